This is an optimization exercise on Yosys and OpenROAD, whose aim is small area, a short achievable clock period and few clock cycles per item, not a production implementation.
At most, simulation tests tie the RTL to the original design; equivalence was not proved.
Order is by start time. A run may have started before the one above it ended, and the first run may already hold edits.
Some runs may be left out. An edit can pass the tests and still lose a function that they never use.
No functional check of the RTL was part of runs 3 to 11, 14, 15, 19 to 25, 32 to 36 and 42.

==> design/flow/design.v <==
module svmstorage(clk,dataIn,address,read,write,dataOut);
input signed [8:0] dataIn;
output signed[8:0] dataOut;
input clk;
input [7:0]address;
input read;
input write;
reg signed[8:0] memory[0:120];
wire signed[8:0] dataOut;
assign dataOut=read?memory[address]:9'b0;
always@(posedge clk)
	begin
	if(write)
		memory[address]<=dataIn;
	end
endmodule
module testDataModule(clk,dataIn,address,read,write,dataOut);
input signed [1:0]  dataIn;
output signed [1:0] dataOut;
input clk;
input [8:0]address;
input read;
input write;
reg signed [1:0] memory[0:10];
wire signed [1:0] dataOut;
assign dataOut=read?memory[address]:2'b0;
always@(posedge clk)
	begin
	if(write)
		memory[address]<=dataIn;
	end
endmodule
module fsm_Hand(clk,rst,start,ready,result,write1,write2,SVMin,datain);
input clk,rst,start;
input write1;
input write2;
input signed [8:0] SVMin;
input signed [1:0]datain;
output result;
output ready;
reg ready;
reg read1,read2;
reg result;
reg signed[15:0] reg_step1;
reg signed[15:0] step2_last;
reg signed[15:0] last;
reg[6:0]state;
parameter IDLE=7'b0000000,setdata=7'b0000001,setdata2=7'b0000010,step1=7'b0000100,step2=7'b0001000,step3=7'b0010000,finish=7'b0100000;
parameter bias=8'b11111111;
wire signed [8:0] svmOut;
wire signed [1:0] dataOut;
reg[7:0]i;
reg[8:0]j,k,l; 
always@(posedge clk or negedge rst)
	if(!rst)
		begin
			ready<=0;
			result<=0;
			i<=0;
			j<=0;
			k<=0;
			reg_step1<=0;		
			step2_last<=0;
			last<=0;
			state<=IDLE;
			read1<=0;
			read2<=0;
		end
	else
		case(state)
			IDLE:begin
				if(start)
					begin
						state<=setdata;
						ready<=0;
						result<=0;
						i<=0;
						j<=0;
						k<=0;
						reg_step1<=0;		
						step2_last<=0;
						last<=0;
						read1<=0;
						read2<=0;	
					end
				else
					state<=IDLE;
			     end
			setdata:begin
					if(write1)
						begin
							if(i==120)
								begin
									i<=i-120;
									state<=setdata2;
									read1<=1;
								end
							else
							begin
								i<=i+1;
								state<=setdata;
							end
						end 
				end
			setdata2:begin
					if(write2)
						begin
							if(j==10)
								begin
									state<=step1;
									read2<=1;
									j<=j-10;
								end
							else
								begin
									j<=j+1;		
									state<=setdata2;
								end
						end
				 end
			step1:begin
				if(j==11)
					begin
						state<=step2;	
						j<=j+k-11;
					end
				else
				   begin
					i<=i+1; 
					j<=j+1; 
					reg_step1<=reg_step1+svmOut*dataOut;
					state<=step1;
				   end
			      end
			step2:begin
				if(k==11)
				  begin
					state<=step3;
				  end
				else
				   begin
					k<=k+1; 
					step2_last<=step2_last+reg_step1*dataOut;
					reg_step1<=0;
					state<=step1;
					j<=j-k;						
				   end
			      end
			step3:begin
				last<=step2_last+bias;
				state<=finish;
			      end
			finish:begin
				ready<=1;
				if(last>0)
					result<=1;
				else
					result<=0;
				state<=IDLE;
			       end
		endcase
svmstorage  svmdata(.clk(clk),.address(i),.read(read1),.write(write1),.dataIn(SVMin),.dataOut(svmOut));
testDataModule testdata(.clk(clk),.address(j),.read(read2),.write(write2),.dataIn(datain),.dataOut(dataOut));
endmodule
==> design/flow/run.sh <==
#!/bin/bash
# synth_recipe.tcl (not shown) runs the flow's synth.tcl, then flattens the netlist and writes it again
# the make line also repeats each setting of config.mk as NAME=value (left out here)
make -C /OpenROAD-flow-scripts/flow DESIGN_CONFIG=/design/flow/config.mk WORK_HOME=/design/flow/orfs CLKGATE_MAP_FILE= SYNTH_SCRIPT=/design/flow/synth_recipe.tcl finish
==> design/flow/config.mk <==
export PLATFORM = sky130hd
export DESIGN_NAME = fsm_Hand
export DESIGN_NICKNAME = fsm_Hand
export VERILOG_FILES = /design/flow/design.v
export SDC_FILE = /design/flow/constraint.sdc
export NUM_CORES = 4
export LEC_CHECK = 0
export CAP_MARGIN = 20
export CORE_MARGIN = 2
export CORE_UTILIZATION = 40
export SLEW_MARGIN = 20
==> design/flow/constraint.sdc <==
create_clock -name core_clock -period 7.0 [get_ports {clk}]
set_input_delay 1.4000 -clock core_clock [delete_from_list [all_inputs] [get_ports {clk}]]
set_output_delay 1.4000 -clock core_clock [all_outputs]
set_load 0.01 [all_outputs]
==> results.json, run 1 <==
{
  "status": "complete, no violations",
  "skew_pair_late_insertion_delay_ps": 740,
  "synthDistinctLibCells": 83,
  "critical_path_class": "flip-flop to flip-flop",
  "critical_path.endpoint": "reg_step1[14]",
  "grt_setup_unrepaired": "no",
  "hold_removal_path_class": "flip-flop to flip-flop",
  "critical_path.max_fanout": 39,
  "design.final.nets": 3658,
  "layout_min_cycle_time_ps": 6570,
  "root_buffer": "clkbuf_16",
  "io-pin-count": 18,
  "maxCapViolCount": 0,
  "instances_no_fill": 5280,
  "drt-vias-per-instance": 5.98,
  "worst-slew-pin-transition_ps": 1260,
  "cts_buffer_depth": 3,
  "synth_edf_count": 1111,
  "post_detailed_route_wirelength_per_cell_um": 28.0,
  "place_inst": 5058,
  "htreeDepth": 3,
  "hold_viol": 0,
  "synth.net_count": 3579,
  "number_of_antenna_cells_inserted": 0,
  "synth_cells": 3464,
  "dr_vias": 31600,
  "worst-r2r-cell-count": 25,
  "crit_top_cell": "a21oi_1",
  "timing.setup.tns_ps": 0,
  "syn-mean-instance-area_um2": 14.5,
  "grtUsageTotal_pct": 22.9,
  "synth.yosys.seq_area_share_pct": 70.8,
  "achievable-frequency_mhz": 152,
  "layout-drive-gt1-share_pct": 12.8,
  "die_h_um": 358,
  "synth.ff_latch_count": 1195,
  "largest_net_degree_at_the_start_of_global_routing": 91,
  "critical_path.top_delay_family": "compound AO/OA/AOI/OAI gates",
  "postLayoutCoreUtil_pct": 45.7,
  "synth.cell_area_um2": 50100,
  "cts_resized": 0,
  "hold_ws_ps": 481,
  "ys.flop_type": "edfxtp_1",
  "cpMaxStageDelayCell": "dfrtp_4",
  "required_time_at_the_endpoint_of_the_critical_path_ps": 7580,
  "antenna_found_initial": 1,
  "slew_violations": 0,
  "report.final.setup_viol": 0,
  "timing.critical_path.from": "i[1]",
  "timing.final.crit_share_pct": 93.9,
  "cts_tree": "yes",
  "globalRoute.totalOverflow": 0,
  "grt_pass1_vias": 30300,
  "critical_path.n_buffers_inverters": 4,
  "yosys_warnings": 3,
  "timing.reg2reg.setup_slack_ps": 430,
  "setup.worst_path.end_class": "flip-flop",
  "layout-area-overhead-vs-synth_pct": 13.1,
  "totalWireLength_um": 148000,
  "cp_data_arrival_time_ps": 7150,
  "postSynth.asyncResetShare_pct": 7.03,
  "clk_pin_slew_ps": 60,
  "drt_iter0_drc": 4358,
  "port_buffers": 17,
  "drt-pass1-iter-count": 7,
  "dpl.hpwl_um": 91300,
  "std_cell_rows": 129,
  "regToRegEndpoint": "reg_step1[14]",
  "numCtsBuffers": 116,
  "post-route-drc-count": 0,
  "initial_core_util_pct": 40.4,
  "design.core.area_um2": 124000,
  "die_w_um": 358,
  "tritoncts_num_sinks": 1195,
  "finalClockSkew_ps": 60.3,
  "gp_routability_congestion": 0.889,
  "grt_first_pass_wirelength_um": 214000,
  "timing.max_slew.rel_slack_pct": 15.6,
  "worst_setup_path_start_kind": "flip-flop",
  "critical_path_cell_count": 25,
  "regToRegStartpoint": "i[1]",
  "ant_nets": 0,
  "die_area_um2": 128000,
  "cpPeakStageDelay_ps": 590,
  "fill_cell_instance_count_of_the_final_layout": 10900
}
[worst reg2reg max path: cells and delay by family (launching register included)]
family	cells	cell delay, ps
AOI/OAI and AO/OA	14	3220
buffers and inverters	4	960
DFF	1	590
adders and majority gates	2	800
and+or+nand+nor	5	820
[per-layer routing]
metal	up-vias	wire length, µm	global-route usage [%]
met1	15900	60800	32.3
li1	13500	-	-
met2	1790	67800	35.7
met4	0	5450	7.76
met3	313	13700	4.20
met5	-	0	0
[worst min-delay path by stage]
stage	from	end	slack (ps)	cells after the start
final	last[13]	last[13]	480	2
after global routing	last[8]	last[8]	510	2
after CTS	last[13]	last[13]	490	2
after detailed placement	last[13]	last[13]	470	2
after global placement	ready	ready	460	1
after floorplan	last[0]	last[0]	450	2
[flip-flops by register name (all words and copies together) (netlist names), 6 cells and up]
register         flops
k                    9
state                6
testdata.memory     22
reg_step1           16
step2_last          16
i                    8
last                16
svmdata.memory    1089
j                    9
[through the flow]
| step | cell area (µm²) | worst slack (ps) |
|---|---|---|
| final | 56700 | 428 |
| after global routing | 56700 | 179 |
| after CTS | 56600 | 237 |
| after detailed placement | 52800 | 306 |
| after global placement | 52700 | 240 |
| after floorplan | 50100 | 1700 |
[timing repair]
action	4_1_cts	5_1_grt
buffers inserted	0	4
setup endpoints to repair	0	1
hold buffers	0	0
[kinds of logic after synthesis]
family | synth area share, %
fa+ha+maj | 2.86
mux | 4.57
compound gates | 11.3
xor+xnor | 1.22
simple gates | 6.49
flops | 70.8
buf+inv | 2.77
[cells in the final DEF (no fill, tap or decap), types with 43 or more instances in the layout]
cell       netlist  routed
edfxtp_1      1111    1111
nor2_1         259     246
a21oi_1        240     240
nand2_1        227     226
o21ai_0        182     181
a22oi_1        167     167
buf_4           12     141
clkbuf_16        0     118
inv_1          117     116
nand3_1         97      97
mux2i_1         95      95
a221oi_1        82      82
dfrtp_1         84      78
ha_1            73      73
xnor2_1         52      52
mux2_2          43      43
[synth_stat cells, drive strengths merged (13+ instances only)]
library cell / count / share of area (%)
mux4: 38 / 1.7
edfxtp: 1111 / 67
nor3: 42 / 0.43
ha: 73 / 1.8
mux2: 43 / 0.97
nand2: 227 / 1.7
a211oi: 23 / 0.34
nor4: 17 / 0.22
a22o: 30 / 0.52
buf: 104 / 1.1
nand2b: 21 / 0.26
a22oi: 167 / 2.5
inv: 119 / 0.89
nor2: 260 / 2.0
a221oi: 83 / 1.5
nand3: 97 / 0.97
xnor2: 52 / 0.91
clkbuf: 100 / 0.75
o21bai: 13 / 0.20
o211ai: 14 / 0.21
dfrtp: 84 / 4.2
a31oi: 16 / 0.20
mux2i: 95 / 1.9
o21ai: 183 / 1.8
fa: 26 / 1.0
xor2: 18 / 0.31
a21oi: 240 / 2.4
[cell type report]
type / instances / area, µm² / area share, %
clock buffers: 143 / 3080 / 5.43
clock inverters: 75 / 786 / 1.39
inverters: 121 / 454 / 0.801
multi-input cells: 1944 / 13400 / 23.6
flip-flops and latches: 1195 / 35500 / 62.6
well taps: 1637 / 2050 / 3.61
repair buffers: 165 / 1450 / 2.56
Testbench counts, summed over its fixed seeds: cycles 55,872, items 192.
Power of run 1 is not shown: the default activity estimate is doubtful for this run.
==> inputs of run 2 (changes only) <==
==> design/flow/design.v (replaced) <==
module svmstorage #(parameter W = 10, parameter DEPTH = 1) (
    input                  clk,
    input                  en,
    input      [W-1:0]     din,
    output     [W-1:0]     tail
);
reg [W-1:0] q [0:DEPTH-1];
integer n;
always @(posedge clk)
    if (en) begin
        q[0] <= din;
        for (n = 1; n < DEPTH; n = n + 1)
            q[n] <= q[n-1];
    end
assign tail = q[DEPTH-1];
endmodule
module testDataModule #(parameter W = 10) (
    input      [1:0]   x,
    input      [W-1:0] v,
    output     [W:0]   opnd,    
    output             neg
);
wire [W:0] vs  = {v[W-1], v};
wire [W:0] mag = x[0] ? vs : (x[1] ? {v, 1'b0} : {(W+1){1'b0}});
assign neg  = x[1];
assign opnd = mag ^ {(W+1){neg}};
endmodule
module fsm_Hand(clk,rst,start,ready,result,write1,write2,SVMin,datain);
input clk,rst,start;
input write1;
input write2;
input signed [8:0] SVMin;
input signed [1:0] datain;
output result;
output ready;
reg ready;
reg result;
localparam IDLE = 2'd0, LW = 2'd1, LX = 2'd2, CP = 2'd3;
reg [1:0] st;
reg [3:0] row, col, k;
reg [8:0]  Wq;
reg [1:0]  xq;
reg [10:1] en;
reg        den;
reg        rot;
reg [10:1] rsel;
reg        fq;
reg [3:0]  kq;
reg        lastq;
wire wbeat = (st == LW) & write1;
wire xbeat = (st == LX) & write2;
always @(posedge clk or negedge rst)
    if (!rst) begin
        st <= IDLE; ready <= 1'b0; result <= 1'b0;
        row <= 4'd0; col <= 4'd0; k <= 4'd0;
        fq <= 1'b0; lastq <= 1'b0; en <= 10'd0; den <= 1'b0;
    end else begin
        lastq <= fq & (kq == 4'd10);
        case (st)
        IDLE: if (start) begin
                st <= LW; ready <= 1'b0; row <= 4'd0; col <= 4'd0; k <= 4'd0;
              end
        LW:   if (write1) begin
                if (col == 4'd10) begin
                    col <= 4'd0; row <= row + 4'd1;
                    if (row == 4'd10) st <= LX;
                end else
                    col <= col + 4'd1;
              end
        LX:   if (write2) begin
                k <= k + 4'd1;
                if (k == 4'd10) st <= CP;
              end
        CP:   if (lastq) begin
                ready  <= 1'b1;
                result <= ~S[15] & (|S);
                st     <= IDLE;
              end
        endcase
        den <= (wbeat & (col == row)) | xbeat;
        begin : enc
            integer c;
            for (c = 1; c <= 10; c = c + 1)
                en[c] <= (wbeat & (((row < c) & (col == c)) | ((row == c) & (col < c)))) | xbeat;
        end
        fq <= xbeat;
    end
always @(posedge clk) begin
    Wq  <= SVMin;
    xq  <= datain;
    kq  <= k;
    rot <= col < row;
    begin : rs
        integer c;
        for (c = 1; c <= 10; c = c + 1)
            rsel[c] <= (row == c);
    end
end
wire [9:0] tail [1:10];
wire [8:0] dtail;
reg [9:0] rtail;
always @* begin : rsel_mux
    integer c;
    rtail = 10'd0;
    for (c = 1; c <= 10; c = c + 1)
        rtail = rtail | ({10{rsel[c]}} & tail[c]);
end
wire [9:0] Wx = {Wq[8], Wq};
wire [9:0] head = rot ? (rtail + Wx) : Wx;
genvar g;
generate
    for (g = 1; g <= 10; g = g + 1) begin : col_q
        svmstorage #(.W(10), .DEPTH(g)) q (.clk(clk), .en(en[g]), .din(head), .tail(tail[g]));
    end
endgenerate
svmstorage #(.W(9), .DEPTH(11)) dq (.clk(clk), .en(den), .din(Wq), .tail(dtail));
wire first = (kq == 4'd0);
wire [14:0] cout [1:10];
reg  [14:0] acc  [2:10];
generate
    for (g = 1; g <= 10; g = g + 1) begin : col_a
        wire [10:0] op;
        wire        ng;
        testDataModule #(.W(10)) m (.x(xq), .v(tail[g]), .opnd(op), .neg(ng));
        if (g == 1) begin : r
            assign cout[g] = {{4{op[10]}}, op} + {14'd0, ng};
        end else begin : r
            wire [14:0] a = first ? 15'd0 : acc[g];
            assign cout[g] = a + {{4{op[10]}}, op} + {14'd0, ng};
            always @(posedge clk)
                if (fq && kq < g - 1) acc[g] <= cout[g];
        end
    end
endgenerate
reg [14:0] fin;
reg [14:0] fsel;
always @* begin : fmux
    integer c;
    fsel = 15'd0;
    for (c = 1; c <= 10; c = c + 1)
        if (kq == c - 1) fsel = cout[c];
end
always @(posedge clk)
    if (fq) fin <= fsel;
reg [15:0] S;
wire [14:0] fop; wire fng; wire fop_hi;
testDataModule #(.W(15)) mf (.x(xq), .v(fin), .opnd({fop_hi, fop}), .neg(fng));
wire [15:0] fterm = first ? 16'd0 : {fop_hi, fop};
wire        fcin  = first ? 1'b0 : fng;
wire [10:0] dterm = xq[0] ? {{2{dtail[8]}}, dtail} : (xq[1] ? {dtail, 2'b00} : 11'd0);
wire [15:0] sbase = first ? 16'd255 : S;
always @(posedge clk)
    if (fq) S <= sbase + fterm + {{5{dterm[10]}}, dterm} + {15'd0, fcin};
endmodule
==> run 2 against run 1 <==
  * Die area fell by 20%
  * Global-route usage down 4.6 points
  * Synthesized cell count fell by 13%
  * Register-to-register slack better by 1400 ps
  * Critical path type unchanged
  * Via count fell by 26%
  * Area after synthesis is 21% lower
  * Critical endpoint is now fin[14]
  * Core utilization down 0.65 points
  * Critical path depth down 13
  * Still clean on timing, DRC and antenna
  * Cell area fell by 22%
  * Setup slack improved by 1400 ps
  * Highest routed layer is now met5
  * Maximum frequency increased by 28%
==> results.json, run 2 <==
{
  "status": "complete, no violations",
  "timing.final.crit_share_pct": 73.6,
  "ant_nets": 0,
  "dr_vias": 23300,
  "synth.area.mux_share_pct": 1.64,
  "synth_cells": 2999,
  "cts_hold_repair.buffers": 0,
  "tritoncts_num_sinks": 870,
  "fill_cell_instance_count_of_the_final_layout": 8843,
  "port_buffers": 17,
  "std_cell_rows": 115,
  "cts_tree": "yes",
  "hold_removal_path_class": "flip-flop to flip-flop",
  "area.sequential_um2": 25700,
  "regToRegEndpoint": "fin[14]",
  "postSynth.asyncResetShare_pct": 3.33,
  "grt_setup_unrepaired": "no",
  "synth_top_family_by_area": "simple AND/OR/NAND/NOR gates",
  "post-route-drc-count": 0,
  "die_h_um": 319,
  "synth_xor_area_share_pct": 3.50,
  "required_time_at_the_endpoint_of_the_critical_path_ps": 7390,
  "drt-pass1-iter-count": 5,
  "slew_violations": 0,
  "antenna_found_initial": 5,
  "synth.cell_area_um2": 39800,
  "worst-slew-pin-transition_ps": 1030,
  "skew_pair_late_insertion_delay_ps": 690,
  "netlist.top_cell.by_area": "edfxtp_1",
  "drt-vias-per-instance": 5.32,
  "achievable-frequency_mhz": 194,
  "synth-compound-area-share_pct": 10.5,
  "largest_register": "col_q.q.q",
  "synth_edf_count": 815,
  "cts_post_setup_buffers_inserted": 0,
  "grt_first_pass_wirelength_um": 139000,
  "hold_viol": 0,
  "design.core.area_um2": 98400,
  "io-pin-count": 18,
  "largest_net_degree_at_the_start_of_global_routing": 159,
  "hold_depth": 0,
  "post_detailed_route_wirelength_per_cell_um": 21.5,
  "numCtsBuffers": 90,
  "globalRoute.totalOverflow": 0,
  "die_area_um2": 102000,
  "timing.setup.tns_ps": 0,
  "clk_pin_slew_ps": 60,
  "critical_path.max_fanout": 56,
  "layout-area-overhead-vs-synth_pct": 11.6,
  "totalWireLength_um": 94200,
  "regToRegStartpoint": "kq[2]",
  "grtUsageTotal_pct": 18.3,
  "ys.flop_type": "edfxtp_1",
  "count_leader_synth": "edfxtp_1",
  "top_regs": "col_q.q.q (550), acc (135), dq.q (99)",
  "maxCapViolCount": 0,
  "cts_resized": 0,
  "cts_buffer_depth": 3,
  "finalClockSkew_ps": 55.0,
  "min-delay-start": "col_q[5].q.q[3][3]",
  "max_reg_flops": 550,
  "cp_data_arrival_time_ps": 5540,
  "gp_routability_congestion": 0.944,
  "timing.max_slew.rel_slack_pct": 30.9,
  "top_cells_by_area_synth": "edfxtp_1 62%, ha_1 5.1%, xnor2_1 2.3%",
  "root_buffer": "clkbuf_16",
  "initial_core_util_pct": 40.4,
  "layout.cells.most_common_list": "815 x edfxtp_1, 235 x nand2_1, 165 x o21ai_0",
  "dpl.hpwl_um": 65700,
  "synth_simple_gate_area_share_pct": 11.2,
  "layout.cells.most_common": "edfxtp_1",
  "htreeDepth": 3,
  "multiInputGateArea_um2": 13300,
  "critical_path_class": "flip-flop to flip-flop",
  "worst_setup_path_start_kind": "flip-flop",
  "synth.yosys.seq_area_share_pct": 64.7,
  "synth.top_cells.by_count": "815 x edfxtp_1, 235 x nand2_1, 165 x o21ai_0",
  "drt_iter0_drc": 2065,
  "whs_endpoint": "col_q[5].q.q[4][3]",
  "grt_pass1_vias": 21800,
  "yosys_warnings": 25,
  "timing.reg2reg.setup_slack_ps": 1850,
  "synth.ff_latch_count": 870,
  "synth_largest_type_area_fraction_pct": 61.6,
  "layout_min_cycle_time_ps": 5150,
  "die_w_um": 319,
  "adder_cell_fraction_of_synth_area_pct": 6.44,
  "report.final.setup_viol": 0,
  "syn-mean-instance-area_um2": 13.3,
  "design.final.nets": 3234,
  "layout-drive-gt1-share_pct": 6.78,
  "setup.worst_path.end_class": "flip-flop",
  "synthDistinctLibCells": 82,
  "synth.net_count": 3204,
  "worst-r2r-cell-count": 12
}
run 2: cell families after synthesis:
logic type / Yosys count
xor gates and xnor gates: 159
DFF: 870
buffers and inverters: 214
AOI/OAI and AO/OA: 618
and+or+nand+nor: 886
adders and majority gates: 189
muxes: 63
run 2: layout make-up:
cell class                      count  share of cell area, %
Inverter                          104                  0.880
Antenna cell                        1                0.00564
Tap cell                         1287                   3.63
Sequential cell                   870                   58.0
Clock inverter                     42                   1.07
Multi-Input combinational cell   1915                   29.9
Timing Repair Buffer               48                   1.04
Clock buffer                      120                   5.46
run 2: through the flow:
step | cell area, µm² | instances | hold slack (ps) | utilization, % | setup slack [ps]
6_report | 44400 | 4387 | 399 | 45.1 | 1850
5_1_grt | 44400 | 4386 | 412 | 45.1 | 1380
4_1_cts | 44300 | 4384 | 408 | 45.0 | 1850
3_5_place_dp | 41400 | 4222 | 405 | 42.1 | 1880
3_3_place_gp | 41400 | 4221 | 400 | 42.1 | 1920
2_1_floorplan | 39800 | 2999 | 400 | - | 1760
run 2: worst max path at each step:
stage	from	end	slack, ps	cells after the start
CTS	kq[2]	fin[14]	1850	12
finish	kq[2]	fin[14]	1850	12
global route	kq[2]	fin[14]	1380	12
floorplan	xq[1]	fin[14]	1760	19
global placement	kq[2]	fin[14]	1920	12
detailed placement	kq[2]	fin[14]	1880	12
run 2: critical path, stage by stage (launching register included):
cell and delay (ps):
dfxtp_1 560, or4_4 910, and2_1 300, ha_1 370
a2111oi_1 740, o211ai_1 300, a2111oi_2 490, o31ai_1 150
xnor2_1 160, a221oi_1 310, o21ai_1 200, a211oi_1 250
o32ai_1 120
run 2: layer usage:
layer / track usage, % / wire length, µm / vias up
met5: 0 / 13 / -
met4: 8.06 / 4320 / 2
met3: 2.86 / 5040 / 174
met2: 28.9 / 43300 / 676
met1: 25.0 / 41500 / 11200
li1: - / - / 11300
Testbench counts for the RTL of run 2, summed over its fixed seeds: cycles 25,920, items 192.
Power of run 2 is not shown: the default activity estimate is doubtful for this run.
==> inputs of run 3 (changes only) <==
--- a/design/flow/design.v
+++ b/design/flow/design.v
@@ -45,7 +45,9 @@
 reg        rot;
 reg [10:1] rsel;
 reg        fq;
-reg [3:0]  kq;
+reg [10:0] kh;       
+reg        first;    
+reg [10:2] accen;
 reg        lastq;
 wire wbeat = (st == LW) & write1;
 wire xbeat = (st == LX) & write2;
@@ -53,9 +55,9 @@
     if (!rst) begin
         st <= IDLE; ready <= 1'b0; result <= 1'b0;
         row <= 4'd0; col <= 4'd0; k <= 4'd0;
-        fq <= 1'b0; lastq <= 1'b0; en <= 10'd0; den <= 1'b0;
+        fq <= 1'b0; first <= 1'b0; kh <= 11'd0; accen <= 9'd0; lastq <= 1'b0; en <= 10'd0; den <= 1'b0;
     end else begin
-        lastq <= fq & (kq == 4'd10);
+        lastq <= kh[10];
         case (st)
         IDLE: if (start) begin
                 st <= LW; ready <= 1'b0; row <= 4'd0; col <= 4'd0; k <= 4'd0;
@@ -84,11 +86,18 @@
                 en[c] <= (wbeat & (((row < c) & (col == c)) | ((row == c) & (col < c)))) | xbeat;
         end
         fq <= xbeat;
+        first <= xbeat & (k == 4'd0);
+        begin : kh_l
+            integer c;
+            for (c = 0; c <= 10; c = c + 1)
+                kh[c] <= xbeat & (k == c);
+            for (c = 2; c <= 10; c = c + 1)
+                accen[c] <= xbeat & (k < c - 1);
+        end
     end
 always @(posedge clk) begin
     Wq  <= SVMin;
     xq  <= datain;
-    kq  <= k;
     rot <= col < row;
     begin : rs
         integer c;
@@ -114,7 +123,6 @@
     end
 endgenerate
 svmstorage #(.W(9), .DEPTH(11)) dq (.clk(clk), .en(den), .din(Wq), .tail(dtail));
-wire first = (kq == 4'd0);
 wire [14:0] cout [1:10];
 reg  [14:0] acc  [2:10];
 generate
@@ -128,7 +136,7 @@
             wire [14:0] a = first ? 15'd0 : acc[g];
             assign cout[g] = a + {{4{op[10]}}, op} + {14'd0, ng};
             always @(posedge clk)
-                if (fq && kq < g - 1) acc[g] <= cout[g];
+                if (accen[g]) acc[g] <= cout[g];
         end
     end
 endgenerate
@@ -138,7 +146,7 @@
     integer c;
     fsel = 15'd0;
     for (c = 1; c <= 10; c = c + 1)
-        if (kq == c - 1) fsel = cout[c];
+        fsel = fsel | ({15{kh[c-1]}} & cout[c]);
 end
 always @(posedge clk)
     if (fq) fin <= fsel;
--- a/design/flow/config.mk
+++ b/design/flow/config.mk
@@ -5,6 +5,7 @@
 export SDC_FILE = /design/flow/constraint.sdc
 export NUM_CORES = 4
 export LEC_CHECK = 0
+export ABC_CLOCK_PERIOD_IN_PS = 2500
 export CAP_MARGIN = 20
 export CORE_MARGIN = 2
 export CORE_UTILIZATION = 40
==> run 3 against run 2 <==
  * First-iteration DRC count rose by 3.5%
  * Synthesized cell count is 2.4% lower
  * Cell count is 1.8% lower
  * Still clean
  * Critical path type unchanged
  * Non-clock buffer count shrank 2
  * Count of clock-buffer cells in the layout shrank 10
  * Flip-flop and latch count up 16
  * Cell area up 0.13%
  * Worst hold slack lost 42 ps
  * Largest cell class unchanged
  * Maximum frequency decreased by 3.1%
==> results.json, run 3 <==
{
  "timing.max_slew.rel_slack_pct": 28.4,
  "synth.net_count": 3134,
  "design.final.nets": 3159,
  "initial_core_util_pct": 40.5,
  "drt_iter0_drc": 2137,
  "cts_post_setup_buffers_inserted": 0,
  "cts_hold_repair.buffers": 0,
  "hold_removal_path_class": "flip-flop to flip-flop",
  "max_reg_flops": 550,
  "gp_routability_congestion": 0.923,
  "synth.top_cells.by_count": "815 x edfxtp_1, 179 x nand2_1, 166 x ha_1",
  "synth_cells": 2926,
  "timing.setup.tns_ps": 0,
  "top_cells_by_area_synth": "edfxtp_1 61%, ha_1 5.2%, dfrtp_1 3.1%",
  "clk_pin_slew_ps": 60,
  "hold_ws_ps": 356,
  "post_detailed_route_wirelength_per_cell_um": 22.1,
  "die_area_um2": 102000,
  "port_buffers": 17,
  "root_buffer": "clkbuf_16",
  "setup.worst_path.end_class": "flip-flop",
  "maxCapViolCount": 0,
  "dr_vias": 23100,
  "antenna_found_initial": 3,
  "yosys_warnings": 25,
  "synth.cell_area_um2": 39900,
  "drt-vias-per-instance": 5.37,
  "ant_nets": 0,
  "layout_min_cycle_time_ps": 5320,
  "cts_resized": 0,
  "grt_pass1_vias": 22400,
  "ys.flop_type": "edfxtp_1",
  "design.core.area_um2": 98600,
  "grt_first_pass_wirelength_um": 143000,
  "achievable-frequency_mhz": 188,
  "layout.cells.most_common": "edfxtp_1",
  "area.sequential_um2": 26200,
  "largest_net_degree_at_the_start_of_global_routing": 82,
  "largest_register": "col_q.q.q",
  "io-pin-count": 18,
  "synth.yosys.seq_area_share_pct": 65.6,
  "count_leader_synth": "edfxtp_1",
  "slew_violations": 0,
  "layout-area-overhead-vs-synth_pct": 11.4,
  "std_cell_rows": 115,
  "htreeDepth": 3,
  "cts_tree": "yes",
  "postSynth.asyncResetShare_pct": 5.53,
  "top_regs": "col_q.q.q (550), acc (135), dq.q (99)",
  "number_of_antenna_cells_inserted": 0,
  "grtUsageTotal_pct": 18.7,
  "cp_data_arrival_time_ps": 5680,
  "globalRoute.totalOverflow": 0,
  "report.final.setup_viol": 0,
  "required_time_at_the_endpoint_of_the_critical_path_ps": 7370,
  "drt-pass1-iter-count": 6,
  "status": "complete, no violations",
  "finalClockSkew_ps": 41.4,
  "worst-slew-pin-transition_ps": 1070,
  "skew_pair_late_insertion_delay_ps": 680,
  "grt_setup_unrepaired": "no",
  "layout-drive-gt1-share_pct": 7.58,
  "synth.ff_latch_count": 886,
  "timing.final.crit_share_pct": 76.0,
  "die_w_um": 320,
  "synth_largest_type_area_fraction_pct": 61.4,
  "netlist.top_cell.by_area": "edfxtp_1",
  "post-route-drc-count": 0,
  "syn-mean-instance-area_um2": 13.6,
  "dpl.hpwl_um": 67100,
  "synth_edf_count": 815,
  "critical_path_class": "flip-flop to flip-flop",
  "numCtsBuffers": 92,
  "critical_path.max_fanout": 81,
  "multiInputGateArea_um2": 12900,
  "worst_setup_path_start_kind": "flip-flop",
  "fill_cell_instance_count_of_the_final_layout": 8628,
  "die_h_um": 320,
  "synthDistinctLibCells": 86,
  "tritoncts_num_sinks": 886,
  "totalWireLength_um": 95200,
  "layout.cells.most_common_list": "815 x edfxtp_1, 179 x nand2_1, 166 x ha_1",
  "cts_buffer_depth": 3,
  "hold_viol": 0
}
-- run 3: cell types whose count changed in the layout (fill, tap and decap cells not counted), sizes merged, moves of 12 or more --
cell	previous run	this run
o211ai	17	4
o21a	14	26
nor2b	31	156
xor2	56	36
nor2	141	112
a222oi	2	14
nand2	235	180
a22oi	60	74
and2	139	24
xnor2	103	121
nand2b	102	125
dfrtp	29	49
a211oi	23	6
a21oi	112	91
-- run 3: per-stage QoR --
step / setup slack, ps / std cells / util, % / cell area, µm²
finish: 1680 / 4310 / 45.1 / 44400
global route: 1240 / 4310 / 45.1 / 44400
CTS: 1660 / 4309 / 45.0 / 44400
detailed placement: 1670 / 4143 / 42.1 / 41500
global placement: 1760 / 4143 / 42.1 / 41500
floorplan: 1980 / 2926 / - / 39900
-- run 3: per-layer routing --
metal | up-vias | GRT usage [%] | wire, µm
met5 | - | 0 | 0
met2 | 637 | 29.7 | 43900
met4 | 0 | 7.20 | 3550
met1 | 11300 | 25.9 | 43000
met3 | 175 | 2.76 | 4700
li1 | 11000 | - | -
-- run 3: worst paths after layout --
kind | startpoint | endpoint | slack (ps) | depth (start not counted)
worst max-delay path | xq[1] | fin[11] | 1680 | 13
worst min-delay path | kh[10] | lastq | 360 | 0
worst max register to register | xq[1] | fin[11] | 1680 | 13
worst min register to register | kh[10] | lastq | 360 | 0
max in group asynchronous | rst | en[8] | 5760 | 1
min in group asynchronous | rst | k[3] | 740 | 1
-- run 3: cell type report --
type / instances / share of cell area [%]
Inverter: 110 / 0.929
Multi-Input combinational cell: 1815 / 29.0
Clock buffer: 110 / 5.36
Clock inverter: 56 / 1.26
Tap cell: 1287 / 3.62
Timing Repair Buffer: 46 / 0.912
Sequential cell: 886 / 58.9
-- run 3: cells by family after synthesis --
kind of cell    synth area share, %
fa+ha+maj                      6.51
mux                            1.60
compound gates                 9.57
simple gates                   11.2
xor+xnor                       3.45
buf+inv                        2.15
flops                          65.6
-- run 3: worst max-delay path, stage by stage (launching register included) --
cell       delay (ps)
dfxtp_4           840
buf_4             580
o21ai_0           190
ha_1              370
a21oi_1           220
a2bb2oi_1         190
o31ai_1           120
o41ai_1           640
o21ai_1           310
nand3_1           160
nand2_1            70
xor2_1            170
a2111oi_0         940
nand3_1           180
Power of run 3 is not shown: the default activity estimate is doubtful for this run.
==> inputs of run 4 (changes only) <==
--- a/design/flow/config.mk
+++ b/design/flow/config.mk
@@ -9,4 +9,5 @@
 export CAP_MARGIN = 20
 export CORE_MARGIN = 2
 export CORE_UTILIZATION = 40
+export SETUP_SLACK_MARGIN = 4.3
 export SLEW_MARGIN = 20
==> run 4 against run 3 <==
  * Still clean on timing, DRC and antenna
  * Critical path depth grew 6
  * Die area unchanged
  * Register-to-register slack better by 1400 ps
  * Via count increased by 9.5%
  * Cell count increased by 5.5%
  * Maximum frequency up 35%
  * Worst hold slack got worse by 6.1 ps
==> results.json, run 4 <==
{
  "numCtsBuffers": 93,
  "layout_min_cycle_time_ps": 3940,
  "cp_data_arrival_time_ps": 4480,
  "synth-compound-area-share_pct": 9.57,
  "timing.setup.tns_ps": 0,
  "initial_core_util_pct": 40.5,
  "timing.final.crit_share_pct": 56.3,
  "layout-area-overhead-vs-synth_pct": 25.7,
  "critical_path_class": "flip-flop to flip-flop",
  "die_w_um": 320,
  "layout.cells.most_common_list": "815 x edfxtp_1, 169 x buf_4, 151 x nand2_1",
  "syn-mean-instance-area_um2": 13.6,
  "report.final.setup_viol": 0,
  "io-pin-count": 18,
  "antenna_found_initial": 5,
  "worst-r2r-cell-count": 19,
  "number_of_antenna_cells_inserted": 0,
  "worst-slew-pin-transition_ps": 1140,
  "gp_routability_congestion": 1.01,
  "hold_removal_path_class": "flip-flop to flip-flop",
  "layout-drive-gt1-share_pct": 26.8,
  "postSynth.asyncResetShare_pct": 5.53,
  "adder_cell_fraction_of_synth_area_pct": 6.51,
  "root_buffer": "clkbuf_16",
  "ant_nets": 0,
  "totalWireLength_um": 111000,
  "die_area_um2": 102000,
  "die_h_um": 320,
  "tritoncts_num_sinks": 886,
  "synth.net_count": 3134,
  "timing.max_slew.rel_slack_pct": 24.0,
  "design.final.nets": 3392,
  "critical_path.max_fanout": 7,
  "dpl.hpwl_um": 65900,
  "synth.area.mux_share_pct": 1.60,
  "hold_viol": 0,
  "status": "complete, no violations",
  "achievable-frequency_mhz": 254,
  "clk_pin_slew_ps": 60,
  "std_cell_rows": 115,
  "top_regs": "col_q.q.q (550), acc (135), dq.q (99)",
  "synth.yosys.seq_area_share_pct": 65.6,
  "max_reg_flops": 550,
  "synth.top_cells.by_count": "815 x edfxtp_1, 179 x nand2_1, 166 x ha_1",
  "top_cells_by_area_synth": "edfxtp_1 61%, ha_1 5.2%, dfrtp_1 3.1%",
  "drt_iter0_drc": 2434,
  "globalRoute.totalOverflow": 0,
  "maxCapViolCount": 0,
  "synth_cells": 2926,
  "cts_buffer_depth": 3,
  "drt-vias-per-instance": 5.57,
  "port_buffers": 17,
  "drt-pass1-iter-count": 7,
  "layout.cells.most_common": "edfxtp_1",
  "synth_top_family_by_area": "simple AND/OR/NAND/NOR gates",
  "synth_simple_gate_area_share_pct": 11.2,
  "worst_setup_path_start_kind": "flip-flop",
  "ys.flop_type": "edfxtp_1",
  "skew_pair_late_insertion_delay_ps": 690,
  "design.core.area_um2": 98600,
  "finalClockSkew_ps": 42.9,
  "synth_xor_area_share_pct": 3.45,
  "hold_depth": 0,
  "fill_cell_instance_count_of_the_final_layout": 8134,
  "cts_hold_repair.buffers": 0,
  "largest_register": "col_q.q.q",
  "count_leader_synth": "edfxtp_1",
  "grt_first_pass_wirelength_um": 160000,
  "synth_edf_count": 815,
  "setup.worst_path.end_class": "flip-flop",
  "synth.ff_latch_count": 886,
  "grt_setup_unrepaired": "yes",
  "synth.cell_area_um2": 39900,
  "dr_vias": 25300,
  "yosys_warnings": 25,
  "grtUsageTotal_pct": 21.0,
  "netlist.top_cell.by_area": "edfxtp_1",
  "required_time_at_the_endpoint_of_the_critical_path_ps": 7530,
  "post-route-drc-count": 0,
  "grt_pass1_vias": 24800,
  "htreeDepth": 3,
  "synthDistinctLibCells": 86,
  "synth_largest_type_area_fraction_pct": 61.4,
  "largest_net_degree_at_the_start_of_global_routing": 91,
  "cts_tree": "yes",
  "slew_violations": 0,
  "post_detailed_route_wirelength_per_cell_um": 24.5
}
## run 4: cell count changes in the layout (fill, tap and decap cells not counted), sizes merged
cell           change
bufbuf             +6
inv                -2
buf              +217
clkinv             -9
mux2               +6
dlymetal6s2s       +1
clkbuf            +13
clkdlybuf4s50      -3
clkinvlp           +7
## run 4: path summary, 6_finish.rpt
path                                to  slack [ps]  startpoint
worst max-delay path             S[14]        3060       xq[0]
worst min-delay path             lastq         350      kh[10]
worst max register to register   S[14]        3060       xq[0]
worst min register to register   lastq         350      kh[10]
max in group asynchronous        kh[0]        5640         rst
min in group asynchronous       col[1]         830         rst
## run 4: layout make-up
cell class	instances	area, µm²	share of cell area (%)
clock inverter	52	543	1.08
tap	1287	1610	3.21
clock buffer	118	2440	4.87
multi-input combinational	1821	15900	31.6
timing repair buffer	272	3070	6.13
inverter	110	415	0.829
sequential	886	26200	52.2
## run 4: timing repair
action / 4_1_cts / 5_1_grt
buffers inserted: 123 / 87
pin swaps: 153 / 145
cloned: 24 / 8
setup endpoints to repair: 245 / 203
endpoints found under the hold margin: 0 / 0
resized for setup: 334 / 301
## run 4: kinds of logic after synthesis
logic type / count (synthesis)
and+or+nand+nor: 847
AOI/OAI and AO/OA: 559
adders and majority gates: 192
DFF: 886
buffers and inverters: 225
muxes: 60
xor gates and xnor gates: 157
## run 4: layer usage
layer,vias up,part of all wire [%],GRT usage (%)
li1,11500,-,-
met1,12600,41,27.8
met2,990,47,33.5
met3,291,5.9,3.01
met4,0,5.9,11.2
met5,-,0,0
## run 4: critical path: stages, from the launching register on
cell and delay [ps]:
dfxtp_4 510, buf_12 160, buf_8 100, nand2_2 40, xor2_1 160, nor2_1 140
fa_1 470, ha_2 220, inv_2 60, fa_2 210, nor2b_2 50, o21ai_2 160
a21boi_2 80, o21ai_2 170, a21boi_2 90, o2111ai_2 220, nand3_2 120, or4_4 450
a211o_1 320, nand3_2 60
## run 4: per-stage QoR
step                      cells  hold WS [ps]  cell area [µm²]  util [%]  worst slack (ps)
after floorplan            2926           331            40400         -              2860
after global placement     4133           345            41700      42.3              2230
after detailed placement   4133           348            41700      42.3              2160
after CTS                  4450           355            47700      48.4              3080
after global routing       4546           357            50100      50.8              2910
final                      4546           350            50100      50.8              3060
Power of run 4 is not shown: the default activity estimate is doubtful for this run.
==> inputs of run 5 (changes only) <==
==> design/flow/design.v (replaced) <==
module svmstorage #(parameter W = 10, parameter DEPTH = 1) (
    input                  clk,
    input                  en,
    input      [W-1:0]     din,
    output     [W-1:0]     tail
);
reg [W-1:0] q [0:DEPTH-1];
integer n;
always @(posedge clk)
    if (en) begin
        q[0] <= din;
        for (n = 1; n < DEPTH; n = n + 1)
            q[n] <= q[n-1];
    end
assign tail = q[DEPTH-1];
endmodule
module testDataModule #(parameter W = 15) (
    input              clk,
    input              clr,
    input              pass,
    input              dbl,
    input              neg,
    input      [9:0]   v,
    output reg [W-1:0] acc
);
wire [W-1:0] vs  = {{(W-10){v[9]}}, v};
wire [W-1:0] mag = ({W{pass}} & vs) | ({W{dbl}} & {vs[W-2:0], 1'b0});
wire [W-1:0] op  = mag ^ {W{neg}};
wire [W-1:0] a   = clr ? {W{1'b0}} : acc;
wire [W:0]   sum = {a, 1'b1} + {op, neg};
always @(posedge clk)
    acc <= sum[W:1];
endmodule
module fsm_Hand(clk,rst,start,ready,result,write1,write2,SVMin,datain);
input clk,rst,start;
input write1;
input write2;
input signed [8:0] SVMin;
input signed [1:0] datain;
output result;
output ready;
reg ready;
reg result;
localparam IDLE = 2'd0, LW = 2'd1, LX = 2'd2, CP = 2'd3;
reg [1:0] st;
reg [3:0] row, col, k;
wire wbeat = (st == LW) & write1;
wire xbeat = (st == LX) & write2;
wire x_pass = datain[0];
wire x_dbl  = datain[1] & ~datain[0];
wire x_neg  = datain[1];
reg lastq;
always @(posedge clk or negedge rst)
    if (!rst) begin
        st <= IDLE; ready <= 1'b0; result <= 1'b0;
    end else
        case (st)
        IDLE: if (start) begin
                st <= LW; ready <= 1'b0;
              end
        LW:   if (write1 && row == 4'd10 && col == 4'd10) st <= LX;
        LX:   if (write2 && k == 4'd10) st <= CP;
        CP:   if (lastq) begin
                ready  <= 1'b1;
                result <= ~ssum[15] & (|ssum);
                st     <= IDLE;
              end
        endcase
always @(posedge clk) begin
    if (st == IDLE) begin
        row <= 4'd0; col <= 4'd0; k <= 4'd0;
    end else begin
        if (wbeat) begin
            if (col == 4'd10) begin
                col <= 4'd0; row <= row + 4'd1;
            end else
                col <= col + 4'd1;
        end
        if (xbeat) k <= k + 4'd1;
    end
end
reg [8:0]  Wq;
reg [10:1] en;
reg        den;
reg        rot;
reg [10:1] rsel;
reg [10:0] kh;                  
reg [10:1] cp, cd, cn;          
reg        clr;                 
reg        sp, sd, sn, dq1, dq4;
always @(posedge clk) begin : ctl
    integer c;
    Wq    <= SVMin;
    den   <= (wbeat & (col == row)) | xbeat;
    rot   <= col < row;
    lastq <= kh[10];
    clr   <= xbeat & (k == 4'd0);
    for (c = 1; c <= 10; c = c + 1) begin
        en[c]   <= (wbeat & (((row < c) & (col == c)) | ((row == c) & (col < c)))) | xbeat;
        rsel[c] <= (row == c);
        cp[c]   <= xbeat & (k < c) & x_pass;
        cd[c]   <= xbeat & (k < c) & x_dbl;
        cn[c]   <= xbeat & (k < c) & x_neg;
    end
    for (c = 0; c <= 10; c = c + 1)
        kh[c] <= xbeat & (k == c);
    sp  <= xbeat & (k != 4'd0) & x_pass;
    sd  <= xbeat & (k != 4'd0) & x_dbl;
    sn  <= xbeat & (k != 4'd0) & x_neg;
    dq1 <= xbeat & datain[0];
    dq4 <= xbeat & x_dbl;
end
wire [9:0] tail [1:10];
wire [8:0] dtail;
reg [9:0] rtail;
always @* begin : rsel_mux
    integer c;
    rtail = 10'd0;
    for (c = 1; c <= 10; c = c + 1)
        rtail = rtail | ({10{rsel[c]}} & tail[c]);
end
wire [9:0] Wx = {Wq[8], Wq};
wire [9:0] head = rot ? (rtail + Wx) : Wx;
genvar g;
generate
    for (g = 1; g <= 10; g = g + 1) begin : col_q
        svmstorage #(.W(10), .DEPTH(g)) q (.clk(clk), .en(en[g]), .din(head), .tail(tail[g]));
    end
endgenerate
svmstorage #(.W(9), .DEPTH(11)) dq (.clk(clk), .en(den), .din(Wq), .tail(dtail));
wire [15:0] accx [1:10];        
generate
    for (g = 1; g <= 10; g = g + 1) begin : col_a
        localparam W = (g == 1) ? 12 : (g <= 3) ? 13 : (g <= 7) ? 14 : 15;
        wire [W-1:0] acc;
        testDataModule #(.W(W)) a (.clk(clk), .clr(clr), .pass(cp[g]), .dbl(cd[g]), .neg(cn[g]),
                                   .v(tail[g]), .acc(acc));
        assign accx[g] = {{(16-W){acc[W-1]}}, acc};
    end
endgenerate
reg [15:0] gsel;
always @* begin : gmux
    integer c;
    gsel = 16'd0;
    for (c = 1; c <= 10; c = c + 1)
        gsel = gsel | ({16{kh[c]}} & accx[c]);
end
wire [15:0] gmag  = ({16{sp}} & gsel) | ({16{sd}} & {gsel[14:0], 1'b0});
wire [15:0] gterm = gmag ^ {16{sn}};
wire [15:0] dx    = {{7{dtail[8]}}, dtail};
wire [15:0] dterm = ({16{dq1}} & dx) | ({16{dq4}} & {dx[13:0], 2'b00});
reg  [15:0] Ss, Sc;
wire [15:0] s0 = clr ? 16'd255 : Ss;
wire [15:0] c0 = clr ? 16'd0   : Sc;
wire [15:0] t1s = s0 ^ c0 ^ gterm;
wire [15:0] t1c = {((s0 & c0) | (s0 & gterm) | (c0 & gterm)), sn} ;
wire [15:0] t2s = t1s ^ t1c[15:0] ^ dterm;
wire [15:0] t2c = {((t1s & t1c[15:0]) | (t1s & dterm) | (t1c[15:0] & dterm)), 1'b0};
always @(posedge clk) begin
    Ss <= t2s;
    Sc <= t2c[15:0];
end
wire [15:0] ssum = Ss + Sc;
endmodule
==> design/flow/config.mk (replaced) <==
export PLATFORM = sky130hd
export DESIGN_NAME = fsm_Hand
export DESIGN_NICKNAME = fsm_Hand
export VERILOG_FILES = /design/flow/design.v
export SDC_FILE = /design/flow/constraint.sdc
export NUM_CORES = 4
export LEC_CHECK = 0
export CAP_MARGIN = 20
export CORE_MARGIN = 2
export CORE_UTILIZATION = 40
export SETUP_SLACK_MARGIN = 4.5
export SLEW_MARGIN = 20
==> run 5 against run 4 <==
  * Cell count fell by 4.6%
  * Non-clock buffer count decreased by 61
  * Setup slack better by 710 ps
  * Sequential share of layout area up 0.86 points
  * Cell area fell by 6.4%
  * Still clean
  * Area after synthesis down 4.0%
  * Flip-flop and latch count grew 27
  * Global-route usage fell by 2.0 points
  * Via count down 9.5%
  * Count of clock-buffer cells in the layout up 2
==> results.json, run 5 <==
{
  "finalClockSkew_ps": 53.9,
  "htreeDepth": 3,
  "grt_setup_unrepaired": "yes",
  "top_cells_by_area_synth": "edfxtp_1 51%, dfxtp_1 14%, ha_1 5.8%",
  "dpl.hpwl_um": 63600,
  "post_dp_cell_area_um2": 39900,
  "place_inst": 3976,
  "maxCapViolCount": 0,
  "synth.yosys.seq_area_share_pct": 64.8,
  "crit_top_cell": "buf_4",
  "synthDistinctLibCells": 72,
  "design.final.nets": 3213,
  "root_buffer": "clkbuf_16",
  "gp_routability_congestion": 0.886,
  "cts_buffer_depth": 3,
  "grt_first_pass_wirelength_um": 140000,
  "layout-drive-gt1-share_pct": 24.4,
  "cpPeakStageDelay_ps": 410,
  "die_h_um": 313,
  "synth_edf_count": 649,
  "drt-vias-per-instance": 5.29,
  "layout.cells.most_common": "edfxtp_1",
  "status": "complete, no violations",
  "globalRoute.totalOverflow": 0,
  "setup.worst_path.end_class": "flip-flop",
  "synth.top_cells.by_count": "649 x edfxtp_1, 260 x dfxtp_1, 238 x xnor2_1",
  "number_of_antenna_cells_inserted": 0,
  "cpMaxStageDelayCell": "edfxtp_1",
  "die_area_um2": 98200,
  "layout.cells.most_common_list": "649 x edfxtp_1, 206 x xnor2_1, 201 x dfxtp_1",
  "synth-compound-area-share_pct": 11.1,
  "synth.ff_latch_count": 913,
  "synth.cell_area_um2": 38300,
  "post_detailed_route_wirelength_per_cell_um": 22.0,
  "die_w_um": 313,
  "timing.final.crit_share_pct": 46.2,
  "timing.reg2reg.setup_slack_ps": 3770,
  "dr_vias": 22900,
  "post-route-drc-count": 0,
  "hold_removal_path_class": "flip-flop to flip-flop",
  "instances_no_fill": 4335,
  "count_leader_synth": "edfxtp_1",
  "ant_nets": 0,
  "layout_min_cycle_time_ps": 3230,
  "clk_pin_slew_ps": 60,
  "fill_cell_instance_count_of_the_final_layout": 8062,
  "initial_core_util_pct": 40.3,
  "syn-mean-instance-area_um2": 13.7,
  "numCtsBuffers": 94,
  "postSynth.asyncResetShare_pct": 0.438,
  "worst-r2r-cell-count": 15,
  "crit_chain": "a22o_1, a221oi_4, nand4_1, ha_1, nor2b_2, o21ai_2, a21boi_2, o21ai_2, buf_4, buf_4, buf_4, nand2_1, nor2_1, nor2_1, mux2_4",
  "synth_xor_area_share_pct": 6.55,
  "critical_path_class": "flip-flop to flip-flop",
  "ys.flop_type": "edfxtp_1",
  "worst-slew-pin-transition_ps": 1050,
  "io-pin-count": 18,
  "synth_simple_gate_area_share_pct": 8.15,
  "hold_depth": 0,
  "largest_net_degree_at_the_start_of_global_routing": 90,
  "totalWireLength_um": 95400,
  "hold_viol": 0,
  "synth_largest_type_area_fraction_pct": 50.9,
  "drt_iter0_drc": 1753,
  "achievable-frequency_mhz": 309,
  "synth_cells": 2783,
  "grt_pass1_vias": 22500,
  "top_regs": "col_q.q.q (550), col_a.a.acc (139), dq.q (99)",
  "grtUsageTotal_pct": 18.9,
  "port_buffers": 17,
  "synth.net_count": 3006,
  "slew_violations": 0,
  "std_cell_rows": 113,
  "cts_hold_repair.buffers": 0,
  "yosys_warnings": 27,
  "skew_pair_late_insertion_delay_ps": 690,
  "layout-area-overhead-vs-synth_pct": 22.6,
  "cts_tree": "yes",
  "cp_data_arrival_time_ps": 3620,
  "report.final.setup_viol": 0,
  "timing.setup.tns_ps": 0,
  "timing.max_slew.rel_slack_pct": 29.9,
  "design.core.area_um2": 94900,
  "post-route-cell-area_um2": 46900,
  "synth_top_family_by_area": "compound AO/OA/AOI/OAI gates",
  "netlist.top_cell.by_area": "edfxtp_1",
  "antenna_found_initial": 1,
  "critical_path.max_fanout": 10,
  "worst_setup_path_start_kind": "flip-flop",
  "largest_register": "col_q.q.q",
  "tritoncts_num_sinks": 913,
  "adder_cell_fraction_of_synth_area_pct": 7.38,
  "drt-pass1-iter-count": 5,
  "required_time_at_the_endpoint_of_the_critical_path_ps": 7380,
  "max_reg_flops": 550,
  "synth.area.mux_share_pct": 0.441
}
## run 5: changes by cell type in the layout (fill, tap and decap cells not counted), moves of 29 or more
cell	delta
buf_4	-29
a22oi_2	+60
nand2b_1	-75
dfrtp_1	-36
inv_1	-44
a21oi_1	+34
dfxtp_1	+186
a22oi_1	+41
nand3_1	-74
ha_1	+35
dfxtp_2	+41
xnor2_1	+120
nand2_1	-83
edfxtp_1	-166
## run 5: cells by family after synthesis
family	count (synthesis)
compound gates	611
xor+xnor	286
fa+ha+maj	207
buf+inv	164
flops	913
mux	16
simple gates	586
## run 5: cell type report
cell class	count	area [µm²]	area share [%]
multi-input cells	1707	14900	31.7
flip-flops and latches	913	24900	53.1
repair buffers	211	2050	4.37
inverters	63	236	0.504
well taps	1265	1580	3.37
clock buffers	120	2510	5.35
clock inverters	56	744	1.59
## run 5: worst max-delay path, delay by kind of cell (launching register included)
family	cells	cell delay, ps
buffers and inverters	3	320
AO/OA/AOI/OAI	5	1000
flip-flops	1	410
adder cells (fa/ha/maj)	1	350
multiplexers	1	350
AND/OR/NAND/NOR	5	500
## run 5: per-stage QoR
stage | worst slack, ps | hold slack (ps) | util, %
after CTS | 3690 | 391 | 47.8
final | 3770 | 398 | 49.4
after detailed placement | 3430 | 405 | 42.0
after global routing | 3640 | 407 | 49.4
after global placement | 3410 | 400 | 42.0
after floorplan | 4160 | 397 | -
## run 5: routing by layer
metal	vias up	GRT usage (%)	wire length, µm
met4	0	6.89	3530
met2	527	30.6	45100
met1	11400	26.2	42600
met3	183	2.49	4220
li1	10800	-	-
met5	-	0	0
## run 5: what timing repair did
action	4_1_cts	5_1_grt
setup buffers	110	64
resized for setup	278	212
endpoints found under the setup margin	235	185
pin swaps	188	170
cloned	7	2
## run 5: path summary, 6_finish.rpt
check / startpoint / endpoint
max: col_q[7].q.q[6][2] / col_q[4].q.q[0][6]
min: col_q[8].q.q[4][7] / col_q[8].q.q[5][7]
max reg2reg: col_q[7].q.q[6][2] / col_q[4].q.q[0][6]
min reg2reg: col_q[8].q.q[4][7] / col_q[8].q.q[5][7]
max in group asynchronous: rst / ready
min in group asynchronous: rst / st[0]
Power of run 5 is not shown: the default activity estimate is doubtful for this run.
==> inputs of run 6 (changes only) <==
--- a/design/flow/config.mk
+++ b/design/flow/config.mk
@@ -8,5 +8,4 @@
 export CAP_MARGIN = 20
 export CORE_MARGIN = 2
 export CORE_UTILIZATION = 40
-export SETUP_SLACK_MARGIN = 4.5
 export SLEW_MARGIN = 20
==> run 6 against run 5 <==
  * Still clean on timing, DRC and antenna
  * Flip-flop and latch count unchanged
  * Die area is the same
  * First-iteration DRC count is 3.1% higher
  * Critical path depth down 3
  * Count of clock-buffer cells in the layout increased by 16
  * Synthesized cell count did not move
  * Global-route usage shrank 0.72 points
  * Core utilization decreased by 4.1 points
  * Critical path type unchanged
==> results.json, run 6 <==
{
  "cts_resized": 0,
  "cts_tree": "yes",
  "post-route-drc-count": 0,
  "skew_pair_late_insertion_delay_ps": 680,
  "initial_core_util_pct": 40.3,
  "layout.cells.most_common": "edfxtp_1",
  "grt_first_pass_wirelength_um": 134000,
  "required_time_at_the_endpoint_of_the_critical_path_ps": 7340,
  "cp_data_arrival_time_ps": 4290,
  "yosys_warnings": 27,
  "cts_buffer_depth": 3,
  "std_cell_rows": 113,
  "regToRegEndpoint": "col_q[3].q.q[0][9]",
  "critical_path_class": "flip-flop to flip-flop",
  "drt-vias-per-instance": 5.26,
  "port_buffers": 17,
  "synth.yosys.seq_area_share_pct": 64.8,
  "top_regs": "col_q.q.q (550), col_a.a.acc (139), dq.q (99)",
  "synthDistinctLibCells": 72,
  "io-pin-count": 18,
  "dr_vias": 21900,
  "numCtsBuffers": 96,
  "ys.flop_type": "edfxtp_1",
  "maxCapViolCount": 0,
  "timing.reg2reg.setup_slack_ps": 3050,
  "slew_violations": 0,
  "antenna_found_initial": 3,
  "layout.cells.most_common_list": "649 x edfxtp_1, 250 x dfxtp_1, 238 x xnor2_1",
  "clk_pin_slew_ps": 60,
  "hold_depth": 0,
  "layout-area-overhead-vs-synth_pct": 12.3,
  "cpMaxStageDelayCell": "xnor2_1",
  "drt-pass1-iter-count": 6,
  "whs_endpoint": "col_q[3].q.q[2][6]",
  "setup.worst_path.end_class": "flip-flop",
  "synth.net_count": 3006,
  "cpPeakStageDelay_ps": 690,
  "synth_cells": 2783,
  "synth.ff_latch_count": 913,
  "post_detailed_route_wirelength_per_cell_um": 21.6,
  "netlist.top_cell.by_area": "edfxtp_1",
  "hold_removal_path_class": "flip-flop to flip-flop",
  "dpl.hpwl_um": 64600,
  "timing.max_slew.rel_slack_pct": 27.5,
  "worst-r2r-cell-count": 12,
  "critical_path.max_fanout": 10,
  "cts_post_setup_buffers_inserted": 0,
  "die_h_um": 313,
  "synth_largest_type_area_fraction_pct": 50.9,
  "timing.final.crit_share_pct": 56.5,
  "worst-slew-pin-transition_ps": 1090,
  "crit_chain": "a22o_1, a221oi_1, nand4_1, ha_1, a21o_1, a21o_1, a21oi_1, o21ai_0, a41o_1, nor3_1, o21ai_0, xnor2_1",
  "die_w_um": 313,
  "largest_register": "col_q.q.q",
  "max_reg_flops": 550,
  "synth_edf_count": 649,
  "drt_iter0_drc": 1807,
  "status": "complete, no violations",
  "postSynth.asyncResetShare_pct": 0.438,
  "largest_net_degree_at_the_start_of_global_routing": 100,
  "synth.cell_area_um2": 38300,
  "regToRegStartpoint": "rsel[7]",
  "timing.critical_path.from": "rsel[7]",
  "grtUsageTotal_pct": 18.2,
  "top_cells_by_area_synth": "edfxtp_1 51%, dfxtp_1 14%, ha_1 5.8%",
  "worst_setup_path_start_kind": "flip-flop",
  "htreeDepth": 3,
  "globalRoute.totalOverflow": 0,
  "count_leader_synth": "edfxtp_1",
  "cts_hold_repair.buffers": 0,
  "ant_nets": 0,
  "layout-drive-gt1-share_pct": 6.84,
  "design.final.nets": 3036,
  "achievable-frequency_mhz": 253,
  "layout_min_cycle_time_ps": 3950,
  "tritoncts_num_sinks": 913,
  "min-delay-start": "col_q[3].q.q[1][6]",
  "die_area_um2": 98200,
  "gp_routability_congestion": 0.898,
  "syn-mean-instance-area_um2": 13.7,
  "grt_pass1_vias": 21400,
  "report.final.setup_viol": 0,
  "grt_setup_unrepaired": "no",
  "totalWireLength_um": 89700,
  "finalClockSkew_ps": 48.2,
  "timing.setup.tns_ps": 0,
  "synth.top_cells.by_count": "649 x edfxtp_1, 260 x dfxtp_1, 238 x xnor2_1",
  "design.core.area_um2": 94900,
  "hold_viol": 0,
  "fill_cell_instance_count_of_the_final_layout": 8426,
  "root_buffer": "clkbuf_16"
}
run 6: cell counts after synthesis:
No cell type changed its count.
run 6: cells by family (layout without fill, tap and decap cells):
family / count (synthesis) / after routing / synth area share (%)
fa+ha+maj: 207 / 207 / 7.38
other cells: 0 / 1 / 0
xor+xnor: 286 / 286 / 6.55
flops: 913 / 913 / 64.8
compound gates: 611 / 611 / 11.1
mux: 16 / 16 / 0.441
buf+inv: 164 / 277 / 1.62
simple gates: 586 / 586 / 8.15
run 6: layout make-up:
type | count | area (µm²) | share of cell area, %
flip-flops and latches | 913 | 24800 | 57.8
clock inverters | 45 | 425 | 0.990
diodes | 1 | 2.50 | 0.00582
inverters | 63 | 236 | 0.550
repair buffers | 33 | 294 | 0.684
multi-input cells | 1706 | 12900 | 29.9
well taps | 1265 | 1580 | 3.68
clock buffers | 136 | 2760 | 6.43
run 6: worst max path at each step:
stage / end / slack (ps) / depth (start not counted)
after floorplan: col_a[9].a.acc[13] / 3750 / 13
after global placement: col_q[10].q.q[0][9] / 3060 / 12
after detailed placement: col_q[8].q.q[0][9] / 3000 / 12
after CTS: col_q[6].q.q[0][9] / 2980 / 12
after global routing: col_q[3].q.q[0][9] / 2660 / 12
final: col_q[3].q.q[0][9] / 3050 / 12
run 6: routing by layer:
layer | wire (µm) | share of wire, % | global-route usage (%) | vias to the layer above
li1 | - | - | - | 10400
met5 | 0 | 0 | 0 | -
met2 | 40900 | 46 | 28.7 | 565
met4 | 3330 | 3.7 | 6.93 | 0
met3 | 3930 | 4.4 | 2.69 | 159
met1 | 41600 | 46 | 25.6 | 10700
run 6: per-stage QoR:
| step | hold WS, ps | instance area (µm²) | util (%) | std cells | setup WS [ps] |
|---|---|---|---|---|---|
| global placement | 401 | 39800 | 41.9 | 3980 | 3060 |
| CTS | 394 | 43000 | 45.3 | 4161 | 2980 |
| global route | 410 | 43000 | 45.3 | 4161 | 2660 |
| floorplan | 397 | 38300 | - | 2783 | 3750 |
| finish | 394 | 43000 | 45.3 | 4162 | 3050 |
| detailed placement | 405 | 39800 | 41.9 | 3980 | 3000 |
run 6: critical path, delay by kind of cell (launching register included):
family                     cells  cell delay, ps
and+or+nand+nor                2             320
xor gates and xnor gates       1             690
AOI/OAI and AO/OA              8            1870
adders and majority gates      1             310
DFF                            1             430
Power of run 6 is not shown: the default activity estimate is doubtful for this run.
==> inputs of run 7 (changes only) <==
--- a/design/flow/config.mk
+++ b/design/flow/config.mk
@@ -7,5 +7,6 @@
 export LEC_CHECK = 0
 export CAP_MARGIN = 20
 export CORE_MARGIN = 2
-export CORE_UTILIZATION = 40
+export CORE_UTILIZATION = 60
+export SETUP_SLACK_MARGIN = 4.5
 export SLEW_MARGIN = 20
==> run 7 against run 6 <==
  * Largest cell class unchanged
  * Via count is 4.9% higher
  * Sequential share of layout area is 3.3 points lower
  * Critical path depth is 1 lower
==> results.json, run 7 <==
{
  "totalWireLength_um": 94100,
  "design.final.nets": 3188,
  "synth_xor_area_share_pct": 6.55,
  "worst_setup_path_start_kind": "flip-flop",
  "timing.setup.tns_ps": 0,
  "grt_setup_unrepaired": "yes",
  "cts_hold_repair.buffers": 0,
  "hold_viol": 0,
  "setup.worst_path.end_class": "flip-flop",
  "grt_pass1_vias": 22300,
  "antenna_found_initial": 0,
  "synthDistinctLibCells": 72,
  "synth_cells": 2783,
  "numCtsBuffers": 91,
  "drt-pass1-iter-count": 6,
  "layout.cells.most_common_list": "649 x edfxtp_1, 214 x xnor2_1, 202 x dfxtp_1",
  "crit_chain": "a22oi_1, nand4_1, ha_1, nor2b_2, o21ai_2, a21boi_2, o21ai_2, a21boi_2, o21ai_2, mux2i_4, nand2_4",
  "timing.max_slew.rel_slack_pct": 14.5,
  "grtUsageTotal_pct": 27.9,
  "required_time_at_the_endpoint_of_the_critical_path_ps": 7330,
  "tritoncts_num_sinks": 913,
  "postSynth.asyncResetShare_pct": 0.438,
  "post-route-drc-count": 0,
  "achievable-frequency_mhz": 305,
  "htreeDepth": 3,
  "synth.area.mux_share_pct": 0.441,
  "die_area_um2": 65800,
  "top_regs": "col_q.q.q (550), col_a.a.acc (139), dq.q (99)",
  "drt_iter0_drc": 2159,
  "layout.cells.most_common": "edfxtp_1",
  "skew_pair_late_insertion_delay_ps": 680,
  "dr_vias": 23000,
  "largest_register": "col_q.q.q",
  "count_leader_synth": "edfxtp_1",
  "top_cells_by_area_synth": "edfxtp_1 51%, dfxtp_1 14%, ha_1 5.8%",
  "cpPeakStageDelay_ps": 510,
  "std_cell_rows": 92,
  "critical_path_class": "flip-flop to flip-flop",
  "cts_tree": "yes",
  "drt-vias-per-instance": 5.91,
  "cp_data_arrival_time_ps": 3610,
  "synth.ff_latch_count": 913,
  "layout-area-overhead-vs-synth_pct": 19.5,
  "synth-compound-area-share_pct": 11.1,
  "synth.yosys.seq_area_share_pct": 64.8,
  "ys.flop_type": "edfxtp_1",
  "synth_largest_type_area_fraction_pct": 50.9,
  "grt_first_pass_wirelength_um": 137000,
  "crit_top_cell": "o21ai_2",
  "synth_simple_gate_area_share_pct": 8.15,
  "synth.top_cells.by_count": "649 x edfxtp_1, 260 x dfxtp_1, 238 x xnor2_1",
  "report.final.setup_viol": 0,
  "design.core.area_um2": 63100,
  "cts_buffer_depth": 3,
  "io-pin-count": 18,
  "hold_removal_path_class": "flip-flop to flip-flop",
  "cpMaxStageDelayCell": "edfxtp_1",
  "timing.final.crit_share_pct": 46.8,
  "clk_pin_slew_ps": 60,
  "max_reg_flops": 550,
  "die_h_um": 257,
  "die_w_um": 257,
  "globalRoute.totalOverflow": 0,
  "maxCapViolCount": 0,
  "layout_min_cycle_time_ps": 3280,
  "dpl.hpwl_um": 60800,
  "post_detailed_route_wirelength_per_cell_um": 24.2,
  "number_of_antenna_cells_inserted": 0,
  "initial_core_util_pct": 60.7,
  "adder_cell_fraction_of_synth_area_pct": 7.38,
  "syn-mean-instance-area_um2": 13.7,
  "synth_edf_count": 649,
  "slew_violations": 0,
  "layout-drive-gt1-share_pct": 21.9,
  "ant_nets": 0,
  "critical_path.max_fanout": 5,
  "gp_routability_congestion": 0.991,
  "synth_top_family_by_area": "compound AO/OA/AOI/OAI gates",
  "fill_cell_instance_count_of_the_final_layout": 4131,
  "worst-slew-pin-transition_ps": 1280,
  "port_buffers": 17,
  "netlist.top_cell.by_area": "edfxtp_1",
  "status": "complete, no violations",
  "finalClockSkew_ps": 62.8,
  "largest_net_degree_at_the_start_of_global_routing": 89,
  "yosys_warnings": 27,
  "root_buffer": "clkbuf_16",
  "hold_ws_ps": 399,
  "synth.cell_area_um2": 38300,
  "synth.net_count": 3006
}
## run 7: final timing paths
path	from	to	slack, ps	cells past startpoint
setup / recovery	col_q[10].q.q[9][2]	col_q[4].q.q[0][8]	3720	11
hold / removal	dq.q[7][8]	dq.q[8][8]	400	0
setup reg to reg	col_q[10].q.q[9][2]	col_q[4].q.q[0][8]	3720	11
hold reg to reg	dq.q[7][8]	dq.q[8][8]	400	0
max in group asynchronous	rst	st[1]	5610	1
min in group asynchronous	rst	ready	1070	1
## run 7: critical path, delay by kind of cell (launching register included)
kind / cells / cell delay [ps]
flip-flops: 1 / 510
AO/OA/AOI/OAI: 6 / 1160
multiplexers: 1 / 390
adder cells (fa/ha/maj): 1 / 370
AND/OR/NAND/NOR: 3 / 520
## run 7: stage by stage
stage | area, µm² | utilization (%) | setup WS [ps] | instances
6_report | 45700 | 72.5 | 3720 | 3888
4_1_cts | 44200 | 70.1 | 3760 | 3809
5_1_grt | 45700 | 72.5 | 3620 | 3888
3_5_place_dp | 39300 | 62.3 | 3370 | 3555
2_1_floorplan | 38500 | - | 4160 | 2783
3_3_place_gp | 39300 | 62.3 | 3420 | 3555
## run 7: cell type report
cell class / instances / area (µm²) / share of cell area (%)
multi-input combinational: 1712 / 14700 / 32.1
tap: 846 / 1060 / 2.31
timing repair buffer: 184 / 1820 / 3.98
clock buffer: 125 / 2450 / 5.37
sequential: 913 / 24900 / 54.5
clock inverter: 45 / 573 / 1.25
inverter: 63 / 236 / 0.517
## run 7: cells by family (layout without fill, tap and decap cells)
logic type	count (synthesis)	after routing
AO/OA/AOI/OAI	611	611
XOR/XNOR	286	286
adder cells (fa/ha/maj)	207	207
buffers and inverters	164	417
flip-flops	913	913
multiplexers	16	21
AND/OR/NAND/NOR	586	587
## run 7: metal layers
layer | GRT usage, % | wire, µm | vias to the layer above
met5 | 0 | 0 | -
met4 | 10.9 | 4400 | 0
met3 | 3.80 | 5210 | 203
met2 | 44.7 | 44200 | 723
met1 | 39.2 | 40300 | 11300
li1 | - | - | 10700
## run 7: repair_timing
action,CTS,global route
hold endpoints to repair,0,0
setup buffers,75,75
pin swaps,136,170
gates cloned,9,3
endpoints found under the setup margin,232,178
gates resized for setup,241,194
Power of run 7 is not shown: the default activity estimate is doubtful for this run.
==> inputs of run 8 (changes only) <==
==> design/flow/design.v (replaced) <==
module svmstorage #(parameter W = 10, parameter DEPTH = 1) (
    input                  clk,
    input                  en,
    input      [W-1:0]     din,
    output     [W-1:0]     tail,
    output     [W-1:0]     pre
);
reg [W-1:0] q [0:DEPTH-1];
integer n;
always @(posedge clk)
    if (en) begin
        q[0] <= din;
        for (n = 1; n < DEPTH; n = n + 1)
            q[n] <= q[n-1];
    end
assign tail = q[DEPTH-1];
assign pre  = q[(DEPTH > 1) ? DEPTH-2 : 0];
endmodule
module testDataModule #(parameter W = 15) (
    input              clk,
    input              clr,
    input              pass,
    input              dbl,
    input              neg,
    input      [9:0]   v,
    output     [W-1:0] acc
);
reg [7:0]   lo;
reg [W-9:0] hi;
reg         pc;
wire [W-1:0] vs  = {{(W-10){v[9]}}, v};
wire [W-1:0] mag = ({W{pass}} & vs) | ({W{dbl}} & {vs[W-2:0], 1'b0});
wire [W-1:0] op  = mag ^ {W{neg}};
wire [7:0]   al  = clr ? 8'd0 : lo;
wire [W-9:0] ah  = clr ? {(W-8){1'b0}} : hi;
wire         ac  = clr ? 1'b0 : pc;
wire [9:0]   sl  = {1'b0, al, 1'b1} + {1'b0, op[7:0], neg};
wire [W-8:0] sh  = {ah, 1'b1} + {op[W-1:8], ac};
always @(posedge clk) begin
    lo <= sl[8:1];
    pc <= sl[9];
    hi <= sh[W-8:1];
end
assign acc = {hi, lo};
endmodule
module fsm_Hand(clk,rst,start,ready,result,write1,write2,SVMin,datain);
input clk,rst,start;
input write1;
input write2;
input signed [8:0] SVMin;
input signed [1:0] datain;
output result;
output ready;
reg ready;
reg result;
localparam IDLE = 2'd0, LW = 2'd1, LX = 2'd2, CP = 2'd3;
reg [1:0] st;
reg [3:0] row, col, k;
wire wbeat = (st == LW) & write1;
wire xbeat = (st == LX) & write2;
wire x_pass = datain[0];
wire x_dbl  = datain[1] & ~datain[0];
wire x_neg  = datain[1];
reg fin;
always @(posedge clk or negedge rst)
    if (!rst) begin
        st <= IDLE; ready <= 1'b0;
    end else
        case (st)
        IDLE: if (start) begin
                st <= LW; ready <= 1'b0;
              end
        LW:   if (write1 && row == 4'd10 && col == 4'd10) st <= LX;
        LX:   if (write2 && k == 4'd10) st <= CP;
        CP:   if (fin) begin
                ready <= 1'b1;
                st    <= IDLE;
              end
        endcase
always @(posedge clk) begin
    if (st == IDLE) begin
        row <= 4'd0; col <= 4'd0; k <= 4'd0;
    end else begin
        if (wbeat) begin
            if (col == 4'd10) begin
                col <= 4'd0; row <= row + 4'd1;
            end else
                col <= col + 4'd1;
        end
        if (xbeat) k <= k + 4'd1;
    end
end
reg [8:0]  Wq;
reg [10:1] en;
reg        den;
reg        rot;
reg [9:0]  rtail;
reg [10:1] cp, cd, cn;          
reg        clr;                 
reg        dq1, dq4;            
reg [10:1] kh;                  
reg        sp, sd, sn, last;
reg [10:1] kh2;
reg        sp2, sd2, sn2, last2;
always @(posedge clk) begin : ctl
    integer c;
    Wq    <= SVMin;
    den   <= (wbeat & (col == row)) | xbeat;
    rot   <= col < row;
    clr   <= xbeat & (k == 4'd0);
    for (c = 1; c <= 10; c = c + 1) begin
        en[c] <= (wbeat & (((row < c) & (col == c)) | ((row == c) & (col < c)))) | xbeat;
        cp[c] <= xbeat & (k < c) & x_pass;
        cd[c] <= xbeat & (k < c) & x_dbl;
        cn[c] <= xbeat & (k < c) & x_neg;
        kh[c] <= xbeat & (k == c);
    end
    dq1  <= xbeat & datain[0];
    dq4  <= xbeat & x_dbl;
    sp   <= xbeat & (k != 4'd0) & x_pass;
    sd   <= xbeat & (k != 4'd0) & x_dbl;
    sn   <= xbeat & (k != 4'd0) & x_neg;
    last <= xbeat & (k == 4'd10);
    kh2  <= kh;
    sp2  <= sp; sd2 <= sd; sn2 <= sn;
    last2 <= last;
    fin  <= last2;
end
wire [9:0] tail [1:10];
wire [9:0] pre  [1:10];
wire [8:0] dtail;
reg [9:0] rnext;
always @* begin : rsel_mux
    integer c;
    rnext = 10'd0;
    for (c = 1; c <= 10; c = c + 1)
        rnext = rnext | ({10{row == c}} & (en[c] ? pre[c] : tail[c]));
end
always @(posedge clk)
    rtail <= rnext;
wire [9:0] Wx = {Wq[8], Wq};
wire [9:0] head = rot ? (rtail + Wx) : Wx;
genvar g;
generate
    for (g = 1; g <= 10; g = g + 1) begin : col_q
        svmstorage #(.W(10), .DEPTH(g)) q (.clk(clk), .en(en[g]), .din(head), .tail(tail[g]), .pre(pre[g]));
    end
endgenerate
svmstorage #(.W(9), .DEPTH(11)) dq (.clk(clk), .en(den), .din(Wq), .tail(dtail), .pre());
wire [15:0] accx [1:10];        
generate
    for (g = 1; g <= 10; g = g + 1) begin : col_a
        localparam W = (g == 1) ? 12 : (g <= 3) ? 13 : (g <= 7) ? 14 : 15;
        wire [W-1:0] acc;
        testDataModule #(.W(W)) a (.clk(clk), .clr(clr), .pass(cp[g]), .dbl(cd[g]), .neg(cn[g]),
                                   .v(tail[g]), .acc(acc));
        assign accx[g] = {{(16-W){acc[W-1]}}, acc};
    end
endgenerate
reg [15:0] gsel;
always @* begin : gmux
    integer c;
    gsel = 16'd0;
    for (c = 1; c <= 10; c = c + 1)
        gsel = gsel | ({16{kh2[c]}} & accx[c]);
end
wire [15:0] gmag  = ({16{sp2}} & gsel) | ({16{sd2}} & {gsel[14:0], 1'b0});
wire [15:0] gterm = gmag ^ {16{sn2}};
wire [15:0] dx    = {{7{dtail[8]}}, dtail};
wire [15:0] dterm = ({16{dq1}} & dx) | ({16{dq4}} & {dx[13:0], 2'b00});
reg  [15:0] Ss, Sc;
wire [15:0] s0 = clr ? 16'd255 : Ss;
wire [15:0] c0 = clr ? 16'd0   : Sc;
wire [15:0] t1s = s0 ^ c0 ^ gterm;
wire [15:0] t1c = {((s0 & c0) | (s0 & gterm) | (c0 & gterm)), sn2};
wire [15:0] t2s = t1s ^ t1c ^ dterm;
wire [15:0] t2c = {((t1s & t1c) | (t1s & dterm) | (t1c & dterm)), 1'b0};
always @(posedge clk) begin
    Ss <= t2s;
    Sc <= t2c;
end
wire [8:0] rlo  = Ss[7:0] + Sc[7:0];
wire [7:0] rhi0 = Ss[15:8] + Sc[15:8];
wire [7:0] rhi1 = Ss[15:8] + Sc[15:8] + 8'd1;
wire       pos0 = ~rhi0[7] & ((|rhi0) | (|rlo[7:0]));
wire       pos1 = ~rhi1[7] & ((|rhi1) | (|rlo[7:0]));
always @(posedge clk)
    if (fin) result <= rlo[8] ? pos1 : pos0;
endmodule
--- a/design/flow/config.mk
+++ b/design/flow/config.mk
@@ -7,6 +7,7 @@
 export LEC_CHECK = 0
 export CAP_MARGIN = 20
 export CORE_MARGIN = 2
-export CORE_UTILIZATION = 60
+export CORE_UTILIZATION = 55
+export CTS_CLUSTER_SIZE = 25
 export SETUP_SLACK_MARGIN = 4.5
 export SLEW_MARGIN = 20
==> run 8 against run 7 <==
  * Critical endpoint is now Ss[6]
  * Largest cell class unchanged
  * Non-clock buffer count fell by 105
  * Cell area fell by 3.9%
  * Highest routed layer unchanged
  * Critical path type unchanged
  * Count of clock-buffer cells in the layout up 2
  * Still clean
==> results.json, run 8 <==
{
  "maxCapViolCount": 0,
  "required_time_at_the_endpoint_of_the_critical_path_ps": 7590,
  "design.final.nets": 3101,
  "cts_hold_repair.buffers": 0,
  "ys.flop_type": "edfxtp_1",
  "cp_data_arrival_time_ps": 3280,
  "drt-pass1-iter-count": 7,
  "layout.cells.most_common": "edfxtp_1",
  "preCtsSetupSlack_ps": 3610,
  "tritoncts_num_sinks": 936,
  "synth.top_cells.by_count": "560 x edfxtp_1, 373 x dfxtp_1, 215 x xnor2_1",
  "dr_vias": 21900,
  "largest_net_degree_at_the_start_of_global_routing": 71,
  "globalRoute.totalOverflow": 0,
  "grt_pass1_vias": 21200,
  "timing.max_slew.rel_slack_pct": 49.7,
  "synth.yosys.seq_area_share_pct": 63.4,
  "timing.final.crit_share_pct": 38.3,
  "slew_violations": 0,
  "yosys_warnings": 27,
  "io-pin-count": 18,
  "area.sequential_um2": 24500,
  "drt_iter0_drc": 1657,
  "synth_largest_type_area_fraction_pct": 43.8,
  "post_detailed_route_wirelength_per_cell_um": 23.1,
  "postSynth.asyncResetShare_pct": 0.321,
  "worst-r2r-cell-count": 9,
  "antenna_found_initial": 1,
  "numCtsBuffers": 94,
  "critical_path.max_fanout": 6,
  "worst_setup_path_start_kind": "flip-flop",
  "initial_core_util_pct": 55.8,
  "status": "complete, no violations",
  "grt_first_pass_wirelength_um": 132000,
  "syn-mean-instance-area_um2": 13.7,
  "dpl.hpwl_um": 62100,
  "regToRegStartpoint": "kh2[3]",
  "netlist.top_cell.by_area": "edfxtp_1",
  "synthDistinctLibCells": 77,
  "ant_nets": 0,
  "grtUsageTotal_pct": 25.1,
  "die_h_um": 268,
  "design.core.area_um2": 68800,
  "layout.cells.most_common_list": "560 x edfxtp_1, 318 x dfxtp_1, 198 x xnor2_1",
  "cts_buffer_depth": 3,
  "max_reg_flops": 550,
  "layout_min_cycle_time_ps": 2680,
  "hold_depth": 0,
  "drt-vias-per-instance": 5.64,
  "timing.reg2reg.setup_slack_ps": 4320,
  "totalWireLength_um": 89500,
  "synth_cells": 2802,
  "die_w_um": 268,
  "synth_edf_count": 560,
  "port_buffers": 17,
  "fill_cell_instance_count_of_the_final_layout": 5121,
  "count_leader_synth": "edfxtp_1",
  "skew_pair_late_insertion_delay_ps": 660,
  "critical_path_class": "flip-flop to flip-flop",
  "root_buffer": "clkbuf_16",
  "finalClockSkew_ps": 23.6,
  "top_regs": "col_q.q.q (550), dq.q (99), col_a.a.lo (80)",
  "layout-area-overhead-vs-synth_pct": 14.4,
  "whs_endpoint": "kh2[3]",
  "layout-drive-gt1-share_pct": 16.9,
  "setup.worst_path.end_class": "flip-flop",
  "synth.cell_area_um2": 38400,
  "die_area_um2": 72000,
  "synth.ff_latch_count": 936,
  "std_cell_rows": 96,
  "synth.net_count": 3035,
  "report.final.setup_viol": 0,
  "regToRegEndpoint": "Ss[6]",
  "multiInputGateArea_um2": 14100,
  "layout_setup_ws_ps": 4320,
  "grt_setup_unrepaired": "yes",
  "achievable-frequency_mhz": 373,
  "number_of_antenna_cells_inserted": 0,
  "worst-slew-pin-transition_ps": 754,
  "hold_removal_path_class": "flip-flop to flip-flop",
  "gp_routability_congestion": 0.909,
  "cts_tree": "yes",
  "largest_register": "col_q.q.q",
  "timing.setup.tns_ps": 0,
  "hold_viol": 0,
  "min-delay-start": "kh[3]",
  "clk_pin_slew_ps": 60,
  "top_cells_by_area_synth": "edfxtp_1 44%, dfxtp_1 19%, ha_1 5.7%",
  "htreeDepth": 3,
  "post-route-drc-count": 0
}
[run 8: final cells by class]
class                           count  area share, %
Clock buffer                      127           5.85
Clock inverter                     48           1.35
Inverter                           66          0.564
Multi-Input combinational cell   1691           32.0
Sequential cell                   936           55.7
Tap cell                          931           2.65
Timing Repair Buffer               79           1.93
[run 8: critical path, stage by stage, from the launching register on]
cell	delay (ps)
dfxtp_4	380
buf_4	170
buf_4	140
a221oi_2	220
nand4_1	230
a22oi_1	270
xor2_1	120
fa_1	520
inv_2	40
fa_2	550
[run 8: logic make-up (layout without fill, tap and decap cells)]
| logic type | count (synthesis) | in the layout | synth area share (%) |
|---|---|---|---|
| fa+ha+maj | 217 | 217 | 7.89 |
| simple gates | 559 | 559 | 7.87 |
| flops | 936 | 936 | 63.4 |
| xor+xnor | 266 | 266 | 6.06 |
| mux | 99 | 99 | 2.89 |
| compound gates | 550 | 550 | 10.2 |
| buf+inv | 175 | 320 | 1.75 |
[run 8: worst max-delay path by stage]
stage               startpoint               end  cells after the start
floorplan               en[10]          rtail[6]                      5
global placement        write2             cp[1]                      7
detailed placement      write2             cp[1]                      7
CTS                      cp[8]  col_a[8].a.hi[6]                      9
global route            kh2[1]             Ss[1]                      9
finish                  kh2[3]             Ss[6]                      9
[run 8: per-layer routing]
metal	track usage [%]	wire length, µm
met2	40.3	41800
met1	35.0	40800
met4	10.3	3810
met5	0	0
met3	2.93	3190
[run 8: what timing repair did]
action / CTS / global route
gates cloned: 1 / 2
pin swaps: 38 / 39
setup buffers: 28 / 17
gates resized for setup: 134 / 90
endpoints found under the setup margin: 195 / 126
[run 8: stage by stage]
stage	cell area [µm²]	util, %	hold slack [ps]	std cells
6_report	44000	63.9	322	3878
5_1_grt	44000	63.9	326	3878
4_1_cts	43500	63.2	322	3859
3_5_place_dp	39500	57.4	313	3655
3_3_place_gp	39500	57.4	314	3655
2_1_floorplan	38500	-	310	2802
Power of run 8 is not shown: the default activity estimate is doubtful for this run.
==> inputs of run 9 (changes only) <==
--- a/design/flow/config.mk
+++ b/design/flow/config.mk
@@ -7,7 +7,6 @@
 export LEC_CHECK = 0
 export CAP_MARGIN = 20
 export CORE_MARGIN = 2
-export CORE_UTILIZATION = 55
-export CTS_CLUSTER_SIZE = 25
+export CORE_UTILIZATION = 40
 export SETUP_SLACK_MARGIN = 4.5
 export SLEW_MARGIN = 20
==> run 9 against run 8 <==
  * Core utilization decreased by 17 points
  * Flip-flop and latch count is the same
  * Critical endpoint is now Ss[3]
  * Setup slack got worse by 48 ps
  * First-iteration DRC count up 1.5%
  * Critical path type unchanged
  * Maximum frequency fell by 1.8%
  * Cell count rose by 9.0%
==> results.json, run 9 <==
{
  "layout.cells.most_common_list": "560 x edfxtp_1, 317 x dfxtp_1, 195 x xnor2_1",
  "numCtsBuffers": 97,
  "timing.max_slew.rel_slack_pct": 23.4,
  "syn-mean-instance-area_um2": 13.7,
  "hold_removal_path_class": "flip-flop to flip-flop",
  "largest_net_degree_at_the_start_of_global_routing": 84,
  "clk_pin_slew_ps": 60,
  "synth_cells": 2802,
  "port_buffers": 17,
  "synth_edf_count": 560,
  "critical_path_class": "flip-flop to flip-flop",
  "fill_cell_instance_count_of_the_final_layout": 8225,
  "report.final.setup_viol": 0,
  "status": "complete, no violations",
  "post-route-drc-count": 0,
  "worst_setup_path_start_kind": "flip-flop",
  "cts_tree": "yes",
  "design.final.nets": 3110,
  "synthDistinctLibCells": 77,
  "finalClockSkew_ps": 63.1,
  "multiInputGateArea_um2": 14000,
  "grt_first_pass_wirelength_um": 135000,
  "top_cells_by_area_synth": "edfxtp_1 44%, dfxtp_1 19%, ha_1 5.7%",
  "die_h_um": 314,
  "max_reg_flops": 550,
  "cp_data_arrival_time_ps": 3270,
  "timing.setup.tns_ps": 0,
  "layout.cells.most_common": "edfxtp_1",
  "number_of_antenna_cells_inserted": 0,
  "io-pin-count": 18,
  "synth.net_count": 3035,
  "synth.ff_latch_count": 936,
  "largest_register": "col_q.q.q",
  "post_detailed_route_wirelength_per_cell_um": 21.4,
  "htreeDepth": 3,
  "drt-pass1-iter-count": 6,
  "critical_path.max_fanout": 13,
  "cts_buffer_depth": 3,
  "std_cell_rows": 113,
  "hold_viol": 0,
  "dpl.hpwl_um": 64200,
  "ys.flop_type": "edfxtp_1",
  "netlist.top_cell.by_area": "edfxtp_1",
  "yosys_warnings": 27,
  "grtUsageTotal_pct": 18.1,
  "place_inst": 3994,
  "maxCapViolCount": 0,
  "die_w_um": 314,
  "postSynth.asyncResetShare_pct": 0.321,
  "grt_setup_unrepaired": "yes",
  "synth_largest_type_area_fraction_pct": 43.8,
  "required_time_at_the_endpoint_of_the_critical_path_ps": 7540,
  "timing.final.crit_share_pct": 39.0,
  "area.sequential_um2": 24500,
  "design.core.area_um2": 95200,
  "gp_routability_congestion": 0.892,
  "achievable-frequency_mhz": 366,
  "skew_pair_late_insertion_delay_ps": 670,
  "dr_vias": 22100,
  "drt-vias-per-instance": 5.23,
  "die_area_um2": 98600,
  "globalRoute.totalOverflow": 0,
  "slew_violations": 0,
  "setup.worst_path.end_class": "flip-flop",
  "tritoncts_num_sinks": 936,
  "totalWireLength_um": 90400,
  "layout_min_cycle_time_ps": 2730,
  "synth.yosys.seq_area_share_pct": 63.4,
  "instances_no_fill": 4226,
  "top_regs": "col_q.q.q (550), dq.q (99), col_a.a.lo (80)",
  "worst-slew-pin-transition_ps": 1150,
  "antenna_found_initial": 1,
  "grt_pass1_vias": 22000,
  "synth.top_cells.by_count": "560 x edfxtp_1, 373 x dfxtp_1, 215 x xnor2_1",
  "root_buffer": "clkbuf_16",
  "count_leader_synth": "edfxtp_1",
  "layout-area-overhead-vs-synth_pct": 15.7,
  "initial_core_util_pct": 40.4,
  "layout-drive-gt1-share_pct": 16.9,
  "synth.cell_area_um2": 38400,
  "ant_nets": 0,
  "drt_iter0_drc": 1682,
  "cts_hold_repair.buffers": 0
}
## run 9: final cells by class
class                      instances  area share, %
timing repair buffer              85           1.95
inverter                          66          0.560
clock inverter                    46           1.20
tap                             1265           3.56
multi-input combinational       1691           31.5
sequential                       936           55.1
clock buffer                     137           6.09
## run 9: worst paths after layout
kind,from,endpoint,slack (ps),cells past startpoint
worst max-delay path,kh2[1],Ss[3],4270,8
worst min-delay path,kh[7],kh2[7],310,0
worst max register to register,kh2[1],Ss[3],4270,8
worst min register to register,kh[7],kh2[7],310,0
max in group asynchronous,rst,st[1],5960,1
min in group asynchronous,rst,ready,900,1
## run 9: timing repair
| action | CTS | global route |
|---|---|---|
| resized for setup | 104 | 110 |
| gates cloned | 1 | 1 |
| endpoints found under the setup margin | 157 | 125 |
| pin swaps | 27 | 53 |
| setup buffers | 24 | 23 |
## run 9: routing by layer
| metal | GRT usage [%] | vias up | wire [µm] |
|---|---|---|---|
| li1 | - | 10500 | - |
| met3 | 2.12 | 152 | 3260 |
| met5 | 0 | - | 0 |
| met1 | 25.1 | 11000 | 41300 |
| met4 | 6.85 | 0 | 3220 |
| met2 | 29.3 | 486 | 42700 |
## run 9: logic make-up after synthesis
kind of cell	Yosys count	share of synthesized area [%]
buf+inv	175	1.75
fa+ha+maj	217	7.89
xor+xnor	266	6.06
simple gates	559	7.87
flops	936	63.4
compound gates	550	10.2
mux	99	2.89
## run 9: per-stage QoR
stage	worst slack (ps)	cell area, µm²	hold slack, ps	utilization, %
after global routing	4150	44400	299	46.7
after CTS	4280	43800	298	46.1
after floorplan	4470	38500	310	-
after detailed placement	3620	40000	313	42.0
after global placement	3680	40000	318	42.0
final	4270	44400	311	46.7
## run 9: critical path: stages, from the launching register on
cell      delay (ps)
dfxtp_4          390
a22o_1           290
a221oi_2         180
nand4_1          290
a22oi_2          290
xor2_1           120
fa_1             550
inv_1             60
fa_1             450
Power of run 9 is not shown: the default activity estimate is doubtful for this run.
==> inputs of run 10 (changes only) <==
==> design/flow/design.v (replaced) <==
module svmstorage #(parameter W = 10, parameter DEPTH = 1) (
    input                  clk,
    input                  en,
    input      [W-1:0]     din,
    output     [W-1:0]     tail,
    output     [W-1:0]     pre
);
reg [W-1:0] q [0:DEPTH-1];
integer n;
always @(posedge clk)
    if (en) begin
        q[0] <= din;
        for (n = 1; n < DEPTH; n = n + 1)
            q[n] <= q[n-1];
    end
assign tail = q[DEPTH-1];
assign pre  = q[(DEPTH > 1) ? DEPTH-2 : 0];
endmodule
module testDataModule (
    input              a1,
    input              a2,
    input              a4,
    input              ng,
    input      [9:0]   v,
    output     [11:0]  u
);
wire [11:0] vs  = {{2{v[9]}}, v};
wire [11:0] mag = ({12{a1}} & vs) | ({12{a2}} & {vs[10:0], 1'b0}) | ({12{a4}} & {vs[9:0], 2'b00});
wire [11:0] t   = mag ^ {12{ng}};
assign u = {~t[11], t[10:0]};
endmodule
module fsm_Hand(clk,rst,start,ready,result,write1,write2,SVMin,datain);
input clk,rst,start;
input write1;
input write2;
input signed [8:0] SVMin;
input signed [1:0] datain;
output result;
output ready;
reg ready;
reg result;
localparam IDLE = 2'd0, LW = 2'd1, LX = 2'd2, CP = 2'd3;
reg [1:0] st;
reg [3:0] row, col, k;
wire wbeat = (st == LW) & write1;
wire xbeat = (st == LX) & write2;
reg fin;
always @(posedge clk or negedge rst)
    if (!rst) begin
        st <= IDLE; ready <= 1'b0;
    end else
        case (st)
        IDLE: if (start) begin
                st <= LW; ready <= 1'b0;
              end
        LW:   if (write1 && row == 4'd10 && col == 4'd10) st <= LX;
        LX:   if (write2 && k == 4'd10) st <= CP;
        CP:   if (fin) begin
                ready <= 1'b1;
                st    <= IDLE;
              end
        endcase
always @(posedge clk) begin
    if (st == IDLE) begin
        row <= 4'd0; col <= 4'd0; k <= 4'd0;
    end else begin
        if (wbeat) begin
            if (col == 4'd10) begin
                col <= 4'd0; row <= row + 4'd1;
            end else
                col <= col + 4'd1;
        end
        if (xbeat) k <= k + 4'd1;
    end
end
reg [9:0] xm1, xm2, xs;
wire dm1 = datain[0];
wire dm2 = datain[1] & ~datain[0];
wire ds  = datain[1];
always @(posedge clk) begin : xh
    integer i;
    for (i = 0; i <= 9; i = i + 1)
        if (xbeat && k == i) begin
            xm1[i] <= dm1; xm2[i] <= dm2; xs[i] <= ds;
        end
end
reg [8:0]  Wq;
reg [9:0]  en;
reg        den;
reg        rot;
reg [9:0]  rtail;
reg [9:0]  a1, a2, a4, ng;      
reg        d1, d4;              
reg        vA, vB, first, last, last2;
always @(posedge clk) begin : ctl
    integer i;
    Wq  <= SVMin;
    den <= (wbeat & (col == row)) | xbeat;
    rot <= col < row;
    for (i = 0; i <= 9; i = i + 1) begin
        en[i] <= (wbeat & (((row == i) & (col > i)) | ((row > i) & (col == i)))) | (xbeat & (k > i));
        a1[i] <= xbeat & (k > i) & dm1 & xm1[i];
        a2[i] <= xbeat & (k > i) & ((dm1 & xm2[i]) | (dm2 & xm1[i]));
        a4[i] <= xbeat & (k > i) & dm2 & xm2[i];
        ng[i] <= xbeat & (k > i) & (ds ^ xs[i]) & (dm1 | dm2) & (xm1[i] | xm2[i]);
    end
    d1    <= xbeat & dm1;
    d4    <= xbeat & dm2;
    vA    <= xbeat;
    vB    <= vA;
    first <= xbeat & (k == 4'd0);
    last  <= xbeat & (k == 4'd10);
    last2 <= last;
    fin   <= last2;
end
wire [9:0] tail [0:9];
wire [9:0] pre  [0:9];
wire [8:0] dtail;
reg [9:0] rnext;
always @* begin : rsel_mux
    integer i;
    rnext = 10'd0;
    for (i = 0; i <= 9; i = i + 1)
        rnext = rnext | ({10{col == i}} & (en[i] ? pre[i] : tail[i]));
end
always @(posedge clk)
    rtail <= rnext;
wire [9:0] Wx = {Wq[8], Wq};
wire [9:0] head = rot ? (rtail + Wx) : Wx;
genvar g;
generate
    for (g = 0; g <= 9; g = g + 1) begin : row_q
        svmstorage #(.W(10), .DEPTH(10 - g)) q (.clk(clk), .en(en[g]), .din(head), .tail(tail[g]), .pre(pre[g]));
    end
endgenerate
svmstorage #(.W(9), .DEPTH(11)) dq (.clk(clk), .en(den), .din(Wq), .tail(dtail), .pre());
wire [11:0] u [0:10];
generate
    for (g = 0; g <= 9; g = g + 1) begin : term
        testDataModule t (.a1(a1[g]), .a2(a2[g]), .a4(a4[g]), .ng(ng[g]), .v(tail[g]), .u(u[g]));
    end
endgenerate
testDataModule td (.a1(d1), .a2(1'b0), .a4(d4), .ng(1'b0), .v({dtail[8], dtail}), .u(u[10]));
function [31:0] csa;            
    input [15:0] a, b, c;
    input        ci;
    begin
        csa[15:0]  = a ^ b ^ c;
        csa[31:16] = {((a & b) | (a & c) | (b & c)), ci};
    end
endfunction
wire [15:0] z [0:10];
generate
    for (g = 0; g <= 10; g = g + 1) begin : zx
        assign z[g] = {4'd0, u[g]};
    end
endgenerate
wire [31:0] l1a = csa(z[0], z[1], z[2], ng[0]);
wire [31:0] l1b = csa(z[3], z[4], z[5], ng[1]);
wire [31:0] l1c = csa(z[6], z[7], z[8], ng[2]);
wire [31:0] l2a = csa(l1a[15:0], l1a[31:16], l1b[15:0], ng[3]);
wire [31:0] l2b = csa(l1b[31:16], l1c[15:0], l1c[31:16], ng[4]);
wire [31:0] l3a = csa(l2a[15:0], l2a[31:16], l2b[15:0], ng[5]);
wire [31:0] l3b = csa(l2b[31:16], z[9], z[10], ng[6]);
reg [15:0] P0, P1, P2, P3;
reg [2:0]  ngB;
always @(posedge clk) begin
    P0 <= l3a[15:0]; P1 <= l3a[31:16]; P2 <= l3b[15:0]; P3 <= l3b[31:16];
    ngB <= ng[9:7];
end
reg firstB;
always @(posedge clk) firstB <= first;
reg  [15:0] Ss, Sc;
wire [15:0] s0 = firstB ? 16'h38FF : Ss;
wire [15:0] c0 = firstB ? 16'h0000 : Sc;
wire [31:0] m1a = csa(P0, P1, P2, ngB[0]);
wire [31:0] m1b = csa(P3, s0, c0, ngB[1]);
wire [31:0] m2  = csa(m1a[15:0], m1a[31:16], m1b[15:0], ngB[2]);
wire [31:0] m3  = csa(m2[15:0], m2[31:16], m1b[31:16], 1'b0);
always @(posedge clk)
    if (vB) begin
        Ss <= m3[15:0];
        Sc <= m3[31:16];
    end
wire [8:0] rlo  = Ss[7:0] + Sc[7:0];
wire [7:0] rhi0 = Ss[15:8] + Sc[15:8];
wire [7:0] rhi1 = Ss[15:8] + Sc[15:8] + 8'd1;
wire       pos0 = ~rhi0[7] & ((|rhi0) | (|rlo[7:0]));
wire       pos1 = ~rhi1[7] & ((|rhi1) | (|rlo[7:0]));
always @(posedge clk)
    if (fin) result <= rlo[8] ? pos1 : pos0;
endmodule
--- a/design/flow/config.mk
+++ b/design/flow/config.mk
@@ -7,6 +7,7 @@
 export LEC_CHECK = 0
 export CAP_MARGIN = 20
 export CORE_MARGIN = 2
-export CORE_UTILIZATION = 40
+export CORE_UTILIZATION = 55
+export CTS_CLUSTER_SIZE = 25
 export SETUP_SLACK_MARGIN = 4.5
 export SLEW_MARGIN = 20
==> run 10 against run 9 <==
  * Area after synthesis decreased by 12%
  * Still clean on timing, DRC and antenna
  * Synthesized cell count decreased by 27%
  * Count of clock-buffer cells in the layout decreased by 24
  * Flip-flop and latch count decreased by 73
  * Maximum frequency decreased by 5.3%
  * Via count decreased by 22%
  * Setup slack got worse by 150 ps
==> results.json, run 10 <==
{
  "io-pin-count": 18,
  "slew_violations": 0,
  "synth_largest_type_area_fraction_pct": 55.4,
  "top_regs": "row_q.q.q (550), dq.q (99), Ss (16)",
  "dpl.hpwl_um": 52300,
  "regToRegEndpoint": "P0[7]",
  "grt_setup_unrepaired": "yes",
  "tritoncts_num_sinks": 863,
  "post-route-drc-count": 0,
  "grt_pass1_vias": 17300,
  "layout-drive-gt1-share_pct": 20.8,
  "netlist.top_cell.by_area": "edfxtp_1",
  "timing.reg2reg.setup_slack_ps": 4110,
  "grt_first_pass_wirelength_um": 111000,
  "globalRoute.totalOverflow": 0,
  "skew_pair_late_insertion_delay_ps": 660,
  "yosys_warnings": 23,
  "synth.cell_area_um2": 33600,
  "std_cell_rows": 90,
  "die_w_um": 251,
  "top_cells_by_area_synth": "edfxtp_1 55%, dfxtp_1 14%, fa_1 8.4%",
  "synth.top_cells.by_count": "621 x edfxtp_1, 239 x dfxtp_1, 142 x fa_1",
  "hold_viol": 0,
  "drt-pass1-iter-count": 10,
  "worst-r2r-cell-count": 7,
  "achievable-frequency_mhz": 347,
  "worst_setup_path_start_kind": "flip-flop",
  "timing.max_slew.rel_slack_pct": 28.0,
  "synth_cells": 2057,
  "ys.flop_type": "edfxtp_1",
  "root_buffer": "clkbuf_16",
  "design.core.area_um2": 60500,
  "required_time_at_the_endpoint_of_the_critical_path_ps": 7500,
  "htreeDepth": 3,
  "die_area_um2": 63200,
  "antenna_found_initial": 7,
  "report.final.setup_viol": 0,
  "finalClockSkew_ps": 45.9,
  "crit_top_cell": "fa_1",
  "layout.cells.most_common_list": "621 x edfxtp_1, 179 x dfxtp_1, 117 x fa_1",
  "regToRegStartpoint": "a1[8]",
  "timing.critical_path.from": "a1[8]",
  "critical_path.n_buffers_inverters": 2,
  "critical_path.max_fanout": 7,
  "count_leader_synth": "edfxtp_1",
  "layout.cells.most_common": "edfxtp_1",
  "cp_data_arrival_time_ps": 3390,
  "design.final.nets": 2333,
  "post_detailed_route_wirelength_per_cell_um": 25.3,
  "dr_vias": 17300,
  "clk_pin_slew_ps": 60,
  "largest_register": "row_q.q.q",
  "grtUsageTotal_pct": 24.2,
  "timing.final.crit_share_pct": 41.2,
  "gp_routability_congestion": 0.890,
  "cpPeakStageDelay_ps": 610,
  "crit_chain": "a222oi_1, xnor2_1, fa_1, inv_1, fa_1, inv_1, fa_1",
  "synthDistinctLibCells": 65,
  "ant_nets": 0,
  "layout-area-overhead-vs-synth_pct": 14.5,
  "cts_tree": "yes",
  "critical_path.top_delay_family": "adder cells",
  "timing.setup.tns_ps": 0,
  "critical_path_cell_count": 7,
  "postSynth.asyncResetShare_pct": 0.348,
  "drt-vias-per-instance": 5.80,
  "worst-slew-pin-transition_ps": 1080,
  "hold_ws_ps": 332,
  "critical_path.endpoint": "P0[7]",
  "number_of_antenna_cells_inserted": 0,
  "status": "complete, no violations",
  "die_h_um": 251,
  "cpMaxStageDelayCell": "a222oi_1",
  "hold_removal_path_class": "flip-flop to flip-flop",
  "maxCapViolCount": 0,
  "synth.net_count": 2262,
  "setup.worst_path.end_class": "flip-flop",
  "fill_cell_instance_count_of_the_final_layout": 4330,
  "largest_net_degree_at_the_start_of_global_routing": 98,
  "synth.yosys.seq_area_share_pct": 69.9,
  "syn-mean-instance-area_um2": 16.4,
  "port_buffers": 17,
  "drt_iter0_drc": 2123,
  "layout_min_cycle_time_ps": 2890,
  "initial_core_util_pct": 55.6,
  "synth.ff_latch_count": 863,
  "numCtsBuffers": 86,
  "max_reg_flops": 550,
  "totalWireLength_um": 75600,
  "cts_buffer_depth": 3,
  "critical_path_class": "flip-flop to flip-flop",
  "synth_edf_count": 621
}
## run 10: changes by cell type in the layout (fill, tap and decap cells not counted), sizes merged, moves of 68 or more
cell	previous run	this run
a21oi	97	26
dfxtp	373	239
a222oi	4	80
a22oi	162	58
xnor2	215	93
inv	67	135
fa	42	142
ha	175	47
nor2b	180	17
## run 10: worst min-delay path by stage
stage	startpoint	to	slack, ps	depth (start not counted)
finish	first	firstB	330	0
global placement	last2	fin	320	0
detailed placement	last	last2	310	0
global route	first	firstB	340	0
floorplan	last2	fin	310	0
CTS	vA	vB	330	0
## run 10: logic make-up after synthesis
logic type	count (synthesis)	synth area share, %
compound gates	295	6.82
xor+xnor	145	3.77
fa+ha+maj	189	10.2
buf+inv	216	2.43
flops	863	69.9
mux	100	3.34
simple gates	249	3.57
## run 10: layout make-up
type / count / area [µm²] / area share (%)
flip-flops and latches: 863 / 23600 / 61.4
multi-input cells: 980 / 9860 / 25.6
clock buffers: 113 / 2350 / 6.09
well taps: 782 / 978 / 2.54
repair buffers: 60 / 613 / 1.59
clock inverters: 49 / 561 / 1.45
inverters: 137 / 531 / 1.38
## run 10: metrics by stage
step,setup slack (ps),cells,util (%),instance area (µm²)
6_report,4110,2984,63.7,38500
5_1_grt,4080,2984,63.7,38500
4_1_cts,4190,2978,63.1,38100
3_5_place_dp,3260,2791,57.3,34600
3_3_place_gp,3310,2791,57.3,34600
2_1_floorplan,4370,2057,-,33800
## run 10: repair_timing
action | in CTS | in global routing
endpoints found under the setup margin | 152 | 128
hold buffers | 0 | 0
pin swaps | 72 | 53
gates resized for setup | 142 | 93
setup buffers | 23 | 5
gates cloned | 2 | 1
endpoints found under the hold margin | 0 | 0
## run 10: per-layer routing
layer	up-vias	wire, µm	GRT usage, %
met4	2	1840	6.58
met2	578	36000	39.1
met5	-	13	0
met3	122	4110	3.55
met1	8833	33500	34.8
li1	7760	-	-
Power of run 10 is not shown: the default activity estimate is doubtful for this run.
==> inputs of run 11 (changes only) <==
--- a/design/flow/config.mk
+++ b/design/flow/config.mk
@@ -7,7 +7,6 @@
 export LEC_CHECK = 0
 export CAP_MARGIN = 20
 export CORE_MARGIN = 2
-export CORE_UTILIZATION = 55
-export CTS_CLUSTER_SIZE = 25
-export SETUP_SLACK_MARGIN = 4.5
+export CORE_UTILIZATION = 60
+export SETUP_SLACK_MARGIN = 4.7
 export SLEW_MARGIN = 20
==> run 11 against run 10 <==
  * Critical path type unchanged
  * Core utilization increased by 7.5 points
  * Via count increased by 1.0%
  * Critical endpoint is now P0[6]
  * First-iteration DRC count increased by 6.6%
  * Maximum frequency decreased by 2.3%
==> results.json, run 11 <==
{
  "initial_core_util_pct": 60.8,
  "die_w_um": 241,
  "top_cells_by_area_synth": "edfxtp_1 55%, dfxtp_1 14%, fa_1 8.4%",
  "max_reg_flops": 550,
  "preCtsSetupSlack_ps": 3300,
  "dr_vias": 17500,
  "top_regs": "row_q.q.q (550), dq.q (99), Ss (16)",
  "synth_cells": 2057,
  "report.final.setup_viol": 0,
  "worst-slew-pin-transition_ps": 939,
  "htreeDepth": 3,
  "critical_path.max_fanout": 10,
  "critical_path.n_buffers_inverters": 2,
  "cpMaxStageDelayCell": "fa_1",
  "synth.area.mux_share_pct": 3.34,
  "crit_top_cell": "fa_1",
  "netlist.top_cell.by_area": "edfxtp_1",
  "post-route-drc-count": 0,
  "numCtsBuffers": 83,
  "layout.cells.most_common_list": "621 x edfxtp_1, 181 x dfxtp_1, 105 x inv_1",
  "layout.cells.most_common": "edfxtp_1",
  "grt_setup_unrepaired": "yes",
  "yosys_warnings": 23,
  "status": "complete, no violations",
  "cts_buffer_depth": 3,
  "synth_simple_gate_area_share_pct": 3.57,
  "worst_setup_path_start_kind": "flip-flop",
  "timing.setup.tns_ps": 0,
  "synthDistinctLibCells": 65,
  "grt_first_pass_wirelength_um": 110000,
  "adder_cell_fraction_of_synth_area_pct": 10.2,
  "fill_cell_instance_count_of_the_final_layout": 3617,
  "maxCapViolCount": 0,
  "globalRoute.totalOverflow": 0,
  "timing.final.crit_share_pct": 42.2,
  "slew_violations": 0,
  "dpl.hpwl_um": 51000,
  "largest_net_degree_at_the_start_of_global_routing": 76,
  "root_buffer": "clkbuf_16",
  "postLayoutCoreUtil_pct": 71.2,
  "cts_tree": "yes",
  "count_leader_synth": "edfxtp_1",
  "place_inst": 2757,
  "crit_chain": "buf_4, a222oi_1, xor2_1, fa_1, fa_1, inv_1, fa_2",
  "cp_data_arrival_time_ps": 3510,
  "layout-drive-gt1-share_pct": 25.2,
  "cpPeakStageDelay_ps": 560,
  "postSynth.asyncResetShare_pct": 0.348,
  "layout_setup_ws_ps": 4050,
  "totalWireLength_um": 76100,
  "ant_nets": 0,
  "layout-area-overhead-vs-synth_pct": 17.0,
  "syn-mean-instance-area_um2": 16.4,
  "multiInputGateArea_um2": 10200,
  "tritoncts_num_sinks": 863,
  "hold_removal_path_class": "flip-flop to flip-flop",
  "area.sequential_um2": 23700,
  "whs_endpoint": "last2",
  "skew_pair_late_insertion_delay_ps": 650,
  "synth.cell_area_um2": 33600,
  "die_area_um2": 58000,
  "synth.top_cells.by_count": "621 x edfxtp_1, 239 x dfxtp_1, 142 x fa_1",
  "ys.flop_type": "edfxtp_1",
  "clk_pin_slew_ps": 60,
  "largest_register": "row_q.q.q",
  "synth_xor_area_share_pct": 3.77,
  "gp_routability_congestion": 0.967,
  "antenna_found_initial": 3,
  "regToRegStartpoint": "a1[5]",
  "synth-compound-area-share_pct": 6.82,
  "grt_pass1_vias": 17400,
  "synth.net_count": 2262,
  "critical_path.top_delay_family": "adder cells",
  "timing.max_slew.rel_slack_pct": 37.3,
  "finalClockSkew_ps": 41.3,
  "synth_largest_type_area_fraction_pct": 55.4,
  "regToRegEndpoint": "P0[6]",
  "worst-r2r-cell-count": 7,
  "synth_edf_count": 621,
  "design.final.nets": 2361,
  "drt-vias-per-instance": 5.87,
  "post_detailed_route_wirelength_per_cell_um": 25.6,
  "drt_iter0_drc": 2264,
  "timing.reg2reg.setup_slack_ps": 4050,
  "port_buffers": 17,
  "hold_depth": 0,
  "instances_no_fill": 2978,
  "required_time_at_the_endpoint_of_the_critical_path_ps": 7550,
  "design.core.area_um2": 55300,
  "critical_path_class": "flip-flop to flip-flop",
  "drt-pass1-iter-count": 10,
  "min-delay-start": "last",
  "hold_viol": 0,
  "layout_min_cycle_time_ps": 2950,
  "synth_top_family_by_area": "adder cells",
  "grtUsageTotal_pct": 26.6,
  "achievable-frequency_mhz": 338,
  "synth.yosys.seq_area_share_pct": 69.9,
  "cts_hold_repair.buffers": 0,
  "setup.worst_path.end_class": "flip-flop",
  "std_cell_rows": 86,
  "io-pin-count": 18,
  "synth.ff_latch_count": 863,
  "die_h_um": 241
}
==> run 11: cell counts after synthesis <==
Identical to the previous run, type by type.
==> run 11: layout make-up <==
type,instances,share of cell area (%)
Sequential cell,863,60.1
Tap cell,748,2.38
Timing Repair Buffer,90,2.56
Multi-Input combinational cell,981,25.9
Inverter,137,1.34
Clock buffer,101,5.81
Clock inverter,55,1.93
Antenna cell,3,0.0191
==> run 11: layer usage <==
metal  routed length [µm]  global-route usage (%)  vias to the layer above
met5                   13                       0                        -
met1                32200                    37.5                     8844
met4                 2430                    8.64                        2
li1                     -                       -                     7837
met3                 4930                    4.03                      130
met2                36500                    43.3                      655
==> run 11: worst max path at each step <==
stage                       start  endpoint  slack (ps)  depth (start not counted)
2_1_floorplan               a1[6]     P0[6]        4370                          8
3_3_place_gp            datain[1]     a2[9]        3350                          5
3_5_place_dp            datain[1]     a2[3]        3300                          5
4_1_cts                     a1[8]     P0[8]        4140                          7
5_1_grt        row_q[4].q.q[5][8]     P0[8]        4020                          6
6_report                    a1[5]     P0[6]        4050                          7
==> run 11: timing repair <==
action,CTS,global route
buffers inserted,38,17
endpoints found under the setup margin,218,161
pin swaps,87,43
cloned,6,1
gates resized for setup,227,68
==> run 11: stage by stage <==
| stage | hold slack (ps) | instance area, µm² |
|---|---|---|
| CTS | 332 | 39000 |
| floorplan | 310 | 34100 |
| detailed placement | 318 | 34800 |
| global placement | 312 | 34800 |
| global route | 335 | 39400 |
| finish | 332 | 39400 |
==> run 11: kinds of logic (layout without fill, tap and decap cells) <==
group,count (synthesis),in the layout
buffers and inverters,216,383
adder cells (fa/ha/maj),189,189
multiplexers,100,102
other,0,3
flip-flops,863,863
XOR/XNOR,145,145
AO/OA/AOI/OAI,295,296
AND/OR/NAND/NOR,249,249
Power of run 11 is not shown: the default activity estimate is doubtful for this run.
==> inputs of run 12 (changes only) <==
--- a/design/flow/design.v
+++ b/design/flow/design.v
@@ -73,17 +73,24 @@
         if (xbeat) k <= k + 4'd1;
     end
 end
-reg [9:0] xm1, xm2, xs;
+reg [1:0] xv [0:9];
 wire dm1 = datain[0];
 wire dm2 = datain[1] & ~datain[0];
 wire ds  = datain[1];
+wire [9:0] xm1, xm2, xs;         
 always @(posedge clk) begin : xh
     integer i;
     for (i = 0; i <= 9; i = i + 1)
-        if (xbeat && k == i) begin
-            xm1[i] <= dm1; xm2[i] <= dm2; xs[i] <= ds;
-        end
-end
+        if (xbeat && k == i) xv[i] <= datain;
+end
+genvar g;
+generate
+    for (g = 0; g <= 9; g = g + 1) begin : xd
+        assign xm1[g] = xv[g][0];
+        assign xm2[g] = xv[g][1] & ~xv[g][0];
+        assign xs[g]  = xv[g][1];
+    end
+endgenerate
 reg [8:0]  Wq;
 reg [9:0]  en;
 reg        den;
@@ -102,7 +109,7 @@
         a1[i] <= xbeat & (k > i) & dm1 & xm1[i];
         a2[i] <= xbeat & (k > i) & ((dm1 & xm2[i]) | (dm2 & xm1[i]));
         a4[i] <= xbeat & (k > i) & dm2 & xm2[i];
-        ng[i] <= xbeat & (k > i) & (ds ^ xs[i]) & (dm1 | dm2) & (xm1[i] | xm2[i]);
+        ng[i] <= xbeat & (k > i) & (ds ^ xs[i]) & (dm1 | dm2) & (xv[i] != 2'b00);
     end
     d1    <= xbeat & dm1;
     d4    <= xbeat & dm2;
@@ -121,13 +128,12 @@
     integer i;
     rnext = 10'd0;
     for (i = 0; i <= 9; i = i + 1)
-        rnext = rnext | ({10{col == i}} & (en[i] ? pre[i] : tail[i]));
+        rnext = rnext | ({10{col == i}} & ((i == 0 && en[0]) ? pre[0] : tail[i]));
 end
 always @(posedge clk)
     rtail <= rnext;
 wire [9:0] Wx = {Wq[8], Wq};
 wire [9:0] head = rot ? (rtail + Wx) : Wx;
-genvar g;
 generate
     for (g = 0; g <= 9; g = g + 1) begin : row_q
         svmstorage #(.W(10), .DEPTH(10 - g)) q (.clk(clk), .en(en[g]), .din(head), .tail(tail[g]), .pre(pre[g]));
@@ -160,33 +166,51 @@
 wire [31:0] l1c = csa(z[6], z[7], z[8], ng[2]);
 wire [31:0] l2a = csa(l1a[15:0], l1a[31:16], l1b[15:0], ng[3]);
 wire [31:0] l2b = csa(l1b[31:16], l1c[15:0], l1c[31:16], ng[4]);
-wire [31:0] l3a = csa(l2a[15:0], l2a[31:16], l2b[15:0], ng[5]);
-wire [31:0] l3b = csa(l2b[31:16], z[9], z[10], ng[6]);
-reg [15:0] P0, P1, P2, P3;
-reg [2:0]  ngB;
+reg [15:0] P [0:5];
+reg [4:0]  ngB;
+reg        firstB;
 always @(posedge clk) begin
-    P0 <= l3a[15:0]; P1 <= l3a[31:16]; P2 <= l3b[15:0]; P3 <= l3b[31:16];
-    ngB <= ng[9:7];
-end
-reg firstB;
-always @(posedge clk) firstB <= first;
+    P[0] <= l2a[15:0]; P[1] <= l2a[31:16];
+    P[2] <= l2b[15:0]; P[3] <= l2b[31:16];
+    P[4] <= z[9];      P[5] <= z[10];
+    ngB    <= ng[9:5];
+    firstB <= first;
+end
 reg  [15:0] Ss, Sc;
 wire [15:0] s0 = firstB ? 16'h38FF : Ss;
 wire [15:0] c0 = firstB ? 16'h0000 : Sc;
-wire [31:0] m1a = csa(P0, P1, P2, ngB[0]);
-wire [31:0] m1b = csa(P3, s0, c0, ngB[1]);
-wire [31:0] m2  = csa(m1a[15:0], m1a[31:16], m1b[15:0], ngB[2]);
-wire [31:0] m3  = csa(m2[15:0], m2[31:16], m1b[31:16], 1'b0);
+wire [31:0] m1a = csa(P[0], P[1], P[2], ngB[0]);
+wire [31:0] m1b = csa(P[3], P[4], P[5], ngB[1]);
+wire [31:0] m2a = csa(m1a[15:0], m1a[31:16], m1b[15:0], ngB[2]);
+wire [31:0] m2b = csa(m1b[31:16], s0, c0, ngB[3]);
+wire [31:0] m3  = csa(m2a[15:0], m2a[31:16], m2b[15:0], ngB[4]);
+wire [31:0] m4  = csa(m3[15:0], m3[31:16], m2b[31:16], 1'b0);
 always @(posedge clk)
     if (vB) begin
-        Ss <= m3[15:0];
-        Sc <= m3[31:16];
-    end
-wire [8:0] rlo  = Ss[7:0] + Sc[7:0];
-wire [7:0] rhi0 = Ss[15:8] + Sc[15:8];
-wire [7:0] rhi1 = Ss[15:8] + Sc[15:8] + 8'd1;
-wire       pos0 = ~rhi0[7] & ((|rhi0) | (|rlo[7:0]));
-wire       pos1 = ~rhi1[7] & ((|rhi1) | (|rlo[7:0]));
-always @(posedge clk)
-    if (fin) result <= rlo[8] ? pos1 : pos0;
+        Ss <= m4[15:0];
+        Sc <= m4[31:16];
+    end
+wire [15:0] rp = Ss ^ Sc;
+wire [15:0] rg = Ss & Sc;
+wire        rzero = (rp == {(Ss[14:0] | Sc[14:0]), 1'b0});
+reg  [14:0] G [0:4];
+reg  [14:0] Pp [0:4];
+always @* begin : ks
+    integer lv, b, d;
+    G[0] = rg[14:0]; Pp[0] = rp[14:0];
+    for (lv = 1; lv <= 4; lv = lv + 1) begin
+        d = 1 << (lv - 1);
+        for (b = 0; b < 15; b = b + 1)
+            if (b >= d) begin
+                G[lv][b]  = G[lv-1][b] | (Pp[lv-1][b] & G[lv-1][b-d]);
+                Pp[lv][b] = Pp[lv-1][b] & Pp[lv-1][b-d];
+            end else begin
+                G[lv][b]  = G[lv-1][b];
+                Pp[lv][b] = Pp[lv-1][b];
+            end
+    end
+end
+wire rsign = rp[15] ^ G[4][14];
+always @(posedge clk)
+    if (fin) result <= ~rsign & ~rzero;
 endmodule
--- a/design/flow/config.mk
+++ b/design/flow/config.mk
@@ -7,6 +7,7 @@
 export LEC_CHECK = 0
 export CAP_MARGIN = 20
 export CORE_MARGIN = 2
-export CORE_UTILIZATION = 60
-export SETUP_SLACK_MARGIN = 4.7
+export CORE_UTILIZATION = 55
+export CTS_CLUSTER_SIZE = 25
+export SETUP_SLACK_MARGIN = 4.5
 export SLEW_MARGIN = 20
==> run 12 against run 11 <==
  * Global-route usage is 1.9 points lower
  * Maximum frequency is 7.7% higher
  * Via count is 1.0% lower
  * Worst hold slack worse by 2.9 ps
  * Non-clock buffer count is 42 lower
  * Register-to-register slack better by 210 ps
  * Setup slack better by 210 ps
  * Flip-flop and latch count is 15 higher
  * Cell count is 3.9% higher
  * Routed wire length is 2.4% higher
==> results.json, run 12 <==
{
  "status": "complete, no violations",
  "die_area_um2": 64700,
  "drt-vias-per-instance": 5.59,
  "cpPeakStageDelay_ps": 560,
  "timing.reg2reg.setup_slack_ps": 4260,
  "tritoncts_num_sinks": 878,
  "fill_cell_instance_count_of_the_final_layout": 4551,
  "grt_setup_unrepaired": "yes",
  "cts_tree": "yes",
  "crit_chain": "inv_2, fa_1, inv_2, fa_2, inv_2, fa_2, inv_2, fa_2",
  "crit_top_cell": "inv_2",
  "timing.max_slew.rel_slack_pct": 27.8,
  "port_buffers": 17,
  "clk_pin_slew_ps": 60,
  "synth_edf_count": 691,
  "cp_data_arrival_time_ps": 3110,
  "synth.ff_latch_count": 878,
  "synth_cells": 2130,
  "gp_routability_congestion": 0.928,
  "worst_setup_path_start_kind": "flip-flop",
  "grt_first_pass_wirelength_um": 114000,
  "synth.net_count": 2347,
  "root_buffer": "clkbuf_16",
  "max_reg_flops": 550,
  "largest_register": "row_q.q.q",
  "initial_core_util_pct": 55.8,
  "design.core.area_um2": 61800,
  "layout.cells.most_common": "edfxtp_1",
  "netlist.top_cell.by_area": "edfxtp_1",
  "die_w_um": 254,
  "die_h_um": 254,
  "layout.cells.most_common_list": "691 x edfxtp_1, 189 x inv_1, 145 x dfxtp_1",
  "worst-slew-pin-transition_ps": 1080,
  "yosys_warnings": 31,
  "timing.setup.tns_ps": 0,
  "largest_net_degree_at_the_start_of_global_routing": 100,
  "syn-mean-instance-area_um2": 16.2,
  "hold_viol": 0,
  "critical_path.max_fanout": 1,
  "timing.critical_path.from": "P[0][11]",
  "totalWireLength_um": 77900,
  "post-route-drc-count": 0,
  "min-delay-start": "first",
  "postSynth.asyncResetShare_pct": 0.342,
  "grt_pass1_vias": 17300,
  "ant_nets": 0,
  "dr_vias": 17300,
  "synth.yosys.seq_area_share_pct": 71.0,
  "count_leader_synth": "edfxtp_1",
  "layout-drive-gt1-share_pct": 13.8,
  "synth.top_cells.by_count": "691 x edfxtp_1, 221 x inv_1, 184 x dfxtp_1",
  "achievable-frequency_mhz": 365,
  "finalClockSkew_ps": 36.2,
  "setup.worst_path.end_class": "flip-flop",
  "io-pin-count": 18,
  "drt_iter0_drc": 2197,
  "grtUsageTotal_pct": 24.8,
  "globalRoute.totalOverflow": 0,
  "drt-pass1-iter-count": 11,
  "layout_setup_ws_ps": 4260,
  "cts_hold_repair.buffers": 0,
  "post_dp_cell_area_um2": 35600,
  "timing.final.crit_share_pct": 39.2,
  "worst-r2r-cell-count": 8,
  "globalRoute.busiestLayer": "met2",
  "ys.flop_type": "edfxtp_1",
  "htreeDepth": 3,
  "hold_removal_path_class": "flip-flop to flip-flop",
  "top_cells_by_area_synth": "edfxtp_1 60%, dfxtp_1 11%, fa_1 8.1%",
  "required_time_at_the_endpoint_of_the_critical_path_ps": 7370,
  "skew_pair_late_insertion_delay_ps": 650,
  "design.final.nets": 2404,
  "cpMaxStageDelayCell": "fa_2",
  "synthDistinctLibCells": 71,
  "slew_violations": 0,
  "whs_endpoint": "firstB",
  "dpl.hpwl_um": 54500,
  "preCtsSetupSlack_ps": 3070,
  "grt.met2_usage_pct": 39.9,
  "globalRouteMet1Util_pct": 34.5,
  "synth.cell_area_um2": 34500,
  "post-route-cell-area_um2": 38700,
  "regToRegEndpoint": "Ss[11]",
  "synth_largest_type_area_fraction_pct": 60.1,
  "numCtsBuffers": 85,
  "critical_path_class": "flip-flop to flip-flop",
  "top_regs": "row_q.q.q (550), dq.q (99), P (77)",
  "post_detailed_route_wirelength_per_cell_um": 25.2,
  "grt_use_met3_pct": 3.26,
  "cts_buffer_depth": 3,
  "antenna_found_initial": 2,
  "std_cell_rows": 91,
  "layout_min_cycle_time_ps": 2740,
  "report.final.setup_viol": 0,
  "maxCapViolCount": 0,
  "layout-area-overhead-vs-synth_pct": 12.3,
  "hold_depth": 0,
  "regToRegStartpoint": "P[0][11]"
}
-- run 12: cell count changes in the layout (fill, tap and decap cells not counted), moves of 17 or more --
cell | previous run | this run
inv_1 | 105 | 189
mux2_2 | 91 | 19
edfxtp_1 | 621 | 691
o21ai_0 | 24 | 62
dfxtp_1 | 181 | 145
fa_2 | 57 | 22
fa_1 | 85 | 118
a22oi_1 | 50 | 26
dfxtp_4 | 30 | 8
ha_1 | 40 | 60
xor2_1 | 50 | 70
buf_4 | 43 | 26
-- run 12: metal layers --
| layer | part of all wire (%) | up-vias |
|---|---|---|
| li1 | - | 7829 |
| met1 | 43 | 8769 |
| met2 | 48 | 551 |
| met3 | 5.6 | 141 |
| met4 | 3.7 | 0 |
| met5 | 0 | - |
-- run 12: logic make-up (layout without fill, tap and decap cells) --
group | count (synthesis) | count (layout) | synth area share, %
buf+inv | 303 | 429 | 3.36
flops | 878 | 878 | 71.0
compound gates | 298 | 298 | 6.55
simple gates | 266 | 266 | 3.82
xor+xnor | 151 | 151 | 3.83
fa+ha+maj | 201 | 201 | 10.3
other cells | 0 | 1 | 0
mux | 33 | 34 | 1.07
-- run 12: layout make-up --
type | instances | area (µm²) | share of cell area, %
Tap cell | 837 | 1050 | 2.70
Clock inverter | 47 | 523 | 1.35
Timing Repair Buffer | 48 | 433 | 1.12
Sequential cell | 878 | 24600 | 63.4
Timing Repair inverter | 1 | 7.51 | 0.0194
Antenna cell | 1 | 2.50 | 0.00646
Multi-Input combinational cell | 950 | 9000 | 23.2
Inverter | 223 | 841 | 2.17
Clock buffer | 110 | 2310 | 5.97
-- run 12: worst max-delay path: cells and delay by family (launching register included) --
family | cells | cell delay, ps
adders and majority gates | 4 | 2020
DFF | 1 | 320
buffers and inverters | 4 | 150
-- run 12: repair_timing --
action,4_1_cts,5_1_grt
gates resized for setup,77,40
gates cloned,2,0
endpoints found under the setup margin,135,119
buffers inserted,9,6
pin swaps,28,32
-- run 12: worst max-delay path by stage --
stage	to	slack, ps
2_1_floorplan	Ss[11]	4370
4_1_cts	Ss[11]	4270
5_1_grt	Ss[11]	4170
6_report	Ss[11]	4260
3_3_place_gp	a2[9]	3230
3_5_place_dp	a4[3]	3070
-- run 12: through the flow --
step                      cells  hold slack [ps]  utilization, %
after floorplan            2130              310               -
after detailed placement   2920              318            57.5
after CTS                  3088              329            62.5
final                      3095              329            62.7
after global routing       3094              334            62.7
after global placement     2920              311            57.5
Testbench counts for the RTL of run 12, summed over its fixed seeds: cycles 26,112, items 192.
Power of run 12 is not shown: the default activity estimate is doubtful for this run.
==> inputs of run 13 (changes only) <==
--- a/design/flow/config.mk
+++ b/design/flow/config.mk
@@ -7,7 +7,8 @@
 export LEC_CHECK = 0
 export CAP_MARGIN = 20
 export CORE_MARGIN = 2
-export CORE_UTILIZATION = 55
-export CTS_CLUSTER_SIZE = 25
-export SETUP_SLACK_MARGIN = 4.5
+export CORE_UTILIZATION = 65
+export CTS_CLUSTER_DIAMETER = 60
+export CTS_CLUSTER_SIZE = 30
+export SETUP_SLACK_MARGIN = 4.4
 export SLEW_MARGIN = 20
==> run 13 against run 12 <==
  * Still clean
  * Via count rose by 0.71%
  * Core utilization grew 8.4 points
  * Sequential share of layout area grew 2.3 points
  * Cell area down 3.6%
  * Critical path depth down 3
  * Non-clock buffer count decreased by 6
  * Cell count shrank 7.4%
  * Count of clock-buffer cells in the layout shrank 56
  * Routed wire length down 0.78%
  * Setup slack improved by 8.3 ps
  * Area after synthesis unchanged
  * Critical path type unchanged
==> results.json, run 13 <==
{
  "synth.ff_latch_count": 878,
  "die_w_um": 234,
  "postSynth.asyncResetShare_pct": 0.342,
  "critical_path_class": "flip-flop to flip-flop",
  "post-route-drc-count": 0,
  "dpl.hpwl_um": 53600,
  "fill_cell_instance_count_of_the_final_layout": 3287,
  "top_cells_by_area_synth": "edfxtp_1 60%, dfxtp_1 11%, fa_1 8.1%",
  "antenna_found_initial": 1,
  "layout.cells.most_common_list": "691 x edfxtp_1, 197 x inv_1, 150 x dfxtp_1",
  "timing.reg2reg.setup_slack_ps": 4270,
  "totalWireLength_um": 77300,
  "drt-vias-per-instance": 6.08,
  "ant_nets": 0,
  "required_time_at_the_endpoint_of_the_critical_path_ps": 7540,
  "status": "complete, no violations",
  "hold_viol": 0,
  "timing.max_slew.rel_slack_pct": 24.9,
  "port_buffers": 17,
  "io-pin-count": 18,
  "setup.worst_path.end_class": "flip-flop",
  "crit_top_cell": "fa_2",
  "largest_net_degree_at_the_start_of_global_routing": 100,
  "die_h_um": 234,
  "top_regs": "row_q.q.q (550), dq.q (99), P (77)",
  "layout-area-overhead-vs-synth_pct": 8.28,
  "layout.cells.most_common": "edfxtp_1",
  "design.core.area_um2": 52600,
  "cts_hold_repair.buffers": 0,
  "tritoncts_num_sinks": 878,
  "maxCapViolCount": 0,
  "cts_tree": "yes",
  "skew_pair_late_insertion_delay_ps": 620,
  "htreeDepth": 2,
  "synth_edf_count": 691,
  "numCtsBuffers": 46,
  "grtUsageTotal_pct": 29.1,
  "critical_path.max_fanout": 3,
  "initial_core_util_pct": 65.7,
  "timing.setup.tns_ps": 0,
  "critical_path.top_delay_family": "adder cells",
  "synthDistinctLibCells": 71,
  "drt-pass1-iter-count": 13,
  "worst-slew-pin-transition_ps": 1130,
  "worst-r2r-cell-count": 5,
  "drt_iter0_drc": 2379,
  "synth.cell_area_um2": 34500,
  "cpMaxStageDelayCell": "a222oi_1",
  "root_buffer": "clkbuf_16",
  "max_reg_flops": 550,
  "std_cell_rows": 84,
  "whs_endpoint": "last2",
  "hold_depth": 0,
  "count_leader_synth": "edfxtp_1",
  "synth.net_count": 2347,
  "largest_register": "row_q.q.q",
  "finalClockSkew_ps": 36.7,
  "critical_path.n_buffers_inverters": 1,
  "crit_chain": "a222oi_1, xor2_1, fa_2, inv_2, fa_2",
  "layout_min_cycle_time_ps": 2730,
  "min-delay-start": "last",
  "grt_setup_unrepaired": "yes",
  "yosys_warnings": 31,
  "layout-drive-gt1-share_pct": 10.4,
  "clk_pin_slew_ps": 100,
  "ys.flop_type": "edfxtp_1",
  "worst_setup_path_start_kind": "flip-flop",
  "post_detailed_route_wirelength_per_cell_um": 27.0,
  "syn-mean-instance-area_um2": 16.2,
  "achievable-frequency_mhz": 366,
  "grt_pass1_vias": 17300,
  "cp_data_arrival_time_ps": 3280,
  "netlist.top_cell.by_area": "edfxtp_1",
  "cts_buffer_depth": 3,
  "synth.top_cells.by_count": "691 x edfxtp_1, 221 x inv_1, 184 x dfxtp_1",
  "timing.final.crit_share_pct": 39.1,
  "gp_routability_congestion": 0.963,
  "multiInputGateArea_um2": 8930,
  "dr_vias": 17400,
  "hold_removal_path_class": "flip-flop to flip-flop",
  "area.sequential_um2": 24600,
  "synth.yosys.seq_area_share_pct": 71.0,
  "cpPeakStageDelay_ps": 810,
  "synth_cells": 2130,
  "slew_violations": 0,
  "grt_first_pass_wirelength_um": 113000,
  "die_area_um2": 54900,
  "globalRoute.totalOverflow": 0,
  "design.final.nets": 2358,
  "regToRegEndpoint": "P[0][6]",
  "synth_largest_type_area_fraction_pct": 60.1,
  "regToRegStartpoint": "row_q[3].q.q[6][6]",
  "report.final.setup_viol": 0
}
==> run 13: cell counts after synthesis <==
Identical to the previous run, type by type.
==> run 13: routing by layer <==
metal	vias to the layer above	share of wire [%]	track usage, %	wire (µm)
li1	7708	-	-	-
met1	8809	40	39.9	31300
met2	747	48	47.3	37200
met3	149	6.6	3.50	5070
met4	0	4.9	13.4	3780
met5	-	0	0	0
==> run 13: layout make-up <==
type,count,area share [%]
clock buffers,54,3.27
inverters,223,2.25
well taps,688,2.30
repair inverters,1,0.0201
clock inverters,30,1.34
flip-flops and latches,878,65.8
repair buffers,42,1.12
multi-input cells,949,23.9
diodes,1,0.00670
==> run 13: worst max-delay path by stage <==
| stage | start | to | slack [ps] | cells after the start |
|---|---|---|---|---|
| floorplan | P[3][11] | Ss[11] | 4350 | 8 |
| global placement | datain[0] | a2[9] | 3280 | 5 |
| detailed placement | datain[0] | a4[3] | 3170 | 4 |
| CTS | P[5][11] | Ss[11] | 4310 | 8 |
| global route | P[5][11] | Ss[11] | 4220 | 8 |
| finish | row_q[3].q.q[6][6] | P[0][6] | 4270 | 5 |
==> run 13: stage by stage <==
stage               util [%]  instance area [µm²]  setup slack, ps  hold slack (ps)  instances
floorplan                  -                34500             4350              310       2130
global placement        67.2                35300             3280              310       2767
detailed placement      67.2                35300             3170              323       2767
CTS                     70.8                37200             4310              348       2860
global route            71.1                37400             4220              351       2865
finish                  71.1                37400             4270              344       2866
==> run 13: logic make-up after synthesis <==
group / count (synthesis) / share of synthesized area, %
simple gates: 266 / 3.82
flops: 878 / 71.0
fa+ha+maj: 201 / 10.3
xor+xnor: 151 / 3.83
buf+inv: 303 / 3.36
compound gates: 298 / 6.55
mux: 33 / 1.07
==> run 13: what timing repair did <==
item                       CTS  global route
pin swaps                   30            20
cloned                       1             0
setup endpoints to repair  115            70
buffers inserted             8             3
resized for setup           57            42
Power of run 13 is not shown: the default activity estimate is doubtful for this run.
==> inputs of run 14 (changes only) <==
--- a/design/flow/design.v
+++ b/design/flow/design.v
@@ -17,15 +17,14 @@
 assign pre  = q[(DEPTH > 1) ? DEPTH-2 : 0];
 endmodule
 module testDataModule (
-    input              a1,
-    input              a2,
-    input              a4,
+    input              pass,
+    input              dbl,
     input              ng,
-    input      [9:0]   v,
+    input      [10:0]  v,
     output     [11:0]  u
 );
-wire [11:0] vs  = {{2{v[9]}}, v};
-wire [11:0] mag = ({12{a1}} & vs) | ({12{a2}} & {vs[10:0], 1'b0}) | ({12{a4}} & {vs[9:0], 2'b00});
+wire [11:0] vs  = {v[10], v};
+wire [11:0] mag = ({12{pass}} & vs) | ({12{dbl}} & {vs[10:0], 1'b0});
 wire [11:0] t   = mag ^ {12{ng}};
 assign u = {~t[11], t[10:0]};
 endmodule
@@ -74,51 +73,47 @@
     end
 end
 reg [1:0] xv [0:9];
+reg [3:0] negs;
 wire dm1 = datain[0];
 wire dm2 = datain[1] & ~datain[0];
 wire ds  = datain[1];
-wire [9:0] xm1, xm2, xs;         
 always @(posedge clk) begin : xh
     integer i;
     for (i = 0; i <= 9; i = i + 1)
         if (xbeat && k == i) xv[i] <= datain;
+    if (st == IDLE) negs <= 4'd0;
+    else if (xbeat) negs <= negs + {3'd0, ds};
 end
 genvar g;
-generate
-    for (g = 0; g <= 9; g = g + 1) begin : xd
-        assign xm1[g] = xv[g][0];
-        assign xm2[g] = xv[g][1] & ~xv[g][0];
-        assign xs[g]  = xv[g][1];
-    end
-endgenerate
 reg [8:0]  Wq;
 reg [9:0]  en;
 reg        den;
 reg        rot;
+reg        pend0;               
 reg [9:0]  rtail;
-reg [9:0]  a1, a2, a4, ng;      
-reg        d1, d4;              
-reg        vA, vB, first, last, last2;
+reg [9:0]  tp, td, tn;          
+reg        kp, kd, kn;          
+reg [3:0]  nneg;                
+reg        vA, first, last;
 always @(posedge clk) begin : ctl
     integer i;
-    Wq  <= SVMin;
-    den <= (wbeat & (col == row)) | xbeat;
-    rot <= col < row;
+    Wq    <= SVMin;
+    den   <= (wbeat & (col == row)) | xbeat;
+    rot   <= col < row;
+    pend0 <= wbeat & (row == 4'd0) & (col == 4'd10);
     for (i = 0; i <= 9; i = i + 1) begin
         en[i] <= (wbeat & (((row == i) & (col > i)) | ((row > i) & (col == i)))) | (xbeat & (k > i));
-        a1[i] <= xbeat & (k > i) & dm1 & xm1[i];
-        a2[i] <= xbeat & (k > i) & ((dm1 & xm2[i]) | (dm2 & xm1[i]));
-        a4[i] <= xbeat & (k > i) & dm2 & xm2[i];
-        ng[i] <= xbeat & (k > i) & (ds ^ xs[i]) & (dm1 | dm2) & (xv[i] != 2'b00);
-    end
-    d1    <= xbeat & dm1;
-    d4    <= xbeat & dm2;
+        tp[i] <= xbeat & (k > i) & xv[i][0];
+        td[i] <= xbeat & (k > i) & xv[i][1] & ~xv[i][0];
+        tn[i] <= xbeat & (k > i) & xv[i][1];
+    end
+    kp    <= xbeat & dm1;
+    kd    <= xbeat & dm2;
+    kn    <= xbeat & ds;
+    nneg  <= xbeat ? negs + {3'd0, ds} : 4'd0;
     vA    <= xbeat;
-    vB    <= vA;
     first <= xbeat & (k == 4'd0);
     last  <= xbeat & (k == 4'd10);
-    last2 <= last;
-    fin   <= last2;
 end
 wire [9:0] tail [0:9];
 wire [9:0] pre  [0:9];
@@ -128,7 +123,7 @@
     integer i;
     rnext = 10'd0;
     for (i = 0; i <= 9; i = i + 1)
-        rnext = rnext | ({10{col == i}} & ((i == 0 && en[0]) ? pre[0] : tail[i]));
+        rnext = rnext | ({10{col == i}} & ((i == 0 && pend0) ? pre[0] : tail[i]));
 end
 always @(posedge clk)
     rtail <= rnext;
@@ -143,53 +138,65 @@
 wire [11:0] u [0:10];
 generate
     for (g = 0; g <= 9; g = g + 1) begin : term
-        testDataModule t (.a1(a1[g]), .a2(a2[g]), .a4(a4[g]), .ng(ng[g]), .v(tail[g]), .u(u[g]));
+        testDataModule t (.pass(tp[g]), .dbl(td[g]), .ng(tn[g]), .v({tail[g][9], tail[g]}), .u(u[g]));
     end
 endgenerate
-testDataModule td (.a1(d1), .a2(1'b0), .a4(d4), .ng(1'b0), .v({dtail[8], dtail}), .u(u[10]));
+testDataModule td0 (.pass(kp), .dbl(kd), .ng(kn), .v({{2{dtail[8]}}, dtail}), .u(u[10]));
 function [31:0] csa;            
     input [15:0] a, b, c;
-    input        ci;
     begin
         csa[15:0]  = a ^ b ^ c;
-        csa[31:16] = {((a & b) | (a & c) | (b & c)), ci};
+        csa[31:16] = {((a & b) | (a & c) | (b & c)), 1'b0};
     end
 endfunction
-wire [15:0] z [0:10];
+wire [15:0] z [0:11];
 generate
     for (g = 0; g <= 10; g = g + 1) begin : zx
         assign z[g] = {4'd0, u[g]};
     end
 endgenerate
-wire [31:0] l1a = csa(z[0], z[1], z[2], ng[0]);
-wire [31:0] l1b = csa(z[3], z[4], z[5], ng[1]);
-wire [31:0] l1c = csa(z[6], z[7], z[8], ng[2]);
-wire [31:0] l2a = csa(l1a[15:0], l1a[31:16], l1b[15:0], ng[3]);
-wire [31:0] l2b = csa(l1b[31:16], l1c[15:0], l1c[31:16], ng[4]);
+assign z[11] = {12'hA80, nneg};
+wire [31:0] l1a = csa(z[0], z[1], z[2]);
+wire [31:0] l1b = csa(z[3], z[4], z[5]);
+wire [31:0] l1c = csa(z[6], z[7], z[8]);
+wire [31:0] l1d = csa(z[9], z[10], z[11]);
+wire [31:0] l2a = csa(l1a[15:0], l1a[31:16], l1b[15:0]);
+wire [31:0] l2b = csa(l1b[31:16], l1c[15:0], l1c[31:16]);
 reg [15:0] P [0:5];
-reg [4:0]  ngB;
-reg        firstB;
+reg        kpB, kdB, knB, vB, firstB, lastB;
 always @(posedge clk) begin
     P[0] <= l2a[15:0]; P[1] <= l2a[31:16];
     P[2] <= l2b[15:0]; P[3] <= l2b[31:16];
-    P[4] <= z[9];      P[5] <= z[10];
-    ngB    <= ng[9:5];
-    firstB <= first;
-end
+    P[4] <= l1d[15:0]; P[5] <= l1d[31:16];
+    kpB <= kp; kdB <= kd; knB <= kn;
+    vB <= vA; firstB <= first; lastB <= last;
+end
+wire [31:0] m1a = csa(P[0], P[1], P[2]);
+wire [31:0] m1b = csa(P[3], P[4], P[5]);
+wire [31:0] m2  = csa(m1a[15:0], m1a[31:16], m1b[15:0]);
+wire [31:0] m3  = csa(m2[15:0], m2[31:16], m1b[31:16]);
+reg [15:0] Q0, Q1;
+reg        kpC, kdC, knC, vC, firstC, lastC;
+always @(posedge clk) begin
+    Q0 <= m3[15:0]; Q1 <= m3[31:16];
+    kpC <= kpB; kdC <= kdB; knC <= knB;
+    vC <= vB; firstC <= firstB; lastC <= lastB;
+end
+wire [15:0] g0 = ({16{kpC}} & Q0) | ({16{kdC}} & {Q0[14:0], 1'b0});
+wire [15:0] g1 = ({16{kpC}} & Q1) | ({16{kdC}} & {Q1[14:0], 1'b0});
+wire [15:0] o0 = g0 ^ {16{knC}};
+wire [15:0] o1 = g1 ^ {16{knC}};
 reg  [15:0] Ss, Sc;
-wire [15:0] s0 = firstB ? 16'h38FF : Ss;
-wire [15:0] c0 = firstB ? 16'h0000 : Sc;
-wire [31:0] m1a = csa(P[0], P[1], P[2], ngB[0]);
-wire [31:0] m1b = csa(P[3], P[4], P[5], ngB[1]);
-wire [31:0] m2a = csa(m1a[15:0], m1a[31:16], m1b[15:0], ngB[2]);
-wire [31:0] m2b = csa(m1b[31:16], s0, c0, ngB[3]);
-wire [31:0] m3  = csa(m2a[15:0], m2a[31:16], m2b[15:0], ngB[4]);
-wire [31:0] m4  = csa(m3[15:0], m3[31:16], m2b[31:16], 1'b0);
-always @(posedge clk)
-    if (vB) begin
-        Ss <= m4[15:0];
-        Sc <= m4[31:16];
-    end
+wire [15:0] s0 = firstC ? 16'd255 : Ss;
+wire [15:0] c0 = firstC ? 16'd0   : Sc;
+wire [31:0] n1 = csa(s0, c0, o0);
+wire [31:0] n2 = csa(n1[15:0], {n1[31:17], knC}, o1);
+always @(posedge clk)
+    if (vC) begin
+        Ss <= n2[15:0];
+        Sc <= {n2[31:17], knC};
+    end
+always @(posedge clk) fin <= lastC;
 wire [15:0] rp = Ss ^ Sc;
 wire [15:0] rg = Ss & Sc;
 wire        rzero = (rp == {(Ss[14:0] | Sc[14:0]), 1'b0});
==> run 14 against run 13 <==
  * Still clean on timing, DRC and antenna
  * Synthesized cell count is 3.6% lower
  * Routed wire length is 12% lower
  * Register-to-register slack better by 240 ps
  * Core utilization is 0.32 points lower
  * Non-clock buffer count is 9 lower
  * Critical path depth is 4 lower
==> results.json, run 14 <==
{
  "top_cells_by_area_synth": "edfxtp_1 60%, dfxtp_1 12%, fa_1 7.7%",
  "critical_path.max_fanout": 1,
  "status": "complete, no violations",
  "post-route-drc-count": 0,
  "instances_no_fill": 2775,
  "layout_setup_ws_ps": 4360,
  "skew_pair_late_insertion_delay_ps": 620,
  "globalRoute.totalOverflow": 0,
  "synth_edf_count": 702,
  "slew_violations": 0,
  "port_buffers": 17,
  "cpPeakStageDelay_ps": 440,
  "synthDistinctLibCells": 71,
  "yosys_warnings": 31,
  "layout-area-overhead-vs-synth_pct": 7.13,
  "initial_core_util_pct": 66.1,
  "cpMaxStageDelayCell": "edfxtp_1",
  "htreeDepth": 2,
  "synth.ff_latch_count": 909,
  "synth_cells": 2053,
  "std_cell_rows": 84,
  "largest_net_degree_at_the_start_of_global_routing": 100,
  "hold_viol": 0,
  "critical_path.top_delay_family": "flip-flops",
  "fill_cell_instance_count_of_the_final_layout": 3307,
  "cts_tree": "yes",
  "place_inst": 2693,
  "hold_removal_path_class": "flip-flop to flip-flop",
  "layout_min_cycle_time_ps": 2640,
  "cp_data_arrival_time_ps": 1240,
  "die_area_um2": 55600,
  "achievable-frequency_mhz": 379,
  "totalWireLength_um": 67700,
  "synth.top_cells.by_count": "702 x edfxtp_1, 204 x dfxtp_1, 136 x xnor2_1",
  "drt-pass1-iter-count": 5,
  "post_dp_cell_area_um2": 35700,
  "ant_nets": 0,
  "preCtsSetupSlack_ps": 3120,
  "root_buffer": "clkbuf_16",
  "grt_first_pass_wirelength_um": 102000,
  "io-pin-count": 18,
  "crit_chain": "buf_2",
  "post_detailed_route_wirelength_per_cell_um": 24.4,
  "ys.flop_type": "edfxtp_1",
  "synth.yosys.seq_area_share_pct": 72.3,
  "grtUsageTotal_pct": 24.9,
  "worst_setup_path_start_kind": "flip-flop",
  "timing.max_slew.rel_slack_pct": 28.0,
  "drt_iter0_drc": 1563,
  "max_reg_flops": 550,
  "synth.cell_area_um2": 34900,
  "cts_buffer_depth": 3,
  "count_leader_synth": "edfxtp_1",
  "design.core.area_um2": 52900,
  "grt_setup_unrepaired": "yes",
  "worst-slew-pin-transition_ps": 1080,
  "gp_routability_congestion": 1.03,
  "drt-vias-per-instance": 5.87,
  "postSynth.asyncResetShare_pct": 0.330,
  "cts_hold_repair.buffers": 0,
  "required_time_at_the_endpoint_of_the_critical_path_ps": 5600,
  "clk_pin_slew_ps": 110,
  "layout-drive-gt1-share_pct": 6.90,
  "syn-mean-instance-area_um2": 17.0,
  "die_h_um": 236,
  "synth_largest_type_area_fraction_pct": 60.4,
  "layout.cells.most_common_list": "702 x edfxtp_1, 192 x dfxtp_1, 136 x xnor2_1",
  "setup.worst_path.end_class": "primary output",
  "die_w_um": 236,
  "top_regs": "row_q.q.q (550), dq.q (99), P (74)",
  "largest_register": "row_q.q.q",
  "design.final.nets": 2281,
  "tritoncts_num_sinks": 909,
  "dpl.hpwl_um": 47000,
  "grt_pass1_vias": 16400,
  "netlist.top_cell.by_area": "edfxtp_1",
  "numCtsBuffers": 46,
  "critical_path.n_buffers_inverters": 1,
  "timing.setup.tns_ps": 0,
  "synth.net_count": 2279,
  "post-route-cell-area_um2": 37400,
  "maxCapViolCount": 0,
  "antenna_found_initial": 3,
  "layout.cells.most_common": "edfxtp_1",
  "critical_path_class": "flip-flop to primary output",
  "dr_vias": 16300,
  "finalClockSkew_ps": 24.0,
  "timing.final.crit_share_pct": 37.7,
  "report.final.setup_viol": 0
}
## run 14: area by class of cell
class / instances / area (µm²) / area share, %
antenna: 1 / 2.50 / 0.00669
clock buffer: 48 / 1160 / 3.10
tap: 688 / 861 / 2.30
multi-input combinational: 942 / 8930 / 23.9
timing repair buffer: 33 / 300 / 0.803
clock inverter: 31 / 423 / 1.13
sequential: 909 / 25300 / 67.5
inverter: 123 / 467 / 1.25
## run 14: cell families (layout without fill, tap and decap cells)
family / after synthesis / count (layout) / share of synthesized area, %
adders and majority gates: 210 / 210 / 10.4
xor gates and xnor gates: 184 / 184 / 4.61
and+or+nand+nor: 232 / 232 / 3.51
muxes: 41 / 41 / 1.40
other: 0 / 1 / 0
buffers and inverters: 202 / 235 / 2.28
AOI/OAI and AO/OA: 275 / 275 / 5.49
DFF: 909 / 909 / 72.3
## run 14: repair_timing
item | CTS | global route
pin swaps | 0 | 1
resized for setup | 17 | 7
buffers inserted | 1 | 0
setup endpoints to repair | 76 | 31
## run 14: per-stage QoR
stage	hold slack [ps]	utilization, %
final	333	70.8
after global routing	339	70.8
after CTS	338	70.7
after detailed placement	313	67.6
after global placement	310	67.6
after floorplan	310	-
## run 14: final timing paths
| kind | start | endpoint | slack [ps] | cells past startpoint |
|---|---|---|---|---|
| min in group asynchronous | rst | st[1] | 980 | 1 |
| max in group asynchronous | rst | ready | 5820 | 1 |
| max reg2reg | tp[5] | P[0][11] | 4510 | 5 |
| min reg2reg | firstB | firstC | 330 | 0 |
| min | firstB | firstC | 330 | 0 |
| max | result | result | 4360 | 1 |
## run 14: metal layers
metal  vias to the layer above  wire length (µm)  global-route usage, %
met5                         -                 0                      0
met4                         0              2110                   8.11
met3                       123              3890                   3.19
met2                       567             33200                   41.2
met1                      8170             28600                   35.1
li1                       7424                 -                      -
Power of run 14 is not shown: the default activity estimate is doubtful for this run.
==> inputs of run 15 (changes only) <==
--- a/design/flow/design.v
+++ b/design/flow/design.v
@@ -52,24 +52,55 @@
         IDLE: if (start) begin
                 st <= LW; ready <= 1'b0;
               end
-        LW:   if (write1 && row == 4'd10 && col == 4'd10) st <= LX;
-        LX:   if (write2 && k == 4'd10) st <= CP;
+        LW:   if (write1 && wl) st <= LX;
+        LX:   if (write2 && kh[10]) st <= CP;
         CP:   if (fin) begin
                 ready <= 1'b1;
                 st    <= IDLE;
               end
         endcase
+function [13:0] wdec;           
+    input [3:0] r, c;
+    integer i;
+    begin
+        for (i = 0; i <= 10; i = i + 1) wdec[i] = (c == i);
+        wdec[11] = (c == r);
+        wdec[12] = (c < r);
+        wdec[13] = (r == 4'd10) && (c == 4'd10);
+    end
+endfunction
+function [9:0] cdec;
+    input [3:0] r, c;
+    integer i;
+    begin
+        for (i = 0; i <= 9; i = i + 1)
+            cdec[i] = ((r == i) && (c > i)) || ((r > i) && (c == i));
+    end
+endfunction
+wire [3:0] col_n = (col == 4'd10) ? 4'd0 : col + 4'd1;
+wire [3:0] row_n = (col == 4'd10) ? row + 4'd1 : row;
+reg  [9:0]  cnd;
+reg  [10:0] colh;
+reg         dg, lt, wl;
+reg  [10:0] kh;
+reg  [9:0]  kgt;
 always @(posedge clk) begin
     if (st == IDLE) begin
         row <= 4'd0; col <= 4'd0; k <= 4'd0;
+        cnd <= cdec(4'd0, 4'd0);
+        {wl, lt, dg, colh} <= wdec(4'd0, 4'd0);
+        kh <= 11'd1; kgt <= 10'd0;
     end else begin
         if (wbeat) begin
-            if (col == 4'd10) begin
-                col <= 4'd0; row <= row + 4'd1;
-            end else
-                col <= col + 4'd1;
+            col <= col_n; row <= row_n;
+            cnd <= cdec(row_n, col_n);
+            {wl, lt, dg, colh} <= wdec(row_n, col_n);
         end
-        if (xbeat) k <= k + 4'd1;
+        if (xbeat) begin
+            k <= k + 4'd1;
+            kh <= {kh[9:0], 1'b0};
+            kgt <= {kgt[8:0], 1'b1};
+        end
     end
 end
 reg [1:0] xv [0:9];
@@ -80,7 +111,7 @@
 always @(posedge clk) begin : xh
     integer i;
     for (i = 0; i <= 9; i = i + 1)
-        if (xbeat && k == i) xv[i] <= datain;
+        if (xbeat && kh[i]) xv[i] <= datain;
     if (st == IDLE) negs <= 4'd0;
     else if (xbeat) negs <= negs + {3'd0, ds};
 end
@@ -98,22 +129,22 @@
 always @(posedge clk) begin : ctl
     integer i;
     Wq    <= SVMin;
-    den   <= (wbeat & (col == row)) | xbeat;
-    rot   <= col < row;
-    pend0 <= wbeat & (row == 4'd0) & (col == 4'd10);
+    den   <= (wbeat & dg) | xbeat;
+    rot   <= lt;
+    pend0 <= wbeat & cnd[0] & colh[10];
     for (i = 0; i <= 9; i = i + 1) begin
-        en[i] <= (wbeat & (((row == i) & (col > i)) | ((row > i) & (col == i)))) | (xbeat & (k > i));
-        tp[i] <= xbeat & (k > i) & xv[i][0];
-        td[i] <= xbeat & (k > i) & xv[i][1] & ~xv[i][0];
-        tn[i] <= xbeat & (k > i) & xv[i][1];
+        en[i] <= (wbeat & cnd[i]) | (xbeat & kgt[i]);
+        tp[i] <= xbeat & kgt[i] & xv[i][0];
+        td[i] <= xbeat & kgt[i] & xv[i][1] & ~xv[i][0];
+        tn[i] <= xbeat & kgt[i] & xv[i][1];
     end
     kp    <= xbeat & dm1;
     kd    <= xbeat & dm2;
     kn    <= xbeat & ds;
     nneg  <= xbeat ? negs + {3'd0, ds} : 4'd0;
     vA    <= xbeat;
-    first <= xbeat & (k == 4'd0);
-    last  <= xbeat & (k == 4'd10);
+    first <= xbeat & kh[0];
+    last  <= xbeat & kh[10];
 end
 wire [9:0] tail [0:9];
 wire [9:0] pre  [0:9];
@@ -123,7 +154,7 @@
     integer i;
     rnext = 10'd0;
     for (i = 0; i <= 9; i = i + 1)
-        rnext = rnext | ({10{col == i}} & ((i == 0 && pend0) ? pre[0] : tail[i]));
+        rnext = rnext | ({10{colh[i]}} & ((i == 0 && pend0) ? pre[0] : tail[i]));
 end
 always @(posedge clk)
     rtail <= rnext;
@@ -219,5 +250,5 @@
 end
 wire rsign = rp[15] ^ G[4][14];
 always @(posedge clk)
-    if (fin) result <= ~rsign & ~rzero;
+    result <= ~rsign & ~rzero;
 endmodule
==> run 15 against run 14 <==
  * Still clean
  * Via count up 8.7%
  * Cell area up 4.4%
  * Setup slack better by 75 ps
  * Die area up 3.4%
  * Non-clock buffer count up 12
  * Area after synthesis up 3.4%
  * Critical path type is now input pin to flip-flop
==> results.json, run 15 <==
{
  "synth_edf_count": 701,
  "port_buffers": 17,
  "preCtsSetupSlack_ps": 2870,
  "grt_setup_unrepaired": "yes",
  "htreeDepth": 2,
  "whs_endpoint": "vC",
  "layout-drive-gt1-share_pct": 7.98,
  "maxCapViolCount": 0,
  "dr_vias": 17700,
  "drt-pass1-iter-count": 9,
  "die_w_um": 240,
  "top_regs": "row_q.q.q (550), dq.q (99), P (74)",
  "worst-r2r-cell-count": 6,
  "postSynth.asyncResetShare_pct": 0.316,
  "antenna_found_initial": 2,
  "top_cells_by_area_synth": "edfxtp_1 58%, dfxtp_1 14%, fa_1 7.5%",
  "totalWireLength_um": 75400,
  "synth.cell_area_um2": 36100,
  "die_area_um2": 57500,
  "regToRegStartpoint": "col[0]",
  "number_of_antenna_cells_inserted": 0,
  "hold_depth": 0,
  "report.final.setup_viol": 0,
  "layout_min_cycle_time_ps": 2560,
  "synth.top_cells.by_count": "701 x edfxtp_1, 246 x dfxtp_1, 142 x xnor2_1",
  "min-delay-start": "vB",
  "finalClockSkew_ps": 37.6,
  "status": "complete, no violations",
  "ys.flop_type": "edfxtp_1",
  "postLayoutCoreUtil_pct": 71.0,
  "timing.setup.tns_ps": 0,
  "worst-slew-pin-transition_ps": 1070,
  "netlist.top_cell.by_area": "edfxtp_1",
  "timing.reg2reg.setup_slack_ps": 4470,
  "yosys_warnings": 31,
  "regToRegEndpoint": "cnd[6]",
  "root_buffer": "clkbuf_16",
  "synthDistinctLibCells": 74,
  "cts_buffer_depth": 3,
  "timing.final.crit_share_pct": 36.6,
  "synth.ff_latch_count": 950,
  "drt-vias-per-instance": 5.92,
  "synth_cells": 2200,
  "post_detailed_route_wirelength_per_cell_um": 25.2,
  "dpl.hpwl_um": 51900,
  "die_h_um": 240,
  "layout.cells.most_common": "edfxtp_1",
  "syn-mean-instance-area_um2": 16.4,
  "gp_routability_congestion": 0.910,
  "grtUsageTotal_pct": 26.7,
  "numCtsBuffers": 49,
  "critical_path_class": "input pin to flip-flop",
  "globalRoute.totalOverflow": 0,
  "tritoncts_num_sinks": 950,
  "critical_path.max_fanout": 41,
  "std_cell_rows": 86,
  "io-pin-count": 18,
  "achievable-frequency_mhz": 391,
  "cp_data_arrival_time_ps": 3120,
  "clk_pin_slew_ps": 90,
  "timing.max_slew.rel_slack_pct": 28.6,
  "drt_iter0_drc": 1690,
  "hold_viol": 0,
  "required_time_at_the_endpoint_of_the_critical_path_ps": 7560,
  "setup.worst_path.end_class": "flip-flop",
  "largest_net_degree_at_the_start_of_global_routing": 82,
  "layout-area-overhead-vs-synth_pct": 8.12,
  "cts_tree": "yes",
  "hold_removal_path_class": "flip-flop to flip-flop",
  "layout_setup_ws_ps": 4440,
  "layout.cells.most_common_list": "701 x edfxtp_1, 232 x dfxtp_1, 142 x xnor2_1",
  "skew_pair_late_insertion_delay_ps": 640,
  "slew_violations": 0,
  "grt_first_pass_wirelength_um": 111000,
  "worst_setup_path_start_kind": "input pin",
  "synth.yosys.seq_area_share_pct": 72.1,
  "ant_nets": 0,
  "largest_register": "row_q.q.q",
  "count_leader_synth": "edfxtp_1",
  "synth_largest_type_area_fraction_pct": 58.3,
  "post-route-drc-count": 0,
  "synth.net_count": 2422,
  "design.core.area_um2": 55000,
  "design.final.nets": 2431,
  "max_reg_flops": 550,
  "initial_core_util_pct": 65.7,
  "grt_pass1_vias": 17800
}
run 15: changes by cell type after synthesis, moves of 13 or more:
cell,delta
and3_1,+15
nand2_1,+81
dfxtp_1,+42
nor2_1,-13
mux2i_1,-20
and2_1,-18
a21oi_1,+18
run 15: cells by family (layout without fill, tap and decap cells):
family / count (synthesis) / count (layout) / synth area share [%]
flip-flops: 950 / 950 / 72.1
buffers and inverters: 204 / 246 / 2.16
multiplexers: 20 / 20 / 0.610
adder cells (fa/ha/maj): 206 / 206 / 9.94
AND/OR/NAND/NOR: 309 / 310 / 4.25
AO/OA/AOI/OAI: 327 / 327 / 6.41
XOR/XNOR: 184 / 184 / 4.50
run 15: worst max-delay path, cell delays in order:
cell and delay [ps]:
clkdlybuf4s50_1 500, and2_1 130, buf_4 350, nand2_1 140
or4b_1 490, nand3_1 90
run 15: worst max-delay path by stage:
stage / start / cells after the start / slack (ps) / endpoint
2_1_floorplan: write2 / 6 / 4460 / xv[0][0]
6_report: write1 / 6 / 4440 / cnd[0]
4_1_cts: Wq[0] / 7 / 4420 / row_q[9].q.q[0][8]
3_3_place_gp: write2 / 5 / 2720 / xv[3][0]
5_1_grt: col[0] / 6 / 4310 / cnd[6]
3_5_place_dp: write2 / 6 / 2870 / xv[4][0]
run 15: per-layer routing:
layer / global-route usage (%) / part of all wire [%]
met3: 3.18 / 5.1
met2: 44.2 / 49
met5: 0 / 0
met4: 9.47 / 3.6
met1: 37.1 / 42
run 15: timing repair:
action / 4_1_cts / 5_1_grt
setup buffers: 8 / 1
endpoints found under the setup margin: 156 / 35
pin swaps: 1 / 2
cloned: 1 / 1
hold buffers: 0 / 0
gates resized for setup: 32 / 13
run 15: final cells by class:
type / instances / area (µm²)
Clock inverter: 34 / 514
Multi-Input combinational cell: 1047 / 9430
Timing Repair Buffer: 45 / 417
Fill cell: 3460 / 15900
Tap cell: 748 / 936
Clock buffer: 51 / 1230
Inverter: 115 / 437
Timing Repair inverter: 1 / 7.51
Sequential cell: 950 / 26100
run 15: through the flow:
stage                     std cells  area [µm²]  hold WS (ps)
final                          2991       39100           333
after global routing           2991       39100           336
after detailed placement       2894       37100           312
after global placement         2892       37000           311
after floorplan                2200       36100           310
after CTS                      2988       38900           335
Power of run 15 is not shown: the default activity estimate is doubtful for this run.
==> inputs of run 16 (changes only) <==
--- a/design/flow/design.v
+++ b/design/flow/design.v
@@ -52,55 +52,24 @@
         IDLE: if (start) begin
                 st <= LW; ready <= 1'b0;
               end
-        LW:   if (write1 && wl) st <= LX;
-        LX:   if (write2 && kh[10]) st <= CP;
+        LW:   if (write1 && row == 4'd10 && col == 4'd10) st <= LX;
+        LX:   if (write2 && k == 4'd10) st <= CP;
         CP:   if (fin) begin
                 ready <= 1'b1;
                 st    <= IDLE;
               end
         endcase
-function [13:0] wdec;           
-    input [3:0] r, c;
-    integer i;
-    begin
-        for (i = 0; i <= 10; i = i + 1) wdec[i] = (c == i);
-        wdec[11] = (c == r);
-        wdec[12] = (c < r);
-        wdec[13] = (r == 4'd10) && (c == 4'd10);
-    end
-endfunction
-function [9:0] cdec;
-    input [3:0] r, c;
-    integer i;
-    begin
-        for (i = 0; i <= 9; i = i + 1)
-            cdec[i] = ((r == i) && (c > i)) || ((r > i) && (c == i));
-    end
-endfunction
-wire [3:0] col_n = (col == 4'd10) ? 4'd0 : col + 4'd1;
-wire [3:0] row_n = (col == 4'd10) ? row + 4'd1 : row;
-reg  [9:0]  cnd;
-reg  [10:0] colh;
-reg         dg, lt, wl;
-reg  [10:0] kh;
-reg  [9:0]  kgt;
 always @(posedge clk) begin
     if (st == IDLE) begin
         row <= 4'd0; col <= 4'd0; k <= 4'd0;
-        cnd <= cdec(4'd0, 4'd0);
-        {wl, lt, dg, colh} <= wdec(4'd0, 4'd0);
-        kh <= 11'd1; kgt <= 10'd0;
     end else begin
         if (wbeat) begin
-            col <= col_n; row <= row_n;
-            cnd <= cdec(row_n, col_n);
-            {wl, lt, dg, colh} <= wdec(row_n, col_n);
+            if (col == 4'd10) begin
+                col <= 4'd0; row <= row + 4'd1;
+            end else
+                col <= col + 4'd1;
         end
-        if (xbeat) begin
-            k <= k + 4'd1;
-            kh <= {kh[9:0], 1'b0};
-            kgt <= {kgt[8:0], 1'b1};
-        end
+        if (xbeat) k <= k + 4'd1;
     end
 end
 reg [1:0] xv [0:9];
@@ -111,7 +80,7 @@
 always @(posedge clk) begin : xh
     integer i;
     for (i = 0; i <= 9; i = i + 1)
-        if (xbeat && kh[i]) xv[i] <= datain;
+        if (xbeat && k == i) xv[i] <= datain;
     if (st == IDLE) negs <= 4'd0;
     else if (xbeat) negs <= negs + {3'd0, ds};
 end
@@ -129,22 +98,22 @@
 always @(posedge clk) begin : ctl
     integer i;
     Wq    <= SVMin;
-    den   <= (wbeat & dg) | xbeat;
-    rot   <= lt;
-    pend0 <= wbeat & cnd[0] & colh[10];
+    den   <= (wbeat & (col == row)) | xbeat;
+    rot   <= col < row;
+    pend0 <= wbeat & (row == 4'd0) & (col == 4'd10);
     for (i = 0; i <= 9; i = i + 1) begin
-        en[i] <= (wbeat & cnd[i]) | (xbeat & kgt[i]);
-        tp[i] <= xbeat & kgt[i] & xv[i][0];
-        td[i] <= xbeat & kgt[i] & xv[i][1] & ~xv[i][0];
-        tn[i] <= xbeat & kgt[i] & xv[i][1];
+        en[i] <= (wbeat & (((row == i) & (col > i)) | ((row > i) & (col == i)))) | (xbeat & (k > i));
+        tp[i] <= xbeat & (k > i) & xv[i][0];
+        td[i] <= xbeat & (k > i) & xv[i][1] & ~xv[i][0];
+        tn[i] <= xbeat & (k > i) & xv[i][1];
     end
     kp    <= xbeat & dm1;
     kd    <= xbeat & dm2;
     kn    <= xbeat & ds;
     nneg  <= xbeat ? negs + {3'd0, ds} : 4'd0;
     vA    <= xbeat;
-    first <= xbeat & kh[0];
-    last  <= xbeat & kh[10];
+    first <= xbeat & (k == 4'd0);
+    last  <= xbeat & (k == 4'd10);
 end
 wire [9:0] tail [0:9];
 wire [9:0] pre  [0:9];
@@ -154,7 +123,7 @@
     integer i;
     rnext = 10'd0;
     for (i = 0; i <= 9; i = i + 1)
-        rnext = rnext | ({10{colh[i]}} & ((i == 0 && pend0) ? pre[0] : tail[i]));
+        rnext = rnext | ({10{col == i}} & ((i == 0 && pend0) ? pre[0] : tail[i]));
 end
 always @(posedge clk)
     rtail <= rnext;
==> run 16 against run 15 <==
  * Cell area is 3.9% lower
  * Worst hold slack better by 1.9 ps
  * Non-clock buffer count is 8 lower
  * Count of clock-buffer cells in the layout is 1 lower
  * First-iteration DRC count is 9.9% lower
  * Area after synthesis is 3.8% lower
  * Global-route usage hardly changed
  * Die area is 3.7% lower
  * Largest cell class unchanged
==> results.json, run 16 <==
{
  "worst-slew-pin-transition_ps": 1090,
  "achievable-frequency_mhz": 384,
  "gp_routability_congestion": 0.936,
  "dpl.hpwl_um": 49400,
  "netlist.top_cell.by_area": "edfxtp_1",
  "globalRoute.totalOverflow": 0,
  "synthDistinctLibCells": 58,
  "design.final.nets": 2286,
  "root_buffer": "clkbuf_16",
  "cp_data_arrival_time_ps": 2910,
  "finalClockSkew_ps": 33.9,
  "area.sequential_um2": 25300,
  "syn-mean-instance-area_um2": 17.0,
  "required_time_at_the_endpoint_of_the_critical_path_ps": 7300,
  "hold_ws_ps": 335,
  "die_h_um": 235,
  "layout.cells.most_common": "edfxtp_1",
  "initial_core_util_pct": 65.9,
  "synth.ff_latch_count": 909,
  "top_regs": "row_q.q.q (550), dq.q (99), P (74)",
  "grtUsageTotal_pct": 26.7,
  "report.final.setup_viol": 0,
  "skew_pair_late_insertion_delay_ps": 630,
  "layout-drive-gt1-share_pct": 7.69,
  "status": "complete, no violations",
  "totalWireLength_um": 71800,
  "clk_pin_slew_ps": 100,
  "setup.worst_path.end_class": "flip-flop",
  "layout.cells.most_common_list": "701 x edfxtp_1, 193 x dfxtp_1, 138 x a22oi_1",
  "numCtsBuffers": 49,
  "htreeDepth": 2,
  "dr_vias": 16500,
  "worst_setup_path_start_kind": "input pin",
  "synth.yosys.seq_area_share_pct": 72.6,
  "fill_cell_instance_count_of_the_final_layout": 3248,
  "maxCapViolCount": 0,
  "timing.setup.tns_ps": 0,
  "ant_nets": 0,
  "hold_removal_path_class": "flip-flop to flip-flop",
  "die_area_um2": 55300,
  "layout_min_cycle_time_ps": 2600,
  "cts_hold_repair.buffers": 0,
  "yosys_warnings": 31,
  "postSynth.asyncResetShare_pct": 0.330,
  "tritoncts_num_sinks": 909,
  "std_cell_rows": 84,
  "largest_register": "row_q.q.q",
  "count_leader_synth": "edfxtp_1",
  "synth_edf_count": 701,
  "post-route-drc-count": 0,
  "synth.net_count": 2274,
  "number_of_antenna_cells_inserted": 0,
  "top_cells_by_area_synth": "edfxtp_1 61%, dfxtp_1 12%, fa_1 7.8%",
  "synth.cell_area_um2": 34800,
  "drt_iter0_drc": 1522,
  "timing.max_slew.rel_slack_pct": 27.4,
  "synth.top_cells.by_count": "701 x edfxtp_1, 205 x dfxtp_1, 138 x a22oi_1",
  "port_buffers": 17,
  "die_w_um": 235,
  "cts_tree": "yes",
  "io-pin-count": 18,
  "hold_viol": 0,
  "drt-pass1-iter-count": 5,
  "drt-vias-per-instance": 5.94,
  "slew_violations": 0,
  "antenna_found_initial": 2,
  "largest_net_degree_at_the_start_of_global_routing": 79,
  "synth_cells": 2048,
  "synth_largest_type_area_fraction_pct": 60.6,
  "layout-area-overhead-vs-synth_pct": 8.01,
  "timing.final.crit_share_pct": 37.2,
  "max_reg_flops": 550,
  "grt_first_pass_wirelength_um": 107000,
  "ys.flop_type": "edfxtp_1",
  "critical_path.max_fanout": 22,
  "post_detailed_route_wirelength_per_cell_um": 25.8,
  "grt_setup_unrepaired": "yes",
  "design.core.area_um2": 52800,
  "grt_pass1_vias": 16900,
  "cts_buffer_depth": 3,
  "multiInputGateArea_um2": 8870,
  "critical_path_class": "input pin to flip-flop"
}
## run 16: cell count changes after synthesis, moves of 15 or more
cell	change
and2_1	+16
xor2_1	+17
nand2_1	-76
xnor2_1	-15
a21oi_1	-19
dfxtp_1	-41
## run 16: final timing paths
path,start,end,slack [ps],cells past startpoint
hold / removal,lastB,lastC,330,0
hold reg to reg,lastB,lastC,330,0
setup reg to reg,Wq[4],row_q[8].q.q[0][9],4480,8
setup / recovery,write2,xv[8][1],4400,5
min in group asynchronous,rst,ready,960,1
max in group asynchronous,rst,st[1],5880,1
## run 16: critical path, cell delays in order
cell and delay [ps]:
clkdlybuf4s50_1 550, nand2_4 210, clkinvlp_4 180, nand2_1 180
nor3b_1 380
## run 16: metrics by stage
| step | area, µm² | utilization, % | setup slack [ps] | instances |
|---|---|---|---|---|
| global route | 37500 | 71.2 | 4370 | 2782 |
| detailed placement | 35600 | 67.6 | 3010 | 2692 |
| global placement | 35600 | 67.6 | 3140 | 2692 |
| finish | 37500 | 71.2 | 4400 | 2782 |
| CTS | 37500 | 71.1 | 4390 | 2782 |
| floorplan | 34800 | - | 4530 | 2048 |
## run 16: layout make-up
type,instances,share of cell area (%)
inverter,120,1.21
tap,688,2.29
sequential,909,67.3
clock inverter,35,1.44
multi-input combinational,943,23.6
clock buffer,50,3.28
timing repair buffer,37,0.880
## run 16: timing repair
item	in CTS	in global routing
resized for setup	15	11
buffers inserted	5	0
endpoints found under the setup margin	103	43
pin swaps	2	2
## run 16: cells by family (layout without fill, tap and decap cells)
family | count (synthesis) | after routing | share of synthesized area [%]
compound gates | 285 | 285 | 5.67
xor+xnor | 184 | 184 | 4.64
fa+ha+maj | 210 | 210 | 10.5
buf+inv | 196 | 242 | 2.16
flops | 909 | 909 | 72.6
mux | 33 | 33 | 1.18
simple gates | 231 | 231 | 3.31
## run 16: per-layer routing
| metal | vias to the layer above | global-route usage, % | routed length (µm) |
|---|---|---|---|
| met5 | - | 0 | 0 |
| li1 | 7444 | - | - |
| met4 | 0 | 8.84 | 2380 |
| met3 | 112 | 3.08 | 3240 |
| met1 | 8506 | 36.4 | 29900 |
| met2 | 457 | 45.6 | 36300 |
Testbench counts for the RTL of run 16, summed over its fixed seeds: cycles 26,304, items 192.
Power of run 16 is not shown: the default activity estimate is doubtful for this run.
==> inputs of run 17 (changes only) <==
--- a/design/flow/config.mk
+++ b/design/flow/config.mk
@@ -10,5 +10,5 @@
 export CORE_UTILIZATION = 65
 export CTS_CLUSTER_DIAMETER = 60
 export CTS_CLUSTER_SIZE = 30
-export SETUP_SLACK_MARGIN = 4.4
+export SETUP_SLACK_MARGIN = 4.65
 export SLEW_MARGIN = 20
==> run 17 against run 16 <==
  * Still clean
  * Count of clock-buffer cells in the layout increased by 2
  * Sequential share of layout area decreased by 0.49 points
  * Clock skew increased by 7.8 ps
  * Maximum frequency increased by 2.0%
  * Critical path type is now flip-flop to primary output
  * Largest cell class unchanged
==> results.json, run 17 <==
{
  "largest_register": "row_q.q.q",
  "instances_no_fill": 2796,
  "critical_path.n_buffers_inverters": 1,
  "layout.cells.most_common": "edfxtp_1",
  "die_area_um2": 55300,
  "htreeDepth": 2,
  "regToRegEndpoint": "row_q[5].q.q[0][9]",
  "numCtsBuffers": 48,
  "cts_hold_repair.buffers": 0,
  "setup.worst_path.end_class": "primary output",
  "critical_path_class": "flip-flop to primary output",
  "cts_tree": "yes",
  "root_buffer": "clkbuf_16",
  "top_cells_by_area_synth": "edfxtp_1 61%, dfxtp_1 12%, fa_1 7.8%",
  "count_leader_synth": "edfxtp_1",
  "synth.yosys.seq_area_share_pct": 72.6,
  "die_h_um": 235,
  "skew_pair_late_insertion_delay_ps": 640,
  "largest_net_degree_at_the_start_of_global_routing": 81,
  "synth.cell_area_um2": 34800,
  "clk_pin_slew_ps": 100,
  "totalWireLength_um": 73800,
  "drt_iter0_drc": 1675,
  "die_w_um": 235,
  "maxCapViolCount": 0,
  "number_of_antenna_cells_inserted": 0,
  "worst-slew-pin-transition_ps": 1120,
  "drt-pass1-iter-count": 7,
  "grtUsageTotal_pct": 27.3,
  "dpl.hpwl_um": 50100,
  "postSynth.asyncResetShare_pct": 0.330,
  "achievable-frequency_mhz": 392,
  "cts_buffer_depth": 3,
  "tritoncts_num_sinks": 909,
  "report.final.setup_viol": 0,
  "dr_vias": 16700,
  "top_regs": "row_q.q.q (550), dq.q (99), P (74)",
  "crit_chain": "buf_2",
  "synth_cells": 2048,
  "netlist.top_cell.by_area": "edfxtp_1",
  "timing.final.crit_share_pct": 36.5,
  "drt-vias-per-instance": 5.98,
  "synth.net_count": 2274,
  "initial_core_util_pct": 65.9,
  "required_time_at_the_endpoint_of_the_critical_path_ps": 5600,
  "critical_path_cell_count": 1,
  "timing.reg2reg.setup_slack_ps": 4500,
  "port_buffers": 17,
  "max_reg_flops": 550,
  "cp_data_arrival_time_ps": 1150,
  "synth_edf_count": 701,
  "synth.top_cells.by_count": "701 x edfxtp_1, 205 x dfxtp_1, 138 x a22oi_1",
  "grt_first_pass_wirelength_um": 110000,
  "design.final.nets": 2300,
  "cpMaxStageDelayCell": "dfrtp_1",
  "synth.ff_latch_count": 909,
  "hold_viol": 0,
  "grt_setup_unrepaired": "yes",
  "design.core.area_um2": 52800,
  "regToRegStartpoint": "Wq[6]",
  "post_detailed_route_wirelength_per_cell_um": 26.4,
  "critical_path.endpoint": "ready",
  "syn-mean-instance-area_um2": 17.0,
  "synthDistinctLibCells": 58,
  "post-route-drc-count": 0,
  "place_inst": 2691,
  "grt_pass1_vias": 17100,
  "cpPeakStageDelay_ps": 390,
  "critical_path.max_fanout": 2,
  "gp_routability_congestion": 0.927,
  "io-pin-count": 18,
  "synth_largest_type_area_fraction_pct": 60.6,
  "finalClockSkew_ps": 41.7,
  "layout-area-overhead-vs-synth_pct": 9.01,
  "worst-r2r-cell-count": 9,
  "timing.critical_path.from": "ready",
  "timing.max_slew.rel_slack_pct": 25.1,
  "globalRoute.totalOverflow": 0,
  "timing.setup.tns_ps": 0,
  "layout_min_cycle_time_ps": 2550,
  "layout-drive-gt1-share_pct": 10.5,
  "worst_setup_path_start_kind": "flip-flop",
  "slew_violations": 0,
  "ant_nets": 0,
  "hold_removal_path_class": "flip-flop to flip-flop",
  "layout.cells.most_common_list": "701 x edfxtp_1, 168 x dfxtp_1, 137 x a22oi_1",
  "antenna_found_initial": 0,
  "status": "complete, no violations",
  "critical_path.top_delay_family": "flip-flops",
  "yosys_warnings": 31,
  "std_cell_rows": 84,
  "fill_cell_instance_count_of_the_final_layout": 3185,
  "ys.flop_type": "edfxtp_1"
}
-- run 17: cell counts after synthesis --
No cell type changed its count.
-- run 17: cells by family after synthesis --
| family | Yosys count | share of synthesized area (%) |
|---|---|---|
| compound gates | 285 | 5.67 |
| mux | 33 | 1.18 |
| xor+xnor | 184 | 4.64 |
| buf+inv | 196 | 2.16 |
| fa+ha+maj | 210 | 10.5 |
| simple gates | 231 | 3.31 |
| flops | 909 | 72.6 |
-- run 17: area by class of cell --
type	count	area [µm²]	area share (%)
Timing Repair Buffer	50	479	1.26
Clock buffer	52	1240	3.27
Multi-Input combinational cell	945	9060	23.9
Sequential cell	909	25300	66.8
Inverter	120	455	1.20
Tap cell	688	861	2.27
Clock inverter	32	498	1.31
-- run 17: routing by layer --
layer | up-vias | share of wire (%) | wire, µm | track usage (%)
met1 | 8516 | 40 | 29800 | 37.5
met3 | 158 | 5.8 | 4300 | 3.55
met4 | 0 | 4.3 | 3150 | 10.2
li1 | 7456 | - | - | -
met5 | - | 0 | 0 | 0
met2 | 599 | 50 | 36600 | 45.5
-- run 17: worst min-delay path by stage --
stage / from / endpoint / slack, ps / depth (start not counted)
6_report: knB / knC / 330 / 0
3_3_place_gp: last / lastB / 310 / 0
5_1_grt: kdB / kdC / 340 / 0
3_5_place_dp: vA / vB / 310 / 0
4_1_cts: kdB / kdC / 340 / 0
2_1_floorplan: lastC / fin / 310 / 0
-- run 17: through the flow --
stage	util, %	hold WS, ps	instance area [µm²]	setup slack, ps
floorplan	-	310	34800	4630
finish	71.8	334	37900	4450
CTS	71.3	336	37600	4400
global placement	67.6	312	35600	3210
global route	71.8	342	37900	4380
detailed placement	67.6	314	35600	2990
-- run 17: repair_timing --
action	CTS	global route
setup endpoints to repair	153	59
resized for setup	55	42
gates cloned	2	2
pin swaps	9	13
setup buffers	8	9
Power of run 17 is not shown: the default activity estimate is doubtful for this run.
==> inputs of run 18 (changes only) <==
--- a/design/flow/config.mk
+++ b/design/flow/config.mk
@@ -10,5 +10,5 @@
 export CORE_UTILIZATION = 65
 export CTS_CLUSTER_DIAMETER = 60
 export CTS_CLUSTER_SIZE = 30
-export SETUP_SLACK_MARGIN = 4.65
+export SETUP_SLACK_MARGIN = 4.55
 export SLEW_MARGIN = 20
==> run 18 against run 17 <==
  * Synthesized cell count stayed put
  * Worst hold slack better by 3.5 ps
  * Non-clock buffer count is 11 lower
  * Area after synthesis stayed put
  * Setup slack worse by 7.4 ps
  * Routed wire length is 0.89% lower
  * Core utilization is 0.62 points lower
  * Largest cell class unchanged
==> results.json, run 18 <==
{
  "setup.worst_path.end_class": "primary output",
  "critical_path.top_delay_family": "flip-flops",
  "grt_pass1_vias": 17000,
  "synth.net_count": 2274,
  "cts_buffer_depth": 3,
  "synth.top_cells.by_count": "701 x edfxtp_1, 205 x dfxtp_1, 138 x a22oi_1",
  "grt_setup_unrepaired": "yes",
  "drt-vias-per-instance": 5.94,
  "layout.cells.most_common": "edfxtp_1",
  "count_leader_synth": "edfxtp_1",
  "ys.flop_type": "edfxtp_1",
  "synth_cells": 2048,
  "layout-drive-gt1-share_pct": 8.54,
  "slew_violations": 0,
  "area.sequential_um2": 25300,
  "report.final.setup_viol": 0,
  "cpMaxStageDelayCell": "dfrtp_1",
  "initial_core_util_pct": 65.9,
  "worst_setup_path_start_kind": "flip-flop",
  "number_of_antenna_cells_inserted": 0,
  "die_area_um2": 55300,
  "std_cell_rows": 84,
  "critical_path.max_fanout": 2,
  "synth_edf_count": 701,
  "synth.yosys.seq_area_share_pct": 72.6,
  "max_reg_flops": 550,
  "antenna_found_initial": 2,
  "die_h_um": 235,
  "dpl.hpwl_um": 49900,
  "io-pin-count": 18,
  "grt_first_pass_wirelength_um": 108000,
  "achievable-frequency_mhz": 390,
  "synth.ff_latch_count": 909,
  "crit_chain": "buf_2",
  "drt-pass1-iter-count": 6,
  "timing.max_slew.rel_slack_pct": 31.5,
  "postLayoutCoreUtil_pct": 71.2,
  "netlist.top_cell.by_area": "edfxtp_1",
  "root_buffer": "clkbuf_16",
  "critical_path_class": "flip-flop to primary output",
  "die_w_um": 235,
  "clk_pin_slew_ps": 100,
  "totalWireLength_um": 73200,
  "finalClockSkew_ps": 43.7,
  "critical_path.n_buffers_inverters": 1,
  "numCtsBuffers": 47,
  "multiInputGateArea_um2": 8960,
  "top_regs": "row_q.q.q (550), dq.q (99), P (74)",
  "hold_removal_path_class": "flip-flop to flip-flop",
  "post_detailed_route_wirelength_per_cell_um": 26.3,
  "synthDistinctLibCells": 58,
  "grtUsageTotal_pct": 26.9,
  "synth.cell_area_um2": 34800,
  "cp_data_arrival_time_ps": 1160,
  "tritoncts_num_sinks": 909,
  "gp_routability_congestion": 0.944,
  "required_time_at_the_endpoint_of_the_critical_path_ps": 5600,
  "dr_vias": 16600,
  "layout.cells.most_common_list": "701 x edfxtp_1, 185 x dfxtp_1, 138 x a22oi_1",
  "htreeDepth": 2,
  "timing.final.crit_share_pct": 36.6,
  "cpPeakStageDelay_ps": 390,
  "port_buffers": 17,
  "drt_iter0_drc": 1642,
  "design.final.nets": 2288,
  "layout_min_cycle_time_ps": 2560,
  "skew_pair_late_insertion_delay_ps": 640,
  "maxCapViolCount": 0,
  "timing.setup.tns_ps": 0,
  "design.core.area_um2": 52800,
  "hold_viol": 0,
  "synth_largest_type_area_fraction_pct": 60.6,
  "layout-area-overhead-vs-synth_pct": 8.07,
  "worst-slew-pin-transition_ps": 1030,
  "syn-mean-instance-area_um2": 17.0,
  "cts_tree": "yes",
  "top_cells_by_area_synth": "edfxtp_1 61%, dfxtp_1 12%, fa_1 7.8%",
  "ant_nets": 0,
  "postSynth.asyncResetShare_pct": 0.330,
  "largest_net_degree_at_the_start_of_global_routing": 81,
  "fill_cell_instance_count_of_the_final_layout": 3213,
  "post-route-drc-count": 0,
  "largest_register": "row_q.q.q",
  "globalRoute.totalOverflow": 0,
  "yosys_warnings": 31,
  "status": "complete, no violations",
  "cts_hold_repair.buffers": 0
}
## run 18: changes by cell type in the layout (fill, tap and decap cells not counted), sizes merged
cell	previous run	this run
inv	132	133
clkdlybuf4s15	1	0
buf	34	23
clkinv	16	15
clkbuf	54	52
dlygate4sd2	1	3
## run 18: worst paths after layout
path / from / to / slack, ps / depth (start not counted)
setup / recovery: ready / ready / 4440 / 1
hold / removal: knB / knC / 340 / 0
setup reg to reg: Wq[1] / row_q[2].q.q[0][6] / 4570 / 8
hold reg to reg: knB / knC / 340 / 0
max in group asynchronous: rst / st[0] / 5890 / 1
min in group asynchronous: rst / ready / 950 / 1
## run 18: cell families after synthesis
family | count (synthesis) | synth area share (%)
fa+ha+maj | 210 | 10.5
buf+inv | 196 | 2.16
compound gates | 285 | 5.67
mux | 33 | 1.18
simple gates | 231 | 3.31
xor+xnor | 184 | 4.64
flops | 909 | 72.6
## run 18: stage by stage
stage / area (µm²) / setup slack, ps / hold WS [ps] / std cells
after floorplan: 34800 / 4580 / 310 / 2048
after global routing: 37600 / 4410 / 341 / 2784
after detailed placement: 35600 / 2980 / 314 / 2692
after CTS: 37400 / 4400 / 337 / 2779
final: 37600 / 4440 / 337 / 2784
after global placement: 35600 / 3160 / 313 / 2692
## run 18: layer usage
metal | routed length, µm | GRT usage [%] | up-vias
li1 | - | - | 7439
met1 | 29800 | 36.5 | 8417
met2 | 36500 | 45.5 | 546
met3 | 4090 | 3.60 | 148
met4 | 2720 | 9.36 | 0
met5 | 0 | 0 | -
## run 18: layout make-up
cell class              count  area share [%]
clock inverters            32            1.22
flip-flops and latches    909            67.3
inverters                 120            1.21
clock buffers              51            3.20
well taps                 688            2.29
multi-input cells         945            23.9
repair buffers             39           0.946
## run 18: repair_timing
item | in CTS | in global routing
pin swaps | 4 | 8
gates resized for setup | 29 | 23
buffers inserted | 3 | 3
endpoints found under the setup margin | 123 | 73
gates cloned | 1 | 2
Power of run 18 is not shown: the default activity estimate is doubtful for this run.
==> inputs of run 19 (changes only) <==
--- a/design/flow/design.v
+++ b/design/flow/design.v
@@ -94,7 +94,7 @@
 reg [9:0]  tp, td, tn;          
 reg        kp, kd, kn;          
 reg [3:0]  nneg;                
-reg        vA, first, last;
+reg        first, last;
 always @(posedge clk) begin : ctl
     integer i;
     Wq    <= SVMin;
@@ -111,7 +111,6 @@
     kd    <= xbeat & dm2;
     kn    <= xbeat & ds;
     nneg  <= xbeat ? negs + {3'd0, ds} : 4'd0;
-    vA    <= xbeat;
     first <= xbeat & (k == 4'd0);
     last  <= xbeat & (k == 4'd10);
 end
@@ -163,24 +162,24 @@
 wire [31:0] l2a = csa(l1a[15:0], l1a[31:16], l1b[15:0]);
 wire [31:0] l2b = csa(l1b[31:16], l1c[15:0], l1c[31:16]);
 reg [15:0] P [0:5];
-reg        kpB, kdB, knB, vB, firstB, lastB;
+reg        kpB, kdB, knB, firstB, lastB;
 always @(posedge clk) begin
     P[0] <= l2a[15:0]; P[1] <= l2a[31:16];
     P[2] <= l2b[15:0]; P[3] <= l2b[31:16];
     P[4] <= l1d[15:0]; P[5] <= l1d[31:16];
     kpB <= kp; kdB <= kd; knB <= kn;
-    vB <= vA; firstB <= first; lastB <= last;
+    firstB <= first; lastB <= last;
 end
 wire [31:0] m1a = csa(P[0], P[1], P[2]);
 wire [31:0] m1b = csa(P[3], P[4], P[5]);
 wire [31:0] m2  = csa(m1a[15:0], m1a[31:16], m1b[15:0]);
 wire [31:0] m3  = csa(m2[15:0], m2[31:16], m1b[31:16]);
 reg [15:0] Q0, Q1;
-reg        kpC, kdC, knC, vC, firstC, lastC;
+reg        kpC, kdC, knC, firstC, lastC;
 always @(posedge clk) begin
     Q0 <= m3[15:0]; Q1 <= m3[31:16];
     kpC <= kpB; kdC <= kdB; knC <= knB;
-    vC <= vB; firstC <= firstB; lastC <= lastB;
+    firstC <= firstB; lastC <= lastB;
 end
 wire [15:0] g0 = ({16{kpC}} & Q0) | ({16{kdC}} & {Q0[14:0], 1'b0});
 wire [15:0] g1 = ({16{kpC}} & Q1) | ({16{kdC}} & {Q1[14:0], 1'b0});
@@ -191,11 +190,10 @@
 wire [15:0] c0 = firstC ? 16'd0   : Sc;
 wire [31:0] n1 = csa(s0, c0, o0);
 wire [31:0] n2 = csa(n1[15:0], {n1[31:17], knC}, o1);
-always @(posedge clk)
-    if (vC) begin
-        Ss <= n2[15:0];
-        Sc <= {n2[31:17], knC};
-    end
+always @(posedge clk) begin
+    Ss <= n2[15:0];
+    Sc <= {n2[31:17], knC};
+end
 always @(posedge clk) fin <= lastC;
 wire [15:0] rp = Ss ^ Sc;
 wire [15:0] rg = Ss & Sc;
==> run 19 against run 18 <==
  * Worst hold slack worse by 3.7 ps
  * Core utilization is 0.35 points lower
  * Largest cell class unchanged
  * First-iteration DRC count is 0.24% lower
  * Flip-flop and latch count shrank 3
  * Area after synthesis is 0.59% lower
  * Via count fell by 0.31%
  * Sequential share of layout area down 0.43 points
  * Register-to-register slack is essentially flat
  * Still clean
  * Synthesized cell count increased by 0.78%
  * Critical path type unchanged
  * Cell count is 0.25% higher
==> results.json, run 19 <==
{
  "status": "complete, no violations",
  "cts_buffer_depth": 3,
  "die_h_um": 235,
  "slew_violations": 0,
  "ys.flop_type": "edfxtp_1",
  "timing.max_slew.rel_slack_pct": 25.1,
  "dr_vias": 16500,
  "report.final.setup_viol": 0,
  "setup.worst_path.end_class": "primary output",
  "cpMaxStageDelayCell": "dfrtp_1",
  "layout_setup_ws_ps": 4440,
  "htreeDepth": 2,
  "grt_setup_unrepaired": "yes",
  "post-route-drc-count": 0,
  "design.core.area_um2": 52600,
  "top_cells_by_area_synth": "edfxtp_1 58%, dfxtp_1 14%, fa_1 7.8%",
  "drt-vias-per-instance": 5.91,
  "largest_register": "row_q.q.q",
  "synth.ff_latch_count": 906,
  "initial_core_util_pct": 65.8,
  "antenna_found_initial": 1,
  "synth.yosys.seq_area_share_pct": 71.9,
  "layout.cells.most_common_list": "669 x edfxtp_1, 215 x dfxtp_1, 139 x a22oi_1",
  "clk_pin_slew_ps": 110,
  "synth_largest_type_area_fraction_pct": 58.1,
  "grt_pass1_vias": 16700,
  "timing.setup.tns_ps": 0,
  "fill_cell_instance_count_of_the_final_layout": 3294,
  "totalWireLength_um": 73100,
  "layout-drive-gt1-share_pct": 7.51,
  "top_regs": "row_q.q.q (550), dq.q (99), P (74)",
  "hold_removal_path_class": "flip-flop to flip-flop",
  "finalClockSkew_ps": 37.8,
  "die_area_um2": 55000,
  "tritoncts_num_sinks": 906,
  "yosys_warnings": 31,
  "syn-mean-instance-area_um2": 16.7,
  "synth_cells": 2064,
  "layout-area-overhead-vs-synth_pct": 7.74,
  "post_detailed_route_wirelength_per_cell_um": 26.2,
  "layout.cells.most_common": "edfxtp_1",
  "ant_nets": 0,
  "drt_iter0_drc": 1638,
  "layout_min_cycle_time_ps": 2560,
  "hold_viol": 0,
  "number_of_antenna_cells_inserted": 0,
  "critical_path_class": "flip-flop to primary output",
  "die_w_um": 235,
  "preCtsSetupSlack_ps": 3590,
  "critical_path.top_delay_family": "flip-flops",
  "synth.top_cells.by_count": "669 x edfxtp_1, 234 x dfxtp_1, 139 x a22oi_1",
  "io-pin-count": 18,
  "port_buffers": 17,
  "cts_tree": "yes",
  "critical_path.max_fanout": 2,
  "maxCapViolCount": 0,
  "timing.final.crit_share_pct": 36.6,
  "max_reg_flops": 550,
  "dpl.hpwl_um": 50800,
  "achievable-frequency_mhz": 390,
  "postSynth.asyncResetShare_pct": 0.331,
  "numCtsBuffers": 49,
  "count_leader_synth": "edfxtp_1",
  "cp_data_arrival_time_ps": 1160,
  "root_buffer": "clkbuf_16",
  "critical_path.n_buffers_inverters": 1,
  "synth.net_count": 2290,
  "synth.cell_area_um2": 34600,
  "worst-slew-pin-transition_ps": 1120,
  "synth_edf_count": 669,
  "grt_first_pass_wirelength_um": 107000,
  "drt-pass1-iter-count": 7,
  "synthDistinctLibCells": 70,
  "gp_routability_congestion": 0.951,
  "globalRoute.totalOverflow": 0,
  "std_cell_rows": 84,
  "design.final.nets": 2295,
  "cts_hold_repair.buffers": 0,
  "required_time_at_the_endpoint_of_the_critical_path_ps": 5600,
  "largest_net_degree_at_the_start_of_global_routing": 100,
  "worst_setup_path_start_kind": "flip-flop",
  "grtUsageTotal_pct": 27.4,
  "cpPeakStageDelay_ps": 400,
  "skew_pair_late_insertion_delay_ps": 630,
  "netlist.top_cell.by_area": "edfxtp_1",
  "crit_chain": "buf_2"
}
run 19: cell families after synthesis:
group | synth area share (%)
AO/OA/AOI/OAI | 6.09
buffers and inverters | 2.31
adder cells (fa/ha/maj) | 10.5
multiplexers | 0.978
XOR/XNOR | 4.69
flip-flops | 71.9
AND/OR/NAND/NOR | 3.50
run 19: through the flow:
step	instance area [µm²]	utilization (%)	hold slack, ps	std cells
detailed placement	35400	67.3	316	2702
global route	37200	70.9	339	2791
global placement	35400	67.3	314	2702
floorplan	34600	-	310	2064
CTS	37200	70.8	337	2790
finish	37200	70.9	333	2791
run 19: worst paths after layout:
path | from | to | slack [ps] | cells past startpoint
hold / removal | knB | knC | 330 | 0
hold reg to reg | knB | knC | 330 | 0
setup / recovery | ready | ready | 4440 | 1
setup reg to reg | tp[4] | P[0][11] | 4570 | 5
min in group asynchronous | rst | ready | 970 | 1
max in group asynchronous | rst | st[1] | 5860 | 1
run 19: layer usage:
metal | global-route usage, % | wire, µm | vias up
met5 | 0 | 0 | -
met3 | 3.59 | 3710 | 139
met4 | 11.5 | 3240 | 0
met1 | 37.0 | 30600 | 8406
met2 | 45.6 | 35600 | 506
li1 | - | - | 7448
run 19: repair_timing:
item,in CTS,in global routing
endpoints found under the setup margin,77,50
setup buffers,3,1
pin swaps,1,2
resized for setup,23,15
run 19: final cells by class:
cell class                 count  area, µm²  share of cell area [%]
multi-input combinational    960       8990                    24.1
clock buffer                  57       1300                    3.49
inverter                     118        443                    1.19
clock inverter                28        458                    1.23
sequential                   906      24900                    66.8
tap                          688        861                    2.31
timing repair buffer          34        293                   0.786
Power of run 19 is not shown: the default activity estimate is doubtful for this run.
==> inputs of run 20 (changes only) <==
==> design/flow/design.v (replaced) <==
module svmstorage #(parameter W = 10, parameter DEPTH = 1) (
    input                  clk,
    input                  en,
    input                  ld,
    input      [W-1:0]     din,
    output     [W-1:0]     head,
    output     [W-1:0]     tail
);
reg [W-1:0] q [0:DEPTH-1];
integer n;
always @(posedge clk) begin
    if (en | ld)
        q[0] <= din;
    if (en)
        for (n = 1; n < DEPTH; n = n + 1)
            q[n] <= q[n-1];
end
assign head = q[0];
assign tail = q[DEPTH-1];
endmodule
module testDataModule (
    input              pass,
    input              dbl,
    input              ng,
    input      [10:0]  v,
    output     [11:0]  u
);
wire [11:0] vs  = {v[10], v};
wire [11:0] mag = ({12{pass}} & vs) | ({12{dbl}} & {vs[10:0], 1'b0});
wire [11:0] t   = mag ^ {12{ng}};
assign u = {~t[11], t[10:0]};
endmodule
module fsm_Hand(clk,rst,start,ready,result,write1,write2,SVMin,datain);
input clk,rst,start;
input write1;
input write2;
input signed [8:0] SVMin;
input signed [1:0] datain;
output result;
output ready;
reg ready;
reg result;
localparam IDLE = 2'd0, LW = 2'd1, LX = 2'd2, CP = 2'd3;
reg [1:0] st;
reg [3:0] row, col, k;
wire wbeat = (st == LW) & write1;
wire xbeat = (st == LX) & write2;
reg fin;
always @(posedge clk or negedge rst)
    if (!rst) begin
        st <= IDLE; ready <= 1'b0;
    end else
        case (st)
        IDLE: if (start) begin
                st <= LW; ready <= 1'b0;
              end
        LW:   if (write1 && row == 4'd10 && col == 4'd10) st <= LX;
        LX:   if (write2 && k == 4'd10) st <= CP;
        CP:   if (fin) begin
                ready <= 1'b1;
                st    <= IDLE;
              end
        endcase
always @(posedge clk) begin
    if (st == IDLE) begin
        row <= 4'd0; col <= 4'd0; k <= 4'd0;
    end else begin
        if (wbeat) begin
            if (col == 4'd10) begin
                col <= 4'd0; row <= row + 4'd1;
            end else
                col <= col + 4'd1;
        end
        if (xbeat) k <= k + 4'd1;
    end
end
reg [1:0] xv [0:8];
reg [1:0] xl;
reg [3:0] negs;
wire dm1 = datain[0];
wire dm2 = datain[1] & ~datain[0];
wire ds  = datain[1];
always @(posedge clk) begin : xh
    integer i;
    for (i = 0; i <= 8; i = i + 1)
        if (xbeat && k == i) xv[i] <= datain;
    if (xbeat) xl <= datain;
    if (st == IDLE) negs <= 4'd0;
    else if (xbeat) negs <= negs + {3'd0, ds};
end
reg [8:0]  Wq;
reg [8:0]  enR;
reg        enN, ldN, den, rot;
reg [9:0]  rtail;
reg        sp, sd, sn;          
reg        dq1, dq4;            
reg        first, lastL;
always @(posedge clk) begin : ctl
    integer i;
    Wq  <= SVMin;
    for (i = 0; i <= 8; i = i + 1)
        enR[i] <= wbeat & (((row == i) & (col >= i + 2)) | ((row >= i + 2) & (col == i)));
    enN <= wbeat & (col == row + 4'd1);
    ldN <= wbeat & (col + 4'd1 == row);
    den <= (wbeat & (col == row)) | xbeat;
    rot <= col < row;
    sp  <= xbeat & (k != 4'd0) & dm1;
    sd  <= xbeat & (k != 4'd0) & dm2;
    sn  <= xbeat & (k != 4'd0) & ds;
    dq1 <= xbeat & dm1;
    dq4 <= xbeat & dm2;
    first <= xbeat & (k == 4'd0);
    lastL <= xbeat & (k == 4'd10);
    fin   <= lastL;
end
wire [9:0] tail [0:8];
wire [9:0] ntail, nhead;
wire [8:0] dtail;
reg [9:0] rnext;
always @* begin : rsel_mux
    integer i;
    rnext = (col + 4'd1 == row) ? nhead : 10'd0;
    for (i = 0; i <= 8; i = i + 1)
        rnext = rnext | ({10{col == i && col + 4'd1 != row}} & tail[i]);
end
always @(posedge clk)
    rtail <= rnext;
wire [9:0] Wx = {Wq[8], Wq};
wire [9:0] hin = rot ? (rtail + Wx) : Wx;
genvar g;
generate
    for (g = 0; g <= 8; g = g + 1) begin : row_q
        svmstorage #(.W(10), .DEPTH(9 - g)) q (.clk(clk), .en(enR[g] | (xbeat & (k > g))), .ld(1'b0),
                                               .din(hin), .head(), .tail(tail[g]));
    end
endgenerate
svmstorage #(.W(10), .DEPTH(10)) nq (.clk(clk), .en(enN | (xbeat & (k != 4'd0))), .ld(ldN),
                                     .din(hin), .head(nhead), .tail(ntail));
svmstorage #(.W(9), .DEPTH(11)) dq (.clk(clk), .en(den), .ld(1'b0),
                                    .din(Wq), .head(), .tail(dtail));
function [31:0] csa;            
    input [15:0] a, b, c;
    begin
        csa[15:0]  = a ^ b ^ c;
        csa[31:16] = {((a & b) | (a & c) | (b & c)), 1'b0};
    end
endfunction
wire [11:0] u [0:9];
wire [15:0] z [0:9];
generate
    for (g = 0; g <= 8; g = g + 1) begin : term
        wire act = (k > g);
        testDataModule t (.pass(act & xv[g][0]), .dbl(act & xv[g][1] & ~xv[g][0]), .ng(act & xv[g][1]),
                          .v({tail[g][9], tail[g]}), .u(u[g]));
        assign z[g] = {4'd0, u[g]};
    end
endgenerate
wire [31:0] l1a = csa(z[0], z[1], z[2]);
wire [31:0] l1b = csa(z[3], z[4], z[5]);
wire [31:0] l1c = csa(z[6], z[7], z[8]);
wire [31:0] l2a = csa(l1a[15:0], l1a[31:16], l1b[15:0]);
wire [31:0] l2b = csa(l1b[31:16], l1c[15:0], l1c[31:16]);
reg  [15:0] F [0:3];
always @(posedge clk)
    if (xbeat) begin
        F[0] <= l2a[15:0]; F[1] <= l2a[31:16];
        F[2] <= l2b[15:0]; F[3] <= l2b[31:16];
    end
testDataModule tl (.pass(xl[0]), .dbl(xl[1] & ~xl[0]), .ng(xl[1]),
                   .v({ntail[9], ntail}), .u(u[9]));
assign z[9] = {4'd0, u[9]};
wire [15:0] zc = {12'hB00, negs};
wire [31:0] m1a = csa(F[0], F[1], F[2]);
wire [31:0] m1b = csa(F[3], z[9], zc);
wire [31:0] m2  = csa(m1a[15:0], m1a[31:16], m1b[15:0]);
wire [31:0] m3  = csa(m2[15:0], m2[31:16], m1b[31:16]);
reg  [15:0] E0, E1;
always @(posedge clk) begin
    E0 <= m3[15:0]; E1 <= m3[31:16];
end
wire [15:0] g0 = ({16{sp}} & E0) | ({16{sd}} & {E0[14:0], 1'b0});
wire [15:0] g1 = ({16{sp}} & E1) | ({16{sd}} & {E1[14:0], 1'b0});
wire [15:0] o0 = g0 ^ {16{sn}};
wire [15:0] o1 = g1 ^ {16{sn}};
wire [15:0] dx = {{7{dtail[8]}}, dtail};
wire [15:0] dterm = ({16{dq1}} & dx) | ({16{dq4}} & {dx[13:0], 2'b00});
reg  [15:0] Ss, Sc;
wire [15:0] s0 = first ? 16'd255 : Ss;
wire [15:0] c0 = first ? 16'd0   : Sc;
wire [31:0] n1 = csa(s0, c0, dterm);
wire [31:0] n2 = csa(n1[15:0], {n1[31:17], sn}, o0);
wire [31:0] n3 = csa(n2[15:0], {n2[31:17], sn}, o1);
always @(posedge clk) begin
    Ss <= n3[15:0];
    Sc <= n3[31:16];
end
wire [15:0] rp = Ss ^ Sc;
wire [15:0] rg = Ss & Sc;
wire        rzero = (rp == {(Ss[14:0] | Sc[14:0]), 1'b0});
reg  [14:0] G [0:4];
reg  [14:0] Pp [0:4];
always @* begin : ks
    integer lv, b, d;
    G[0] = rg[14:0]; Pp[0] = rp[14:0];
    for (lv = 1; lv <= 4; lv = lv + 1) begin
        d = 1 << (lv - 1);
        for (b = 0; b < 15; b = b + 1)
            if (b >= d) begin
                G[lv][b]  = G[lv-1][b] | (Pp[lv-1][b] & G[lv-1][b-d]);
                Pp[lv][b] = Pp[lv-1][b] & Pp[lv-1][b-d];
            end else begin
                G[lv][b]  = G[lv-1][b];
                Pp[lv][b] = Pp[lv-1][b];
            end
    end
end
wire rsign = rp[15] ^ G[4][14];
always @(posedge clk)
    result <= ~rsign & ~rzero;
endmodule
==> run 20 against run 19 <==
  * Still clean
  * Cell area increased by 4.0%
  * Die area decreased by 1.2%
  * Setup slack improved by 2.7 ps
  * Core utilization increased by 4.2 points
  * Synthesized cell count increased by 7.4%
  * Cell count increased by 9.2%
  * First-iteration DRC count decreased by 8.9%
  * Sequential share of layout area decreased by 4.7 points
  * Count of clock-buffer cells in the layout unchanged
  * Register-to-register slack got worse by 130 ps
  * Critical endpoint is now E0[3]
  * Highest routed layer unchanged
==> results.json, run 20 <==
{
  "post_detailed_route_wirelength_per_cell_um": 22.1,
  "crit_top_cell": "fa_2",
  "synth_top_family_by_area": "adder cells",
  "critical_path.max_fanout": 6,
  "max_reg_flops": 450,
  "ant_nets": 0,
  "std_cell_rows": 83,
  "timing.setup.tns_ps": 0,
  "cp_data_arrival_time_ps": 3060,
  "drt_iter0_drc": 1492,
  "layout_min_cycle_time_ps": 2560,
  "slew_violations": 0,
  "netlist.top_cell.by_area": "edfxtp_1",
  "ys.flop_type": "edfxtp_1",
  "yosys_warnings": 31,
  "io-pin-count": 18,
  "post-route-drc-count": 0,
  "report.final.setup_viol": 0,
  "gp_routability_congestion": 0.916,
  "synth.net_count": 2448,
  "drt-vias-per-instance": 5.71,
  "clk_pin_slew_ps": 90,
  "die_h_um": 233,
  "initial_core_util_pct": 66.1,
  "totalWireLength_um": 67300,
  "synth-compound-area-share_pct": 5.51,
  "globalRoute.totalOverflow": 0,
  "preCtsSetupSlack_ps": 2710,
  "layout-area-overhead-vs-synth_pct": 13.4,
  "design.final.nets": 2561,
  "cts_tree": "yes",
  "achievable-frequency_mhz": 391,
  "synth_xor_area_share_pct": 4.10,
  "layout.cells.most_common_list": "719 x edfxtp_1, 165 x inv_1, 165 x nor2_1",
  "grt_setup_unrepaired": "yes",
  "port_buffers": 17,
  "root_buffer": "clkbuf_16",
  "setup.worst_path.end_class": "flip-flop",
  "count_leader_synth": "edfxtp_1",
  "antenna_found_initial": 5,
  "synth_cells": 2216,
  "top_regs": "row_q.q.q (450), nq.q (100), dq.q (99)",
  "syn-mean-instance-area_um2": 15.4,
  "maxCapViolCount": 0,
  "postSynth.asyncResetShare_pct": 0.358,
  "dr_vias": 17400,
  "post-route-cell-area_um2": 38700,
  "synth.yosys.seq_area_share_pct": 70.3,
  "synth.cell_area_um2": 34100,
  "synth.area.mux_share_pct": 0.590,
  "grt_first_pass_wirelength_um": 100000,
  "worst_setup_path_start_kind": "flip-flop",
  "hold_viol": 0,
  "finalClockSkew_ps": 21.9,
  "crit_chain": "nor3b_2, a21oi_2, fa_1, inv_2, fa_2, fa_2",
  "grt_pass1_vias": 17000,
  "skew_pair_late_insertion_delay_ps": 620,
  "tritoncts_num_sinks": 839,
  "timing.final.crit_share_pct": 36.5,
  "layout_setup_ws_ps": 4440,
  "synth.ff_latch_count": 839,
  "layout-drive-gt1-share_pct": 16.3,
  "synth_simple_gate_area_share_pct": 5.65,
  "dpl.hpwl_um": 44400,
  "drt-pass1-iter-count": 8,
  "cts_buffer_depth": 3,
  "adder_cell_fraction_of_synth_area_pct": 10.9,
  "postLayoutCoreUtil_pct": 75.0,
  "worst-slew-pin-transition_ps": 1170,
  "hold_removal_path_class": "flip-flop to flip-flop",
  "top_cells_by_area_synth": "edfxtp_1 63%, fa_1 8.0%, dfxtp_1 6.9%",
  "synth_edf_count": 719,
  "synth.top_cells.by_count": "719 x edfxtp_1, 184 x nor2_1, 176 x inv_1",
  "synth_largest_type_area_fraction_pct": 63.2,
  "post_dp_cell_area_um2": 35100,
  "largest_net_degree_at_the_start_of_global_routing": 74,
  "numCtsBuffers": 47,
  "design.core.area_um2": 51600,
  "largest_register": "row_q.q.q",
  "layout.cells.most_common": "edfxtp_1",
  "required_time_at_the_endpoint_of_the_critical_path_ps": 7500,
  "cpPeakStageDelay_ps": 560,
  "critical_path_class": "flip-flop to flip-flop",
  "grtUsageTotal_pct": 25.2,
  "die_area_um2": 54400,
  "synthDistinctLibCells": 62,
  "htreeDepth": 2,
  "cpMaxStageDelayCell": "fa_2",
  "die_w_um": 233,
  "status": "complete, no violations",
  "timing.max_slew.rel_slack_pct": 22.3
}
-- run 20: changes by cell type in the layout (fill, tap and decap cells not counted), moves of 50 or more --
cell,delta
dfxtp_1,-115
nor2_1,+103
xnor2_1,-84
a22oi_1,-80
nand2_1,+66
a21oi_1,+65
buf_4,+58
edfxtp_1,+50
inv_1,+50
-- run 20: critical path, delay by kind of cell, from the launching register on --
kind                       cells  cell delay, ps
and+or+nand+nor                1             280
adders and majority gates      3            1480
buffers and inverters          1              40
AOI/OAI and AO/OA              1              80
DFF                            1             550
-- run 20: layer usage --
| metal | global-route usage (%) | vias up | part of all wire, % | routed length, µm |
|---|---|---|---|---|
| met3 | 3.28 | 113 | 7.2 | 4880 |
| met4 | 7.78 | 0 | 3.0 | 2040 |
| met5 | 0 | - | 0 | 0 |
| met1 | 37.2 | 8589 | 42 | 28500 |
| li1 | - | 8046 | - | - |
| met2 | 40.0 | 645 | 47 | 32000 |
-- run 20: final timing paths --
check | cells after the start | to | startpoint | slack, ps
worst min-delay path | 0 | fin | lastL | 350
max in group asynchronous | 1 | st[0] | rst | 5850
worst max-delay path | 6 | E0[3] | xl[0] | 4440
worst max register to register | 6 | E0[3] | xl[0] | 4440
worst min register to register | 0 | fin | lastL | 350
min in group asynchronous | 1 | st[1] | rst | 980
-- run 20: area by class of cell --
type | instances | area (µm²)
tap | 680 | 851
fill | 3040 | 12900
timing repair buffer | 132 | 1340
clock inverter | 30 | 499
multi-input combinational | 1132 | 10000
antenna | 1 | 2.50
sequential | 839 | 24000
clock buffer | 57 | 1270
inverter | 177 | 689
-- run 20: metrics by stage --
step	hold WS, ps	cells
after CTS	348	3019
after global routing	350	3047
after floorplan	310	2216
after global placement	311	2844
after detailed placement	336	2844
final	348	3048
-- run 20: logic make-up (layout without fill, tap and decap cells) --
kind of cell,after synthesis,after routing
flops,839,839
simple gates,428,436
compound gates,296,302
buf+inv,259,396
fa+ha+maj,216,216
xor+xnor,159,159
mux,19,19
other cells,0,1
-- run 20: timing repair --
item,4_1_cts,5_1_grt
hold buffers,0,0
buffers inserted,73,25
gates cloned,15,3
pin swaps,54,63
setup endpoints to repair,793,132
resized for setup,131,122
Power of run 20 is not shown: the default activity estimate is doubtful for this run.
==> inputs of run 21 (changes only) <==
--- a/design/flow/design.v
+++ b/design/flow/design.v
@@ -75,7 +75,8 @@
     end
 end
 reg [1:0] xv [0:8];
-reg [1:0] xl;
+reg       lp, ld, ln;           
+reg [8:0] kgt;                  
 reg [3:0] negs;
 wire dm1 = datain[0];
 wire dm2 = datain[1] & ~datain[0];
@@ -84,9 +85,14 @@
     integer i;
     for (i = 0; i <= 8; i = i + 1)
         if (xbeat && k == i) xv[i] <= datain;
-    if (xbeat) xl <= datain;
-    if (st == IDLE) negs <= 4'd0;
-    else if (xbeat) negs <= negs + {3'd0, ds};
+    if (xbeat) begin
+        lp <= dm1; ld <= dm2; ln <= ds;
+    end
+    if (st == IDLE) begin
+        negs <= 4'd0; kgt <= 9'd0;
+    end else if (xbeat) begin
+        negs <= negs + {3'd0, ds}; kgt <= {kgt[7:0], 1'b1};
+    end
 end
 reg [8:0]  Wq;
 reg [8:0]  enR;
@@ -130,7 +136,7 @@
 genvar g;
 generate
     for (g = 0; g <= 8; g = g + 1) begin : row_q
-        svmstorage #(.W(10), .DEPTH(9 - g)) q (.clk(clk), .en(enR[g] | (xbeat & (k > g))), .ld(1'b0),
+        svmstorage #(.W(10), .DEPTH(9 - g)) q (.clk(clk), .en(enR[g] | (xbeat & kgt[g])), .ld(1'b0),
                                                .din(hin), .head(), .tail(tail[g]));
     end
 endgenerate
@@ -149,7 +155,7 @@
 wire [15:0] z [0:9];
 generate
     for (g = 0; g <= 8; g = g + 1) begin : term
-        wire act = (k > g);
+        wire act = kgt[g];
         testDataModule t (.pass(act & xv[g][0]), .dbl(act & xv[g][1] & ~xv[g][0]), .ng(act & xv[g][1]),
                           .v({tail[g][9], tail[g]}), .u(u[g]));
         assign z[g] = {4'd0, u[g]};
@@ -166,7 +172,7 @@
         F[0] <= l2a[15:0]; F[1] <= l2a[31:16];
         F[2] <= l2b[15:0]; F[3] <= l2b[31:16];
     end
-testDataModule tl (.pass(xl[0]), .dbl(xl[1] & ~xl[0]), .ng(xl[1]),
+testDataModule tl (.pass(lp), .dbl(ld), .ng(ln),
                    .v({ntail[9], ntail}), .u(u[9]));
 assign z[9] = {4'd0, u[9]};
 wire [15:0] zc = {12'hB00, negs};
==> run 21 against run 20 <==
  * Cell count rose by 1.8%
  * Via count is 4.1% higher
  * Routed wire length grew 14%
  * Still clean
  * Global-route usage rose by 2.9 points
  * Worst hold slack lost 5.4 ps
  * First-iteration DRC count up 22%
  * Non-clock buffer count shrank 3
  * Sequential share of layout area down 0.56 points
==> results.json, run 21 <==
{
  "status": "complete, no violations",
  "hold_viol": 0,
  "regToRegStartpoint": "lp",
  "syn-mean-instance-area_um2": 15.4,
  "synth_largest_type_area_fraction_pct": 62.7,
  "std_cell_rows": 84,
  "worst-slew-pin-transition_ps": 731,
  "grt_setup_unrepaired": "yes",
  "hold_removal_path_class": "flip-flop to flip-flop",
  "grt_pass1_vias": 17900,
  "synth_cells": 2248,
  "regToRegEndpoint": "E0[3]",
  "post-route-drc-count": 0,
  "largest_register": "row_q.q.q",
  "layout-area-overhead-vs-synth_pct": 14.3,
  "post_dp_cell_area_um2": 35400,
  "critical_path_class": "flip-flop to flip-flop",
  "drt_iter0_drc": 1823,
  "hold_ws_ps": 343,
  "layout.cells.most_common": "edfxtp_1",
  "postSynth.asyncResetShare_pct": 0.353,
  "drt-pass1-iter-count": 5,
  "totalWireLength_um": 76800,
  "grt.met2_usage_pct": 46.9,
  "netlist.top_cell.by_area": "edfxtp_1",
  "initial_core_util_pct": 65.7,
  "synth_edf_count": 720,
  "htreeDepth": 2,
  "slew_violations": 0,
  "timing.max_slew.rel_slack_pct": 51.1,
  "hold_depth": 0,
  "cp_data_arrival_time_ps": 3140,
  "top_regs": "row_q.q.q (450), nq.q (100), dq.q (99)",
  "setup.worst_path.end_class": "flip-flop",
  "worst-r2r-cell-count": 7,
  "clk_pin_slew_ps": 100,
  "largest_net_degree_at_the_start_of_global_routing": 92,
  "ys.flop_type": "edfxtp_1",
  "report.final.setup_viol": 0,
  "min-delay-start": "lastL",
  "count_leader_synth": "edfxtp_1",
  "cts_tree": "yes",
  "cts_hold_repair.buffers": 0,
  "die_w_um": 234,
  "antenna_found_initial": 4,
  "grt_first_pass_wirelength_um": 110000,
  "timing.final.crit_share_pct": 38.1,
  "dr_vias": 18100,
  "skew_pair_late_insertion_delay_ps": 630,
  "cts_buffer_depth": 3,
  "grtUsageTotal_pct": 28.2,
  "die_h_um": 234,
  "ant_nets": 0,
  "io-pin-count": 18,
  "globalRoute.busiestLayer": "met2",
  "finalClockSkew_ps": 42.7,
  "port_buffers": 17,
  "die_area_um2": 54900,
  "grt_use_met3_pct": 3.53,
  "post-route-cell-area_um2": 39400,
  "synth.net_count": 2480,
  "timing.reg2reg.setup_slack_ps": 4340,
  "timing.setup.tns_ps": 0,
  "design.core.area_um2": 52600,
  "number_of_antenna_cells_inserted": 0,
  "layout.cells.most_common_list": "720 x edfxtp_1, 159 x inv_1, 148 x nand2_1",
  "tritoncts_num_sinks": 849,
  "layout_min_cycle_time_ps": 2660,
  "post_detailed_route_wirelength_per_cell_um": 24.7,
  "critical_path.max_fanout": 4,
  "synthDistinctLibCells": 54,
  "achievable-frequency_mhz": 375,
  "dpl.hpwl_um": 48400,
  "worst_setup_path_start_kind": "flip-flop",
  "gp_routability_congestion": 0.928,
  "synth.ff_latch_count": 849,
  "synth.top_cells.by_count": "720 x edfxtp_1, 178 x inv_1, 162 x nand2_1",
  "top_cells_by_area_synth": "edfxtp_1 63%, fa_1 7.9%, dfxtp_1 7.3%",
  "numCtsBuffers": 45,
  "globalRoute.totalOverflow": 0,
  "drt-vias-per-instance": 5.84,
  "design.final.nets": 2613,
  "synth.yosys.seq_area_share_pct": 70.2,
  "synth.cell_area_um2": 34500,
  "required_time_at_the_endpoint_of_the_critical_path_ps": 7480,
  "max_reg_flops": 450,
  "layout-drive-gt1-share_pct": 17.7,
  "root_buffer": "clkbuf_16",
  "yosys_warnings": 31,
  "whs_endpoint": "fin",
  "maxCapViolCount": 0,
  "globalRouteMet1Util_pct": 37.1
}
[run 21: final cells by class]
cell class	instances	area [µm²]
Clock buffer	52	1190
Clock inverter	29	462
Fill cell	3004	13100
Inverter	179	701
Multi-Input combinational cell	1175	10600
Sequential cell	849	24300
Tap cell	688	861
Timing Repair Buffer	129	1320
Timing Repair inverter	2	32.5
[run 21: kinds of logic (layout without fill, tap and decap cells)]
logic type | count (synthesis) | count (layout) | share of synthesized area [%]
AND/OR/NAND/NOR | 474 | 517 | 6.87
multiplexers | 16 | 16 | 0.493
buffers and inverters | 267 | 391 | 2.93
flip-flops | 849 | 849 | 70.2
AO/OA/AOI/OAI | 300 | 300 | 5.46
adder cells (fa/ha/maj) | 216 | 216 | 10.8
XOR/XNOR | 126 | 126 | 3.24
[run 21: critical path, stage by stage, from the launching register on]
cell and delay, ps:
edfxtp_1 510, buf_4 190, a22oi_2 200, xor2_2 230
fa_1 450, inv_1 90, fa_2 450, fa_1 430
[run 21: what timing repair did]
item | in CTS | in global routing
pin swaps | 45 | 76
setup endpoints to repair | 775 | 105
cloned | 44 | 6
resized for setup | 150 | 132
buffers inserted | 70 | 30
endpoints found under the hold margin | 0 | 0
[run 21: through the flow]
stage / setup WS [ps] / utilization (%) / std cells
floorplan: 4230 / - / 2248
global placement: 2850 / 67.4 / 2871
detailed placement: 2780 / 67.4 / 2871
CTS: 4420 / 73.6 / 3066
global route: 4310 / 75.1 / 3103
finish: 4340 / 75.1 / 3103
[run 21: how the worst max path moves through the flow]
stage,from,to,slack (ps),depth (start not counted)
3_3_place_gp,write2,row_q[0].q.q[0][4],2850,5
5_1_grt,lp,E0[3],4310,7
2_1_floorplan,write2,row_q[0].q.q[0][0],4230,5
6_report,lp,E0[3],4340,7
3_5_place_dp,write2,row_q[1].q.q[0][1],2780,5
4_1_cts,lp,E0[2],4420,6
[run 21: routing by layer]
layer	vias up	wire, µm
met5	-	10
met4	2	3980
met3	170	4760
met2	648	38000
met1	9053	30000
li1	8234	-
Power of run 21 is not shown: the default activity estimate is doubtful for this run.
==> inputs of run 22 (changes only) <==
==> design/flow/design.v: back to that of run 19 <==
--- a/design/flow/config.mk
+++ b/design/flow/config.mk
@@ -7,8 +7,8 @@
 export LEC_CHECK = 0
 export CAP_MARGIN = 20
 export CORE_MARGIN = 2
-export CORE_UTILIZATION = 65
+export CORE_UTILIZATION = 60
 export CTS_CLUSTER_DIAMETER = 60
 export CTS_CLUSTER_SIZE = 30
-export SETUP_SLACK_MARGIN = 4.55
+export SETUP_SLACK_MARGIN = 4.5
 export SLEW_MARGIN = 20
==> run 22 against run 21 <==
  * Still clean
  * Worst hold slack improved by 3.6 ps
  * Area after synthesis rose by 0.15%
  * First-iteration DRC count down 27%
  * Die area rose by 8.3%
  * Largest cell class unchanged
==> results.json, run 22 <==
{
  "dr_vias": 16400,
  "achievable-frequency_mhz": 393,
  "status": "complete, no violations",
  "gp_routability_congestion": 0.976,
  "largest_net_degree_at_the_start_of_global_routing": 83,
  "skew_pair_late_insertion_delay_ps": 610,
  "drt-vias-per-instance": 5.73,
  "cpPeakStageDelay_ps": 390,
  "synthDistinctLibCells": 70,
  "netlist.top_cell.by_area": "edfxtp_1",
  "yosys_warnings": 31,
  "dpl.hpwl_um": 51300,
  "largest_register": "row_q.q.q",
  "tritoncts_num_sinks": 906,
  "drt-pass1-iter-count": 6,
  "timing.final.crit_share_pct": 36.4,
  "timing.setup.tns_ps": 0,
  "grt_setup_unrepaired": "yes",
  "number_of_antenna_cells_inserted": 0,
  "preCtsSetupSlack_ps": 3600,
  "worst-slew-pin-transition_ps": 1110,
  "slew_violations": 0,
  "clk_pin_slew_ps": 100,
  "std_cell_rows": 87,
  "hold_viol": 0,
  "cts_hold_repair.buffers": 0,
  "post-route-drc-count": 0,
  "synth_edf_count": 669,
  "design.final.nets": 2297,
  "antenna_found_initial": 6,
  "synth.yosys.seq_area_share_pct": 71.9,
  "top_cells_by_area_synth": "edfxtp_1 58%, dfxtp_1 14%, fa_1 7.8%",
  "io-pin-count": 18,
  "port_buffers": 17,
  "finalClockSkew_ps": 34.0,
  "postSynth.asyncResetShare_pct": 0.331,
  "layout_min_cycle_time_ps": 2550,
  "grt_first_pass_wirelength_um": 109000,
  "design.core.area_um2": 56700,
  "grt_pass1_vias": 16700,
  "ys.flop_type": "edfxtp_1",
  "critical_path.top_delay_family": "flip-flops",
  "globalRouteMet1Util_pct": 35.0,
  "timing.max_slew.rel_slack_pct": 26.0,
  "synth_cells": 2064,
  "die_h_um": 244,
  "grt.met2_usage_pct": 42.3,
  "syn-mean-instance-area_um2": 16.7,
  "layout.cells.most_common_list": "669 x edfxtp_1, 216 x dfxtp_1, 139 x a22oi_1",
  "max_reg_flops": 550,
  "critical_path.n_buffers_inverters": 1,
  "root_buffer": "clkbuf_16",
  "synth_largest_type_area_fraction_pct": 58.1,
  "cts_buffer_depth": 3,
  "ant_nets": 0,
  "post_detailed_route_wirelength_per_cell_um": 25.6,
  "drt_iter0_drc": 1337,
  "layout-drive-gt1-share_pct": 7.74,
  "report.final.setup_viol": 0,
  "count_leader_synth": "edfxtp_1",
  "postLayoutCoreUtil_pct": 65.9,
  "layout.cells.most_common": "edfxtp_1",
  "totalWireLength_um": 73300,
  "post-route-cell-area_um2": 37400,
  "crit_chain": "buf_2",
  "die_w_um": 244,
  "maxCapViolCount": 0,
  "worst_setup_path_start_kind": "flip-flop",
  "required_time_at_the_endpoint_of_the_critical_path_ps": 5600,
  "initial_core_util_pct": 60.9,
  "cp_data_arrival_time_ps": 1150,
  "hold_removal_path_class": "flip-flop to flip-flop",
  "synth.ff_latch_count": 906,
  "grtUsageTotal_pct": 25.2,
  "htreeDepth": 2,
  "critical_path.max_fanout": 2,
  "top_regs": "row_q.q.q (550), dq.q (99), P (74)",
  "globalRoute.totalOverflow": 0,
  "grt_use_met3_pct": 3.00,
  "cts_tree": "yes",
  "synth.cell_area_um2": 34600,
  "globalRoute.busiestLayer": "met2",
  "synth.top_cells.by_count": "669 x edfxtp_1, 234 x dfxtp_1, 139 x a22oi_1",
  "numCtsBuffers": 50,
  "critical_path_class": "flip-flop to primary output",
  "synth.net_count": 2290,
  "cpMaxStageDelayCell": "dfrtp_1",
  "die_area_um2": 59500,
  "layout_setup_ws_ps": 4450,
  "setup.worst_path.end_class": "primary output",
  "post_dp_cell_area_um2": 35500,
  "layout-area-overhead-vs-synth_pct": 8.14
}
==> run 22: routing by layer <==
metal  part of all wire (%)  up-vias
li1                       -     7467
met1                     43     8376
met2                     49      437
met3                    4.4      123
met4                    3.5        2
met5                  0.018        -
==> run 22: kinds of logic (layout without fill, tap and decap cells) <==
family          count (synthesis)  in the layout  share of synthesized area, %
xor+xnor                      185            185                          4.69
mux                            31             31                         0.978
compound gates                299            299                          6.09
fa+ha+maj                     210            210                          10.5
simple gates                  235            235                          3.50
flops                         906            906                          71.9
buf+inv                       198            239                          2.31
==> run 22: final cells by class <==
| class | instances | area (µm²) |
|---|---|---|
| repair buffers | 35 | 309 |
| fillers | 3797 | 19300 |
| well taps | 756 | 946 |
| clock buffers | 52 | 1280 |
| flip-flops and latches | 906 | 24900 |
| inverters | 118 | 443 |
| clock inverters | 34 | 512 |
| multi-input cells | 960 | 9000 |
==> run 22: worst register-to-register path: cells and delay by family, from the launching register on <==
kind / cells / cell delay, ps
AND/OR/NAND/NOR: 1 / 890
flip-flops: 1 / 320
buffers and inverters: 1 / 340
AO/OA/AOI/OAI: 3 / 840
==> run 22: worst paths after layout <==
kind,from,endpoint,slack [ps],cells past startpoint
min in group asynchronous,rst,ready,960,1
min,lastB,lastC,350,0
min reg2reg,lastB,lastC,350,0
max in group asynchronous,rst,st[0],5880,1
max,ready,ready,4450,1
max reg2reg,col[1],rtail[2],4480,5
==> run 22: what timing repair did <==
item,in CTS,in global routing
pin swaps,1,4
hold endpoints to repair,0,0
buffers inserted,1,3
gates resized for setup,22,14
setup endpoints to repair,53,56
==> run 22: metrics by stage <==
stage          std cells  hold slack [ps]
2_1_floorplan       2064              310
3_3_place_gp        2771              310
3_5_place_dp        2771              326
4_1_cts             2858              351
5_1_grt             2861              356
6_report            2861              347
Power of run 22 is not shown: the default activity estimate is doubtful for this run.
==> inputs of run 23 (changes only) <==
==> design/flow/design.v (replaced) <==
module svmstorage #(parameter W = 10, parameter DEPTH = 1) (
    input                  clk,
    input                  en,
    input                  ld,
    input      [W-1:0]     din,
    output     [W-1:0]     head,
    output     [W-1:0]     tail,
    output     [W-1:0]     pre
);
reg [W-1:0] q [0:DEPTH-1];
integer n;
always @(posedge clk) begin
    if (en | ld)
        q[0] <= din;
    if (en)
        for (n = 1; n < DEPTH; n = n + 1)
            q[n] <= q[n-1];
end
assign head = q[0];
assign tail = q[DEPTH-1];
assign pre  = q[(DEPTH > 1) ? DEPTH-2 : 0];
endmodule
module testDataModule (
    input              pass,
    input              dbl,
    input              ng,
    input      [10:0]  v,
    output     [11:0]  u
);
wire [11:0] vs  = {v[10], v};
wire [11:0] mag = ({12{pass}} & vs) | ({12{dbl}} & {vs[10:0], 1'b0});
wire [11:0] t   = mag ^ {12{ng}};
assign u = {~t[11], t[10:0]};
endmodule
module fsm_Hand(clk,rst,start,ready,result,write1,write2,SVMin,datain);
input clk,rst,start;
input write1;
input write2;
input signed [8:0] SVMin;
input signed [1:0] datain;
output result;
output ready;
reg ready;
reg result;
localparam IDLE = 2'd0, LW = 2'd1, LX = 2'd2, CP = 2'd3;
reg [1:0] st;
reg [3:0] row, col, k;
wire wbeat = (st == LW) & write1;
wire xbeat = (st == LX) & write2;
reg fin;
always @(posedge clk or negedge rst)
    if (!rst) begin
        st <= IDLE; ready <= 1'b0;
    end else
        case (st)
        IDLE: if (start) begin
                st <= LW; ready <= 1'b0;
              end
        LW:   if (write1 && row == 4'd10 && col == 4'd10) st <= LX;
        LX:   if (write2 && k == 4'd10) st <= CP;
        CP:   if (fin) begin
                ready <= 1'b1;
                st    <= IDLE;
              end
        endcase
always @(posedge clk) begin
    if (st == IDLE) begin
        row <= 4'd0; col <= 4'd0; k <= 4'd0;
    end else begin
        if (wbeat) begin
            if (col == 4'd10) begin
                col <= 4'd0; row <= row + 4'd1;
            end else
                col <= col + 4'd1;
        end
        if (xbeat) k <= k + 4'd1;
    end
end
reg [1:0] xv [0:8];
reg [8:0] kgt;                  
reg [3:0] negs;
wire dm1 = datain[0];
wire dm2 = datain[1] & ~datain[0];
wire ds  = datain[1];
always @(posedge clk) begin : xh
    integer i;
    for (i = 0; i <= 8; i = i + 1)
        if (xbeat && k == i) xv[i] <= datain;
    if (st == IDLE) begin
        negs <= 4'd0; kgt <= 9'd0;
    end else if (xbeat) begin
        negs <= negs + {3'd0, ds}; kgt <= {kgt[7:0], 1'b1};
    end
end
reg [8:0]  Wq;
reg [8:0]  enR;
reg        enN, ldN, den, rot;
reg [9:0]  rtail;
reg        sp, sd, sn;          
reg        dq1, dq4;            
reg        first, lastL;
always @(posedge clk) begin : ctl
    integer i;
    Wq  <= SVMin;
    for (i = 0; i <= 8; i = i + 1)
        enR[i] <= wbeat & (((row == i) & (col >= i + 2)) | ((row >= i + 2) & (col == i)));
    enN <= wbeat & (col == row + 4'd1);
    ldN <= wbeat & (col + 4'd1 == row);
    den <= (wbeat & (col == row)) | xbeat;
    rot <= col < row;
    sp  <= xbeat & (k != 4'd0) & dm1;
    sd  <= xbeat & (k != 4'd0) & dm2;
    sn  <= xbeat & (k != 4'd0) & ds;
    dq1 <= xbeat & dm1;
    dq4 <= xbeat & dm2;
    first <= xbeat & (k == 4'd0);
    lastL <= xbeat & (k == 4'd10);
    fin   <= lastL;
end
wire [9:0] tail [0:8];
wire [9:0] ntail, npre, nhead;
wire [8:0] dtail;
reg [9:0] rnext;
always @* begin : rsel_mux
    integer i;
    rnext = (col + 4'd1 == row) ? nhead : 10'd0;
    for (i = 0; i <= 8; i = i + 1)
        rnext = rnext | ({10{col == i && col + 4'd1 != row}} & tail[i]);
end
always @(posedge clk)
    rtail <= rnext;
wire [9:0] Wx = {Wq[8], Wq};
wire [9:0] hin = rot ? (rtail + Wx) : Wx;
genvar g;
generate
    for (g = 0; g <= 8; g = g + 1) begin : row_q
        svmstorage #(.W(10), .DEPTH(9 - g)) q (.clk(clk), .en(enR[g] | (xbeat & kgt[g])), .ld(1'b0),
                                               .din(hin), .head(), .tail(tail[g]), .pre());
    end
endgenerate
svmstorage #(.W(10), .DEPTH(10)) nq (.clk(clk), .en(enN | (xbeat & (k != 4'd0))), .ld(ldN),
                                     .din(hin), .head(nhead), .tail(ntail), .pre(npre));
svmstorage #(.W(9), .DEPTH(11)) dq (.clk(clk), .en(den), .ld(1'b0),
                                    .din(Wq), .head(), .tail(dtail), .pre());
function [31:0] csa;            
    input [15:0] a, b, c;
    begin
        csa[15:0]  = a ^ b ^ c;
        csa[31:16] = {((a & b) | (a & c) | (b & c)), 1'b0};
    end
endfunction
wire [11:0] u [0:9];
wire [15:0] z [0:9];
generate
    for (g = 0; g <= 8; g = g + 1) begin : term
        wire act = kgt[g];
        testDataModule t (.pass(act & xv[g][0]), .dbl(act & xv[g][1] & ~xv[g][0]), .ng(act & xv[g][1]),
                          .v({tail[g][9], tail[g]}), .u(u[g]));
        assign z[g] = {4'd0, u[g]};
    end
endgenerate
wire [31:0] l1a = csa(z[0], z[1], z[2]);
wire [31:0] l1b = csa(z[3], z[4], z[5]);
wire [31:0] l1c = csa(z[6], z[7], z[8]);
wire [31:0] l2a = csa(l1a[15:0], l1a[31:16], l1b[15:0]);
wire [31:0] l2b = csa(l1b[31:16], l1c[15:0], l1c[31:16]);
reg  [15:0] F [0:3];
always @(posedge clk)
    if (xbeat) begin
        F[0] <= l2a[15:0]; F[1] <= l2a[31:16];
        F[2] <= l2b[15:0]; F[3] <= l2b[31:16];
    end
wire [9:0] nnext = (k == 4'd0) ? ntail : npre;
reg  [11:0] ul;
testDataModule tl (.pass(dm1), .dbl(dm2), .ng(ds), .v({nnext[9], nnext}), .u(u[9]));
always @(posedge clk)
    if (xbeat) ul <= u[9];
assign z[9] = {4'd0, ul};
wire [15:0] zc = {12'hB00, negs};
wire [31:0] m1a = csa(F[0], F[1], F[2]);
wire [31:0] m1b = csa(F[3], z[9], zc);
wire [31:0] m2  = csa(m1a[15:0], m1a[31:16], m1b[15:0]);
wire [31:0] m3  = csa(m2[15:0], m2[31:16], m1b[31:16]);
reg  [15:0] E0, E1;
always @(posedge clk) begin
    E0 <= m3[15:0]; E1 <= m3[31:16];
end
wire [15:0] g0 = ({16{sp}} & E0) | ({16{sd}} & {E0[14:0], 1'b0});
wire [15:0] g1 = ({16{sp}} & E1) | ({16{sd}} & {E1[14:0], 1'b0});
wire [15:0] o0 = g0 ^ {16{sn}};
wire [15:0] o1 = g1 ^ {16{sn}};
wire [15:0] dx = {{7{dtail[8]}}, dtail};
wire [15:0] dterm = ({16{dq1}} & dx) | ({16{dq4}} & {dx[13:0], 2'b00});
reg  [15:0] Ss, Sc;
wire [15:0] s0 = first ? 16'd255 : Ss;
wire [15:0] c0 = first ? 16'd0   : Sc;
wire [31:0] n1 = csa(s0, c0, dterm);
wire [31:0] n2 = csa(n1[15:0], {n1[31:17], sn}, o0);
wire [31:0] n3 = csa(n2[15:0], {n2[31:17], sn}, o1);
always @(posedge clk) begin
    Ss <= n3[15:0];
    Sc <= n3[31:16];
end
wire [15:0] rp = Ss ^ Sc;
wire [15:0] rg = Ss & Sc;
wire        rzero = (rp == {(Ss[14:0] | Sc[14:0]), 1'b0});
reg  [14:0] G [0:4];
reg  [14:0] Pp [0:4];
always @* begin : ks
    integer lv, b, d;
    G[0] = rg[14:0]; Pp[0] = rp[14:0];
    for (lv = 1; lv <= 4; lv = lv + 1) begin
        d = 1 << (lv - 1);
        for (b = 0; b < 15; b = b + 1)
            if (b >= d) begin
                G[lv][b]  = G[lv-1][b] | (Pp[lv-1][b] & G[lv-1][b-d]);
                Pp[lv][b] = Pp[lv-1][b] & Pp[lv-1][b-d];
            end else begin
                G[lv][b]  = G[lv-1][b];
                Pp[lv][b] = Pp[lv-1][b];
            end
    end
end
wire rsign = rp[15] ^ G[4][14];
always @(posedge clk)
    result <= ~rsign & ~rzero;
endmodule
--- a/design/flow/config.mk
+++ b/design/flow/config.mk
@@ -7,8 +7,8 @@
 export LEC_CHECK = 0
 export CAP_MARGIN = 20
 export CORE_MARGIN = 2
-export CORE_UTILIZATION = 60
+export CORE_UTILIZATION = 65
 export CTS_CLUSTER_DIAMETER = 60
 export CTS_CLUSTER_SIZE = 30
-export SETUP_SLACK_MARGIN = 4.5
+export SETUP_SLACK_MARGIN = 4.55
 export SLEW_MARGIN = 20
==> run 23 against run 22 <==
  * Highest routed layer unchanged
  * Sequential share of layout area down 3.5 points
  * Via count up 9.2%
  * Critical endpoint unchanged
  * Core utilization up 7.7 points
  * First-iteration DRC count up 27%
  * Critical path depth unchanged
  * Count of clock-buffer cells in the layout up 2
  * Routed wire length up 2.4%
  * Worst hold slack worse by 11 ps
  * Clock skew down 8.4 ps
  * Cell count up 7.0%
  * Area after synthesis up 0.77%
==> results.json, run 23 <==
{
  "worst-r2r-cell-count": 8,
  "timing.setup.tns_ps": 0,
  "hold_viol": 0,
  "slew_violations": 0,
  "cpPeakStageDelay_ps": 390,
  "top_regs": "row_q.q.q (450), nq.q (100), dq.q (99)",
  "top_cells_by_area_synth": "edfxtp_1 63%, fa_1 7.9%, dfxtp_1 7.2%",
  "synth_cells": 2250,
  "dr_vias": 17900,
  "post_detailed_route_wirelength_per_cell_um": 24.5,
  "largest_net_degree_at_the_start_of_global_routing": 77,
  "hold_depth": 0,
  "design.core.area_um2": 52800,
  "hold_removal_path_class": "flip-flop to flip-flop",
  "cts_buffer_depth": 3,
  "drt_iter0_drc": 1698,
  "synthDistinctLibCells": 56,
  "totalWireLength_um": 75000,
  "die_area_um2": 55400,
  "number_of_antenna_cells_inserted": 0,
  "largest_register": "row_q.q.q",
  "status": "complete, no violations",
  "htreeDepth": 2,
  "netlist.top_cell.by_area": "edfxtp_1",
  "synth.net_count": 2482,
  "drt-vias-per-instance": 5.85,
  "grt_first_pass_wirelength_um": 111000,
  "critical_path.max_fanout": 2,
  "layout-drive-gt1-share_pct": 12.4,
  "synth.yosys.seq_area_share_pct": 70.3,
  "critical_path.endpoint": "ready",
  "synth.cell_area_um2": 34800,
  "critical_path_cell_count": 1,
  "design.final.nets": 2569,
  "required_time_at_the_endpoint_of_the_critical_path_ps": 5600,
  "initial_core_util_pct": 66.0,
  "antenna_found_initial": 2,
  "maxCapViolCount": 0,
  "grt_setup_unrepaired": "yes",
  "syn-mean-instance-area_um2": 15.5,
  "synth_edf_count": 729,
  "crit_chain": "buf_2",
  "report.final.setup_viol": 0,
  "layout_min_cycle_time_ps": 2540,
  "globalRoute.totalOverflow": 0,
  "layout-area-overhead-vs-synth_pct": 11.5,
  "critical_path.n_buffers_inverters": 1,
  "tritoncts_num_sinks": 858,
  "regToRegStartpoint": "rtail[1]",
  "cts_tree": "yes",
  "skew_pair_late_insertion_delay_ps": 620,
  "synth.ff_latch_count": 858,
  "port_buffers": 17,
  "drt-pass1-iter-count": 6,
  "die_h_um": 235,
  "yosys_warnings": 31,
  "synth_largest_type_area_fraction_pct": 62.9,
  "timing.reg2reg.setup_slack_ps": 4570,
  "worst-slew-pin-transition_ps": 917,
  "root_buffer": "clkbuf_16",
  "layout.cells.most_common": "edfxtp_1",
  "grt_pass1_vias": 17800,
  "ys.flop_type": "edfxtp_1",
  "finalClockSkew_ps": 25.6,
  "numCtsBuffers": 45,
  "timing.final.crit_share_pct": 36.3,
  "ant_nets": 0,
  "std_cell_rows": 84,
  "postSynth.asyncResetShare_pct": 0.350,
  "synth.top_cells.by_count": "729 x edfxtp_1, 164 x inv_1, 143 x nand2_1",
  "post-route-drc-count": 0,
  "timing.max_slew.rel_slack_pct": 38.9,
  "gp_routability_congestion": 0.955,
  "worst_setup_path_start_kind": "flip-flop",
  "layout.cells.most_common_list": "729 x edfxtp_1, 163 x inv_1, 135 x nand2_1",
  "dpl.hpwl_um": 48700,
  "cpMaxStageDelayCell": "dfrtp_1",
  "cp_data_arrival_time_ps": 1140,
  "min-delay-start": "lastL",
  "fill_cell_instance_count_of_the_final_layout": 3191,
  "grtUsageTotal_pct": 27.6,
  "max_reg_flops": 450,
  "setup.worst_path.end_class": "primary output",
  "regToRegEndpoint": "row_q[0].q.q[0][9]",
  "clk_pin_slew_ps": 90,
  "cts_hold_repair.buffers": 0,
  "achievable-frequency_mhz": 394,
  "io-pin-count": 18,
  "count_leader_synth": "edfxtp_1",
  "critical_path_class": "flip-flop to primary output",
  "die_w_um": 235,
  "critical_path.top_delay_family": "flip-flops",
  "timing.critical_path.from": "ready"
}
## run 23: cell count changes in the layout (fill, tap and decap cells not counted), moves of 21 or more
cell | previous run | this run
and2_1 | 20 | 47
a21oi_1 | 30 | 53
nand3_1 | 16 | 64
buf_4 | 17 | 52
inv_1 | 115 | 163
a22oi_1 | 139 | 46
dfxtp_1 | 216 | 113
xnor2_1 | 135 | 65
nand2b_4 | 0 | 38
nor2b_1 | 18 | 39
edfxtp_1 | 669 | 729
nand2_1 | 47 | 135
nand2b_1 | 11 | 67
o21ai_1 | 8 | 67
## run 23: how the worst min path moves through the flow
stage	endpoint	slack [ps]
after floorplan	fin	310
after global placement	fin	320
after detailed placement	fin	310
after CTS	fin	340
after global routing	fin	340
final	fin	340
## run 23: cells by family after synthesis
logic type / Yosys count / share of synthesized area, %
AOI/OAI and AO/OA: 291 / 5.42
muxes: 24 / 0.722
buffers and inverters: 259 / 2.85
xor gates and xnor gates: 113 / 2.86
adders and majority gates: 216 / 10.7
and+or+nand+nor: 489 / 7.12
DFF: 858 / 70.3
## run 23: area by class of cell
| type | count | area, µm² | area share (%) |
|---|---|---|---|
| inverters | 168 | 647 | 1.67 |
| clock inverters | 28 | 447 | 1.15 |
| well taps | 688 | 861 | 2.22 |
| clock buffers | 54 | 1210 | 3.12 |
| multi-input cells | 1171 | 10200 | 26.4 |
| repair buffers | 90 | 882 | 2.27 |
| repair inverters | 3 | 26.3 | 0.0677 |
| flip-flops and latches | 858 | 24500 | 63.1 |
## run 23: per-layer routing
metal	global-route usage, %	part of all wire (%)	up-vias
met1	37.3	40	9001
met4	9.71	3.7	2
met5	0	0.015	-
met2	47.0	50	589
met3	3.25	6.3	119
li1	-	-	8199
## run 23: repair_timing
action	in CTS	in global routing
setup endpoints to repair	747	95
resized for setup	76	65
buffers inserted	52	9
pin swaps	5	22
cloned	41	1
## run 23: per-stage QoR
step	utilization, %	area [µm²]	worst slack (ps)	hold slack, ps	cells
2_1_floorplan	-	35000	4170	310	2250
3_3_place_gp	67.7	35700	2710	321	2875
3_5_place_dp	67.7	35700	2640	314	2875
4_1_cts	73.0	38500	4420	338	3050
5_1_grt	73.6	38800	4410	342	3060
6_report	73.6	38800	4460	336	3060
Power of run 23 is not shown: the default activity estimate is doubtful for this run.
==> inputs of run 24 (changes only) <==
==> design/flow/design.v: back to that of run 19 <==
--- a/design/flow/config.mk
+++ b/design/flow/config.mk
@@ -10,5 +10,5 @@
 export CORE_UTILIZATION = 65
 export CTS_CLUSTER_DIAMETER = 60
 export CTS_CLUSTER_SIZE = 30
-export SETUP_SLACK_MARGIN = 4.55
+export SETUP_SLACK_MARGIN = 4.45
 export SLEW_MARGIN = 20
==> run 24 against run 23 <==
  * Sequential share of layout area up 3.6 points
  * Count of clock-buffer cells in the layout unchanged
  * Routed wire length down 2.0%
  * Register-to-register slack worse by 70 ps
  * Setup slack worse by 14 ps
  * Cell count down 8.8%
  * Synthesized cell count down 8.3%
  * Maximum frequency down 0.53%
  * Clock skew up 9.9 ps
  * Worst hold slack worse by 1.4 ps
  * Via count down 7.3%
==> results.json, run 24 <==
{
  "dpl.hpwl_um": 50600,
  "count_leader_synth": "edfxtp_1",
  "post_detailed_route_wirelength_per_cell_um": 26.3,
  "synthDistinctLibCells": 70,
  "post_dp_cell_area_um2": 35400,
  "initial_core_util_pct": 65.8,
  "htreeDepth": 2,
  "hold_viol": 0,
  "grt_pass1_vias": 16600,
  "post-route-cell-area_um2": 37300,
  "netlist.top_cell.by_area": "edfxtp_1",
  "status": "complete, no violations",
  "cts_tree": "yes",
  "crit_chain": "clkbuf_2",
  "required_time_at_the_endpoint_of_the_critical_path_ps": 5600,
  "layout.cells.most_common_list": "669 x edfxtp_1, 223 x dfxtp_1, 139 x a22oi_1",
  "worst-slew-pin-transition_ps": 1090,
  "tritoncts_num_sinks": 906,
  "layout_min_cycle_time_ps": 2550,
  "cp_data_arrival_time_ps": 1150,
  "regToRegStartpoint": "tp[6]",
  "slew_violations": 0,
  "skew_pair_late_insertion_delay_ps": 630,
  "cts_buffer_depth": 3,
  "top_regs": "row_q.q.q (550), dq.q (99), P (74)",
  "synth-compound-area-share_pct": 6.09,
  "synth.yosys.seq_area_share_pct": 71.9,
  "timing.reg2reg.setup_slack_ps": 4500,
  "port_buffers": 17,
  "die_w_um": 235,
  "critical_path.top_delay_family": "flip-flops",
  "timing.max_slew.rel_slack_pct": 27.3,
  "synth_simple_gate_area_share_pct": 3.50,
  "totalWireLength_um": 73500,
  "postSynth.asyncResetShare_pct": 0.331,
  "yosys_warnings": 31,
  "grt_setup_unrepaired": "yes",
  "gp_routability_congestion": 0.945,
  "synth_top_family_by_area": "adder cells",
  "io-pin-count": 18,
  "number_of_antenna_cells_inserted": 0,
  "grt_first_pass_wirelength_um": 108000,
  "drt-vias-per-instance": 5.95,
  "die_area_um2": 55000,
  "adder_cell_fraction_of_synth_area_pct": 10.5,
  "clk_pin_slew_ps": 110,
  "report.final.setup_viol": 0,
  "largest_net_degree_at_the_start_of_global_routing": 85,
  "cpMaxStageDelayCell": "dfrtp_1",
  "synth.cell_area_um2": 34600,
  "finalClockSkew_ps": 35.5,
  "syn-mean-instance-area_um2": 16.7,
  "critical_path.n_buffers_inverters": 1,
  "die_h_um": 235,
  "layout-drive-gt1-share_pct": 6.89,
  "synth.area.mux_share_pct": 0.978,
  "critical_path.max_fanout": 2,
  "setup.worst_path.end_class": "primary output",
  "worst_setup_path_start_kind": "flip-flop",
  "regToRegEndpoint": "P[2][8]",
  "drt_iter0_drc": 1635,
  "hold_depth": 0,
  "critical_path_class": "flip-flop to primary output",
  "drt-pass1-iter-count": 5,
  "numCtsBuffers": 48,
  "max_reg_flops": 550,
  "timing.setup.tns_ps": 0,
  "post-route-drc-count": 0,
  "ys.flop_type": "edfxtp_1",
  "root_buffer": "clkbuf_16",
  "worst-r2r-cell-count": 5,
  "whs_endpoint": "knC",
  "synth_edf_count": 669,
  "synth.top_cells.by_count": "669 x edfxtp_1, 234 x dfxtp_1, 139 x a22oi_1",
  "ant_nets": 0,
  "dr_vias": 16600,
  "min-delay-start": "knB",
  "antenna_found_initial": 1,
  "maxCapViolCount": 0,
  "timing.final.crit_share_pct": 36.5,
  "synth_largest_type_area_fraction_pct": 58.1,
  "grtUsageTotal_pct": 27.7,
  "synth_xor_area_share_pct": 4.69,
  "top_cells_by_area_synth": "edfxtp_1 58%, dfxtp_1 14%, fa_1 7.8%",
  "cts_hold_repair.buffers": 0,
  "hold_removal_path_class": "flip-flop to flip-flop",
  "largest_register": "row_q.q.q",
  "achievable-frequency_mhz": 392,
  "synth_cells": 2064,
  "synth.net_count": 2290,
  "design.core.area_um2": 52600,
  "globalRoute.totalOverflow": 0,
  "std_cell_rows": 84,
  "cpPeakStageDelay_ps": 410,
  "layout.cells.most_common": "edfxtp_1",
  "layout-area-overhead-vs-synth_pct": 7.82,
  "design.final.nets": 2296,
  "synth.ff_latch_count": 906
}
## run 24: cell count changes in the layout (fill, tap and decap cells not counted), sizes merged, moves of 15 or more
cell and delta:
nand2 -95, a22oi +92, nor2b -21, nand3 -48
o21ai -53, xnor2 +69, and2 -24, dfxtp +108
inv -54, edfxtp -60, nand2b -100, buf -55
a21oi -23, a22o -15
## run 24: cell families after synthesis
family / Yosys count
DFF: 906
AOI/OAI and AO/OA: 299
and+or+nand+nor: 235
adders and majority gates: 210
buffers and inverters: 198
xor gates and xnor gates: 185
muxes: 31
## run 24: timing repair
item / 4_1_cts / 5_1_grt
setup buffers: 1 / 1
pin swaps: 0 / 1
resized for setup: 14 / 7
cloned: 0 / 0
setup endpoints to repair: 44 / 34
## run 24: worst max-delay path by stage
| stage | startpoint | to | slack [ps] | cells past startpoint |
|---|---|---|---|---|
| final | ready | ready | 4450 | 1 |
| after global routing | write2 | td[8] | 4380 | 6 |
| after CTS | ready | ready | 4270 | 1 |
| after detailed placement | write2 | xv[8][1] | 3570 | 4 |
| after global placement | write2 | xv[8][0] | 3710 | 4 |
| after floorplan | write2 | xv[4][0] | 4460 | 5 |
## run 24: layout make-up
| type | count | area, µm² |
|---|---|---|
| Timing Repair Buffer | 36 | 340 |
| Clock inverter | 30 | 497 |
| Clock buffer | 54 | 1280 |
| Fill cell | 3279 | 15300 |
| Multi-Input combinational cell | 960 | 8970 |
| Sequential cell | 906 | 24900 |
| Tap cell | 688 | 861 |
| Inverter | 118 | 443 |
## run 24: metrics by stage
stage / setup WS (ps) / std cells / hold WS [ps] / util, %
finish: 4450 / 2792 / 335 / 70.9
global route: 4380 / 2792 / 349 / 70.9
CTS: 4270 / 2790 / 339 / 70.8
detailed placement: 3570 / 2705 / 314 / 67.4
global placement: 3710 / 2704 / 312 / 67.3
floorplan: 4460 / 2064 / 310 / -
## run 24: per-layer routing
metal  routed length (µm)  GRT usage, %
met5                    0             0
met4                 2790          9.79
met3                 3880          3.52
met2                36200          45.7
met1                30600          38.6
Power of run 24 is not shown: the default activity estimate is doubtful for this run.
==> inputs of run 25 (changes only) <==
==> design/flow/design.v (replaced) <==
module svmstorage #(parameter W = 10, parameter DEPTH = 1) (
    input                  clk,
    input                  en,
    input                  ld,
    input      [W-1:0]     din,
    output     [W-1:0]     head,
    output     [W-1:0]     tail,
    output     [W-1:0]     pre
);
reg [W-1:0] q [0:DEPTH-1];
integer n;
always @(posedge clk) begin
    if (en | ld)
        q[0] <= din;
    if (en)
        for (n = 1; n < DEPTH; n = n + 1)
            q[n] <= q[n-1];
end
assign head = q[0];
assign tail = q[DEPTH-1];
assign pre  = q[(DEPTH > 1) ? DEPTH-2 : 0];
endmodule
module testDataModule (
    input              pass,
    input              dbl,
    input              ng,
    input      [10:0]  v,
    output     [11:0]  u
);
wire [11:0] vs  = {v[10], v};
wire [11:0] mag = ({12{pass}} & vs) | ({12{dbl}} & {vs[10:0], 1'b0});
wire [11:0] t   = mag ^ {12{ng}};
assign u = {~t[11], t[10:0]};
endmodule
module fsm_Hand(clk,rst,start,ready,result,write1,write2,SVMin,datain);
input clk,rst,start;
input write1;
input write2;
input signed [8:0] SVMin;
input signed [1:0] datain;
output result;
output ready;
reg ready;
reg result;
localparam IDLE = 2'd0, LW = 2'd1, LX = 2'd2, CP = 2'd3;
reg [1:0] st;
reg [3:0] row, col, k;
wire wbeat = (st == LW) & write1;
wire xbeat = (st == LX) & write2;
reg fin;
always @(posedge clk or negedge rst)
    if (!rst) begin
        st <= IDLE; ready <= 1'b0;
    end else
        case (st)
        IDLE: if (start) begin
                st <= LW; ready <= 1'b0;
              end
        LW:   if (write1 && row == 4'd10 && col == 4'd10) st <= LX;
        LX:   if (write2 && k == 4'd10) st <= CP;
        CP:   if (fin) begin
                ready <= 1'b1;
                st    <= IDLE;
              end
        endcase
always @(posedge clk) begin
    if (st == IDLE) begin
        row <= 4'd0; col <= 4'd0; k <= 4'd0;
    end else begin
        if (wbeat) begin
            if (col == 4'd10) begin
                col <= 4'd0; row <= row + 4'd1;
            end else
                col <= col + 4'd1;
        end
        if (xbeat) k <= k + 4'd1;
    end
end
reg [1:0] xv [0:8];
reg [8:0] kgt;                  
reg [3:0] negs;
wire dm1 = datain[0];
wire dm2 = datain[1] & ~datain[0];
wire ds  = datain[1];
always @(posedge clk) begin : xh
    integer i;
    for (i = 0; i <= 8; i = i + 1)
        if (xbeat && k == i) xv[i] <= datain;
    if (st == IDLE) begin
        negs <= 4'd0; kgt <= 9'd0;
    end else if (xbeat) begin
        negs <= negs + {3'd0, ds}; kgt <= {kgt[7:0], 1'b1};
    end
end
reg [8:0]  Wq;
reg [8:0]  enR;
reg        enN, ldN, den, rot;
reg [9:0]  rtail;
reg        sp, sd, sn;          
reg        dq1, dq4;            
reg        first, lastL;
always @(posedge clk) begin : ctl
    integer i;
    Wq  <= SVMin;
    for (i = 0; i <= 8; i = i + 1)
        enR[i] <= wbeat & (((row == i) & (col >= i + 2)) | ((row >= i + 2) & (col == i)));
    enN <= wbeat & (col == row + 4'd1);
    ldN <= wbeat & (col + 4'd1 == row);
    den <= (wbeat & (col == row)) | xbeat;
    rot <= col < row;
    sp  <= xbeat & (k != 4'd0) & dm1;
    sd  <= xbeat & (k != 4'd0) & dm2;
    sn  <= xbeat & (k != 4'd0) & ds;
    dq1 <= xbeat & dm1;
    dq4 <= xbeat & dm2;
    first <= xbeat & (k == 4'd0);
    lastL <= xbeat & (k == 4'd10);
    fin   <= lastL;
end
wire [9:0] tail [0:8];
wire [9:0] ntail, npre, nhead;
wire [8:0] dtail;
reg [9:0] rnext;
always @* begin : rsel_mux
    integer i;
    rnext = (col + 4'd1 == row) ? nhead : 10'd0;
    for (i = 0; i <= 8; i = i + 1)
        rnext = rnext | ({10{col == i && col + 4'd1 != row}} & tail[i]);
end
always @(posedge clk)
    rtail <= rnext;
wire [9:0] Wx = {Wq[8], Wq};
wire [9:0] hin = rot ? (rtail + Wx) : Wx;
genvar g;
generate
    for (g = 0; g <= 8; g = g + 1) begin : row_q
        svmstorage #(.W(10), .DEPTH(9 - g)) q (.clk(clk), .en(enR[g] | (xbeat & kgt[g])), .ld(1'b0),
                                               .din(hin), .head(), .tail(tail[g]), .pre());
    end
endgenerate
svmstorage #(.W(10), .DEPTH(10)) nq (.clk(clk), .en(enN | (xbeat & (k != 4'd0))), .ld(ldN),
                                     .din(hin), .head(nhead), .tail(ntail), .pre(npre));
svmstorage #(.W(9), .DEPTH(11)) dq (.clk(clk), .en(den), .ld(1'b0),
                                    .din(Wq), .head(), .tail(dtail), .pre());
function [31:0] csa;            
    input [15:0] a, b, c;
    begin
        csa[15:0]  = a ^ b ^ c;
        csa[31:16] = {((a & b) | (a & c) | (b & c)), 1'b0};
    end
endfunction
wire [11:0] u [0:9];
wire [15:0] z [0:9];
generate
    for (g = 0; g <= 8; g = g + 1) begin : term
        wire act = kgt[g];
        testDataModule t (.pass(act & xv[g][0]), .dbl(act & xv[g][1] & ~xv[g][0]), .ng(act & xv[g][1]),
                          .v({tail[g][9], tail[g]}), .u(u[g]));
        assign z[g] = {4'd0, u[g]};
    end
endgenerate
wire [31:0] l1a = csa(z[0], z[1], z[2]);
wire [31:0] l1b = csa(z[3], z[4], z[5]);
wire [31:0] l1c = csa(z[6], z[7], z[8]);
wire [31:0] l2a = csa(l1a[15:0], l1a[31:16], l1b[15:0]);
wire [31:0] l2b = csa(l1b[31:16], l1c[15:0], l1c[31:16]);
reg  [15:0] F [0:3];
reg         vB;                 
always @(posedge clk) begin
    F[0] <= l2a[15:0]; F[1] <= l2a[31:16];
    F[2] <= l2b[15:0]; F[3] <= l2b[31:16];
    vB   <= xbeat;
end
wire [9:0] nnext = (k == 4'd0) ? ntail : npre;
reg  [11:0] ul;
testDataModule tl (.pass(dm1), .dbl(dm2), .ng(ds), .v({nnext[9], nnext}), .u(u[9]));
always @(posedge clk)
    ul <= u[9];
assign z[9] = {4'd0, ul};
wire [15:0] zc = {12'hB00, negs};
wire [31:0] m1a = csa(F[0], F[1], F[2]);
wire [31:0] m1b = csa(F[3], z[9], zc);
wire [31:0] m2  = csa(m1a[15:0], m1a[31:16], m1b[15:0]);
wire [31:0] m3  = csa(m2[15:0], m2[31:16], m1b[31:16]);
reg  [15:0] E0, E1;
always @(posedge clk)
    if (vB) begin
        E0 <= m3[15:0]; E1 <= m3[31:16];
    end
wire [15:0] g0 = ({16{sp}} & E0) | ({16{sd}} & {E0[14:0], 1'b0});
wire [15:0] g1 = ({16{sp}} & E1) | ({16{sd}} & {E1[14:0], 1'b0});
wire [15:0] o0 = g0 ^ {16{sn}};
wire [15:0] o1 = g1 ^ {16{sn}};
wire [15:0] dx = {{7{dtail[8]}}, dtail};
wire [15:0] dterm = ({16{dq1}} & dx) | ({16{dq4}} & {dx[13:0], 2'b00});
reg  [15:0] Ss, Sc;
wire [15:0] s0 = first ? 16'd255 : Ss;
wire [15:0] c0 = first ? 16'd0   : Sc;
wire [31:0] n1 = csa(s0, c0, dterm);
wire [31:0] n2 = csa(n1[15:0], {n1[31:17], sn}, o0);
wire [31:0] n3 = csa(n2[15:0], {n2[31:17], sn}, o1);
always @(posedge clk) begin
    Ss <= n3[15:0];
    Sc <= n3[31:16];
end
wire [15:0] rp = Ss ^ Sc;
wire [15:0] rg = Ss & Sc;
wire        rzero = (rp == {(Ss[14:0] | Sc[14:0]), 1'b0});
reg  [14:0] G [0:4];
reg  [14:0] Pp [0:4];
always @* begin : ks
    integer lv, b, d;
    G[0] = rg[14:0]; Pp[0] = rp[14:0];
    for (lv = 1; lv <= 4; lv = lv + 1) begin
        d = 1 << (lv - 1);
        for (b = 0; b < 15; b = b + 1)
            if (b >= d) begin
                G[lv][b]  = G[lv-1][b] | (Pp[lv-1][b] & G[lv-1][b-d]);
                Pp[lv][b] = Pp[lv-1][b] & Pp[lv-1][b-d];
            end else begin
                G[lv][b]  = G[lv-1][b];
                Pp[lv][b] = Pp[lv-1][b];
            end
    end
end
wire rsign = rp[15] ^ G[4][14];
always @(posedge clk)
    result <= ~rsign & ~rzero;
endmodule
--- a/design/flow/config.mk
+++ b/design/flow/config.mk
@@ -10,5 +10,5 @@
 export CORE_UTILIZATION = 65
 export CTS_CLUSTER_DIAMETER = 60
 export CTS_CLUSTER_SIZE = 30
-export SETUP_SLACK_MARGIN = 4.45
+export SETUP_SLACK_MARGIN = 4.55
 export SLEW_MARGIN = 20
==> run 25 against run 24 <==
  * Area after synthesis about the same
  * Largest cell class unchanged
  * Die area about the same
  * Setup slack worse by 11 ps
  * First-iteration DRC count down 0.98%
  * Highest routed layer unchanged
  * Critical path type unchanged
  * Critical endpoint unchanged
  * Cell count up 9.6%
  * Flip-flop and latch count down 47
  * Via count up 7.2%
  * Cell area up 2.9%
  * Critical path depth unchanged
==> results.json, run 25 <==
{
  "achievable-frequency_mhz": 390,
  "drt-vias-per-instance": 5.82,
  "htreeDepth": 2,
  "cp_data_arrival_time_ps": 1160,
  "hold_removal_path_class": "flip-flop to flip-flop",
  "tritoncts_num_sinks": 859,
  "critical_path.top_delay_family": "flip-flops",
  "hold_depth": 0,
  "port_buffers": 17,
  "timing.critical_path.from": "ready",
  "timing.max_slew.rel_slack_pct": 41.1,
  "synth_edf_count": 696,
  "synth.top_cells.by_count": "696 x edfxtp_1, 167 x nand2_1, 166 x inv_1",
  "status": "complete, no violations",
  "cts_buffer_depth": 3,
  "gp_routability_congestion": 1.02,
  "regToRegStartpoint": "dq1",
  "crit_chain": "buf_2",
  "number_of_antenna_cells_inserted": 0,
  "design.core.area_um2": 52600,
  "post_detailed_route_wirelength_per_cell_um": 24.5,
  "postSynth.asyncResetShare_pct": 0.349,
  "globalRoute.totalOverflow": 0,
  "largest_register": "row_q.q.q",
  "layout_min_cycle_time_ps": 2560,
  "die_h_um": 235,
  "drt-pass1-iter-count": 6,
  "synth_cells": 2274,
  "worst-r2r-cell-count": 6,
  "critical_path.max_fanout": 2,
  "antenna_found_initial": 1,
  "dpl.hpwl_um": 49300,
  "postLayoutCoreUtil_pct": 73.0,
  "syn-mean-instance-area_um2": 15.2,
  "yosys_warnings": 31,
  "die_w_um": 235,
  "synth.yosys.seq_area_share_pct": 69.9,
  "cpMaxStageDelayCell": "dfrtp_1",
  "die_area_um2": 55100,
  "critical_path_class": "flip-flop to primary output",
  "skew_pair_late_insertion_delay_ps": 650,
  "totalWireLength_um": 74900,
  "fill_cell_instance_count_of_the_final_layout": 3231,
  "grt_pass1_vias": 17400,
  "top_regs": "row_q.q.q (450), nq.q (100), dq.q (99)",
  "largest_net_degree_at_the_start_of_global_routing": 100,
  "max_reg_flops": 450,
  "io-pin-count": 18,
  "worst_setup_path_start_kind": "flip-flop",
  "timing.setup.tns_ps": 0,
  "drt_iter0_drc": 1619,
  "layout-area-overhead-vs-synth_pct": 10.9,
  "dr_vias": 17800,
  "layout.cells.most_common": "edfxtp_1",
  "worst-slew-pin-transition_ps": 881,
  "layout.cells.most_common_list": "696 x edfxtp_1, 165 x inv_1, 161 x nand2_1",
  "synthDistinctLibCells": 56,
  "report.final.setup_viol": 0,
  "netlist.top_cell.by_area": "edfxtp_1",
  "critical_path.n_buffers_inverters": 1,
  "synth.net_count": 2506,
  "root_buffer": "clkbuf_16",
  "design.final.nets": 2564,
  "ant_nets": 0,
  "timing.final.crit_share_pct": 36.6,
  "hold_viol": 0,
  "layout-drive-gt1-share_pct": 10.5,
  "min-delay-start": "lastL",
  "finalClockSkew_ps": 35.1,
  "synth.ff_latch_count": 859,
  "cts_tree": "yes",
  "ys.flop_type": "edfxtp_1",
  "count_leader_synth": "edfxtp_1",
  "critical_path_cell_count": 1,
  "std_cell_rows": 84,
  "cpPeakStageDelay_ps": 390,
  "clk_pin_slew_ps": 100,
  "slew_violations": 0,
  "setup.worst_path.end_class": "primary output",
  "synth.cell_area_um2": 34600,
  "maxCapViolCount": 0,
  "required_time_at_the_endpoint_of_the_critical_path_ps": 5600,
  "top_cells_by_area_synth": "edfxtp_1 60%, dfxtp_1 9.3%, fa_1 7.9%",
  "grtUsageTotal_pct": 27.1,
  "initial_core_util_pct": 65.8,
  "post-route-drc-count": 0,
  "grt_setup_unrepaired": "yes",
  "synth_largest_type_area_fraction_pct": 60.4,
  "grt_first_pass_wirelength_um": 109000,
  "numCtsBuffers": 48
}
[run 25: cell types whose count changed in the layout (fill, tap and decap cells not counted), moves of 43 or more]
cell and change:
a22oi_1 -75, nand2_1 +114, nand2b_1 +59, inv_1 +50, dfxtp_1 -78, nand3_1 +43, xnor2_1 -74
[run 25: final cells by class]
cell class / instances / area, µm² / share of cell area (%)
inverter: 167 / 642 / 1.67
clock buffer: 55 / 1230 / 3.20
clock inverter: 35 / 596 / 1.55
sequential: 859 / 24200 / 63.2
timing repair buffer: 83 / 852 / 2.22
multi-input combinational: 1173 / 9940 / 25.9
tap: 688 / 861 / 2.25
[run 25: routing by layer]
layer	part of all wire [%]	track usage (%)
met5	0	0
met4	5.4	12.3
met3	5.7	2.96
met2	48	43.7
met1	41	38.0
[run 25: logic make-up (layout without fill, tap and decap cells)]
| group | after synthesis | count (layout) | share of synthesized area, % |
|---|---|---|---|
| and+or+nand+nor | 522 | 534 | 7.64 |
| DFF | 859 | 859 | 69.9 |
| xor gates and xnor gates | 114 | 114 | 2.89 |
| adders and majority gates | 216 | 216 | 10.8 |
| muxes | 24 | 24 | 0.727 |
| buffers and inverters | 257 | 340 | 2.80 |
| AOI/OAI and AO/OA | 282 | 285 | 5.24 |
[run 25: final timing paths]
| check | end | slack [ps] |
|---|---|---|
| worst max-delay path | ready | 4440 |
| worst max register to register | Ss[7] | 4590 |
| worst min register to register | fin | 360 |
| worst min-delay path | fin | 360 |
| max in group asynchronous | ready | 5900 |
| min in group asynchronous | st[1] | 940 |
[run 25: stage by stage]
step / std cells / hold slack (ps) / cell area, µm² / worst slack (ps)
after floorplan: 2274 / 310 / 34700 / 4190
after global placement: 2895 / 316 / 35500 / 3080
after detailed placement: 2895 / 334 / 35500 / 3030
after CTS: 3035 / 359 / 38000 / 4410
after global routing: 3060 / 365 / 38300 / 4390
final: 3060 / 357 / 38300 / 4440
[run 25: what timing repair did]
action                     4_1_cts  5_1_grt
setup buffers                   35       24
hold buffers                     0        0
pin swaps                        8        9
cloned                          15        1
setup endpoints to repair      686       91
resized for setup               60       36
Power of run 25 is not shown: the default activity estimate is doubtful for this run.
==> inputs of run 26 (changes only) <==
--- a/design/flow/design.v
+++ b/design/flow/design.v
@@ -151,10 +151,22 @@
 endfunction
 wire [11:0] u [0:9];
 wire [15:0] z [0:9];
+reg [8:0] tp, td, tn;
+always @(posedge clk) begin : tc
+    integer i;
+    reg [1:0] xn;
+    reg       an;
+    for (i = 0; i <= 8; i = i + 1) begin
+        xn = (xbeat && k == i) ? datain : xv[i];
+        an = (st != IDLE) & (kgt[i] | (xbeat & (k == i)));
+        tp[i] <= an & xn[0];
+        td[i] <= an & xn[1] & ~xn[0];
+        tn[i] <= an & xn[1];
+    end
+end
 generate
     for (g = 0; g <= 8; g = g + 1) begin : term
-        wire act = kgt[g];
-        testDataModule t (.pass(act & xv[g][0]), .dbl(act & xv[g][1] & ~xv[g][0]), .ng(act & xv[g][1]),
+        testDataModule t (.pass(tp[g]), .dbl(td[g]), .ng(tn[g]),
                           .v({tail[g][9], tail[g]}), .u(u[g]));
         assign z[g] = {4'd0, u[g]};
     end
--- a/design/flow/config.mk
+++ b/design/flow/config.mk
@@ -12,3 +12,4 @@
 export CTS_CLUSTER_SIZE = 30
 export SETUP_SLACK_MARGIN = 4.55
 export SLEW_MARGIN = 20
+export TNS_END_PERCENT = 30
==> run 26 against run 25 <==
  * Synthesized cell count is 4.2% lower
  * Count of clock-buffer cells in the layout is 1 higher
  * Core utilization is 0.84 points lower
  * Register-to-register slack worse by 70 ps
  * Routed wire length is 8.7% lower
  * Non-clock buffer count is 37 lower
  * Cell area is 0.75% lower
  * Setup slack better by 46 ps
  * Cell count is 4.3% lower
==> results.json, run 26 <==
{
  "status": "complete, no violations",
  "ant_nets": 0,
  "count_leader_synth": "edfxtp_1",
  "critical_path.top_delay_family": "flip-flops",
  "finalClockSkew_ps": 27.4,
  "cts_tree": "yes",
  "synth.ff_latch_count": 886,
  "synth.yosys.seq_area_share_pct": 70.5,
  "post_detailed_route_wirelength_per_cell_um": 23.3,
  "layout.cells.most_common_list": "678 x edfxtp_1, 195 x dfxtp_1, 170 x inv_1",
  "hold_depth": 0,
  "dpl.hpwl_um": 47200,
  "slew_violations": 0,
  "max_reg_flops": 450,
  "io-pin-count": 18,
  "grtUsageTotal_pct": 25.0,
  "critical_path.endpoint": "ready",
  "skew_pair_late_insertion_delay_ps": 620,
  "die_w_um": 235,
  "critical_path.max_fanout": 2,
  "globalRoute.totalOverflow": 0,
  "root_buffer": "clkbuf_16",
  "drt_iter0_drc": 1598,
  "synth_edf_count": 678,
  "std_cell_rows": 84,
  "layout-area-overhead-vs-synth_pct": 9.37,
  "layout-drive-gt1-share_pct": 8.97,
  "regToRegStartpoint": "rot",
  "syn-mean-instance-area_um2": 16.0,
  "cts_buffer_depth": 3,
  "die_area_um2": 55400,
  "netlist.top_cell.by_area": "edfxtp_1",
  "drt-vias-per-instance": 5.86,
  "totalWireLength_um": 68300,
  "layout_min_cycle_time_ps": 2520,
  "dr_vias": 17200,
  "synth.top_cells.by_count": "678 x edfxtp_1, 205 x dfxtp_1, 173 x inv_1",
  "grt_first_pass_wirelength_um": 102000,
  "synthDistinctLibCells": 66,
  "synth_cells": 2179,
  "report.final.setup_viol": 0,
  "top_regs": "row_q.q.q (450), nq.q (100), dq.q (99)",
  "timing.setup.tns_ps": 0,
  "postSynth.asyncResetShare_pct": 0.339,
  "layout.cells.most_common": "edfxtp_1",
  "top_cells_by_area_synth": "edfxtp_1 59%, dfxtp_1 12%, fa_1 7.9%",
  "timing.reg2reg.setup_slack_ps": 4520,
  "synth_largest_type_area_fraction_pct": 58.5,
  "crit_chain": "clkbuf_2",
  "hold_viol": 0,
  "cpMaxStageDelayCell": "dfrtp_1",
  "worst_setup_path_start_kind": "flip-flop",
  "die_h_um": 235,
  "critical_path_class": "flip-flop to primary output",
  "regToRegEndpoint": "nq.q[0][6]",
  "worst-r2r-cell-count": 6,
  "initial_core_util_pct": 65.9,
  "hold_removal_path_class": "flip-flop to flip-flop",
  "cts_hold_repair.buffers": 0,
  "achievable-frequency_mhz": 397,
  "gp_routability_congestion": 0.979,
  "post-route-drc-count": 0,
  "yosys_warnings": 31,
  "design.core.area_um2": 52800,
  "critical_path_cell_count": 1,
  "port_buffers": 17,
  "timing.max_slew.rel_slack_pct": 43.2,
  "setup.worst_path.end_class": "primary output",
  "numCtsBuffers": 46,
  "tritoncts_num_sinks": 886,
  "maxCapViolCount": 0,
  "largest_register": "row_q.q.q",
  "grt_pass1_vias": 16900,
  "critical_path.n_buffers_inverters": 1,
  "timing.critical_path.from": "ready",
  "timing.final.crit_share_pct": 36.0,
  "drt-pass1-iter-count": 5,
  "grt_setup_unrepaired": "yes",
  "ys.flop_type": "edfxtp_1",
  "antenna_found_initial": 5,
  "htreeDepth": 2,
  "required_time_at_the_endpoint_of_the_critical_path_ps": 5600,
  "synth.net_count": 2411,
  "largest_net_degree_at_the_start_of_global_routing": 100,
  "worst-slew-pin-transition_ps": 851,
  "synth.cell_area_um2": 34800,
  "cpPeakStageDelay_ps": 390,
  "clk_pin_slew_ps": 90,
  "design.final.nets": 2438,
  "cp_data_arrival_time_ps": 1120
}
## run 26: cell count changes after synthesis, sizes merged, moves of 17 or more
cell / before / now
xnor2: 64 / 118
nand2b: 78 / 19
nand2: 167 / 96
nand3: 61 / 35
nor2b: 37 / 10
and2: 54 / 15
dfxtp: 160 / 205
o21ai: 87 / 23
clkbuf: 85 / 53
edfxtp: 696 / 678
a22oi: 67 / 133
buf: 5 / 33
nor3: 9 / 26
## run 26: worst min-delay path by stage
stage	start	slack, ps	to
CTS	lastL	340	fin
floorplan	lastL	310	fin
finish	lastL	330	fin
detailed placement	lastL	310	fin
global placement	lastL	320	fin
global route	lastL	360	fin
## run 26: cell families (layout without fill, tap and decap cells)
kind of cell / count (synthesis) / count (layout) / share of synthesized area [%]
buffers and inverters: 260 / 302 / 2.88
adders and majority gates: 216 / 216 / 10.7
muxes: 40 / 40 / 1.18
other: 0 / 1 / 0
DFF: 886 / 886 / 70.5
AOI/OAI and AO/OA: 275 / 275 / 5.56
and+or+nand+nor: 326 / 345 / 4.66
xor gates and xnor gates: 176 / 176 / 4.47
## run 26: through the flow
stage	utilization [%]	instance area, µm²	cells	setup WS [ps]	hold WS (ps)
CTS	71.4	37700	2916	4130	336
floorplan	-	34800	2179	3430	310
detailed placement	67.6	35700	2816	2900	314
global placement	67.6	35700	2816	2950	318
finish	72.1	38100	2929	4480	335
global route	72.1	38100	2928	4440	361
## run 26: layer usage
layer | wire length [µm] | vias up | part of all wire, % | global-route usage [%]
met1 | 28300 | 8588 | 41 | 34.0
li1 | - | 7847 | - | -
met2 | 33200 | 597 | 49 | 40.9
met4 | 2760 | 0 | 4.0 | 9.96
met3 | 4010 | 134 | 5.9 | 4.09
met5 | 0 | - | 0 | 0
## run 26: cell type report
class                   instances  area [µm²]
diodes                          1        2.50
fillers                      3267       14700
clock buffers                  56        1310
inverters                     174         653
well taps                     688         861
flip-flops and latches        886       24600
repair buffers                 46         544
multi-input cells            1052        9770
clock inverters                26         359
## run 26: timing repair
action                                  CTS  global route
pin swaps                                 1            11
endpoints found under the hold margin     0             0
gates resized for setup                  35            59
endpoints found under the setup margin  685           423
gates cloned                             17             4
setup buffers                             1             7
Testbench counts for the RTL of run 26, summed over its fixed seeds: cycles 25,920, items 192.
Power of run 26 is not shown: the default activity estimate is doubtful for this run.
==> inputs of run 27 (changes only) <==
--- a/design/flow/config.mk
+++ b/design/flow/config.mk
@@ -7,9 +7,8 @@
 export LEC_CHECK = 0
 export CAP_MARGIN = 20
 export CORE_MARGIN = 2
-export CORE_UTILIZATION = 65
+export CORE_UTILIZATION = 68
 export CTS_CLUSTER_DIAMETER = 60
 export CTS_CLUSTER_SIZE = 30
 export SETUP_SLACK_MARGIN = 4.55
 export SLEW_MARGIN = 20
-export TNS_END_PERCENT = 30
==> run 27 against run 26 <==
  * Sequential share of layout area is 0.20 points lower
  * First-iteration DRC count is 14% higher
  * Synthesized cell count stayed put
  * Worst hold slack hardly changed
  * Critical path type unchanged
==> results.json, run 27 <==
{
  "std_cell_rows": 82,
  "layout.cells.most_common_list": "678 x edfxtp_1, 195 x dfxtp_1, 173 x inv_1",
  "worst-r2r-cell-count": 6,
  "globalRoute.totalOverflow": 0,
  "synth.top_cells.by_count": "678 x edfxtp_1, 205 x dfxtp_1, 173 x inv_1",
  "ys.flop_type": "edfxtp_1",
  "post-route-cell-area_um2": 38200,
  "setup.worst_path.end_class": "primary output",
  "crit_chain": "buf_2",
  "top_cells_by_area_synth": "edfxtp_1 59%, dfxtp_1 12%, fa_1 7.9%",
  "largest_register": "row_q.q.q",
  "critical_path_class": "flip-flop to primary output",
  "numCtsBuffers": 45,
  "yosys_warnings": 31,
  "synth.cell_area_um2": 34800,
  "critical_path.endpoint": "ready",
  "die_area_um2": 53000,
  "hold_removal_path_class": "flip-flop to flip-flop",
  "drt_iter0_drc": 1825,
  "synth.yosys.seq_area_share_pct": 70.5,
  "achievable-frequency_mhz": 397,
  "dpl.hpwl_um": 47100,
  "syn-mean-instance-area_um2": 16.0,
  "critical_path.n_buffers_inverters": 1,
  "design.core.area_um2": 50400,
  "critical_path.top_delay_family": "flip-flops",
  "synth_largest_type_area_fraction_pct": 58.5,
  "synthDistinctLibCells": 66,
  "count_leader_synth": "edfxtp_1",
  "layout-drive-gt1-share_pct": 9.61,
  "grt_pass1_vias": 17400,
  "timing.critical_path.from": "ready",
  "worst-slew-pin-transition_ps": 887,
  "netlist.top_cell.by_area": "edfxtp_1",
  "die_w_um": 230,
  "tritoncts_num_sinks": 886,
  "synth_cells": 2179,
  "finalClockSkew_ps": 32.3,
  "drt-pass1-iter-count": 8,
  "regToRegStartpoint": "dq4",
  "post_detailed_route_wirelength_per_cell_um": 24.7,
  "slew_violations": 0,
  "post-route-drc-count": 0,
  "cpMaxStageDelayCell": "dfrtp_1",
  "cp_data_arrival_time_ps": 1120,
  "met2RoutedLength_um": 36300,
  "layout-area-overhead-vs-synth_pct": 9.71,
  "drt-vias-per-instance": 6.00,
  "totalWireLength_um": 72400,
  "postSynth.asyncResetShare_pct": 0.339,
  "area.sequential_um2": 24600,
  "top_regs": "row_q.q.q (450), nq.q (100), dq.q (99)",
  "io-pin-count": 18,
  "critical_path_cell_count": 1,
  "report.final.setup_viol": 0,
  "port_buffers": 17,
  "synth.ff_latch_count": 886,
  "htreeDepth": 2,
  "layout.cells.most_common": "edfxtp_1",
  "maxCapViolCount": 0,
  "ant_nets": 0,
  "max_reg_flops": 450,
  "synth_edf_count": 678,
  "largest_net_degree_at_the_start_of_global_routing": 100,
  "post_dp_cell_area_um2": 35700,
  "initial_core_util_pct": 69.1,
  "gp_routability_congestion": 0.958,
  "skew_pair_late_insertion_delay_ps": 610,
  "cpPeakStageDelay_ps": 390,
  "number_of_antenna_cells_inserted": 0,
  "grt_first_pass_wirelength_um": 106000,
  "hold_viol": 0,
  "synth.net_count": 2411,
  "root_buffer": "clkbuf_16",
  "die_h_um": 230,
  "grt_setup_unrepaired": "yes",
  "layout_min_cycle_time_ps": 2520,
  "cts_buffer_depth": 3,
  "required_time_at_the_endpoint_of_the_critical_path_ps": 5600,
  "multiInputGateArea_um2": 10000,
  "regToRegEndpoint": "Ss[6]",
  "dr_vias": 17600,
  "design.final.nets": 2454,
  "clk_pin_slew_ps": 100,
  "cts_tree": "yes",
  "top_signal_layer_used": "met5",
  "status": "complete, no violations",
  "timing.setup.tns_ps": 0,
  "grtUsageTotal_pct": 27.6,
  "route.layer.met1.wl_um": 28700,
  "timing.reg2reg.setup_slack_ps": 4530,
  "critical_path.max_fanout": 2,
  "timing.max_slew.rel_slack_pct": 40.9,
  "fill_cell_instance_count_of_the_final_layout": 2900,
  "timing.final.crit_share_pct": 35.9,
  "worst_setup_path_start_kind": "flip-flop",
  "antenna_found_initial": 6,
  "met3RoutedLength_um": 4650
}
## run 27: cell count changes in the layout (fill, tap and decap cells not counted), sizes merged
cell / delta
buf: -4
bufbuf: +1
bufinv: +1
clkinv: -5
diode: -1
inv: +4
nand2b: +19
o21bai: +1
## run 27: timing repair
action                     in CTS  in global routing
setup endpoints to repair     688                150
pin swaps                       3                  7
buffers inserted                5                  5
gates cloned                   38                  3
hold buffers                    0                  0
resized for setup              73                 24
## run 27: how the worst min path moves through the flow
stage	slack, ps	to	from	cells after the start
final	330	fin	lastL	0
after global routing	340	fin	lastL	0
after CTS	340	fin	lastL	0
after detailed placement	310	fin	lastL	0
after global placement	320	fin	lastL	0
after floorplan	310	fin	lastL	0
## run 27: stage by stage
| stage | std cells | worst slack [ps] | hold WS, ps | utilization [%] |
|---|---|---|---|---|
| 4_1_cts | 2920 | 4450 | 337 | 75.3 |
| 6_report | 2929 | 4480 | 335 | 75.8 |
| 5_1_grt | 2929 | 4460 | 344 | 75.8 |
| 3_3_place_gp | 2795 | 2850 | 317 | 70.8 |
| 2_1_floorplan | 2179 | 3430 | 310 | - |
| 3_5_place_dp | 2795 | 2750 | 314 | 70.8 |
## run 27: cell type report
cell class | instances | share of cell area, %
sequential | 886 | 64.4
multi-input combinational | 1072 | 26.2
clock buffer | 56 | 3.28
tap | 672 | 2.20
inverter | 174 | 1.72
timing repair buffer | 43 | 1.31
clock inverter | 26 | 0.905
## run 27: cell families (layout without fill, tap and decap cells)
family,count (synthesis),in the layout,synth area share [%]
AND/OR/NAND/NOR,326,364,4.66
AO/OA/AOI/OAI,275,276,5.56
adder cells (fa/ha/maj),216,216,10.7
multiplexers,40,40,1.18
XOR/XNOR,176,176,4.47
buffers and inverters,260,299,2.88
flip-flops,886,886,70.5
## run 27: layer usage
metal / up-vias / GRT usage (%)
li1: 7915 / -
met1: 8876 / 36.2
met2: 647 / 47.1
met3: 120 / 4.64
met4: 4 / 9.96
met5: - / 0
Power of run 27 is not shown: the default activity estimate is doubtful for this run.
==> inputs of run 28 (changes only) <==
--- a/design/flow/config.mk
+++ b/design/flow/config.mk
@@ -7,7 +7,7 @@
 export LEC_CHECK = 0
 export CAP_MARGIN = 20
 export CORE_MARGIN = 2
-export CORE_UTILIZATION = 68
+export CORE_UTILIZATION = 65
 export CTS_CLUSTER_DIAMETER = 60
 export CTS_CLUSTER_SIZE = 30
 export SETUP_SLACK_MARGIN = 4.55
==> run 28 against run 27 <==
  * First-iteration DRC count is 12% lower
  * Synthesized cell count stayed put
  * Die area up 4.5%
  * Core utilization down 3.1 points
  * Global-route usage fell by 1.7 points
  * Clock skew grew 12 ps
  * Routed wire length decreased by 2.2%
  * Count of clock-buffer cells in the layout down 6
  * Sequential share of layout area decreased by 0.25 points
  * Register-to-register slack better by 30 ps
==> results.json, run 28 <==
{
  "post-route-drc-count": 0,
  "cp_data_arrival_time_ps": 1110,
  "post_detailed_route_wirelength_per_cell_um": 24.0,
  "synth.cell_area_um2": 34800,
  "timing.final.crit_share_pct": 35.9,
  "synth_xor_area_share_pct": 4.47,
  "synth_edf_count": 678,
  "yosys_warnings": 31,
  "preCtsSetupSlack_ps": 2770,
  "regToRegStartpoint": "dq.q[10][8]",
  "synth.top_cells.by_count": "678 x edfxtp_1, 205 x dfxtp_1, 173 x inv_1",
  "achievable-frequency_mhz": 398,
  "layout_min_cycle_time_ps": 2510,
  "synthDistinctLibCells": 66,
  "drt_iter0_drc": 1608,
  "min-delay-start": "lastL",
  "instances_no_fill": 2948,
  "critical_path.n_buffers_inverters": 1,
  "netlist.top_cell.by_area": "edfxtp_1",
  "timing.critical_path.from": "ready",
  "report.final.setup_viol": 0,
  "dr_vias": 17500,
  "count_leader_synth": "edfxtp_1",
  "largest_register": "row_q.q.q",
  "place_inst": 2811,
  "max_reg_flops": 450,
  "layout_setup_ws_ps": 4490,
  "top_cells_by_area_synth": "edfxtp_1 59%, dfxtp_1 12%, fa_1 7.9%",
  "drt-pass1-iter-count": 6,
  "std_cell_rows": 84,
  "initial_core_util_pct": 65.9,
  "htreeDepth": 2,
  "cts_tree": "yes",
  "post_dp_cell_area_um2": 35700,
  "ant_nets": 0,
  "port_buffers": 17,
  "design.core.area_um2": 52800,
  "adder_cell_fraction_of_synth_area_pct": 10.7,
  "antenna_found_initial": 3,
  "worst_setup_path_start_kind": "flip-flop",
  "number_of_antenna_cells_inserted": 0,
  "grt_pass1_vias": 17300,
  "ys.flop_type": "edfxtp_1",
  "syn-mean-instance-area_um2": 16.0,
  "drt-vias-per-instance": 5.93,
  "layout-drive-gt1-share_pct": 9.91,
  "synth_largest_type_area_fraction_pct": 58.5,
  "slew_violations": 0,
  "layout-area-overhead-vs-synth_pct": 10.1,
  "globalRoute.totalOverflow": 0,
  "setup.worst_path.end_class": "primary output",
  "die_area_um2": 55400,
  "largest_net_degree_at_the_start_of_global_routing": 100,
  "cpPeakStageDelay_ps": 390,
  "critical_path.top_delay_family": "flip-flops",
  "post-route-cell-area_um2": 38300,
  "timing.max_slew.rel_slack_pct": 44.5,
  "totalWireLength_um": 70800,
  "die_w_um": 235,
  "maxCapViolCount": 0,
  "synth.ff_latch_count": 886,
  "clk_pin_slew_ps": 90,
  "layout.cells.most_common": "edfxtp_1",
  "status": "complete, no violations",
  "timing.reg2reg.setup_slack_ps": 4560,
  "synth.area.mux_share_pct": 1.18,
  "timing.setup.tns_ps": 0,
  "crit_chain": "buf_2",
  "critical_path_class": "flip-flop to primary output",
  "io-pin-count": 18,
  "required_time_at_the_endpoint_of_the_critical_path_ps": 5600,
  "hold_viol": 0,
  "synth-compound-area-share_pct": 5.56,
  "root_buffer": "clkbuf_16",
  "synth.net_count": 2411,
  "skew_pair_late_insertion_delay_ps": 630,
  "die_h_um": 235,
  "finalClockSkew_ps": 43.9,
  "numCtsBuffers": 45,
  "postSynth.asyncResetShare_pct": 0.339,
  "synth_simple_gate_area_share_pct": 4.66,
  "cts_buffer_depth": 3,
  "synth.yosys.seq_area_share_pct": 70.5,
  "layout.cells.most_common_list": "678 x edfxtp_1, 193 x dfxtp_1, 173 x inv_1",
  "dpl.hpwl_um": 47100,
  "cpMaxStageDelayCell": "dfrtp_1",
  "worst-slew-pin-transition_ps": 832,
  "top_regs": "row_q.q.q (450), nq.q (100), dq.q (99)",
  "grt_setup_unrepaired": "yes",
  "grtUsageTotal_pct": 25.9,
  "grt_first_pass_wirelength_um": 105000,
  "hold_removal_path_class": "flip-flop to flip-flop",
  "critical_path.max_fanout": 2,
  "gp_routability_congestion": 0.936,
  "tritoncts_num_sinks": 886,
  "synth_cells": 2179,
  "fill_cell_instance_count_of_the_final_layout": 3267,
  "design.final.nets": 2459,
  "synth_top_family_by_area": "adder cells"
}
-- run 28: layout make-up --
class	count	area (µm²)	area share, %
Sequential cell	886	24600	64.1
Tap cell	688	861	2.25
Clock inverter	30	479	1.25
Inverter	174	653	1.70
Multi-Input combinational cell	1071	10000	26.2
Timing Repair Buffer	49	507	1.32
Clock buffer	50	1210	3.15
-- run 28: cells by family (layout without fill, tap and decap cells) --
logic type | Yosys count | in the layout
simple gates | 326 | 364
flops | 886 | 886
mux | 40 | 40
compound gates | 275 | 275
fa+ha+maj | 216 | 216
xor+xnor | 176 | 176
buf+inv | 260 | 303
-- run 28: final timing paths --
kind / endpoint / depth (start not counted)
worst max register to register: Ss[10] / 7
max in group asynchronous: st[0] / 1
min in group asynchronous: st[1] / 1
worst max-delay path: ready / 1
worst min-delay path: fin / 0
worst min register to register: fin / 0
-- run 28: metal layers --
layer | up-vias | track usage (%) | part of all wire (%) | wire (µm)
li1 | 7939 | - | - | -
met1 | 8786 | 35.1 | 41 | 28700
met2 | 594 | 42.4 | 48 | 34300
met3 | 165 | 3.40 | 5.7 | 4030
met4 | 0 | 12.1 | 5.4 | 3820
met5 | - | 0 | 0 | 0
-- run 28: timing repair --
action	4_1_cts	5_1_grt
resized for setup	82	26
pin swaps	5	7
hold buffers	0	0
gates cloned	33	6
buffers inserted	5	12
setup endpoints to repair	674	165
-- run 28: per-stage QoR --
step,hold WS (ps),utilization (%)
2_1_floorplan,310,-
3_3_place_gp,321,67.6
3_5_place_dp,319,67.6
4_1_cts,341,72.1
5_1_grt,343,72.6
6_report,340,72.6
Power of run 28 is not shown: the default activity estimate is doubtful for this run.
==> inputs of run 29 (changes only) <==
--- a/design/flow/config.mk
+++ b/design/flow/config.mk
@@ -8,7 +8,7 @@
 export CAP_MARGIN = 20
 export CORE_MARGIN = 2
 export CORE_UTILIZATION = 65
-export CTS_CLUSTER_DIAMETER = 60
-export CTS_CLUSTER_SIZE = 30
+export CTS_CLUSTER_DIAMETER = 70
+export CTS_CLUSTER_SIZE = 36
 export SETUP_SLACK_MARGIN = 4.55
 export SLEW_MARGIN = 20
==> run 29 against run 28 <==
  * Still clean
  * Die area stayed put
  * Synthesized cell count stayed put
  * Count of clock-buffer cells in the layout is 7 lower
  * Core utilization is 0.25 points lower
  * Flip-flop and latch count stayed put
  * Largest cell class unchanged
==> results.json, run 29 <==
{
  "root_buffer": "clkbuf_16",
  "report.final.setup_viol": 0,
  "synth.yosys.seq_area_share_pct": 70.5,
  "top_regs": "row_q.q.q (450), nq.q (100), dq.q (99)",
  "layout.cells.most_common": "edfxtp_1",
  "maxCapViolCount": 0,
  "timing.setup.tns_ps": 0,
  "antenna_found_initial": 3,
  "crit_chain": "buf_2",
  "cts_tree": "yes",
  "ys.flop_type": "edfxtp_1",
  "critical_path.top_delay_family": "flip-flops",
  "dpl.hpwl_um": 47100,
  "grt_setup_unrepaired": "yes",
  "required_time_at_the_endpoint_of_the_critical_path_ps": 5600,
  "count_leader_synth": "edfxtp_1",
  "timing.critical_path.from": "ready",
  "syn-mean-instance-area_um2": 16.0,
  "skew_pair_late_insertion_delay_ps": 640,
  "globalRoute.totalOverflow": 0,
  "tritoncts_num_sinks": 886,
  "ant_nets": 0,
  "worst_setup_path_start_kind": "flip-flop",
  "synth_edf_count": 678,
  "cpPeakStageDelay_ps": 400,
  "layout-drive-gt1-share_pct": 10.2,
  "die_w_um": 235,
  "yosys_warnings": 31,
  "hold_viol": 0,
  "achievable-frequency_mhz": 391,
  "timing.max_slew.rel_slack_pct": 44.4,
  "layout.cells.most_common_list": "678 x edfxtp_1, 187 x dfxtp_1, 173 x inv_1",
  "critical_path.max_fanout": 2,
  "dr_vias": 17400,
  "synthDistinctLibCells": 66,
  "synth_xor_area_share_pct": 4.47,
  "synth_largest_type_area_fraction_pct": 58.5,
  "grtUsageTotal_pct": 25.9,
  "drt-vias-per-instance": 5.92,
  "design.final.nets": 2457,
  "layout_min_cycle_time_ps": 2560,
  "timing.final.crit_share_pct": 36.5,
  "slew_violations": 0,
  "die_h_um": 235,
  "grt_first_pass_wirelength_um": 105000,
  "post-route-drc-count": 0,
  "grt_pass1_vias": 17200,
  "synth_cells": 2179,
  "top_cells_by_area_synth": "edfxtp_1 59%, dfxtp_1 12%, fa_1 7.9%",
  "synth.ff_latch_count": 886,
  "regToRegStartpoint": "col[1]",
  "synth.cell_area_um2": 34800,
  "max_reg_flops": 450,
  "initial_core_util_pct": 65.9,
  "htreeDepth": 2,
  "cts_hold_repair.buffers": 0,
  "min-delay-start": "lastL",
  "largest_net_degree_at_the_start_of_global_routing": 100,
  "synth_top_family_by_area": "adder cells",
  "gp_routability_congestion": 0.936,
  "drt_iter0_drc": 1613,
  "die_area_um2": 55400,
  "hold_removal_path_class": "flip-flop to flip-flop",
  "netlist.top_cell.by_area": "edfxtp_1",
  "design.core.area_um2": 52800,
  "drt-pass1-iter-count": 6,
  "synth-compound-area-share_pct": 5.56,
  "totalWireLength_um": 71200,
  "layout-area-overhead-vs-synth_pct": 9.75,
  "adder_cell_fraction_of_synth_area_pct": 10.7,
  "synth_simple_gate_area_share_pct": 4.66,
  "worst-slew-pin-transition_ps": 834,
  "postSynth.asyncResetShare_pct": 0.339,
  "io-pin-count": 18,
  "port_buffers": 17,
  "number_of_antenna_cells_inserted": 0,
  "cp_data_arrival_time_ps": 1160,
  "cpMaxStageDelayCell": "dfrtp_1",
  "numCtsBuffers": 41,
  "finalClockSkew_ps": 41.3,
  "synth.area.mux_share_pct": 1.18,
  "critical_path_class": "flip-flop to primary output",
  "clk_pin_slew_ps": 110,
  "setup.worst_path.end_class": "primary output",
  "synth.top_cells.by_count": "678 x edfxtp_1, 205 x dfxtp_1, 173 x inv_1",
  "post_detailed_route_wirelength_per_cell_um": 24.2,
  "synth.net_count": 2411,
  "cts_buffer_depth": 3,
  "std_cell_rows": 84,
  "critical_path.n_buffers_inverters": 1,
  "largest_register": "row_q.q.q",
  "status": "complete, no violations"
}
==> run 29: cell counts after synthesis <==
No cell type changed its count.
==> run 29: area by class of cell <==
| cell class | count | area, µm² |
|---|---|---|
| Clock buffer | 43 | 1030 |
| Sequential cell | 886 | 24600 |
| Multi-Input combinational cell | 1073 | 10100 |
| Timing Repair Buffer | 49 | 523 |
| Clock inverter | 29 | 472 |
| Tap cell | 688 | 861 |
| Fill cell | 3291 | 14600 |
| Inverter | 174 | 657 |
==> run 29: layer usage <==
metal | wire length, µm | global-route usage (%) | part of all wire, % | up-vias
met5 | 0 | 0 | 0 | -
met4 | 2950 | 10.4 | 4.1 | 0
met3 | 4090 | 3.25 | 5.7 | 131
met2 | 35200 | 43.3 | 49 | 563
met1 | 29000 | 35.0 | 41 | 8796
li1 | - | - | - | 7922
==> run 29: cell families (layout without fill, tap and decap cells) <==
group	count (synthesis)	in the layout
compound gates	275	275
xor+xnor	176	176
fa+ha+maj	216	216
buf+inv	260	295
flops	886	886
mux	40	41
simple gates	326	365
==> run 29: path summary, 6_finish.rpt <==
kind | end | cells after the start | slack, ps
hold reg to reg | fin | 0 | 350
hold / removal | fin | 0 | 350
min in group asynchronous | st[0] | 1 | 960
max in group asynchronous | st[1] | 1 | 5870
setup reg to reg | rtail[3] | 7 | 4540
setup / recovery | ready | 1 | 4440
==> run 29: stage by stage <==
stage	util (%)	hold WS, ps	setup WS, ps	cells	cell area, µm²
5_1_grt	72.4	348	4420	2942	38200
3_3_place_gp	67.6	321	2830	2811	35700
6_report	72.4	345	4440	2942	38200
2_1_floorplan	-	310	3430	2179	34900
3_5_place_dp	67.6	319	2770	2811	35700
4_1_cts	71.9	345	4430	2927	37900
==> run 29: timing repair <==
item	4_1_cts	5_1_grt
setup buffers	5	10
pin swaps	5	10
setup endpoints to repair	672	100
gates resized for setup	89	28
cloned	39	4
Power of run 29 is not shown: the default activity estimate is doubtful for this run.
==> inputs of run 30 (changes only) <==
--- a/design/flow/config.mk
+++ b/design/flow/config.mk
@@ -8,7 +8,8 @@
 export CAP_MARGIN = 20
 export CORE_MARGIN = 2
 export CORE_UTILIZATION = 65
-export CTS_CLUSTER_DIAMETER = 70
-export CTS_CLUSTER_SIZE = 36
+export CTS_CLUSTER_DIAMETER = 60
+export CTS_CLUSTER_SIZE = 30
+export PLACE_DENSITY = 0.68
 export SETUP_SLACK_MARGIN = 4.55
 export SLEW_MARGIN = 20
==> run 30 against run 29 <==
  * Synthesized cell count unchanged
  * Worst hold slack lost 4.9 ps
  * Via count grew 0.41%
  * Flip-flop and latch count unchanged
  * Clock skew rose by 2.6 ps
  * Register-to-register slack gained 20 ps
  * Setup slack better by 42 ps
  * Count of clock-buffer cells in the layout increased by 7
  * Global-route usage barely moved
  * Critical path depth unchanged
  * Highest routed layer unchanged
  * Critical path type unchanged
  * Routed wire length down 0.60%
==> results.json, run 30 <==
{
  "port_buffers": 17,
  "antenna_found_initial": 3,
  "timing.final.crit_share_pct": 35.9,
  "htreeDepth": 2,
  "synth.net_count": 2411,
  "largest_net_degree_at_the_start_of_global_routing": 100,
  "achievable-frequency_mhz": 398,
  "place_inst": 2811,
  "critical_path.n_buffers_inverters": 1,
  "cts_buffer_depth": 3,
  "synth_edf_count": 678,
  "timing.setup.tns_ps": 0,
  "postSynth.asyncResetShare_pct": 0.339,
  "required_time_at_the_endpoint_of_the_critical_path_ps": 5600,
  "drt_iter0_drc": 1608,
  "cpMaxStageDelayCell": "dfrtp_1",
  "critical_path.max_fanout": 2,
  "instances_no_fill": 2948,
  "die_w_um": 235,
  "skew_pair_late_insertion_delay_ps": 630,
  "adder_cell_fraction_of_synth_area_pct": 10.7,
  "grt_first_pass_wirelength_um": 105000,
  "number_of_antenna_cells_inserted": 0,
  "top_cells_by_area_synth": "edfxtp_1 59%, dfxtp_1 12%, fa_1 7.9%",
  "dr_vias": 17500,
  "synth_simple_gate_area_share_pct": 4.66,
  "post-route-drc-count": 0,
  "count_leader_synth": "edfxtp_1",
  "dpl.hpwl_um": 47100,
  "synth_largest_type_area_fraction_pct": 58.5,
  "max_reg_flops": 450,
  "grt_setup_unrepaired": "yes",
  "maxCapViolCount": 0,
  "ys.flop_type": "edfxtp_1",
  "synth_cells": 2179,
  "crit_chain": "buf_2",
  "fill_cell_instance_count_of_the_final_layout": 3267,
  "grt_pass1_vias": 17300,
  "synth.area.mux_share_pct": 1.18,
  "netlist.top_cell.by_area": "edfxtp_1",
  "synth_xor_area_share_pct": 4.47,
  "cpPeakStageDelay_ps": 390,
  "post-route-cell-area_um2": 38300,
  "numCtsBuffers": 45,
  "initial_core_util_pct": 65.9,
  "layout.cells.most_common_list": "678 x edfxtp_1, 193 x dfxtp_1, 173 x inv_1",
  "cp_data_arrival_time_ps": 1110,
  "root_buffer": "clkbuf_16",
  "die_h_um": 235,
  "synth.ff_latch_count": 886,
  "die_area_um2": 55400,
  "postLayoutCoreUtil_pct": 72.6,
  "status": "complete, no violations",
  "cts_tree": "yes",
  "critical_path_class": "flip-flop to primary output",
  "top_regs": "row_q.q.q (450), nq.q (100), dq.q (99)",
  "setup.worst_path.end_class": "primary output",
  "syn-mean-instance-area_um2": 16.0,
  "synthDistinctLibCells": 66,
  "cts_hold_repair.buffers": 0,
  "totalWireLength_um": 70800,
  "io-pin-count": 18,
  "finalClockSkew_ps": 43.9,
  "drt-pass1-iter-count": 6,
  "clk_pin_slew_ps": 90,
  "layout-drive-gt1-share_pct": 9.91,
  "yosys_warnings": 31,
  "design.core.area_um2": 52800,
  "layout-area-overhead-vs-synth_pct": 10.1,
  "report.final.setup_viol": 0,
  "tritoncts_num_sinks": 886,
  "worst-slew-pin-transition_ps": 832,
  "slew_violations": 0,
  "post_dp_cell_area_um2": 35700,
  "worst_setup_path_start_kind": "flip-flop",
  "synth-compound-area-share_pct": 5.56,
  "drt-vias-per-instance": 5.93,
  "post_detailed_route_wirelength_per_cell_um": 24.0,
  "timing.max_slew.rel_slack_pct": 44.5,
  "ant_nets": 0,
  "hold_viol": 0,
  "synth_top_family_by_area": "adder cells",
  "layout_min_cycle_time_ps": 2510,
  "synth.yosys.seq_area_share_pct": 70.5,
  "layout.cells.most_common": "edfxtp_1",
  "globalRoute.totalOverflow": 0,
  "grtUsageTotal_pct": 25.9,
  "std_cell_rows": 84,
  "hold_removal_path_class": "flip-flop to flip-flop",
  "synth.top_cells.by_count": "678 x edfxtp_1, 205 x dfxtp_1, 173 x inv_1",
  "gp_routability_congestion": 0.936,
  "synth.cell_area_um2": 34800,
  "critical_path.top_delay_family": "flip-flops",
  "largest_register": "row_q.q.q",
  "design.final.nets": 2459
}
run 30: cell counts after synthesis:
No cell type changed its count.
run 30: through the flow:
step	worst slack, ps	hold WS, ps
after global placement	2830	321
after global routing	4450	343
after CTS	4450	341
after detailed placement	2770	319
after floorplan	3430	310
final	4490	340
run 30: repair_timing:
item | in CTS | in global routing
setup buffers | 5 | 12
pin swaps | 5 | 7
cloned | 33 | 6
gates resized for setup | 82 | 26
endpoints found under the setup margin | 674 | 165
run 30: cell families after synthesis:
family                   after synthesis
XOR/XNOR                             176
buffers and inverters                260
AND/OR/NAND/NOR                      326
AO/OA/AOI/OAI                        275
flip-flops                           886
adder cells (fa/ha/maj)              216
multiplexers                          40
run 30: layout make-up:
| class | instances | area [µm²] | share of cell area [%] |
|---|---|---|---|
| multi-input combinational | 1071 | 10000 | 26.2 |
| clock buffer | 50 | 1210 | 3.15 |
| timing repair buffer | 49 | 507 | 1.32 |
| tap | 688 | 861 | 2.25 |
| sequential | 886 | 24600 | 64.1 |
| clock inverter | 30 | 479 | 1.25 |
| inverter | 174 | 653 | 1.70 |
run 30: worst paths after layout:
| check | endpoint | slack [ps] | start | cells past startpoint |
|---|---|---|---|---|
| setup / recovery | ready | 4490 | ready | 1 |
| hold / removal | fin | 340 | lastL | 0 |
| setup reg to reg | Ss[10] | 4560 | dq.q[10][8] | 7 |
| hold reg to reg | fin | 340 | lastL | 0 |
| max in group asynchronous | st[0] | 5840 | rst | 1 |
| min in group asynchronous | st[1] | 1000 | rst | 1 |
run 30: metal layers:
metal | vias to the layer above | wire length, µm | track usage [%]
li1 | 7939 | - | -
met1 | 8786 | 28700 | 35.1
met2 | 594 | 34300 | 42.4
met4 | 0 | 3820 | 12.1
met3 | 165 | 4030 | 3.40
met5 | - | 0 | 0
Power of run 30 is not shown: the default activity estimate is doubtful for this run.
==> inputs of run 31 (changes only) <==
--- a/design/flow/config.mk
+++ b/design/flow/config.mk
@@ -10,6 +10,6 @@
 export CORE_UTILIZATION = 65
 export CTS_CLUSTER_DIAMETER = 60
 export CTS_CLUSTER_SIZE = 30
-export PLACE_DENSITY = 0.68
+export PLACE_DENSITY = 0.75
 export SETUP_SLACK_MARGIN = 4.55
 export SLEW_MARGIN = 20
==> run 31 against run 30 <==
  * Routed wire length down 0.27%
  * Sequential share of layout area up 0.082 points
  * Critical path type unchanged
  * Still clean
  * Critical endpoint unchanged
  * Worst hold slack better by 20 ps
  * Non-clock buffer count down 2
==> results.json, run 31 <==
{
  "status": "complete, no violations",
  "design.final.nets": 2451,
  "required_time_at_the_endpoint_of_the_critical_path_ps": 5600,
  "grtUsageTotal_pct": 25.6,
  "totalWireLength_um": 70600,
  "report.final.setup_viol": 0,
  "layout_setup_ws_ps": 4460,
  "area.sequential_um2": 24600,
  "syn-mean-instance-area_um2": 16.0,
  "gp_routability_congestion": 0.932,
  "netlist.top_cell.by_area": "edfxtp_1",
  "synth.ff_latch_count": 886,
  "grt_pass1_vias": 17200,
  "cp_data_arrival_time_ps": 1140,
  "timing.max_slew.rel_slack_pct": 40.6,
  "grt_first_pass_wirelength_um": 104000,
  "dr_vias": 17400,
  "htreeDepth": 2,
  "synth.net_count": 2411,
  "layout.cells.most_common_list": "678 x edfxtp_1, 191 x dfxtp_1, 173 x inv_1",
  "top_cells_by_area_synth": "edfxtp_1 59%, dfxtp_1 12%, fa_1 7.9%",
  "fill_cell_instance_count_of_the_final_layout": 3237,
  "finalClockSkew_ps": 28.1,
  "synth_largest_type_area_fraction_pct": 58.5,
  "largest_net_degree_at_the_start_of_global_routing": 100,
  "design.core.area_um2": 52800,
  "grt_setup_unrepaired": "yes",
  "count_leader_synth": "edfxtp_1",
  "port_buffers": 17,
  "ys.flop_type": "edfxtp_1",
  "drt-vias-per-instance": 5.90,
  "synth.yosys.seq_area_share_pct": 70.5,
  "critical_path_class": "flip-flop to primary output",
  "synthDistinctLibCells": 66,
  "synth.cell_area_um2": 34800,
  "timing.final.crit_share_pct": 36.2,
  "synth_edf_count": 678,
  "maxCapViolCount": 0,
  "die_h_um": 235,
  "achievable-frequency_mhz": 394,
  "worst-slew-pin-transition_ps": 891,
  "preCtsSetupSlack_ps": 2650,
  "synth_cells": 2179,
  "io-pin-count": 18,
  "max_reg_flops": 450,
  "synth.top_cells.by_count": "678 x edfxtp_1, 205 x dfxtp_1, 173 x inv_1",
  "postSynth.asyncResetShare_pct": 0.339,
  "drt-pass1-iter-count": 6,
  "die_area_um2": 55400,
  "initial_core_util_pct": 65.9,
  "layout-area-overhead-vs-synth_pct": 10.0,
  "hold_removal_path_class": "flip-flop to flip-flop",
  "drt_iter0_drc": 1703,
  "yosys_warnings": 31,
  "layout.cells.most_common": "edfxtp_1",
  "ant_nets": 0,
  "tritoncts_num_sinks": 886,
  "critical_path.max_fanout": 2,
  "layout-drive-gt1-share_pct": 9.95,
  "die_w_um": 235,
  "std_cell_rows": 84,
  "post-route-drc-count": 0,
  "skew_pair_late_insertion_delay_ps": 620,
  "cts_buffer_depth": 3,
  "cpMaxStageDelayCell": "dfrtp_1",
  "antenna_found_initial": 3,
  "cts_tree": "yes",
  "post_detailed_route_wirelength_per_cell_um": 24.0,
  "hold_ws_ps": 360,
  "multiInputGateArea_um2": 9910,
  "worst_setup_path_start_kind": "flip-flop",
  "largest_register": "row_q.q.q",
  "setup.worst_path.end_class": "primary output",
  "slew_violations": 0,
  "clk_pin_slew_ps": 100,
  "critical_path.top_delay_family": "flip-flops",
  "numCtsBuffers": 46,
  "timing.setup.tns_ps": 0,
  "dpl.hpwl_um": 47600,
  "globalRoute.totalOverflow": 0,
  "cpPeakStageDelay_ps": 390,
  "instances_no_fill": 2942,
  "top_regs": "row_q.q.q (450), nq.q (100), dq.q (99)",
  "critical_path.n_buffers_inverters": 1,
  "crit_chain": "buf_2",
  "place_inst": 2812,
  "hold_viol": 0,
  "root_buffer": "clkbuf_16",
  "layout_min_cycle_time_ps": 2540,
  "cts_hold_repair.buffers": 0
}
## run 31: final cells by class
cell class	count	area share [%]
sequential	886	64.2
multi-input combinational	1064	25.9
clock buffer	48	3.11
tap	688	2.25
inverter	174	1.74
clock inverter	32	1.49
timing repair buffer	47	1.30
antenna	3	0.0196
## run 31: per-layer routing
layer / global-route usage [%] / routed length, µm
met1: 34.5 / 28500
met2: 43.1 / 35000
met3: 3.33 / 4210
met4: 9.86 / 2920
met5: 0 / 0
## run 31: final timing paths
kind,from,endpoint,slack [ps],depth (start not counted)
max,ready,ready,4460,1
min,lastL,fin,360,0
max reg2reg,dq.q[10][8],Ss[8],4520,7
min reg2reg,lastL,fin,360,0
max in group asynchronous,rst,st[1],5850,1
min in group asynchronous,rst,ready,970,1
## run 31: cells by family (layout without fill, tap and decap cells)
group                    Yosys count  after routing  synth area share [%]
AND/OR/NAND/NOR                  326            357                  4.66
multiplexers                      40             40                  1.18
buffers and inverters            260            301                  2.88
adder cells (fa/ha/maj)          216            216                  10.7
flip-flops                       886            886                  70.5
AO/OA/AOI/OAI                    275            275                  5.56
XOR/XNOR                         176            176                  4.47
other                              0              3                     0
## run 31: stage by stage
| stage | util [%] | area, µm² |
|---|---|---|
| after global routing | 72.5 | 38300 |
| after CTS | 71.8 | 37900 |
| after floorplan | - | 34900 |
| after global placement | 67.7 | 35700 |
| final | 72.5 | 38300 |
| after detailed placement | 67.7 | 35700 |
## run 31: timing repair
item                       4_1_cts  5_1_grt
gates cloned                    19       13
pin swaps                        6        7
setup endpoints to repair      705      364
gates resized for setup         66       41
setup buffers                    5        9
## run 31: worst reg2reg max path: stages (launching register included)
cell,delay (ps)
edfxtp_1,470
buf_6,160
a22o_4,230
fa_1,490
inv_1,50
fa_1,480
inv_1,60
fa_1,420
Power of run 31 is not shown: the default activity estimate is doubtful for this run.
==> inputs of run 32 (changes only) <==
--- a/design/flow/design.v
+++ b/design/flow/design.v
@@ -99,22 +99,32 @@
 reg        sp, sd, sn;          
 reg        dq1, dq4;            
 reg        first, lastL;
+reg        dfx;                 
+reg        lp, ld, ln;          
+reg        sp1, sd1, sn1, dq11, dq41, first1, last1, dfx1;
 always @(posedge clk) begin : ctl
     integer i;
     Wq  <= SVMin;
     for (i = 0; i <= 8; i = i + 1)
-        enR[i] <= wbeat & (((row == i) & (col >= i + 2)) | ((row >= i + 2) & (col == i)));
-    enN <= wbeat & (col == row + 4'd1);
+        enR[i] <= (wbeat & (((row == i) & (col >= i + 2)) | ((row >= i + 2) & (col == i)))) |
+                  (xbeat & kgt[i]);
+    enN <= (wbeat & (col == row + 4'd1)) | xbeat;
     ldN <= wbeat & (col + 4'd1 == row);
-    den <= (wbeat & (col == row)) | xbeat;
+    den <= wbeat & (col == row);
     rot <= col < row;
-    sp  <= xbeat & (k != 4'd0) & dm1;
-    sd  <= xbeat & (k != 4'd0) & dm2;
-    sn  <= xbeat & (k != 4'd0) & ds;
-    dq1 <= xbeat & dm1;
-    dq4 <= xbeat & dm2;
-    first <= xbeat & (k == 4'd0);
-    lastL <= xbeat & (k == 4'd10);
+    lp  <= xbeat & dm1;
+    ld  <= xbeat & dm2;
+    ln  <= xbeat & ds;
+    sp1 <= xbeat & (k != 4'd0) & dm1;
+    sd1 <= xbeat & (k != 4'd0) & dm2;
+    sn1 <= xbeat & (k != 4'd0) & ds;
+    dq11 <= xbeat & dm1;
+    dq41 <= xbeat & dm2;
+    first1 <= xbeat & (k == 4'd0);
+    last1  <= xbeat & (k == 4'd10);
+    dfx1   <= xbeat;
+    sp <= sp1; sd <= sd1; sn <= sn1; dq1 <= dq11; dq4 <= dq41;
+    first <= first1; lastL <= last1; dfx <= dfx1;
     fin   <= lastL;
 end
 wire [9:0] tail [0:8];
@@ -134,13 +144,13 @@
 genvar g;
 generate
     for (g = 0; g <= 8; g = g + 1) begin : row_q
-        svmstorage #(.W(10), .DEPTH(9 - g)) q (.clk(clk), .en(enR[g] | (xbeat & kgt[g])), .ld(1'b0),
+        svmstorage #(.W(10), .DEPTH(9 - g)) q (.clk(clk), .en(enR[g]), .ld(1'b0),
                                                .din(hin), .head(), .tail(tail[g]), .pre());
     end
 endgenerate
-svmstorage #(.W(10), .DEPTH(10)) nq (.clk(clk), .en(enN | (xbeat & (k != 4'd0))), .ld(ldN),
+svmstorage #(.W(10), .DEPTH(10)) nq (.clk(clk), .en(enN), .ld(ldN),
                                      .din(hin), .head(nhead), .tail(ntail), .pre(npre));
-svmstorage #(.W(9), .DEPTH(11)) dq (.clk(clk), .en(den), .ld(1'b0),
+svmstorage #(.W(9), .DEPTH(11)) dq (.clk(clk), .en(den | dfx), .ld(1'b0),
                                     .din(Wq), .head(), .tail(dtail), .pre());
 function [31:0] csa;            
     input [15:0] a, b, c;
@@ -154,14 +164,10 @@
 reg [8:0] tp, td, tn;
 always @(posedge clk) begin : tc
     integer i;
-    reg [1:0] xn;
-    reg       an;
     for (i = 0; i <= 8; i = i + 1) begin
-        xn = (xbeat && k == i) ? datain : xv[i];
-        an = (st != IDLE) & (kgt[i] | (xbeat & (k == i)));
-        tp[i] <= an & xn[0];
-        td[i] <= an & xn[1] & ~xn[0];
-        tn[i] <= an & xn[1];
+        tp[i] <= xbeat & kgt[i] & xv[i][0];
+        td[i] <= xbeat & kgt[i] & xv[i][1] & ~xv[i][0];
+        tn[i] <= xbeat & kgt[i] & xv[i][1];
     end
 end
 generate
@@ -177,26 +183,28 @@
 wire [31:0] l2a = csa(l1a[15:0], l1a[31:16], l1b[15:0]);
 wire [31:0] l2b = csa(l1b[31:16], l1c[15:0], l1c[31:16]);
 reg  [15:0] F [0:3];
-reg         vB;                 
+reg         vB, vC;             
+reg  [3:0]  negsB;
 always @(posedge clk) begin
     F[0] <= l2a[15:0]; F[1] <= l2a[31:16];
     F[2] <= l2b[15:0]; F[3] <= l2b[31:16];
     vB   <= xbeat;
-end
-wire [9:0] nnext = (k == 4'd0) ? ntail : npre;
+    vC   <= vB;
+    negsB <= negs;
+end
 reg  [11:0] ul;
-testDataModule tl (.pass(dm1), .dbl(dm2), .ng(ds), .v({nnext[9], nnext}), .u(u[9]));
+testDataModule tl (.pass(lp), .dbl(ld), .ng(ln), .v({ntail[9], ntail}), .u(u[9]));
 always @(posedge clk)
     ul <= u[9];
 assign z[9] = {4'd0, ul};
-wire [15:0] zc = {12'hB00, negs};
+wire [15:0] zc = {12'hB00, negsB};
 wire [31:0] m1a = csa(F[0], F[1], F[2]);
 wire [31:0] m1b = csa(F[3], z[9], zc);
 wire [31:0] m2  = csa(m1a[15:0], m1a[31:16], m1b[15:0]);
 wire [31:0] m3  = csa(m2[15:0], m2[31:16], m1b[31:16]);
 reg  [15:0] E0, E1;
 always @(posedge clk)
-    if (vB) begin
+    if (vC) begin
         E0 <= m3[15:0]; E1 <= m3[31:16];
     end
 wire [15:0] g0 = ({16{sp}} & E0) | ({16{sd}} & {E0[14:0], 1'b0});
--- a/design/flow/config.mk
+++ b/design/flow/config.mk
@@ -10,6 +10,5 @@
 export CORE_UTILIZATION = 65
 export CTS_CLUSTER_DIAMETER = 60
 export CTS_CLUSTER_SIZE = 30
-export PLACE_DENSITY = 0.75
 export SETUP_SLACK_MARGIN = 4.55
 export SLEW_MARGIN = 20
==> run 32 against run 31 <==
  * Highest routed layer unchanged
  * First-iteration DRC count is 1.2% lower
  * Critical endpoint unchanged
  * Cell area is 1.3% lower
  * Clock skew is 12 ps higher
  * Via count is 5.3% lower
  * Core utilization is 0.77 points lower
  * Global-route usage is 0.47 points lower
  * Setup slack worse by 28 ps
  * Synthesized cell count is 3.9% lower
  * Worst hold slack worse by 17 ps
==> results.json, run 32 <==
{
  "globalRoute.totalOverflow": 0,
  "synthDistinctLibCells": 67,
  "clk_pin_slew_ps": 100,
  "initial_core_util_pct": 66.0,
  "port_buffers": 17,
  "worst-slew-pin-transition_ps": 1140,
  "multiInputGateArea_um2": 9070,
  "layout-area-overhead-vs-synth_pct": 8.79,
  "io-pin-count": 18,
  "timing.final.crit_share_pct": 36.6,
  "cp_data_arrival_time_ps": 1160,
  "layout-drive-gt1-share_pct": 8.62,
  "layout_min_cycle_time_ps": 2560,
  "tritoncts_num_sinks": 899,
  "ant_nets": 0,
  "top_cells_by_area_synth": "edfxtp_1 60%, dfxtp_1 12%, fa_1 7.9%",
  "gp_routability_congestion": 0.930,
  "required_time_at_the_endpoint_of_the_critical_path_ps": 5600,
  "grt_first_pass_wirelength_um": 102000,
  "layout.cells.most_common_list": "696 x edfxtp_1, 175 x dfxtp_1, 158 x inv_1",
  "worst_setup_path_start_kind": "flip-flop",
  "cts_tree": "yes",
  "cts_hold_repair.buffers": 0,
  "achievable-frequency_mhz": 390,
  "hold_viol": 0,
  "drt-pass1-iter-count": 7,
  "ys.flop_type": "edfxtp_1",
  "drt_iter0_drc": 1682,
  "post-route-drc-count": 0,
  "synth.ff_latch_count": 899,
  "cpPeakStageDelay_ps": 410,
  "post_detailed_route_wirelength_per_cell_um": 24.1,
  "synth.cell_area_um2": 34700,
  "synth_largest_type_area_fraction_pct": 60.2,
  "root_buffer": "clkbuf_16",
  "count_leader_synth": "edfxtp_1",
  "die_w_um": 235,
  "die_area_um2": 55300,
  "synth.yosys.seq_area_share_pct": 71.9,
  "dpl.hpwl_um": 47500,
  "cts_buffer_depth": 3,
  "grtUsageTotal_pct": 25.1,
  "slew_violations": 0,
  "setup.worst_path.end_class": "primary output",
  "synth_edf_count": 696,
  "layout.cells.most_common": "edfxtp_1",
  "skew_pair_late_insertion_delay_ps": 620,
  "timing.reg2reg.setup_slack_ps": 4450,
  "numCtsBuffers": 47,
  "dr_vias": 16400,
  "synth.top_cells.by_count": "696 x edfxtp_1, 200 x dfxtp_1, 161 x inv_1",
  "critical_path.top_delay_family": "flip-flops",
  "design.core.area_um2": 52700,
  "drt-vias-per-instance": 5.80,
  "htreeDepth": 2,
  "timing.setup.tns_ps": 0,
  "design.final.nets": 2342,
  "timing.max_slew.rel_slack_pct": 24.2,
  "die_h_um": 235,
  "critical_path.n_buffers_inverters": 1,
  "critical_path.max_fanout": 2,
  "syn-mean-instance-area_um2": 16.6,
  "max_reg_flops": 450,
  "maxCapViolCount": 0,
  "critical_path_class": "flip-flop to primary output",
  "netlist.top_cell.by_area": "edfxtp_1",
  "totalWireLength_um": 68200,
  "postSynth.asyncResetShare_pct": 0.334,
  "largest_net_degree_at_the_start_of_global_routing": 100,
  "crit_chain": "buf_2",
  "grt_pass1_vias": 16600,
  "synth.net_count": 2327,
  "report.final.setup_viol": 0,
  "std_cell_rows": 84,
  "fill_cell_instance_count_of_the_final_layout": 3228,
  "top_regs": "row_q.q.q (450), nq.q (100), dq.q (99)",
  "yosys_warnings": 31,
  "hold_ws_ps": 344,
  "cpMaxStageDelayCell": "dfrtp_1",
  "largest_register": "row_q.q.q",
  "finalClockSkew_ps": 39.8,
  "area.sequential_um2": 25000,
  "hold_removal_path_class": "flip-flop to flip-flop",
  "antenna_found_initial": 1,
  "status": "complete, no violations",
  "grt_setup_unrepaired": "yes",
  "synth_cells": 2095
}
==> run 32: path summary, 6_finish.rpt <==
check                      startpoint                  to  cells after the start
max                             ready               ready                      1
min                            first1               first                      0
max reg2reg                     Wq[1]  row_q[1].q.q[0][9]                     10
min reg2reg                    first1               first                      0
max in group asynchronous         rst               st[1]                      1
min in group asynchronous         rst               st[0]                      1
==> run 32: cell families (layout without fill, tap and decap cells) <==
family                   after synthesis  count (layout)  share of synthesized area (%)
multiplexers                          23              23                          0.713
other                                  0               1                              0
XOR/XNOR                             177             177                           4.48
flip-flops                           899             899                           71.9
adder cells (fa/ha/maj)              216             216                           10.7
AND/OR/NAND/NOR                      253             253                           3.74
buffers and inverters                243             293                           2.68
AO/OA/AOI/OAI                        284             284                           5.74
==> run 32: timing repair <==
action,CTS,global route
cloned,0,1
pin swaps,7,10
buffers inserted,2,10
setup endpoints to repair,146,106
resized for setup,40,39
==> run 32: cell type report <==
type                            count  share of cell area [%]
Antenna cell                        1                 0.00662
Clock buffer                       53                    3.28
Clock inverter                     31                    1.39
Inverter                          165                    1.67
Multi-Input combinational cell    953                    24.0
Sequential cell                   899                    66.2
Tap cell                          688                    2.28
Timing Repair Buffer               44                    1.12
==> run 32: metrics by stage <==
step | instances | utilization, % | worst slack [ps] | instance area [µm²]
after detailed placement | 2735 | 67.6 | 3430 | 35600
after global routing | 2833 | 71.8 | 4390 | 37800
final | 2834 | 71.8 | 4440 | 37800
after CTS | 2821 | 71.2 | 4410 | 37500
after floorplan | 2095 | - | 4600 | 34700
after global placement | 2735 | 67.6 | 3480 | 35600
==> run 32: routing by layer <==
layer	share of wire [%]	track usage, %
met1	43	35.4
met2	48	40.4
met4	3.5	8.90
met5	0	0
met3	5.5	4.02
Power of run 32 is not shown: the default activity estimate is doubtful for this run.
==> inputs of run 33 (changes only) <==
--- a/design/flow/config.mk
+++ b/design/flow/config.mk
@@ -7,7 +7,7 @@
 export LEC_CHECK = 0
 export CAP_MARGIN = 20
 export CORE_MARGIN = 2
-export CORE_UTILIZATION = 65
+export CORE_UTILIZATION = 68
 export CTS_CLUSTER_DIAMETER = 60
 export CTS_CLUSTER_SIZE = 30
 export SETUP_SLACK_MARGIN = 4.55
==> run 33 against run 32 <==
  * Largest cell class unchanged
  * Routed wire length increased by 2.8%
  * Highest routed layer unchanged
  * Area after synthesis is the same
  * Global-route usage rose by 2.2 points
  * Worst hold slack worse by 17 ps
==> results.json, run 33 <==
{
  "antenna_found_initial": 2,
  "root_buffer": "clkbuf_16",
  "syn-mean-instance-area_um2": 16.6,
  "largest_net_degree_at_the_start_of_global_routing": 100,
  "crit_top_cell": "fa_1",
  "timing.reg2reg.setup_slack_ps": 4450,
  "maxCapViolCount": 0,
  "synth_cells": 2095,
  "die_w_um": 230,
  "layout.cells.most_common_list": "696 x edfxtp_1, 174 x dfxtp_1, 159 x inv_1",
  "regToRegEndpoint": "Ss[9]",
  "layout-area-overhead-vs-synth_pct": 8.15,
  "grt_first_pass_wirelength_um": 106000,
  "post-route-drc-count": 0,
  "instances_no_fill": 2810,
  "dpl.hpwl_um": 47800,
  "hold_viol": 0,
  "required_time_at_the_endpoint_of_the_critical_path_ps": 7550,
  "initial_core_util_pct": 69.1,
  "cts_hold_repair.buffers": 0,
  "crit_chain": "buf_6, a22o_4, fa_1, inv_2, fa_1, inv_1, fa_2",
  "report.final.setup_viol": 0,
  "count_leader_synth": "edfxtp_1",
  "worst-r2r-cell-count": 7,
  "critical_path_cell_count": 7,
  "totalWireLength_um": 70100,
  "met2RoutedLength_um": 35800,
  "grt_setup_unrepaired": "yes",
  "top_signal_layer_used": "met4",
  "timing.max_slew.rel_slack_pct": 29.7,
  "cpMaxStageDelayCell": "fa_1",
  "top_regs": "row_q.q.q (450), nq.q (100), dq.q (99)",
  "critical_path_class": "flip-flop to flip-flop",
  "cpPeakStageDelay_ps": 510,
  "met3RoutedLength_um": 3850,
  "synth.cell_area_um2": 34700,
  "layout_min_cycle_time_ps": 2550,
  "design.core.area_um2": 50300,
  "ant_nets": 0,
  "route.layer.met1.wl_um": 28200,
  "critical_path.max_fanout": 2,
  "numCtsBuffers": 47,
  "globalRoute.totalOverflow": 0,
  "netlist.top_cell.by_area": "edfxtp_1",
  "tritoncts_num_sinks": 899,
  "gp_routability_congestion": 0.960,
  "layout-drive-gt1-share_pct": 8.19,
  "dr_vias": 16700,
  "critical_path.endpoint": "Ss[9]",
  "drt_iter0_drc": 1699,
  "timing.critical_path.from": "dq.q[10][8]",
  "design.final.nets": 2335,
  "critical_path.top_delay_family": "adder cells",
  "ys.flop_type": "edfxtp_1",
  "io-pin-count": 18,
  "synth.net_count": 2327,
  "max_reg_flops": 450,
  "synth.top_cells.by_count": "696 x edfxtp_1, 200 x dfxtp_1, 161 x inv_1",
  "finalClockSkew_ps": 26.4,
  "die_h_um": 230,
  "place_inst": 2720,
  "layout.cells.most_common": "edfxtp_1",
  "worst-slew-pin-transition_ps": 1050,
  "synth.ff_latch_count": 899,
  "synth.yosys.seq_area_share_pct": 71.9,
  "timing.setup.tns_ps": 0,
  "status": "complete, no violations",
  "port_buffers": 17,
  "grtUsageTotal_pct": 27.3,
  "achievable-frequency_mhz": 392,
  "postLayoutCoreUtil_pct": 74.7,
  "slew_violations": 0,
  "cts_tree": "yes",
  "synthDistinctLibCells": 67,
  "cts_buffer_depth": 3,
  "postSynth.asyncResetShare_pct": 0.334,
  "regToRegStartpoint": "dq.q[10][8]",
  "hold_removal_path_class": "flip-flop to flip-flop",
  "skew_pair_late_insertion_delay_ps": 610,
  "std_cell_rows": 82,
  "yosys_warnings": 31,
  "post_detailed_route_wirelength_per_cell_um": 24.9,
  "setup.worst_path.end_class": "flip-flop",
  "critical_path.n_buffers_inverters": 3,
  "timing.final.crit_share_pct": 36.5,
  "synth_largest_type_area_fraction_pct": 60.2,
  "drt-pass1-iter-count": 6,
  "synth_edf_count": 696,
  "largest_register": "row_q.q.q",
  "worst_setup_path_start_kind": "flip-flop",
  "cp_data_arrival_time_ps": 3100,
  "htreeDepth": 2,
  "top_cells_by_area_synth": "edfxtp_1 60%, dfxtp_1 12%, fa_1 7.9%",
  "drt-vias-per-instance": 5.94,
  "fill_cell_instance_count_of_the_final_layout": 2889,
  "grt_pass1_vias": 17000,
  "die_area_um2": 52900,
  "clk_pin_slew_ps": 110
}
## run 33: kinds of logic after synthesis
group                    Yosys count  synth area share [%]
AO/OA/AOI/OAI                    284                  5.74
AND/OR/NAND/NOR                  253                  3.74
multiplexers                      23                 0.713
XOR/XNOR                         177                  4.48
buffers and inverters            243                  2.68
adder cells (fa/ha/maj)          216                  10.7
flip-flops                       899                  71.9
## run 33: what timing repair did
| action | CTS | global route |
|---|---|---|
| gates resized for setup | 45 | 32 |
| setup buffers | 2 | 3 |
| hold endpoints to repair | 0 | 0 |
| pin swaps | 4 | 7 |
| setup endpoints to repair | 148 | 89 |
## run 33: area by class of cell
cell class	count	area [µm²]	area share [%]
antenna	1	2.50	0.00666
clock buffer	56	1260	3.36
clock inverter	27	437	1.16
inverter	165	632	1.68
multi-input combinational	953	9000	24.0
sequential	899	25000	66.6
tap	672	841	2.24
timing repair buffer	37	364	0.969
## run 33: how the worst min path moves through the flow
stage	start	to	slack (ps)	depth (start not counted)
finish	sp1	sp	330	0
global route	sp1	sp	340	0
CTS	first1	first	330	0
detailed placement	first1	first	310	0
global placement	first1	first	310	0
floorplan	lastL	fin	310	0
## run 33: stage by stage
stage               cell area, µm²  hold WS [ps]  setup WS (ps)
CTS                          37400           332           4450
global route                 37600           337           4430
finish                       37600           327           4450
global placement             35600           313           3500
floorplan                    34700           310           4600
detailed placement           35600           312           3390
## run 33: per-layer routing
metal  vias up  track usage (%)
met2       557             47.1
met1      8478             37.2
met3       107             3.22
met5         -                0
met4         0             8.06
li1       7536                -
Power of run 33 is not shown: the default activity estimate is doubtful for this run.
==> inputs of run 34 (changes only) <==
--- a/design/flow/config.mk
+++ b/design/flow/config.mk
@@ -7,8 +7,8 @@
 export LEC_CHECK = 0
 export CAP_MARGIN = 20
 export CORE_MARGIN = 2
-export CORE_UTILIZATION = 68
+export CORE_UTILIZATION = 65
 export CTS_CLUSTER_DIAMETER = 60
 export CTS_CLUSTER_SIZE = 30
-export SETUP_SLACK_MARGIN = 4.55
+export SETUP_SLACK_MARGIN = 4.6
 export SLEW_MARGIN = 20
==> run 34 against run 33 <==
  * Still clean on timing, DRC and antenna
  * Count of clock-buffer cells in the layout is 3 lower
  * Flip-flop and latch count stayed put
  * Maximum frequency is 0.47% lower
  * Via count is 1.3% lower
  * Setup slack worse by 12 ps
  * Cell area is 0.64% higher
==> results.json, run 34 <==
{
  "die_area_um2": 55300,
  "dpl.hpwl_um": 47500,
  "area.sequential_um2": 25000,
  "design.final.nets": 2341,
  "layout.cells.most_common_list": "696 x edfxtp_1, 166 x dfxtp_1, 158 x inv_1",
  "regToRegEndpoint": "Ss[8]",
  "achievable-frequency_mhz": 390,
  "synth.ff_latch_count": 899,
  "cts_buffer_depth": 3,
  "crit_chain": "buf_2",
  "critical_path.n_buffers_inverters": 1,
  "postSynth.asyncResetShare_pct": 0.334,
  "min-delay-start": "first1",
  "synth.net_count": 2327,
  "maxCapViolCount": 0,
  "root_buffer": "clkbuf_16",
  "regToRegStartpoint": "dq.q[10][8]",
  "multiInputGateArea_um2": 9100,
  "top_cells_by_area_synth": "edfxtp_1 60%, dfxtp_1 12%, fa_1 7.9%",
  "cpMaxStageDelayCell": "dfrtp_1",
  "tritoncts_num_sinks": 899,
  "top_regs": "row_q.q.q (450), nq.q (100), dq.q (99)",
  "status": "complete, no violations",
  "layout-drive-gt1-share_pct": 9.33,
  "antenna_found_initial": 1,
  "max_reg_flops": 450,
  "required_time_at_the_endpoint_of_the_critical_path_ps": 5600,
  "synth_edf_count": 696,
  "grt_pass1_vias": 16600,
  "totalWireLength_um": 68300,
  "initial_core_util_pct": 66.0,
  "syn-mean-instance-area_um2": 16.6,
  "synth.cell_area_um2": 34700,
  "std_cell_rows": 84,
  "critical_path_class": "flip-flop to primary output",
  "post-route-drc-count": 0,
  "slew_violations": 0,
  "timing.final.crit_share_pct": 36.6,
  "largest_net_degree_at_the_start_of_global_routing": 100,
  "whs_endpoint": "first",
  "synth.top_cells.by_count": "696 x edfxtp_1, 200 x dfxtp_1, 161 x inv_1",
  "io-pin-count": 18,
  "timing.reg2reg.setup_slack_ps": 4520,
  "dr_vias": 16500,
  "grt_setup_unrepaired": "yes",
  "timing.setup.tns_ps": 0,
  "critical_path.max_fanout": 2,
  "layout.cells.most_common": "edfxtp_1",
  "cp_data_arrival_time_ps": 1160,
  "finalClockSkew_ps": 37.0,
  "critical_path.top_delay_family": "flip-flops",
  "port_buffers": 17,
  "critical_path_cell_count": 1,
  "worst_setup_path_start_kind": "flip-flop",
  "synth.yosys.seq_area_share_pct": 71.9,
  "cts_tree": "yes",
  "clk_pin_slew_ps": 110,
  "grtUsageTotal_pct": 25.1,
  "cts_hold_repair.buffers": 0,
  "worst-slew-pin-transition_ps": 1100,
  "worst-r2r-cell-count": 6,
  "layout-area-overhead-vs-synth_pct": 8.85,
  "ys.flop_type": "edfxtp_1",
  "count_leader_synth": "edfxtp_1",
  "globalRoute.totalOverflow": 0,
  "die_w_um": 235,
  "htreeDepth": 2,
  "hold_viol": 0,
  "design.core.area_um2": 52700,
  "yosys_warnings": 31,
  "layout_min_cycle_time_ps": 2560,
  "grt_first_pass_wirelength_um": 103000,
  "skew_pair_late_insertion_delay_ps": 620,
  "synthDistinctLibCells": 67,
  "cpPeakStageDelay_ps": 410,
  "drt_iter0_drc": 1796,
  "post_detailed_route_wirelength_per_cell_um": 24.1,
  "drt-pass1-iter-count": 6,
  "ant_nets": 0,
  "timing.critical_path.from": "ready",
  "netlist.top_cell.by_area": "edfxtp_1",
  "number_of_antenna_cells_inserted": 0,
  "setup.worst_path.end_class": "primary output",
  "synth_cells": 2095,
  "hold_depth": 0,
  "report.final.setup_viol": 0,
  "hold_removal_path_class": "flip-flop to flip-flop",
  "synth_largest_type_area_fraction_pct": 60.2,
  "die_h_um": 235,
  "timing.max_slew.rel_slack_pct": 26.5,
  "largest_register": "row_q.q.q",
  "numCtsBuffers": 47,
  "gp_routability_congestion": 0.930,
  "drt-vias-per-instance": 5.81,
  "fill_cell_instance_count_of_the_final_layout": 3218
}
run 34: through the flow:
| stage | setup slack (ps) | utilization [%] | std cells | hold slack (ps) | instance area (µm²) |
|---|---|---|---|---|---|
| after CTS | 4410 | 71.3 | 2821 | 344 | 37500 |
| after global placement | 3480 | 67.6 | 2735 | 312 | 35600 |
| after global routing | 4390 | 71.8 | 2832 | 350 | 37800 |
| after floorplan | 4600 | - | 2095 | 310 | 34700 |
| final | 4440 | 71.8 | 2832 | 345 | 37800 |
| after detailed placement | 3430 | 67.6 | 2735 | 312 | 35600 |
run 34: timing repair:
item	4_1_cts	5_1_grt
gates resized for setup	54	40
gates cloned	0	1
buffers inserted	2	9
pin swaps	10	9
setup endpoints to repair	158	78
run 34: kinds of logic (layout without fill, tap and decap cells):
group	after synthesis	in the layout	synth area share (%)
AO/OA/AOI/OAI	284	284	5.74
AND/OR/NAND/NOR	253	253	3.74
multiplexers	23	23	0.713
buffers and inverters	243	292	2.68
XOR/XNOR	177	177	4.48
adder cells (fa/ha/maj)	216	216	10.7
flip-flops	899	899	71.9
run 34: final cells by class:
class | count | share of cell area, %
clock buffers | 53 | 3.28
clock inverters | 31 | 1.39
inverters | 165 | 1.66
multi-input cells | 953 | 24.1
flip-flops and latches | 899 | 66.2
well taps | 688 | 2.28
repair buffers | 43 | 1.08
run 34: worst max path at each step:
stage / end
finish: ready
global route: ready
CTS: ready
detailed placement: xv[2][0]
global placement: xv[1][0]
floorplan: Ss[8]
run 34: layer usage:
metal	GRT usage (%)	vias to the layer above	part of all wire, %
li1	-	7539	-
met1	35.4	8302	42
met2	40.4	503	48
met3	4.12	109	5.7
met4	9.00	0	3.6
met5	0	-	0
run 34: worst register-to-register path, stage by stage, from the launching register on:
cell      delay (ps)
edfxtp_1         510
a22o_4           310
fa_1             510
inv_2             40
fa_1             500
inv_2             40
fa_2             500
Power of run 34 is not shown: the default activity estimate is doubtful for this run.
==> inputs of run 35 (changes only) <==
--- a/design/flow/design.v
+++ b/design/flow/design.v
@@ -94,37 +94,26 @@
 end
 reg [8:0]  Wq;
 reg [8:0]  enR;
-reg        enN, ldN, den, rot;
+reg        enN, ldN, den;
 reg [9:0]  rtail;
 reg        sp, sd, sn;          
 reg        dq1, dq4;            
 reg        first, lastL;
-reg        dfx;                 
-reg        lp, ld, ln;          
-reg        sp1, sd1, sn1, dq11, dq41, first1, last1, dfx1;
 always @(posedge clk) begin : ctl
     integer i;
     Wq  <= SVMin;
     for (i = 0; i <= 8; i = i + 1)
-        enR[i] <= (wbeat & (((row == i) & (col >= i + 2)) | ((row >= i + 2) & (col == i)))) |
-                  (xbeat & kgt[i]);
-    enN <= (wbeat & (col == row + 4'd1)) | xbeat;
+        enR[i] <= wbeat & (((row == i) & (col >= i + 2)) | ((row >= i + 2) & (col == i)));
+    enN <= wbeat & (col == row + 4'd1);
     ldN <= wbeat & (col + 4'd1 == row);
-    den <= wbeat & (col == row);
-    rot <= col < row;
-    lp  <= xbeat & dm1;
-    ld  <= xbeat & dm2;
-    ln  <= xbeat & ds;
-    sp1 <= xbeat & (k != 4'd0) & dm1;
-    sd1 <= xbeat & (k != 4'd0) & dm2;
-    sn1 <= xbeat & (k != 4'd0) & ds;
-    dq11 <= xbeat & dm1;
-    dq41 <= xbeat & dm2;
-    first1 <= xbeat & (k == 4'd0);
-    last1  <= xbeat & (k == 4'd10);
-    dfx1   <= xbeat;
-    sp <= sp1; sd <= sd1; sn <= sn1; dq1 <= dq11; dq4 <= dq41;
-    first <= first1; lastL <= last1; dfx <= dfx1;
+    den <= (wbeat & (col == row)) | xbeat;
+    sp  <= xbeat & (k != 4'd0) & dm1;
+    sd  <= xbeat & (k != 4'd0) & dm2;
+    sn  <= xbeat & (k != 4'd0) & ds;
+    dq1 <= xbeat & dm1;
+    dq4 <= xbeat & dm2;
+    first <= xbeat & (k == 4'd0);
+    lastL <= xbeat & (k == 4'd10);
     fin   <= lastL;
 end
 wire [9:0] tail [0:8];
@@ -135,22 +124,22 @@
     integer i;
     rnext = (col + 4'd1 == row) ? nhead : 10'd0;
     for (i = 0; i <= 8; i = i + 1)
-        rnext = rnext | ({10{col == i && col + 4'd1 != row}} & tail[i]);
+        rnext = rnext | ({10{col == i && col + 4'd1 < row}} & tail[i]);
 end
 always @(posedge clk)
     rtail <= rnext;
 wire [9:0] Wx = {Wq[8], Wq};
-wire [9:0] hin = rot ? (rtail + Wx) : Wx;
+wire [9:0] hin = rtail + Wx;
 genvar g;
 generate
     for (g = 0; g <= 8; g = g + 1) begin : row_q
-        svmstorage #(.W(10), .DEPTH(9 - g)) q (.clk(clk), .en(enR[g]), .ld(1'b0),
+        svmstorage #(.W(10), .DEPTH(9 - g)) q (.clk(clk), .en(enR[g] | (xbeat & kgt[g])), .ld(1'b0),
                                                .din(hin), .head(), .tail(tail[g]), .pre());
     end
 endgenerate
-svmstorage #(.W(10), .DEPTH(10)) nq (.clk(clk), .en(enN), .ld(ldN),
+svmstorage #(.W(10), .DEPTH(10)) nq (.clk(clk), .en(enN | (xbeat & (k != 4'd0))), .ld(ldN),
                                      .din(hin), .head(nhead), .tail(ntail), .pre(npre));
-svmstorage #(.W(9), .DEPTH(11)) dq (.clk(clk), .en(den | dfx), .ld(1'b0),
+svmstorage #(.W(9), .DEPTH(11)) dq (.clk(clk), .en(den), .ld(1'b0),
                                     .din(Wq), .head(), .tail(dtail), .pre());
 function [31:0] csa;            
     input [15:0] a, b, c;
@@ -164,10 +153,14 @@
 reg [8:0] tp, td, tn;
 always @(posedge clk) begin : tc
     integer i;
+    reg [1:0] xn;
+    reg       an;
     for (i = 0; i <= 8; i = i + 1) begin
-        tp[i] <= xbeat & kgt[i] & xv[i][0];
-        td[i] <= xbeat & kgt[i] & xv[i][1] & ~xv[i][0];
-        tn[i] <= xbeat & kgt[i] & xv[i][1];
+        xn = (xbeat && k == i) ? datain : xv[i];
+        an = (st != IDLE) & (kgt[i] | (xbeat & (k == i)));
+        tp[i] <= an & xn[0];
+        td[i] <= an & xn[1] & ~xn[0];
+        tn[i] <= an & xn[1];
     end
 end
 generate
@@ -183,28 +176,26 @@
 wire [31:0] l2a = csa(l1a[15:0], l1a[31:16], l1b[15:0]);
 wire [31:0] l2b = csa(l1b[31:16], l1c[15:0], l1c[31:16]);
 reg  [15:0] F [0:3];
-reg         vB, vC;             
-reg  [3:0]  negsB;
+reg         vB;                 
 always @(posedge clk) begin
     F[0] <= l2a[15:0]; F[1] <= l2a[31:16];
     F[2] <= l2b[15:0]; F[3] <= l2b[31:16];
     vB   <= xbeat;
-    vC   <= vB;
-    negsB <= negs;
-end
+end
+wire [9:0] nnext = (k == 4'd0) ? ntail : npre;
 reg  [11:0] ul;
-testDataModule tl (.pass(lp), .dbl(ld), .ng(ln), .v({ntail[9], ntail}), .u(u[9]));
+testDataModule tl (.pass(dm1), .dbl(dm2), .ng(ds), .v({nnext[9], nnext}), .u(u[9]));
 always @(posedge clk)
     ul <= u[9];
 assign z[9] = {4'd0, ul};
-wire [15:0] zc = {12'hB00, negsB};
+wire [15:0] zc = {12'hB00, negs};
 wire [31:0] m1a = csa(F[0], F[1], F[2]);
 wire [31:0] m1b = csa(F[3], z[9], zc);
 wire [31:0] m2  = csa(m1a[15:0], m1a[31:16], m1b[15:0]);
 wire [31:0] m3  = csa(m2[15:0], m2[31:16], m1b[31:16]);
 reg  [15:0] E0, E1;
 always @(posedge clk)
-    if (vC) begin
+    if (vB) begin
         E0 <= m3[15:0]; E1 <= m3[31:16];
     end
 wire [15:0] g0 = ({16{sp}} & E0) | ({16{sd}} & {E0[14:0], 1'b0});
--- a/design/flow/config.mk
+++ b/design/flow/config.mk
@@ -7,8 +7,8 @@
 export LEC_CHECK = 0
 export CAP_MARGIN = 20
 export CORE_MARGIN = 2
-export CORE_UTILIZATION = 65
+export CORE_UTILIZATION = 68
 export CTS_CLUSTER_DIAMETER = 60
 export CTS_CLUSTER_SIZE = 30
-export SETUP_SLACK_MARGIN = 4.6
+export SETUP_SLACK_MARGIN = 4.55
 export SLEW_MARGIN = 20
==> run 35 against run 34 <==
  * Die area fell by 5.0%
  * Maximum frequency increased by 0.98%
  * Setup slack improved by 25 ps
  * Register-to-register slack gained 100 ps
  * Worst hold slack improved by 2.6 ps
  * Synthesized cell count rose by 1.6%
  * Area after synthesis is 0.66% lower
  * Routed wire length shrank 0.13%
  * Count of clock-buffer cells in the layout grew 5
  * Non-clock buffer count rose by 9
  * Global-route usage rose by 1.6 points
  * Critical path type unchanged
  * Cell count rose by 1.7%
==> results.json, run 35 <==
{
  "numCtsBuffers": 46,
  "max_reg_flops": 450,
  "cpPeakStageDelay_ps": 400,
  "critical_path.top_delay_family": "flip-flops",
  "critical_path.max_fanout": 3,
  "synth.ff_latch_count": 885,
  "yosys_warnings": 31,
  "dr_vias": 17000,
  "die_w_um": 229,
  "tritoncts_num_sinks": 885,
  "synth.area.mux_share_pct": 0.740,
  "cts_tree": "yes",
  "initial_core_util_pct": 68.8,
  "dpl.hpwl_um": 45400,
  "io-pin-count": 18,
  "synth-compound-area-share_pct": 5.91,
  "std_cell_rows": 82,
  "ant_nets": 0,
  "count_leader_synth": "edfxtp_1",
  "grtUsageTotal_pct": 26.7,
  "hold_viol": 0,
  "drt-vias-per-instance": 5.89,
  "grt_pass1_vias": 17000,
  "critical_path_class": "flip-flop to primary output",
  "achievable-frequency_mhz": 394,
  "worst_setup_path_start_kind": "flip-flop",
  "synth.net_count": 2359,
  "htreeDepth": 2,
  "layout_min_cycle_time_ps": 2540,
  "root_buffer": "clkbuf_16",
  "cts_hold_repair.buffers": 0,
  "largest_net_degree_at_the_start_of_global_routing": 80,
  "synth_simple_gate_area_share_pct": 4.02,
  "slew_violations": 0,
  "status": "complete, no violations",
  "timing.final.crit_share_pct": 36.3,
  "layout-drive-gt1-share_pct": 10.4,
  "finalClockSkew_ps": 30.6,
  "hold_removal_path_class": "flip-flop to flip-flop",
  "worst-slew-pin-transition_ps": 1040,
  "clk_pin_slew_ps": 100,
  "timing.max_slew.rel_slack_pct": 30.5,
  "design.core.area_um2": 50200,
  "synthDistinctLibCells": 67,
  "grt_setup_unrepaired": "yes",
  "setup.worst_path.end_class": "primary output",
  "drt_iter0_drc": 1740,
  "report.final.setup_viol": 0,
  "synth_edf_count": 678,
  "post-route-drc-count": 0,
  "synth_top_family_by_area": "adder cells",
  "cp_data_arrival_time_ps": 1140,
  "gp_routability_congestion": 0.943,
  "cpMaxStageDelayCell": "dfrtp_1",
  "synth.yosys.seq_area_share_pct": 71.0,
  "antenna_found_initial": 1,
  "timing.setup.tns_ps": 0,
  "critical_path.n_buffers_inverters": 1,
  "synth_largest_type_area_fraction_pct": 59.0,
  "drt-pass1-iter-count": 8,
  "grt_first_pass_wirelength_um": 103000,
  "netlist.top_cell.by_area": "edfxtp_1",
  "crit_chain": "buf_2",
  "layout.cells.most_common": "edfxtp_1",
  "cts_buffer_depth": 3,
  "postSynth.asyncResetShare_pct": 0.339,
  "syn-mean-instance-area_um2": 16.2,
  "adder_cell_fraction_of_synth_area_pct": 10.8,
  "ys.flop_type": "edfxtp_1",
  "top_cells_by_area_synth": "edfxtp_1 59%, dfxtp_1 12%, fa_1 7.9%",
  "die_area_um2": 52600,
  "post_detailed_route_wirelength_per_cell_um": 23.7,
  "synth.cell_area_um2": 34500,
  "skew_pair_late_insertion_delay_ps": 600,
  "maxCapViolCount": 0,
  "globalRoute.totalOverflow": 0,
  "synth_cells": 2128,
  "port_buffers": 17,
  "fill_cell_instance_count_of_the_final_layout": 2967,
  "layout-area-overhead-vs-synth_pct": 9.81,
  "required_time_at_the_endpoint_of_the_critical_path_ps": 5600,
  "totalWireLength_um": 68200,
  "layout.cells.most_common_list": "678 x edfxtp_1, 188 x dfxtp_1, 174 x inv_1",
  "die_h_um": 229,
  "synth.top_cells.by_count": "678 x edfxtp_1, 204 x dfxtp_1, 174 x inv_1",
  "synth_xor_area_share_pct": 4.57,
  "design.final.nets": 2401,
  "largest_register": "row_q.q.q",
  "top_regs": "row_q.q.q (450), nq.q (100), dq.q (99)"
}
[run 35: cells by family (layout without fill, tap and decap cells)]
logic type | Yosys count | after routing
mux | 25 | 25
fa+ha+maj | 215 | 215
xor+xnor | 180 | 180
other cells | 0 | 1
compound gates | 283 | 286
flops | 885 | 885
simple gates | 285 | 303
buf+inv | 255 | 314
[run 35: through the flow]
stage	cells	utilization [%]	setup WS (ps)	area [µm²]	hold WS, ps
after detailed placement	2746	70.5	2880	35400	317
after CTS	2871	75.2	4420	37700	350
after global placement	2746	70.5	2990	35400	315
after global routing	2880	75.5	4420	37900	352
after floorplan	2128	-	4050	34600	310
final	2881	75.5	4460	37900	348
[run 35: layer usage]
metal	part of all wire, %	GRT usage (%)
met5	0	0
met4	3.5	8.95
met3	7.3	3.95
met2	48	42.3
met1	42	38.8
[run 35: final timing paths]
kind | start | endpoint | slack, ps | cells past startpoint
max | ready | ready | 4460 | 1
min | lastL | fin | 350 | 0
max reg2reg | first | Ss[1] | 4620 | 6
min reg2reg | lastL | fin | 350 | 0
max in group asynchronous | rst | st[1] | 5860 | 1
min in group asynchronous | rst | ready | 980 | 1
[run 35: timing repair]
action	in CTS	in global routing
pin swaps	6	3
setup endpoints to repair	668	68
cloned	23	0
setup buffers	16	9
gates resized for setup	76	23
[run 35: area by class of cell]
class                           count  area, µm²  area share (%)
Antenna cell                        1       2.50         0.00660
Clock buffer                       58       1310            3.46
Clock inverter                     28        378           0.997
Inverter                          175        673            1.78
Multi-Input combinational cell   1009       9570            25.2
Sequential cell                   885      24600            64.8
Tap cell                          672        841            2.22
Timing Repair Buffer               52        562            1.48
Timing Repair inverter              1       8.76          0.0231
Power of run 35 is not shown: the default activity estimate is doubtful for this run.
==> inputs of run 36 (changes only) <==
--- a/design/flow/config.mk
+++ b/design/flow/config.mk
@@ -7,7 +7,7 @@
 export LEC_CHECK = 0
 export CAP_MARGIN = 20
 export CORE_MARGIN = 2
-export CORE_UTILIZATION = 68
+export CORE_UTILIZATION = 65
 export CTS_CLUSTER_DIAMETER = 60
 export CTS_CLUSTER_SIZE = 30
 export SETUP_SLACK_MARGIN = 4.55
==> run 36 against run 35 <==
  * Critical path type unchanged
  * Clock skew shrank 7.6 ps
  * Cell count is essentially flat
  * Worst hold slack lost 15 ps
  * Non-clock buffer count shrank 9
  * Cell area is essentially flat
  * Still clean on timing, DRC and antenna
  * Via count shrank 2.2%
  * Core utilization shrank 3.5 points
  * Register-to-register slack is essentially flat
  * Critical path depth is the same
  * Sequential share of layout area grew 0.050 points
  * Die area grew 4.5%
  * Setup slack lost 25 ps
==> results.json, run 36 <==
{
  "status": "complete, no violations",
  "cp_data_arrival_time_ps": 1160,
  "critical_path.top_delay_family": "flip-flops",
  "synth.cell_area_um2": 34500,
  "maxCapViolCount": 0,
  "htreeDepth": 2,
  "cts_buffer_depth": 3,
  "timing.critical_path.from": "ready",
  "postSynth.asyncResetShare_pct": 0.339,
  "ant_nets": 0,
  "design.core.area_um2": 52600,
  "die_h_um": 234,
  "timing.final.crit_share_pct": 36.6,
  "gp_routability_congestion": 0.918,
  "synth.net_count": 2359,
  "drt-pass1-iter-count": 6,
  "worst-r2r-cell-count": 8,
  "syn-mean-instance-area_um2": 16.2,
  "hold_removal_path_class": "flip-flop to flip-flop",
  "post-route-drc-count": 0,
  "number_of_antenna_cells_inserted": 0,
  "skew_pair_late_insertion_delay_ps": 620,
  "grt_setup_unrepaired": "yes",
  "crit_chain": "buf_2",
  "std_cell_rows": 84,
  "count_leader_synth": "edfxtp_1",
  "synth.ff_latch_count": 885,
  "grt_pass1_vias": 16200,
  "layout-drive-gt1-share_pct": 9.27,
  "clk_pin_slew_ps": 90,
  "drt-vias-per-instance": 5.77,
  "setup.worst_path.end_class": "primary output",
  "globalRoute.totalOverflow": 0,
  "largest_register": "row_q.q.q",
  "initial_core_util_pct": 65.7,
  "totalWireLength_um": 65500,
  "cts_tree": "yes",
  "worst-slew-pin-transition_ps": 1100,
  "timing.setup.tns_ps": 0,
  "hold_ws_ps": 333,
  "top_regs": "row_q.q.q (450), nq.q (100), dq.q (99)",
  "drt_iter0_drc": 1771,
  "synth.yosys.seq_area_share_pct": 71.0,
  "postLayoutCoreUtil_pct": 72.1,
  "post-route-cell-area_um2": 37900,
  "timing.reg2reg.setup_slack_ps": 4610,
  "finalClockSkew_ps": 23.0,
  "design.final.nets": 2385,
  "synth_edf_count": 678,
  "cpMaxStageDelayCell": "dfrtp_1",
  "post_dp_cell_area_um2": 35400,
  "yosys_warnings": 31,
  "layout_min_cycle_time_ps": 2560,
  "hold_viol": 0,
  "synthDistinctLibCells": 67,
  "numCtsBuffers": 47,
  "synth_cells": 2128,
  "dpl.hpwl_um": 45000,
  "grt_first_pass_wirelength_um": 98100,
  "antenna_found_initial": 1,
  "tritoncts_num_sinks": 885,
  "top_cells_by_area_synth": "edfxtp_1 59%, dfxtp_1 12%, fa_1 7.9%",
  "max_reg_flops": 450,
  "synth_largest_type_area_fraction_pct": 59.0,
  "die_area_um2": 55000,
  "post_detailed_route_wirelength_per_cell_um": 22.8,
  "critical_path_cell_count": 1,
  "critical_path_class": "flip-flop to primary output",
  "layout.cells.most_common": "edfxtp_1",
  "layout-area-overhead-vs-synth_pct": 9.73,
  "grtUsageTotal_pct": 24.7,
  "cpPeakStageDelay_ps": 410,
  "ys.flop_type": "edfxtp_1",
  "report.final.setup_viol": 0,
  "layout.cells.most_common_list": "678 x edfxtp_1, 187 x dfxtp_1, 174 x inv_1",
  "port_buffers": 17,
  "io-pin-count": 18,
  "required_time_at_the_endpoint_of_the_critical_path_ps": 5600,
  "dr_vias": 16600,
  "timing.max_slew.rel_slack_pct": 26.5,
  "die_w_um": 234,
  "regToRegStartpoint": "Wq[1]",
  "critical_path.n_buffers_inverters": 1,
  "critical_path.max_fanout": 3,
  "critical_path.endpoint": "ready",
  "regToRegEndpoint": "row_q[1].q.q[0][9]",
  "netlist.top_cell.by_area": "edfxtp_1",
  "worst_setup_path_start_kind": "flip-flop",
  "slew_violations": 0,
  "largest_net_degree_at_the_start_of_global_routing": 81,
  "root_buffer": "clkbuf_16",
  "synth.top_cells.by_count": "678 x edfxtp_1, 204 x dfxtp_1, 174 x inv_1",
  "achievable-frequency_mhz": 390
}
==> run 36: cell counts after synthesis <==
No cell type changed its count.
==> run 36: logic make-up after synthesis <==
kind of cell,Yosys count,synth area share (%)
compound gates,283,5.91
xor+xnor,180,4.57
simple gates,285,4.02
flops,885,71.0
fa+ha+maj,215,10.8
mux,25,0.740
buf+inv,255,2.94
==> run 36: per-stage QoR <==
stage | std cells | setup slack (ps)
global placement | 2761 | 2950
detailed placement | 2761 | 2890
finish | 2879 | 4440
floorplan | 2128 | 4050
CTS | 2875 | 4400
global route | 2879 | 4390
==> run 36: final cells by class <==
class	instances	area (µm²)
Timing Repair inverter	1	8.76
Multi-Input combinational cell	1001	9410
Timing Repair Buffer	43	543
Inverter	175	683
Clock buffer	56	1270
Tap cell	688	861
Fill cell	3324	14700
Sequential cell	885	24600
Clock inverter	30	537
==> run 36: worst min path at each step <==
stage | depth (start not counted) | start | endpoint
floorplan | 0 | lastL | fin
global placement | 0 | lastL | fin
detailed placement | 0 | lastL | fin
CTS | 0 | lastL | fin
global route | 0 | lastL | fin
finish | 0 | lastL | fin
==> run 36: routing by layer <==
layer	vias up	global-route usage [%]	wire length [µm]
met3	104	4.38	4280
met2	534	39.3	31100
met4	0	6.49	1580
met5	-	0	0
met1	8319	35.9	28500
li1	7651	-	-
==> run 36: what timing repair did <==
item	CTS	global route
cloned	14	1
gates resized for setup	54	26
pin swaps	6	1
hold buffers	0	0
endpoints found under the setup margin	680	186
setup buffers	14	3
Power of run 36 is not shown: the default activity estimate is doubtful for this run.
==> inputs of run 37 (changes only) <==
--- a/design/flow/design.v
+++ b/design/flow/design.v
@@ -76,7 +76,7 @@
         if (xbeat) k <= k + 4'd1;
     end
 end
-reg [1:0] xv [0:8];
+reg [8:0] tp, td, tn;           
 reg [8:0] kgt;                  
 reg [3:0] negs;
 wire dm1 = datain[0];
@@ -85,7 +85,11 @@
 always @(posedge clk) begin : xh
     integer i;
     for (i = 0; i <= 8; i = i + 1)
-        if (xbeat && k == i) xv[i] <= datain;
+        if (st == IDLE) begin
+            tp[i] <= 1'b0; td[i] <= 1'b0; tn[i] <= 1'b0;
+        end else if (xbeat && k == i) begin
+            tp[i] <= dm1; td[i] <= dm2; tn[i] <= ds;
+        end
     if (st == IDLE) begin
         negs <= 4'd0; kgt <= 9'd0;
     end else if (xbeat) begin
@@ -150,19 +154,6 @@
 endfunction
 wire [11:0] u [0:9];
 wire [15:0] z [0:9];
-reg [8:0] tp, td, tn;
-always @(posedge clk) begin : tc
-    integer i;
-    reg [1:0] xn;
-    reg       an;
-    for (i = 0; i <= 8; i = i + 1) begin
-        xn = (xbeat && k == i) ? datain : xv[i];
-        an = (st != IDLE) & (kgt[i] | (xbeat & (k == i)));
-        tp[i] <= an & xn[0];
-        td[i] <= an & xn[1] & ~xn[0];
-        tn[i] <= an & xn[1];
-    end
-end
 generate
     for (g = 0; g <= 8; g = g + 1) begin : term
         testDataModule t (.pass(tp[g]), .dbl(td[g]), .ng(tn[g]),
--- a/design/flow/config.mk
+++ b/design/flow/config.mk
@@ -7,7 +7,7 @@
 export LEC_CHECK = 0
 export CAP_MARGIN = 20
 export CORE_MARGIN = 2
-export CORE_UTILIZATION = 65
+export CORE_UTILIZATION = 68
 export CTS_CLUSTER_DIAMETER = 60
 export CTS_CLUSTER_SIZE = 30
 export SETUP_SLACK_MARGIN = 4.55
==> run 37 against run 36 <==
  * Core utilization is 4.7 points higher
  * Synthesized cell count is 0.75% lower
  * Flip-flop and latch count is 18 lower
  * Maximum frequency is 1.4% higher
  * Area after synthesis is 1.4% lower
  * Cell area is 0.36% lower
  * Routed wire length is 9.1% higher
  * Worst hold slack better by 6.2 ps
  * Highest routed layer unchanged
==> results.json, run 37 <==
{
  "ys.flop_type": "edfxtp_1",
  "adder_cell_fraction_of_synth_area_pct": 10.9,
  "dr_vias": 17300,
  "layout-area-overhead-vs-synth_pct": 10.8,
  "postLayoutCoreUtil_pct": 76.8,
  "htreeDepth": 2,
  "required_time_at_the_endpoint_of_the_critical_path_ps": 5600,
  "top_cells_by_area_synth": "edfxtp_1 60%, dfxtp_1 11%, fa_1 8.1%",
  "cpPeakStageDelay_ps": 380,
  "timing.setup.tns_ps": 0,
  "die_w_um": 228,
  "globalRoute.totalOverflow": 0,
  "synth_xor_area_share_pct": 4.68,
  "synth.top_cells.by_count": "678 x edfxtp_1, 186 x dfxtp_1, 166 x inv_1",
  "synth_top_family_by_area": "adder cells",
  "design.core.area_um2": 49200,
  "slew_violations": 0,
  "tritoncts_num_sinks": 867,
  "totalWireLength_um": 71500,
  "grt_setup_unrepaired": "yes",
  "drt-vias-per-instance": 6.01,
  "skew_pair_late_insertion_delay_ps": 620,
  "netlist.top_cell.by_area": "edfxtp_1",
  "worst_setup_path_start_kind": "flip-flop",
  "synth-compound-area-share_pct": 6.16,
  "cpMaxStageDelayCell": "dfrtp_1",
  "root_buffer": "clkbuf_16",
  "largest_register": "row_q.q.q",
  "critical_path.max_fanout": 2,
  "numCtsBuffers": 45,
  "synthDistinctLibCells": 65,
  "achievable-frequency_mhz": 395,
  "std_cell_rows": 81,
  "finalClockSkew_ps": 31.7,
  "synth.cell_area_um2": 34000,
  "largest_net_degree_at_the_start_of_global_routing": 95,
  "critical_path_class": "flip-flop to primary output",
  "die_h_um": 228,
  "layout_setup_ws_ps": 4470,
  "io-pin-count": 18,
  "grtUsageTotal_pct": 28.0,
  "cts_buffer_depth": 3,
  "yosys_warnings": 29,
  "drt-pass1-iter-count": 6,
  "synth_edf_count": 678,
  "synth_largest_type_area_fraction_pct": 59.8,
  "grt_first_pass_wirelength_um": 107000,
  "cp_data_arrival_time_ps": 1130,
  "hold_viol": 0,
  "die_area_um2": 51900,
  "syn-mean-instance-area_um2": 16.1,
  "antenna_found_initial": 2,
  "cts_tree": "yes",
  "preCtsSetupSlack_ps": 2640,
  "layout.cells.most_common_list": "678 x edfxtp_1, 167 x dfxtp_1, 163 x inv_1",
  "ant_nets": 0,
  "synth.area.mux_share_pct": 0.540,
  "count_leader_synth": "edfxtp_1",
  "post_detailed_route_wirelength_per_cell_um": 24.8,
  "top_regs": "row_q.q.q (450), nq.q (100), dq.q (99)",
  "grt_pass1_vias": 17300,
  "design.final.nets": 2416,
  "maxCapViolCount": 0,
  "crit_chain": "buf_2",
  "timing.max_slew.rel_slack_pct": 40.5,
  "gp_routability_congestion": 0.994,
  "synth.net_count": 2343,
  "max_reg_flops": 450,
  "layout-drive-gt1-share_pct": 11.1,
  "critical_path.n_buffers_inverters": 1,
  "hold_ws_ps": 340,
  "layout.cells.most_common": "edfxtp_1",
  "synth.ff_latch_count": 867,
  "drt_iter0_drc": 1714,
  "report.final.setup_viol": 0,
  "port_buffers": 17,
  "status": "complete, no violations",
  "synth.yosys.seq_area_share_pct": 71.0,
  "critical_path.top_delay_family": "flip-flops",
  "worst-slew-pin-transition_ps": 893,
  "setup.worst_path.end_class": "primary output",
  "postSynth.asyncResetShare_pct": 0.346,
  "synth_simple_gate_area_share_pct": 3.83,
  "cts_hold_repair.buffers": 0,
  "dpl.hpwl_um": 46200,
  "timing.final.crit_share_pct": 36.1,
  "hold_removal_path_class": "flip-flop to flip-flop",
  "initial_core_util_pct": 69.2,
  "clk_pin_slew_ps": 110,
  "synth_cells": 2112,
  "post-route-drc-count": 0,
  "layout_min_cycle_time_ps": 2530,
  "fill_cell_instance_count_of_the_final_layout": 2766
}
[run 37: cell count changes in the layout (fill, tap and decap cells not counted), sizes merged, moves of 13 or more]
| cell | before | now |
|---|---|---|
| a221oi | 19 | 1 |
| a22oi | 133 | 150 |
| buf | 27 | 47 |
| dfxtp | 204 | 186 |
| nand2b | 29 | 65 |
| o21ai | 14 | 35 |
| xnor2 | 108 | 121 |
[run 37: path summary, 6_finish.rpt]
path,slack (ps),startpoint,endpoint,depth (start not counted)
min in group asynchronous,960,rst,st[0],1
max in group asynchronous,5890,rst,st[1],1
max,4470,ready,ready,1
min reg2reg,340,lastL,fin,0
max reg2reg,4540,dq.q[10][8],Ss[12],8
min,340,lastL,fin,0
[run 37: per-stage QoR]
step | instance area (µm²) | std cells
after floorplan | 34100 | 2112
after global placement | 34900 | 2725
after detailed placement | 34900 | 2725
after CTS | 37500 | 2868
after global routing | 37700 | 2883
final | 37700 | 2884
[run 37: logic make-up (layout without fill, tap and decap cells)]
group / count (synthesis) / in the layout
other: 0 / 1
xor gates and xnor gates: 182 / 182
buffers and inverters: 250 / 309
muxes: 18 / 18
DFF: 867 / 867
AOI/OAI and AO/OA: 309 / 310
and+or+nand+nor: 271 / 318
adders and majority gates: 215 / 215
[run 37: routing by layer]
layer	GRT usage (%)	share of wire, %
met1	37.8	40
met2	47.4	50
met3	3.61	5.8
met4	10.5	4.4
met5	0	0
[run 37: final cells by class]
type | count | area [µm²] | area share [%]
clock inverter | 31 | 499 | 1.32
timing repair buffer | 62 | 563 | 1.49
tap | 664 | 831 | 2.20
sequential | 867 | 24200 | 64.1
antenna | 1 | 2.50 | 0.00663
multi-input combinational | 1043 | 9810 | 26.0
clock buffer | 50 | 1200 | 3.17
inverter | 166 | 627 | 1.66
[run 37: what timing repair did]
item | CTS | global route
cloned | 47 | 1
setup endpoints to repair | 647 | 63
resized for setup | 97 | 35
setup buffers | 15 | 14
pin swaps | 7 | 12
Testbench counts for the RTL of run 37, summed over its fixed seeds: cycles 25,920, items 192.
Power of run 37 is not shown: the default activity estimate is doubtful for this run.
==> inputs of run 38 (changes only) <==
--- a/design/flow/config.mk
+++ b/design/flow/config.mk
@@ -7,7 +7,7 @@
 export LEC_CHECK = 0
 export CAP_MARGIN = 20
 export CORE_MARGIN = 2
-export CORE_UTILIZATION = 68
+export CORE_UTILIZATION = 65
 export CTS_CLUSTER_DIAMETER = 60
 export CTS_CLUSTER_SIZE = 30
 export SETUP_SLACK_MARGIN = 4.55
==> run 38 against run 37 <==
  * Global-route usage fell by 1.8 points
  * Routed wire length fell by 3.4%
  * Area after synthesis did not move
  * Cell count rose by 0.28%
  * Critical path type unchanged
  * Critical endpoint unchanged
  * Worst hold slack improved by 6.7 ps
  * Core utilization fell by 3.7 points
==> results.json, run 38 <==
{
  "status": "complete, no violations",
  "dr_vias": 16800,
  "die_h_um": 233,
  "synth_largest_type_area_fraction_pct": 59.8,
  "layout-area-overhead-vs-synth_pct": 10.6,
  "grt_pass1_vias": 16800,
  "drt_iter0_drc": 1565,
  "instances_no_fill": 2892,
  "cpMaxStageDelayCell": "dfrtp_1",
  "critical_path_class": "flip-flop to primary output",
  "report.final.setup_viol": 0,
  "fill_cell_instance_count_of_the_final_layout": 3209,
  "critical_path.top_delay_family": "flip-flops",
  "crit_chain": "buf_6",
  "grt_first_pass_wirelength_um": 103000,
  "design.core.area_um2": 51500,
  "achievable-frequency_mhz": 394,
  "yosys_warnings": 29,
  "globalRoute.totalOverflow": 0,
  "timing.max_slew.rel_slack_pct": 35.6,
  "io-pin-count": 18,
  "layout_min_cycle_time_ps": 2540,
  "synth_edf_count": 678,
  "synth.cell_area_um2": 34000,
  "design.final.nets": 2405,
  "max_reg_flops": 450,
  "setup.worst_path.end_class": "primary output",
  "postLayoutCoreUtil_pct": 73.1,
  "grtUsageTotal_pct": 26.2,
  "critical_path.max_fanout": 2,
  "finalClockSkew_ps": 28.1,
  "critical_path.n_buffers_inverters": 1,
  "htreeDepth": 2,
  "largest_net_degree_at_the_start_of_global_routing": 92,
  "layout.cells.most_common_list": "678 x edfxtp_1, 164 x dfxtp_1, 163 x inv_1",
  "ant_nets": 0,
  "area.sequential_um2": 24200,
  "synth_cells": 2112,
  "synth.yosys.seq_area_share_pct": 71.0,
  "cts_buffer_depth": 3,
  "hold_removal_path_class": "flip-flop to flip-flop",
  "multiInputGateArea_um2": 9640,
  "netlist.top_cell.by_area": "edfxtp_1",
  "cts_hold_repair.buffers": 0,
  "count_leader_synth": "edfxtp_1",
  "cp_data_arrival_time_ps": 1140,
  "grt_setup_unrepaired": "yes",
  "die_area_um2": 54200,
  "skew_pair_late_insertion_delay_ps": 620,
  "drt-vias-per-instance": 5.82,
  "initial_core_util_pct": 66.1,
  "synth.net_count": 2343,
  "root_buffer": "clkbuf_16",
  "timing.final.crit_share_pct": 36.2,
  "top_regs": "row_q.q.q (450), nq.q (100), dq.q (99)",
  "worst-slew-pin-transition_ps": 965,
  "timing.setup.tns_ps": 0,
  "ys.flop_type": "edfxtp_1",
  "die_w_um": 233,
  "synth.ff_latch_count": 867,
  "hold_ws_ps": 346,
  "post-route-drc-count": 0,
  "synth.top_cells.by_count": "678 x edfxtp_1, 186 x dfxtp_1, 166 x inv_1",
  "top_cells_by_area_synth": "edfxtp_1 60%, dfxtp_1 11%, fa_1 8.1%",
  "port_buffers": 17,
  "totalWireLength_um": 69100,
  "synthDistinctLibCells": 65,
  "tritoncts_num_sinks": 867,
  "place_inst": 2741,
  "antenna_found_initial": 2,
  "cts_tree": "yes",
  "syn-mean-instance-area_um2": 16.1,
  "post_detailed_route_wirelength_per_cell_um": 23.9,
  "postSynth.asyncResetShare_pct": 0.346,
  "drt-pass1-iter-count": 6,
  "dpl.hpwl_um": 45600,
  "hold_viol": 0,
  "numCtsBuffers": 45,
  "layout.cells.most_common": "edfxtp_1",
  "gp_routability_congestion": 1.03,
  "cpPeakStageDelay_ps": 400,
  "std_cell_rows": 83,
  "clk_pin_slew_ps": 110,
  "largest_register": "row_q.q.q",
  "worst_setup_path_start_kind": "flip-flop",
  "maxCapViolCount": 0,
  "layout-drive-gt1-share_pct": 10.8,
  "slew_violations": 0,
  "required_time_at_the_endpoint_of_the_critical_path_ps": 5600
}
-- run 38: cell counts after synthesis --
Identical to the previous run, type by type.
-- run 38: timing repair --
| item | in CTS | in global routing |
|---|---|---|
| buffers inserted | 14 | 12 |
| pin swaps | 4 | 9 |
| cloned | 38 | 2 |
| endpoints found under the setup margin | 653 | 51 |
| resized for setup | 86 | 37 |
| endpoints found under the hold margin | 0 | 0 |
-- run 38: worst paths after layout --
path,depth (start not counted),slack (ps),startpoint,endpoint
worst max-delay path,1,4460,ready,ready
worst min-delay path,0,350,lastL,fin
worst max register to register,5,4600,tp[3],F[0][11]
worst min register to register,0,350,lastL,fin
max in group asynchronous,1,5870,rst,ready
min in group asynchronous,1,970,rst,st[1]
-- run 38: logic make-up after synthesis --
kind of cell	share of synthesized area, %
flops	71.0
simple gates	3.83
compound gates	6.16
mux	0.540
fa+ha+maj	10.9
xor+xnor	4.68
buf+inv	2.89
-- run 38: routing by layer --
metal | global-route usage (%) | routed length [µm]
met1 | 35.4 | 28300
met2 | 42.6 | 33200
met3 | 3.80 | 3770
met4 | 12.4 | 3820
met5 | 0 | 0
-- run 38: layout make-up --
type / count / share of cell area [%]
flip-flops and latches: 867 / 64.3
clock buffers: 55 / 3.26
repair buffers: 60 / 1.53
inverters: 166 / 1.67
diodes: 1 / 0.00665
well taps: 680 / 2.26
multi-input cells: 1034 / 25.6
clock inverters: 29 / 1.34
-- run 38: per-stage QoR --
step           setup WS (ps)  cell area, µm²
4_1_cts                 4420           37400
3_3_place_gp            2600           34900
2_1_floorplan           3420           34100
3_5_place_dp            2460           34900
6_report                4460           37600
5_1_grt                 4420           37600
Power of run 38 is not shown: the default activity estimate is doubtful for this run.
==> inputs of run 39 (changes only) <==
--- a/design/flow/config.mk
+++ b/design/flow/config.mk
@@ -8,7 +8,7 @@
 export CAP_MARGIN = 20
 export CORE_MARGIN = 2
 export CORE_UTILIZATION = 65
-export CTS_CLUSTER_DIAMETER = 60
-export CTS_CLUSTER_SIZE = 30
+export CTS_CLUSTER_DIAMETER = 55
+export CTS_CLUSTER_SIZE = 32
 export SETUP_SLACK_MARGIN = 4.55
 export SLEW_MARGIN = 20
==> run 39 against run 38 <==
  * Routed wire length up 0.11%
  * Area after synthesis unchanged
  * Via count up 0.37%
  * Global-route usage up 0.13 points
  * Sequential share of layout area down 0.18 points
  * Setup slack worse by 14 ps
  * Non-clock buffer count up 1
  * Cell area up 0.28%
  * Die area unchanged
  * Critical endpoint unchanged
==> results.json, run 39 <==
{
  "timing.setup.tns_ps": 0,
  "dr_vias": 16900,
  "totalWireLength_um": 69100,
  "drt-vias-per-instance": 5.83,
  "post-route-drc-count": 0,
  "worst-r2r-cell-count": 9,
  "tritoncts_num_sinks": 867,
  "postSynth.asyncResetShare_pct": 0.346,
  "slew_violations": 0,
  "gp_routability_congestion": 1.03,
  "dpl.hpwl_um": 45600,
  "min-delay-start": "lastL",
  "design.final.nets": 2410,
  "whs_endpoint": "fin",
  "layout_min_cycle_time_ps": 2550,
  "post_detailed_route_wirelength_per_cell_um": 23.8,
  "die_w_um": 233,
  "post_dp_cell_area_um2": 34900,
  "layout.cells.most_common": "edfxtp_1",
  "count_leader_synth": "edfxtp_1",
  "crit_chain": "buf_6",
  "worst_setup_path_start_kind": "flip-flop",
  "place_inst": 2741,
  "instances_no_fill": 2902,
  "largest_register": "row_q.q.q",
  "grt_pass1_vias": 16900,
  "worst-slew-pin-transition_ps": 926,
  "grtUsageTotal_pct": 26.3,
  "yosys_warnings": 29,
  "antenna_found_initial": 2,
  "cpMaxStageDelayCell": "dfrtp_1",
  "timing.final.crit_share_pct": 36.4,
  "finalClockSkew_ps": 26.8,
  "hold_depth": 0,
  "synth.cell_area_um2": 34000,
  "top_regs": "row_q.q.q (450), nq.q (100), dq.q (99)",
  "maxCapViolCount": 0,
  "max_reg_flops": 450,
  "clk_pin_slew_ps": 100,
  "port_buffers": 17,
  "skew_pair_late_insertion_delay_ps": 640,
  "layout.cells.most_common_list": "678 x edfxtp_1, 165 x dfxtp_1, 162 x inv_1",
  "hold_removal_path_class": "flip-flop to flip-flop",
  "regToRegStartpoint": "col[0]",
  "std_cell_rows": 83,
  "timing.reg2reg.setup_slack_ps": 4550,
  "critical_path.n_buffers_inverters": 1,
  "die_area_um2": 54200,
  "required_time_at_the_endpoint_of_the_critical_path_ps": 5600,
  "drt-pass1-iter-count": 5,
  "design.core.area_um2": 51500,
  "synth_edf_count": 678,
  "cp_data_arrival_time_ps": 1150,
  "synth.yosys.seq_area_share_pct": 71.0,
  "ant_nets": 0,
  "ys.flop_type": "edfxtp_1",
  "largest_net_degree_at_the_start_of_global_routing": 92,
  "synth.net_count": 2343,
  "netlist.top_cell.by_area": "edfxtp_1",
  "synth_largest_type_area_fraction_pct": 59.8,
  "timing.max_slew.rel_slack_pct": 38.2,
  "top_cells_by_area_synth": "edfxtp_1 60%, dfxtp_1 11%, fa_1 8.1%",
  "layout-drive-gt1-share_pct": 11.2,
  "syn-mean-instance-area_um2": 16.1,
  "layout-area-overhead-vs-synth_pct": 10.9,
  "numCtsBuffers": 49,
  "status": "complete, no violations",
  "report.final.setup_viol": 0,
  "grt_first_pass_wirelength_um": 103000,
  "io-pin-count": 18,
  "die_h_um": 233,
  "critical_path.max_fanout": 2,
  "globalRoute.totalOverflow": 0,
  "grt_setup_unrepaired": "yes",
  "hold_viol": 0,
  "critical_path_class": "flip-flop to primary output",
  "htreeDepth": 2,
  "cts_tree": "yes",
  "drt_iter0_drc": 1662,
  "initial_core_util_pct": 66.1,
  "synth_cells": 2112,
  "critical_path.top_delay_family": "flip-flops",
  "synth.top_cells.by_count": "678 x edfxtp_1, 186 x dfxtp_1, 166 x inv_1",
  "regToRegEndpoint": "rtail[6]",
  "synth.ff_latch_count": 867,
  "cpPeakStageDelay_ps": 400,
  "achievable-frequency_mhz": 392,
  "setup.worst_path.end_class": "primary output",
  "cts_buffer_depth": 3,
  "postLayoutCoreUtil_pct": 73.3,
  "post-route-cell-area_um2": 37700,
  "synthDistinctLibCells": 65,
  "root_buffer": "clkbuf_16"
}
run 39: repair_timing:
action,4_1_cts,5_1_grt
hold buffers,0,0
setup endpoints to repair,653,66
pin swaps,4,13
gates cloned,38,2
setup buffers,13,14
resized for setup,84,37
run 39: area by class of cell:
type / instances / area, µm²
Clock inverter: 40 / 604
Timing Repair Buffer: 61 / 558
Multi-Input combinational cell: 1034 / 9630
Clock buffer: 52 / 1260
Inverter: 166 / 627
Tap cell: 680 / 851
Sequential cell: 867 / 24200
Antenna cell: 2 / 5.00
Fill cell: 3196 / 13800
run 39: worst max-delay path by stage:
stage	from	endpoint	slack [ps]	depth (start not counted)
floorplan	write2	nq.q[0][0]	3420	3
global placement	write2	row_q[0].q.q[0][5]	2600	6
detailed placement	write2	row_q[0].q.q[0][4]	2460	6
CTS	ready	ready	4400	1
global route	ready	ready	4410	1
finish	ready	ready	4450	1
run 39: logic make-up after synthesis:
family	Yosys count	share of synthesized area, %
DFF	867	71.0
and+or+nand+nor	271	3.83
AOI/OAI and AO/OA	309	6.16
adders and majority gates	215	10.9
muxes	18	0.540
xor gates and xnor gates	182	4.68
buffers and inverters	250	2.89
run 39: metrics by stage:
step / worst slack (ps) / hold WS (ps)
2_1_floorplan: 3420 / 310
4_1_cts: 4400 / 338
3_3_place_gp: 2600 / 315
3_5_place_dp: 2460 / 314
5_1_grt: 4410 / 345
6_report: 4450 / 337
run 39: metal layers:
metal / vias to the layer above / global-route usage [%] / part of all wire (%)
li1: 7717 / - / -
met1: 8401 / 35.9 / 41
met2: 598 / 42.7 / 48
met3: 191 / 3.14 / 5.5
met4: 0 / 13.1 / 5.7
met5: - / 0 / 0
Power of run 39 is not shown: the default activity estimate is doubtful for this run.
==> inputs of run 40 (changes only) <==
--- a/design/flow/config.mk
+++ b/design/flow/config.mk
@@ -8,7 +8,7 @@
 export CAP_MARGIN = 20
 export CORE_MARGIN = 2
 export CORE_UTILIZATION = 65
-export CTS_CLUSTER_DIAMETER = 55
-export CTS_CLUSTER_SIZE = 32
+export CTS_CLUSTER_DIAMETER = 50
+export CTS_CLUSTER_SIZE = 24
 export SETUP_SLACK_MARGIN = 4.55
 export SLEW_MARGIN = 20
==> run 40 against run 39 <==
  * Via count is 1.9% higher
  * Register-to-register slack about the same
  * Flip-flop and latch count unchanged
  * Routed wire length is 2.6% higher
  * Non-clock buffer count increased by 3
  * Core utilization increased by 1.4 points
==> results.json, run 40 <==
{
  "max_reg_flops": 450,
  "ant_nets": 0,
  "setup.worst_path.end_class": "primary output",
  "layout.cells.most_common": "edfxtp_1",
  "netlist.top_cell.by_area": "edfxtp_1",
  "std_cell_rows": 83,
  "slew_violations": 0,
  "design.core.area_um2": 51500,
  "gp_routability_congestion": 1.03,
  "count_leader_synth": "edfxtp_1",
  "tritoncts_num_sinks": 867,
  "numCtsBuffers": 71,
  "grtUsageTotal_pct": 27.1,
  "achievable-frequency_mhz": 392,
  "synth.net_count": 2343,
  "layout.cells.most_common_list": "678 x edfxtp_1, 164 x dfxtp_1, 162 x inv_1",
  "syn-mean-instance-area_um2": 16.1,
  "yosys_warnings": 29,
  "synthDistinctLibCells": 65,
  "grt_pass1_vias": 17400,
  "regToRegEndpoint": "rtail[1]",
  "timing.setup.tns_ps": 0,
  "timing.reg2reg.setup_slack_ps": 4550,
  "cpMaxStageDelayCell": "dfrtp_1",
  "timing.final.crit_share_pct": 36.5,
  "cts_hold_repair.buffers": 0,
  "worst-slew-pin-transition_ps": 931,
  "design.final.nets": 2438,
  "drt-pass1-iter-count": 8,
  "cts_buffer_depth": 3,
  "largest_register": "row_q.q.q",
  "regToRegStartpoint": "col[1]",
  "crit_chain": "buf_6",
  "critical_path_class": "flip-flop to primary output",
  "top_cells_by_area_synth": "edfxtp_1 60%, dfxtp_1 11%, fa_1 8.1%",
  "grt_first_pass_wirelength_um": 106000,
  "port_buffers": 17,
  "globalRoute.totalOverflow": 0,
  "htreeDepth": 3,
  "totalWireLength_um": 70900,
  "synth_edf_count": 678,
  "cp_data_arrival_time_ps": 1150,
  "ys.flop_type": "edfxtp_1",
  "min-delay-start": "lastL",
  "maxCapViolCount": 0,
  "hold_viol": 0,
  "layout-drive-gt1-share_pct": 13.0,
  "grt_setup_unrepaired": "yes",
  "post_detailed_route_wirelength_per_cell_um": 24.1,
  "worst_setup_path_start_kind": "flip-flop",
  "post-route-drc-count": 0,
  "layout-area-overhead-vs-synth_pct": 13.0,
  "largest_net_degree_at_the_start_of_global_routing": 92,
  "timing.max_slew.rel_slack_pct": 38.0,
  "report.final.setup_viol": 0,
  "drt_iter0_drc": 1673,
  "initial_core_util_pct": 66.1,
  "required_time_at_the_endpoint_of_the_critical_path_ps": 5600,
  "antenna_found_initial": 4,
  "synth_largest_type_area_fraction_pct": 59.8,
  "hold_depth": 0,
  "whs_endpoint": "fin",
  "synth.top_cells.by_count": "678 x edfxtp_1, 186 x dfxtp_1, 166 x inv_1",
  "finalClockSkew_ps": 32.7,
  "drt-vias-per-instance": 5.85,
  "die_h_um": 233,
  "status": "complete, no violations",
  "die_area_um2": 54200,
  "die_w_um": 233,
  "synth.cell_area_um2": 34000,
  "synth.yosys.seq_area_share_pct": 71.0,
  "hold_removal_path_class": "flip-flop to flip-flop",
  "postSynth.asyncResetShare_pct": 0.346,
  "skew_pair_late_insertion_delay_ps": 640,
  "synth.ff_latch_count": 867,
  "critical_path.n_buffers_inverters": 1,
  "critical_path.max_fanout": 2,
  "worst-r2r-cell-count": 9,
  "top_regs": "row_q.q.q (450), nq.q (100), dq.q (99)",
  "dpl.hpwl_um": 45600,
  "root_buffer": "clkbuf_16",
  "clk_pin_slew_ps": 70,
  "synth_cells": 2112,
  "cts_tree": "yes",
  "critical_path.top_delay_family": "flip-flops",
  "layout_min_cycle_time_ps": 2550,
  "cpPeakStageDelay_ps": 390,
  "dr_vias": 17200,
  "io-pin-count": 18
}
[run 40: cell counts after synthesis]
Identical to the previous run, type by type.
[run 40: worst max path at each step]
stage	endpoint	cells past startpoint	slack (ps)	start
after floorplan	nq.q[0][0]	3	3420	write2
after detailed placement	row_q[0].q.q[0][4]	6	2460	write2
after global routing	ready	1	4420	ready
after CTS	ready	1	4410	ready
final	ready	1	4450	ready
after global placement	row_q[0].q.q[0][5]	6	2600	write2
[run 40: kinds of logic (layout without fill, tap and decap cells)]
kind of cell	after synthesis	count (layout)	share of synthesized area [%]
simple gates	271	312	3.83
mux	18	18	0.540
compound gates	309	310	6.16
flops	867	867	71.0
fa+ha+maj	215	215	10.9
other cells	0	1	0
xor+xnor	182	182	4.68
buf+inv	250	358	2.89
[run 40: routing by layer]
layer | global-route usage, % | vias up | wire, µm
met5 | 0 | - | 31
met4 | 13.0 | 4 | 3460
met3 | 3.87 | 168 | 3670
met2 | 44.6 | 573 | 35000
met1 | 36.0 | 8672 | 28700
li1 | - | 7807 | -
[run 40: final cells by class]
type | instances | area (µm²)
Timing Repair Buffer | 64 | 584
Fill cell | 3093 | 13100
Multi-Input combinational cell | 1037 | 9720
Inverter | 166 | 629
Sequential cell | 867 | 24200
Clock buffer | 79 | 1840
Tap cell | 680 | 851
Antenna cell | 1 | 2.50
Clock inverter | 49 | 617
[run 40: what timing repair did]
item / in CTS / in global routing
pin swaps: 7 / 14
resized for setup: 91 / 45
hold endpoints to repair: 0 / 0
endpoints found under the setup margin: 653 / 65
gates cloned: 41 / 2
setup buffers: 17 / 13
[run 40: stage by stage]
step	instance area [µm²]	utilization (%)	cells	setup slack, ps	hold slack, ps
4_1_cts	38200	74.2	2927	4410	330
5_1_grt	38400	74.6	2942	4420	335
2_1_floorplan	34100	-	2112	3420	310
6_report	38400	74.6	2943	4450	329
3_3_place_gp	34900	67.8	2741	2600	315
3_5_place_dp	34900	67.8	2741	2460	314
Power of run 40 is not shown: the default activity estimate is doubtful for this run.
==> inputs of run 41 (changes only) <==
--- a/design/flow/design.v
+++ b/design/flow/design.v
@@ -77,24 +77,21 @@
     end
 end
 reg [8:0] tp, td, tn;           
-reg [8:0] kgt;                  
 reg [3:0] negs;
 wire dm1 = datain[0];
 wire dm2 = datain[1] & ~datain[0];
 wire ds  = datain[1];
+wire dn  = datain[1] | ~datain[0];
 always @(posedge clk) begin : xh
     integer i;
     for (i = 0; i <= 8; i = i + 1)
         if (st == IDLE) begin
             tp[i] <= 1'b0; td[i] <= 1'b0; tn[i] <= 1'b0;
         end else if (xbeat && k == i) begin
-            tp[i] <= dm1; td[i] <= dm2; tn[i] <= ds;
+            tp[i] <= dm1; td[i] <= dm2; tn[i] <= dn;
         end
-    if (st == IDLE) begin
-        negs <= 4'd0; kgt <= 9'd0;
-    end else if (xbeat) begin
-        negs <= negs + {3'd0, ds}; kgt <= {kgt[7:0], 1'b1};
-    end
+    if (st == IDLE) negs <= 4'd0;
+    else if (xbeat) negs <= negs + {3'd0, dn};
 end
 reg [8:0]  Wq;
 reg [8:0]  enR;
@@ -137,7 +134,7 @@
 genvar g;
 generate
     for (g = 0; g <= 8; g = g + 1) begin : row_q
-        svmstorage #(.W(10), .DEPTH(9 - g)) q (.clk(clk), .en(enR[g] | (xbeat & kgt[g])), .ld(1'b0),
+        svmstorage #(.W(10), .DEPTH(9 - g)) q (.clk(clk), .en(enR[g] | (xbeat & (tp[g] | tn[g]))), .ld(1'b0),
                                                .din(hin), .head(), .tail(tail[g]), .pre());
     end
 endgenerate
@@ -175,7 +172,7 @@
 end
 wire [9:0] nnext = (k == 4'd0) ? ntail : npre;
 reg  [11:0] ul;
-testDataModule tl (.pass(dm1), .dbl(dm2), .ng(ds), .v({nnext[9], nnext}), .u(u[9]));
+testDataModule tl (.pass(dm1), .dbl(dm2), .ng(dn), .v({nnext[9], nnext}), .u(u[9]));
 always @(posedge clk)
     ul <= u[9];
 assign z[9] = {4'd0, ul};
--- a/design/flow/config.mk
+++ b/design/flow/config.mk
@@ -8,7 +8,7 @@
 export CAP_MARGIN = 20
 export CORE_MARGIN = 2
 export CORE_UTILIZATION = 65
-export CTS_CLUSTER_DIAMETER = 50
-export CTS_CLUSTER_SIZE = 24
+export CTS_CLUSTER_DIAMETER = 60
+export CTS_CLUSTER_SIZE = 30
 export SETUP_SLACK_MARGIN = 4.55
 export SLEW_MARGIN = 20
==> run 41 against run 40 <==
  * Still clean
  * First-iteration DRC count decreased by 11%
  * Cell count decreased by 3.8%
  * Register-to-register slack improved by 50 ps
  * Global-route usage decreased by 0.79 points
  * Largest cell class unchanged
==> results.json, run 41 <==
{
  "maxCapViolCount": 0,
  "layout-area-overhead-vs-synth_pct": 9.95,
  "critical_path_class": "flip-flop to primary output",
  "postSynth.asyncResetShare_pct": 0.350,
  "critical_path.top_delay_family": "flip-flops",
  "cts_buffer_depth": 3,
  "layout-drive-gt1-share_pct": 9.62,
  "timing.max_slew.rel_slack_pct": 39.9,
  "initial_core_util_pct": 65.8,
  "largest_net_degree_at_the_start_of_global_routing": 81,
  "cp_data_arrival_time_ps": 1120,
  "synth.top_cells.by_count": "678 x edfxtp_1, 177 x dfxtp_1, 166 x inv_1",
  "netlist.top_cell.by_area": "edfxtp_1",
  "syn-mean-instance-area_um2": 16.1,
  "ys.flop_type": "edfxtp_1",
  "timing.final.crit_share_pct": 36.0,
  "achievable-frequency_mhz": 397,
  "totalWireLength_um": 68200,
  "largest_register": "row_q.q.q",
  "gp_routability_congestion": 0.926,
  "top_regs": "row_q.q.q (450), nq.q (100), dq.q (99)",
  "synthDistinctLibCells": 59,
  "synth.cell_area_um2": 33800,
  "die_area_um2": 53800,
  "ant_nets": 0,
  "std_cell_rows": 83,
  "layout.cells.most_common_list": "678 x edfxtp_1, 165 x inv_1, 152 x dfxtp_1",
  "port_buffers": 17,
  "hold_ws_ps": 353,
  "root_buffer": "clkbuf_16",
  "worst-slew-pin-transition_ps": 900,
  "io-pin-count": 18,
  "clk_pin_slew_ps": 90,
  "synth_edf_count": 678,
  "cpPeakStageDelay_ps": 380,
  "critical_path.max_fanout": 2,
  "antenna_found_initial": 0,
  "slew_violations": 0,
  "dr_vias": 16300,
  "synth.ff_latch_count": 858,
  "grt_setup_unrepaired": "yes",
  "cts_tree": "yes",
  "die_w_um": 232,
  "synth.yosys.seq_area_share_pct": 71.0,
  "worst_setup_path_start_kind": "flip-flop",
  "post_detailed_route_wirelength_per_cell_um": 24.1,
  "drt-pass1-iter-count": 5,
  "dpl.hpwl_um": 46500,
  "area.sequential_um2": 24000,
  "multiInputGateArea_um2": 9250,
  "numCtsBuffers": 48,
  "globalRoute.totalOverflow": 0,
  "grt_first_pass_wirelength_um": 102000,
  "design.final.nets": 2345,
  "grtUsageTotal_pct": 26.3,
  "drt_iter0_drc": 1490,
  "design.core.area_um2": 51300,
  "report.final.setup_viol": 0,
  "hold_viol": 0,
  "layout.cells.most_common": "edfxtp_1",
  "cpMaxStageDelayCell": "dfrtp_1",
  "finalClockSkew_ps": 32.4,
  "max_reg_flops": 450,
  "die_h_um": 232,
  "drt-vias-per-instance": 5.77,
  "skew_pair_late_insertion_delay_ps": 630,
  "fill_cell_instance_count_of_the_final_layout": 3156,
  "critical_path.n_buffers_inverters": 1,
  "hold_removal_path_class": "flip-flop to flip-flop",
  "number_of_antenna_cells_inserted": 0,
  "synth_cells": 2092,
  "setup.worst_path.end_class": "primary output",
  "synth.net_count": 2323,
  "count_leader_synth": "edfxtp_1",
  "post-route-drc-count": 0,
  "yosys_warnings": 29,
  "top_cells_by_area_synth": "edfxtp_1 60%, dfxtp_1 10%, fa_1 8.1%",
  "timing.setup.tns_ps": 0,
  "status": "complete, no violations",
  "tritoncts_num_sinks": 858,
  "synth_largest_type_area_fraction_pct": 60.3,
  "required_time_at_the_endpoint_of_the_critical_path_ps": 5600,
  "crit_chain": "buf_2",
  "grt_pass1_vias": 16500,
  "layout_min_cycle_time_ps": 2520,
  "htreeDepth": 2
}
run 41: cell count changes in the layout (fill, tap and decap cells not counted), sizes merged, moves of 9 or more:
cell,before,now
clkinv,26,11
o21bai,2,15
a221oi,1,20
nand3,38,25
buf,48,36
dfxtp,186,177
nor2,57,91
a22oi,150,127
nand2,98,89
clkbuf,81,59
o21ai,35,19
nand2b,59,14
run 41: cell families after synthesis:
kind of cell | after synthesis | share of synthesized area [%]
AO/OA/AOI/OAI | 285 | 5.93
XOR/XNOR | 182 | 4.72
flip-flops | 858 | 71.0
AND/OR/NAND/NOR | 274 | 3.67
buffers and inverters | 253 | 2.94
multiplexers | 25 | 0.748
adder cells (fa/ha/maj) | 215 | 11.0
run 41: area by class of cell:
| class | count | share of cell area, % |
|---|---|---|
| Clock buffer | 58 | 3.51 |
| Multi-Input combinational cell | 987 | 24.9 |
| Clock inverter | 29 | 1.54 |
| Tap cell | 680 | 2.29 |
| Inverter | 168 | 1.72 |
| Timing Repair Buffer | 51 | 1.34 |
| Sequential cell | 858 | 64.7 |
run 41: layer usage:
| layer | GRT usage, % | vias up | share of wire (%) |
|---|---|---|---|
| met5 | 0 | - | 0 |
| met4 | 10.2 | 0 | 4.3 |
| met3 | 3.36 | 123 | 5.1 |
| met2 | 43.3 | 488 | 49 |
| met1 | 36.4 | 8233 | 42 |
| li1 | - | 7481 | - |
run 41: final timing paths:
kind	start	end	slack, ps	cells past startpoint
worst min register to register	lastL	fin	350	0
min in group asynchronous	rst	ready	970	1
worst min-delay path	lastL	fin	350	0
max in group asynchronous	rst	st[0]	5890	1
worst max-delay path	ready	ready	4480	1
worst max register to register	td[2]	F[0][1]	4600	4
run 41: what timing repair did:
action,CTS,global route
setup buffers,4,9
gates resized for setup,68,32
cloned,6,0
endpoints found under the setup margin,642,272
hold buffers,0,0
pin swaps,6,7
run 41: per-stage QoR:
stage | instances | util [%] | cell area (µm²) | setup slack (ps)
finish | 2831 | 72.4 | 37100 | 4480
global route | 2831 | 72.4 | 37100 | 4430
CTS | 2822 | 72.1 | 37000 | 4450
detailed placement | 2725 | 67.8 | 34800 | 2690
global placement | 2724 | 67.8 | 34800 | 2860
floorplan | 2092 | - | 34000 | 3370
Testbench counts for the RTL of run 41, summed over its fixed seeds: cycles 25,920, items 192.
Power of run 41 is not shown: the default activity estimate is doubtful for this run.
==> inputs of run 42 (changes only) <==
--- a/design/flow/design.v
+++ b/design/flow/design.v
@@ -118,7 +118,7 @@
     fin   <= lastL;
 end
 wire [9:0] tail [0:8];
-wire [9:0] ntail, npre, nhead;
+wire [9:0] ntail, nhead;
 wire [8:0] dtail;
 reg [9:0] rnext;
 always @* begin : rsel_mux
@@ -138,8 +138,8 @@
                                                .din(hin), .head(), .tail(tail[g]), .pre());
     end
 endgenerate
-svmstorage #(.W(10), .DEPTH(10)) nq (.clk(clk), .en(enN | (xbeat & (k != 4'd0))), .ld(ldN),
-                                     .din(hin), .head(nhead), .tail(ntail), .pre(npre));
+svmstorage #(.W(10), .DEPTH(10)) nq (.clk(clk), .en(enN | xbeat), .ld(ldN),
+                                     .din(hin), .head(nhead), .tail(ntail), .pre());
 svmstorage #(.W(9), .DEPTH(11)) dq (.clk(clk), .en(den), .ld(1'b0),
                                     .din(Wq), .head(), .tail(dtail), .pre());
 function [31:0] csa;            
@@ -170,9 +170,8 @@
     F[2] <= l2b[15:0]; F[3] <= l2b[31:16];
     vB   <= xbeat;
 end
-wire [9:0] nnext = (k == 4'd0) ? ntail : npre;
 reg  [11:0] ul;
-testDataModule tl (.pass(dm1), .dbl(dm2), .ng(dn), .v({nnext[9], nnext}), .u(u[9]));
+testDataModule tl (.pass(dm1), .dbl(dm2), .ng(dn), .v({ntail[9], ntail}), .u(u[9]));
 always @(posedge clk)
     ul <= u[9];
 assign z[9] = {4'd0, ul};
==> run 42 against run 41 <==
  * Still clean
  * Flip-flop and latch count unchanged
  * Cell count down 0.39%
  * Count of clock-buffer cells in the layout down 7
  * Routed wire length down 0.22%
  * Cell area down 0.46%
  * Critical path depth unchanged
  * Core utilization down 0.33 points
  * Maximum frequency down 1.1%
  * Global-route usage down 0.26 points
  * First-iteration DRC count up 14%
  * Non-clock buffer count up 7
  * Critical endpoint unchanged
  * Highest routed layer unchanged
==> results.json, run 42 <==
{
  "status": "complete, no violations",
  "yosys_warnings": 29,
  "synth.net_count": 2314,
  "layout-area-overhead-vs-synth_pct": 9.65,
  "largest_register": "row_q.q.q",
  "syn-mean-instance-area_um2": 16.2,
  "gp_routability_congestion": 0.950,
  "grtUsageTotal_pct": 26.1,
  "synth_cells": 2083,
  "layout.cells.most_common": "edfxtp_1",
  "regToRegEndpoint": "F[0][6]",
  "grt_pass1_vias": 16400,
  "min-delay-start": "lastL",
  "number_of_antenna_cells_inserted": 0,
  "layout-drive-gt1-share_pct": 9.86,
  "die_h_um": 232,
  "required_time_at_the_endpoint_of_the_critical_path_ps": 5600,
  "area.sequential_um2": 24000,
  "root_buffer": "clkbuf_16",
  "layout_min_cycle_time_ps": 2550,
  "synth_largest_type_area_fraction_pct": 60.4,
  "maxCapViolCount": 0,
  "worst-r2r-cell-count": 3,
  "post_detailed_route_wirelength_per_cell_um": 24.1,
  "postSynth.asyncResetShare_pct": 0.350,
  "ys.flop_type": "edfxtp_1",
  "achievable-frequency_mhz": 392,
  "timing.reg2reg.setup_slack_ps": 4570,
  "critical_path_class": "flip-flop to primary output",
  "drt-pass1-iter-count": 6,
  "critical_path.max_fanout": 2,
  "layout.cells.most_common_list": "678 x edfxtp_1, 163 x inv_1, 161 x a22oi_1",
  "globalRoute.totalOverflow": 0,
  "htreeDepth": 2,
  "route.layer.met1.wl_um": 27800,
  "drt-vias-per-instance": 5.82,
  "hold_depth": 0,
  "port_buffers": 17,
  "report.final.setup_viol": 0,
  "std_cell_rows": 83,
  "synth.ff_latch_count": 858,
  "synth_edf_count": 678,
  "cts_buffer_depth": 3,
  "largest_net_degree_at_the_start_of_global_routing": 91,
  "die_area_um2": 53700,
  "count_leader_synth": "edfxtp_1",
  "hold_removal_path_class": "flip-flop to flip-flop",
  "drt_iter0_drc": 1696,
  "met2RoutedLength_um": 32600,
  "post-route-drc-count": 0,
  "worst_setup_path_start_kind": "flip-flop",
  "timing.max_slew.rel_slack_pct": 31.0,
  "dr_vias": 16400,
  "multiInputGateArea_um2": 9140,
  "timing.setup.tns_ps": 0,
  "top_regs": "row_q.q.q (450), nq.q (100), dq.q (99)",
  "io-pin-count": 18,
  "top_cells_by_area_synth": "edfxtp_1 60%, dfxtp_1 11%, fa_1 8.1%",
  "numCtsBuffers": 47,
  "synth.yosys.seq_area_share_pct": 71.1,
  "regToRegStartpoint": "tn[5]",
  "worst-slew-pin-transition_ps": 1040,
  "synth.cell_area_um2": 33700,
  "cts_tree": "yes",
  "fill_cell_instance_count_of_the_final_layout": 3121,
  "crit_chain": "buf_2",
  "clk_pin_slew_ps": 100,
  "cpMaxStageDelayCell": "dfrtp_1",
  "critical_path.n_buffers_inverters": 1,
  "timing.final.crit_share_pct": 36.4,
  "top_signal_layer_used": "met4",
  "ant_nets": 0,
  "max_reg_flops": 450,
  "synthDistinctLibCells": 62,
  "antenna_found_initial": 0,
  "skew_pair_late_insertion_delay_ps": 630,
  "netlist.top_cell.by_area": "edfxtp_1",
  "dpl.hpwl_um": 46600,
  "design.core.area_um2": 51300,
  "initial_core_util_pct": 65.7,
  "whs_endpoint": "fin",
  "slew_violations": 0,
  "design.final.nets": 2337,
  "met3RoutedLength_um": 4040,
  "hold_viol": 0,
  "critical_path.top_delay_family": "flip-flops",
  "grt_first_pass_wirelength_um": 101000,
  "cp_data_arrival_time_ps": 1150,
  "grt_setup_unrepaired": "yes",
  "tritoncts_num_sinks": 858,
  "synth.top_cells.by_count": "678 x edfxtp_1, 177 x dfxtp_1, 165 x inv_1",
  "cpPeakStageDelay_ps": 390,
  "die_w_um": 232,
  "setup.worst_path.end_class": "primary output",
  "finalClockSkew_ps": 33.9,
  "totalWireLength_um": 68000
}
## run 42: cell count changes after synthesis, moves of 10 or more
cell and change:
a22oi_1 +34, nand2_1 -18, mux2i_1 -17, a221oi_1 -12
a21oi_1 -21, buf_2 +10
## run 42: logic make-up (layout without fill, tap and decap cells)
logic type / count (synthesis) / in the layout / synth area share (%)
adders and majority gates: 215 / 215 / 11.0
AOI/OAI and AO/OA: 296 / 299 / 6.10
muxes: 8 / 8 / 0.245
xor gates and xnor gates: 182 / 182 / 4.73
and+or+nand+nor: 269 / 272 / 3.82
buffers and inverters: 255 / 306 / 2.96
DFF: 858 / 858 / 71.1
## run 42: routing by layer
layer  up-vias  global-route usage, %
met3       147                   4.47
li1       7471                      -
met2       551                   41.2
met1      8240                   35.4
met5         -                      0
met4         0                   13.4
## run 42: stage by stage
stage                     cells  area [µm²]  util, %  setup slack, ps  hold slack [ps]
final                      2820       37000     72.1             4450              348
after detailed placement   2710       34700     67.6             2790              325
after global routing       2820       37000     72.1             4420              362
after global placement     2710       34700     67.6             2850              316
after floorplan            2083       33900        -             3570              310
after CTS                  2808       36800     71.7             4410              349
## run 42: layout make-up
type / instances / share of cell area, %
clock buffer: 51 / 3.34
sequential: 858 / 65.0
timing repair buffer: 58 / 1.58
tap: 680 / 2.30
multi-input combinational: 976 / 24.7
clock inverter: 32 / 1.40
inverter: 165 / 1.69
## run 42: worst max-delay path by stage
stage                start                 end  slack (ps)  cells past startpoint
finish               ready               ready        4450                      1
global placement    write2  row_q[1].q.q[7][1]        2850                      4
global route         ready               ready        4420                      1
floorplan           write2  row_q[0].q.q[0][0]        3570                      3
CTS                  ready               ready        4410                      1
detailed placement  write2  row_q[1].q.q[7][1]        2790                      4
## run 42: repair_timing
action	in CTS	in global routing
pin swaps	11	14
endpoints found under the setup margin	675	104
hold buffers	0	0
resized for setup	68	23
cloned	5	1
setup buffers	10	11
Power of run 42 is not shown: the default activity estimate is doubtful for this run.

## port drivers added, routing unchanged
In the flow no input, the clock included, has a driving cell. The finished layouts below were timed again as built, in two steps. Step 1 sets driving cells, clkbuf_16 on the clock port and buf_2 on the other inputs (assumed; they add their load-dependent delay and slew). Step 2 also shifts input and output timing later by t, the mid clock arrival at the registers, as if the neighbouring blocks saw the same clock. a / b / c = ideal / step 1 / step 2; a / b = the first two.
run	t (ns)	setup slack, ns	worst register clock-pin slew, ns	pins driven straight from the clock port
run 1	0.788	0.428 / 0.428 / 0.428	0.07 / 0.07	1
run 2	0.733	1.848 / 1.848 / 1.848	0.06 / 0.06	1
run 3	0.728	1.682 / 1.682 / 1.682	0.07 / 0.07	1
run 4	0.734	3.058 / 3.058 / 3.058	0.07 / 0.07	1
run 5	0.722	3.766 / 3.766 / 3.766	0.06 / 0.06	1
run 6	0.723	3.047 / 3.047 / 3.047	0.07 / 0.07	1
run 7	0.716	3.723 / 3.723 / 3.723	0.08 / 0.08	1
run 8	0.710	4.317 / 4.317 / 3.953	0.06 / 0.06	1
run 9	0.708	4.269 / 4.269 / 3.864	0.07 / 0.07	1
run 10	0.702	4.115 / 4.115 / 3.825	0.07 / 0.07	1
run 11	0.697	4.046 / 4.046 / 4.046	0.08 / 0.08	1
run 12	0.693	4.258 / 4.258 / 3.820	0.07 / 0.07	1
run 13	0.664	4.266 / 4.266 / 3.888	0.11 / 0.11	1
run 14	0.671	4.364 / 4.303 / 3.802	0.11 / 0.11	1
run 15	0.686	4.439 / 4.405 / 3.792	0.11 / 0.11	1
run 16	0.674	4.396 / 4.368 / 3.731	0.11 / 0.11	1
run 17	0.678	4.446 / 4.388 / 4.021	0.12 / 0.12	1
run 18	0.675	4.439 / 4.377 / 3.988	0.12 / 0.12	1
run 19	0.667	4.439 / 4.380 / 3.913	0.11 / 0.11	1
run 20	0.664	4.442 / 4.410 / 3.877	0.11 / 0.11	1
run 21	0.668	4.335 / 4.335 / 3.996	0.11 / 0.11	1
run 22	0.662	4.454 / 4.392 / 3.908	0.11 / 0.11	1
run 23	0.667	4.461 / 4.398 / 3.927	0.12 / 0.12	1
run 24	0.674	4.448 / 4.389 / 3.804	0.11 / 0.11	1
run 25	0.688	4.437 / 4.377 / 3.983	0.11 / 0.11	1
run 26	0.668	4.483 / 4.421 / 3.861	0.11 / 0.11	1
run 27	0.662	4.484 / 4.421 / 3.898	0.11 / 0.11	1
run 28	0.665	4.485 / 4.427 / 3.907	0.11 / 0.11	1
run 29	0.676	4.443 / 4.386 / 3.898	0.12 / 0.12	1
run 30	0.665	4.485 / 4.427 / 3.907	0.11 / 0.11	1
run 31	0.665	4.463 / 4.402 / 3.889	0.11 / 0.11	1
run 32	0.664	4.436 / 4.376 / 3.993	0.11 / 0.11	1
run 33	0.659	4.448 / 4.402 / 3.970	0.11 / 0.11	1
run 34	0.661	4.436 / 4.377 / 3.953	0.11 / 0.11	1
run 35	0.655	4.461 / 4.403 / 3.987	0.12 / 0.12	1
run 36	0.667	4.436 / 4.376 / 3.946	0.11 / 0.11	1
run 37	0.665	4.471 / 4.410 / 3.934	0.11 / 0.11	1
run 38	0.668	4.463 / 4.399 / 3.936	0.11 / 0.11	1
run 39	0.689	4.450 / 4.387 / 4.008	0.11 / 0.11	1
run 40	0.691	4.447 / 4.383 / 4.018	0.09 / 0.09	1
run 41	0.667	4.478 / 4.419 / 3.946	0.11 / 0.11	1
run 42	0.673	4.450 / 4.390 / 3.958	0.12 / 0.12	1
After both steps setup and hold are still met in every run listed. The setup slack of run 16, which loses most, moves by -0.028 ns with the drivers and by -0.665 ns with both steps.
